Source: an optimization exercise on an open RTL-to-GDS flow (aim: small area). Production flows keep margins and buffers that such runs may drop. RTL that was checked went through simulation tests only; none was proved equivalent to the original. Order is by start time. A run may have started before the one above it ended, and the first run may already hold edits. The series may have gaps, and a smaller design here may also do less where the tests do not look. No functional check of the RTL was part of runs 1, 5, 7, 8, 11, 14, 15 and 21.

## flow/run.sh

```bash
#!/bin/bash
# synth_recipe.tcl (not shown) runs the flow's synth.tcl, then flattens the netlist and writes it again
# the make line also repeats each setting of config.mk as NAME=value (left out here)
make -C /OpenROAD-flow-scripts/flow DESIGN_CONFIG=/design/flow/config.mk WORK_HOME=/design/flow/orfs CLKGATE_MAP_FILE= SYNTH_SCRIPT=/design/flow/synth_recipe.tcl finish
```

## flow/constraint.sdc

```tcl
create_clock -name core_clock -period 13.0 [get_ports {clk}]
set_input_delay 2.6000 -clock core_clock [delete_from_list [all_inputs] [get_ports {clk}]]
set_output_delay 2.6000 -clock core_clock [all_outputs]
set_load 0.01 [all_outputs]
```

## flow/design.v

```verilog
module dq #(  parameter width=8, parameter depth=2)  (clk, q, d);
  input  clk;
  input  [width-1:0] d;
  output [width-1:0] q;
  integer i;
  reg [width-1:0] delay_line [depth-1:0];
  always @(posedge clk) begin
    delay_line[0] <= {width{1'b1}} ^ d;
    for(i=1; i<depth; i=i+1) begin
      delay_line[i] <= delay_line[i-1];
    end
  end
  assign q = {width{1'b1}} ^ delay_line[depth-1];
endmodule
module dd #( parameter width = 8) (clk, d,q);
  input  clk;
  input  [width-1:0] d;
  output [width-1:0] q;
  reg [width-1:0] delay_line ;
  always @(posedge clk) begin
    delay_line <= {width{1'b1}} ^ d;
  end
  assign q = {width{1'b1}} ^ delay_line;
endmodule
module mul(clk, mul_a, mul_b, mul_z);
  input clk;
  input [31:0] mul_a;
  input [31:0] mul_b;
  output [31:0] mul_z;
  wire [31:0] s_0;
  wire [31:0] s_1;
  wire [31:0] s_2;
  wire [0:0] s_3;
  wire [0:0] s_4;
  wire [31:0] s_5;
  wire [0:0] s_6;
  wire [31:0] s_7;
  wire [30:0] s_8;
  wire [31:0] s_9;
  wire [31:0] s_10;
  wire [31:0] s_11;
  wire [30:0] s_12;
  wire [31:0] s_13;
  wire [31:0] s_14;
  wire [31:0] s_15;
  wire [30:0] s_16;
  wire [31:0] s_17;
  wire [31:0] s_18;
  wire [8:0] s_19;
  wire [8:0] s_20;
  wire [7:0] s_21;
  wire [22:0] s_22;
  wire [23:0] s_23;
  wire [23:0] s_24;
  wire [23:0] s_25;
  wire [24:0] s_26;
  wire [24:0] s_27;
  wire [24:0] s_28;
  wire [24:0] s_29;
  wire [23:0] s_30;
  wire [47:0] s_31;
  wire [47:0] s_32;
  wire [47:0] s_33;
  wire [47:0] s_34;
  wire [47:0] s_35;
  wire [95:0] s_36;
  wire [95:0] s_37;
  wire [47:0] s_38;
  wire [50:0] s_39;
  wire [16:0] s_40;
  wire [36:0] s_41;
  wire [36:0] s_42;
  wire [35:0] s_43;
  wire [33:0] s_44;
  wire [33:0] s_45;
  wire [33:0] s_46;
  wire [16:0] s_47;
  wire [33:0] s_48;
  wire [23:0] s_49;
  wire [0:0] s_50;
  wire [0:0] s_51;
  wire [0:0] s_52;
  wire [0:0] s_53;
  wire [7:0] s_54;
  wire [7:0] s_55;
  wire [6:0] s_56;
  wire [7:0] s_57;
  wire [22:0] s_58;
  wire [16:0] s_59;
  wire [33:0] s_60;
  wire [23:0] s_61;
  wire [0:0] s_62;
  wire [0:0] s_63;
  wire [0:0] s_64;
  wire [0:0] s_65;
  wire [7:0] s_66;
  wire [7:0] s_67;
  wire [6:0] s_68;
  wire [7:0] s_69;
  wire [22:0] s_70;
  wire [35:0] s_71;
  wire [35:0] s_72;
  wire [35:0] s_73;
  wire [34:0] s_74;
  wire [33:0] s_75;
  wire [33:0] s_76;
  wire [33:0] s_77;
  wire [16:0] s_78;
  wire [34:0] s_79;
  wire [34:0] s_80;
  wire [33:0] s_81;
  wire [33:0] s_82;
  wire [33:0] s_83;
  wire [16:0] s_84;
  wire [33:0] s_85;
  wire [33:0] s_86;
  wire [33:0] s_87;
  wire [4:0] s_88;
  wire [4:0] s_89;
  wire [33:0] s_90;
  wire [33:0] s_91;
  wire [16:0] s_92;
  wire [16:0] s_93;
  wire [16:0] s_94;
  wire [47:0] s_95;
  wire [9:0] s_96;
  wire [9:0] s_97;
  wire [0:0] s_98;
  wire [9:0] s_99;
  wire [9:0] s_100;
  wire [9:0] s_101;
  wire [9:0] s_102;
  wire [9:0] s_103;
  wire [7:0] s_104;
  wire [7:0] s_105;
  wire [9:0] s_106;
  wire [7:0] s_107;
  wire [7:0] s_108;
  wire [0:0] s_109;
  wire [0:0] s_110;
  wire [9:0] s_111;
  wire [9:0] s_112;
  wire [6:0] s_113;
  wire [6:0] s_114;
  wire [0:0] s_115;
  wire [0:0] s_116;
  wire [5:0] s_117;
  wire [0:0] s_118;
  wire [0:0] s_119;
  wire [4:0] s_120;
  wire [0:0] s_121;
  wire [0:0] s_122;
  wire [3:0] s_123;
  wire [0:0] s_124;
  wire [0:0] s_125;
  wire [2:0] s_126;
  wire [0:0] s_127;
  wire [0:0] s_128;
  wire [1:0] s_129;
  wire [0:0] s_130;
  wire [0:0] s_131;
  wire [0:0] s_132;
  wire [1:0] s_133;
  wire [3:0] s_134;
  wire [7:0] s_135;
  wire [15:0] s_136;
  wire [31:0] s_137;
  wire [63:0] s_138;
  wire [62:0] s_139;
  wire [61:0] s_140;
  wire [60:0] s_141;
  wire [59:0] s_142;
  wire [58:0] s_143;
  wire [57:0] s_144;
  wire [56:0] s_145;
  wire [55:0] s_146;
  wire [54:0] s_147;
  wire [53:0] s_148;
  wire [52:0] s_149;
  wire [51:0] s_150;
  wire [50:0] s_151;
  wire [49:0] s_152;
  wire [48:0] s_153;
  wire [0:0] s_154;
  wire [0:0] s_155;
  wire [0:0] s_156;
  wire [0:0] s_157;
  wire [0:0] s_158;
  wire [0:0] s_159;
  wire [0:0] s_160;
  wire [0:0] s_161;
  wire [0:0] s_162;
  wire [0:0] s_163;
  wire [0:0] s_164;
  wire [0:0] s_165;
  wire [0:0] s_166;
  wire [0:0] s_167;
  wire [0:0] s_168;
  wire [0:0] s_169;
  wire [0:0] s_170;
  wire [0:0] s_171;
  wire [0:0] s_172;
  wire [0:0] s_173;
  wire [0:0] s_174;
  wire [0:0] s_175;
  wire [0:0] s_176;
  wire [1:0] s_177;
  wire [0:0] s_178;
  wire [0:0] s_179;
  wire [0:0] s_180;
  wire [1:0] s_181;
  wire [0:0] s_182;
  wire [0:0] s_183;
  wire [0:0] s_184;
  wire [0:0] s_185;
  wire [0:0] s_186;
  wire [0:0] s_187;
  wire [1:0] s_188;
  wire [0:0] s_189;
  wire [0:0] s_190;
  wire [0:0] s_191;
  wire [0:0] s_192;
  wire [0:0] s_193;
  wire [0:0] s_194;
  wire [2:0] s_195;
  wire [0:0] s_196;
  wire [0:0] s_197;
  wire [1:0] s_198;
  wire [0:0] s_199;
  wire [0:0] s_200;
  wire [0:0] s_201;
  wire [1:0] s_202;
  wire [3:0] s_203;
  wire [0:0] s_204;
  wire [0:0] s_205;
  wire [0:0] s_206;
  wire [0:0] s_207;
  wire [0:0] s_208;
  wire [0:0] s_209;
  wire [0:0] s_210;
  wire [1:0] s_211;
  wire [0:0] s_212;
  wire [0:0] s_213;
  wire [0:0] s_214;
  wire [1:0] s_215;
  wire [0:0] s_216;
  wire [0:0] s_217;
  wire [0:0] s_218;
  wire [0:0] s_219;
  wire [0:0] s_220;
  wire [0:0] s_221;
  wire [1:0] s_222;
  wire [0:0] s_223;
  wire [0:0] s_224;
  wire [0:0] s_225;
  wire [0:0] s_226;
  wire [0:0] s_227;
  wire [2:0] s_228;
  wire [0:0] s_229;
  wire [0:0] s_230;
  wire [1:0] s_231;
  wire [1:0] s_232;
  wire [1:0] s_233;
  wire [0:0] s_234;
  wire [3:0] s_235;
  wire [0:0] s_236;
  wire [0:0] s_237;
  wire [2:0] s_238;
  wire [0:0] s_239;
  wire [0:0] s_240;
  wire [1:0] s_241;
  wire [0:0] s_242;
  wire [0:0] s_243;
  wire [0:0] s_244;
  wire [1:0] s_245;
  wire [3:0] s_246;
  wire [7:0] s_247;
  wire [0:0] s_248;
  wire [0:0] s_249;
  wire [0:0] s_250;
  wire [0:0] s_251;
  wire [0:0] s_252;
  wire [0:0] s_253;
  wire [0:0] s_254;
  wire [1:0] s_255;
  wire [0:0] s_256;
  wire [0:0] s_257;
  wire [0:0] s_258;
  wire [1:0] s_259;
  wire [0:0] s_260;
  wire [0:0] s_261;
  wire [0:0] s_262;
  wire [0:0] s_263;
  wire [0:0] s_264;
  wire [0:0] s_265;
  wire [1:0] s_266;
  wire [0:0] s_267;
  wire [0:0] s_268;
  wire [0:0] s_269;
  wire [0:0] s_270;
  wire [0:0] s_271;
  wire [0:0] s_272;
  wire [2:0] s_273;
  wire [0:0] s_274;
  wire [0:0] s_275;
  wire [1:0] s_276;
  wire [0:0] s_277;
  wire [0:0] s_278;
  wire [0:0] s_279;
  wire [1:0] s_280;
  wire [3:0] s_281;
  wire [0:0] s_282;
  wire [0:0] s_283;
  wire [0:0] s_284;
  wire [0:0] s_285;
  wire [0:0] s_286;
  wire [0:0] s_287;
  wire [0:0] s_288;
  wire [1:0] s_289;
  wire [0:0] s_290;
  wire [0:0] s_291;
  wire [0:0] s_292;
  wire [1:0] s_293;
  wire [0:0] s_294;
  wire [0:0] s_295;
  wire [0:0] s_296;
  wire [0:0] s_297;
  wire [0:0] s_298;
  wire [0:0] s_299;
  wire [1:0] s_300;
  wire [0:0] s_301;
  wire [0:0] s_302;
  wire [0:0] s_303;
  wire [0:0] s_304;
  wire [0:0] s_305;
  wire [2:0] s_306;
  wire [0:0] s_307;
  wire [0:0] s_308;
  wire [1:0] s_309;
  wire [1:0] s_310;
  wire [1:0] s_311;
  wire [3:0] s_312;
  wire [0:0] s_313;
  wire [0:0] s_314;
  wire [2:0] s_315;
  wire [2:0] s_316;
  wire [2:0] s_317;
  wire [0:0] s_318;
  wire [4:0] s_319;
  wire [0:0] s_320;
  wire [0:0] s_321;
  wire [3:0] s_322;
  wire [0:0] s_323;
  wire [0:0] s_324;
  wire [2:0] s_325;
  wire [0:0] s_326;
  wire [0:0] s_327;
  wire [1:0] s_328;
  wire [0:0] s_329;
  wire [0:0] s_330;
  wire [0:0] s_331;
  wire [1:0] s_332;
  wire [3:0] s_333;
  wire [7:0] s_334;
  wire [15:0] s_335;
  wire [0:0] s_336;
  wire [0:0] s_337;
  wire [0:0] s_338;
  wire [0:0] s_339;
  wire [0:0] s_340;
  wire [0:0] s_341;
  wire [0:0] s_342;
  wire [1:0] s_343;
  wire [0:0] s_344;
  wire [0:0] s_345;
  wire [0:0] s_346;
  wire [1:0] s_347;
  wire [0:0] s_348;
  wire [0:0] s_349;
  wire [0:0] s_350;
  wire [0:0] s_351;
  wire [0:0] s_352;
  wire [0:0] s_353;
  wire [1:0] s_354;
  wire [0:0] s_355;
  wire [0:0] s_356;
  wire [0:0] s_357;
  wire [0:0] s_358;
  wire [0:0] s_359;
  wire [0:0] s_360;
  wire [2:0] s_361;
  wire [0:0] s_362;
  wire [0:0] s_363;
  wire [1:0] s_364;
  wire [0:0] s_365;
  wire [0:0] s_366;
  wire [0:0] s_367;
  wire [1:0] s_368;
  wire [3:0] s_369;
  wire [0:0] s_370;
  wire [0:0] s_371;
  wire [0:0] s_372;
  wire [0:0] s_373;
  wire [0:0] s_374;
  wire [0:0] s_375;
  wire [0:0] s_376;
  wire [1:0] s_377;
  wire [0:0] s_378;
  wire [0:0] s_379;
  wire [0:0] s_380;
  wire [1:0] s_381;
  wire [0:0] s_382;
  wire [0:0] s_383;
  wire [0:0] s_384;
  wire [0:0] s_385;
  wire [0:0] s_386;
  wire [0:0] s_387;
  wire [1:0] s_388;
  wire [0:0] s_389;
  wire [0:0] s_390;
  wire [0:0] s_391;
  wire [0:0] s_392;
  wire [0:0] s_393;
  wire [2:0] s_394;
  wire [0:0] s_395;
  wire [0:0] s_396;
  wire [1:0] s_397;
  wire [1:0] s_398;
  wire [1:0] s_399;
  wire [0:0] s_400;
  wire [3:0] s_401;
  wire [0:0] s_402;
  wire [0:0] s_403;
  wire [2:0] s_404;
  wire [0:0] s_405;
  wire [0:0] s_406;
  wire [1:0] s_407;
  wire [0:0] s_408;
  wire [0:0] s_409;
  wire [0:0] s_410;
  wire [1:0] s_411;
  wire [3:0] s_412;
  wire [7:0] s_413;
  wire [0:0] s_414;
  wire [0:0] s_415;
  wire [0:0] s_416;
  wire [0:0] s_417;
  wire [0:0] s_418;
  wire [0:0] s_419;
  wire [0:0] s_420;
  wire [1:0] s_421;
  wire [0:0] s_422;
  wire [0:0] s_423;
  wire [0:0] s_424;
  wire [1:0] s_425;
  wire [0:0] s_426;
  wire [0:0] s_427;
  wire [0:0] s_428;
  wire [0:0] s_429;
  wire [0:0] s_430;
  wire [0:0] s_431;
  wire [1:0] s_432;
  wire [0:0] s_433;
  wire [0:0] s_434;
  wire [0:0] s_435;
  wire [0:0] s_436;
  wire [0:0] s_437;
  wire [0:0] s_438;
  wire [2:0] s_439;
  wire [0:0] s_440;
  wire [0:0] s_441;
  wire [1:0] s_442;
  wire [0:0] s_443;
  wire [0:0] s_444;
  wire [0:0] s_445;
  wire [1:0] s_446;
  wire [3:0] s_447;
  wire [0:0] s_448;
  wire [0:0] s_449;
  wire [0:0] s_450;
  wire [0:0] s_451;
  wire [0:0] s_452;
  wire [0:0] s_453;
  wire [0:0] s_454;
  wire [1:0] s_455;
  wire [0:0] s_456;
  wire [0:0] s_457;
  wire [0:0] s_458;
  wire [1:0] s_459;
  wire [0:0] s_460;
  wire [0:0] s_461;
  wire [0:0] s_462;
  wire [0:0] s_463;
  wire [0:0] s_464;
  wire [0:0] s_465;
  wire [1:0] s_466;
  wire [0:0] s_467;
  wire [0:0] s_468;
  wire [0:0] s_469;
  wire [0:0] s_470;
  wire [0:0] s_471;
  wire [2:0] s_472;
  wire [0:0] s_473;
  wire [0:0] s_474;
  wire [1:0] s_475;
  wire [1:0] s_476;
  wire [1:0] s_477;
  wire [3:0] s_478;
  wire [0:0] s_479;
  wire [0:0] s_480;
  wire [2:0] s_481;
  wire [2:0] s_482;
  wire [2:0] s_483;
  wire [4:0] s_484;
  wire [0:0] s_485;
  wire [0:0] s_486;
  wire [3:0] s_487;
  wire [3:0] s_488;
  wire [3:0] s_489;
  wire [0:0] s_490;
  wire [5:0] s_491;
  wire [0:0] s_492;
  wire [0:0] s_493;
  wire [4:0] s_494;
  wire [0:0] s_495;
  wire [0:0] s_496;
  wire [3:0] s_497;
  wire [0:0] s_498;
  wire [0:0] s_499;
  wire [2:0] s_500;
  wire [0:0] s_501;
  wire [0:0] s_502;
  wire [1:0] s_503;
  wire [0:0] s_504;
  wire [0:0] s_505;
  wire [0:0] s_506;
  wire [1:0] s_507;
  wire [3:0] s_508;
  wire [7:0] s_509;
  wire [15:0] s_510;
  wire [31:0] s_511;
  wire [0:0] s_512;
  wire [0:0] s_513;
  wire [0:0] s_514;
  wire [0:0] s_515;
  wire [0:0] s_516;
  wire [0:0] s_517;
  wire [0:0] s_518;
  wire [1:0] s_519;
  wire [0:0] s_520;
  wire [0:0] s_521;
  wire [0:0] s_522;
  wire [1:0] s_523;
  wire [0:0] s_524;
  wire [0:0] s_525;
  wire [0:0] s_526;
  wire [0:0] s_527;
  wire [0:0] s_528;
  wire [0:0] s_529;
  wire [1:0] s_530;
  wire [0:0] s_531;
  wire [0:0] s_532;
  wire [0:0] s_533;
  wire [0:0] s_534;
  wire [0:0] s_535;
  wire [0:0] s_536;
  wire [2:0] s_537;
  wire [0:0] s_538;
  wire [0:0] s_539;
  wire [1:0] s_540;
  wire [0:0] s_541;
  wire [0:0] s_542;
  wire [0:0] s_543;
  wire [1:0] s_544;
  wire [3:0] s_545;
  wire [0:0] s_546;
  wire [0:0] s_547;
  wire [0:0] s_548;
  wire [0:0] s_549;
  wire [0:0] s_550;
  wire [0:0] s_551;
  wire [0:0] s_552;
  wire [1:0] s_553;
  wire [0:0] s_554;
  wire [0:0] s_555;
  wire [0:0] s_556;
  wire [1:0] s_557;
  wire [0:0] s_558;
  wire [0:0] s_559;
  wire [0:0] s_560;
  wire [0:0] s_561;
  wire [0:0] s_562;
  wire [0:0] s_563;
  wire [1:0] s_564;
  wire [0:0] s_565;
  wire [0:0] s_566;
  wire [0:0] s_567;
  wire [0:0] s_568;
  wire [0:0] s_569;
  wire [2:0] s_570;
  wire [0:0] s_571;
  wire [0:0] s_572;
  wire [1:0] s_573;
  wire [1:0] s_574;
  wire [1:0] s_575;
  wire [0:0] s_576;
  wire [3:0] s_577;
  wire [0:0] s_578;
  wire [0:0] s_579;
  wire [2:0] s_580;
  wire [0:0] s_581;
  wire [0:0] s_582;
  wire [1:0] s_583;
  wire [0:0] s_584;
  wire [0:0] s_585;
  wire [0:0] s_586;
  wire [1:0] s_587;
  wire [3:0] s_588;
  wire [7:0] s_589;
  wire [0:0] s_590;
  wire [0:0] s_591;
  wire [0:0] s_592;
  wire [0:0] s_593;
  wire [0:0] s_594;
  wire [0:0] s_595;
  wire [0:0] s_596;
  wire [1:0] s_597;
  wire [0:0] s_598;
  wire [0:0] s_599;
  wire [0:0] s_600;
  wire [1:0] s_601;
  wire [0:0] s_602;
  wire [0:0] s_603;
  wire [0:0] s_604;
  wire [0:0] s_605;
  wire [0:0] s_606;
  wire [0:0] s_607;
  wire [1:0] s_608;
  wire [0:0] s_609;
  wire [0:0] s_610;
  wire [0:0] s_611;
  wire [0:0] s_612;
  wire [0:0] s_613;
  wire [0:0] s_614;
  wire [2:0] s_615;
  wire [0:0] s_616;
  wire [0:0] s_617;
  wire [1:0] s_618;
  wire [0:0] s_619;
  wire [0:0] s_620;
  wire [0:0] s_621;
  wire [1:0] s_622;
  wire [3:0] s_623;
  wire [0:0] s_624;
  wire [0:0] s_625;
  wire [0:0] s_626;
  wire [0:0] s_627;
  wire [0:0] s_628;
  wire [0:0] s_629;
  wire [0:0] s_630;
  wire [1:0] s_631;
  wire [0:0] s_632;
  wire [0:0] s_633;
  wire [0:0] s_634;
  wire [1:0] s_635;
  wire [0:0] s_636;
  wire [0:0] s_637;
  wire [0:0] s_638;
  wire [0:0] s_639;
  wire [0:0] s_640;
  wire [0:0] s_641;
  wire [1:0] s_642;
  wire [0:0] s_643;
  wire [0:0] s_644;
  wire [0:0] s_645;
  wire [0:0] s_646;
  wire [0:0] s_647;
  wire [2:0] s_648;
  wire [0:0] s_649;
  wire [0:0] s_650;
  wire [1:0] s_651;
  wire [1:0] s_652;
  wire [1:0] s_653;
  wire [3:0] s_654;
  wire [0:0] s_655;
  wire [0:0] s_656;
  wire [2:0] s_657;
  wire [2:0] s_658;
  wire [2:0] s_659;
  wire [0:0] s_660;
  wire [4:0] s_661;
  wire [0:0] s_662;
  wire [0:0] s_663;
  wire [3:0] s_664;
  wire [0:0] s_665;
  wire [0:0] s_666;
  wire [2:0] s_667;
  wire [0:0] s_668;
  wire [0:0] s_669;
  wire [1:0] s_670;
  wire [0:0] s_671;
  wire [0:0] s_672;
  wire [0:0] s_673;
  wire [1:0] s_674;
  wire [3:0] s_675;
  wire [7:0] s_676;
  wire [15:0] s_677;
  wire [0:0] s_678;
  wire [0:0] s_679;
  wire [0:0] s_680;
  wire [0:0] s_681;
  wire [0:0] s_682;
  wire [0:0] s_683;
  wire [0:0] s_684;
  wire [1:0] s_685;
  wire [0:0] s_686;
  wire [0:0] s_687;
  wire [0:0] s_688;
  wire [1:0] s_689;
  wire [0:0] s_690;
  wire [0:0] s_691;
  wire [0:0] s_692;
  wire [0:0] s_693;
  wire [0:0] s_694;
  wire [0:0] s_695;
  wire [1:0] s_696;
  wire [0:0] s_697;
  wire [0:0] s_698;
  wire [0:0] s_699;
  wire [0:0] s_700;
  wire [0:0] s_701;
  wire [0:0] s_702;
  wire [2:0] s_703;
  wire [0:0] s_704;
  wire [0:0] s_705;
  wire [1:0] s_706;
  wire [0:0] s_707;
  wire [0:0] s_708;
  wire [0:0] s_709;
  wire [1:0] s_710;
  wire [3:0] s_711;
  wire [0:0] s_712;
  wire [0:0] s_713;
  wire [0:0] s_714;
  wire [0:0] s_715;
  wire [0:0] s_716;
  wire [0:0] s_717;
  wire [0:0] s_718;
  wire [1:0] s_719;
  wire [0:0] s_720;
  wire [0:0] s_721;
  wire [0:0] s_722;
  wire [1:0] s_723;
  wire [0:0] s_724;
  wire [0:0] s_725;
  wire [0:0] s_726;
  wire [0:0] s_727;
  wire [0:0] s_728;
  wire [0:0] s_729;
  wire [1:0] s_730;
  wire [0:0] s_731;
  wire [0:0] s_732;
  wire [0:0] s_733;
  wire [0:0] s_734;
  wire [0:0] s_735;
  wire [2:0] s_736;
  wire [0:0] s_737;
  wire [0:0] s_738;
  wire [1:0] s_739;
  wire [1:0] s_740;
  wire [1:0] s_741;
  wire [0:0] s_742;
  wire [3:0] s_743;
  wire [0:0] s_744;
  wire [0:0] s_745;
  wire [2:0] s_746;
  wire [0:0] s_747;
  wire [0:0] s_748;
  wire [1:0] s_749;
  wire [0:0] s_750;
  wire [0:0] s_751;
  wire [0:0] s_752;
  wire [1:0] s_753;
  wire [3:0] s_754;
  wire [7:0] s_755;
  wire [0:0] s_756;
  wire [0:0] s_757;
  wire [0:0] s_758;
  wire [0:0] s_759;
  wire [0:0] s_760;
  wire [0:0] s_761;
  wire [0:0] s_762;
  wire [1:0] s_763;
  wire [0:0] s_764;
  wire [0:0] s_765;
  wire [0:0] s_766;
  wire [1:0] s_767;
  wire [0:0] s_768;
  wire [0:0] s_769;
  wire [0:0] s_770;
  wire [0:0] s_771;
  wire [0:0] s_772;
  wire [0:0] s_773;
  wire [1:0] s_774;
  wire [0:0] s_775;
  wire [0:0] s_776;
  wire [0:0] s_777;
  wire [0:0] s_778;
  wire [0:0] s_779;
  wire [0:0] s_780;
  wire [2:0] s_781;
  wire [0:0] s_782;
  wire [0:0] s_783;
  wire [1:0] s_784;
  wire [0:0] s_785;
  wire [0:0] s_786;
  wire [0:0] s_787;
  wire [1:0] s_788;
  wire [3:0] s_789;
  wire [0:0] s_790;
  wire [0:0] s_791;
  wire [0:0] s_792;
  wire [0:0] s_793;
  wire [0:0] s_794;
  wire [0:0] s_795;
  wire [0:0] s_796;
  wire [1:0] s_797;
  wire [0:0] s_798;
  wire [0:0] s_799;
  wire [0:0] s_800;
  wire [1:0] s_801;
  wire [0:0] s_802;
  wire [0:0] s_803;
  wire [0:0] s_804;
  wire [0:0] s_805;
  wire [0:0] s_806;
  wire [0:0] s_807;
  wire [1:0] s_808;
  wire [0:0] s_809;
  wire [0:0] s_810;
  wire [0:0] s_811;
  wire [0:0] s_812;
  wire [0:0] s_813;
  wire [2:0] s_814;
  wire [0:0] s_815;
  wire [0:0] s_816;
  wire [1:0] s_817;
  wire [1:0] s_818;
  wire [1:0] s_819;
  wire [3:0] s_820;
  wire [0:0] s_821;
  wire [0:0] s_822;
  wire [2:0] s_823;
  wire [2:0] s_824;
  wire [2:0] s_825;
  wire [4:0] s_826;
  wire [0:0] s_827;
  wire [0:0] s_828;
  wire [3:0] s_829;
  wire [3:0] s_830;
  wire [3:0] s_831;
  wire [5:0] s_832;
  wire [0:0] s_833;
  wire [0:0] s_834;
  wire [4:0] s_835;
  wire [4:0] s_836;
  wire [4:0] s_837;
  wire [9:0] s_838;
  wire [9:0] s_839;
  wire [9:0] s_840;
  wire [9:0] s_841;
  wire [9:0] s_842;
  wire [0:0] s_843;
  wire [9:0] s_844;
  wire [9:0] s_845;
  wire [0:0] s_846;
  wire [23:0] s_847;
  wire [0:0] s_848;
  wire [0:0] s_849;
  wire [0:0] s_850;
  wire [0:0] s_851;
  wire [0:0] s_852;
  wire [0:0] s_853;
  wire [0:0] s_854;
  wire [0:0] s_855;
  wire [0:0] s_856;
  wire [0:0] s_857;
  wire [21:0] s_858;
  wire [23:0] s_859;
  wire [0:0] s_860;
  wire [0:0] s_861;
  wire [47:0] s_862;
  wire [0:0] s_863;
  wire [0:0] s_864;
  wire [0:0] s_865;
  wire [23:0] s_866;
  wire [0:0] s_867;
  wire [31:0] s_868;
  wire [8:0] s_869;
  wire [0:0] s_870;
  wire [7:0] s_871;
  wire [7:0] s_872;
  wire [9:0] s_873;
  wire [9:0] s_874;
  wire [9:0] s_875;
  wire [9:0] s_876;
  wire [9:0] s_877;
  wire [9:0] s_878;
  wire [6:0] s_879;
  wire [22:0] s_880;
  wire [0:0] s_881;
  wire [0:0] s_882;
  wire [7:0] s_883;
  wire [0:0] s_884;
  wire [0:0] s_885;
  wire [0:0] s_886;
  wire [23:0] s_887;
  wire [0:0] s_888;
  wire [0:0] s_889;
  wire [0:0] s_890;
  wire [8:0] s_891;
  wire [0:0] s_892;
  wire [0:0] s_893;
  wire [0:0] s_894;
  wire [7:0] s_895;
  wire [0:0] s_896;
  wire [22:0] s_897;
  wire [0:0] s_898;
  wire [0:0] s_899;
  wire [0:0] s_900;
  wire [7:0] s_901;
  wire [0:0] s_902;
  wire [22:0] s_903;
  wire [0:0] s_904;
  wire [0:0] s_905;
  wire [0:0] s_906;
  wire [0:0] s_907;
  wire [0:0] s_908;
  wire [0:0] s_909;
  wire [7:0] s_910;
  wire [0:0] s_911;
  wire [22:0] s_912;
  wire [0:0] s_913;
  wire [0:0] s_914;
  wire [7:0] s_915;
  wire [0:0] s_916;
  wire [22:0] s_917;
  wire [0:0] s_918;
  wire [0:0] s_919;
  wire [0:0] s_920;
  wire [0:0] s_921;
  wire [0:0] s_922;
  wire [0:0] s_923;
  assign s_0 = s_904?s_1:s_9;
  dq #(32, 9) dq_s_1 (clk, s_1, s_2);
  assign s_2 = {s_3,s_8};
  assign s_3 = s_4 ^ s_6;
  assign s_4 = s_5[31];
  assign s_5 = mul_a;
  assign s_6 = s_7[31];
  assign s_7 = mul_b;
  assign s_8 = 31'd2143289344;
  assign s_9 = s_888?s_10:s_13;
  dq #(32, 9) dq_s_10 (clk, s_10, s_11);
  assign s_11 = {s_3,s_12};
  assign s_12 = 31'd2139095040;
  assign s_13 = s_886?s_14:s_17;
  dq #(32, 9) dq_s_14 (clk, s_14, s_15);
  assign s_15 = {s_3,s_16};
  assign s_16 = 31'd0;
  assign s_17 = s_881?s_18:s_868;
  assign s_18 = {s_19,s_22};
  dq #(9, 9) dq_s_19 (clk, s_19, s_20);
  assign s_20 = {s_3,s_21};
  assign s_21 = 8'd0;
  assign s_22 = s_23[22:0];
  dq #(24, 1) dq_s_23 (clk, s_23, s_24);
  assign s_24 = s_867?s_25:s_866;
  assign s_25 = s_26[24:1];
  assign s_26 = s_848?s_27:s_847;
  dq #(25, 1) dq_s_27 (clk, s_27, s_28);
  assign s_28 = s_29 + s_846;
  assign s_29 = s_30;
  assign s_30 = s_31[47:24];
  dq #(48, 1) dq_s_31 (clk, s_31, s_32);
  assign s_32 = s_33 << s_111;
  dq #(48, 2) dq_s_33 (clk, s_33, s_34);
  dq #(48, 1) dq_s_34 (clk, s_34, s_35);
  assign s_35 = s_36[95:48];
  assign s_36 = s_37 >> s_96;
  assign s_37 = {s_38,s_95};
  assign s_38 = s_39[47:0];
  assign s_39 = {s_40,s_90};
  assign s_40 = s_41[16:0];
  dq #(37, 1) dq_s_41 (clk, s_41, s_42);
  assign s_42 = s_43;
  assign s_43 = s_44 + s_71;
  dq #(34, 2) dq_s_44 (clk, s_44, s_45);
  assign s_45 = s_46 * s_59;
  assign s_46 = s_47;
  assign s_47 = s_48[33:17];
  assign s_48 = s_49;
  assign s_49 = {s_50,s_58};
  assign s_50 = s_53?s_51:s_52;
  assign s_51 = 1'd0;
  assign s_52 = 1'd1;
  assign s_53 = s_54 == s_57;
  assign s_54 = s_55 - s_56;
  assign s_55 = s_5[30:23];
  assign s_56 = 7'd127;
  assign s_57 = -8'd127;
  assign s_58 = s_5[22:0];
  assign s_59 = s_60[33:17];
  assign s_60 = s_61;
  assign s_61 = {s_62,s_70};
  assign s_62 = s_65?s_63:s_64;
  assign s_63 = 1'd0;
  assign s_64 = 1'd1;
  assign s_65 = s_66 == s_69;
  assign s_66 = s_67 - s_68;
  assign s_67 = s_7[30:23];
  assign s_68 = 7'd127;
  assign s_69 = -8'd127;
  assign s_70 = s_7[22:0];
  assign s_71 = s_72 >> s_89;
  dq #(36, 1) dq_s_72 (clk, s_72, s_73);
  assign s_73 = s_74;
  assign s_74 = s_75 + s_79;
  dq #(34, 1) dq_s_75 (clk, s_75, s_76);
  assign s_76 = s_77 * s_78;
  assign s_77 = s_47;
  assign s_78 = s_60[16:0];
  dq #(35, 1) dq_s_79 (clk, s_79, s_80);
  assign s_80 = s_81;
  assign s_81 = s_82 + s_85;
  assign s_82 = s_83 * s_59;
  assign s_83 = s_84;
  assign s_84 = s_48[16:0];
  assign s_85 = s_86 >> s_88;
  assign s_86 = s_87 * s_78;
  assign s_87 = s_84;
  assign s_88 = 5'd17;
  assign s_89 = 5'd17;
  dq #(34, 1) dq_s_90 (clk, s_90, s_91);
  assign s_91 = {s_92,s_93};
  assign s_92 = s_72[16:0];
  dq #(17, 2) dq_s_93 (clk, s_93, s_94);
  assign s_94 = s_86[16:0];
  assign s_95 = 48'd0;
  dq #(10, 3) dq_s_96 (clk, s_96, s_97);
  assign s_97 = s_110?s_98:s_99;
  assign s_98 = 1'd0;
  assign s_99 = s_100 - s_101;
  assign s_100 = -10'd126;
  assign s_101 = s_102 + s_109;
  assign s_102 = s_103 + s_106;
  assign s_103 = $signed(s_104);
  assign s_104 = s_53?s_105:s_54;
  assign s_105 = -8'd126;
  assign s_106 = $signed(s_107);
  assign s_107 = s_65?s_108:s_66;
  assign s_108 = -8'd126;
  assign s_109 = 1'd1;
  assign s_110 = s_99[9];
  dq #(10, 1) dq_s_111 (clk, s_111, s_112);
  assign s_112 = s_843?s_113:s_838;
  dq #(7, 1) dq_s_113 (clk, s_113, s_114);
  assign s_114 = {s_115,s_832};
  assign s_115 = s_116 & s_490;
  assign s_116 = s_117[5];
  assign s_117 = {s_118,s_484};
  assign s_118 = s_119 & s_318;
  assign s_119 = s_120[4];
  assign s_120 = {s_121,s_312};
  assign s_121 = s_122 & s_234;
  assign s_122 = s_123[3];
  assign s_123 = {s_124,s_228};
  assign s_124 = s_125 & s_194;
  assign s_125 = s_126[2];
  assign s_126 = {s_127,s_188};
  assign s_127 = s_128 & s_176;
  assign s_128 = s_129[1];
  assign s_129 = {s_130,s_172};
  assign s_130 = s_131 & s_170;
  assign s_131 = ~s_132;
  assign s_132 = s_133[1];
  assign s_133 = s_134[3:2];
  assign s_134 = s_135[7:4];
  assign s_135 = s_136[15:8];
  assign s_136 = s_137[31:16];
  assign s_137 = s_138[63:32];
  assign s_138 = {s_139,s_169};
  assign s_139 = {s_140,s_168};
  assign s_140 = {s_141,s_167};
  assign s_141 = {s_142,s_166};
  assign s_142 = {s_143,s_165};
  assign s_143 = {s_144,s_164};
  assign s_144 = {s_145,s_163};
  assign s_145 = {s_146,s_162};
  assign s_146 = {s_147,s_161};
  assign s_147 = {s_148,s_160};
  assign s_148 = {s_149,s_159};
  assign s_149 = {s_150,s_158};
  assign s_150 = {s_151,s_157};
  assign s_151 = {s_152,s_156};
  assign s_152 = {s_153,s_155};
  assign s_153 = {s_34,s_154};
  assign s_154 = 1'd1;
  assign s_155 = 1'd1;
  assign s_156 = 1'd1;
  assign s_157 = 1'd1;
  assign s_158 = 1'd1;
  assign s_159 = 1'd1;
  assign s_160 = 1'd1;
  assign s_161 = 1'd1;
  assign s_162 = 1'd1;
  assign s_163 = 1'd1;
  assign s_164 = 1'd1;
  assign s_165 = 1'd1;
  assign s_166 = 1'd1;
  assign s_167 = 1'd1;
  assign s_168 = 1'd1;
  assign s_169 = 1'd1;
  assign s_170 = ~s_171;
  assign s_171 = s_133[0];
  assign s_172 = s_173 & s_175;
  assign s_173 = ~s_174;
  assign s_174 = s_133[1];
  assign s_175 = s_133[0];
  assign s_176 = s_177[1];
  assign s_177 = {s_178,s_184};
  assign s_178 = s_179 & s_182;
  assign s_179 = ~s_180;
  assign s_180 = s_181[1];
  assign s_181 = s_134[1:0];
  assign s_182 = ~s_183;
  assign s_183 = s_181[0];
  assign s_184 = s_185 & s_187;
  assign s_185 = ~s_186;
  assign s_186 = s_181[1];
  assign s_187 = s_181[0];
  assign s_188 = {s_189,s_191};
  assign s_189 = s_128 & s_190;
  assign s_190 = ~s_176;
  assign s_191 = s_128?s_192:s_193;
  assign s_192 = s_177[0:0];
  assign s_193 = s_129[0:0];
  assign s_194 = s_195[2];
  assign s_195 = {s_196,s_222};
  assign s_196 = s_197 & s_210;
  assign s_197 = s_198[1];
  assign s_198 = {s_199,s_206};
  assign s_199 = s_200 & s_204;
  assign s_200 = ~s_201;
  assign s_201 = s_202[1];
  assign s_202 = s_203[3:2];
  assign s_203 = s_135[3:0];
  assign s_204 = ~s_205;
  assign s_205 = s_202[0];
  assign s_206 = s_207 & s_209;
  assign s_207 = ~s_208;
  assign s_208 = s_202[1];
  assign s_209 = s_202[0];
  assign s_210 = s_211[1];
  assign s_211 = {s_212,s_218};
  assign s_212 = s_213 & s_216;
  assign s_213 = ~s_214;
  assign s_214 = s_215[1];
  assign s_215 = s_203[1:0];
  assign s_216 = ~s_217;
  assign s_217 = s_215[0];
  assign s_218 = s_219 & s_221;
  assign s_219 = ~s_220;
  assign s_220 = s_215[1];
  assign s_221 = s_215[0];
  assign s_222 = {s_223,s_225};
  assign s_223 = s_197 & s_224;
  assign s_224 = ~s_210;
  assign s_225 = s_197?s_226:s_227;
  assign s_226 = s_211[0:0];
  assign s_227 = s_198[0:0];
  assign s_228 = {s_229,s_231};
  assign s_229 = s_125 & s_230;
  assign s_230 = ~s_194;
  assign s_231 = s_125?s_232:s_233;
  assign s_232 = s_195[1:0];
  assign s_233 = s_126[1:0];
  assign s_234 = s_235[3];
  assign s_235 = {s_236,s_306};
  assign s_236 = s_237 & s_272;
  assign s_237 = s_238[2];
  assign s_238 = {s_239,s_266};
  assign s_239 = s_240 & s_254;
  assign s_240 = s_241[1];
  assign s_241 = {s_242,s_250};
  assign s_242 = s_243 & s_248;
  assign s_243 = ~s_244;
  assign s_244 = s_245[1];
  assign s_245 = s_246[3:2];
  assign s_246 = s_247[7:4];
  assign s_247 = s_136[7:0];
  assign s_248 = ~s_249;
  assign s_249 = s_245[0];
  assign s_250 = s_251 & s_253;
  assign s_251 = ~s_252;
  assign s_252 = s_245[1];
  assign s_253 = s_245[0];
  assign s_254 = s_255[1];
  assign s_255 = {s_256,s_262};
  assign s_256 = s_257 & s_260;
  assign s_257 = ~s_258;
  assign s_258 = s_259[1];
  assign s_259 = s_246[1:0];
  assign s_260 = ~s_261;
  assign s_261 = s_259[0];
  assign s_262 = s_263 & s_265;
  assign s_263 = ~s_264;
  assign s_264 = s_259[1];
  assign s_265 = s_259[0];
  assign s_266 = {s_267,s_269};
  assign s_267 = s_240 & s_268;
  assign s_268 = ~s_254;
  assign s_269 = s_240?s_270:s_271;
  assign s_270 = s_255[0:0];
  assign s_271 = s_241[0:0];
  assign s_272 = s_273[2];
  assign s_273 = {s_274,s_300};
  assign s_274 = s_275 & s_288;
  assign s_275 = s_276[1];
  assign s_276 = {s_277,s_284};
  assign s_277 = s_278 & s_282;
  assign s_278 = ~s_279;
  assign s_279 = s_280[1];
  assign s_280 = s_281[3:2];
  assign s_281 = s_247[3:0];
  assign s_282 = ~s_283;
  assign s_283 = s_280[0];
  assign s_284 = s_285 & s_287;
  assign s_285 = ~s_286;
  assign s_286 = s_280[1];
  assign s_287 = s_280[0];
  assign s_288 = s_289[1];
  assign s_289 = {s_290,s_296};
  assign s_290 = s_291 & s_294;
  assign s_291 = ~s_292;
  assign s_292 = s_293[1];
  assign s_293 = s_281[1:0];
  assign s_294 = ~s_295;
  assign s_295 = s_293[0];
  assign s_296 = s_297 & s_299;
  assign s_297 = ~s_298;
  assign s_298 = s_293[1];
  assign s_299 = s_293[0];
  assign s_300 = {s_301,s_303};
  assign s_301 = s_275 & s_302;
  assign s_302 = ~s_288;
  assign s_303 = s_275?s_304:s_305;
  assign s_304 = s_289[0:0];
  assign s_305 = s_276[0:0];
  assign s_306 = {s_307,s_309};
  assign s_307 = s_237 & s_308;
  assign s_308 = ~s_272;
  assign s_309 = s_237?s_310:s_311;
  assign s_310 = s_273[1:0];
  assign s_311 = s_238[1:0];
  assign s_312 = {s_313,s_315};
  assign s_313 = s_122 & s_314;
  assign s_314 = ~s_234;
  assign s_315 = s_122?s_316:s_317;
  assign s_316 = s_235[2:0];
  assign s_317 = s_123[2:0];
  assign s_318 = s_319[4];
  assign s_319 = {s_320,s_478};
  assign s_320 = s_321 & s_400;
  assign s_321 = s_322[3];
  assign s_322 = {s_323,s_394};
  assign s_323 = s_324 & s_360;
  assign s_324 = s_325[2];
  assign s_325 = {s_326,s_354};
  assign s_326 = s_327 & s_342;
  assign s_327 = s_328[1];
  assign s_328 = {s_329,s_338};
  assign s_329 = s_330 & s_336;
  assign s_330 = ~s_331;
  assign s_331 = s_332[1];
  assign s_332 = s_333[3:2];
  assign s_333 = s_334[7:4];
  assign s_334 = s_335[15:8];
  assign s_335 = s_137[15:0];
  assign s_336 = ~s_337;
  assign s_337 = s_332[0];
  assign s_338 = s_339 & s_341;
  assign s_339 = ~s_340;
  assign s_340 = s_332[1];
  assign s_341 = s_332[0];
  assign s_342 = s_343[1];
  assign s_343 = {s_344,s_350};
  assign s_344 = s_345 & s_348;
  assign s_345 = ~s_346;
  assign s_346 = s_347[1];
  assign s_347 = s_333[1:0];
  assign s_348 = ~s_349;
  assign s_349 = s_347[0];
  assign s_350 = s_351 & s_353;
  assign s_351 = ~s_352;
  assign s_352 = s_347[1];
  assign s_353 = s_347[0];
  assign s_354 = {s_355,s_357};
  assign s_355 = s_327 & s_356;
  assign s_356 = ~s_342;
  assign s_357 = s_327?s_358:s_359;
  assign s_358 = s_343[0:0];
  assign s_359 = s_328[0:0];
  assign s_360 = s_361[2];
  assign s_361 = {s_362,s_388};
  assign s_362 = s_363 & s_376;
  assign s_363 = s_364[1];
  assign s_364 = {s_365,s_372};
  assign s_365 = s_366 & s_370;
  assign s_366 = ~s_367;
  assign s_367 = s_368[1];
  assign s_368 = s_369[3:2];
  assign s_369 = s_334[3:0];
  assign s_370 = ~s_371;
  assign s_371 = s_368[0];
  assign s_372 = s_373 & s_375;
  assign s_373 = ~s_374;
  assign s_374 = s_368[1];
  assign s_375 = s_368[0];
  assign s_376 = s_377[1];
  assign s_377 = {s_378,s_384};
  assign s_378 = s_379 & s_382;
  assign s_379 = ~s_380;
  assign s_380 = s_381[1];
  assign s_381 = s_369[1:0];
  assign s_382 = ~s_383;
  assign s_383 = s_381[0];
  assign s_384 = s_385 & s_387;
  assign s_385 = ~s_386;
  assign s_386 = s_381[1];
  assign s_387 = s_381[0];
  assign s_388 = {s_389,s_391};
  assign s_389 = s_363 & s_390;
  assign s_390 = ~s_376;
  assign s_391 = s_363?s_392:s_393;
  assign s_392 = s_377[0:0];
  assign s_393 = s_364[0:0];
  assign s_394 = {s_395,s_397};
  assign s_395 = s_324 & s_396;
  assign s_396 = ~s_360;
  assign s_397 = s_324?s_398:s_399;
  assign s_398 = s_361[1:0];
  assign s_399 = s_325[1:0];
  assign s_400 = s_401[3];
  assign s_401 = {s_402,s_472};
  assign s_402 = s_403 & s_438;
  assign s_403 = s_404[2];
  assign s_404 = {s_405,s_432};
  assign s_405 = s_406 & s_420;
  assign s_406 = s_407[1];
  assign s_407 = {s_408,s_416};
  assign s_408 = s_409 & s_414;
  assign s_409 = ~s_410;
  assign s_410 = s_411[1];
  assign s_411 = s_412[3:2];
  assign s_412 = s_413[7:4];
  assign s_413 = s_335[7:0];
  assign s_414 = ~s_415;
  assign s_415 = s_411[0];
  assign s_416 = s_417 & s_419;
  assign s_417 = ~s_418;
  assign s_418 = s_411[1];
  assign s_419 = s_411[0];
  assign s_420 = s_421[1];
  assign s_421 = {s_422,s_428};
  assign s_422 = s_423 & s_426;
  assign s_423 = ~s_424;
  assign s_424 = s_425[1];
  assign s_425 = s_412[1:0];
  assign s_426 = ~s_427;
  assign s_427 = s_425[0];
  assign s_428 = s_429 & s_431;
  assign s_429 = ~s_430;
  assign s_430 = s_425[1];
  assign s_431 = s_425[0];
  assign s_432 = {s_433,s_435};
  assign s_433 = s_406 & s_434;
  assign s_434 = ~s_420;
  assign s_435 = s_406?s_436:s_437;
  assign s_436 = s_421[0:0];
  assign s_437 = s_407[0:0];
  assign s_438 = s_439[2];
  assign s_439 = {s_440,s_466};
  assign s_440 = s_441 & s_454;
  assign s_441 = s_442[1];
  assign s_442 = {s_443,s_450};
  assign s_443 = s_444 & s_448;
  assign s_444 = ~s_445;
  assign s_445 = s_446[1];
  assign s_446 = s_447[3:2];
  assign s_447 = s_413[3:0];
  assign s_448 = ~s_449;
  assign s_449 = s_446[0];
  assign s_450 = s_451 & s_453;
  assign s_451 = ~s_452;
  assign s_452 = s_446[1];
  assign s_453 = s_446[0];
  assign s_454 = s_455[1];
  assign s_455 = {s_456,s_462};
  assign s_456 = s_457 & s_460;
  assign s_457 = ~s_458;
  assign s_458 = s_459[1];
  assign s_459 = s_447[1:0];
  assign s_460 = ~s_461;
  assign s_461 = s_459[0];
  assign s_462 = s_463 & s_465;
  assign s_463 = ~s_464;
  assign s_464 = s_459[1];
  assign s_465 = s_459[0];
  assign s_466 = {s_467,s_469};
  assign s_467 = s_441 & s_468;
  assign s_468 = ~s_454;
  assign s_469 = s_441?s_470:s_471;
  assign s_470 = s_455[0:0];
  assign s_471 = s_442[0:0];
  assign s_472 = {s_473,s_475};
  assign s_473 = s_403 & s_474;
  assign s_474 = ~s_438;
  assign s_475 = s_403?s_476:s_477;
  assign s_476 = s_439[1:0];
  assign s_477 = s_404[1:0];
  assign s_478 = {s_479,s_481};
  assign s_479 = s_321 & s_480;
  assign s_480 = ~s_400;
  assign s_481 = s_321?s_482:s_483;
  assign s_482 = s_401[2:0];
  assign s_483 = s_322[2:0];
  assign s_484 = {s_485,s_487};
  assign s_485 = s_119 & s_486;
  assign s_486 = ~s_318;
  assign s_487 = s_119?s_488:s_489;
  assign s_488 = s_319[3:0];
  assign s_489 = s_120[3:0];
  assign s_490 = s_491[5];
  assign s_491 = {s_492,s_826};
  assign s_492 = s_493 & s_660;
  assign s_493 = s_494[4];
  assign s_494 = {s_495,s_654};
  assign s_495 = s_496 & s_576;
  assign s_496 = s_497[3];
  assign s_497 = {s_498,s_570};
  assign s_498 = s_499 & s_536;
  assign s_499 = s_500[2];
  assign s_500 = {s_501,s_530};
  assign s_501 = s_502 & s_518;
  assign s_502 = s_503[1];
  assign s_503 = {s_504,s_514};
  assign s_504 = s_505 & s_512;
  assign s_505 = ~s_506;
  assign s_506 = s_507[1];
  assign s_507 = s_508[3:2];
  assign s_508 = s_509[7:4];
  assign s_509 = s_510[15:8];
  assign s_510 = s_511[31:16];
  assign s_511 = s_138[31:0];
  assign s_512 = ~s_513;
  assign s_513 = s_507[0];
  assign s_514 = s_515 & s_517;
  assign s_515 = ~s_516;
  assign s_516 = s_507[1];
  assign s_517 = s_507[0];
  assign s_518 = s_519[1];
  assign s_519 = {s_520,s_526};
  assign s_520 = s_521 & s_524;
  assign s_521 = ~s_522;
  assign s_522 = s_523[1];
  assign s_523 = s_508[1:0];
  assign s_524 = ~s_525;
  assign s_525 = s_523[0];
  assign s_526 = s_527 & s_529;
  assign s_527 = ~s_528;
  assign s_528 = s_523[1];
  assign s_529 = s_523[0];
  assign s_530 = {s_531,s_533};
  assign s_531 = s_502 & s_532;
  assign s_532 = ~s_518;
  assign s_533 = s_502?s_534:s_535;
  assign s_534 = s_519[0:0];
  assign s_535 = s_503[0:0];
  assign s_536 = s_537[2];
  assign s_537 = {s_538,s_564};
  assign s_538 = s_539 & s_552;
  assign s_539 = s_540[1];
  assign s_540 = {s_541,s_548};
  assign s_541 = s_542 & s_546;
  assign s_542 = ~s_543;
  assign s_543 = s_544[1];
  assign s_544 = s_545[3:2];
  assign s_545 = s_509[3:0];
  assign s_546 = ~s_547;
  assign s_547 = s_544[0];
  assign s_548 = s_549 & s_551;
  assign s_549 = ~s_550;
  assign s_550 = s_544[1];
  assign s_551 = s_544[0];
  assign s_552 = s_553[1];
  assign s_553 = {s_554,s_560};
  assign s_554 = s_555 & s_558;
  assign s_555 = ~s_556;
  assign s_556 = s_557[1];
  assign s_557 = s_545[1:0];
  assign s_558 = ~s_559;
  assign s_559 = s_557[0];
  assign s_560 = s_561 & s_563;
  assign s_561 = ~s_562;
  assign s_562 = s_557[1];
  assign s_563 = s_557[0];
  assign s_564 = {s_565,s_567};
  assign s_565 = s_539 & s_566;
  assign s_566 = ~s_552;
  assign s_567 = s_539?s_568:s_569;
  assign s_568 = s_553[0:0];
  assign s_569 = s_540[0:0];
  assign s_570 = {s_571,s_573};
  assign s_571 = s_499 & s_572;
  assign s_572 = ~s_536;
  assign s_573 = s_499?s_574:s_575;
  assign s_574 = s_537[1:0];
  assign s_575 = s_500[1:0];
  assign s_576 = s_577[3];
  assign s_577 = {s_578,s_648};
  assign s_578 = s_579 & s_614;
  assign s_579 = s_580[2];
  assign s_580 = {s_581,s_608};
  assign s_581 = s_582 & s_596;
  assign s_582 = s_583[1];
  assign s_583 = {s_584,s_592};
  assign s_584 = s_585 & s_590;
  assign s_585 = ~s_586;
  assign s_586 = s_587[1];
  assign s_587 = s_588[3:2];
  assign s_588 = s_589[7:4];
  assign s_589 = s_510[7:0];
  assign s_590 = ~s_591;
  assign s_591 = s_587[0];
  assign s_592 = s_593 & s_595;
  assign s_593 = ~s_594;
  assign s_594 = s_587[1];
  assign s_595 = s_587[0];
  assign s_596 = s_597[1];
  assign s_597 = {s_598,s_604};
  assign s_598 = s_599 & s_602;
  assign s_599 = ~s_600;
  assign s_600 = s_601[1];
  assign s_601 = s_588[1:0];
  assign s_602 = ~s_603;
  assign s_603 = s_601[0];
  assign s_604 = s_605 & s_607;
  assign s_605 = ~s_606;
  assign s_606 = s_601[1];
  assign s_607 = s_601[0];
  assign s_608 = {s_609,s_611};
  assign s_609 = s_582 & s_610;
  assign s_610 = ~s_596;
  assign s_611 = s_582?s_612:s_613;
  assign s_612 = s_597[0:0];
  assign s_613 = s_583[0:0];
  assign s_614 = s_615[2];
  assign s_615 = {s_616,s_642};
  assign s_616 = s_617 & s_630;
  assign s_617 = s_618[1];
  assign s_618 = {s_619,s_626};
  assign s_619 = s_620 & s_624;
  assign s_620 = ~s_621;
  assign s_621 = s_622[1];
  assign s_622 = s_623[3:2];
  assign s_623 = s_589[3:0];
  assign s_624 = ~s_625;
  assign s_625 = s_622[0];
  assign s_626 = s_627 & s_629;
  assign s_627 = ~s_628;
  assign s_628 = s_622[1];
  assign s_629 = s_622[0];
  assign s_630 = s_631[1];
  assign s_631 = {s_632,s_638};
  assign s_632 = s_633 & s_636;
  assign s_633 = ~s_634;
  assign s_634 = s_635[1];
  assign s_635 = s_623[1:0];
  assign s_636 = ~s_637;
  assign s_637 = s_635[0];
  assign s_638 = s_639 & s_641;
  assign s_639 = ~s_640;
  assign s_640 = s_635[1];
  assign s_641 = s_635[0];
  assign s_642 = {s_643,s_645};
  assign s_643 = s_617 & s_644;
  assign s_644 = ~s_630;
  assign s_645 = s_617?s_646:s_647;
  assign s_646 = s_631[0:0];
  assign s_647 = s_618[0:0];
  assign s_648 = {s_649,s_651};
  assign s_649 = s_579 & s_650;
  assign s_650 = ~s_614;
  assign s_651 = s_579?s_652:s_653;
  assign s_652 = s_615[1:0];
  assign s_653 = s_580[1:0];
  assign s_654 = {s_655,s_657};
  assign s_655 = s_496 & s_656;
  assign s_656 = ~s_576;
  assign s_657 = s_496?s_658:s_659;
  assign s_658 = s_577[2:0];
  assign s_659 = s_497[2:0];
  assign s_660 = s_661[4];
  assign s_661 = {s_662,s_820};
  assign s_662 = s_663 & s_742;
  assign s_663 = s_664[3];
  assign s_664 = {s_665,s_736};
  assign s_665 = s_666 & s_702;
  assign s_666 = s_667[2];
  assign s_667 = {s_668,s_696};
  assign s_668 = s_669 & s_684;
  assign s_669 = s_670[1];
  assign s_670 = {s_671,s_680};
  assign s_671 = s_672 & s_678;
  assign s_672 = ~s_673;
  assign s_673 = s_674[1];
  assign s_674 = s_675[3:2];
  assign s_675 = s_676[7:4];
  assign s_676 = s_677[15:8];
  assign s_677 = s_511[15:0];
  assign s_678 = ~s_679;
  assign s_679 = s_674[0];
  assign s_680 = s_681 & s_683;
  assign s_681 = ~s_682;
  assign s_682 = s_674[1];
  assign s_683 = s_674[0];
  assign s_684 = s_685[1];
  assign s_685 = {s_686,s_692};
  assign s_686 = s_687 & s_690;
  assign s_687 = ~s_688;
  assign s_688 = s_689[1];
  assign s_689 = s_675[1:0];
  assign s_690 = ~s_691;
  assign s_691 = s_689[0];
  assign s_692 = s_693 & s_695;
  assign s_693 = ~s_694;
  assign s_694 = s_689[1];
  assign s_695 = s_689[0];
  assign s_696 = {s_697,s_699};
  assign s_697 = s_669 & s_698;
  assign s_698 = ~s_684;
  assign s_699 = s_669?s_700:s_701;
  assign s_700 = s_685[0:0];
  assign s_701 = s_670[0:0];
  assign s_702 = s_703[2];
  assign s_703 = {s_704,s_730};
  assign s_704 = s_705 & s_718;
  assign s_705 = s_706[1];
  assign s_706 = {s_707,s_714};
  assign s_707 = s_708 & s_712;
  assign s_708 = ~s_709;
  assign s_709 = s_710[1];
  assign s_710 = s_711[3:2];
  assign s_711 = s_676[3:0];
  assign s_712 = ~s_713;
  assign s_713 = s_710[0];
  assign s_714 = s_715 & s_717;
  assign s_715 = ~s_716;
  assign s_716 = s_710[1];
  assign s_717 = s_710[0];
  assign s_718 = s_719[1];
  assign s_719 = {s_720,s_726};
  assign s_720 = s_721 & s_724;
  assign s_721 = ~s_722;
  assign s_722 = s_723[1];
  assign s_723 = s_711[1:0];
  assign s_724 = ~s_725;
  assign s_725 = s_723[0];
  assign s_726 = s_727 & s_729;
  assign s_727 = ~s_728;
  assign s_728 = s_723[1];
  assign s_729 = s_723[0];
  assign s_730 = {s_731,s_733};
  assign s_731 = s_705 & s_732;
  assign s_732 = ~s_718;
  assign s_733 = s_705?s_734:s_735;
  assign s_734 = s_719[0:0];
  assign s_735 = s_706[0:0];
  assign s_736 = {s_737,s_739};
  assign s_737 = s_666 & s_738;
  assign s_738 = ~s_702;
  assign s_739 = s_666?s_740:s_741;
  assign s_740 = s_703[1:0];
  assign s_741 = s_667[1:0];
  assign s_742 = s_743[3];
  assign s_743 = {s_744,s_814};
  assign s_744 = s_745 & s_780;
  assign s_745 = s_746[2];
  assign s_746 = {s_747,s_774};
  assign s_747 = s_748 & s_762;
  assign s_748 = s_749[1];
  assign s_749 = {s_750,s_758};
  assign s_750 = s_751 & s_756;
  assign s_751 = ~s_752;
  assign s_752 = s_753[1];
  assign s_753 = s_754[3:2];
  assign s_754 = s_755[7:4];
  assign s_755 = s_677[7:0];
  assign s_756 = ~s_757;
  assign s_757 = s_753[0];
  assign s_758 = s_759 & s_761;
  assign s_759 = ~s_760;
  assign s_760 = s_753[1];
  assign s_761 = s_753[0];
  assign s_762 = s_763[1];
  assign s_763 = {s_764,s_770};
  assign s_764 = s_765 & s_768;
  assign s_765 = ~s_766;
  assign s_766 = s_767[1];
  assign s_767 = s_754[1:0];
  assign s_768 = ~s_769;
  assign s_769 = s_767[0];
  assign s_770 = s_771 & s_773;
  assign s_771 = ~s_772;
  assign s_772 = s_767[1];
  assign s_773 = s_767[0];
  assign s_774 = {s_775,s_777};
  assign s_775 = s_748 & s_776;
  assign s_776 = ~s_762;
  assign s_777 = s_748?s_778:s_779;
  assign s_778 = s_763[0:0];
  assign s_779 = s_749[0:0];
  assign s_780 = s_781[2];
  assign s_781 = {s_782,s_808};
  assign s_782 = s_783 & s_796;
  assign s_783 = s_784[1];
  assign s_784 = {s_785,s_792};
  assign s_785 = s_786 & s_790;
  assign s_786 = ~s_787;
  assign s_787 = s_788[1];
  assign s_788 = s_789[3:2];
  assign s_789 = s_755[3:0];
  assign s_790 = ~s_791;
  assign s_791 = s_788[0];
  assign s_792 = s_793 & s_795;
  assign s_793 = ~s_794;
  assign s_794 = s_788[1];
  assign s_795 = s_788[0];
  assign s_796 = s_797[1];
  assign s_797 = {s_798,s_804};
  assign s_798 = s_799 & s_802;
  assign s_799 = ~s_800;
  assign s_800 = s_801[1];
  assign s_801 = s_789[1:0];
  assign s_802 = ~s_803;
  assign s_803 = s_801[0];
  assign s_804 = s_805 & s_807;
  assign s_805 = ~s_806;
  assign s_806 = s_801[1];
  assign s_807 = s_801[0];
  assign s_808 = {s_809,s_811};
  assign s_809 = s_783 & s_810;
  assign s_810 = ~s_796;
  assign s_811 = s_783?s_812:s_813;
  assign s_812 = s_797[0:0];
  assign s_813 = s_784[0:0];
  assign s_814 = {s_815,s_817};
  assign s_815 = s_745 & s_816;
  assign s_816 = ~s_780;
  assign s_817 = s_745?s_818:s_819;
  assign s_818 = s_781[1:0];
  assign s_819 = s_746[1:0];
  assign s_820 = {s_821,s_823};
  assign s_821 = s_663 & s_822;
  assign s_822 = ~s_742;
  assign s_823 = s_663?s_824:s_825;
  assign s_824 = s_743[2:0];
  assign s_825 = s_664[2:0];
  assign s_826 = {s_827,s_829};
  assign s_827 = s_493 & s_828;
  assign s_828 = ~s_660;
  assign s_829 = s_493?s_830:s_831;
  assign s_830 = s_661[3:0];
  assign s_831 = s_494[3:0];
  assign s_832 = {s_833,s_835};
  assign s_833 = s_116 & s_834;
  assign s_834 = ~s_490;
  assign s_835 = s_116?s_836:s_837;
  assign s_836 = s_491[4:0];
  assign s_837 = s_117[4:0];
  dq #(10, 4) dq_s_838 (clk, s_838, s_839);
  assign s_839 = s_840 - s_842;
  dq #(10, 1) dq_s_840 (clk, s_840, s_841);
  assign s_841 = s_101 + s_97;
  assign s_842 = -10'd126;
  assign s_843 = s_844 <= s_845;
  assign s_844 = s_113;
  dq #(10, 4) dq_s_845 (clk, s_845, s_839);
  assign s_846 = 1'd1;
  dq #(24, 1) dq_s_847 (clk, s_847, s_30);
  assign s_848 = s_849 & s_851;
  dq #(1, 1) dq_s_849 (clk, s_849, s_850);
  assign s_850 = s_31[23];
  assign s_851 = s_852 | s_864;
  assign s_852 = s_853 | s_855;
  dq #(1, 1) dq_s_853 (clk, s_853, s_854);
  assign s_854 = s_31[22];
  dq #(1, 1) dq_s_855 (clk, s_855, s_856);
  assign s_856 = s_857 | s_860;
  assign s_857 = s_858 != s_859;
  assign s_858 = s_31[21:0];
  assign s_859 = 24'd0;
  dq #(1, 4) dq_s_860 (clk, s_860, s_861);
  assign s_861 = s_862 != s_863;
  assign s_862 = s_36[47:0];
  assign s_863 = 1'd0;
  dq #(1, 1) dq_s_864 (clk, s_864, s_865);
  assign s_865 = s_30[0];
  assign s_866 = s_26[23:0];
  assign s_867 = s_26[24];
  assign s_868 = {s_869,s_880};
  assign s_869 = {s_870,s_871};
  dq #(1, 9) dq_s_870 (clk, s_870, s_3);
  assign s_871 = s_872 + s_879;
  assign s_872 = s_873[7:0];
  dq #(10, 1) dq_s_873 (clk, s_873, s_874);
  assign s_874 = s_875 + s_867;
  dq #(10, 1) dq_s_875 (clk, s_875, s_876);
  dq #(10, 1) dq_s_876 (clk, s_876, s_877);
  assign s_877 = s_878 - s_111;
  dq #(10, 5) dq_s_878 (clk, s_878, s_840);
  assign s_879 = 7'd127;
  assign s_880 = s_23[22:0];
  assign s_881 = s_882 & s_884;
  assign s_882 = s_872 == s_883;
  assign s_883 = -8'd126;
  assign s_884 = ~s_885;
  assign s_885 = s_23[23];
  assign s_886 = s_23 == s_887;
  assign s_887 = 24'd0;
  assign s_888 = s_889 | s_898;
  assign s_889 = s_890 | s_892;
  assign s_890 = $signed(s_873) > $signed(s_891);
  assign s_891 = 9'd127;
  dq #(1, 9) dq_s_892 (clk, s_892, s_893);
  assign s_893 = s_894 & s_896;
  assign s_894 = s_54 == s_895;
  assign s_895 = 8'd128;
  assign s_896 = s_58 == s_897;
  assign s_897 = 23'd0;
  dq #(1, 9) dq_s_898 (clk, s_898, s_899);
  assign s_899 = s_900 & s_902;
  assign s_900 = s_66 == s_901;
  assign s_901 = 8'd128;
  assign s_902 = s_70 == s_903;
  assign s_903 = 23'd0;
  dq #(1, 9) dq_s_904 (clk, s_904, s_905);
  assign s_905 = s_906 | s_921;
  assign s_906 = s_907 | s_918;
  assign s_907 = s_908 | s_913;
  assign s_908 = s_909 & s_911;
  assign s_909 = s_54 == s_910;
  assign s_910 = 8'd128;
  assign s_911 = s_58 != s_912;
  assign s_912 = 23'd0;
  assign s_913 = s_914 & s_916;
  assign s_914 = s_66 == s_915;
  assign s_915 = 8'd128;
  assign s_916 = s_70 != s_917;
  assign s_917 = 23'd0;
  assign s_918 = s_893 & s_919;
  assign s_919 = s_61 == s_920;
  assign s_920 = 1'd0;
  assign s_921 = s_899 & s_922;
  assign s_922 = s_49 == s_923;
  assign s_923 = 1'd0;
  assign mul_z = s_0;
endmodule
module add(clk, add_a, add_b, add_z);
  input clk;
  input [31:0] add_a;
  input [31:0] add_b;
  output [31:0] add_z;
  wire [31:0] s_0;
  wire [31:0] s_1;
  wire [0:0] s_2;
  wire [0:0] s_3;
  wire [0:0] s_4;
  wire [0:0] s_5;
  wire [0:0] s_6;
  wire [31:0] s_7;
  wire [0:0] s_8;
  wire [31:0] s_9;
  wire [0:0] s_10;
  wire [0:0] s_11;
  wire [0:0] s_12;
  wire [8:0] s_13;
  wire [7:0] s_14;
  wire [7:0] s_15;
  wire [7:0] s_16;
  wire [7:0] s_17;
  wire [6:0] s_18;
  wire [0:0] s_19;
  wire [7:0] s_20;
  wire [8:0] s_21;
  wire [7:0] s_22;
  wire [7:0] s_23;
  wire [7:0] s_24;
  wire [7:0] s_25;
  wire [6:0] s_26;
  wire [0:0] s_27;
  wire [7:0] s_28;
  wire [0:0] s_29;
  wire [0:0] s_30;
  wire [7:0] s_31;
  wire [0:0] s_32;
  wire [22:0] s_33;
  wire [22:0] s_34;
  wire [0:0] s_35;
  wire [0:0] s_36;
  wire [0:0] s_37;
  wire [7:0] s_38;
  wire [0:0] s_39;
  wire [22:0] s_40;
  wire [22:0] s_41;
  wire [0:0] s_42;
  wire [0:0] s_43;
  wire [27:0] s_44;
  wire [27:0] s_45;
  wire [23:0] s_46;
  wire [23:0] s_47;
  wire [0:0] s_48;
  wire [0:0] s_49;
  wire [0:0] s_50;
  wire [23:0] s_51;
  wire [0:0] s_52;
  wire [0:0] s_53;
  wire [0:0] s_54;
  wire [1:0] s_55;
  wire [27:0] s_56;
  wire [27:0] s_57;
  wire [27:0] s_58;
  wire [27:0] s_59;
  wire [23:0] s_60;
  wire [1:0] s_61;
  wire [8:0] s_62;
  wire [8:0] s_63;
  wire [8:0] s_64;
  wire [0:0] s_65;
  wire [27:0] s_66;
  wire [27:0] s_67;
  wire [27:0] s_68;
  wire [0:0] s_69;
  wire [0:0] s_70;
  wire [0:0] s_71;
  wire [0:0] s_72;
  wire [0:0] s_73;
  wire [0:0] s_74;
  wire [0:0] s_75;
  wire [27:0] s_76;
  wire [27:0] s_77;
  wire [27:0] s_78;
  wire [27:0] s_79;
  wire [27:0] s_80;
  wire [27:0] s_81;
  wire [27:0] s_82;
  wire [27:0] s_83;
  wire [27:0] s_84;
  wire [0:0] s_85;
  wire [0:0] s_86;
  wire [0:0] s_87;
  wire [0:0] s_88;
  wire [0:0] s_89;
  wire [8:0] s_90;
  wire [8:0] s_91;
  wire [8:0] s_92;
  wire [8:0] s_93;
  wire [8:0] s_94;
  wire [8:0] s_95;
  wire [8:0] s_96;
  wire [8:0] s_97;
  wire [8:0] s_98;
  wire [8:0] s_99;
  wire [0:0] s_100;
  wire [8:0] s_101;
  wire [8:0] s_102;
  wire [5:0] s_103;
  wire [5:0] s_104;
  wire [0:0] s_105;
  wire [0:0] s_106;
  wire [4:0] s_107;
  wire [0:0] s_108;
  wire [0:0] s_109;
  wire [3:0] s_110;
  wire [0:0] s_111;
  wire [0:0] s_112;
  wire [2:0] s_113;
  wire [0:0] s_114;
  wire [0:0] s_115;
  wire [1:0] s_116;
  wire [0:0] s_117;
  wire [0:0] s_118;
  wire [0:0] s_119;
  wire [1:0] s_120;
  wire [3:0] s_121;
  wire [7:0] s_122;
  wire [15:0] s_123;
  wire [31:0] s_124;
  wire [30:0] s_125;
  wire [29:0] s_126;
  wire [28:0] s_127;
  wire [27:0] s_128;
  wire [0:0] s_129;
  wire [0:0] s_130;
  wire [0:0] s_131;
  wire [0:0] s_132;
  wire [0:0] s_133;
  wire [0:0] s_134;
  wire [0:0] s_135;
  wire [0:0] s_136;
  wire [0:0] s_137;
  wire [0:0] s_138;
  wire [0:0] s_139;
  wire [1:0] s_140;
  wire [0:0] s_141;
  wire [0:0] s_142;
  wire [0:0] s_143;
  wire [1:0] s_144;
  wire [0:0] s_145;
  wire [0:0] s_146;
  wire [0:0] s_147;
  wire [0:0] s_148;
  wire [0:0] s_149;
  wire [0:0] s_150;
  wire [1:0] s_151;
  wire [0:0] s_152;
  wire [0:0] s_153;
  wire [0:0] s_154;
  wire [0:0] s_155;
  wire [0:0] s_156;
  wire [0:0] s_157;
  wire [2:0] s_158;
  wire [0:0] s_159;
  wire [0:0] s_160;
  wire [1:0] s_161;
  wire [0:0] s_162;
  wire [0:0] s_163;
  wire [0:0] s_164;
  wire [1:0] s_165;
  wire [3:0] s_166;
  wire [0:0] s_167;
  wire [0:0] s_168;
  wire [0:0] s_169;
  wire [0:0] s_170;
  wire [0:0] s_171;
  wire [0:0] s_172;
  wire [0:0] s_173;
  wire [1:0] s_174;
  wire [0:0] s_175;
  wire [0:0] s_176;
  wire [0:0] s_177;
  wire [1:0] s_178;
  wire [0:0] s_179;
  wire [0:0] s_180;
  wire [0:0] s_181;
  wire [0:0] s_182;
  wire [0:0] s_183;
  wire [0:0] s_184;
  wire [1:0] s_185;
  wire [0:0] s_186;
  wire [0:0] s_187;
  wire [0:0] s_188;
  wire [0:0] s_189;
  wire [0:0] s_190;
  wire [2:0] s_191;
  wire [0:0] s_192;
  wire [0:0] s_193;
  wire [1:0] s_194;
  wire [1:0] s_195;
  wire [1:0] s_196;
  wire [0:0] s_197;
  wire [3:0] s_198;
  wire [0:0] s_199;
  wire [0:0] s_200;
  wire [2:0] s_201;
  wire [0:0] s_202;
  wire [0:0] s_203;
  wire [1:0] s_204;
  wire [0:0] s_205;
  wire [0:0] s_206;
  wire [0:0] s_207;
  wire [1:0] s_208;
  wire [3:0] s_209;
  wire [7:0] s_210;
  wire [0:0] s_211;
  wire [0:0] s_212;
  wire [0:0] s_213;
  wire [0:0] s_214;
  wire [0:0] s_215;
  wire [0:0] s_216;
  wire [0:0] s_217;
  wire [1:0] s_218;
  wire [0:0] s_219;
  wire [0:0] s_220;
  wire [0:0] s_221;
  wire [1:0] s_222;
  wire [0:0] s_223;
  wire [0:0] s_224;
  wire [0:0] s_225;
  wire [0:0] s_226;
  wire [0:0] s_227;
  wire [0:0] s_228;
  wire [1:0] s_229;
  wire [0:0] s_230;
  wire [0:0] s_231;
  wire [0:0] s_232;
  wire [0:0] s_233;
  wire [0:0] s_234;
  wire [0:0] s_235;
  wire [2:0] s_236;
  wire [0:0] s_237;
  wire [0:0] s_238;
  wire [1:0] s_239;
  wire [0:0] s_240;
  wire [0:0] s_241;
  wire [0:0] s_242;
  wire [1:0] s_243;
  wire [3:0] s_244;
  wire [0:0] s_245;
  wire [0:0] s_246;
  wire [0:0] s_247;
  wire [0:0] s_248;
  wire [0:0] s_249;
  wire [0:0] s_250;
  wire [0:0] s_251;
  wire [1:0] s_252;
  wire [0:0] s_253;
  wire [0:0] s_254;
  wire [0:0] s_255;
  wire [1:0] s_256;
  wire [0:0] s_257;
  wire [0:0] s_258;
  wire [0:0] s_259;
  wire [0:0] s_260;
  wire [0:0] s_261;
  wire [0:0] s_262;
  wire [1:0] s_263;
  wire [0:0] s_264;
  wire [0:0] s_265;
  wire [0:0] s_266;
  wire [0:0] s_267;
  wire [0:0] s_268;
  wire [2:0] s_269;
  wire [0:0] s_270;
  wire [0:0] s_271;
  wire [1:0] s_272;
  wire [1:0] s_273;
  wire [1:0] s_274;
  wire [3:0] s_275;
  wire [0:0] s_276;
  wire [0:0] s_277;
  wire [2:0] s_278;
  wire [2:0] s_279;
  wire [2:0] s_280;
  wire [0:0] s_281;
  wire [4:0] s_282;
  wire [0:0] s_283;
  wire [0:0] s_284;
  wire [3:0] s_285;
  wire [0:0] s_286;
  wire [0:0] s_287;
  wire [2:0] s_288;
  wire [0:0] s_289;
  wire [0:0] s_290;
  wire [1:0] s_291;
  wire [0:0] s_292;
  wire [0:0] s_293;
  wire [0:0] s_294;
  wire [1:0] s_295;
  wire [3:0] s_296;
  wire [7:0] s_297;
  wire [15:0] s_298;
  wire [0:0] s_299;
  wire [0:0] s_300;
  wire [0:0] s_301;
  wire [0:0] s_302;
  wire [0:0] s_303;
  wire [0:0] s_304;
  wire [0:0] s_305;
  wire [1:0] s_306;
  wire [0:0] s_307;
  wire [0:0] s_308;
  wire [0:0] s_309;
  wire [1:0] s_310;
  wire [0:0] s_311;
  wire [0:0] s_312;
  wire [0:0] s_313;
  wire [0:0] s_314;
  wire [0:0] s_315;
  wire [0:0] s_316;
  wire [1:0] s_317;
  wire [0:0] s_318;
  wire [0:0] s_319;
  wire [0:0] s_320;
  wire [0:0] s_321;
  wire [0:0] s_322;
  wire [0:0] s_323;
  wire [2:0] s_324;
  wire [0:0] s_325;
  wire [0:0] s_326;
  wire [1:0] s_327;
  wire [0:0] s_328;
  wire [0:0] s_329;
  wire [0:0] s_330;
  wire [1:0] s_331;
  wire [3:0] s_332;
  wire [0:0] s_333;
  wire [0:0] s_334;
  wire [0:0] s_335;
  wire [0:0] s_336;
  wire [0:0] s_337;
  wire [0:0] s_338;
  wire [0:0] s_339;
  wire [1:0] s_340;
  wire [0:0] s_341;
  wire [0:0] s_342;
  wire [0:0] s_343;
  wire [1:0] s_344;
  wire [0:0] s_345;
  wire [0:0] s_346;
  wire [0:0] s_347;
  wire [0:0] s_348;
  wire [0:0] s_349;
  wire [0:0] s_350;
  wire [1:0] s_351;
  wire [0:0] s_352;
  wire [0:0] s_353;
  wire [0:0] s_354;
  wire [0:0] s_355;
  wire [0:0] s_356;
  wire [2:0] s_357;
  wire [0:0] s_358;
  wire [0:0] s_359;
  wire [1:0] s_360;
  wire [1:0] s_361;
  wire [1:0] s_362;
  wire [0:0] s_363;
  wire [3:0] s_364;
  wire [0:0] s_365;
  wire [0:0] s_366;
  wire [2:0] s_367;
  wire [0:0] s_368;
  wire [0:0] s_369;
  wire [1:0] s_370;
  wire [0:0] s_371;
  wire [0:0] s_372;
  wire [0:0] s_373;
  wire [1:0] s_374;
  wire [3:0] s_375;
  wire [7:0] s_376;
  wire [0:0] s_377;
  wire [0:0] s_378;
  wire [0:0] s_379;
  wire [0:0] s_380;
  wire [0:0] s_381;
  wire [0:0] s_382;
  wire [0:0] s_383;
  wire [1:0] s_384;
  wire [0:0] s_385;
  wire [0:0] s_386;
  wire [0:0] s_387;
  wire [1:0] s_388;
  wire [0:0] s_389;
  wire [0:0] s_390;
  wire [0:0] s_391;
  wire [0:0] s_392;
  wire [0:0] s_393;
  wire [0:0] s_394;
  wire [1:0] s_395;
  wire [0:0] s_396;
  wire [0:0] s_397;
  wire [0:0] s_398;
  wire [0:0] s_399;
  wire [0:0] s_400;
  wire [0:0] s_401;
  wire [2:0] s_402;
  wire [0:0] s_403;
  wire [0:0] s_404;
  wire [1:0] s_405;
  wire [0:0] s_406;
  wire [0:0] s_407;
  wire [0:0] s_408;
  wire [1:0] s_409;
  wire [3:0] s_410;
  wire [0:0] s_411;
  wire [0:0] s_412;
  wire [0:0] s_413;
  wire [0:0] s_414;
  wire [0:0] s_415;
  wire [0:0] s_416;
  wire [0:0] s_417;
  wire [1:0] s_418;
  wire [0:0] s_419;
  wire [0:0] s_420;
  wire [0:0] s_421;
  wire [1:0] s_422;
  wire [0:0] s_423;
  wire [0:0] s_424;
  wire [0:0] s_425;
  wire [0:0] s_426;
  wire [0:0] s_427;
  wire [0:0] s_428;
  wire [1:0] s_429;
  wire [0:0] s_430;
  wire [0:0] s_431;
  wire [0:0] s_432;
  wire [0:0] s_433;
  wire [0:0] s_434;
  wire [2:0] s_435;
  wire [0:0] s_436;
  wire [0:0] s_437;
  wire [1:0] s_438;
  wire [1:0] s_439;
  wire [1:0] s_440;
  wire [3:0] s_441;
  wire [0:0] s_442;
  wire [0:0] s_443;
  wire [2:0] s_444;
  wire [2:0] s_445;
  wire [2:0] s_446;
  wire [4:0] s_447;
  wire [0:0] s_448;
  wire [0:0] s_449;
  wire [3:0] s_450;
  wire [3:0] s_451;
  wire [3:0] s_452;
  wire [8:0] s_453;
  wire [8:0] s_454;
  wire [8:0] s_455;
  wire [0:0] s_456;
  wire [8:0] s_457;
  wire [8:0] s_458;
  wire [0:0] s_459;
  wire [24:0] s_460;
  wire [24:0] s_461;
  wire [24:0] s_462;
  wire [24:0] s_463;
  wire [23:0] s_464;
  wire [27:0] s_465;
  wire [27:0] s_466;
  wire [27:0] s_467;
  wire [0:0] s_468;
  wire [23:0] s_469;
  wire [0:0] s_470;
  wire [0:0] s_471;
  wire [0:0] s_472;
  wire [0:0] s_473;
  wire [0:0] s_474;
  wire [0:0] s_475;
  wire [0:0] s_476;
  wire [0:0] s_477;
  wire [0:0] s_478;
  wire [0:0] s_479;
  wire [0:0] s_480;
  wire [0:0] s_481;
  wire [0:0] s_482;
  wire [7:0] s_483;
  wire [0:0] s_484;
  wire [0:0] s_485;
  wire [30:0] s_486;
  wire [31:0] s_487;
  wire [31:0] s_488;
  wire [30:0] s_489;
  wire [31:0] s_490;
  wire [31:0] s_491;
  wire [30:0] s_492;
  wire [31:0] s_493;
  wire [31:0] s_494;
  wire [8:0] s_495;
  wire [7:0] s_496;
  wire [22:0] s_497;
  wire [23:0] s_498;
  wire [23:0] s_499;
  wire [23:0] s_500;
  wire [23:0] s_501;
  wire [31:0] s_502;
  wire [8:0] s_503;
  wire [7:0] s_504;
  wire [7:0] s_505;
  wire [6:0] s_506;
  wire [22:0] s_507;
  wire [0:0] s_508;
  wire [0:0] s_509;
  wire [7:0] s_510;
  wire [0:0] s_511;
  wire [0:0] s_512;
  wire [0:0] s_513;
  wire [23:0] s_514;
  wire [0:0] s_515;
  wire [0:0] s_516;
  wire [0:0] s_517;
  wire [0:0] s_518;
  wire [0:0] s_519;
  wire [7:0] s_520;
  wire [0:0] s_521;
  wire [22:0] s_522;
  wire [0:0] s_523;
  wire [0:0] s_524;
  wire [7:0] s_525;
  wire [0:0] s_526;
  wire [22:0] s_527;
  wire [0:0] s_528;
  wire [0:0] s_529;
  wire [0:0] s_530;
  assign s_0 = s_515?s_1:s_487;
  assign s_1 = {s_2,s_486};
  assign s_2 = s_87?s_3:s_70;
  dq #(1, 7) dq_s_3 (clk, s_3, s_4);
  assign s_4 = s_43?s_5:s_42;
  assign s_5 = s_10?s_6:s_8;
  assign s_6 = s_7[31];
  assign s_7 = add_a;
  assign s_8 = s_9[31];
  assign s_9 = add_b;
  assign s_10 = s_11 & s_35;
  assign s_11 = s_12 | s_29;
  assign s_12 = $signed(s_13) > $signed(s_21);
  assign s_13 = $signed(s_14);
  assign s_14 = s_19?s_15:s_16;
  assign s_15 = -8'd126;
  assign s_16 = s_17 - s_18;
  assign s_17 = s_7[30:23];
  assign s_18 = 7'd127;
  assign s_19 = s_16 == s_20;
  assign s_20 = -8'd127;
  assign s_21 = $signed(s_22);
  assign s_22 = s_27?s_23:s_24;
  assign s_23 = -8'd126;
  assign s_24 = s_25 - s_26;
  assign s_25 = s_9[30:23];
  assign s_26 = 7'd127;
  assign s_27 = s_24 == s_28;
  assign s_28 = -8'd127;
  assign s_29 = s_30 & s_32;
  assign s_30 = s_16 == s_31;
  assign s_31 = 8'd128;
  assign s_32 = s_33 == s_34;
  assign s_33 = s_7[22:0];
  assign s_34 = 23'd0;
  assign s_35 = ~s_36;
  assign s_36 = s_37 & s_39;
  assign s_37 = s_24 == s_38;
  assign s_38 = 8'd128;
  assign s_39 = s_40 == s_41;
  assign s_40 = s_9[22:0];
  assign s_41 = 23'd0;
  assign s_42 = s_10?s_8:s_6;
  assign s_43 = s_44 >= s_56;
  assign s_44 = s_45 << s_55;
  assign s_45 = s_46;
  assign s_46 = s_10?s_47:s_51;
  assign s_47 = {s_48,s_33};
  assign s_48 = s_19?s_49:s_50;
  assign s_49 = 1'd0;
  assign s_50 = 1'd1;
  assign s_51 = {s_52,s_40};
  assign s_52 = s_27?s_53:s_54;
  assign s_53 = 1'd0;
  assign s_54 = 1'd1;
  assign s_55 = 2'd3;
  assign s_56 = s_57 | s_65;
  assign s_57 = s_58 >> s_62;
  assign s_58 = s_59 << s_61;
  assign s_59 = s_60;
  assign s_60 = s_10?s_51:s_47;
  assign s_61 = 2'd3;
  assign s_62 = s_63 - s_64;
  assign s_63 = s_10?s_13:s_21;
  assign s_64 = s_10?s_21:s_13;
  assign s_65 = s_66 != s_69;
  assign s_66 = s_58 << s_67;
  assign s_67 = s_68 - s_62;
  assign s_68 = 28'd28;
  assign s_69 = 1'd0;
  dq #(1, 5) dq_s_70 (clk, s_70, s_71);
  assign s_71 = s_75?s_72:s_74;
  dq #(1, 2) dq_s_72 (clk, s_72, s_73);
  assign s_73 = s_6 & s_8;
  dq #(1, 2) dq_s_74 (clk, s_74, s_4);
  assign s_75 = s_76 == s_86;
  dq #(28, 1) dq_s_76 (clk, s_76, s_77);
  assign s_77 = s_78 + s_80;
  dq #(28, 1) dq_s_78 (clk, s_78, s_79);
  assign s_79 = s_43?s_44:s_56;
  dq #(28, 1) dq_s_80 (clk, s_80, s_81);
  assign s_81 = s_85?s_82:s_83;
  assign s_82 = s_43?s_56:s_44;
  assign s_83 = s_84 - s_82;
  assign s_84 = 28'd0;
  assign s_85 = s_6 == s_8;
  assign s_86 = 1'd0;
  assign s_87 = s_88 | s_485;
  assign s_88 = s_89 | s_484;
  assign s_89 = $signed(s_90) > $signed(s_483);
  dq #(9, 1) dq_s_90 (clk, s_90, s_91);
  assign s_91 = s_92 + s_459;
  dq #(9, 1) dq_s_92 (clk, s_92, s_93);
  dq #(9, 1) dq_s_93 (clk, s_93, s_94);
  assign s_94 = s_95 - s_101;
  dq #(9, 3) dq_s_95 (clk, s_95, s_96);
  dq #(9, 1) dq_s_96 (clk, s_96, s_97);
  assign s_97 = s_98 + s_100;
  assign s_98 = s_43?s_63:s_99;
  assign s_99 = s_64 + s_62;
  assign s_100 = 1'd1;
  dq #(9, 1) dq_s_101 (clk, s_101, s_102);
  assign s_102 = s_456?s_103:s_453;
  dq #(6, 1) dq_s_103 (clk, s_103, s_104);
  assign s_104 = {s_105,s_447};
  assign s_105 = s_106 & s_281;
  assign s_106 = s_107[4];
  assign s_107 = {s_108,s_275};
  assign s_108 = s_109 & s_197;
  assign s_109 = s_110[3];
  assign s_110 = {s_111,s_191};
  assign s_111 = s_112 & s_157;
  assign s_112 = s_113[2];
  assign s_113 = {s_114,s_151};
  assign s_114 = s_115 & s_139;
  assign s_115 = s_116[1];
  assign s_116 = {s_117,s_135};
  assign s_117 = s_118 & s_133;
  assign s_118 = ~s_119;
  assign s_119 = s_120[1];
  assign s_120 = s_121[3:2];
  assign s_121 = s_122[7:4];
  assign s_122 = s_123[15:8];
  assign s_123 = s_124[31:16];
  assign s_124 = {s_125,s_132};
  assign s_125 = {s_126,s_131};
  assign s_126 = {s_127,s_130};
  assign s_127 = {s_128,s_129};
  dq #(28, 1) dq_s_128 (clk, s_128, s_77);
  assign s_129 = 1'd1;
  assign s_130 = 1'd1;
  assign s_131 = 1'd1;
  assign s_132 = 1'd1;
  assign s_133 = ~s_134;
  assign s_134 = s_120[0];
  assign s_135 = s_136 & s_138;
  assign s_136 = ~s_137;
  assign s_137 = s_120[1];
  assign s_138 = s_120[0];
  assign s_139 = s_140[1];
  assign s_140 = {s_141,s_147};
  assign s_141 = s_142 & s_145;
  assign s_142 = ~s_143;
  assign s_143 = s_144[1];
  assign s_144 = s_121[1:0];
  assign s_145 = ~s_146;
  assign s_146 = s_144[0];
  assign s_147 = s_148 & s_150;
  assign s_148 = ~s_149;
  assign s_149 = s_144[1];
  assign s_150 = s_144[0];
  assign s_151 = {s_152,s_154};
  assign s_152 = s_115 & s_153;
  assign s_153 = ~s_139;
  assign s_154 = s_115?s_155:s_156;
  assign s_155 = s_140[0:0];
  assign s_156 = s_116[0:0];
  assign s_157 = s_158[2];
  assign s_158 = {s_159,s_185};
  assign s_159 = s_160 & s_173;
  assign s_160 = s_161[1];
  assign s_161 = {s_162,s_169};
  assign s_162 = s_163 & s_167;
  assign s_163 = ~s_164;
  assign s_164 = s_165[1];
  assign s_165 = s_166[3:2];
  assign s_166 = s_122[3:0];
  assign s_167 = ~s_168;
  assign s_168 = s_165[0];
  assign s_169 = s_170 & s_172;
  assign s_170 = ~s_171;
  assign s_171 = s_165[1];
  assign s_172 = s_165[0];
  assign s_173 = s_174[1];
  assign s_174 = {s_175,s_181};
  assign s_175 = s_176 & s_179;
  assign s_176 = ~s_177;
  assign s_177 = s_178[1];
  assign s_178 = s_166[1:0];
  assign s_179 = ~s_180;
  assign s_180 = s_178[0];
  assign s_181 = s_182 & s_184;
  assign s_182 = ~s_183;
  assign s_183 = s_178[1];
  assign s_184 = s_178[0];
  assign s_185 = {s_186,s_188};
  assign s_186 = s_160 & s_187;
  assign s_187 = ~s_173;
  assign s_188 = s_160?s_189:s_190;
  assign s_189 = s_174[0:0];
  assign s_190 = s_161[0:0];
  assign s_191 = {s_192,s_194};
  assign s_192 = s_112 & s_193;
  assign s_193 = ~s_157;
  assign s_194 = s_112?s_195:s_196;
  assign s_195 = s_158[1:0];
  assign s_196 = s_113[1:0];
  assign s_197 = s_198[3];
  assign s_198 = {s_199,s_269};
  assign s_199 = s_200 & s_235;
  assign s_200 = s_201[2];
  assign s_201 = {s_202,s_229};
  assign s_202 = s_203 & s_217;
  assign s_203 = s_204[1];
  assign s_204 = {s_205,s_213};
  assign s_205 = s_206 & s_211;
  assign s_206 = ~s_207;
  assign s_207 = s_208[1];
  assign s_208 = s_209[3:2];
  assign s_209 = s_210[7:4];
  assign s_210 = s_123[7:0];
  assign s_211 = ~s_212;
  assign s_212 = s_208[0];
  assign s_213 = s_214 & s_216;
  assign s_214 = ~s_215;
  assign s_215 = s_208[1];
  assign s_216 = s_208[0];
  assign s_217 = s_218[1];
  assign s_218 = {s_219,s_225};
  assign s_219 = s_220 & s_223;
  assign s_220 = ~s_221;
  assign s_221 = s_222[1];
  assign s_222 = s_209[1:0];
  assign s_223 = ~s_224;
  assign s_224 = s_222[0];
  assign s_225 = s_226 & s_228;
  assign s_226 = ~s_227;
  assign s_227 = s_222[1];
  assign s_228 = s_222[0];
  assign s_229 = {s_230,s_232};
  assign s_230 = s_203 & s_231;
  assign s_231 = ~s_217;
  assign s_232 = s_203?s_233:s_234;
  assign s_233 = s_218[0:0];
  assign s_234 = s_204[0:0];
  assign s_235 = s_236[2];
  assign s_236 = {s_237,s_263};
  assign s_237 = s_238 & s_251;
  assign s_238 = s_239[1];
  assign s_239 = {s_240,s_247};
  assign s_240 = s_241 & s_245;
  assign s_241 = ~s_242;
  assign s_242 = s_243[1];
  assign s_243 = s_244[3:2];
  assign s_244 = s_210[3:0];
  assign s_245 = ~s_246;
  assign s_246 = s_243[0];
  assign s_247 = s_248 & s_250;
  assign s_248 = ~s_249;
  assign s_249 = s_243[1];
  assign s_250 = s_243[0];
  assign s_251 = s_252[1];
  assign s_252 = {s_253,s_259};
  assign s_253 = s_254 & s_257;
  assign s_254 = ~s_255;
  assign s_255 = s_256[1];
  assign s_256 = s_244[1:0];
  assign s_257 = ~s_258;
  assign s_258 = s_256[0];
  assign s_259 = s_260 & s_262;
  assign s_260 = ~s_261;
  assign s_261 = s_256[1];
  assign s_262 = s_256[0];
  assign s_263 = {s_264,s_266};
  assign s_264 = s_238 & s_265;
  assign s_265 = ~s_251;
  assign s_266 = s_238?s_267:s_268;
  assign s_267 = s_252[0:0];
  assign s_268 = s_239[0:0];
  assign s_269 = {s_270,s_272};
  assign s_270 = s_200 & s_271;
  assign s_271 = ~s_235;
  assign s_272 = s_200?s_273:s_274;
  assign s_273 = s_236[1:0];
  assign s_274 = s_201[1:0];
  assign s_275 = {s_276,s_278};
  assign s_276 = s_109 & s_277;
  assign s_277 = ~s_197;
  assign s_278 = s_109?s_279:s_280;
  assign s_279 = s_198[2:0];
  assign s_280 = s_110[2:0];
  assign s_281 = s_282[4];
  assign s_282 = {s_283,s_441};
  assign s_283 = s_284 & s_363;
  assign s_284 = s_285[3];
  assign s_285 = {s_286,s_357};
  assign s_286 = s_287 & s_323;
  assign s_287 = s_288[2];
  assign s_288 = {s_289,s_317};
  assign s_289 = s_290 & s_305;
  assign s_290 = s_291[1];
  assign s_291 = {s_292,s_301};
  assign s_292 = s_293 & s_299;
  assign s_293 = ~s_294;
  assign s_294 = s_295[1];
  assign s_295 = s_296[3:2];
  assign s_296 = s_297[7:4];
  assign s_297 = s_298[15:8];
  assign s_298 = s_124[15:0];
  assign s_299 = ~s_300;
  assign s_300 = s_295[0];
  assign s_301 = s_302 & s_304;
  assign s_302 = ~s_303;
  assign s_303 = s_295[1];
  assign s_304 = s_295[0];
  assign s_305 = s_306[1];
  assign s_306 = {s_307,s_313};
  assign s_307 = s_308 & s_311;
  assign s_308 = ~s_309;
  assign s_309 = s_310[1];
  assign s_310 = s_296[1:0];
  assign s_311 = ~s_312;
  assign s_312 = s_310[0];
  assign s_313 = s_314 & s_316;
  assign s_314 = ~s_315;
  assign s_315 = s_310[1];
  assign s_316 = s_310[0];
  assign s_317 = {s_318,s_320};
  assign s_318 = s_290 & s_319;
  assign s_319 = ~s_305;
  assign s_320 = s_290?s_321:s_322;
  assign s_321 = s_306[0:0];
  assign s_322 = s_291[0:0];
  assign s_323 = s_324[2];
  assign s_324 = {s_325,s_351};
  assign s_325 = s_326 & s_339;
  assign s_326 = s_327[1];
  assign s_327 = {s_328,s_335};
  assign s_328 = s_329 & s_333;
  assign s_329 = ~s_330;
  assign s_330 = s_331[1];
  assign s_331 = s_332[3:2];
  assign s_332 = s_297[3:0];
  assign s_333 = ~s_334;
  assign s_334 = s_331[0];
  assign s_335 = s_336 & s_338;
  assign s_336 = ~s_337;
  assign s_337 = s_331[1];
  assign s_338 = s_331[0];
  assign s_339 = s_340[1];
  assign s_340 = {s_341,s_347};
  assign s_341 = s_342 & s_345;
  assign s_342 = ~s_343;
  assign s_343 = s_344[1];
  assign s_344 = s_332[1:0];
  assign s_345 = ~s_346;
  assign s_346 = s_344[0];
  assign s_347 = s_348 & s_350;
  assign s_348 = ~s_349;
  assign s_349 = s_344[1];
  assign s_350 = s_344[0];
  assign s_351 = {s_352,s_354};
  assign s_352 = s_326 & s_353;
  assign s_353 = ~s_339;
  assign s_354 = s_326?s_355:s_356;
  assign s_355 = s_340[0:0];
  assign s_356 = s_327[0:0];
  assign s_357 = {s_358,s_360};
  assign s_358 = s_287 & s_359;
  assign s_359 = ~s_323;
  assign s_360 = s_287?s_361:s_362;
  assign s_361 = s_324[1:0];
  assign s_362 = s_288[1:0];
  assign s_363 = s_364[3];
  assign s_364 = {s_365,s_435};
  assign s_365 = s_366 & s_401;
  assign s_366 = s_367[2];
  assign s_367 = {s_368,s_395};
  assign s_368 = s_369 & s_383;
  assign s_369 = s_370[1];
  assign s_370 = {s_371,s_379};
  assign s_371 = s_372 & s_377;
  assign s_372 = ~s_373;
  assign s_373 = s_374[1];
  assign s_374 = s_375[3:2];
  assign s_375 = s_376[7:4];
  assign s_376 = s_298[7:0];
  assign s_377 = ~s_378;
  assign s_378 = s_374[0];
  assign s_379 = s_380 & s_382;
  assign s_380 = ~s_381;
  assign s_381 = s_374[1];
  assign s_382 = s_374[0];
  assign s_383 = s_384[1];
  assign s_384 = {s_385,s_391};
  assign s_385 = s_386 & s_389;
  assign s_386 = ~s_387;
  assign s_387 = s_388[1];
  assign s_388 = s_375[1:0];
  assign s_389 = ~s_390;
  assign s_390 = s_388[0];
  assign s_391 = s_392 & s_394;
  assign s_392 = ~s_393;
  assign s_393 = s_388[1];
  assign s_394 = s_388[0];
  assign s_395 = {s_396,s_398};
  assign s_396 = s_369 & s_397;
  assign s_397 = ~s_383;
  assign s_398 = s_369?s_399:s_400;
  assign s_399 = s_384[0:0];
  assign s_400 = s_370[0:0];
  assign s_401 = s_402[2];
  assign s_402 = {s_403,s_429};
  assign s_403 = s_404 & s_417;
  assign s_404 = s_405[1];
  assign s_405 = {s_406,s_413};
  assign s_406 = s_407 & s_411;
  assign s_407 = ~s_408;
  assign s_408 = s_409[1];
  assign s_409 = s_410[3:2];
  assign s_410 = s_376[3:0];
  assign s_411 = ~s_412;
  assign s_412 = s_409[0];
  assign s_413 = s_414 & s_416;
  assign s_414 = ~s_415;
  assign s_415 = s_409[1];
  assign s_416 = s_409[0];
  assign s_417 = s_418[1];
  assign s_418 = {s_419,s_425};
  assign s_419 = s_420 & s_423;
  assign s_420 = ~s_421;
  assign s_421 = s_422[1];
  assign s_422 = s_410[1:0];
  assign s_423 = ~s_424;
  assign s_424 = s_422[0];
  assign s_425 = s_426 & s_428;
  assign s_426 = ~s_427;
  assign s_427 = s_422[1];
  assign s_428 = s_422[0];
  assign s_429 = {s_430,s_432};
  assign s_430 = s_404 & s_431;
  assign s_431 = ~s_417;
  assign s_432 = s_404?s_433:s_434;
  assign s_433 = s_418[0:0];
  assign s_434 = s_405[0:0];
  assign s_435 = {s_436,s_438};
  assign s_436 = s_366 & s_437;
  assign s_437 = ~s_401;
  assign s_438 = s_366?s_439:s_440;
  assign s_439 = s_402[1:0];
  assign s_440 = s_367[1:0];
  assign s_441 = {s_442,s_444};
  assign s_442 = s_284 & s_443;
  assign s_443 = ~s_363;
  assign s_444 = s_284?s_445:s_446;
  assign s_445 = s_364[2:0];
  assign s_446 = s_285[2:0];
  assign s_447 = {s_448,s_450};
  assign s_448 = s_106 & s_449;
  assign s_449 = ~s_281;
  assign s_450 = s_106?s_451:s_452;
  assign s_451 = s_282[3:0];
  assign s_452 = s_107[3:0];
  dq #(9, 2) dq_s_453 (clk, s_453, s_454);
  assign s_454 = s_96 - s_455;
  assign s_455 = -9'd126;
  assign s_456 = s_457 <= s_458;
  assign s_457 = s_103;
  dq #(9, 2) dq_s_458 (clk, s_458, s_454);
  assign s_459 = s_460[24];
  assign s_460 = s_470?s_461:s_469;
  dq #(25, 1) dq_s_461 (clk, s_461, s_462);
  assign s_462 = s_463 + s_468;
  assign s_463 = s_464;
  assign s_464 = s_465[27:4];
  dq #(28, 1) dq_s_465 (clk, s_465, s_466);
  assign s_466 = s_467 << s_101;
  dq #(28, 2) dq_s_467 (clk, s_467, s_128);
  assign s_468 = 1'd1;
  dq #(24, 1) dq_s_469 (clk, s_469, s_464);
  assign s_470 = s_471 & s_473;
  dq #(1, 1) dq_s_471 (clk, s_471, s_472);
  assign s_472 = s_465[3];
  assign s_473 = s_474 | s_481;
  assign s_474 = s_475 | s_477;
  dq #(1, 1) dq_s_475 (clk, s_475, s_476);
  assign s_476 = s_465[2];
  dq #(1, 1) dq_s_477 (clk, s_477, s_478);
  assign s_478 = s_479 | s_480;
  assign s_479 = s_465[1];
  assign s_480 = s_465[0];
  dq #(1, 1) dq_s_481 (clk, s_481, s_482);
  assign s_482 = s_464[0];
  assign s_483 = 8'd127;
  dq #(1, 7) dq_s_484 (clk, s_484, s_29);
  dq #(1, 7) dq_s_485 (clk, s_485, s_36);
  assign s_486 = 31'd2143289344;
  assign s_487 = s_87?s_488:s_490;
  assign s_488 = {s_2,s_489};
  assign s_489 = 31'd2139095040;
  assign s_490 = s_513?s_491:s_493;
  assign s_491 = {s_2,s_492};
  assign s_492 = 31'd0;
  assign s_493 = s_508?s_494:s_502;
  assign s_494 = {s_495,s_497};
  assign s_495 = {s_2,s_496};
  assign s_496 = 8'd0;
  assign s_497 = s_498[22:0];
  dq #(24, 1) dq_s_498 (clk, s_498, s_499);
  assign s_499 = s_459?s_500:s_501;
  assign s_500 = s_460[24:1];
  assign s_501 = s_460[23:0];
  assign s_502 = {s_503,s_507};
  assign s_503 = {s_2,s_504};
  assign s_504 = s_505 + s_506;
  assign s_505 = s_90[7:0];
  assign s_506 = 7'd127;
  assign s_507 = s_498[22:0];
  assign s_508 = s_509 & s_511;
  assign s_509 = s_505 == s_510;
  assign s_510 = -8'd126;
  assign s_511 = ~s_512;
  assign s_512 = s_498[23];
  assign s_513 = s_498 == s_514;
  assign s_514 = 24'd0;
  dq #(1, 7) dq_s_515 (clk, s_515, s_516);
  assign s_516 = s_517 | s_528;
  assign s_517 = s_518 | s_523;
  assign s_518 = s_519 & s_521;
  assign s_519 = s_16 == s_520;
  assign s_520 = 8'd128;
  assign s_521 = s_33 != s_522;
  assign s_522 = 23'd0;
  assign s_523 = s_524 & s_526;
  assign s_524 = s_24 == s_525;
  assign s_525 = 8'd128;
  assign s_526 = s_40 != s_527;
  assign s_527 = 23'd0;
  assign s_528 = s_529 & s_530;
  assign s_529 = s_29 & s_36;
  assign s_530 = s_6 ^ s_8;
  assign add_z = s_0;
endmodule
module mac(clk,a,b,c,op,z);
  input clk;
  input [31:0] a;
  input [31:0] b;
  input [31:0] c;
  input op;
  output [31:0] z;
  wire [31:0] ab;
  wire sign;
  wire [32:0] c0,c1,c2,c3,c4,c5,c6,c7,c8,c9;
  mul multiply (clk, a, b,ab);
  dd #(33) dd_s0 (clk, {op,c}, c0);
  dd #(33) dd_s1 (clk, c0, c1);
  dd #(33) dd_s2 (clk, c1, c2);
  dd #(33) dd_s3 (clk, c2, c3);
  dd #(33) dd_s4 (clk, c3, c4);
  dd #(33) dd_s5 (clk, c4, c5);
  dd #(33) dd_s6 (clk, c5, c6);
  dd #(33) dd_s7 (clk, c6, c7);
  dd #(33) dd_s8 (clk, c7, c8);
  dd #(33) dd_s9 (clk, c8, c9);
  assign sign =  ~c9[32] ^ c9[31];
  add add_sub (clk, ab, {sign,c9[30:0]},z);
endmodule
```

## flow/config.mk

```make
export PLATFORM = sky130hd
export DESIGN_NAME = mac
export DESIGN_NICKNAME = mac
export VERILOG_FILES = /design/flow/design.v
export SDC_FILE = /design/flow/constraint.sdc
export NUM_CORES = 4
export LEC_CHECK = 0
export CAP_MARGIN = 20
export CORE_MARGIN = 2
export CORE_UTILIZATION = 40
export SLEW_MARGIN = 20
```

==> out/qor.yml, run 1 <==
place.detailed.instances: 9685
boundaryPins: 130
outcome: "finished clean"
clockRootBuffer: "sky130_fd_sc_hd__clkbuf_16"
setup_repair_after_global_routing_missed_its_margin: "false"
yosys.cell_types.count: 100
count_of_maximum_capacitance_violations: 0
antenna_violation_net_count_after_detailed_routing: 0
cell_area_after_placement_sq_mm: 0.0739
wl_per_cell_um: 16.5
cells_after_synth: 7381
drtIter0Drc: 2765
initial_antenna_violation_count: 1
post_synthesis_share_of_cell_area_spent_on_and_or_nand_and_nor_gates_pct: 14.4
regToRegSetupSlack_ns: 0.94
finish.net_count: 8423
worst_hold_path_type: "reg2reg"
core_area_sq_mm: 0.173
first_global_vias: 50400
netlist.top_cell.by_area: "sky130_fd_sc_hd__dfxtp_1"
grt_max_degree: 87
final_cells: 9940
finalWirelength_um: 164000
worst_hold_path.num_cells: 0
worst_r2r_endpoint: "add_sub.dq_s_80.delay_line[0][24]$_DFF_P_"
detail_route.vias_per_cell: 5.00
min_to: "dd_s9.delay_line[22]$_DFF_P_"
final_setup_violations: 0
placement_rows: 153
synth.area.mux_share_pct: 6.13
cpPeakStageDelay_ns: 0.60
mappedNetlistArea_sq_mm: 0.0695
synth_top_area_share_pct: 39.2
hold_path.startpoint: "dd_s8.delay_line[22]$_DFF_P_"
drive_gt1_share_pct: 7.58
synth_adder_area_share_pct: 19.3
drt_pre_antenna_iters: 6
worst_slack_ns: 0.708
floorplan.initialDensity_pct: 40.1
tightestPinTransition_ns: 1.10
cts-buffers-inserted: 139
grt-ovfl-total: 0
synth_compound_area_share_pct: 10.1
critical_path_class: "in2reg"
syn2layout_area_growth_pct: 13.2
crit-reg2reg-launch: "multiply.dq_s_873.delay_line[0][1]$_DFF_P_"
clk_pin_slew_ns: 0.06
pre_cts_setup_slack_ns: -0.0981
critical_path.most_common_cell: "sky130_fd_sc_hd__fa_1"
io_buffer_count: 129
synth_sequential_area_ratio_pct: 39.2
timing.critical_path.fanout_max: 25
cp.arrival_ns: 13.01
global_route_wire_length_before_repair_um: 265000
die-height_um: 421
post_synth_main_area_contributors: "sky130_fd_sc_hd__dfxtp_1, sky130_fd_sc_hd__fa_1, sky130_fd_sc_hd__ha_1"
tritoncts: "yes"
slew_violations: 0
critical_path.slowest_cell: "sky130_fd_sc_hd__a2111oi_0"
gpl.final_weighted_congestion: 0.896
end_kind: "flip-flop"
layout_worst_path_cycle_share_pct: 94.6
synth-warning-count: 59
holdBufCountCts: 0
reg2regPathDepth: 53
maximum_clock_frequency_mhz: 81.4
clkSinkCount: 1363
dominant_combinational_cell_family_by_area_after_synthesis: "adder cells"
worst-path-buf-inv: 11
async_reset_ff_share_pct: 0
synth-seq-cells: 1363
cts_htree_levels: 4
route.vias.total: 49700
hold_violations: 0
detail_route.drc_violations: 0
clock_insertion_delay_worst_skew_ns: 0.78
post-route-min-period_ns: 12.29
tns_ns: 0
post-route-cell-area_sq_mm: 0.0787
skew_ns: 0.0330
fill_cells: 16500
die_area_sq_mm: 0.177
start_kind: "input port"
insertedDiodeCount: 0
avgSynthCellArea_sq_um: 9.42
critPathRequiredTime_ns: 13.71
overall_die_width_um: 421
worst_path_dominant_cell_family: "adder cells"
yosys.area_share.xor_xnor_pct: 4.09
global_routing_usage_summed_across_all_routing_layers_pct: 18.4
ys_dominant_reg_cell: "sky130_fd_sc_hd__dfxtp_1"
clock_path_buffers: 3
hpwl_um: 127000
synth_edf_count: 0
timing.max_slew.rel_slack_pct: 25.8
-- state kept, by name, indices dropped and copies added, names as in the netlist, 33 cells and up --
register	cells
add_sub.dq_s_467.delay_line	56
dd_s0.delay_line	33
dd_s1.delay_line	33
dd_s2.delay_line	33
dd_s3.delay_line	33
dd_s4.delay_line	33
dd_s5.delay_line	33
dd_s6.delay_line	33
dd_s7.delay_line	33
dd_s8.delay_line	33
dd_s9.delay_line	33
multiply.dq_s_31.delay_line	48
multiply.dq_s_33.delay_line	96
multiply.dq_s_34.delay_line	48
multiply.dq_s_845.delay_line	40
multiply.dq_s_878.delay_line	46
multiply.dq_s_90.delay_line	34
multiply.dq_s_93.delay_line	34
-- per-stage QoR --
step / hold slack (ns) / utilization [%]
2_1_floorplan: 0.310 / -
3_3_place_gp: 0.310 / 42.6
3_5_place_dp: 0.312 / 42.6
4_1_cts: 0.303 / 45.4
5_1_grt: 0.312 / 45.4
6_report: 0.310 / 45.4
-- kinds of logic (layout without fill, tap and decap cells) --
logic type / Yosys count / after routing
AND/OR/NAND/NOR: 2130 / 2130
flip-flops: 1363 / 1363
buffers and inverters: 1234 / 1461
AO/OA/AOI/OAI: 1109 / 1109
adder cells (fa/ha/maj): 822 / 822
multiplexers: 400 / 400
XOR/XNOR: 322 / 322
other: 1 / 8
-- synth_stat cells (all sizes together) (45+ instances only) --
master / count
o21bai: 63
a21oi: 364
nand2: 902
nand4: 74
mux2i: 304
and3: 45
mux2: 84
o211ai: 96
nor2: 346
fa: 419
xor2: 124
dfxtp: 1363
o21ai: 260
xnor2: 197
a31oi: 52
and2: 232
nor3: 138
clkbuf: 258
buf: 58
inv: 917
ha: 403
nand3: 139
-- final cells by class --
class	instances	area [sq um]	share of cell area, %
Inverter	918	3450	4.38
Timing Repair Buffer	290	2630	3.34
Clock inverter	66	866	1.10
Clock buffer	187	3910	4.96
Sequential cell	1363	27300	34.7
Multi-Input combinational cell	4791	37600	47.8
Tap cell	2325	2910	3.70
-- cell usage in the layout, fill, tap and decap left out, drive strengths merged, types with 63 or more instances in the layout --
cell type | Yosys | layout
nand4 | 74 | 74
inv | 917 | 932
fa | 419 | 419
buf | 58 | 161
clkbuf | 258 | 187
nor3 | 138 | 138
mux2 | 84 | 84
o21bai | 63 | 63
a21oi | 364 | 364
o21ai | 260 | 260
nand3 | 139 | 139
dfxtp | 1363 | 1363
ha | 403 | 403
xnor2 | 197 | 197
xor2 | 124 | 124
o211ai | 96 | 96
nor2 | 346 | 346
and2 | 232 | 232
mux2i | 304 | 304
clkdlybuf4s50 | 0 | 129
nand2 | 902 | 902
-- how the worst max path moves through the flow --
| stage | start | cells after the start | end | slack (ns) |
|---|---|---|---|---|
| global placement | b[2] | 43 | multiply.dq_s_79.delay_line[0][24]$_DFF_P_ | 0.11 |
| finish | b[2] | 45 | multiply.dq_s_79.delay_line[0][24]$_DFF_P_ | 0.71 |
| CTS | b[2] | 45 | multiply.dq_s_79.delay_line[0][24]$_DFF_P_ | 0.75 |
| floorplan | b[2] | 46 | multiply.dq_s_79.delay_line[0][24]$_DFF_P_ | 1.09 |
| global route | multiply.dq_s_873.delay_line[0][1]$_DFF_P_ | 52 | add_sub.dq_s_80.delay_line[0][24]$_DFF_P_ | 0.05 |
| detailed placement | b[2] | 45 | multiply.dq_s_79.delay_line[0][24]$_DFF_P_ | -0.1 |
-- routing by layer --
metal | vias to the layer above | global-route usage [%] | part of all wire (%)
li1 | 24500 | - | -
met1 | 23800 | 22.5 | 43
met2 | 1045 | 32.3 | 49
met3 | 320 | 2.52 | 3.9
met4 | 0 | 7.70 | 3.8
met5 | - | 0 | 0
-- repair_timing --
item,4_1_cts,5_1_grt
setup buffers,0,0
endpoints found under the setup margin,0,9
gates resized for setup,0,5
Power of run 1 is not shown: default switching activity piles up to over one toggle a cycle in this logic, so the estimate is an artifact.
==> run 2: changes to the inputs <==
==> flow/design.v (replaced) <==
module dline #(parameter W = 32, parameter N = 1) (clk, d, q);
  input          clk;
  input  [W-1:0] d;
  output [W-1:0] q;
  reg [W-1:0] r [0:N-1];
  integer i;
  always @(posedge clk) begin
    r[0] <= d;
    for (i = 1; i < N; i = i + 1)
      r[i] <= r[i-1];
  end
  assign q = r[N-1];
endmodule
module lzc24(x, n);
  input  [23:0] x;
  output reg [4:0] n;
  integer i;
  always @* begin
    n = 5'd24;
    for (i = 0; i < 24; i = i + 1)
      if (x[i]) n = 5'd23 - i[4:0];
  end
endmodule
module tzc24(x, n);
  input  [23:0] x;
  output reg [4:0] n;
  integer i;
  always @* begin
    n = 5'd24;
    for (i = 23; i >= 0; i = i - 1)
      if (x[i]) n = i[4:0];
  end
endmodule
module mul(a, b, z);
  input  [31:0] a, b;
  output [31:0] z;
  wire       s    = a[31] ^ b[31];
  wire [7:0] ea   = a[30:23];
  wire [7:0] eb   = b[30:23];
  wire       anz  = |ea;
  wire       bnz  = |eb;
  wire       amax = &ea;
  wire       bmax = &eb;
  wire       amz  = ~|a[22:0];
  wire       bmz  = ~|b[22:0];
  wire       nan  = (amax & ~amz) | (bmax & ~bmz) |
                    (amax & ~bnz & bmz) | (bmax & ~anz & amz);
  wire       inf  = amax | bmax;
  wire [23:0] ma = {anz, a[22:0]};
  wire [23:0] mb = {bnz, b[22:0]};
  wire [47:0] p  = ma * mb;
  wire [4:0] la, lb, ta, tb;
  lzc24 u_la(ma, la);
  lzc24 u_lb(mb, lb);
  tzc24 u_ta(ma, ta);
  tzc24 u_tb(mb, tb);
  wire [5:0] lza = la + lb;
  wire [5:0] tz  = ta + tb;
  wire signed [9:0] zb = $signed({2'b00, ea[7:1], ea[0] | ~anz}) +
                         $signed({2'b00, eb[7:1], eb[0] | ~bnz}) - 10'sd126;
  wire signed [9:0] zm1 = zb - 10'sd1;
  wire signed [9:0] lzs = $signed({4'b0000, lza});
  wire              lim = zm1 <= lzs;            
  wire signed [9:0] l0f = lim ? zm1 : lzs;       
  wire signed [6:0] l0  = (l0f < -10'sd31) ? -7'sd31 :
                          (l0f >  10'sd31) ?  7'sd31 : l0f[6:0];
  wire [5:0]        u   = 6'd31 - l0[5:0];       
  wire [109:0] w = {31'b0, p, 31'b0} >> u;
  wire [26:0]  q = w[47:21];
  wire extra = ~q[26] & ~lim;
  wire [23:0] m  = extra ? q[25:2] : q[26:3];
  wire        g  = extra ? q[1] : q[2];
  wire        r  = extra ? q[0] : q[1];
  wire signed [7:0] lowlim = 8'sd21 - {l0[6], l0};
  wire        st0 = ~lowlim[7] & ($signed({2'b00, tz}) < lowlim);
  wire        st = st0 | (~extra & q[0]);
  wire        up = g & (r | st | m[0]);
  wire [24:0] mr = {1'b0, m} + {24'b0, up};
  wire [23:0] mant = {mr[24] | mr[23], mr[22:0]};
  wire signed [9:0] e = zb - {{3{l0[6]}}, l0} - {9'b0, extra} + {9'b0, mr[24]};
  wire ovf = e > 10'sd254;
  assign z = nan         ? {s, 9'h1ff, 22'b0} :
             (inf | ovf) ? {s, 8'hff, 23'b0} :
                           {s, mant[23] ? e[7:0] : 8'h00, mant[22:0]};
endmodule
module add(x, y, z);
  input  [31:0] x, y;
  output [31:0] z;
  wire       sx   = x[31];
  wire       sy   = y[31];
  wire       xmax = &x[30:23];
  wire       ymax = &y[30:23];
  wire       xmz  = ~|x[22:0];
  wire       ymz  = ~|y[22:0];
  wire       xn   = xmax & ~xmz;
  wire       yn   = ymax & ~ymz;
  wire       xi   = xmax & xmz;
  wire       yi   = ymax & ymz;
  wire [32:0] kx = xmax ? {10'b0000000001, x[22:0]} : {x[30:0], 2'b00};
  wire [32:0] ky = ymax ? {10'b0000000001, y[22:0]} : {y[30:0], 2'b00};
  wire xgt = kx > ky;
  wire tie = kx == ky;
  wire sdp = tie ? (sx & sy) : (xgt ? sx : sy);
  wire sgn = (xi & yi)  ? sy :
             (xi & ~yn) ? sx :
             (yi & ~xn) ? sy : sdp;
  wire nan = xn | yn | (xi & yi & (sx ^ sy));
  wire inf = xi | yi;
  wire [30:0] bg = xgt ? x[30:0] : y[30:0];
  wire [30:0] sm = xgt ? y[30:0] : x[30:0];
  wire        bnz = |bg[30:23];
  wire        snz = |sm[30:23];
  wire [7:0]  eb  = {bg[30:24], bg[23] | ~bnz};
  wire [7:0]  es  = {sm[30:24], sm[23] | ~snz};
  wire [23:0] mb  = {bnz, bg[22:0]};
  wire [23:0] ms  = {snz, sm[22:0]};
  wire [7:0]  d   = eb - es;
  wire [4:0]  dd  = (d > 8'd31) ? 5'd31 : d[4:0];
  wire [26:0] sx3 = {ms, 3'b000};
  wire [26:0] sa  = sx3 >> dd;
  wire [26:0] lost = sx3 & ~({27{1'b1}} << dd);
  wire        stk = |lost;
  wire [27:0] bgx = {1'b0, mb, 3'b000};
  wire [27:0] smx = {1'b0, sa[26:1], sa[0] | stk};
  wire [27:0] sum = (sx ^ sy) ? bgx - smx : bgx + smx;
  reg [4:0] lz;
  integer i;
  always @* begin
    lz = 5'd28;
    for (i = 0; i < 28; i = i + 1)
      if (sum[i]) lz = 5'd27 - i[4:0];
  end
  wire [4:0]  sh  = ({3'b000, lz} <= eb) ? lz : eb[4:0];
  wire [27:0] sn  = sum << sh;
  wire [23:0] m   = sn[27:4];
  wire        g   = sn[3];
  wire        r   = sn[2];
  wire        st  = sn[1] | sn[0];
  wire        up  = g & (r | st | m[0]);
  wire [24:0] mr  = {1'b0, m} + {24'b0, up};
  wire [23:0] mant = {mr[24] | mr[23], mr[22:0]};
  wire [9:0]  e   = {2'b00, eb} + 10'd1 - {5'b0, sh} + {9'b0, mr[24]};
  wire        ovf = e > 10'd254;
  assign z = nan         ? {sgn, 9'h1ff, 22'b0} :
             (inf | ovf) ? {sgn, 8'hff, 23'b0} :
                           {sgn, mant[23] ? e[7:0] : 8'h00, mant[22:0]};
endmodule
module mac(clk, a, b, c, op, z);
  input         clk;
  input  [31:0] a;
  input  [31:0] b;
  input  [31:0] c;
  input         op;
  output [31:0] z;
  reg  [31:0] c1, c2, p2;
  wire [31:0] pm, s;
  mul u_mul(a, b, pm);
  always @(posedge clk) begin
    c1 <= {~op ^ c[31], c[30:0]};
    c2 <= c1;
    p2 <= pm;
  end
  add u_add(p2, c2, s);
  dline #(32, 15) u_dl(clk, s, z);
endmodule
==> run 2 against run 1 <==
Effect of this change: the layout now fails its checks (negative setup slack); clock skew about the same; utilization grew 10 points; area after synthesis fell by 28%; global-route usage grew 8.5 points; worst hold slack improved by 0.00078 ns; cell count down 9.3%; die area down 27%; sequential cell count decreased by 787; sequential share of layout area fell by 18 points.
==> out/qor.yml, run 2 <==
cells_after_synth: 5834
clockRootBuffer: "sky130_fd_sc_hd__clkbuf_16"
critical_path.most_common_cell: "sky130_fd_sc_hd__buf_4"
worst_r2r_endpoint: "u_dl.r[0][25]$_SDFF_PP1_"
count_of_maximum_capacitance_violations: 0
setup_repair_after_global_routing_missed_its_margin: "true"
grt_max_degree: 61
synth_most_common_cell: "sky130_fd_sc_hd__nand2_1"
worst_slack_ns: -3.47
io_buffer_count: 129
finish.net_count: 8256
final_cells: 9020
tightestPinTransition_ns: 1.19
synth_top_area_share_pct: 22.9
syn2layout_area_growth_pct: 38.7
layout.cells.most_common_list: "sky130_fd_sc_hd__buf_4, sky130_fd_sc_hd__nand2_1, sky130_fd_sc_hd__inv_1"
place.detailed.instances: 8785
cpPeakStageDelay_ns: 0.49
clkSinkCount: 576
final_setup_violations: 62
boundaryPins: 130
clock_insertion_delay_worst_skew_ns: 0.63
placement_rows: 130
worst_hold_path_type: "reg2reg"
largest_register_ffs: 480
holdBufCountCts: 0
hold_path.startpoint: "c1[30]$_DFF_P_"
mappedNetlistArea_sq_mm: 0.0504
clk_pin_slew_ns: 0.07
drive_gt1_share_pct: 30.0
netlist.top_cell.by_area: "sky130_fd_sc_hd__dfxtp_1"
regToRegSetupSlack_ns: -3.47
drtIter0Drc: 3565
maximum_clock_frequency_mhz: 60.7
yosys-top-cells-count: "sky130_fd_sc_hd__nand2_1, sky130_fd_sc_hd__inv_1, sky130_fd_sc_hd__dfxtp_1"
timing.max_slew.rel_slack_pct: 20.1
start_kind: "flip-flop"
clock_path_buffers: 3
final_common_cell: "sky130_fd_sc_hd__buf_4"
floorplan.initialDensity_pct: 40.2
end_kind: "flip-flop"
worst_hold_path.num_cells: 0
gpl.final_weighted_congestion: 0.953
min_to: "c2[30]$_DFF_P_"
synth-warning-count: 6
async_reset_ff_share_pct: 0
avgSynthCellArea_sq_um: 8.63
core_area_sq_mm: 0.125
antenna_violation_net_count_after_detailed_routing: 0
initial_antenna_violation_count: 3
worst-path-buf-inv: 20
wl_per_cell_um: 19.8
first_global_vias: 48000
cts-buffers-inserted: 50
die_area_sq_mm: 0.129
finalWirelength_um: 178000
synth-seq-cells: 576
timing.critical_path.from: "c2[23]$_DFF_P_"
grt-ovfl-total: 0
global_routing_usage_summed_across_all_routing_layers_pct: 26.9
critical_path_class: "reg2reg"
hpwl_um: 146000
post-route-min-period_ns: 16.47
slew_violations: 0
synth_edf_count: 0
critical_path.slowest_cell: "sky130_fd_sc_hd__or4b_4"
yosys.cell_types.count: 115
global_route_wire_length_before_repair_um: 274000
reg2regPathDepth: 94
detail_route.vias_per_cell: 5.33
outcome: "complete, but fails checks"
crit-reg2reg-launch: "c2[23]$_DFF_P_"
cts_htree_levels: 2
overall_die_width_um: 359
post_synth_main_area_contributors: "sky130_fd_sc_hd__dfxtp_1, sky130_fd_sc_hd__fa_1, sky130_fd_sc_hd__ha_1"
critPathRequiredTime_ns: 13.48
skew_ns: 0.0328
hold_violations: 0
synth_sequential_area_ratio_pct: 22.9
route.vias.total: 48100
failed_layout_checks: "negative setup slack"
drt_pre_antenna_iters: 7
worst_path_dominant_cell_family: "simple AND/OR/NAND/NOR gates"
layout_worst_path_cycle_share_pct: 127
cell_area_after_placement_sq_mm: 0.0650
detail_route.drc_violations: 0
cp.arrival_ns: 16.95
die-height_um: 359
tritoncts: "yes"
ys_dominant_reg_cell: "sky130_fd_sc_hd__dfxtp_1"
largest_register: "u_dl.r"
timing.critical_path.fanout_max: 10
post-route-cell-area_sq_mm: 0.0698
==> run 2: cell types whose count changed after synthesis, sizes merged, moves of 62 or more <==
cell	change
mux2i	-158
xnor2	-109
ha	-62
xor2	-85
nand2	-156
a211oi	+64
inv	-276
o21ai	-69
a21oi	-115
fa	+71
dfxtp	-787
==> run 2: through the flow <==
step                hold WS (ns)  util [%]  setup slack, ns  TNS (ns)
floorplan                  0.310         -            -3.42   -130.55
global placement           0.310      51.9            -3.60   -169.37
detailed placement         0.312      51.9            -4.00   -183.84
global route               0.323      55.8            -4.26   -177.23
finish                     0.311      55.8            -3.47   -138.94
CTS                        0.303      54.1            -3.32   -140.63
==> run 2: final cells by class <==
type	instances	area [sq um]
clock inverters	27	368
well taps	1650	2060
fillers	11300	55400
inverters	645	2430
clock buffers	66	1410
flip-flops and latches	576	11500
diodes	2	5.00
multi-input cells	4285	37000
repair buffers	1769	15000
==> run 2: worst max path at each step <==
stage / end / slack [ns] / cells past startpoint
final: u_dl.r[0][25]$_SDFF_PP1_ / -3.47 / 94
after global routing: u_dl.r[0][22]$_SDFF_PP1_ / -4.26 / 93
after CTS: u_dl.r[0][22]$_SDFF_PP1_ / -3.32 / 92
after detailed placement: u_dl.r[0][28]$_SDFF_PP1_ / -4.00 / 87
after global placement: u_dl.r[0][28]$_SDFF_PP1_ / -3.60 / 87
after floorplan: u_dl.r[0][23]$_SDFF_PP1_ / -3.42 / 100
==> run 2: what timing repair did <==
action	CTS	global route
gates cloned	5	9
gates resized for setup	115	303
endpoints found under the setup margin	62	62
setup buffers	44	87
pin swaps	57	144
==> run 2: cells by family after synthesis <==
| group | count (synthesis) | synth area share [%] |
|---|---|---|
| AO/OA/AOI/OAI | 1151 | 15.9 |
| XOR/XNOR | 129 | 2.30 |
| adder cells (fa/ha/maj) | 833 | 28.0 |
| buffers and inverters | 975 | 7.48 |
| flip-flops | 576 | 22.9 |
| multiplexers | 222 | 4.86 |
| AND/OR/NAND/NOR | 1948 | 18.5 |
==> run 2: metal layers <==
metal / share of wire [%] / track usage, % / vias to the layer above / wire [um]
li1: - / - / 22800 / -
met1: 45 / 37.4 / 23300 / 80000
met2: 46 / 43.9 / 1586 / 81200
met3: 6.3 / 3.23 / 297 / 11200
met4: 3.4 / 7.56 / 4 / 6030
met5: 0.015 / 0 / - / 27
Power of run 2 is left out for the same reason.
==> run 3: changes to the inputs <==
--- a/flow/design.v
+++ b/flow/design.v
@@ -33,5 +33,6 @@
 endmodule
-module mul(a, b, z);
+module mul(a, b, z, up);
   input  [31:0] a, b;
   output [31:0] z;
+  output        up;
   wire       s    = a[31] ^ b[31];
@@ -56,3 +57,3 @@
   tzc24 u_tb(mb, tb);
-  wire [5:0] lza = la + lb;
+  wire [5:0] lza = {1'b0, la | lb};
   wire [5:0] tz  = ta + tb;
@@ -76,14 +77,15 @@
   wire        st = st0 | (~extra & q[0]);
-  wire        up = g & (r | st | m[0]);
-  wire [24:0] mr = {1'b0, m} + {24'b0, up};
-  wire [23:0] mant = {mr[24] | mr[23], mr[22:0]};
-  wire signed [9:0] e = zb - {{3{l0[6]}}, l0} - {9'b0, extra} + {9'b0, mr[24]};
+  wire        rup = g & (r | st | m[0]);
+  wire signed [9:0] e = zb - {{3{l0[6]}}, l0} - {9'b0, extra};
   wire ovf = e > 10'sd254;
-  assign z = nan         ? {s, 9'h1ff, 22'b0} :
-             (inf | ovf) ? {s, 8'hff, 23'b0} :
-                           {s, mant[23] ? e[7:0] : 8'h00, mant[22:0]};
+  assign z  = nan         ? {s, 9'h1ff, 22'b0} :
+              (inf | ovf) ? {s, 8'hff, 23'b0} :
+                            {s, m[23] ? e[7:0] : 8'h00, m[22:0]};
+  assign up = rup & ~(nan | inf | ovf);
 endmodule
-module add(x, y, z);
+module add_align(x, y, sgn, nan, inf, eb, sum);
   input  [31:0] x, y;
-  output [31:0] z;
+  output        sgn, nan, inf;
+  output [7:0]  eb;
+  output [27:0] sum;
   wire       sx   = x[31];
@@ -103,7 +105,7 @@
   wire sdp = tie ? (sx & sy) : (xgt ? sx : sy);
-  wire sgn = (xi & yi)  ? sy :
-             (xi & ~yn) ? sx :
-             (yi & ~xn) ? sy : sdp;
-  wire nan = xn | yn | (xi & yi & (sx ^ sy));
-  wire inf = xi | yi;
+  assign sgn = (xi & yi)  ? sy :
+               (xi & ~yn) ? sx :
+               (yi & ~xn) ? sy : sdp;
+  assign nan = xn | yn | (xi & yi & (sx ^ sy));
+  assign inf = xi | yi;
   wire [30:0] bg = xgt ? x[30:0] : y[30:0];
@@ -112,3 +114,3 @@
   wire        snz = |sm[30:23];
-  wire [7:0]  eb  = {bg[30:24], bg[23] | ~bnz};
+  assign      eb  = {bg[30:24], bg[23] | ~bnz};
   wire [7:0]  es  = {sm[30:24], sm[23] | ~snz};
@@ -124,3 +126,9 @@
   wire [27:0] smx = {1'b0, sa[26:1], sa[0] | stk};
-  wire [27:0] sum = (sx ^ sy) ? bgx - smx : bgx + smx;
+  assign sum = (sx ^ sy) ? bgx - smx : bgx + smx;
+endmodule
+module add_round(sgn, nan, inf, eb, sum, z);
+  input         sgn, nan, inf;
+  input  [7:0]  eb;
+  input  [27:0] sum;
+  output [31:0] z;
   reg [4:0] lz;
@@ -139,9 +147,9 @@
   wire        up  = g & (r | st | m[0]);
-  wire [24:0] mr  = {1'b0, m} + {24'b0, up};
-  wire [23:0] mant = {mr[24] | mr[23], mr[22:0]};
-  wire [9:0]  e   = {2'b00, eb} + 10'd1 - {5'b0, sh} + {9'b0, mr[24]};
-  wire        ovf = e > 10'd254;
+  wire [8:0]  e   = {1'b0, eb} + 9'd1 - {4'b0, sh};
+  wire        ovf = e[8] | (&e[7:0]);             
+  wire [30:0] zu  = {m[23] ? e[7:0] : 8'h00, m[22:0]};
+  wire [30:0] zr  = zu + {30'b0, up};
   assign z = nan         ? {sgn, 9'h1ff, 22'b0} :
              (inf | ovf) ? {sgn, 8'hff, 23'b0} :
-                           {sgn, mant[23] ? e[7:0] : 8'h00, mant[22:0]};
+                           {sgn, zr};
 endmodule
@@ -154,12 +162,30 @@
   output [31:0] z;
-  reg  [31:0] c1, c2, p2;
-  wire [31:0] pm, s;
-  mul u_mul(a, b, pm);
+  reg  [31:0] c1, c2, p2, r4;
+  reg         u2;
+  reg         sg3, nan3, inf3;
+  reg  [7:0]  eb3;
+  reg  [27:0] sum3;
+  wire [31:0] pm;
+  wire        pu;
+  mul u_mul(a, b, pm, pu);
+  wire [31:0] x = {p2[31], p2[30:0] + {30'b0, u2}};
+  wire        sg, nan, inf;
+  wire [7:0]  eb;
+  wire [27:0] sum;
+  add_align u_al(x, c2, sg, nan, inf, eb, sum);
+  wire [31:0] s;
+  add_round u_rd(sg3, nan3, inf3, eb3, sum3, s);
   always @(posedge clk) begin
-    c1 <= {~op ^ c[31], c[30:0]};
-    c2 <= c1;
-    p2 <= pm;
+    c1   <= {~op ^ c[31], c[30:0]};
+    c2   <= c1;
+    p2   <= pm;
+    u2   <= pu;
+    sg3  <= sg;
+    nan3 <= nan;
+    inf3 <= inf;
+    eb3  <= eb;
+    sum3 <= sum;
+    r4   <= s;
   end
-  add u_add(p2, c2, s);
-  dline #(32, 15) u_dl(clk, s, z);
+  dline #(32, 13) u_dl(clk, r4, z);
 endmodule
==> run 3 against run 2 <==
Effect of this change: now clean on timing, DRC and antenna; first-iteration DRC count decreased by 13%; worst hold slack improved by 0.00098 ns; register-to-register slack improved by 4.1 ns; wire length decreased by 18%; non-clock buffer count decreased by 978; clock-buffer cell count unchanged; sequential share of layout area is 3.5 points higher; fmax rose by 31%.
==> out/qor.yml, run 3 <==
largest_register: "u_dl.r"
final_setup_violations: 0
timing.max_slew.rel_slack_pct: 23.7
tritoncts: "yes"
timing.critical_path.fanout_max: 13
netlist.top_cell.by_area: "sky130_fd_sc_hd__dfxtp_1"
grt-ovfl-total: 0
post-route-min-period_ns: 12.59
core_area_sq_mm: 0.119
first_global_vias: 40600
io_buffer_count: 129
ys_dominant_reg_cell: "sky130_fd_sc_hd__dfxtp_1"
globalRouteMet3Util_pct: 5.16
mappedNetlistArea_sq_mm: 0.0480
synth-warning-count: 6
start_kind: "input port"
yosys.cell_types.count: 110
placement_rows: 127
drive_gt1_share_pct: 16.9
critical_path.most_common_cell: "sky130_fd_sc_hd__fa_1"
grt.met1_usage_pct: 33.7
antenna_violation_net_count_after_detailed_routing: 0
gpl.final_weighted_congestion: 0.950
count_of_maximum_capacitance_violations: 0
finish.net_count: 6955
route.vias.total: 41100
global_route_wire_length_before_repair_um: 229000
initial_antenna_violation_count: 2
setup_repair_after_global_routing_missed_its_margin: "true"
finalWirelength_um: 146000
overall_die_width_um: 350
synth_most_common_cell: "sky130_fd_sc_hd__nand2_1"
clockRootBuffer: "sky130_fd_sc_hd__clkbuf_16"
yosys-top-cells-count: "sky130_fd_sc_hd__nand2_1, sky130_fd_sc_hd__inv_1, sky130_fd_sc_hd__dfxtp_1"
slew_violations: 0
holdBufCountCts: 0
synth_edf_count: 0
hpwl_um: 117000
grt_max_degree: 62
global_routing_usage_summed_across_all_routing_layers_pct: 23.5
boundaryPins: 130
clock_path_buffers: 3
die-height_um: 350
cts-buffers-inserted: 50
cpPeakStageDelay_ns: 0.59
clock_insertion_delay_worst_skew_ns: 0.62
clk_pin_slew_ns: 0.07
layout.cells.most_common_list: "sky130_fd_sc_hd__nand2_1, sky130_fd_sc_hd__inv_1, sky130_fd_sc_hd__dfxtp_1"
largest_register_ffs: 416
end_kind: "flip-flop"
drt_pre_antenna_iters: 8
avgSynthCellArea_sq_um: 8.72
cp.arrival_ns: 13.15
die_area_sq_mm: 0.123
hold_violations: 0
clkSinkCount: 584
maximum_clock_frequency_mhz: 79.4
worst_hold_path_type: "reg2reg"
drtIter0Drc: 3116
gr-max-usage-layer: "met2"
layout_worst_path_cycle_share_pct: 96.8
skew_ns: 0.0314
outcome: "finished clean"
detail_route.drc_violations: 0
cells_after_synth: 5507
syn2layout_area_growth_pct: 21.8
synth_sequential_area_ratio_pct: 24.4
tightestPinTransition_ns: 1.12
post_synth_main_area_contributors: "sky130_fd_sc_hd__dfxtp_1, sky130_fd_sc_hd__fa_1, sky130_fd_sc_hd__ha_1"
critPathRequiredTime_ns: 13.56
detail_route.vias_per_cell: 5.34
final_common_cell: "sky130_fd_sc_hd__nand2_1"
cts_htree_levels: 2
synth_top_area_share_pct: 24.4
critical_path_class: "in2reg"
synth-seq-cells: 584
wl_per_cell_um: 19.0
async_reset_ff_share_pct: 0
tns_ns: 0
global_route.usage.met2_pct: 36.3
critical_path.slowest_cell: "sky130_fd_sc_hd__fa_1"
floorplan.initialDensity_pct: 40.2
run 3: changes by cell type after synthesis, sizes merged, moves of 17 or more:
cell / previous run / this run
a211o: 30 / 11
a211oi: 89 / 106
a21oi: 249 / 293
and2: 224 / 185
buf: 86 / 65
ha: 341 / 321
mux2: 65 / 36
nand2: 746 / 718
nor2: 399 / 313
nor2b: 44 / 21
o211ai: 58 / 39
or3: 48 / 22
xor2: 39 / 61
run 3: cells by family (layout without fill, tap and decap cells):
family | after synthesis | count (layout) | share of synthesized area [%]
and+or+nand+nor | 1729 | 1729 | 17.0
AOI/OAI and AO/OA | 1077 | 1077 | 15.1
buffers and inverters | 962 | 1541 | 7.62
adders and majority gates | 811 | 811 | 28.8
DFF | 584 | 584 | 24.4
muxes | 178 | 178 | 4.07
xor gates and xnor gates | 166 | 166 | 3.12
other | 0 | 1 | 0
run 3: area by class of cell:
class / count / area (sq um)
fill: 11400 / 61000
multi-input combinational: 3961 / 33500
tap: 1612 / 2020
clock inverter: 24 / 310
clock buffer: 66 / 1380
inverter: 660 / 2480
sequential: 584 / 11700
antenna: 1 / 2.50
timing repair buffer: 791 / 7030
run 3: path summary, 6_finish.rpt:
kind / depth (start not counted) / to / from / slack [ns]
worst min-delay path: 0 / u_dl.r[0][0]$_DFF_P_ / r4[0]$_SDFF_PP0_ / 0.31
worst max register to register: 66 / sum3[24]$_DFF_P_ / p2[10]$_SDFF_PP0_ / 0.60
worst max-delay path: 50 / u2$_DFF_P_ / b[0] / 0.41
worst min register to register: 0 / u_dl.r[0][0]$_DFF_P_ / r4[0]$_SDFF_PP0_ / 0.31
run 3: routing by layer:
| layer | routed length (um) | share of wire, % |
|---|---|---|
| met5 | 64 | 0.044 |
| met4 | 3440 | 2.4 |
| met2 | 63500 | 43 |
| met3 | 11600 | 8.0 |
| met1 | 67400 | 46 |
run 3: per-stage QoR:
stage / instance area [sq um] / hold slack, ns / instances / utilization (%) / worst slack [ns]
floorplan: 48200 / 0.310 / 5507 / - / -0.0656
global placement: 55100 / 0.310 / 7553 / 46.1 / -0.830
detailed placement: 55100 / 0.312 / 7553 / 46.1 / -0.859
CTS: 56900 / 0.313 / 7643 / 47.6 / 0.00792
global route: 58500 / 0.312 / 7698 / 48.9 / -0.0557
finish: 58500 / 0.312 / 7699 / 48.9 / 0.411
run 3: worst max-delay path, delay by kind of cell:
family          cells  cell delay [ns]
compound gates     19             3.36
xor+xnor            3             0.47
fa+ha+maj          10             4.37
buf+inv            10             1.35
simple gates        8             0.96
run 3: what timing repair did:
item                       in CTS  in global routing
gates resized for setup        11                293
pin swaps                       2                159
setup endpoints to repair      32                 42
cloned                          0                  6
buffers inserted                0                 49
hold endpoints to repair        0                  0
Power of run 3 is left out for the same reason.
==> run 4: changes to the inputs <==
--- a/flow/config.mk
+++ b/flow/config.mk
@@ -7,5 +7,6 @@
 export LEC_CHECK = 0
-export CAP_MARGIN = 20
+export CAP_MARGIN = 0
 export CORE_MARGIN = 2
-export CORE_UTILIZATION = 40
-export SLEW_MARGIN = 20
+export CORE_UTILIZATION = 60
+export GPL_TIMING_DRIVEN = 0
+export SLEW_MARGIN = 0
==> run 4 against run 3 <==
Effect of this change: now fails the layout checks on max-capacitance violations, max-slew violations, negative setup slack; die area is 33% lower; area after synthesis unchanged; largest cell class unchanged; highest routed layer unchanged; critical path type unchanged; cell count decreased by 11%; worst setup slack got worse by 0.65 ns; register-to-register slack got worse by 0.10 ns; critical path depth is 2 lower.
==> out/qor.yml, run 4 <==
io_buffer_count: 108
layout.cells.most_common_list: "sky130_fd_sc_hd__nand2_1, sky130_fd_sc_hd__inv_1, sky130_fd_sc_hd__dfxtp_1"
detail_route.vias_per_cell: 6.44
failed_layout_checks: "max-capacitance violations, max-slew violations, negative setup slack"
synth_most_common_cell: "sky130_fd_sc_hd__nand2_1"
yosys.cell_types.count: 110
drive_gt1_share_pct: 12.2
worst_hold_path.num_cells: 0
maximum_clock_frequency_mhz: 75.5
hold_violations: 0
initial_antenna_violation_count: 12
antenna_violation_net_count_after_detailed_routing: 0
critPathRequiredTime_ns: 13.52
critical_path.most_common_cell: "sky130_fd_sc_hd__fa_1"
final_cells: 6890
cts-buffers-inserted: 47
reg2regPathDepth: 57
post_synthesis_share_of_cell_area_spent_on_and_or_nand_and_nor_gates_pct: 17.0
finalWirelength_um: 174000
worst_r2r_endpoint: "sum3[25]$_DFF_P_"
grt_max_degree: 20
slew_violations: 3
dominant_combinational_cell_family_by_area_after_synthesis: "adder cells"
core_area_sq_mm: 0.0791
syn2layout_area_growth_pct: 15.5
skew_ns: 0.0228
tritoncts: "yes"
layout_worst_path_cycle_share_pct: 102
critical_path_class: "in2reg"
tightestPinTransition_ns: 1.57
end_kind: "flip-flop"
finalHoldWorstSlack_ns: 0.313
detail_route.drc_violations: 0
hpwl_um: 126000
drtIter0Drc: 5944
clockRootBuffer: "sky130_fd_sc_hd__clkbuf_16"
overall_die_width_um: 287
timing.critical_path.fanout_max: 10
outcome: "complete, but fails checks"
timing.max_slew.rel_slack_pct: -7.19
grt-ovfl-total: 0
boundaryPins: 130
cells_after_synth: 5507
start_kind: "input port"
post_synth_main_area_contributors: "sky130_fd_sc_hd__dfxtp_1, sky130_fd_sc_hd__fa_1, sky130_fd_sc_hd__ha_1"
synth-seq-cells: 584
die_area_sq_mm: 0.0823
clkSinkCount: 584
min_to: "u_dl.r[10][3]$_DFF_P_"
hold_path.startpoint: "u_dl.r[9][3]$_DFF_P_"
final_common_cell: "sky130_fd_sc_hd__nand2_1"
setup_repair_after_global_routing_missed_its_margin: "true"
count_of_maximum_capacitance_violations: 1
pre_cts_setup_slack_ns: -3.51
final_setup_violations: 29
synth_adder_area_share_pct: 28.8
ys_dominant_reg_cell: "sky130_fd_sc_hd__dfxtp_1"
first_global_vias: 43800
floorplan.initialDensity_pct: 60.7
largest_register: "u_dl.r"
synth_top_area_share_pct: 24.4
clk_pin_slew_ns: 0.07
cp.arrival_ns: 13.75
largest_register_ffs: 416
regToRegSetupSlack_ns: 0.50
worst_slack_ns: -0.237
async_reset_ff_share_pct: 0
post-route-min-period_ns: 13.24
synth.area.mux_share_pct: 4.07
crit-reg2reg-launch: "p2[14]$_SDFF_PP0_"
mappedNetlistArea_sq_mm: 0.0480
finish.net_count: 6705
cts_htree_levels: 2
netlist.top_cell.by_area: "sky130_fd_sc_hd__dfxtp_1"
place.detailed.instances: 6665
cpPeakStageDelay_ns: 0.62
synth-warning-count: 6
drt_pre_antenna_iters: 9
worst_hold_path_type: "reg2reg"
route.vias.total: 44400
clock_path_buffers: 3
yosys-top-cells-count: "sky130_fd_sc_hd__nand2_1, sky130_fd_sc_hd__inv_1, sky130_fd_sc_hd__dfxtp_1"
global_routing_usage_summed_across_all_routing_layers_pct: 41.8
synth_sequential_area_ratio_pct: 24.4
synth_compound_area_share_pct: 15.1
die-height_um: 287
synth_edf_count: 0
avgSynthCellArea_sq_um: 8.72
critical_path.slowest_cell: "sky130_fd_sc_hd__fa_2"
wl_per_cell_um: 25.3
global_route_wire_length_before_repair_um: 262000
yosys.area_share.xor_xnor_pct: 3.12
clock_insertion_delay_worst_skew_ns: 0.60
gpl.final_weighted_congestion: 1.05
placement_rows: 103
==> run 4: cell count changes in the layout (fill, tap and decap cells not counted), sizes merged, moves of 4 or more <==
cell / before / now
diode: 1 / 5
dlymetal6s2s: 46 / 0
clkbuf: 74 / 289
buf: 658 / 238
clkdlybuf4s15: 0 / 9
dlygate4sd2: 0 / 6
clkdlybuf4s50: 79 / 67
==> run 4: stage by stage <==
step	cell area [sq um]	TNS, ns	utilization [%]
floorplan	48200	-0.789	-
global placement	50600	-156.03	63.9
detailed placement	50600	-155.98	63.9
CTS	54900	-0.0778	69.4
global route	55400	-12.57	70.1
finish	55500	-3.97	70.1
==> run 4: worst max-delay path: cells and delay by family <==
family          cells  cell delay, ns
buf+inv             8            1.30
simple gates        7            0.87
xor+xnor            2            0.31
fa+ha+maj          10            4.65
compound gates     21            4.01
==> run 4: layout make-up <==
cell class                      instances  area, sq um
Antenna cell                            5         12.5
Buffer                                287         2410
Clock buffer                           65         1340
Clock inverter                         21          238
Fill cell                            6120        23700
Inverter                              660         2490
Multi-Input combinational cell       3961        33700
Sequential cell                       584        11700
Tap cell                             1050         1310
Timing Repair Buffer                  257         2200
==> run 4: how the worst max path moves through the flow <==
stage | from | to | cells past startpoint
global route | a[1] | u2$_DFF_P_ | 48
floorplan | a[29] | u2$_DFF_P_ | 48
CTS | b[29] | u2$_DFF_P_ | 52
global placement | p2[14]$_SDFF_PP0_ | sum3[25]$_DFF_P_ | 63
finish | a[1] | u2$_DFF_P_ | 48
detailed placement | p2[14]$_SDFF_PP0_ | sum3[25]$_DFF_P_ | 63
==> run 4: kinds of logic (layout without fill, tap and decap cells) <==
kind of cell,Yosys count,in the layout
AO/OA/AOI/OAI,1077,1077
other,0,5
flip-flops,584,584
AND/OR/NAND/NOR,1729,1729
multiplexers,178,178
XOR/XNOR,166,166
buffers and inverters,962,1290
adder cells (fa/ha/maj),811,811
==> run 4: metal layers <==
metal  vias to the layer above  track usage (%)  routed length, um
met5                         -                0                 90
met4                         6             21.0              11600
met3                       916             14.0              23000
met2                      3303             63.6              74200
met1                     21100             53.2              65200
li1                      19100                -                  -
==> run 4: timing repair <==
item / 4_1_cts / 5_1_grt
pin swaps: 107 / 77
cloned: 1 / 1
hold buffers: 0 / 0
endpoints found under the setup margin: 59 / 44
setup buffers: 101 / 47
resized for setup: 661 / 87
Power of run 4 is left out for the same reason.
==> run 5: changes to the inputs <==
--- a/flow/design.v
+++ b/flow/design.v
@@ -51,3 +51,4 @@
   wire [23:0] mb = {bnz, b[22:0]};
-  wire [47:0] p  = ma * mb;
+  wire [47:0] p;
+  mult24 u_mult(ma, mb, p);
   wire [4:0] la, lb, ta, tb;
@@ -85,2 +86,1277 @@
 endmodule
+module mult24(x, y, p);
+  input  [23:0] x, y;
+  output [47:0] p;
+  wire one1 = y[0] ^ 1'b0;
+  wire two2 = (y[1] & ~y[0] & ~1'b0) | (~y[1] & y[0] & 1'b0);
+  wire neg3 = y[1] & ~(y[0] & 1'b0);
+  wire xn4 = x[0] ^ neg3;
+  wire xn5 = x[1] ^ neg3;
+  wire xn6 = x[2] ^ neg3;
+  wire xn7 = x[3] ^ neg3;
+  wire xn8 = x[4] ^ neg3;
+  wire xn9 = x[5] ^ neg3;
+  wire xn10 = x[6] ^ neg3;
+  wire xn11 = x[7] ^ neg3;
+  wire xn12 = x[8] ^ neg3;
+  wire xn13 = x[9] ^ neg3;
+  wire xn14 = x[10] ^ neg3;
+  wire xn15 = x[11] ^ neg3;
+  wire xn16 = x[12] ^ neg3;
+  wire xn17 = x[13] ^ neg3;
+  wire xn18 = x[14] ^ neg3;
+  wire xn19 = x[15] ^ neg3;
+  wire xn20 = x[16] ^ neg3;
+  wire xn21 = x[17] ^ neg3;
+  wire xn22 = x[18] ^ neg3;
+  wire xn23 = x[19] ^ neg3;
+  wire xn24 = x[20] ^ neg3;
+  wire xn25 = x[21] ^ neg3;
+  wire xn26 = x[22] ^ neg3;
+  wire xn27 = x[23] ^ neg3;
+  wire bp28 = (one1 & xn4) | (two2 & neg3);
+  wire bp29 = (one1 & xn5) | (two2 & xn4);
+  wire bp30 = (one1 & xn6) | (two2 & xn5);
+  wire bp31 = (one1 & xn7) | (two2 & xn6);
+  wire bp32 = (one1 & xn8) | (two2 & xn7);
+  wire bp33 = (one1 & xn9) | (two2 & xn8);
+  wire bp34 = (one1 & xn10) | (two2 & xn9);
+  wire bp35 = (one1 & xn11) | (two2 & xn10);
+  wire bp36 = (one1 & xn12) | (two2 & xn11);
+  wire bp37 = (one1 & xn13) | (two2 & xn12);
+  wire bp38 = (one1 & xn14) | (two2 & xn13);
+  wire bp39 = (one1 & xn15) | (two2 & xn14);
+  wire bp40 = (one1 & xn16) | (two2 & xn15);
+  wire bp41 = (one1 & xn17) | (two2 & xn16);
+  wire bp42 = (one1 & xn18) | (two2 & xn17);
+  wire bp43 = (one1 & xn19) | (two2 & xn18);
+  wire bp44 = (one1 & xn20) | (two2 & xn19);
+  wire bp45 = (one1 & xn21) | (two2 & xn20);
+  wire bp46 = (one1 & xn22) | (two2 & xn21);
+  wire bp47 = (one1 & xn23) | (two2 & xn22);
+  wire bp48 = (one1 & xn24) | (two2 & xn23);
+  wire bp49 = (one1 & xn25) | (two2 & xn24);
+  wire bp50 = (one1 & xn26) | (two2 & xn25);
+  wire bp51 = (one1 & xn27) | (two2 & xn26);
+  wire bp52 = (one1 & neg3) | (two2 & xn27);
+  wire ns53 = ~neg3;
+  wire ng54 = neg3;
+  wire one55 = y[2] ^ y[1];
+  wire two56 = (y[3] & ~y[2] & ~y[1]) | (~y[3] & y[2] & y[1]);
+  wire neg57 = y[3] & ~(y[2] & y[1]);
+  wire xn58 = x[0] ^ neg57;
+  wire xn59 = x[1] ^ neg57;
+  wire xn60 = x[2] ^ neg57;
+  wire xn61 = x[3] ^ neg57;
+  wire xn62 = x[4] ^ neg57;
+  wire xn63 = x[5] ^ neg57;
+  wire xn64 = x[6] ^ neg57;
+  wire xn65 = x[7] ^ neg57;
+  wire xn66 = x[8] ^ neg57;
+  wire xn67 = x[9] ^ neg57;
+  wire xn68 = x[10] ^ neg57;
+  wire xn69 = x[11] ^ neg57;
+  wire xn70 = x[12] ^ neg57;
+  wire xn71 = x[13] ^ neg57;
+  wire xn72 = x[14] ^ neg57;
+  wire xn73 = x[15] ^ neg57;
+  wire xn74 = x[16] ^ neg57;
+  wire xn75 = x[17] ^ neg57;
+  wire xn76 = x[18] ^ neg57;
+  wire xn77 = x[19] ^ neg57;
+  wire xn78 = x[20] ^ neg57;
+  wire xn79 = x[21] ^ neg57;
+  wire xn80 = x[22] ^ neg57;
+  wire xn81 = x[23] ^ neg57;
+  wire bp82 = (one55 & xn58) | (two56 & neg57);
+  wire bp83 = (one55 & xn59) | (two56 & xn58);
+  wire bp84 = (one55 & xn60) | (two56 & xn59);
+  wire bp85 = (one55 & xn61) | (two56 & xn60);
+  wire bp86 = (one55 & xn62) | (two56 & xn61);
+  wire bp87 = (one55 & xn63) | (two56 & xn62);
+  wire bp88 = (one55 & xn64) | (two56 & xn63);
+  wire bp89 = (one55 & xn65) | (two56 & xn64);
+  wire bp90 = (one55 & xn66) | (two56 & xn65);
+  wire bp91 = (one55 & xn67) | (two56 & xn66);
+  wire bp92 = (one55 & xn68) | (two56 & xn67);
+  wire bp93 = (one55 & xn69) | (two56 & xn68);
+  wire bp94 = (one55 & xn70) | (two56 & xn69);
+  wire bp95 = (one55 & xn71) | (two56 & xn70);
+  wire bp96 = (one55 & xn72) | (two56 & xn71);
+  wire bp97 = (one55 & xn73) | (two56 & xn72);
+  wire bp98 = (one55 & xn74) | (two56 & xn73);
+  wire bp99 = (one55 & xn75) | (two56 & xn74);
+  wire bp100 = (one55 & xn76) | (two56 & xn75);
+  wire bp101 = (one55 & xn77) | (two56 & xn76);
+  wire bp102 = (one55 & xn78) | (two56 & xn77);
+  wire bp103 = (one55 & xn79) | (two56 & xn78);
+  wire bp104 = (one55 & xn80) | (two56 & xn79);
+  wire bp105 = (one55 & xn81) | (two56 & xn80);
+  wire bp106 = (one55 & neg57) | (two56 & xn81);
+  wire ns107 = ~neg57;
+  wire ng108 = neg57;
+  wire one109 = y[4] ^ y[3];
+  wire two110 = (y[5] & ~y[4] & ~y[3]) | (~y[5] & y[4] & y[3]);
+  wire neg111 = y[5] & ~(y[4] & y[3]);
+  wire xn112 = x[0] ^ neg111;
+  wire xn113 = x[1] ^ neg111;
+  wire xn114 = x[2] ^ neg111;
+  wire xn115 = x[3] ^ neg111;
+  wire xn116 = x[4] ^ neg111;
+  wire xn117 = x[5] ^ neg111;
+  wire xn118 = x[6] ^ neg111;
+  wire xn119 = x[7] ^ neg111;
+  wire xn120 = x[8] ^ neg111;
+  wire xn121 = x[9] ^ neg111;
+  wire xn122 = x[10] ^ neg111;
+  wire xn123 = x[11] ^ neg111;
+  wire xn124 = x[12] ^ neg111;
+  wire xn125 = x[13] ^ neg111;
+  wire xn126 = x[14] ^ neg111;
+  wire xn127 = x[15] ^ neg111;
+  wire xn128 = x[16] ^ neg111;
+  wire xn129 = x[17] ^ neg111;
+  wire xn130 = x[18] ^ neg111;
+  wire xn131 = x[19] ^ neg111;
+  wire xn132 = x[20] ^ neg111;
+  wire xn133 = x[21] ^ neg111;
+  wire xn134 = x[22] ^ neg111;
+  wire xn135 = x[23] ^ neg111;
+  wire bp136 = (one109 & xn112) | (two110 & neg111);
+  wire bp137 = (one109 & xn113) | (two110 & xn112);
+  wire bp138 = (one109 & xn114) | (two110 & xn113);
+  wire bp139 = (one109 & xn115) | (two110 & xn114);
+  wire bp140 = (one109 & xn116) | (two110 & xn115);
+  wire bp141 = (one109 & xn117) | (two110 & xn116);
+  wire bp142 = (one109 & xn118) | (two110 & xn117);
+  wire bp143 = (one109 & xn119) | (two110 & xn118);
+  wire bp144 = (one109 & xn120) | (two110 & xn119);
+  wire bp145 = (one109 & xn121) | (two110 & xn120);
+  wire bp146 = (one109 & xn122) | (two110 & xn121);
+  wire bp147 = (one109 & xn123) | (two110 & xn122);
+  wire bp148 = (one109 & xn124) | (two110 & xn123);
+  wire bp149 = (one109 & xn125) | (two110 & xn124);
+  wire bp150 = (one109 & xn126) | (two110 & xn125);
+  wire bp151 = (one109 & xn127) | (two110 & xn126);
+  wire bp152 = (one109 & xn128) | (two110 & xn127);
+  wire bp153 = (one109 & xn129) | (two110 & xn128);
+  wire bp154 = (one109 & xn130) | (two110 & xn129);
+  wire bp155 = (one109 & xn131) | (two110 & xn130);
+  wire bp156 = (one109 & xn132) | (two110 & xn131);
+  wire bp157 = (one109 & xn133) | (two110 & xn132);
+  wire bp158 = (one109 & xn134) | (two110 & xn133);
+  wire bp159 = (one109 & xn135) | (two110 & xn134);
+  wire bp160 = (one109 & neg111) | (two110 & xn135);
+  wire ns161 = ~neg111;
+  wire ng162 = neg111;
+  wire one163 = y[6] ^ y[5];
+  wire two164 = (y[7] & ~y[6] & ~y[5]) | (~y[7] & y[6] & y[5]);
+  wire neg165 = y[7] & ~(y[6] & y[5]);
+  wire xn166 = x[0] ^ neg165;
+  wire xn167 = x[1] ^ neg165;
+  wire xn168 = x[2] ^ neg165;
+  wire xn169 = x[3] ^ neg165;
+  wire xn170 = x[4] ^ neg165;
+  wire xn171 = x[5] ^ neg165;
+  wire xn172 = x[6] ^ neg165;
+  wire xn173 = x[7] ^ neg165;
+  wire xn174 = x[8] ^ neg165;
+  wire xn175 = x[9] ^ neg165;
+  wire xn176 = x[10] ^ neg165;
+  wire xn177 = x[11] ^ neg165;
+  wire xn178 = x[12] ^ neg165;
+  wire xn179 = x[13] ^ neg165;
+  wire xn180 = x[14] ^ neg165;
+  wire xn181 = x[15] ^ neg165;
+  wire xn182 = x[16] ^ neg165;
+  wire xn183 = x[17] ^ neg165;
+  wire xn184 = x[18] ^ neg165;
+  wire xn185 = x[19] ^ neg165;
+  wire xn186 = x[20] ^ neg165;
+  wire xn187 = x[21] ^ neg165;
+  wire xn188 = x[22] ^ neg165;
+  wire xn189 = x[23] ^ neg165;
+  wire bp190 = (one163 & xn166) | (two164 & neg165);
+  wire bp191 = (one163 & xn167) | (two164 & xn166);
+  wire bp192 = (one163 & xn168) | (two164 & xn167);
+  wire bp193 = (one163 & xn169) | (two164 & xn168);
+  wire bp194 = (one163 & xn170) | (two164 & xn169);
+  wire bp195 = (one163 & xn171) | (two164 & xn170);
+  wire bp196 = (one163 & xn172) | (two164 & xn171);
+  wire bp197 = (one163 & xn173) | (two164 & xn172);
+  wire bp198 = (one163 & xn174) | (two164 & xn173);
+  wire bp199 = (one163 & xn175) | (two164 & xn174);
+  wire bp200 = (one163 & xn176) | (two164 & xn175);
+  wire bp201 = (one163 & xn177) | (two164 & xn176);
+  wire bp202 = (one163 & xn178) | (two164 & xn177);
+  wire bp203 = (one163 & xn179) | (two164 & xn178);
+  wire bp204 = (one163 & xn180) | (two164 & xn179);
+  wire bp205 = (one163 & xn181) | (two164 & xn180);
+  wire bp206 = (one163 & xn182) | (two164 & xn181);
+  wire bp207 = (one163 & xn183) | (two164 & xn182);
+  wire bp208 = (one163 & xn184) | (two164 & xn183);
+  wire bp209 = (one163 & xn185) | (two164 & xn184);
+  wire bp210 = (one163 & xn186) | (two164 & xn185);
+  wire bp211 = (one163 & xn187) | (two164 & xn186);
+  wire bp212 = (one163 & xn188) | (two164 & xn187);
+  wire bp213 = (one163 & xn189) | (two164 & xn188);
+  wire bp214 = (one163 & neg165) | (two164 & xn189);
+  wire ns215 = ~neg165;
+  wire ng216 = neg165;
+  wire one217 = y[8] ^ y[7];
+  wire two218 = (y[9] & ~y[8] & ~y[7]) | (~y[9] & y[8] & y[7]);
+  wire neg219 = y[9] & ~(y[8] & y[7]);
+  wire xn220 = x[0] ^ neg219;
+  wire xn221 = x[1] ^ neg219;
+  wire xn222 = x[2] ^ neg219;
+  wire xn223 = x[3] ^ neg219;
+  wire xn224 = x[4] ^ neg219;
+  wire xn225 = x[5] ^ neg219;
+  wire xn226 = x[6] ^ neg219;
+  wire xn227 = x[7] ^ neg219;
+  wire xn228 = x[8] ^ neg219;
+  wire xn229 = x[9] ^ neg219;
+  wire xn230 = x[10] ^ neg219;
+  wire xn231 = x[11] ^ neg219;
+  wire xn232 = x[12] ^ neg219;
+  wire xn233 = x[13] ^ neg219;
+  wire xn234 = x[14] ^ neg219;
+  wire xn235 = x[15] ^ neg219;
+  wire xn236 = x[16] ^ neg219;
+  wire xn237 = x[17] ^ neg219;
+  wire xn238 = x[18] ^ neg219;
+  wire xn239 = x[19] ^ neg219;
+  wire xn240 = x[20] ^ neg219;
+  wire xn241 = x[21] ^ neg219;
+  wire xn242 = x[22] ^ neg219;
+  wire xn243 = x[23] ^ neg219;
+  wire bp244 = (one217 & xn220) | (two218 & neg219);
+  wire bp245 = (one217 & xn221) | (two218 & xn220);
+  wire bp246 = (one217 & xn222) | (two218 & xn221);
+  wire bp247 = (one217 & xn223) | (two218 & xn222);
+  wire bp248 = (one217 & xn224) | (two218 & xn223);
+  wire bp249 = (one217 & xn225) | (two218 & xn224);
+  wire bp250 = (one217 & xn226) | (two218 & xn225);
+  wire bp251 = (one217 & xn227) | (two218 & xn226);
+  wire bp252 = (one217 & xn228) | (two218 & xn227);
+  wire bp253 = (one217 & xn229) | (two218 & xn228);
+  wire bp254 = (one217 & xn230) | (two218 & xn229);
+  wire bp255 = (one217 & xn231) | (two218 & xn230);
+  wire bp256 = (one217 & xn232) | (two218 & xn231);
+  wire bp257 = (one217 & xn233) | (two218 & xn232);
+  wire bp258 = (one217 & xn234) | (two218 & xn233);
+  wire bp259 = (one217 & xn235) | (two218 & xn234);
+  wire bp260 = (one217 & xn236) | (two218 & xn235);
+  wire bp261 = (one217 & xn237) | (two218 & xn236);
+  wire bp262 = (one217 & xn238) | (two218 & xn237);
+  wire bp263 = (one217 & xn239) | (two218 & xn238);
+  wire bp264 = (one217 & xn240) | (two218 & xn239);
+  wire bp265 = (one217 & xn241) | (two218 & xn240);
+  wire bp266 = (one217 & xn242) | (two218 & xn241);
+  wire bp267 = (one217 & xn243) | (two218 & xn242);
+  wire bp268 = (one217 & neg219) | (two218 & xn243);
+  wire ns269 = ~neg219;
+  wire ng270 = neg219;
+  wire one271 = y[10] ^ y[9];
+  wire two272 = (y[11] & ~y[10] & ~y[9]) | (~y[11] & y[10] & y[9]);
+  wire neg273 = y[11] & ~(y[10] & y[9]);
+  wire xn274 = x[0] ^ neg273;
+  wire xn275 = x[1] ^ neg273;
+  wire xn276 = x[2] ^ neg273;
+  wire xn277 = x[3] ^ neg273;
+  wire xn278 = x[4] ^ neg273;
+  wire xn279 = x[5] ^ neg273;
+  wire xn280 = x[6] ^ neg273;
+  wire xn281 = x[7] ^ neg273;
+  wire xn282 = x[8] ^ neg273;
+  wire xn283 = x[9] ^ neg273;
+  wire xn284 = x[10] ^ neg273;
+  wire xn285 = x[11] ^ neg273;
+  wire xn286 = x[12] ^ neg273;
+  wire xn287 = x[13] ^ neg273;
+  wire xn288 = x[14] ^ neg273;
+  wire xn289 = x[15] ^ neg273;
+  wire xn290 = x[16] ^ neg273;
+  wire xn291 = x[17] ^ neg273;
+  wire xn292 = x[18] ^ neg273;
+  wire xn293 = x[19] ^ neg273;
+  wire xn294 = x[20] ^ neg273;
+  wire xn295 = x[21] ^ neg273;
+  wire xn296 = x[22] ^ neg273;
+  wire xn297 = x[23] ^ neg273;
+  wire bp298 = (one271 & xn274) | (two272 & neg273);
+  wire bp299 = (one271 & xn275) | (two272 & xn274);
+  wire bp300 = (one271 & xn276) | (two272 & xn275);
+  wire bp301 = (one271 & xn277) | (two272 & xn276);
+  wire bp302 = (one271 & xn278) | (two272 & xn277);
+  wire bp303 = (one271 & xn279) | (two272 & xn278);
+  wire bp304 = (one271 & xn280) | (two272 & xn279);
+  wire bp305 = (one271 & xn281) | (two272 & xn280);
+  wire bp306 = (one271 & xn282) | (two272 & xn281);
+  wire bp307 = (one271 & xn283) | (two272 & xn282);
+  wire bp308 = (one271 & xn284) | (two272 & xn283);
+  wire bp309 = (one271 & xn285) | (two272 & xn284);
+  wire bp310 = (one271 & xn286) | (two272 & xn285);
+  wire bp311 = (one271 & xn287) | (two272 & xn286);
+  wire bp312 = (one271 & xn288) | (two272 & xn287);
+  wire bp313 = (one271 & xn289) | (two272 & xn288);
+  wire bp314 = (one271 & xn290) | (two272 & xn289);
+  wire bp315 = (one271 & xn291) | (two272 & xn290);
+  wire bp316 = (one271 & xn292) | (two272 & xn291);
+  wire bp317 = (one271 & xn293) | (two272 & xn292);
+  wire bp318 = (one271 & xn294) | (two272 & xn293);
+  wire bp319 = (one271 & xn295) | (two272 & xn294);
+  wire bp320 = (one271 & xn296) | (two272 & xn295);
+  wire bp321 = (one271 & xn297) | (two272 & xn296);
+  wire bp322 = (one271 & neg273) | (two272 & xn297);
+  wire ns323 = ~neg273;
+  wire ng324 = neg273;
+  wire one325 = y[12] ^ y[11];
+  wire two326 = (y[13] & ~y[12] & ~y[11]) | (~y[13] & y[12] & y[11]);
+  wire neg327 = y[13] & ~(y[12] & y[11]);
+  wire xn328 = x[0] ^ neg327;
+  wire xn329 = x[1] ^ neg327;
+  wire xn330 = x[2] ^ neg327;
+  wire xn331 = x[3] ^ neg327;
+  wire xn332 = x[4] ^ neg327;
+  wire xn333 = x[5] ^ neg327;
+  wire xn334 = x[6] ^ neg327;
+  wire xn335 = x[7] ^ neg327;
+  wire xn336 = x[8] ^ neg327;
+  wire xn337 = x[9] ^ neg327;
+  wire xn338 = x[10] ^ neg327;
+  wire xn339 = x[11] ^ neg327;
+  wire xn340 = x[12] ^ neg327;
+  wire xn341 = x[13] ^ neg327;
+  wire xn342 = x[14] ^ neg327;
+  wire xn343 = x[15] ^ neg327;
+  wire xn344 = x[16] ^ neg327;
+  wire xn345 = x[17] ^ neg327;
+  wire xn346 = x[18] ^ neg327;
+  wire xn347 = x[19] ^ neg327;
+  wire xn348 = x[20] ^ neg327;
+  wire xn349 = x[21] ^ neg327;
+  wire xn350 = x[22] ^ neg327;
+  wire xn351 = x[23] ^ neg327;
+  wire bp352 = (one325 & xn328) | (two326 & neg327);
+  wire bp353 = (one325 & xn329) | (two326 & xn328);
+  wire bp354 = (one325 & xn330) | (two326 & xn329);
+  wire bp355 = (one325 & xn331) | (two326 & xn330);
+  wire bp356 = (one325 & xn332) | (two326 & xn331);
+  wire bp357 = (one325 & xn333) | (two326 & xn332);
+  wire bp358 = (one325 & xn334) | (two326 & xn333);
+  wire bp359 = (one325 & xn335) | (two326 & xn334);
+  wire bp360 = (one325 & xn336) | (two326 & xn335);
+  wire bp361 = (one325 & xn337) | (two326 & xn336);
+  wire bp362 = (one325 & xn338) | (two326 & xn337);
+  wire bp363 = (one325 & xn339) | (two326 & xn338);
+  wire bp364 = (one325 & xn340) | (two326 & xn339);
+  wire bp365 = (one325 & xn341) | (two326 & xn340);
+  wire bp366 = (one325 & xn342) | (two326 & xn341);
+  wire bp367 = (one325 & xn343) | (two326 & xn342);
+  wire bp368 = (one325 & xn344) | (two326 & xn343);
+  wire bp369 = (one325 & xn345) | (two326 & xn344);
+  wire bp370 = (one325 & xn346) | (two326 & xn345);
+  wire bp371 = (one325 & xn347) | (two326 & xn346);
+  wire bp372 = (one325 & xn348) | (two326 & xn347);
+  wire bp373 = (one325 & xn349) | (two326 & xn348);
+  wire bp374 = (one325 & xn350) | (two326 & xn349);
+  wire bp375 = (one325 & xn351) | (two326 & xn350);
+  wire bp376 = (one325 & neg327) | (two326 & xn351);
+  wire ns377 = ~neg327;
+  wire ng378 = neg327;
+  wire one379 = y[14] ^ y[13];
+  wire two380 = (y[15] & ~y[14] & ~y[13]) | (~y[15] & y[14] & y[13]);
+  wire neg381 = y[15] & ~(y[14] & y[13]);
+  wire xn382 = x[0] ^ neg381;
+  wire xn383 = x[1] ^ neg381;
+  wire xn384 = x[2] ^ neg381;
+  wire xn385 = x[3] ^ neg381;
+  wire xn386 = x[4] ^ neg381;
+  wire xn387 = x[5] ^ neg381;
+  wire xn388 = x[6] ^ neg381;
+  wire xn389 = x[7] ^ neg381;
+  wire xn390 = x[8] ^ neg381;
+  wire xn391 = x[9] ^ neg381;
+  wire xn392 = x[10] ^ neg381;
+  wire xn393 = x[11] ^ neg381;
+  wire xn394 = x[12] ^ neg381;
+  wire xn395 = x[13] ^ neg381;
+  wire xn396 = x[14] ^ neg381;
+  wire xn397 = x[15] ^ neg381;
+  wire xn398 = x[16] ^ neg381;
+  wire xn399 = x[17] ^ neg381;
+  wire xn400 = x[18] ^ neg381;
+  wire xn401 = x[19] ^ neg381;
+  wire xn402 = x[20] ^ neg381;
+  wire xn403 = x[21] ^ neg381;
+  wire xn404 = x[22] ^ neg381;
+  wire xn405 = x[23] ^ neg381;
+  wire bp406 = (one379 & xn382) | (two380 & neg381);
+  wire bp407 = (one379 & xn383) | (two380 & xn382);
+  wire bp408 = (one379 & xn384) | (two380 & xn383);
+  wire bp409 = (one379 & xn385) | (two380 & xn384);
+  wire bp410 = (one379 & xn386) | (two380 & xn385);
+  wire bp411 = (one379 & xn387) | (two380 & xn386);
+  wire bp412 = (one379 & xn388) | (two380 & xn387);
+  wire bp413 = (one379 & xn389) | (two380 & xn388);
+  wire bp414 = (one379 & xn390) | (two380 & xn389);
+  wire bp415 = (one379 & xn391) | (two380 & xn390);
+  wire bp416 = (one379 & xn392) | (two380 & xn391);
+  wire bp417 = (one379 & xn393) | (two380 & xn392);
+  wire bp418 = (one379 & xn394) | (two380 & xn393);
+  wire bp419 = (one379 & xn395) | (two380 & xn394);
+  wire bp420 = (one379 & xn396) | (two380 & xn395);
+  wire bp421 = (one379 & xn397) | (two380 & xn396);
+  wire bp422 = (one379 & xn398) | (two380 & xn397);
+  wire bp423 = (one379 & xn399) | (two380 & xn398);
+  wire bp424 = (one379 & xn400) | (two380 & xn399);
+  wire bp425 = (one379 & xn401) | (two380 & xn400);
+  wire bp426 = (one379 & xn402) | (two380 & xn401);
+  wire bp427 = (one379 & xn403) | (two380 & xn402);
+  wire bp428 = (one379 & xn404) | (two380 & xn403);
+  wire bp429 = (one379 & xn405) | (two380 & xn404);
+  wire bp430 = (one379 & neg381) | (two380 & xn405);
+  wire ns431 = ~neg381;
+  wire ng432 = neg381;
+  wire one433 = y[16] ^ y[15];
+  wire two434 = (y[17] & ~y[16] & ~y[15]) | (~y[17] & y[16] & y[15]);
+  wire neg435 = y[17] & ~(y[16] & y[15]);
+  wire xn436 = x[0] ^ neg435;
+  wire xn437 = x[1] ^ neg435;
+  wire xn438 = x[2] ^ neg435;
+  wire xn439 = x[3] ^ neg435;
+  wire xn440 = x[4] ^ neg435;
+  wire xn441 = x[5] ^ neg435;
+  wire xn442 = x[6] ^ neg435;
+  wire xn443 = x[7] ^ neg435;
+  wire xn444 = x[8] ^ neg435;
+  wire xn445 = x[9] ^ neg435;
+  wire xn446 = x[10] ^ neg435;
+  wire xn447 = x[11] ^ neg435;
+  wire xn448 = x[12] ^ neg435;
+  wire xn449 = x[13] ^ neg435;
+  wire xn450 = x[14] ^ neg435;
+  wire xn451 = x[15] ^ neg435;
+  wire xn452 = x[16] ^ neg435;
+  wire xn453 = x[17] ^ neg435;
+  wire xn454 = x[18] ^ neg435;
+  wire xn455 = x[19] ^ neg435;
+  wire xn456 = x[20] ^ neg435;
+  wire xn457 = x[21] ^ neg435;
+  wire xn458 = x[22] ^ neg435;
+  wire xn459 = x[23] ^ neg435;
+  wire bp460 = (one433 & xn436) | (two434 & neg435);
+  wire bp461 = (one433 & xn437) | (two434 & xn436);
+  wire bp462 = (one433 & xn438) | (two434 & xn437);
+  wire bp463 = (one433 & xn439) | (two434 & xn438);
+  wire bp464 = (one433 & xn440) | (two434 & xn439);
+  wire bp465 = (one433 & xn441) | (two434 & xn440);
+  wire bp466 = (one433 & xn442) | (two434 & xn441);
+  wire bp467 = (one433 & xn443) | (two434 & xn442);
+  wire bp468 = (one433 & xn444) | (two434 & xn443);
+  wire bp469 = (one433 & xn445) | (two434 & xn444);
+  wire bp470 = (one433 & xn446) | (two434 & xn445);
+  wire bp471 = (one433 & xn447) | (two434 & xn446);
+  wire bp472 = (one433 & xn448) | (two434 & xn447);
+  wire bp473 = (one433 & xn449) | (two434 & xn448);
+  wire bp474 = (one433 & xn450) | (two434 & xn449);
+  wire bp475 = (one433 & xn451) | (two434 & xn450);
+  wire bp476 = (one433 & xn452) | (two434 & xn451);
+  wire bp477 = (one433 & xn453) | (two434 & xn452);
+  wire bp478 = (one433 & xn454) | (two434 & xn453);
+  wire bp479 = (one433 & xn455) | (two434 & xn454);
+  wire bp480 = (one433 & xn456) | (two434 & xn455);
+  wire bp481 = (one433 & xn457) | (two434 & xn456);
+  wire bp482 = (one433 & xn458) | (two434 & xn457);
+  wire bp483 = (one433 & xn459) | (two434 & xn458);
+  wire bp484 = (one433 & neg435) | (two434 & xn459);
+  wire ns485 = ~neg435;
+  wire ng486 = neg435;
+  wire one487 = y[18] ^ y[17];
+  wire two488 = (y[19] & ~y[18] & ~y[17]) | (~y[19] & y[18] & y[17]);
+  wire neg489 = y[19] & ~(y[18] & y[17]);
+  wire xn490 = x[0] ^ neg489;
+  wire xn491 = x[1] ^ neg489;
+  wire xn492 = x[2] ^ neg489;
+  wire xn493 = x[3] ^ neg489;
+  wire xn494 = x[4] ^ neg489;
+  wire xn495 = x[5] ^ neg489;
+  wire xn496 = x[6] ^ neg489;
+  wire xn497 = x[7] ^ neg489;
+  wire xn498 = x[8] ^ neg489;
+  wire xn499 = x[9] ^ neg489;
+  wire xn500 = x[10] ^ neg489;
+  wire xn501 = x[11] ^ neg489;
+  wire xn502 = x[12] ^ neg489;
+  wire xn503 = x[13] ^ neg489;
+  wire xn504 = x[14] ^ neg489;
+  wire xn505 = x[15] ^ neg489;
+  wire xn506 = x[16] ^ neg489;
+  wire xn507 = x[17] ^ neg489;
+  wire xn508 = x[18] ^ neg489;
+  wire xn509 = x[19] ^ neg489;
+  wire xn510 = x[20] ^ neg489;
+  wire xn511 = x[21] ^ neg489;
+  wire xn512 = x[22] ^ neg489;
+  wire xn513 = x[23] ^ neg489;
+  wire bp514 = (one487 & xn490) | (two488 & neg489);
+  wire bp515 = (one487 & xn491) | (two488 & xn490);
+  wire bp516 = (one487 & xn492) | (two488 & xn491);
+  wire bp517 = (one487 & xn493) | (two488 & xn492);
+  wire bp518 = (one487 & xn494) | (two488 & xn493);
+  wire bp519 = (one487 & xn495) | (two488 & xn494);
+  wire bp520 = (one487 & xn496) | (two488 & xn495);
+  wire bp521 = (one487 & xn497) | (two488 & xn496);
+  wire bp522 = (one487 & xn498) | (two488 & xn497);
+  wire bp523 = (one487 & xn499) | (two488 & xn498);
+  wire bp524 = (one487 & xn500) | (two488 & xn499);
+  wire bp525 = (one487 & xn501) | (two488 & xn500);
+  wire bp526 = (one487 & xn502) | (two488 & xn501);
+  wire bp527 = (one487 & xn503) | (two488 & xn502);
+  wire bp528 = (one487 & xn504) | (two488 & xn503);
+  wire bp529 = (one487 & xn505) | (two488 & xn504);
+  wire bp530 = (one487 & xn506) | (two488 & xn505);
+  wire bp531 = (one487 & xn507) | (two488 & xn506);
+  wire bp532 = (one487 & xn508) | (two488 & xn507);
+  wire bp533 = (one487 & xn509) | (two488 & xn508);
+  wire bp534 = (one487 & xn510) | (two488 & xn509);
+  wire bp535 = (one487 & xn511) | (two488 & xn510);
+  wire bp536 = (one487 & xn512) | (two488 & xn511);
+  wire bp537 = (one487 & xn513) | (two488 & xn512);
+  wire bp538 = (one487 & neg489) | (two488 & xn513);
+  wire ns539 = ~neg489;
+  wire ng540 = neg489;
+  wire one541 = y[20] ^ y[19];
+  wire two542 = (y[21] & ~y[20] & ~y[19]) | (~y[21] & y[20] & y[19]);
+  wire neg543 = y[21] & ~(y[20] & y[19]);
+  wire xn544 = x[0] ^ neg543;
+  wire xn545 = x[1] ^ neg543;
+  wire xn546 = x[2] ^ neg543;
+  wire xn547 = x[3] ^ neg543;
+  wire xn548 = x[4] ^ neg543;
+  wire xn549 = x[5] ^ neg543;
+  wire xn550 = x[6] ^ neg543;
+  wire xn551 = x[7] ^ neg543;
+  wire xn552 = x[8] ^ neg543;
+  wire xn553 = x[9] ^ neg543;
+  wire xn554 = x[10] ^ neg543;
+  wire xn555 = x[11] ^ neg543;
+  wire xn556 = x[12] ^ neg543;
+  wire xn557 = x[13] ^ neg543;
+  wire xn558 = x[14] ^ neg543;
+  wire xn559 = x[15] ^ neg543;
+  wire xn560 = x[16] ^ neg543;
+  wire xn561 = x[17] ^ neg543;
+  wire xn562 = x[18] ^ neg543;
+  wire xn563 = x[19] ^ neg543;
+  wire xn564 = x[20] ^ neg543;
+  wire xn565 = x[21] ^ neg543;
+  wire xn566 = x[22] ^ neg543;
+  wire xn567 = x[23] ^ neg543;
+  wire bp568 = (one541 & xn544) | (two542 & neg543);
+  wire bp569 = (one541 & xn545) | (two542 & xn544);
+  wire bp570 = (one541 & xn546) | (two542 & xn545);
+  wire bp571 = (one541 & xn547) | (two542 & xn546);
+  wire bp572 = (one541 & xn548) | (two542 & xn547);
+  wire bp573 = (one541 & xn549) | (two542 & xn548);
+  wire bp574 = (one541 & xn550) | (two542 & xn549);
+  wire bp575 = (one541 & xn551) | (two542 & xn550);
+  wire bp576 = (one541 & xn552) | (two542 & xn551);
+  wire bp577 = (one541 & xn553) | (two542 & xn552);
+  wire bp578 = (one541 & xn554) | (two542 & xn553);
+  wire bp579 = (one541 & xn555) | (two542 & xn554);
+  wire bp580 = (one541 & xn556) | (two542 & xn555);
+  wire bp581 = (one541 & xn557) | (two542 & xn556);
+  wire bp582 = (one541 & xn558) | (two542 & xn557);
+  wire bp583 = (one541 & xn559) | (two542 & xn558);
+  wire bp584 = (one541 & xn560) | (two542 & xn559);
+  wire bp585 = (one541 & xn561) | (two542 & xn560);
+  wire bp586 = (one541 & xn562) | (two542 & xn561);
+  wire bp587 = (one541 & xn563) | (two542 & xn562);
+  wire bp588 = (one541 & xn564) | (two542 & xn563);
+  wire bp589 = (one541 & xn565) | (two542 & xn564);
+  wire bp590 = (one541 & xn566) | (two542 & xn565);
+  wire bp591 = (one541 & xn567) | (two542 & xn566);
+  wire bp592 = (one541 & neg543) | (two542 & xn567);
+  wire ns593 = ~neg543;
+  wire ng594 = neg543;
+  wire one595 = y[22] ^ y[21];
+  wire two596 = (y[23] & ~y[22] & ~y[21]) | (~y[23] & y[22] & y[21]);
+  wire neg597 = y[23] & ~(y[22] & y[21]);
+  wire xn598 = x[0] ^ neg597;
+  wire xn599 = x[1] ^ neg597;
+  wire xn600 = x[2] ^ neg597;
+  wire xn601 = x[3] ^ neg597;
+  wire xn602 = x[4] ^ neg597;
+  wire xn603 = x[5] ^ neg597;
+  wire xn604 = x[6] ^ neg597;
+  wire xn605 = x[7] ^ neg597;
+  wire xn606 = x[8] ^ neg597;
+  wire xn607 = x[9] ^ neg597;
+  wire xn608 = x[10] ^ neg597;
+  wire xn609 = x[11] ^ neg597;
+  wire xn610 = x[12] ^ neg597;
+  wire xn611 = x[13] ^ neg597;
+  wire xn612 = x[14] ^ neg597;
+  wire xn613 = x[15] ^ neg597;
+  wire xn614 = x[16] ^ neg597;
+  wire xn615 = x[17] ^ neg597;
+  wire xn616 = x[18] ^ neg597;
+  wire xn617 = x[19] ^ neg597;
+  wire xn618 = x[20] ^ neg597;
+  wire xn619 = x[21] ^ neg597;
+  wire xn620 = x[22] ^ neg597;
+  wire xn621 = x[23] ^ neg597;
+  wire bp622 = (one595 & xn598) | (two596 & neg597);
+  wire bp623 = (one595 & xn599) | (two596 & xn598);
+  wire bp624 = (one595 & xn600) | (two596 & xn599);
+  wire bp625 = (one595 & xn601) | (two596 & xn600);
+  wire bp626 = (one595 & xn602) | (two596 & xn601);
+  wire bp627 = (one595 & xn603) | (two596 & xn602);
+  wire bp628 = (one595 & xn604) | (two596 & xn603);
+  wire bp629 = (one595 & xn605) | (two596 & xn604);
+  wire bp630 = (one595 & xn606) | (two596 & xn605);
+  wire bp631 = (one595 & xn607) | (two596 & xn606);
+  wire bp632 = (one595 & xn608) | (two596 & xn607);
+  wire bp633 = (one595 & xn609) | (two596 & xn608);
+  wire bp634 = (one595 & xn610) | (two596 & xn609);
+  wire bp635 = (one595 & xn611) | (two596 & xn610);
+  wire bp636 = (one595 & xn612) | (two596 & xn611);
+  wire bp637 = (one595 & xn613) | (two596 & xn612);
+  wire bp638 = (one595 & xn614) | (two596 & xn613);
+  wire bp639 = (one595 & xn615) | (two596 & xn614);
+  wire bp640 = (one595 & xn616) | (two596 & xn615);
+  wire bp641 = (one595 & xn617) | (two596 & xn616);
+  wire bp642 = (one595 & xn618) | (two596 & xn617);
+  wire bp643 = (one595 & xn619) | (two596 & xn618);
+  wire bp644 = (one595 & xn620) | (two596 & xn619);
+  wire bp645 = (one595 & xn621) | (two596 & xn620);
+  wire bp646 = (one595 & neg597) | (two596 & xn621);
+  wire ns647 = ~neg597;
+  wire ng648 = neg597;
+  wire pl649 = x[0] & y[23];
+  wire pl650 = x[1] & y[23];
+  wire pl651 = x[2] & y[23];
+  wire pl652 = x[3] & y[23];
+  wire pl653 = x[4] & y[23];
+  wire pl654 = x[5] & y[23];
+  wire pl655 = x[6] & y[23];
+  wire pl656 = x[7] & y[23];
+  wire pl657 = x[8] & y[23];
+  wire pl658 = x[9] & y[23];
+  wire pl659 = x[10] & y[23];
+  wire pl660 = x[11] & y[23];
+  wire pl661 = x[12] & y[23];
+  wire pl662 = x[13] & y[23];
+  wire pl663 = x[14] & y[23];
+  wire pl664 = x[15] & y[23];
+  wire pl665 = x[16] & y[23];
+  wire pl666 = x[17] & y[23];
+  wire pl667 = x[18] & y[23];
+  wire pl668 = x[19] & y[23];
+  wire pl669 = x[20] & y[23];
+  wire pl670 = x[21] & y[23];
+  wire pl671 = x[22] & y[23];
+  wire pl672 = x[23] & y[23];
+  wire s673 = ns53 ^ bp105;
+  wire c674 = ns53 & bp105;
+  wire s675 = bp106 ^ bp158;
+  wire c676 = bp106 & bp158;
+  wire s677 = bp44 ^ bp96;
+  wire c678 = bp44 & bp96;
+  wire s679 = bp45 ^ bp97;
+  wire c680 = bp45 & bp97;
+  wire s681 = bp46 ^ bp98 ^ bp150;
+  wire c682 = (bp46 & bp98) | (bp46 & bp150) | (bp98 & bp150);
+  wire s683 = bp202 ^ bp254;
+  wire c684 = bp202 & bp254;
+  wire s685 = bp47 ^ bp99 ^ bp151;
+  wire c686 = (bp47 & bp99) | (bp47 & bp151) | (bp99 & bp151);
+  wire s687 = bp203 ^ bp255;
+  wire c688 = bp203 & bp255;
+  wire s689 = bp48 ^ bp100 ^ bp152;
+  wire c690 = (bp48 & bp100) | (bp48 & bp152) | (bp100 & bp152);
+  wire s691 = bp204 ^ bp256 ^ bp308;
+  wire c692 = (bp204 & bp256) | (bp204 & bp308) | (bp256 & bp308);
+  wire s693 = bp360 ^ bp412;
+  wire c694 = bp360 & bp412;
+  wire s695 = bp49 ^ bp101 ^ bp153;
+  wire c696 = (bp49 & bp101) | (bp49 & bp153) | (bp101 & bp153);
+  wire s697 = bp205 ^ bp257 ^ bp309;
+  wire c698 = (bp205 & bp257) | (bp205 & bp309) | (bp257 & bp309);
+  wire s699 = bp361 ^ bp413;
+  wire c700 = bp361 & bp413;
+  wire s701 = bp50 ^ bp102 ^ bp154;
+  wire c702 = (bp50 & bp102) | (bp50 & bp154) | (bp102 & bp154);
+  wire s703 = bp206 ^ bp258 ^ bp310;
+  wire c704 = (bp206 & bp258) | (bp206 & bp310) | (bp258 & bp310);
+  wire s705 = bp362 ^ bp414 ^ bp466;
+  wire c706 = (bp362 & bp414) | (bp362 & bp466) | (bp414 & bp466);
+  wire s707 = bp518 ^ bp570;
+  wire c708 = bp518 & bp570;
+  wire s709 = bp51 ^ bp103 ^ bp155;
+  wire c710 = (bp51 & bp103) | (bp51 & bp155) | (bp103 & bp155);
+  wire s711 = bp207 ^ bp259 ^ bp311;
+  wire c712 = (bp207 & bp259) | (bp207 & bp311) | (bp259 & bp311);
+  wire s713 = bp363 ^ bp415 ^ bp467;
+  wire c714 = (bp363 & bp415) | (bp363 & bp467) | (bp415 & bp467);
+  wire s715 = bp519 ^ bp571;
+  wire c716 = bp519 & bp571;
+  wire s717 = bp52 ^ bp104 ^ bp156;
+  wire c718 = (bp52 & bp104) | (bp52 & bp156) | (bp104 & bp156);
+  wire s719 = bp208 ^ bp260 ^ bp312;
+  wire c720 = (bp208 & bp260) | (bp208 & bp312) | (bp260 & bp312);
+  wire s721 = bp364 ^ bp416 ^ bp468;
+  wire c722 = (bp364 & bp416) | (bp364 & bp468) | (bp416 & bp468);
+  wire s723 = bp520 ^ bp572 ^ bp624;
+  wire c724 = (bp520 & bp572) | (bp520 & bp624) | (bp572 & bp624);
+  wire s725 = bp157 ^ bp209 ^ bp261;
+  wire c726 = (bp157 & bp209) | (bp157 & bp261) | (bp209 & bp261);
+  wire s727 = bp313 ^ bp365 ^ bp417;
+  wire c728 = (bp313 & bp365) | (bp313 & bp417) | (bp365 & bp417);
+  wire s729 = bp469 ^ bp521 ^ bp573;
+  wire c730 = (bp469 & bp521) | (bp469 & bp573) | (bp521 & bp573);
+  wire s731 = bp625 ^ pl650 ^ 1'b1;
+  wire c732 = (bp625 & pl650) | (bp625 & 1'b1) | (pl650 & 1'b1);
+  wire s733 = bp210 ^ bp262 ^ bp314;
+  wire c734 = (bp210 & bp262) | (bp210 & bp314) | (bp262 & bp314);
+  wire s735 = bp366 ^ bp418 ^ bp470;
+  wire c736 = (bp366 & bp418) | (bp366 & bp470) | (bp418 & bp470);
+  wire s737 = bp522 ^ bp574 ^ bp626;
+  wire c738 = (bp522 & bp574) | (bp522 & bp626) | (bp574 & bp626);
+  wire s739 = pl651 ^ 1'b1 ^ c674;
+  wire c740 = (pl651 & 1'b1) | (pl651 & c674) | (1'b1 & c674);
+  wire s741 = ns107 ^ bp159 ^ bp211;
+  wire c742 = (ns107 & bp159) | (ns107 & bp211) | (bp159 & bp211);
+  wire s743 = bp263 ^ bp315 ^ bp367;
+  wire c744 = (bp263 & bp315) | (bp263 & bp367) | (bp315 & bp367);
+  wire s745 = bp419 ^ bp471 ^ bp523;
+  wire c746 = (bp419 & bp471) | (bp419 & bp523) | (bp471 & bp523);
+  wire s747 = bp575 ^ bp627 ^ pl652;
+  wire c748 = (bp575 & bp627) | (bp575 & pl652) | (bp627 & pl652);
+  wire s749 = bp160 ^ bp212 ^ bp264;
+  wire c750 = (bp160 & bp212) | (bp160 & bp264) | (bp212 & bp264);
+  wire s751 = bp316 ^ bp368 ^ bp420;
+  wire c752 = (bp316 & bp368) | (bp316 & bp420) | (bp368 & bp420);
+  wire s753 = bp472 ^ bp524 ^ bp576;
+  wire c754 = (bp472 & bp524) | (bp472 & bp576) | (bp524 & bp576);
+  wire s755 = bp628 ^ pl653;
+  wire c756 = bp628 & pl653;
+  wire s757 = ns161 ^ bp213 ^ bp265;
+  wire c758 = (ns161 & bp213) | (ns161 & bp265) | (bp213 & bp265);
+  wire s759 = bp317 ^ bp369 ^ bp421;
+  wire c760 = (bp317 & bp369) | (bp317 & bp421) | (bp369 & bp421);
+  wire s761 = bp473 ^ bp525 ^ bp577;
+  wire c762 = (bp473 & bp525) | (bp473 & bp577) | (bp525 & bp577);
+  wire s763 = bp214 ^ bp266 ^ bp318;
+  wire c764 = (bp214 & bp266) | (bp214 & bp318) | (bp266 & bp318);
+  wire s765 = bp370 ^ bp422 ^ bp474;
+  wire c766 = (bp370 & bp422) | (bp370 & bp474) | (bp422 & bp474);
+  wire s767 = bp526 ^ bp578;
+  wire c768 = bp526 & bp578;
+  wire s769 = ns215 ^ bp267 ^ bp319;
+  wire c770 = (ns215 & bp267) | (ns215 & bp319) | (bp267 & bp319);
+  wire s771 = bp371 ^ bp423 ^ bp475;
+  wire c772 = (bp371 & bp423) | (bp371 & bp475) | (bp423 & bp475);
+  wire s773 = bp268 ^ bp320 ^ bp372;
+  wire c774 = (bp268 & bp320) | (bp268 & bp372) | (bp320 & bp372);
+  wire s775 = bp424 ^ bp476;
+  wire c776 = bp424 & bp476;
+  wire s777 = ns269 ^ bp321 ^ bp373;
+  wire c778 = (ns269 & bp321) | (ns269 & bp373) | (bp321 & bp373);
+  wire s779 = bp322 ^ bp374;
+  wire c780 = bp322 & bp374;
+  wire s781 = bp38 ^ bp90;
+  wire c782 = bp38 & bp90;
+  wire s783 = bp39 ^ bp91;
+  wire c784 = bp39 & bp91;
+  wire s785 = bp40 ^ bp92 ^ bp144;
+  wire c786 = (bp40 & bp92) | (bp40 & bp144) | (bp92 & bp144);
+  wire s787 = bp196 ^ bp248;
+  wire c788 = bp196 & bp248;
+  wire s789 = bp41 ^ bp93 ^ bp145;
+  wire c790 = (bp41 & bp93) | (bp41 & bp145) | (bp93 & bp145);
+  wire s791 = bp197 ^ bp249;
+  wire c792 = bp197 & bp249;
+  wire s793 = bp42 ^ bp94 ^ bp146;
+  wire c794 = (bp42 & bp94) | (bp42 & bp146) | (bp94 & bp146);
+  wire s795 = bp198 ^ bp250 ^ bp302;
+  wire c796 = (bp198 & bp250) | (bp198 & bp302) | (bp250 & bp302);
+  wire s797 = bp354 ^ bp406;
+  wire c798 = bp354 & bp406;
+  wire s799 = bp43 ^ bp95 ^ bp147;
+  wire c800 = (bp43 & bp95) | (bp43 & bp147) | (bp95 & bp147);
+  wire s801 = bp199 ^ bp251 ^ bp303;
+  wire c802 = (bp199 & bp251) | (bp199 & bp303) | (bp251 & bp303);
+  wire s803 = bp355 ^ bp407;
+  wire c804 = bp355 & bp407;
+  wire s805 = bp148 ^ bp200 ^ bp252;
+  wire c806 = (bp148 & bp200) | (bp148 & bp252) | (bp200 & bp252);
+  wire s807 = bp304 ^ bp356 ^ bp408;
+  wire c808 = (bp304 & bp356) | (bp304 & bp408) | (bp356 & bp408);
+  wire s809 = bp460 ^ ng486 ^ s677;
+  wire c810 = (bp460 & ng486) | (bp460 & s677) | (ng486 & s677);
+  wire s811 = bp149 ^ bp201 ^ bp253;
+  wire c812 = (bp149 & bp201) | (bp149 & bp253) | (bp201 & bp253);
+  wire s813 = bp305 ^ bp357 ^ bp409;
+  wire c814 = (bp305 & bp357) | (bp305 & bp409) | (bp357 & bp409);
+  wire s815 = bp461 ^ c678 ^ s679;
+  wire c816 = (bp461 & c678) | (bp461 & s679) | (c678 & s679);
+  wire s817 = bp306 ^ bp358 ^ bp410;
+  wire c818 = (bp306 & bp358) | (bp306 & bp410) | (bp358 & bp410);
+  wire s819 = bp462 ^ bp514 ^ ng540;
+  wire c820 = (bp462 & bp514) | (bp462 & ng540) | (bp514 & ng540);
+  wire s821 = c680 ^ s681 ^ s683;
+  wire c822 = (c680 & s681) | (c680 & s683) | (s681 & s683);
+  wire s823 = bp307 ^ bp359 ^ bp411;
+  wire c824 = (bp307 & bp359) | (bp307 & bp411) | (bp359 & bp411);
+  wire s825 = bp463 ^ bp515 ^ c682;
+  wire c826 = (bp463 & bp515) | (bp463 & c682) | (bp515 & c682);
+  wire s827 = c684 ^ s685 ^ s687;
+  wire c828 = (c684 & s685) | (c684 & s687) | (s685 & s687);
+  wire s829 = bp464 ^ bp516 ^ bp568;
+  wire c830 = (bp464 & bp516) | (bp464 & bp568) | (bp516 & bp568);
+  wire s831 = ng594 ^ c686 ^ c688;
+  wire c832 = (ng594 & c686) | (ng594 & c688) | (c686 & c688);
+  wire s833 = s689 ^ s691 ^ s693;
+  wire c834 = (s689 & s691) | (s689 & s693) | (s691 & s693);
+  wire s835 = bp465 ^ bp517 ^ bp569;
+  wire c836 = (bp465 & bp517) | (bp465 & bp569) | (bp517 & bp569);
+  wire s837 = c690 ^ c692 ^ c694;
+  wire c838 = (c690 & c692) | (c690 & c694) | (c692 & c694);
+  wire s839 = s695 ^ s697 ^ s699;
+  wire c840 = (s695 & s697) | (s695 & s699) | (s697 & s699);
+  wire s841 = bp622 ^ ng648 ^ c696;
+  wire c842 = (bp622 & ng648) | (bp622 & c696) | (ng648 & c696);
+  wire s843 = c698 ^ c700 ^ s701;
+  wire c844 = (c698 & c700) | (c698 & s701) | (c700 & s701);
+  wire s845 = s703 ^ s705 ^ s707;
+  wire c846 = (s703 & s705) | (s703 & s707) | (s705 & s707);
+  wire s847 = bp623 ^ c702 ^ c704;
+  wire c848 = (bp623 & c702) | (bp623 & c704) | (c702 & c704);
+  wire s849 = c706 ^ c708 ^ s709;
+  wire c850 = (c706 & c708) | (c706 & s709) | (c708 & s709);
+  wire s851 = s711 ^ s713 ^ s715;
+  wire c852 = (s711 & s713) | (s711 & s715) | (s713 & s715);
+  wire s853 = pl649 ^ c710 ^ c712;
+  wire c854 = (pl649 & c710) | (pl649 & c712) | (c710 & c712);
+  wire s855 = c714 ^ c716 ^ s717;
+  wire c856 = (c714 & c716) | (c714 & s717) | (c716 & s717);
+  wire s857 = s719 ^ s721 ^ s723;
+  wire c858 = (s719 & s721) | (s719 & s723) | (s721 & s723);
+  wire s859 = s673 ^ c718 ^ c720;
+  wire c860 = (s673 & c718) | (s673 & c720) | (c718 & c720);
+  wire s861 = c722 ^ c724 ^ s725;
+  wire c862 = (c722 & c724) | (c722 & s725) | (c724 & s725);
+  wire s863 = s727 ^ s729 ^ s731;
+  wire c864 = (s727 & s729) | (s727 & s731) | (s729 & s731);
+  wire s865 = s675 ^ c726 ^ c728;
+  wire c866 = (s675 & c726) | (s675 & c728) | (c726 & c728);
+  wire s867 = c730 ^ c732 ^ s733;
+  wire c868 = (c730 & c732) | (c730 & s733) | (c732 & s733);
+  wire s869 = s735 ^ s737 ^ s739;
+  wire c870 = (s735 & s737) | (s735 & s739) | (s737 & s739);
+  wire s871 = c676 ^ c734 ^ c736;
+  wire c872 = (c676 & c734) | (c676 & c736) | (c734 & c736);
+  wire s873 = c738 ^ c740 ^ s741;
+  wire c874 = (c738 & c740) | (c738 & s741) | (c740 & s741);
+  wire s875 = s743 ^ s745 ^ s747;
+  wire c876 = (s743 & s745) | (s743 & s747) | (s745 & s747);
+  wire s877 = 1'b1 ^ c742 ^ c744;
+  wire c878 = (1'b1 & c742) | (1'b1 & c744) | (c742 & c744);
+  wire s879 = c746 ^ c748 ^ s749;
+  wire c880 = (c746 & c748) | (c746 & s749) | (c748 & s749);
+  wire s881 = s751 ^ s753 ^ s755;
+  wire c882 = (s751 & s753) | (s751 & s755) | (s753 & s755);
+  wire s883 = bp629 ^ pl654 ^ c750;
+  wire c884 = (bp629 & pl654) | (bp629 & c750) | (pl654 & c750);
+  wire s885 = c752 ^ c754 ^ c756;
+  wire c886 = (c752 & c754) | (c752 & c756) | (c754 & c756);
+  wire s887 = s757 ^ s759 ^ s761;
+  wire c888 = (s757 & s759) | (s757 & s761) | (s759 & s761);
+  wire s889 = bp630 ^ pl655 ^ 1'b1;
+  wire c890 = (bp630 & pl655) | (bp630 & 1'b1) | (pl655 & 1'b1);
+  wire s891 = c758 ^ c760 ^ c762;
+  wire c892 = (c758 & c760) | (c758 & c762) | (c760 & c762);
+  wire s893 = s763 ^ s765 ^ s767;
+  wire c894 = (s763 & s765) | (s763 & s767) | (s765 & s767);
+  wire s895 = bp527 ^ bp579 ^ bp631;
+  wire c896 = (bp527 & bp579) | (bp527 & bp631) | (bp579 & bp631);
+  wire s897 = pl656 ^ c764 ^ c766;
+  wire c898 = (pl656 & c764) | (pl656 & c766) | (c764 & c766);
+  wire s899 = c768 ^ s769 ^ s771;
+  wire c900 = (c768 & s769) | (c768 & s771) | (s769 & s771);
+  wire s901 = bp528 ^ bp580 ^ bp632;
+  wire c902 = (bp528 & bp580) | (bp528 & bp632) | (bp580 & bp632);
+  wire s903 = pl657 ^ 1'b1 ^ c770;
+  wire c904 = (pl657 & 1'b1) | (pl657 & c770) | (1'b1 & c770);
+  wire s905 = c772 ^ s773 ^ s775;
+  wire c906 = (c772 & s773) | (c772 & s775) | (s773 & s775);
+  wire s907 = bp425 ^ bp477 ^ bp529;
+  wire c908 = (bp425 & bp477) | (bp425 & bp529) | (bp477 & bp529);
+  wire s909 = bp581 ^ bp633 ^ pl658;
+  wire c910 = (bp581 & bp633) | (bp581 & pl658) | (bp633 & pl658);
+  wire s911 = c774 ^ c776 ^ s777;
+  wire c912 = (c774 & c776) | (c774 & s777) | (c776 & s777);
+  wire s913 = bp426 ^ bp478 ^ bp530;
+  wire c914 = (bp426 & bp478) | (bp426 & bp530) | (bp478 & bp530);
+  wire s915 = bp582 ^ bp634 ^ pl659;
+  wire c916 = (bp582 & bp634) | (bp582 & pl659) | (bp634 & pl659);
+  wire s917 = 1'b1 ^ c778 ^ s779;
+  wire c918 = (1'b1 & c778) | (1'b1 & s779) | (c778 & s779);
+  wire s919 = ns323 ^ bp375 ^ bp427;
+  wire c920 = (ns323 & bp375) | (ns323 & bp427) | (bp375 & bp427);
+  wire s921 = bp479 ^ bp531 ^ bp583;
+  wire c922 = (bp479 & bp531) | (bp479 & bp583) | (bp531 & bp583);
+  wire s923 = bp635 ^ pl660 ^ c780;
+  wire c924 = (bp635 & pl660) | (bp635 & c780) | (pl660 & c780);
+  wire s925 = bp376 ^ bp428 ^ bp480;
+  wire c926 = (bp376 & bp428) | (bp376 & bp480) | (bp428 & bp480);
+  wire s927 = bp532 ^ bp584 ^ bp636;
+  wire c928 = (bp532 & bp584) | (bp532 & bp636) | (bp584 & bp636);
+  wire s929 = pl661 ^ 1'b1;
+  wire c930 = pl661 & 1'b1;
+  wire s931 = ns377 ^ bp429 ^ bp481;
+  wire c932 = (ns377 & bp429) | (ns377 & bp481) | (bp429 & bp481);
+  wire s933 = bp533 ^ bp585 ^ bp637;
+  wire c934 = (bp533 & bp585) | (bp533 & bp637) | (bp585 & bp637);
+  wire s935 = bp430 ^ bp482 ^ bp534;
+  wire c936 = (bp430 & bp482) | (bp430 & bp534) | (bp482 & bp534);
+  wire s937 = bp586 ^ bp638;
+  wire c938 = bp586 & bp638;
+  wire s939 = ns431 ^ bp483 ^ bp535;
+  wire c940 = (ns431 & bp483) | (ns431 & bp535) | (bp483 & bp535);
+  wire s941 = bp484 ^ bp536;
+  wire c942 = bp484 & bp536;
+  wire s943 = bp34 ^ bp86;
+  wire c944 = bp34 & bp86;
+  wire s945 = bp35 ^ bp87;
+  wire c946 = bp35 & bp87;
+  wire s947 = bp36 ^ bp88 ^ bp140;
+  wire c948 = (bp36 & bp88) | (bp36 & bp140) | (bp88 & bp140);
+  wire s949 = bp192 ^ bp244;
+  wire c950 = bp192 & bp244;
+  wire s951 = bp37 ^ bp89 ^ bp141;
+  wire c952 = (bp37 & bp89) | (bp37 & bp141) | (bp89 & bp141);
+  wire s953 = bp193 ^ bp245;
+  wire c954 = bp193 & bp245;
+  wire s955 = bp142 ^ bp194 ^ bp246;
+  wire c956 = (bp142 & bp194) | (bp142 & bp246) | (bp194 & bp246);
+  wire s957 = bp298 ^ ng324 ^ s781;
+  wire c958 = (bp298 & ng324) | (bp298 & s781) | (ng324 & s781);
+  wire s959 = bp143 ^ bp195 ^ bp247;
+  wire c960 = (bp143 & bp195) | (bp143 & bp247) | (bp195 & bp247);
+  wire s961 = bp299 ^ c782 ^ s783;
+  wire c962 = (bp299 & c782) | (bp299 & s783) | (c782 & s783);
+  wire s963 = bp300 ^ bp352 ^ ng378;
+  wire c964 = (bp300 & bp352) | (bp300 & ng378) | (bp352 & ng378);
+  wire s965 = c784 ^ s785 ^ s787;
+  wire c966 = (c784 & s785) | (c784 & s787) | (s785 & s787);
+  wire s967 = bp301 ^ bp353 ^ c786;
+  wire c968 = (bp301 & bp353) | (bp301 & c786) | (bp353 & c786);
+  wire s969 = c788 ^ s789 ^ s791;
+  wire c970 = (c788 & s789) | (c788 & s791) | (s789 & s791);
+  wire s971 = ng432 ^ c790 ^ c792;
+  wire c972 = (ng432 & c790) | (ng432 & c792) | (c790 & c792);
+  wire s973 = s793 ^ s795 ^ s797;
+  wire c974 = (s793 & s795) | (s793 & s797) | (s795 & s797);
+  wire s975 = c794 ^ c796 ^ c798;
+  wire c976 = (c794 & c796) | (c794 & c798) | (c796 & c798);
+  wire s977 = s799 ^ s801 ^ s803;
+  wire c978 = (s799 & s801) | (s799 & s803) | (s801 & s803);
+  wire s979 = c800 ^ c802 ^ c804;
+  wire c980 = (c800 & c802) | (c800 & c804) | (c802 & c804);
+  wire s981 = s805 ^ s807 ^ s809;
+  wire c982 = (s805 & s807) | (s805 & s809) | (s807 & s809);
+  wire s983 = c806 ^ c808 ^ c810;
+  wire c984 = (c806 & c808) | (c806 & c810) | (c808 & c810);
+  wire s985 = s811 ^ s813 ^ s815;
+  wire c986 = (s811 & s813) | (s811 & s815) | (s813 & s815);
+  wire s987 = c812 ^ c814 ^ c816;
+  wire c988 = (c812 & c814) | (c812 & c816) | (c814 & c816);
+  wire s989 = s817 ^ s819 ^ s821;
+  wire c990 = (s817 & s819) | (s817 & s821) | (s819 & s821);
+  wire s991 = c818 ^ c820 ^ c822;
+  wire c992 = (c818 & c820) | (c818 & c822) | (c820 & c822);
+  wire s993 = s823 ^ s825 ^ s827;
+  wire c994 = (s823 & s825) | (s823 & s827) | (s825 & s827);
+  wire s995 = c824 ^ c826 ^ c828;
+  wire c996 = (c824 & c826) | (c824 & c828) | (c826 & c828);
+  wire s997 = s829 ^ s831 ^ s833;
+  wire c998 = (s829 & s831) | (s829 & s833) | (s831 & s833);
+  wire s999 = c830 ^ c832 ^ c834;
+  wire c1000 = (c830 & c832) | (c830 & c834) | (c832 & c834);
+  wire s1001 = s835 ^ s837 ^ s839;
+  wire c1002 = (s835 & s837) | (s835 & s839) | (s837 & s839);
+  wire s1003 = c836 ^ c838 ^ c840;
+  wire c1004 = (c836 & c838) | (c836 & c840) | (c838 & c840);
+  wire s1005 = s841 ^ s843 ^ s845;
+  wire c1006 = (s841 & s843) | (s841 & s845) | (s843 & s845);
+  wire s1007 = c842 ^ c844 ^ c846;
+  wire c1008 = (c842 & c844) | (c842 & c846) | (c844 & c846);
+  wire s1009 = s847 ^ s849 ^ s851;
+  wire c1010 = (s847 & s849) | (s847 & s851) | (s849 & s851);
+  wire s1011 = c848 ^ c850 ^ c852;
+  wire c1012 = (c848 & c850) | (c848 & c852) | (c850 & c852);
+  wire s1013 = s853 ^ s855 ^ s857;
+  wire c1014 = (s853 & s855) | (s853 & s857) | (s855 & s857);
+  wire s1015 = c854 ^ c856 ^ c858;
+  wire c1016 = (c854 & c856) | (c854 & c858) | (c856 & c858);
+  wire s1017 = s859 ^ s861 ^ s863;
+  wire c1018 = (s859 & s861) | (s859 & s863) | (s861 & s863);
+  wire s1019 = c860 ^ c862 ^ c864;
+  wire c1020 = (c860 & c862) | (c860 & c864) | (c862 & c864);
+  wire s1021 = s865 ^ s867 ^ s869;
+  wire c1022 = (s865 & s867) | (s865 & s869) | (s867 & s869);
+  wire s1023 = c866 ^ c868 ^ c870;
+  wire c1024 = (c866 & c868) | (c866 & c870) | (c868 & c870);
+  wire s1025 = s871 ^ s873 ^ s875;
+  wire c1026 = (s871 & s873) | (s871 & s875) | (s873 & s875);
+  wire s1027 = c872 ^ c874 ^ c876;
+  wire c1028 = (c872 & c874) | (c872 & c876) | (c874 & c876);
+  wire s1029 = s877 ^ s879 ^ s881;
+  wire c1030 = (s877 & s879) | (s877 & s881) | (s879 & s881);
+  wire s1031 = c878 ^ c880 ^ c882;
+  wire c1032 = (c878 & c880) | (c878 & c882) | (c880 & c882);
+  wire s1033 = s883 ^ s885 ^ s887;
+  wire c1034 = (s883 & s885) | (s883 & s887) | (s885 & s887);
+  wire s1035 = c884 ^ c886 ^ c888;
+  wire c1036 = (c884 & c886) | (c884 & c888) | (c886 & c888);
+  wire s1037 = s889 ^ s891 ^ s893;
+  wire c1038 = (s889 & s891) | (s889 & s893) | (s891 & s893);
+  wire s1039 = c890 ^ c892 ^ c894;
+  wire c1040 = (c890 & c892) | (c890 & c894) | (c892 & c894);
+  wire s1041 = s895 ^ s897 ^ s899;
+  wire c1042 = (s895 & s897) | (s895 & s899) | (s897 & s899);
+  wire s1043 = c896 ^ c898 ^ c900;
+  wire c1044 = (c896 & c898) | (c896 & c900) | (c898 & c900);
+  wire s1045 = s901 ^ s903 ^ s905;
+  wire c1046 = (s901 & s903) | (s901 & s905) | (s903 & s905);
+  wire s1047 = c902 ^ c904 ^ c906;
+  wire c1048 = (c902 & c904) | (c902 & c906) | (c904 & c906);
+  wire s1049 = s907 ^ s909 ^ s911;
+  wire c1050 = (s907 & s909) | (s907 & s911) | (s909 & s911);
+  wire s1051 = c908 ^ c910 ^ c912;
+  wire c1052 = (c908 & c910) | (c908 & c912) | (c910 & c912);
+  wire s1053 = s913 ^ s915 ^ s917;
+  wire c1054 = (s913 & s915) | (s913 & s917) | (s915 & s917);
+  wire s1055 = c914 ^ c916 ^ c918;
+  wire c1056 = (c914 & c916) | (c914 & c918) | (c916 & c918);
+  wire s1057 = s919 ^ s921 ^ s923;
+  wire c1058 = (s919 & s921) | (s919 & s923) | (s921 & s923);
+  wire s1059 = c920 ^ c922 ^ c924;
+  wire c1060 = (c920 & c922) | (c920 & c924) | (c922 & c924);
+  wire s1061 = s925 ^ s927 ^ s929;
+  wire c1062 = (s925 & s927) | (s925 & s929) | (s927 & s929);
+  wire s1063 = pl662 ^ c926 ^ c928;
+  wire c1064 = (pl662 & c926) | (pl662 & c928) | (c926 & c928);
+  wire s1065 = c930 ^ s931 ^ s933;
+  wire c1066 = (c930 & s931) | (c930 & s933) | (s931 & s933);
+  wire s1067 = pl663 ^ 1'b1 ^ c932;
+  wire c1068 = (pl663 & 1'b1) | (pl663 & c932) | (1'b1 & c932);
+  wire s1069 = c934 ^ s935 ^ s937;
+  wire c1070 = (c934 & s935) | (c934 & s937) | (s935 & s937);
+  wire s1071 = bp587 ^ bp639 ^ pl664;
+  wire c1072 = (bp587 & bp639) | (bp587 & pl664) | (bp639 & pl664);
+  wire s1073 = c936 ^ c938 ^ s939;
+  wire c1074 = (c936 & c938) | (c936 & s939) | (c938 & s939);
+  wire s1075 = bp588 ^ bp640 ^ pl665;
+  wire c1076 = (bp588 & bp640) | (bp588 & pl665) | (bp640 & pl665);
+  wire s1077 = 1'b1 ^ c940 ^ s941;
+  wire c1078 = (1'b1 & c940) | (1'b1 & s941) | (c940 & s941);
+  wire s1079 = ns485 ^ bp537 ^ bp589;
+  wire c1080 = (ns485 & bp537) | (ns485 & bp589) | (bp537 & bp589);
+  wire s1081 = bp641 ^ pl666 ^ c942;
+  wire c1082 = (bp641 & pl666) | (bp641 & c942) | (pl666 & c942);
+  wire s1083 = bp538 ^ bp590 ^ bp642;
+  wire c1084 = (bp538 & bp590) | (bp538 & bp642) | (bp590 & bp642);
+  wire s1085 = pl667 ^ 1'b1;
+  wire c1086 = pl667 & 1'b1;
+  wire s1087 = ns539 ^ bp591 ^ bp643;
+  wire c1088 = (ns539 & bp591) | (ns539 & bp643) | (bp591 & bp643);
+  wire s1089 = bp592 ^ bp644;
+  wire c1090 = bp592 & bp644;
+  wire s1091 = bp32 ^ bp84;
+  wire c1092 = bp32 & bp84;
+  wire s1093 = bp33 ^ bp85;
+  wire c1094 = bp33 & bp85;
+  wire s1095 = bp138 ^ bp190 ^ ng216;
+  wire c1096 = (bp138 & bp190) | (bp138 & ng216) | (bp190 & ng216);
+  wire s1097 = bp139 ^ bp191 ^ c944;
+  wire c1098 = (bp139 & bp191) | (bp139 & c944) | (bp191 & c944);
+  wire s1099 = ng270 ^ c946 ^ s947;
+  wire c1100 = (ng270 & c946) | (ng270 & s947) | (c946 & s947);
+  wire s1101 = c948 ^ c950 ^ s951;
+  wire c1102 = (c948 & c950) | (c948 & s951) | (c950 & s951);
+  wire s1103 = c952 ^ c954 ^ s955;
+  wire c1104 = (c952 & c954) | (c952 & s955) | (c954 & s955);
+  wire s1105 = c956 ^ c958 ^ s959;
+  wire c1106 = (c956 & c958) | (c956 & s959) | (c958 & s959);
+  wire s1107 = c960 ^ c962 ^ s963;
+  wire c1108 = (c960 & c962) | (c960 & s963) | (c962 & s963);
+  wire s1109 = c964 ^ c966 ^ s967;
+  wire c1110 = (c964 & c966) | (c964 & s967) | (c966 & s967);
+  wire s1111 = c968 ^ c970 ^ s971;
+  wire c1112 = (c968 & c970) | (c968 & s971) | (c970 & s971);
+  wire s1113 = c972 ^ c974 ^ s975;
+  wire c1114 = (c972 & c974) | (c972 & s975) | (c974 & s975);
+  wire s1115 = c976 ^ c978 ^ s979;
+  wire c1116 = (c976 & c978) | (c976 & s979) | (c978 & s979);
+  wire s1117 = c980 ^ c982 ^ s983;
+  wire c1118 = (c980 & c982) | (c980 & s983) | (c982 & s983);
+  wire s1119 = c984 ^ c986 ^ s987;
+  wire c1120 = (c984 & c986) | (c984 & s987) | (c986 & s987);
+  wire s1121 = c988 ^ c990 ^ s991;
+  wire c1122 = (c988 & c990) | (c988 & s991) | (c990 & s991);
+  wire s1123 = c992 ^ c994 ^ s995;
+  wire c1124 = (c992 & c994) | (c992 & s995) | (c994 & s995);
+  wire s1125 = c996 ^ c998 ^ s999;
+  wire c1126 = (c996 & c998) | (c996 & s999) | (c998 & s999);
+  wire s1127 = c1000 ^ c1002 ^ s1003;
+  wire c1128 = (c1000 & c1002) | (c1000 & s1003) | (c1002 & s1003);
+  wire s1129 = c1004 ^ c1006 ^ s1007;
+  wire c1130 = (c1004 & c1006) | (c1004 & s1007) | (c1006 & s1007);
+  wire s1131 = c1008 ^ c1010 ^ s1011;
+  wire c1132 = (c1008 & c1010) | (c1008 & s1011) | (c1010 & s1011);
+  wire s1133 = c1012 ^ c1014 ^ s1015;
+  wire c1134 = (c1012 & c1014) | (c1012 & s1015) | (c1014 & s1015);
+  wire s1135 = c1016 ^ c1018 ^ s1019;
+  wire c1136 = (c1016 & c1018) | (c1016 & s1019) | (c1018 & s1019);
+  wire s1137 = c1020 ^ c1022 ^ s1023;
+  wire c1138 = (c1020 & c1022) | (c1020 & s1023) | (c1022 & s1023);
+  wire s1139 = c1024 ^ c1026 ^ s1027;
+  wire c1140 = (c1024 & c1026) | (c1024 & s1027) | (c1026 & s1027);
+  wire s1141 = c1028 ^ c1030 ^ s1031;
+  wire c1142 = (c1028 & c1030) | (c1028 & s1031) | (c1030 & s1031);
+  wire s1143 = c1032 ^ c1034 ^ s1035;
+  wire c1144 = (c1032 & c1034) | (c1032 & s1035) | (c1034 & s1035);
+  wire s1145 = c1036 ^ c1038 ^ s1039;
+  wire c1146 = (c1036 & c1038) | (c1036 & s1039) | (c1038 & s1039);
+  wire s1147 = c1040 ^ c1042 ^ s1043;
+  wire c1148 = (c1040 & c1042) | (c1040 & s1043) | (c1042 & s1043);
+  wire s1149 = c1044 ^ c1046 ^ s1047;
+  wire c1150 = (c1044 & c1046) | (c1044 & s1047) | (c1046 & s1047);
+  wire s1151 = c1048 ^ c1050 ^ s1051;
+  wire c1152 = (c1048 & c1050) | (c1048 & s1051) | (c1050 & s1051);
+  wire s1153 = c1052 ^ c1054 ^ s1055;
+  wire c1154 = (c1052 & c1054) | (c1052 & s1055) | (c1054 & s1055);
+  wire s1155 = c1056 ^ c1058 ^ s1059;
+  wire c1156 = (c1056 & c1058) | (c1056 & s1059) | (c1058 & s1059);
+  wire s1157 = c1060 ^ c1062 ^ s1063;
+  wire c1158 = (c1060 & c1062) | (c1060 & s1063) | (c1062 & s1063);
+  wire s1159 = c1064 ^ c1066 ^ s1067;
+  wire c1160 = (c1064 & c1066) | (c1064 & s1067) | (c1066 & s1067);
+  wire s1161 = c1068 ^ c1070 ^ s1071;
+  wire c1162 = (c1068 & c1070) | (c1068 & s1071) | (c1070 & s1071);
+  wire s1163 = c1072 ^ c1074 ^ s1075;
+  wire c1164 = (c1072 & c1074) | (c1072 & s1075) | (c1074 & s1075);
+  wire s1165 = c1076 ^ c1078 ^ s1079;
+  wire c1166 = (c1076 & c1078) | (c1076 & s1079) | (c1078 & s1079);
+  wire s1167 = c1080 ^ c1082 ^ s1083;
+  wire c1168 = (c1080 & c1082) | (c1080 & s1083) | (c1082 & s1083);
+  wire s1169 = pl668 ^ c1084 ^ c1086;
+  wire c1170 = (pl668 & c1084) | (pl668 & c1086) | (c1084 & c1086);
+  wire s1171 = pl669 ^ 1'b1 ^ c1088;
+  wire c1172 = (pl669 & 1'b1) | (pl669 & c1088) | (1'b1 & c1088);
+  wire s1173 = ns593 ^ bp645 ^ pl670;
+  wire c1174 = (ns593 & bp645) | (ns593 & pl670) | (bp645 & pl670);
+  wire s1175 = bp646 ^ pl671;
+  wire c1176 = bp646 & pl671;
+  wire s1177 = bp30 ^ bp82;
+  wire c1178 = bp30 & bp82;
+  wire s1179 = bp31 ^ bp83;
+  wire c1180 = bp31 & bp83;
+  wire s1181 = bp136 ^ ng162 ^ s1091;
+  wire c1182 = (bp136 & ng162) | (bp136 & s1091) | (ng162 & s1091);
+  wire s1183 = bp137 ^ c1092 ^ s1093;
+  wire c1184 = (bp137 & c1092) | (bp137 & s1093) | (c1092 & s1093);
+  wire s1185 = s943 ^ c1094 ^ s1095;
+  wire c1186 = (s943 & c1094) | (s943 & s1095) | (c1094 & s1095);
+  wire s1187 = s945 ^ c1096 ^ s1097;
+  wire c1188 = (s945 & c1096) | (s945 & s1097) | (c1096 & s1097);
+  wire s1189 = s949 ^ c1098 ^ s1099;
+  wire c1190 = (s949 & c1098) | (s949 & s1099) | (c1098 & s1099);
+  wire s1191 = s953 ^ c1100 ^ s1101;
+  wire c1192 = (s953 & c1100) | (s953 & s1101) | (c1100 & s1101);
+  wire s1193 = s957 ^ c1102 ^ s1103;
+  wire c1194 = (s957 & c1102) | (s957 & s1103) | (c1102 & s1103);
+  wire s1195 = s961 ^ c1104 ^ s1105;
+  wire c1196 = (s961 & c1104) | (s961 & s1105) | (c1104 & s1105);
+  wire s1197 = s965 ^ c1106 ^ s1107;
+  wire c1198 = (s965 & c1106) | (s965 & s1107) | (c1106 & s1107);
+  wire s1199 = s969 ^ c1108 ^ s1109;
+  wire c1200 = (s969 & c1108) | (s969 & s1109) | (c1108 & s1109);
+  wire s1201 = s973 ^ c1110 ^ s1111;
+  wire c1202 = (s973 & c1110) | (s973 & s1111) | (c1110 & s1111);
+  wire s1203 = s977 ^ c1112 ^ s1113;
+  wire c1204 = (s977 & c1112) | (s977 & s1113) | (c1112 & s1113);
+  wire s1205 = s981 ^ c1114 ^ s1115;
+  wire c1206 = (s981 & c1114) | (s981 & s1115) | (c1114 & s1115);
+  wire s1207 = s985 ^ c1116 ^ s1117;
+  wire c1208 = (s985 & c1116) | (s985 & s1117) | (c1116 & s1117);
+  wire s1209 = s989 ^ c1118 ^ s1119;
+  wire c1210 = (s989 & c1118) | (s989 & s1119) | (c1118 & s1119);
+  wire s1211 = s993 ^ c1120 ^ s1121;
+  wire c1212 = (s993 & c1120) | (s993 & s1121) | (c1120 & s1121);
+  wire s1213 = s997 ^ c1122 ^ s1123;
+  wire c1214 = (s997 & c1122) | (s997 & s1123) | (c1122 & s1123);
+  wire s1215 = s1001 ^ c1124 ^ s1125;
+  wire c1216 = (s1001 & c1124) | (s1001 & s1125) | (c1124 & s1125);
+  wire s1217 = s1005 ^ c1126 ^ s1127;
+  wire c1218 = (s1005 & c1126) | (s1005 & s1127) | (c1126 & s1127);
+  wire s1219 = s1009 ^ c1128 ^ s1129;
+  wire c1220 = (s1009 & c1128) | (s1009 & s1129) | (c1128 & s1129);
+  wire s1221 = s1013 ^ c1130 ^ s1131;
+  wire c1222 = (s1013 & c1130) | (s1013 & s1131) | (c1130 & s1131);
+  wire s1223 = s1017 ^ c1132 ^ s1133;
+  wire c1224 = (s1017 & c1132) | (s1017 & s1133) | (c1132 & s1133);
+  wire s1225 = s1021 ^ c1134 ^ s1135;
+  wire c1226 = (s1021 & c1134) | (s1021 & s1135) | (c1134 & s1135);
+  wire s1227 = s1025 ^ c1136 ^ s1137;
+  wire c1228 = (s1025 & c1136) | (s1025 & s1137) | (c1136 & s1137);
+  wire s1229 = s1029 ^ c1138 ^ s1139;
+  wire c1230 = (s1029 & c1138) | (s1029 & s1139) | (c1138 & s1139);
+  wire s1231 = s1033 ^ c1140 ^ s1141;
+  wire c1232 = (s1033 & c1140) | (s1033 & s1141) | (c1140 & s1141);
+  wire s1233 = s1037 ^ c1142 ^ s1143;
+  wire c1234 = (s1037 & c1142) | (s1037 & s1143) | (c1142 & s1143);
+  wire s1235 = s1041 ^ c1144 ^ s1145;
+  wire c1236 = (s1041 & c1144) | (s1041 & s1145) | (c1144 & s1145);
+  wire s1237 = s1045 ^ c1146 ^ s1147;
+  wire c1238 = (s1045 & c1146) | (s1045 & s1147) | (c1146 & s1147);
+  wire s1239 = s1049 ^ c1148 ^ s1149;
+  wire c1240 = (s1049 & c1148) | (s1049 & s1149) | (c1148 & s1149);
+  wire s1241 = s1053 ^ c1150 ^ s1151;
+  wire c1242 = (s1053 & c1150) | (s1053 & s1151) | (c1150 & s1151);
+  wire s1243 = s1057 ^ c1152 ^ s1153;
+  wire c1244 = (s1057 & c1152) | (s1057 & s1153) | (c1152 & s1153);
+  wire s1245 = s1061 ^ c1154 ^ s1155;
+  wire c1246 = (s1061 & c1154) | (s1061 & s1155) | (c1154 & s1155);
+  wire s1247 = s1065 ^ c1156 ^ s1157;
+  wire c1248 = (s1065 & c1156) | (s1065 & s1157) | (c1156 & s1157);
+  wire s1249 = s1069 ^ c1158 ^ s1159;
+  wire c1250 = (s1069 & c1158) | (s1069 & s1159) | (c1158 & s1159);
+  wire s1251 = s1073 ^ c1160 ^ s1161;
+  wire c1252 = (s1073 & c1160) | (s1073 & s1161) | (c1160 & s1161);
+  wire s1253 = s1077 ^ c1162 ^ s1163;
+  wire c1254 = (s1077 & c1162) | (s1077 & s1163) | (c1162 & s1163);
+  wire s1255 = s1081 ^ c1164 ^ s1165;
+  wire c1256 = (s1081 & c1164) | (s1081 & s1165) | (c1164 & s1165);
+  wire s1257 = s1085 ^ c1166 ^ s1167;
+  wire c1258 = (s1085 & c1166) | (s1085 & s1167) | (c1166 & s1167);
+  wire s1259 = s1087 ^ c1168 ^ s1169;
+  wire c1260 = (s1087 & c1168) | (s1087 & s1169) | (c1168 & s1169);
+  wire s1261 = s1089 ^ c1170 ^ s1171;
+  wire c1262 = (s1089 & c1170) | (s1089 & s1171) | (c1170 & s1171);
+  wire s1263 = c1090 ^ c1172 ^ s1173;
+  wire c1264 = (c1090 & c1172) | (c1090 & s1173) | (c1172 & s1173);
+  wire s1265 = 1'b1 ^ c1174 ^ s1175;
+  wire c1266 = (1'b1 & c1174) | (1'b1 & s1175) | (c1174 & s1175);
+  wire s1267 = ns647 ^ pl672 ^ c1176;
+  wire c1268 = (ns647 & pl672) | (ns647 & c1176) | (pl672 & c1176);
+  wire [47:0] r0 = {c1266, c1264, c1262, c1260, c1258, c1256, c1254, c1252, c1250, c1248, c1246, c1244, c1242, c1240, c1238, c1236, c1234, c1232, c1230, c1228, c1226, c1224, c1222, c1220, c1218, c1216, c1214, c1212, c1210, c1208, c1206, c1204, c1202, c1200, c1198, c1196, c1194, c1192, c1190, c1188, c1186, c1184, c1182, c1180, c1178, ng108, bp29, bp28};
+  wire [47:0] r1 = {s1267, s1265, s1263, s1261, s1259, s1257, s1255, s1253, s1251, s1249, s1247, s1245, s1243, s1241, s1239, s1237, s1235, s1233, s1231, s1229, s1227, s1225, s1223, s1221, s1219, s1217, s1215, s1213, s1211, s1209, s1207, s1205, s1203, s1201, s1199, s1197, s1195, s1193, s1191, s1189, s1187, s1185, s1183, s1181, s1179, s1177, 1'b0, ng54};
+  assign p = r0 + r1;
+endmodule
 module add_align(x, y, sgn, nan, inf, eb, sum);
--- a/flow/config.mk
+++ b/flow/config.mk
@@ -7,6 +7,5 @@
 export LEC_CHECK = 0
-export CAP_MARGIN = 0
+export CAP_MARGIN = 20
 export CORE_MARGIN = 2
-export CORE_UTILIZATION = 60
-export GPL_TIMING_DRIVEN = 0
-export SLEW_MARGIN = 0
+export CORE_UTILIZATION = 40
+export SLEW_MARGIN = 20
==> run 5 against run 4 <==
Effect of this change: now clean on timing, DRC and antenna; synthesized cell count shrank 4.2%; register-to-register slack gained 0.30 ns; die area grew 40%; sequential share of layout area grew 1.4 points; cell count grew 2.6%; fmax grew 7.4%; via count shrank 9.6%; first-iteration DRC count shrank 42%; worst hold slack lost 0.021 ns; worst setup slack gained 0.91 ns; critical path type unchanged.
==> out/qor.yml, run 5 <==
finish.net_count: 6130
outcome: "finished clean"
antenna_violation_net_count_after_detailed_routing: 0
clockRootBuffer: "sky130_fd_sc_hd__clkbuf_16"
boundaryPins: 130
holdBufCountCts: 0
global_routing_usage_summed_across_all_routing_layers_pct: 25.1
initial_antenna_violation_count: 2
die_area_sq_mm: 0.115
clock_path_buffers: 3
synth-warning-count: 6
slew_violations: 0
worst_hold_path.num_cells: 0
synth_top_area_share_pct: 26.0
netlist.top_cell.by_area: "sky130_fd_sc_hd__dfxtp_1"
largest_register_ffs: 416
clkSinkCount: 584
syn2layout_area_growth_pct: 15.6
grt_max_degree: 77
tightestPinTransition_ns: 1.13
clock_insertion_delay_worst_skew_ns: 0.66
layout_worst_path_cycle_share_pct: 94.8
skew_ns: 0.0421
io_buffer_count: 129
floorplan.initialDensity_pct: 40.2
critPathRequiredTime_ns: 13.56
overall_die_width_um: 339
cts_htree_levels: 2
detail_route.drc_violations: 0
layout.cells.most_common_list: "sky130_fd_sc_hd__dfxtp_1, sky130_fd_sc_hd__inv_1, sky130_fd_sc_hd__nor2_1"
final_setup_violations: 0
cpPeakStageDelay_ns: 0.53
hold_violations: 0
global_route_wire_length_before_repair_um: 227000
drive_gt1_share_pct: 11.6
maximum_clock_frequency_mhz: 81.1
synth_edf_count: 0
pre_cts_setup_slack_ns: -0.161
post_synth_main_area_contributors: "sky130_fd_sc_hd__dfxtp_1, sky130_fd_sc_hd__fa_1, sky130_fd_sc_hd__xnor2_1"
synth_sequential_area_ratio_pct: 26.0
hpwl_um: 119000
clk_pin_slew_ns: 0.06
critical_path.slowest_cell: "sky130_fd_sc_hd__fa_1"
grt-ovfl-total: 0
setup_repair_after_global_routing_missed_its_margin: "false"
yosys.cell_types.count: 118
cts-buffers-inserted: 56
post-route-min-period_ns: 12.32
synth-seq-cells: 584
count_of_maximum_capacitance_violations: 0
die-height_um: 339
end_kind: "flip-flop"
core_area_sq_mm: 0.112
utilization_pct: 46.4
regToRegSetupSlack_ns: 0.80
wl_per_cell_um: 20.8
synth_most_common_cell: "sky130_fd_sc_hd__dfxtp_1"
drt_pre_antenna_iters: 6
critical_path_class: "in2reg"
avgSynthCellArea_sq_um: 8.53
start_kind: "input port"
finalWirelength_um: 147000
cells_after_synth: 5274
placement_rows: 123
gpl.final_weighted_congestion: 0.971
ys_dominant_reg_cell: "sky130_fd_sc_hd__dfxtp_1"
timing.critical_path.fanout_max: 18
timing.max_slew.rel_slack_pct: 24.2
mappedNetlistArea_sq_mm: 0.0450
final_common_cell: "sky130_fd_sc_hd__dfxtp_1"
critical_path.most_common_cell: "sky130_fd_sc_hd__fa_1"
worst_slack_ns: 0.677
tns_ns: 0
async_reset_ff_share_pct: 0
reg2regPathDepth: 55
yosys-top-cells-count: "sky130_fd_sc_hd__dfxtp_1, sky130_fd_sc_hd__inv_1, sky130_fd_sc_hd__nor2_1"
drtIter0Drc: 3474
first_global_vias: 38500
cp.arrival_ns: 12.88
largest_register: "u_dl.r"
route.vias.total: 40100
insertedDiodeCount: 0
detail_route.vias_per_cell: 5.67
tritoncts: "yes"
worst_hold_path_type: "reg2reg"
-- run 5: cell types whose count changed after synthesis, sizes merged, moves of 63 or more --
| cell | before | now |
|---|---|---|
| nand2 | 718 | 376 |
| o21ai | 194 | 257 |
| a21oi | 293 | 365 |
| inv | 657 | 452 |
| and2 | 185 | 27 |
| xnor2 | 103 | 359 |
| ha | 321 | 247 |
| fa | 488 | 259 |
| nor2 | 313 | 402 |
| o22ai | 18 | 171 |
-- run 5: worst max-delay path: cells and delay by family --
family,cells,cell delay [ns]
adder cells (fa/ha/maj),9,3.58
XOR/XNOR,3,0.39
buffers and inverters,8,1.26
AO/OA/AOI/OAI,17,3.69
multiplexers,1,0.28
AND/OR/NAND/NOR,8,1.07
-- run 5: path summary, 6_finish.rpt --
kind | from | end
hold reg to reg | u_dl.r[5][30]$_DFF_P_ | u_dl.r[6][30]$_DFF_P_
hold / removal | u_dl.r[5][30]$_DFF_P_ | u_dl.r[6][30]$_DFF_P_
setup / recovery | b[2] | p2[17]$_SDFF_PP0_
setup reg to reg | p2[24]$_SDFF_PP1_ | sum3[23]$_DFF_P_
-- run 5: routing by layer --
metal | up-vias | track usage (%) | wire length (um)
met5 | - | 0 | 10
met4 | 2 | 9.68 | 5910
met3 | 274 | 3.72 | 11000
met2 | 1598 | 39.9 | 65800
met1 | 19300 | 34.2 | 64600
li1 | 19000 | - | -
-- run 5: layout make-up --
class	instances	area (sq um)
clock inverter	32	400
sequential	584	11700
multi-input combinational	3921	30500
inverter	464	1750
fill	11100	60000
timing repair buffer	499	4200
clock buffer	72	1560
tap	1500	1880
-- run 5: metrics by stage --
stage,area (sq um),hold slack [ns],instances
after floorplan,45000,0.310,5274
after global placement,49900,0.310,6965
after detailed placement,49900,0.312,6965
after CTS,51900,0.288,7069
after global routing,52000,0.293,7072
final,52000,0.292,7072
-- run 5: logic make-up (layout without fill, tap and decap cells) --
group / count (synthesis) / after routing / synth area share [%]
compound gates: 1381 / 1382 / 20.1
xor+xnor: 440 / 440 / 8.80
fa+ha+maj: 508 / 508 / 18.4
buf+inv: 770 / 1067 / 6.62
flops: 584 / 584 / 26.0
mux: 227 / 227 / 5.49
simple gates: 1364 / 1364 / 14.6
-- run 5: what timing repair did --
action,CTS,global route
endpoints found under the setup margin,0,38
buffers inserted,0,2
resized for setup,0,16
Power of run 5 is left out for the same reason.
==> run 6: changes to the inputs <==
--- a/flow/design.v
+++ b/flow/design.v
@@ -62,8 +62,7 @@
                          $signed({2'b00, eb[7:1], eb[0] | ~bnz}) - 10'sd126;
+  wire signed [9:0] t   = zb - 10'sd1 - $signed({4'b0000, lza});
+  wire              lim = t[9] | (t == 10'sd0);   
   wire signed [9:0] zm1 = zb - 10'sd1;
-  wire signed [9:0] lzs = $signed({4'b0000, lza});
-  wire              lim = zm1 <= lzs;            
-  wire signed [9:0] l0f = lim ? zm1 : lzs;       
-  wire signed [6:0] l0  = (l0f < -10'sd31) ? -7'sd31 :
-                          (l0f >  10'sd31) ?  7'sd31 : l0f[6:0];
+  wire signed [6:0] l0  = lim ? ((zm1 < -10'sd31) ? -7'sd31 : zm1[6:0])
+                            : ((lza > 6'd31) ? 7'sd31 : {1'b0, lza});
   wire [5:0]        u   = 6'd31 - l0[5:0];       
@@ -79,4 +78,4 @@
   wire        rup = g & (r | st | m[0]);
-  wire signed [9:0] e = zb - {{3{l0[6]}}, l0} - {9'b0, extra};
-  wire ovf = e > 10'sd254;
+  wire signed [9:0] e = lim ? 10'sd1 : t + 10'sd1 - {9'b0, extra};
+  wire ovf = ~lim & (e > 10'sd254);
   assign z  = nan         ? {s, 9'h1ff, 22'b0} :
@@ -1402,3 +1401,4 @@
   wire [27:0] smx = {1'b0, sa[26:1], sa[0] | stk};
-  assign sum = (sx ^ sy) ? bgx - smx : bgx + smx;
+  wire        sub = sx ^ sy;
+  assign sum = bgx + (smx ^ {28{sub}}) + {27'b0, sub};
 endmodule
==> run 6 against run 5 <==
Effect of this change: via count is 5.2% lower; sequential cell count unchanged; register-to-register slack got worse by 0.08 ns; highest routed layer is now met4.
==> out/qor.yml, run 6 <==
outcome: "finished clean"
timing.critical_path.fanout_max: 10
yosys-top-cells-count: "sky130_fd_sc_hd__dfxtp_1, sky130_fd_sc_hd__nor2_1, sky130_fd_sc_hd__inv_1"
cpPeakStageDelay_ns: 0.58
drive_gt1_share_pct: 10.6
worst_hold_path_type: "reg2reg"
boundaryPins: 130
dominant_combinational_cell_family_by_area_after_synthesis: "compound AO/OA/AOI/OAI gates"
cp.arrival_ns: 12.79
placement_rows: 121
skew_ns: 0.0421
io_buffer_count: 129
clkSinkCount: 584
core_area_sq_mm: 0.109
slew_violations: 0
yosys.area_share.xor_xnor_pct: 9.07
synth_most_common_cell: "sky130_fd_sc_hd__dfxtp_1"
count_of_maximum_capacitance_violations: 0
crit-reg2reg-launch: "p2[0]$_SDFF_PP0_"
global_route_wire_length_before_repair_um: 214000
async_reset_ff_share_pct: 0
synth_top_area_share_pct: 26.8
final_common_cell: "sky130_fd_sc_hd__dfxtp_1"
insertedDiodeCount: 0
tns_ns: 0
clk_pin_slew_ns: 0.06
synth-warning-count: 6
maximum_clock_frequency_mhz: 81.5
route.vias.total: 38000
grt-ovfl-total: 0
holdBufCountCts: 0
wl_per_cell_um: 20.7
min_to: "u_dl.r[1][5]$_DFF_P_"
cells_after_synth: 5045
synth_adder_area_share_pct: 18.2
start_kind: "flip-flop"
regToRegSetupSlack_ns: 0.72
first_global_vias: 36500
finish.net_count: 5822
ys_dominant_reg_cell: "sky130_fd_sc_hd__dfxtp_1"
netlist.top_cell.by_area: "sky130_fd_sc_hd__dfxtp_1"
critical_path_class: "reg2reg"
layout_worst_path_cycle_share_pct: 94.4
detail_route.drc_violations: 0
drtIter0Drc: 3579
grt_max_degree: 81
tritoncts: "yes"
worst-path-buf-inv: 7
mappedNetlistArea_sq_mm: 0.0437
post_cts_buffers: 0
synth.area.mux_share_pct: 6.90
floorplan.initialDensity_pct: 40.2
synth_sequential_area_ratio_pct: 26.8
cts-resized-gates: 0
worst_hold_path.num_cells: 0
detail_route.vias_per_cell: 5.67
critPathRequiredTime_ns: 13.52
drt_pre_antenna_iters: 6
antenna_violation_net_count_after_detailed_routing: 0
reg2regPathDepth: 51
end_kind: "flip-flop"
clock_insertion_delay_worst_skew_ns: 0.64
post_synth_main_area_contributors: "sky130_fd_sc_hd__dfxtp_1, sky130_fd_sc_hd__fa_1, sky130_fd_sc_hd__xnor2_1"
yosys.cell_types.count: 98
finalWirelength_um: 139000
post_synthesis_share_of_cell_area_spent_on_and_or_nand_and_nor_gates_pct: 13.5
clock_path_buffers: 3
cts-buffers-inserted: 55
final_setup_violations: 0
avgSynthCellArea_sq_um: 8.65
global_routing_usage_summed_across_all_routing_layers_pct: 24.3
tightestPinTransition_ns: 0.991
clockRootBuffer: "sky130_fd_sc_hd__clkbuf_16"
gpl.final_weighted_congestion: 0.961
die-height_um: 334
largest_register: "u_dl.r"
initial_antenna_violation_count: 2
hold_path.startpoint: "u_dl.r[0][5]$_DFF_P_"
synth_compound_area_share_pct: 19.4
fill_cells: 10600
die_area_sq_mm: 0.112
worst_path_dominant_cell_family: "simple AND/OR/NAND/NOR gates"
hold_violations: 0
synth_edf_count: 0
critical_path.slowest_cell: "sky130_fd_sc_hd__a221oi_1"
critical_path.most_common_cell: "sky130_fd_sc_hd__ha_1"
largest_register_ffs: 416
synth-seq-cells: 584
cts_htree_levels: 2
hpwl_um: 111000
setup_repair_after_global_routing_missed_its_margin: "false"
syn2layout_area_growth_pct: 14.7
layout.cells.most_common_list: "sky130_fd_sc_hd__dfxtp_1, sky130_fd_sc_hd__nor2_1, sky130_fd_sc_hd__inv_1"
post-route-min-period_ns: 12.28
timing.max_slew.rel_slack_pct: 32.3
worst_r2r_endpoint: "sum3[20]$_DFF_P_"
overall_die_width_um: 334
## run 6: worst max path at each step
| stage | from | to | cells past startpoint |
|---|---|---|---|
| finish | p2[0]$_SDFF_PP0_ | sum3[20]$_DFF_P_ | 51 |
| global route | b[1] | p2[22]$_SDFF_PP1_ | 43 |
| CTS | b[1] | p2[14]$_SDFF_PP0_ | 42 |
| detailed placement | b[1] | u2$_DFF_P_ | 42 |
| global placement | b[1] | u2$_DFF_P_ | 46 |
| floorplan | b[7] | p2[12]$_SDFF_PP0_ | 42 |
## run 6: worst reg2reg max path, delay by kind of cell, from the launching register on
| family | cells | cell delay, ns |
|---|---|---|
| buf+inv | 7 | 1.41 |
| flops | 1 | 0.32 |
| xor+xnor | 1 | 0.13 |
| fa+ha+maj | 7 | 1.59 |
| simple gates | 19 | 5.29 |
| compound gates | 16 | 3.31 |
| mux | 1 | 0.12 |
## run 6: cell type report
cell class,count,area (sq um),share of cell area [%]
multi-input combinational,3747,29300,58.6
clock buffer,79,1570,3.13
timing repair buffer,459,3860,7.71
clock inverter,22,319,0.638
inverter,398,1500,3.00
tap,1414,1770,3.54
sequential,584,11700,23.4
## run 6: cells by family after synthesis
kind of cell    count (synthesis)
flops                         584
simple gates                 1258
fa+ha+maj                     479
compound gates               1296
mux                           267
buf+inv                       714
xor+xnor                      447
## run 6: stage by stage
stage	instances	cell area (sq um)	worst slack [ns]	utilization, %	hold WS, ns
finish	6703	50000	0.725	46.1	0.299
global route	6703	50000	0.00359	46.1	0.304
CTS	6703	50000	0.646	46.1	0.299
detailed placement	6602	48100	0.0318	44.3	0.312
global placement	6602	48100	0.252	44.3	0.310
floorplan	5045	43700	0.486	-	0.310
## run 6: routing by layer
layer | vias up | track usage, % | routed length, um
met5 | - | 0 | 0
met4 | 0 | 7.74 | 4380
met3 | 225 | 3.71 | 10100
met2 | 1418 | 38.0 | 61000
met1 | 18300 | 34.4 | 63300
li1 | 18100 | - | -
Power of run 6 is left out for the same reason.
==> run 7: changes to the inputs <==
--- a/flow/design.v
+++ b/flow/design.v
@@ -33,7 +33,10 @@
 endmodule
-module mul(a, b, z, up);
+module mul(a, b, s, nan, inf, lim, q, st0, e8, ovf0, ovf1);
   input  [31:0] a, b;
-  output [31:0] z;
-  output        up;
-  wire       s    = a[31] ^ b[31];
+  output        s, nan, inf, lim;
+  output [26:0] q;
+  output        st0;
+  output [7:0]  e8;
+  output        ovf0, ovf1;
+  assign     s    = a[31] ^ b[31];
   wire [7:0] ea   = a[30:23];
@@ -46,5 +49,5 @@
   wire       bmz  = ~|b[22:0];
-  wire       nan  = (amax & ~amz) | (bmax & ~bmz) |
+  assign     nan  = (amax & ~amz) | (bmax & ~bmz) |
                     (amax & ~bnz & bmz) | (bmax & ~anz & amz);
-  wire       inf  = amax | bmax;
+  assign     inf  = amax | bmax;
   wire [23:0] ma = {anz, a[22:0]};
@@ -63,3 +66,3 @@
   wire signed [9:0] t   = zb - 10'sd1 - $signed({4'b0000, lza});
-  wire              lim = t[9] | (t == 10'sd0);   
+  assign            lim = t[9] | (t == 10'sd0);   
   wire signed [9:0] zm1 = zb - 10'sd1;
@@ -69,3 +72,18 @@
   wire [109:0] w = {31'b0, p, 31'b0} >> u;
-  wire [26:0]  q = w[47:21];
+  assign       q = w[47:21];
+  wire signed [7:0] lowlim = 8'sd21 - {l0[6], l0};
+  assign st0 = ~lowlim[7] & ($signed({2'b00, tz}) < lowlim);
+  wire signed [9:0] et = t + 10'sd1;
+  assign e8   = lim ? 8'd1 : et[7:0];
+  assign ovf0 = ~lim & (et > 10'sd255);
+  assign ovf1 = ~lim & (et == 10'sd255);
+endmodule
+module mul_fin(s, nan, inf, lim, q, st0, e8, ovf0, ovf1, z, up);
+  input         s, nan, inf, lim;
+  input  [26:0] q;
+  input         st0;
+  input  [7:0]  e8;
+  input         ovf0, ovf1;
+  output [31:0] z;
+  output        up;
   wire extra = ~q[26] & ~lim;
@@ -74,11 +92,9 @@
   wire        r  = extra ? q[0] : q[1];
-  wire signed [7:0] lowlim = 8'sd21 - {l0[6], l0};
-  wire        st0 = ~lowlim[7] & ($signed({2'b00, tz}) < lowlim);
   wire        st = st0 | (~extra & q[0]);
   wire        rup = g & (r | st | m[0]);
-  wire signed [9:0] e = lim ? 10'sd1 : t + 10'sd1 - {9'b0, extra};
-  wire ovf = ~lim & (e > 10'sd254);
+  wire [7:0]  e  = e8 - {7'b0, extra};
+  wire        ovf = ovf0 | (ovf1 & ~extra);
   assign z  = nan         ? {s, 9'h1ff, 22'b0} :
               (inf | ovf) ? {s, 8'hff, 23'b0} :
-                            {s, m[23] ? e[7:0] : 8'h00, m[22:0]};
+                            {s, m[23] ? e : 8'h00, m[22:0]};
   assign up = rup & ~(nan | inf | ovf);
@@ -1438,4 +1454,6 @@
   output [31:0] z;
-  reg  [31:0] c1, c2, p2, r4;
-  reg         u2;
+  reg  [31:0] c1, c2, r4;
+  reg         ps2, pn2, pi2, pl2, pst2, po02, po12;
+  reg  [26:0] pq2;
+  reg  [7:0]  pe2;
   reg         sg3, nan3, inf3;
@@ -1443,6 +1461,10 @@
   reg  [27:0] sum3;
-  wire [31:0] pm;
+  wire        ps, pn, pi, pl, pst, po0, po1;
+  wire [26:0] pq;
+  wire [7:0]  pe;
+  mul u_mul(a, b, ps, pn, pi, pl, pq, pst, pe, po0, po1);
+  wire [31:0] pz;
   wire        pu;
-  mul u_mul(a, b, pm, pu);
-  wire [31:0] x = {p2[31], p2[30:0] + {30'b0, u2}};
+  mul_fin u_fin(ps2, pn2, pi2, pl2, pq2, pst2, pe2, po02, po12, pz, pu);
+  wire [31:0] x = {pz[31], pz[30:0] + {30'b0, pu}};
   wire        sg, nan, inf;
@@ -1456,4 +1478,11 @@
     c2   <= c1;
-    p2   <= pm;
-    u2   <= pu;
+    ps2  <= ps;
+    pn2  <= pn;
+    pi2  <= pi;
+    pl2  <= pl;
+    pq2  <= pq;
+    pst2 <= pst;
+    pe2  <= pe;
+    po02 <= po0;
+    po12 <= po1;
     sg3  <= sg;
==> run 7 against run 6 <==
Effect of this change: wire length decreased by 3.7%; utilization shrank 0.56 points; worst hold slack gained 0.0090 ns; synthesized cell count increased by 0.24%; fmax is 1.0% lower; cell count shrank 2.3%; highest routed layer unchanged; still clean.
==> out/qor.yml, run 7 <==
layout.cells.most_common_list: "sky130_fd_sc_hd__dfxtp_1, sky130_fd_sc_hd__nand2_1, sky130_fd_sc_hd__nor2_1"
core_area_sq_mm: 0.107
overall_die_width_um: 333
cp.arrival_ns: 12.88
regToRegSetupSlack_ns: 0.60
mappedNetlistArea_sq_mm: 0.0433
slew_violations: 0
wl_per_cell_um: 20.4
worst_hold_path_type: "reg2reg"
initial_antenna_violation_count: 2
start_kind: "flip-flop"
antenna_violation_net_count_after_detailed_routing: 0
min_to: "u_dl.r[1][16]$_DFF_P_"
route.vias.total: 37100
clock_path_buffers: 3
maximum_clock_frequency_mhz: 80.6
insertedDiodeCount: 0
worst_hold_path.num_cells: 0
synth-seq-cells: 593
cts_htree_levels: 2
drtIter0Drc: 3243
yosys.cell_types.count: 102
synth-warning-count: 6
timing.max_slew.rel_slack_pct: 25.0
synth_sequential_area_ratio_pct: 27.4
critPathRequiredTime_ns: 13.48
cells_after_synth: 5057
yosys-top-cells-count: "sky130_fd_sc_hd__dfxtp_1, sky130_fd_sc_hd__nand2_1, sky130_fd_sc_hd__nor2_1"
tightestPinTransition_ns: 1.12
placement_rows: 120
floorplan.initialDensity_pct: 40.4
synth_most_common_cell: "sky130_fd_sc_hd__dfxtp_1"
cts-buffers-inserted: 50
cell_area_after_placement_sq_mm: 0.0465
drt_pre_antenna_iters: 6
grt_max_degree: 76
avgSynthCellArea_sq_um: 8.57
detail_route.vias_per_cell: 5.67
tritoncts: "yes"
finalWirelength_um: 134000
clkSinkCount: 593
synth_edf_count: 0
critical_path.slowest_cell: "sky130_fd_sc_hd__or4_4"
post-route-min-period_ns: 12.40
largest_register_ffs: 416
reg2regPathDepth: 57
hold_violations: 0
end_kind: "flip-flop"
gpl.final_weighted_congestion: 0.968
detail_route.drc_violations: 0
io_buffer_count: 129
worst_slack_ns: 0.599
crit-reg2reg-launch: "po02$_DFF_P_"
largest_register: "u_dl.r"
layout_worst_path_cycle_share_pct: 95.4
outcome: "finished clean"
final_common_cell: "sky130_fd_sc_hd__dfxtp_1"
global_routing_usage_summed_across_all_routing_layers_pct: 23.5
grt-ovfl-total: 0
post-route-cell-area_sq_mm: 0.0488
critical_path_class: "reg2reg"
async_reset_ff_share_pct: 0
clockRootBuffer: "sky130_fd_sc_hd__clkbuf_16"
worst_r2r_endpoint: "sum3[25]$_DFF_P_"
die_area_sq_mm: 0.111
cpPeakStageDelay_ns: 0.59
netlist.top_cell.by_area: "sky130_fd_sc_hd__dfxtp_1"
count_of_maximum_capacitance_violations: 0
timing.critical_path.fanout_max: 10
skew_ns: 0.0340
die-height_um: 333
hold_path.startpoint: "u_dl.r[0][16]$_DFF_P_"
final_setup_violations: 0
first_global_vias: 35300
clock_insertion_delay_worst_skew_ns: 0.62
pre_cts_setup_slack_ns: 0.0649
drive_gt1_share_pct: 8.09
syn2layout_area_growth_pct: 12.7
ys_dominant_reg_cell: "sky130_fd_sc_hd__dfxtp_1"
utilization_pct: 45.5
post_synth_main_area_contributors: "sky130_fd_sc_hd__dfxtp_1, sky130_fd_sc_hd__fa_1, sky130_fd_sc_hd__xnor2_1"
finish.net_count: 5675
boundaryPins: 130
global_route_wire_length_before_repair_um: 207000
hpwl_um: 104000
clk_pin_slew_ns: 0.06
synth_top_area_share_pct: 27.4
fill_cells: 10600
## run 7: changes by cell type after synthesis, sizes merged, moves of 23 or more
cell / before / now
nand2: 323 / 417
o21ai: 201 / 274
a21oi: 354 / 303
nor2: 423 / 380
mux2i: 195 / 153
nand2b: 33 / 58
xor2: 111 / 134
## run 7: layout make-up
type	count	area (sq um)	share of cell area (%)
Clock inverter	26	510	1.05
Timing Repair Buffer	300	2650	5.44
Multi-Input combinational cell	3782	29300	59.9
Inverter	380	1430	2.92
Tap cell	1403	1760	3.60
Clock buffer	62	1350	2.76
Sequential cell	593	11900	24.3
## run 7: cell families (layout without fill, tap and decap cells)
| logic type | Yosys count | count (layout) | synth area share (%) |
|---|---|---|---|
| fa+ha+maj | 474 | 474 | 18.1 |
| mux | 203 | 203 | 5.09 |
| simple gates | 1340 | 1342 | 14.6 |
| flops | 593 | 593 | 27.4 |
| xor+xnor | 476 | 476 | 9.73 |
| buf+inv | 684 | 768 | 5.98 |
| compound gates | 1287 | 1287 | 19.1 |
## run 7: critical path, delay by kind of cell (launching register included)
kind                     cells  cell delay [ns]
buffers and inverters        7             0.97
AND/OR/NAND/NOR             25             6.31
flip-flops                   1             0.34
XOR/XNOR                     2             0.30
adder cells (fa/ha/maj)      5             1.13
multiplexers                 4             0.71
AO/OA/AOI/OAI               14             2.54
## run 7: through the flow
step | TNS [ns] | cells | hold WS (ns)
5_1_grt | -0.248 | 6546 | 0.314
2_1_floorplan | 0 | 5057 | 0.310
4_1_cts | 0 | 6515 | 0.313
3_3_place_gp | 0 | 6427 | 0.309
6_report | 0 | 6546 | 0.307
3_5_place_dp | 0 | 6427 | 0.312
## run 7: repair_timing
action | CTS | global route
gates resized for setup | 0 | 36
endpoints found under the setup margin | 0 | 21
setup buffers | 0 | 25
hold buffers | 0 | 0
## run 7: worst max path at each step
| stage | startpoint | endpoint | slack (ns) | cells past startpoint |
|---|---|---|---|---|
| 2_1_floorplan | po02$_DFF_P_ | sum3[25]$_DFF_P_ | 0.07 | 65 |
| 3_3_place_gp | po02$_DFF_P_ | sum3[25]$_DFF_P_ | 0.29 | 57 |
| 3_5_place_dp | po02$_DFF_P_ | sum3[25]$_DFF_P_ | 0.06 | 57 |
| 4_1_cts | pl2$_DFF_P_ | sum3[25]$_DFF_P_ | 0.008 | 57 |
| 5_1_grt | po02$_DFF_P_ | sum3[25]$_DFF_P_ | -0.14 | 58 |
| 6_report | po02$_DFF_P_ | sum3[25]$_DFF_P_ | 0.60 | 57 |
## run 7: routing by layer
metal	global-route usage (%)	wire, um
met2	36.1	57600
met5	0	0
met4	6.79	4140
met3	4.10	9900
met1	33.5	62000
Power of run 7 is left out for the same reason.
==> run 8: changes to the inputs <==
--- a/flow/design.v
+++ b/flow/design.v
@@ -33,2 +33,30 @@
 endmodule
+module inc_rip #(parameter W = 31) (a, ci, s);
+  input  [W-1:0] a;
+  input          ci;
+  output [W-1:0] s;
+  wire [W:0] c;
+  assign c[0] = ci;
+  genvar i;
+  generate
+    for (i = 0; i < W; i = i + 1) begin : g
+      assign s[i]   = a[i] ^ c[i];
+      assign c[i+1] = a[i] & c[i];
+    end
+  endgenerate
+endmodule
+module add_rip #(parameter W = 8) (a, b, ci, s);
+  input  [W-1:0] a, b;
+  input          ci;
+  output [W-1:0] s;
+  wire [W:0] c;
+  assign c[0] = ci;
+  genvar i;
+  generate
+    for (i = 0; i < W; i = i + 1) begin : g
+      assign s[i]   = a[i] ^ b[i] ^ c[i];
+      assign c[i+1] = (a[i] & b[i]) | (c[i] & (a[i] ^ b[i]));
+    end
+  endgenerate
+endmodule
 module mul(a, b, s, nan, inf, lim, q, st0, e8, ovf0, ovf1);
@@ -62,19 +90,21 @@
   wire [5:0] lza = {1'b0, la | lb};
-  wire [5:0] tz  = ta + tb;
-  wire signed [9:0] zb = $signed({2'b00, ea[7:1], ea[0] | ~anz}) +
-                         $signed({2'b00, eb[7:1], eb[0] | ~bnz}) - 10'sd126;
-  wire signed [9:0] t   = zb - 10'sd1 - $signed({4'b0000, lza});
-  assign            lim = t[9] | (t == 10'sd0);   
-  wire signed [9:0] zm1 = zb - 10'sd1;
-  wire signed [6:0] l0  = lim ? ((zm1 < -10'sd31) ? -7'sd31 : zm1[6:0])
-                            : ((lza > 6'd31) ? 7'sd31 : {1'b0, lza});
-  wire [5:0]        u   = 6'd31 - l0[5:0];       
+  wire [5:0] tz;
+  add_rip #(6) u_tz({1'b0, ta}, {1'b0, tb}, 1'b0, tz);
+  wire [9:0] es, zb, et, zm1;
+  add_rip #(10) u_es({2'b00, ea[7:1], ea[0] | ~anz}, {2'b00, eb[7:1], eb[0] | ~bnz}, 1'b0, es);
+  add_rip #(10) u_zb(es, -10'd126, 1'b0, zb);
+  add_rip #(10) u_zm(es, -10'd127, 1'b0, zm1);
+  add_rip #(10) u_et(zb, {4'b1111, ~lza}, 1'b1, et);
+  assign lim = et[9] | (et[8:1] == 8'd0);        
+  wire signed [6:0] l0  = lim ? ((zm1[9] & ~(&zm1[8:5] & |zm1[4:0])) ? -7'sd31 : zm1[6:0])
+                            : (lza[5] ? 7'sd31 : {1'b0, lza});
+  wire [5:0] u = {l0[5], ~l0[4:0]};              
   wire [109:0] w = {31'b0, p, 31'b0} >> u;
   assign       q = w[47:21];
-  wire signed [7:0] lowlim = 8'sd21 - {l0[6], l0};
-  assign st0 = ~lowlim[7] & ($signed({2'b00, tz}) < lowlim);
-  wire signed [9:0] et = t + 10'sd1;
+  wire [7:0] tl;
+  add_rip #(8) u_tl({2'b00, tz}, {l0[6], l0}, 1'b0, tl);
+  assign st0 = tl[7] | (tl < 8'd21);
   assign e8   = lim ? 8'd1 : et[7:0];
-  assign ovf0 = ~lim & (et > 10'sd255);
-  assign ovf1 = ~lim & (et == 10'sd255);
+  assign ovf0 = ~lim & ~et[9] & et[8];
+  assign ovf1 = ~lim & ~et[9] & ~et[8] & (&et[7:0]);
 endmodule
@@ -1442,3 +1472,4 @@
   wire [30:0] zu  = {m[23] ? e[7:0] : 8'h00, m[22:0]};
-  wire [30:0] zr  = zu + {30'b0, up};
+  wire [30:0] zr;
+  inc_rip #(31) u_inc(zu, up, zr);
   assign z = nan         ? {sgn, 9'h1ff, 22'b0} :
==> run 8 against run 7 <==
Effect of this change: global-route usage up 0.44 points; final area fell by 0.62%; synthesized cell count is 0.91% lower; area after synthesis is 0.10% higher; non-clock buffer count is 30 lower; first-iteration DRC count is 10% higher; sequential cell count is the same; utilization fell by 0.34 points; worst setup slack better by 0.29 ns; critical path type unchanged; critical endpoint is now sum3[26]$_DFF_P_; sequential share of layout area increased by 0.15 points.
==> out/qor.yml, run 8 <==
largest_register_ffs: 416
clkSinkCount: 593
synth_sequential_area_ratio_pct: 27.4
overall_die_width_um: 333
cp.arrival_ns: 12.63
drive_gt1_share_pct: 7.22
syn2layout_area_growth_pct: 11.9
drt_pre_antenna_iters: 9
synth-seq-cells: 593
final_cells: 6483
clk_pin_slew_ns: 0.07
global_route_wire_length_before_repair_um: 210000
yosys.cell_types.count: 107
synth_top_area_share_pct: 27.4
detail_route.drc_violations: 0
initial_antenna_violation_count: 2
mappedNetlistArea_sq_mm: 0.0434
worst_hold_path_type: "reg2reg"
insertedDiodeCount: 0
critical_path.slowest_cell: "sky130_fd_sc_hd__or4b_2"
finalWirelength_um: 136000
outcome: "finished clean"
avgSynthCellArea_sq_um: 8.66
cpPeakStageDelay_ns: 0.69
layout.cells.most_common_list: "sky130_fd_sc_hd__dfxtp_1, sky130_fd_sc_hd__nand2_1, sky130_fd_sc_hd__inv_1"
cells_after_synth: 5011
tns_ns: 0
cts-buffers-inserted: 55
critical_path.most_common_cell: "sky130_fd_sc_hd__ha_1"
clock_path_buffers: 3
setup_repair_after_global_routing_missed_its_margin: "false"
core_area_sq_mm: 0.107
start_kind: "flip-flop"
timing.critical_path.fanout_max: 21
yosys-top-cells-count: "sky130_fd_sc_hd__dfxtp_1, sky130_fd_sc_hd__nand2_1, sky130_fd_sc_hd__inv_1"
synth-warning-count: 6
hold_violations: 0
synth_most_common_cell: "sky130_fd_sc_hd__dfxtp_1"
netlist.top_cell.by_area: "sky130_fd_sc_hd__dfxtp_1"
final_common_cell: "sky130_fd_sc_hd__dfxtp_1"
hpwl_um: 106000
clockRootBuffer: "sky130_fd_sc_hd__clkbuf_16"
holdBufCountCts: 0
critical_path_class: "reg2reg"
post-route-min-period_ns: 12.11
ys_dominant_reg_cell: "sky130_fd_sc_hd__dfxtp_1"
post_synth_main_area_contributors: "sky130_fd_sc_hd__dfxtp_1, sky130_fd_sc_hd__fa_1, sky130_fd_sc_hd__ha_1"
antenna_violation_net_count_after_detailed_routing: 0
die-height_um: 333
boundaryPins: 130
grt-ovfl-total: 0
cts_htree_levels: 2
detail_route.vias_per_cell: 5.71
synth_edf_count: 0
count_of_maximum_capacitance_violations: 0
io_buffer_count: 129
async_reset_ff_share_pct: 0
gpl.final_weighted_congestion: 0.982
tightestPinTransition_ns: 1.20
clock_insertion_delay_worst_skew_ns: 0.63
floorplan.initialDensity_pct: 40.4
final_setup_violations: 0
finish.net_count: 5645
end_kind: "flip-flop"
first_global_vias: 35300
die_area_sq_mm: 0.111
critPathRequiredTime_ns: 13.51
route.vias.total: 37000
maximum_clock_frequency_mhz: 82.5
wl_per_cell_um: 20.9
slew_violations: 0
place.detailed.instances: 6384
largest_register: "u_dl.r"
skew_ns: 0.0440
grt_max_degree: 61
tritoncts: "yes"
timing.max_slew.rel_slack_pct: 17.7
layout_worst_path_cycle_share_pct: 93.2
placement_rows: 120
global_routing_usage_summed_across_all_routing_layers_pct: 23.9
finalHoldWorstSlack_ns: 0.292
drtIter0Drc: 3571
==> run 8: changes by cell type in the layout (fill, tap and decap cells not counted), sizes merged, moves of 32 or more <==
cell	change
nand3	-36
mux2i	+32
inv	+40
o21ai	-35
xor2	-32
and3	+35
==> run 8: cells by family after synthesis <==
| kind of cell | share of synthesized area, % |
|---|---|
| compound gates | 18.5 |
| xor+xnor | 8.52 |
| fa+ha+maj | 19.5 |
| buf+inv | 6.35 |
| flops | 27.4 |
| mux | 5.70 |
| simple gates | 14.0 |
==> run 8: per-layer routing <==
| metal | up-vias | global-route usage [%] | wire (um) | share of wire (%) |
|---|---|---|---|---|
| met5 | - | 0 | 13 | 0.0096 |
| met4 | 2 | 7.26 | 4180 | 3.1 |
| met3 | 242 | 3.51 | 10800 | 8.0 |
| met2 | 1483 | 37.1 | 59200 | 44 |
| met1 | 17900 | 34.2 | 61400 | 45 |
| li1 | 17400 | - | - | - |
==> run 8: final timing paths <==
check,startpoint,to,slack (ns),cells after the start
max,pl2$_DFF_P_,sum3[26]$_DFF_P_,0.89,53
min,u_dl.r[11][7]$_DFF_P_,u_dl.r[12][7]$_DFF_P_,0.29,0
max reg2reg,pl2$_DFF_P_,sum3[26]$_DFF_P_,0.89,53
min reg2reg,u_dl.r[11][7]$_DFF_P_,u_dl.r[12][7]$_DFF_P_,0.29,0
==> run 8: area by class of cell <==
| type | instances | area [sq um] |
|---|---|---|
| Fill cell | 10500 | 58800 |
| Multi-Input combinational cell | 3692 | 28900 |
| Sequential cell | 593 | 11900 |
| Timing Repair Buffer | 270 | 2360 |
| Tap cell | 1403 | 1760 |
| Inverter | 426 | 1600 |
| Clock buffer | 72 | 1530 |
| Clock inverter | 27 | 498 |
==> run 8: metrics by stage <==
| stage | util (%) | setup WS, ns | cell area [sq um] |
|---|---|---|---|
| 2_1_floorplan | - | 0.0604 | 43400 |
| 3_3_place_gp | 43.2 | 0.332 | 46400 |
| 3_5_place_dp | 43.2 | 0.0935 | 46400 |
| 4_1_cts | 45.1 | 0.0648 | 48400 |
| 5_1_grt | 45.2 | 0.0175 | 48500 |
| 6_report | 45.2 | 0.885 | 48500 |
==> run 8: worst max-delay path: cells and delay by family, from the launching register on <==
family | cells | cell delay, ns
AOI/OAI and AO/OA | 14 | 2.81
adders and majority gates | 6 | 1.57
buffers and inverters | 7 | 1.13
DFF | 1 | 0.39
muxes | 2 | 0.31
and+or+nand+nor | 24 | 5.80
==> run 8: timing repair <==
action                     in CTS  in global routing
gates resized for setup         0                 16
setup endpoints to repair       0                 24
buffers inserted                0                  0
Power of run 8 is left out for the same reason.
==> run 9: changes to the inputs <==
--- a/flow/design.v
+++ b/flow/design.v
@@ -1404,3 +1404,322 @@
   wire [47:0] r1 = {s1267, s1265, s1263, s1261, s1259, s1257, s1255, s1253, s1251, s1249, s1247, s1245, s1243, s1241, s1239, s1237, s1235, s1233, s1231, s1229, s1227, s1225, s1223, s1221, s1219, s1217, s1215, s1213, s1211, s1209, s1207, s1205, s1203, s1201, s1199, s1197, s1195, s1193, s1191, s1189, s1187, s1185, s1183, s1181, s1179, s1177, 1'b0, ng54};
-  assign p = r0 + r1;
+  wire g0_0 = r0[0] & r1[0];
+  wire p0_0 = r0[0] ^ r1[0];
+  wire g0_1 = r0[1] & r1[1];
+  wire p0_1 = r0[1] ^ r1[1];
+  wire g0_2 = r0[2] & r1[2];
+  wire p0_2 = r0[2] ^ r1[2];
+  wire g0_3 = r0[3] & r1[3];
+  wire p0_3 = r0[3] ^ r1[3];
+  wire g0_4 = r0[4] & r1[4];
+  wire p0_4 = r0[4] ^ r1[4];
+  wire g0_5 = r0[5] & r1[5];
+  wire p0_5 = r0[5] ^ r1[5];
+  wire g0_6 = r0[6] & r1[6];
+  wire p0_6 = r0[6] ^ r1[6];
+  wire g0_7 = r0[7] & r1[7];
+  wire p0_7 = r0[7] ^ r1[7];
+  wire g0_8 = r0[8] & r1[8];
+  wire p0_8 = r0[8] ^ r1[8];
+  wire g0_9 = r0[9] & r1[9];
+  wire p0_9 = r0[9] ^ r1[9];
+  wire g0_10 = r0[10] & r1[10];
+  wire p0_10 = r0[10] ^ r1[10];
+  wire g0_11 = r0[11] & r1[11];
+  wire p0_11 = r0[11] ^ r1[11];
+  wire g0_12 = r0[12] & r1[12];
+  wire p0_12 = r0[12] ^ r1[12];
+  wire g0_13 = r0[13] & r1[13];
+  wire p0_13 = r0[13] ^ r1[13];
+  wire g0_14 = r0[14] & r1[14];
+  wire p0_14 = r0[14] ^ r1[14];
+  wire g0_15 = r0[15] & r1[15];
+  wire p0_15 = r0[15] ^ r1[15];
+  wire g0_16 = r0[16] & r1[16];
+  wire p0_16 = r0[16] ^ r1[16];
+  wire g0_17 = r0[17] & r1[17];
+  wire p0_17 = r0[17] ^ r1[17];
+  wire g0_18 = r0[18] & r1[18];
+  wire p0_18 = r0[18] ^ r1[18];
+  wire g0_19 = r0[19] & r1[19];
+  wire p0_19 = r0[19] ^ r1[19];
+  wire g0_20 = r0[20] & r1[20];
+  wire p0_20 = r0[20] ^ r1[20];
+  wire g0_21 = r0[21] & r1[21];
+  wire p0_21 = r0[21] ^ r1[21];
+  wire g0_22 = r0[22] & r1[22];
+  wire p0_22 = r0[22] ^ r1[22];
+  wire g0_23 = r0[23] & r1[23];
+  wire p0_23 = r0[23] ^ r1[23];
+  wire g0_24 = r0[24] & r1[24];
+  wire p0_24 = r0[24] ^ r1[24];
+  wire g0_25 = r0[25] & r1[25];
+  wire p0_25 = r0[25] ^ r1[25];
+  wire g0_26 = r0[26] & r1[26];
+  wire p0_26 = r0[26] ^ r1[26];
+  wire g0_27 = r0[27] & r1[27];
+  wire p0_27 = r0[27] ^ r1[27];
+  wire g0_28 = r0[28] & r1[28];
+  wire p0_28 = r0[28] ^ r1[28];
+  wire g0_29 = r0[29] & r1[29];
+  wire p0_29 = r0[29] ^ r1[29];
+  wire g0_30 = r0[30] & r1[30];
+  wire p0_30 = r0[30] ^ r1[30];
+  wire g0_31 = r0[31] & r1[31];
+  wire p0_31 = r0[31] ^ r1[31];
+  wire g0_32 = r0[32] & r1[32];
+  wire p0_32 = r0[32] ^ r1[32];
+  wire g0_33 = r0[33] & r1[33];
+  wire p0_33 = r0[33] ^ r1[33];
+  wire g0_34 = r0[34] & r1[34];
+  wire p0_34 = r0[34] ^ r1[34];
+  wire g0_35 = r0[35] & r1[35];
+  wire p0_35 = r0[35] ^ r1[35];
+  wire g0_36 = r0[36] & r1[36];
+  wire p0_36 = r0[36] ^ r1[36];
+  wire g0_37 = r0[37] & r1[37];
+  wire p0_37 = r0[37] ^ r1[37];
+  wire g0_38 = r0[38] & r1[38];
+  wire p0_38 = r0[38] ^ r1[38];
+  wire g0_39 = r0[39] & r1[39];
+  wire p0_39 = r0[39] ^ r1[39];
+  wire g0_40 = r0[40] & r1[40];
+  wire p0_40 = r0[40] ^ r1[40];
+  wire g0_41 = r0[41] & r1[41];
+  wire p0_41 = r0[41] ^ r1[41];
+  wire g0_42 = r0[42] & r1[42];
+  wire p0_42 = r0[42] ^ r1[42];
+  wire g0_43 = r0[43] & r1[43];
+  wire p0_43 = r0[43] ^ r1[43];
+  wire g0_44 = r0[44] & r1[44];
+  wire p0_44 = r0[44] ^ r1[44];
+  wire g0_45 = r0[45] & r1[45];
+  wire p0_45 = r0[45] ^ r1[45];
+  wire g0_46 = r0[46] & r1[46];
+  wire p0_46 = r0[46] ^ r1[46];
+  wire g0_47 = r0[47] & r1[47];
+  wire p0_47 = r0[47] ^ r1[47];
+  wire gg1 = g0_1 | (p0_1 & g0_0);
+  wire pg1 = p0_1 & p0_0;
+  wire gg2 = g0_3 | (p0_3 & g0_2);
+  wire pg2 = p0_3 & p0_2;
+  wire gg3 = g0_5 | (p0_5 & g0_4);
+  wire pg3 = p0_5 & p0_4;
+  wire gg4 = g0_7 | (p0_7 & g0_6);
+  wire pg4 = p0_7 & p0_6;
+  wire gg5 = g0_9 | (p0_9 & g0_8);
+  wire pg5 = p0_9 & p0_8;
+  wire gg6 = g0_11 | (p0_11 & g0_10);
+  wire pg6 = p0_11 & p0_10;
+  wire gg7 = g0_13 | (p0_13 & g0_12);
+  wire pg7 = p0_13 & p0_12;
+  wire gg8 = g0_15 | (p0_15 & g0_14);
+  wire pg8 = p0_15 & p0_14;
+  wire gg9 = g0_17 | (p0_17 & g0_16);
+  wire pg9 = p0_17 & p0_16;
+  wire gg10 = g0_19 | (p0_19 & g0_18);
+  wire pg10 = p0_19 & p0_18;
+  wire gg11 = g0_21 | (p0_21 & g0_20);
+  wire pg11 = p0_21 & p0_20;
+  wire gg12 = g0_23 | (p0_23 & g0_22);
+  wire pg12 = p0_23 & p0_22;
+  wire gg13 = g0_25 | (p0_25 & g0_24);
+  wire pg13 = p0_25 & p0_24;
+  wire gg14 = g0_27 | (p0_27 & g0_26);
+  wire pg14 = p0_27 & p0_26;
+  wire gg15 = g0_29 | (p0_29 & g0_28);
+  wire pg15 = p0_29 & p0_28;
+  wire gg16 = g0_31 | (p0_31 & g0_30);
+  wire pg16 = p0_31 & p0_30;
+  wire gg17 = g0_33 | (p0_33 & g0_32);
+  wire pg17 = p0_33 & p0_32;
+  wire gg18 = g0_35 | (p0_35 & g0_34);
+  wire pg18 = p0_35 & p0_34;
+  wire gg19 = g0_37 | (p0_37 & g0_36);
+  wire pg19 = p0_37 & p0_36;
+  wire gg20 = g0_39 | (p0_39 & g0_38);
+  wire pg20 = p0_39 & p0_38;
+  wire gg21 = g0_41 | (p0_41 & g0_40);
+  wire pg21 = p0_41 & p0_40;
+  wire gg22 = g0_43 | (p0_43 & g0_42);
+  wire pg22 = p0_43 & p0_42;
+  wire gg23 = g0_45 | (p0_45 & g0_44);
+  wire pg23 = p0_45 & p0_44;
+  wire gg24 = g0_47 | (p0_47 & g0_46);
+  wire pg24 = p0_47 & p0_46;
+  wire gg25 = gg2 | (pg2 & gg1);
+  wire pg25 = pg2 & pg1;
+  wire gg26 = gg4 | (pg4 & gg3);
+  wire pg26 = pg4 & pg3;
+  wire gg27 = gg6 | (pg6 & gg5);
+  wire pg27 = pg6 & pg5;
+  wire gg28 = gg8 | (pg8 & gg7);
+  wire pg28 = pg8 & pg7;
+  wire gg29 = gg10 | (pg10 & gg9);
+  wire pg29 = pg10 & pg9;
+  wire gg30 = gg12 | (pg12 & gg11);
+  wire pg30 = pg12 & pg11;
+  wire gg31 = gg14 | (pg14 & gg13);
+  wire pg31 = pg14 & pg13;
+  wire gg32 = gg16 | (pg16 & gg15);
+  wire pg32 = pg16 & pg15;
+  wire gg33 = gg18 | (pg18 & gg17);
+  wire pg33 = pg18 & pg17;
+  wire gg34 = gg20 | (pg20 & gg19);
+  wire pg34 = pg20 & pg19;
+  wire gg35 = gg22 | (pg22 & gg21);
+  wire pg35 = pg22 & pg21;
+  wire gg36 = gg24 | (pg24 & gg23);
+  wire pg36 = pg24 & pg23;
+  wire gg37 = gg26 | (pg26 & gg25);
+  wire pg37 = pg26 & pg25;
+  wire gg38 = gg28 | (pg28 & gg27);
+  wire pg38 = pg28 & pg27;
+  wire gg39 = gg30 | (pg30 & gg29);
+  wire pg39 = pg30 & pg29;
+  wire gg40 = gg32 | (pg32 & gg31);
+  wire pg40 = pg32 & pg31;
+  wire gg41 = gg34 | (pg34 & gg33);
+  wire pg41 = pg34 & pg33;
+  wire gg42 = gg36 | (pg36 & gg35);
+  wire pg42 = pg36 & pg35;
+  wire gg43 = gg38 | (pg38 & gg37);
+  wire pg43 = pg38 & pg37;
+  wire gg44 = gg40 | (pg40 & gg39);
+  wire pg44 = pg40 & pg39;
+  wire gg45 = gg42 | (pg42 & gg41);
+  wire pg45 = pg42 & pg41;
+  wire gg46 = gg44 | (pg44 & gg43);
+  wire pg46 = pg44 & pg43;
+  wire gg47 = gg45 | (pg45 & gg46);
+  wire pg47 = pg45 & pg46;
+  wire gg48 = gg39 | (pg39 & gg43);
+  wire pg48 = pg39 & pg43;
+  wire gg49 = gg41 | (pg41 & gg46);
+  wire pg49 = pg41 & pg46;
+  wire gg50 = gg27 | (pg27 & gg37);
+  wire pg50 = pg27 & pg37;
+  wire gg51 = gg29 | (pg29 & gg43);
+  wire pg51 = pg29 & pg43;
+  wire gg52 = gg31 | (pg31 & gg48);
+  wire pg52 = pg31 & pg48;
+  wire gg53 = gg33 | (pg33 & gg46);
+  wire pg53 = pg33 & pg46;
+  wire gg54 = gg35 | (pg35 & gg49);
+  wire pg54 = pg35 & pg49;
+  wire gg55 = gg3 | (pg3 & gg25);
+  wire pg55 = pg3 & pg25;
+  wire gg56 = gg5 | (pg5 & gg37);
+  wire pg56 = pg5 & pg37;
+  wire gg57 = gg7 | (pg7 & gg50);
+  wire pg57 = pg7 & pg50;
+  wire gg58 = gg9 | (pg9 & gg43);
+  wire pg58 = pg9 & pg43;
+  wire gg59 = gg11 | (pg11 & gg51);
+  wire pg59 = pg11 & pg51;
+  wire gg60 = gg13 | (pg13 & gg48);
+  wire pg60 = pg13 & pg48;
+  wire gg61 = gg15 | (pg15 & gg52);
+  wire pg61 = pg15 & pg52;
+  wire gg62 = gg17 | (pg17 & gg46);
+  wire pg62 = pg17 & pg46;
+  wire gg63 = gg19 | (pg19 & gg53);
+  wire pg63 = pg19 & pg53;
+  wire gg64 = gg21 | (pg21 & gg49);
+  wire pg64 = pg21 & pg49;
+  wire gg65 = gg23 | (pg23 & gg54);
+  wire pg65 = pg23 & pg54;
+  wire gg66 = g0_2 | (p0_2 & gg1);
+  wire pg66 = p0_2 & pg1;
+  wire gg67 = g0_4 | (p0_4 & gg25);
+  wire pg67 = p0_4 & pg25;
+  wire gg68 = g0_6 | (p0_6 & gg55);
+  wire pg68 = p0_6 & pg55;
+  wire gg69 = g0_8 | (p0_8 & gg37);
+  wire pg69 = p0_8 & pg37;
+  wire gg70 = g0_10 | (p0_10 & gg56);
+  wire pg70 = p0_10 & pg56;
+  wire gg71 = g0_12 | (p0_12 & gg50);
+  wire pg71 = p0_12 & pg50;
+  wire gg72 = g0_14 | (p0_14 & gg57);
+  wire pg72 = p0_14 & pg57;
+  wire gg73 = g0_16 | (p0_16 & gg43);
+  wire pg73 = p0_16 & pg43;
+  wire gg74 = g0_18 | (p0_18 & gg58);
+  wire pg74 = p0_18 & pg58;
+  wire gg75 = g0_20 | (p0_20 & gg51);
+  wire pg75 = p0_20 & pg51;
+  wire gg76 = g0_22 | (p0_22 & gg59);
+  wire pg76 = p0_22 & pg59;
+  wire gg77 = g0_24 | (p0_24 & gg48);
+  wire pg77 = p0_24 & pg48;
+  wire gg78 = g0_26 | (p0_26 & gg60);
+  wire pg78 = p0_26 & pg60;
+  wire gg79 = g0_28 | (p0_28 & gg52);
+  wire pg79 = p0_28 & pg52;
+  wire gg80 = g0_30 | (p0_30 & gg61);
+  wire pg80 = p0_30 & pg61;
+  wire gg81 = g0_32 | (p0_32 & gg46);
+  wire pg81 = p0_32 & pg46;
+  wire gg82 = g0_34 | (p0_34 & gg62);
+  wire pg82 = p0_34 & pg62;
+  wire gg83 = g0_36 | (p0_36 & gg53);
+  wire pg83 = p0_36 & pg53;
+  wire gg84 = g0_38 | (p0_38 & gg63);
+  wire pg84 = p0_38 & pg63;
+  wire gg85 = g0_40 | (p0_40 & gg49);
+  wire pg85 = p0_40 & pg49;
+  wire gg86 = g0_42 | (p0_42 & gg64);
+  wire pg86 = p0_42 & pg64;
+  wire gg87 = g0_44 | (p0_44 & gg54);
+  wire pg87 = p0_44 & pg54;
+  wire gg88 = g0_46 | (p0_46 & gg65);
+  wire pg88 = p0_46 & pg65;
+  assign p[0] = p0_0;
+  assign p[1] = p0_1 ^ g0_0;
+  assign p[2] = p0_2 ^ gg1;
+  assign p[3] = p0_3 ^ gg66;
+  assign p[4] = p0_4 ^ gg25;
+  assign p[5] = p0_5 ^ gg67;
+  assign p[6] = p0_6 ^ gg55;
+  assign p[7] = p0_7 ^ gg68;
+  assign p[8] = p0_8 ^ gg37;
+  assign p[9] = p0_9 ^ gg69;
+  assign p[10] = p0_10 ^ gg56;
+  assign p[11] = p0_11 ^ gg70;
+  assign p[12] = p0_12 ^ gg50;
+  assign p[13] = p0_13 ^ gg71;
+  assign p[14] = p0_14 ^ gg57;
+  assign p[15] = p0_15 ^ gg72;
+  assign p[16] = p0_16 ^ gg43;
+  assign p[17] = p0_17 ^ gg73;
+  assign p[18] = p0_18 ^ gg58;
+  assign p[19] = p0_19 ^ gg74;
+  assign p[20] = p0_20 ^ gg51;
+  assign p[21] = p0_21 ^ gg75;
+  assign p[22] = p0_22 ^ gg59;
+  assign p[23] = p0_23 ^ gg76;
+  assign p[24] = p0_24 ^ gg48;
+  assign p[25] = p0_25 ^ gg77;
+  assign p[26] = p0_26 ^ gg60;
+  assign p[27] = p0_27 ^ gg78;
+  assign p[28] = p0_28 ^ gg52;
+  assign p[29] = p0_29 ^ gg79;
+  assign p[30] = p0_30 ^ gg61;
+  assign p[31] = p0_31 ^ gg80;
+  assign p[32] = p0_32 ^ gg46;
+  assign p[33] = p0_33 ^ gg81;
+  assign p[34] = p0_34 ^ gg62;
+  assign p[35] = p0_35 ^ gg82;
+  assign p[36] = p0_36 ^ gg53;
+  assign p[37] = p0_37 ^ gg83;
+  assign p[38] = p0_38 ^ gg63;
+  assign p[39] = p0_39 ^ gg84;
+  assign p[40] = p0_40 ^ gg49;
+  assign p[41] = p0_41 ^ gg85;
+  assign p[42] = p0_42 ^ gg64;
+  assign p[43] = p0_43 ^ gg86;
+  assign p[44] = p0_44 ^ gg54;
+  assign p[45] = p0_45 ^ gg87;
+  assign p[46] = p0_46 ^ gg65;
+  assign p[47] = p0_47 ^ gg88;
 endmodule
==> run 9 against run 8 <==
Effect of this change: still clean; register-to-register slack got worse by 0.22 ns; sequential share of layout area is 0.84 points higher; critical path depth decreased by 1; global-route usage is 0.75 points lower; non-clock buffer count grew 26; synthesized cell count fell by 7.7%; cell count down 5.5%; final area is 3.3% lower; sequential cell count stayed put; largest cell class unchanged.
==> out/qor.yml, run 9 <==
post-route-min-period_ns: 12.33
route.vias.total: 34000
maximum_clock_frequency_mhz: 81.1
dr_wl_met2_um: 55100
clock_path_buffers: 3
tritoncts: "yes"
fill_cells: 10100
die-height_um: 326
initial_antenna_violation_count: 3
gpl.final_weighted_congestion: 0.976
netlist.top_cell.by_area: "sky130_fd_sc_hd__dfxtp_1"
highest_metal_used: "met5"
routed-wl-met3_um: 9870
slew_violations: 0
wl_per_cell_um: 20.5
detail_route.vias_per_cell: 5.55
global_route_wire_length_before_repair_um: 194000
cts_htree_levels: 2
pre_cts_setup_slack_ns: 0.373
met1Wirelength_um: 56000
critPathRequiredTime_ns: 13.50
synth_edf_count: 0
synth_most_common_cell: "sky130_fd_sc_hd__dfxtp_1"
detail_route.drc_violations: 0
critical_path_class: "reg2reg"
layout.cells.most_common_list: "sky130_fd_sc_hd__dfxtp_1, sky130_fd_sc_hd__inv_1, sky130_fd_sc_hd__nand2_1"
layout_worst_path_cycle_share_pct: 94.9
async_reset_ff_share_pct: 0
hold_violations: 0
critical_path.most_common_cell: "sky130_fd_sc_hd__a21oi_1"
final_common_cell: "sky130_fd_sc_hd__dfxtp_1"
worst_slack_ns: 0.669
yosys-top-cells-count: "sky130_fd_sc_hd__dfxtp_1, sky130_fd_sc_hd__inv_1, sky130_fd_sc_hd__nand2_1"
finalWirelength_um: 125000
largest_register_ffs: 416
synth-seq-cells: 593
worst-path-buf-inv: 4
cp.arrival_ns: 12.83
boundaryPins: 130
core_area_sq_mm: 0.103
worst_hold_path_type: "reg2reg"
avgSynthCellArea_sq_um: 8.98
drt_pre_antenna_iters: 6
tightestPinTransition_ns: 1.06
regToRegSetupSlack_ns: 0.67
start_kind: "flip-flop"
skew_ns: 0.0922
clock_insertion_delay_worst_skew_ns: 0.65
first_global_vias: 33100
hpwl_um: 98900
critical_path.slowest_cell: "sky130_fd_sc_hd__or4_1"
placement_rows: 118
drive_gt1_share_pct: 7.90
synth_top_area_share_pct: 28.6
io_buffer_count: 129
antenna_violation_net_count_after_detailed_routing: 0
seqCellArea_sq_mm: 0.0119
ys_dominant_reg_cell: "sky130_fd_sc_hd__dfxtp_1"
finish.net_count: 5329
cts-buffers-inserted: 54
worst_path_dominant_cell_family: "compound AO/OA/AOI/OAI gates"
finalHoldWorstSlack_ns: 0.290
overall_die_width_um: 326
clockRootBuffer: "sky130_fd_sc_hd__clkbuf_16"
count_of_maximum_capacitance_violations: 0
yosys.cell_types.count: 115
final_setup_violations: 0
global_routing_usage_summed_across_all_routing_layers_pct: 23.2
floorplan.initialDensity_pct: 40.3
outcome: "finished clean"
largest_register: "u_dl.r"
end_kind: "flip-flop"
syn2layout_area_growth_pct: 12.9
synth-warning-count: 6
timing.max_slew.rel_slack_pct: 29.4
clkSinkCount: 593
post_synth_main_area_contributors: "sky130_fd_sc_hd__dfxtp_1, sky130_fd_sc_hd__fa_1, sky130_fd_sc_hd__ha_1"
cells_after_synth: 4627
cpPeakStageDelay_ns: 0.54
clk_pin_slew_ns: 0.06
grt_max_degree: 67
drtIter0Drc: 3212
synth_sequential_area_ratio_pct: 28.6
mappedNetlistArea_sq_mm: 0.0415
timing.critical_path.fanout_max: 17
die_area_sq_mm: 0.106
multi_input_comb_area_sq_mm: 0.0273
grt-ovfl-total: 0
run 9: repair_timing:
action | 4_1_cts | 5_1_grt
setup endpoints to repair | 0 | 18
resized for setup | 0 | 11
buffers inserted | 0 | 8
endpoints found under the hold margin | 0 | 0
hold buffers | 0 | 0
run 9: path summary, 6_finish.rpt:
check                           cells past startpoint                    end                   from
worst max-delay path                               52       sum3[22]$_DFF_P_           po02$_DFF_P_
worst min-delay path                                0  u_dl.r[5][21]$_DFF_P_  u_dl.r[4][21]$_DFF_P_
worst max register to register                     52       sum3[22]$_DFF_P_           po02$_DFF_P_
worst min register to register                      0  u_dl.r[5][21]$_DFF_P_  u_dl.r[4][21]$_DFF_P_
run 9: routing by layer:
| layer | GRT usage (%) | up-vias |
|---|---|---|
| met1 | 32.5 | 16300 |
| met2 | 36.3 | 1410 |
| met4 | 7.83 | 2 |
| li1 | - | 16000 |
| met3 | 3.63 | 238 |
| met5 | 0 | - |
run 9: kinds of logic after synthesis:
kind of cell | after synthesis | share of synthesized area [%]
AOI/OAI and AO/OA | 1058 | 16.4
buffers and inverters | 676 | 6.16
xor gates and xnor gates | 379 | 8.01
DFF | 593 | 28.6
muxes | 277 | 6.89
adders and majority gates | 532 | 21.4
and+or+nand+nor | 1112 | 12.6
run 9: worst reg2reg max path: cells and delay by family (launching register included):
family | cells | cell delay [ns]
buf+inv | 4 | 0.72
xor+xnor | 2 | 0.28
simple gates | 16 | 4.10
fa+ha+maj | 6 | 1.50
flops | 1 | 0.31
compound gates | 22 | 4.99
mux | 2 | 0.28
run 9: area by class of cell:
cell class              instances  area share (%)
diodes                          1         0.00534
repair buffers                296            5.58
clock buffers                  69            3.15
well taps                    1380            3.68
flip-flops and latches        593            25.3
inverters                     398            3.19
multi-input cells            3358            58.2
clock inverters                30           0.896
run 9: per-stage QoR:
stage	area [sq um]	util [%]	TNS (ns)	std cells
after CTS	46800	45.3	0	6116
after detailed placement	44900	43.5	0	6017
after global routing	46900	45.4	-0.224	6124
after global placement	44900	43.5	0	6017
final	46900	45.4	0	6125
after floorplan	41600	-	0	4627
Power of run 9 is left out for the same reason.
==> run 10: changes to the inputs <==
--- a/flow/design.v
+++ b/flow/design.v
@@ -13,120 +13,2 @@
 endmodule
-module lzc24(x, n);
-  input  [23:0] x;
-  output reg [4:0] n;
-  integer i;
-  always @* begin
-    n = 5'd24;
-    for (i = 0; i < 24; i = i + 1)
-      if (x[i]) n = 5'd23 - i[4:0];
-  end
-endmodule
-module tzc24(x, n);
-  input  [23:0] x;
-  output reg [4:0] n;
-  integer i;
-  always @* begin
-    n = 5'd24;
-    for (i = 23; i >= 0; i = i - 1)
-      if (x[i]) n = i[4:0];
-  end
-endmodule
-module inc_rip #(parameter W = 31) (a, ci, s);
-  input  [W-1:0] a;
-  input          ci;
-  output [W-1:0] s;
-  wire [W:0] c;
-  assign c[0] = ci;
-  genvar i;
-  generate
-    for (i = 0; i < W; i = i + 1) begin : g
-      assign s[i]   = a[i] ^ c[i];
-      assign c[i+1] = a[i] & c[i];
-    end
-  endgenerate
-endmodule
-module add_rip #(parameter W = 8) (a, b, ci, s);
-  input  [W-1:0] a, b;
-  input          ci;
-  output [W-1:0] s;
-  wire [W:0] c;
-  assign c[0] = ci;
-  genvar i;
-  generate
-    for (i = 0; i < W; i = i + 1) begin : g
-      assign s[i]   = a[i] ^ b[i] ^ c[i];
-      assign c[i+1] = (a[i] & b[i]) | (c[i] & (a[i] ^ b[i]));
-    end
-  endgenerate
-endmodule
-module mul(a, b, s, nan, inf, lim, q, st0, e8, ovf0, ovf1);
-  input  [31:0] a, b;
-  output        s, nan, inf, lim;
-  output [26:0] q;
-  output        st0;
-  output [7:0]  e8;
-  output        ovf0, ovf1;
-  assign     s    = a[31] ^ b[31];
-  wire [7:0] ea   = a[30:23];
-  wire [7:0] eb   = b[30:23];
-  wire       anz  = |ea;
-  wire       bnz  = |eb;
-  wire       amax = &ea;
-  wire       bmax = &eb;
-  wire       amz  = ~|a[22:0];
-  wire       bmz  = ~|b[22:0];
-  assign     nan  = (amax & ~amz) | (bmax & ~bmz) |
-                    (amax & ~bnz & bmz) | (bmax & ~anz & amz);
-  assign     inf  = amax | bmax;
-  wire [23:0] ma = {anz, a[22:0]};
-  wire [23:0] mb = {bnz, b[22:0]};
-  wire [47:0] p;
-  mult24 u_mult(ma, mb, p);
-  wire [4:0] la, lb, ta, tb;
-  lzc24 u_la(ma, la);
-  lzc24 u_lb(mb, lb);
-  tzc24 u_ta(ma, ta);
-  tzc24 u_tb(mb, tb);
-  wire [5:0] lza = {1'b0, la | lb};
-  wire [5:0] tz;
-  add_rip #(6) u_tz({1'b0, ta}, {1'b0, tb}, 1'b0, tz);
-  wire [9:0] es, zb, et, zm1;
-  add_rip #(10) u_es({2'b00, ea[7:1], ea[0] | ~anz}, {2'b00, eb[7:1], eb[0] | ~bnz}, 1'b0, es);
-  add_rip #(10) u_zb(es, -10'd126, 1'b0, zb);
-  add_rip #(10) u_zm(es, -10'd127, 1'b0, zm1);
-  add_rip #(10) u_et(zb, {4'b1111, ~lza}, 1'b1, et);
-  assign lim = et[9] | (et[8:1] == 8'd0);        
-  wire signed [6:0] l0  = lim ? ((zm1[9] & ~(&zm1[8:5] & |zm1[4:0])) ? -7'sd31 : zm1[6:0])
-                            : (lza[5] ? 7'sd31 : {1'b0, lza});
-  wire [5:0] u = {l0[5], ~l0[4:0]};              
-  wire [109:0] w = {31'b0, p, 31'b0} >> u;
-  assign       q = w[47:21];
-  wire [7:0] tl;
-  add_rip #(8) u_tl({2'b00, tz}, {l0[6], l0}, 1'b0, tl);
-  assign st0 = tl[7] | (tl < 8'd21);
-  assign e8   = lim ? 8'd1 : et[7:0];
-  assign ovf0 = ~lim & ~et[9] & et[8];
-  assign ovf1 = ~lim & ~et[9] & ~et[8] & (&et[7:0]);
-endmodule
-module mul_fin(s, nan, inf, lim, q, st0, e8, ovf0, ovf1, z, up);
-  input         s, nan, inf, lim;
-  input  [26:0] q;
-  input         st0;
-  input  [7:0]  e8;
-  input         ovf0, ovf1;
-  output [31:0] z;
-  output        up;
-  wire extra = ~q[26] & ~lim;
-  wire [23:0] m  = extra ? q[25:2] : q[26:3];
-  wire        g  = extra ? q[1] : q[2];
-  wire        r  = extra ? q[0] : q[1];
-  wire        st = st0 | (~extra & q[0]);
-  wire        rup = g & (r | st | m[0]);
-  wire [7:0]  e  = e8 - {7'b0, extra};
-  wire        ovf = ovf0 | (ovf1 & ~extra);
-  assign z  = nan         ? {s, 9'h1ff, 22'b0} :
-              (inf | ovf) ? {s, 8'hff, 23'b0} :
-                            {s, m[23] ? e : 8'h00, m[22:0]};
-  assign up = rup & ~(nan | inf | ovf);
-endmodule
 module mult24(x, y, p);
@@ -806,598 +688,598 @@
   wire pl672 = x[23] & y[23];
-  wire s673 = ns53 ^ bp105;
-  wire c674 = ns53 & bp105;
-  wire s675 = bp106 ^ bp158;
-  wire c676 = bp106 & bp158;
-  wire s677 = bp44 ^ bp96;
-  wire c678 = bp44 & bp96;
-  wire s679 = bp45 ^ bp97;
-  wire c680 = bp45 & bp97;
-  wire s681 = bp46 ^ bp98 ^ bp150;
-  wire c682 = (bp46 & bp98) | (bp46 & bp150) | (bp98 & bp150);
-  wire s683 = bp202 ^ bp254;
-  wire c684 = bp202 & bp254;
-  wire s685 = bp47 ^ bp99 ^ bp151;
-  wire c686 = (bp47 & bp99) | (bp47 & bp151) | (bp99 & bp151);
-  wire s687 = bp203 ^ bp255;
-  wire c688 = bp203 & bp255;
-  wire s689 = bp48 ^ bp100 ^ bp152;
-  wire c690 = (bp48 & bp100) | (bp48 & bp152) | (bp100 & bp152);
-  wire s691 = bp204 ^ bp256 ^ bp308;
-  wire c692 = (bp204 & bp256) | (bp204 & bp308) | (bp256 & bp308);
-  wire s693 = bp360 ^ bp412;
-  wire c694 = bp360 & bp412;
-  wire s695 = bp49 ^ bp101 ^ bp153;
-  wire c696 = (bp49 & bp101) | (bp49 & bp153) | (bp101 & bp153);
-  wire s697 = bp205 ^ bp257 ^ bp309;
-  wire c698 = (bp205 & bp257) | (bp205 & bp309) | (bp257 & bp309);
-  wire s699 = bp361 ^ bp413;
-  wire c700 = bp361 & bp413;
-  wire s701 = bp50 ^ bp102 ^ bp154;
-  wire c702 = (bp50 & bp102) | (bp50 & bp154) | (bp102 & bp154);
-  wire s703 = bp206 ^ bp258 ^ bp310;
-  wire c704 = (bp206 & bp258) | (bp206 & bp310) | (bp258 & bp310);
-  wire s705 = bp362 ^ bp414 ^ bp466;
-  wire c706 = (bp362 & bp414) | (bp362 & bp466) | (bp414 & bp466);
-  wire s707 = bp518 ^ bp570;
-  wire c708 = bp518 & bp570;
-  wire s709 = bp51 ^ bp103 ^ bp155;
-  wire c710 = (bp51 & bp103) | (bp51 & bp155) | (bp103 & bp155);
-  wire s711 = bp207 ^ bp259 ^ bp311;
-  wire c712 = (bp207 & bp259) | (bp207 & bp311) | (bp259 & bp311);
-  wire s713 = bp363 ^ bp415 ^ bp467;
-  wire c714 = (bp363 & bp415) | (bp363 & bp467) | (bp415 & bp467);
-  wire s715 = bp519 ^ bp571;
-  wire c716 = bp519 & bp571;
-  wire s717 = bp52 ^ bp104 ^ bp156;
-  wire c718 = (bp52 & bp104) | (bp52 & bp156) | (bp104 & bp156);
-  wire s719 = bp208 ^ bp260 ^ bp312;
-  wire c720 = (bp208 & bp260) | (bp208 & bp312) | (bp260 & bp312);
-  wire s721 = bp364 ^ bp416 ^ bp468;
-  wire c722 = (bp364 & bp416) | (bp364 & bp468) | (bp416 & bp468);
-  wire s723 = bp520 ^ bp572 ^ bp624;
-  wire c724 = (bp520 & bp572) | (bp520 & bp624) | (bp572 & bp624);
-  wire s725 = bp157 ^ bp209 ^ bp261;
-  wire c726 = (bp157 & bp209) | (bp157 & bp261) | (bp209 & bp261);
-  wire s727 = bp313 ^ bp365 ^ bp417;
-  wire c728 = (bp313 & bp365) | (bp313 & bp417) | (bp365 & bp417);
-  wire s729 = bp469 ^ bp521 ^ bp573;
-  wire c730 = (bp469 & bp521) | (bp469 & bp573) | (bp521 & bp573);
-  wire s731 = bp625 ^ pl650 ^ 1'b1;
-  wire c732 = (bp625 & pl650) | (bp625 & 1'b1) | (pl650 & 1'b1);
-  wire s733 = bp210 ^ bp262 ^ bp314;
-  wire c734 = (bp210 & bp262) | (bp210 & bp314) | (bp262 & bp314);
-  wire s735 = bp366 ^ bp418 ^ bp470;
-  wire c736 = (bp366 & bp418) | (bp366 & bp470) | (bp418 & bp470);
-  wire s737 = bp522 ^ bp574 ^ bp626;
-  wire c738 = (bp522 & bp574) | (bp522 & bp626) | (bp574 & bp626);
-  wire s739 = pl651 ^ 1'b1 ^ c674;
-  wire c740 = (pl651 & 1'b1) | (pl651 & c674) | (1'b1 & c674);
-  wire s741 = ns107 ^ bp159 ^ bp211;
-  wire c742 = (ns107 & bp159) | (ns107 & bp211) | (bp159 & bp211);
-  wire s743 = bp263 ^ bp315 ^ bp367;
-  wire c744 = (bp263 & bp315) | (bp263 & bp367) | (bp315 & bp367);
-  wire s745 = bp419 ^ bp471 ^ bp523;
-  wire c746 = (bp419 & bp471) | (bp419 & bp523) | (bp471 & bp523);
-  wire s747 = bp575 ^ bp627 ^ pl652;
-  wire c748 = (bp575 & bp627) | (bp575 & pl652) | (bp627 & pl652);
-  wire s749 = bp160 ^ bp212 ^ bp264;
-  wire c750 = (bp160 & bp212) | (bp160 & bp264) | (bp212 & bp264);
-  wire s751 = bp316 ^ bp368 ^ bp420;
-  wire c752 = (bp316 & bp368) | (bp316 & bp420) | (bp368 & bp420);
-  wire s753 = bp472 ^ bp524 ^ bp576;
-  wire c754 = (bp472 & bp524) | (bp472 & bp576) | (bp524 & bp576);
-  wire s755 = bp628 ^ pl653;
-  wire c756 = bp628 & pl653;
-  wire s757 = ns161 ^ bp213 ^ bp265;
-  wire c758 = (ns161 & bp213) | (ns161 & bp265) | (bp213 & bp265);
-  wire s759 = bp317 ^ bp369 ^ bp421;
-  wire c760 = (bp317 & bp369) | (bp317 & bp421) | (bp369 & bp421);
-  wire s761 = bp473 ^ bp525 ^ bp577;
-  wire c762 = (bp473 & bp525) | (bp473 & bp577) | (bp525 & bp577);
-  wire s763 = bp214 ^ bp266 ^ bp318;
-  wire c764 = (bp214 & bp266) | (bp214 & bp318) | (bp266 & bp318);
-  wire s765 = bp370 ^ bp422 ^ bp474;
-  wire c766 = (bp370 & bp422) | (bp370 & bp474) | (bp422 & bp474);
-  wire s767 = bp526 ^ bp578;
-  wire c768 = bp526 & bp578;
-  wire s769 = ns215 ^ bp267 ^ bp319;
-  wire c770 = (ns215 & bp267) | (ns215 & bp319) | (bp267 & bp319);
-  wire s771 = bp371 ^ bp423 ^ bp475;
-  wire c772 = (bp371 & bp423) | (bp371 & bp475) | (bp423 & bp475);
-  wire s773 = bp268 ^ bp320 ^ bp372;
-  wire c774 = (bp268 & bp320) | (bp268 & bp372) | (bp320 & bp372);
-  wire s775 = bp424 ^ bp476;
-  wire c776 = bp424 & bp476;
-  wire s777 = ns269 ^ bp321 ^ bp373;
-  wire c778 = (ns269 & bp321) | (ns269 & bp373) | (bp321 & bp373);
-  wire s779 = bp322 ^ bp374;
-  wire c780 = bp322 & bp374;
-  wire s781 = bp38 ^ bp90;
-  wire c782 = bp38 & bp90;
-  wire s783 = bp39 ^ bp91;
-  wire c784 = bp39 & bp91;
-  wire s785 = bp40 ^ bp92 ^ bp144;
-  wire c786 = (bp40 & bp92) | (bp40 & bp144) | (bp92 & bp144);
-  wire s787 = bp196 ^ bp248;
-  wire c788 = bp196 & bp248;
-  wire s789 = bp41 ^ bp93 ^ bp145;
-  wire c790 = (bp41 & bp93) | (bp41 & bp145) | (bp93 & bp145);
-  wire s791 = bp197 ^ bp249;
-  wire c792 = bp197 & bp249;
-  wire s793 = bp42 ^ bp94 ^ bp146;
-  wire c794 = (bp42 & bp94) | (bp42 & bp146) | (bp94 & bp146);
-  wire s795 = bp198 ^ bp250 ^ bp302;
-  wire c796 = (bp198 & bp250) | (bp198 & bp302) | (bp250 & bp302);
-  wire s797 = bp354 ^ bp406;
-  wire c798 = bp354 & bp406;
-  wire s799 = bp43 ^ bp95 ^ bp147;
-  wire c800 = (bp43 & bp95) | (bp43 & bp147) | (bp95 & bp147);
-  wire s801 = bp199 ^ bp251 ^ bp303;
-  wire c802 = (bp199 & bp251) | (bp199 & bp303) | (bp251 & bp303);
-  wire s803 = bp355 ^ bp407;
-  wire c804 = bp355 & bp407;
-  wire s805 = bp148 ^ bp200 ^ bp252;
-  wire c806 = (bp148 & bp200) | (bp148 & bp252) | (bp200 & bp252);
-  wire s807 = bp304 ^ bp356 ^ bp408;
-  wire c808 = (bp304 & bp356) | (bp304 & bp408) | (bp356 & bp408);
-  wire s809 = bp460 ^ ng486 ^ s677;
-  wire c810 = (bp460 & ng486) | (bp460 & s677) | (ng486 & s677);
-  wire s811 = bp149 ^ bp201 ^ bp253;
-  wire c812 = (bp149 & bp201) | (bp149 & bp253) | (bp201 & bp253);
-  wire s813 = bp305 ^ bp357 ^ bp409;
-  wire c814 = (bp305 & bp357) | (bp305 & bp409) | (bp357 & bp409);
-  wire s815 = bp461 ^ c678 ^ s679;
-  wire c816 = (bp461 & c678) | (bp461 & s679) | (c678 & s679);
-  wire s817 = bp306 ^ bp358 ^ bp410;
-  wire c818 = (bp306 & bp358) | (bp306 & bp410) | (bp358 & bp410);
-  wire s819 = bp462 ^ bp514 ^ ng540;
-  wire c820 = (bp462 & bp514) | (bp462 & ng540) | (bp514 & ng540);
-  wire s821 = c680 ^ s681 ^ s683;
-  wire c822 = (c680 & s681) | (c680 & s683) | (s681 & s683);
-  wire s823 = bp307 ^ bp359 ^ bp411;
-  wire c824 = (bp307 & bp359) | (bp307 & bp411) | (bp359 & bp411);
-  wire s825 = bp463 ^ bp515 ^ c682;
-  wire c826 = (bp463 & bp515) | (bp463 & c682) | (bp515 & c682);
-  wire s827 = c684 ^ s685 ^ s687;
-  wire c828 = (c684 & s685) | (c684 & s687) | (s685 & s687);
-  wire s829 = bp464 ^ bp516 ^ bp568;
-  wire c830 = (bp464 & bp516) | (bp464 & bp568) | (bp516 & bp568);
-  wire s831 = ng594 ^ c686 ^ c688;
-  wire c832 = (ng594 & c686) | (ng594 & c688) | (c686 & c688);
-  wire s833 = s689 ^ s691 ^ s693;
-  wire c834 = (s689 & s691) | (s689 & s693) | (s691 & s693);
-  wire s835 = bp465 ^ bp517 ^ bp569;
-  wire c836 = (bp465 & bp517) | (bp465 & bp569) | (bp517 & bp569);
-  wire s837 = c690 ^ c692 ^ c694;
-  wire c838 = (c690 & c692) | (c690 & c694) | (c692 & c694);
-  wire s839 = s695 ^ s697 ^ s699;
-  wire c840 = (s695 & s697) | (s695 & s699) | (s697 & s699);
-  wire s841 = bp622 ^ ng648 ^ c696;
-  wire c842 = (bp622 & ng648) | (bp622 & c696) | (ng648 & c696);
-  wire s843 = c698 ^ c700 ^ s701;
-  wire c844 = (c698 & c700) | (c698 & s701) | (c700 & s701);
-  wire s845 = s703 ^ s705 ^ s707;
-  wire c846 = (s703 & s705) | (s703 & s707) | (s705 & s707);
-  wire s847 = bp623 ^ c702 ^ c704;
-  wire c848 = (bp623 & c702) | (bp623 & c704) | (c702 & c704);
-  wire s849 = c706 ^ c708 ^ s709;
-  wire c850 = (c706 & c708) | (c706 & s709) | (c708 & s709);
-  wire s851 = s711 ^ s713 ^ s715;
-  wire c852 = (s711 & s713) | (s711 & s715) | (s713 & s715);
-  wire s853 = pl649 ^ c710 ^ c712;
-  wire c854 = (pl649 & c710) | (pl649 & c712) | (c710 & c712);
-  wire s855 = c714 ^ c716 ^ s717;
-  wire c856 = (c714 & c716) | (c714 & s717) | (c716 & s717);
-  wire s857 = s719 ^ s721 ^ s723;
-  wire c858 = (s719 & s721) | (s719 & s723) | (s721 & s723);
-  wire s859 = s673 ^ c718 ^ c720;
-  wire c860 = (s673 & c718) | (s673 & c720) | (c718 & c720);
-  wire s861 = c722 ^ c724 ^ s725;
-  wire c862 = (c722 & c724) | (c722 & s725) | (c724 & s725);
-  wire s863 = s727 ^ s729 ^ s731;
-  wire c864 = (s727 & s729) | (s727 & s731) | (s729 & s731);
-  wire s865 = s675 ^ c726 ^ c728;
-  wire c866 = (s675 & c726) | (s675 & c728) | (c726 & c728);
-  wire s867 = c730 ^ c732 ^ s733;
-  wire c868 = (c730 & c732) | (c730 & s733) | (c732 & s733);
-  wire s869 = s735 ^ s737 ^ s739;
-  wire c870 = (s735 & s737) | (s735 & s739) | (s737 & s739);
-  wire s871 = c676 ^ c734 ^ c736;
-  wire c872 = (c676 & c734) | (c676 & c736) | (c734 & c736);
-  wire s873 = c738 ^ c740 ^ s741;
-  wire c874 = (c738 & c740) | (c738 & s741) | (c740 & s741);
-  wire s875 = s743 ^ s745 ^ s747;
-  wire c876 = (s743 & s745) | (s743 & s747) | (s745 & s747);
-  wire s877 = 1'b1 ^ c742 ^ c744;
-  wire c878 = (1'b1 & c742) | (1'b1 & c744) | (c742 & c744);
-  wire s879 = c746 ^ c748 ^ s749;
-  wire c880 = (c746 & c748) | (c746 & s749) | (c748 & s749);
-  wire s881 = s751 ^ s753 ^ s755;
-  wire c882 = (s751 & s753) | (s751 & s755) | (s753 & s755);
-  wire s883 = bp629 ^ pl654 ^ c750;
-  wire c884 = (bp629 & pl654) | (bp629 & c750) | (pl654 & c750);
-  wire s885 = c752 ^ c754 ^ c756;
-  wire c886 = (c752 & c754) | (c752 & c756) | (c754 & c756);
-  wire s887 = s757 ^ s759 ^ s761;
-  wire c888 = (s757 & s759) | (s757 & s761) | (s759 & s761);
-  wire s889 = bp630 ^ pl655 ^ 1'b1;
-  wire c890 = (bp630 & pl655) | (bp630 & 1'b1) | (pl655 & 1'b1);
-  wire s891 = c758 ^ c760 ^ c762;
-  wire c892 = (c758 & c760) | (c758 & c762) | (c760 & c762);
-  wire s893 = s763 ^ s765 ^ s767;
-  wire c894 = (s763 & s765) | (s763 & s767) | (s765 & s767);
-  wire s895 = bp527 ^ bp579 ^ bp631;
-  wire c896 = (bp527 & bp579) | (bp527 & bp631) | (bp579 & bp631);
-  wire s897 = pl656 ^ c764 ^ c766;
-  wire c898 = (pl656 & c764) | (pl656 & c766) | (c764 & c766);
-  wire s899 = c768 ^ s769 ^ s771;
-  wire c900 = (c768 & s769) | (c768 & s771) | (s769 & s771);
-  wire s901 = bp528 ^ bp580 ^ bp632;
-  wire c902 = (bp528 & bp580) | (bp528 & bp632) | (bp580 & bp632);
-  wire s903 = pl657 ^ 1'b1 ^ c770;
-  wire c904 = (pl657 & 1'b1) | (pl657 & c770) | (1'b1 & c770);
-  wire s905 = c772 ^ s773 ^ s775;
-  wire c906 = (c772 & s773) | (c772 & s775) | (s773 & s775);
-  wire s907 = bp425 ^ bp477 ^ bp529;
-  wire c908 = (bp425 & bp477) | (bp425 & bp529) | (bp477 & bp529);
-  wire s909 = bp581 ^ bp633 ^ pl658;
-  wire c910 = (bp581 & bp633) | (bp581 & pl658) | (bp633 & pl658);
-  wire s911 = c774 ^ c776 ^ s777;
-  wire c912 = (c774 & c776) | (c774 & s777) | (c776 & s777);
-  wire s913 = bp426 ^ bp478 ^ bp530;
-  wire c914 = (bp426 & bp478) | (bp426 & bp530) | (bp478 & bp530);
-  wire s915 = bp582 ^ bp634 ^ pl659;
-  wire c916 = (bp582 & bp634) | (bp582 & pl659) | (bp634 & pl659);
-  wire s917 = 1'b1 ^ c778 ^ s779;
-  wire c918 = (1'b1 & c778) | (1'b1 & s779) | (c778 & s779);
-  wire s919 = ns323 ^ bp375 ^ bp427;
-  wire c920 = (ns323 & bp375) | (ns323 & bp427) | (bp375 & bp427);
-  wire s921 = bp479 ^ bp531 ^ bp583;
-  wire c922 = (bp479 & bp531) | (bp479 & bp583) | (bp531 & bp583);
-  wire s923 = bp635 ^ pl660 ^ c780;
-  wire c924 = (bp635 & pl660) | (bp635 & c780) | (pl660 & c780);
-  wire s925 = bp376 ^ bp428 ^ bp480;
-  wire c926 = (bp376 & bp428) | (bp376 & bp480) | (bp428 & bp480);
-  wire s927 = bp532 ^ bp584 ^ bp636;
-  wire c928 = (bp532 & bp584) | (bp532 & bp636) | (bp584 & bp636);
-  wire s929 = pl661 ^ 1'b1;
-  wire c930 = pl661 & 1'b1;
-  wire s931 = ns377 ^ bp429 ^ bp481;
-  wire c932 = (ns377 & bp429) | (ns377 & bp481) | (bp429 & bp481);
-  wire s933 = bp533 ^ bp585 ^ bp637;
-  wire c934 = (bp533 & bp585) | (bp533 & bp637) | (bp585 & bp637);
-  wire s935 = bp430 ^ bp482 ^ bp534;
-  wire c936 = (bp430 & bp482) | (bp430 & bp534) | (bp482 & bp534);
-  wire s937 = bp586 ^ bp638;
-  wire c938 = bp586 & bp638;
-  wire s939 = ns431 ^ bp483 ^ bp535;
-  wire c940 = (ns431 & bp483) | (ns431 & bp535) | (bp483 & bp535);
-  wire s941 = bp484 ^ bp536;
-  wire c942 = bp484 & bp536;
-  wire s943 = bp34 ^ bp86;
-  wire c944 = bp34 & bp86;
-  wire s945 = bp35 ^ bp87;
-  wire c946 = bp35 & bp87;
-  wire s947 = bp36 ^ bp88 ^ bp140;
-  wire c948 = (bp36 & bp88) | (bp36 & bp140) | (bp88 & bp140);
-  wire s949 = bp192 ^ bp244;
-  wire c950 = bp192 & bp244;
-  wire s951 = bp37 ^ bp89 ^ bp141;
-  wire c952 = (bp37 & bp89) | (bp37 & bp141) | (bp89 & bp141);
-  wire s953 = bp193 ^ bp245;
-  wire c954 = bp193 & bp245;
-  wire s955 = bp142 ^ bp194 ^ bp246;
-  wire c956 = (bp142 & bp194) | (bp142 & bp246) | (bp194 & bp246);
-  wire s957 = bp298 ^ ng324 ^ s781;
-  wire c958 = (bp298 & ng324) | (bp298 & s781) | (ng324 & s781);
-  wire s959 = bp143 ^ bp195 ^ bp247;
-  wire c960 = (bp143 & bp195) | (bp143 & bp247) | (bp195 & bp247);
-  wire s961 = bp299 ^ c782 ^ s783;
-  wire c962 = (bp299 & c782) | (bp299 & s783) | (c782 & s783);
-  wire s963 = bp300 ^ bp352 ^ ng378;
-  wire c964 = (bp300 & bp352) | (bp300 & ng378) | (bp352 & ng378);
-  wire s965 = c784 ^ s785 ^ s787;
-  wire c966 = (c784 & s785) | (c784 & s787) | (s785 & s787);
-  wire s967 = bp301 ^ bp353 ^ c786;
-  wire c968 = (bp301 & bp353) | (bp301 & c786) | (bp353 & c786);
-  wire s969 = c788 ^ s789 ^ s791;
-  wire c970 = (c788 & s789) | (c788 & s791) | (s789 & s791);
-  wire s971 = ng432 ^ c790 ^ c792;
-  wire c972 = (ng432 & c790) | (ng432 & c792) | (c790 & c792);
-  wire s973 = s793 ^ s795 ^ s797;
-  wire c974 = (s793 & s795) | (s793 & s797) | (s795 & s797);
-  wire s975 = c794 ^ c796 ^ c798;
-  wire c976 = (c794 & c796) | (c794 & c798) | (c796 & c798);
-  wire s977 = s799 ^ s801 ^ s803;
-  wire c978 = (s799 & s801) | (s799 & s803) | (s801 & s803);
-  wire s979 = c800 ^ c802 ^ c804;
-  wire c980 = (c800 & c802) | (c800 & c804) | (c802 & c804);
-  wire s981 = s805 ^ s807 ^ s809;
-  wire c982 = (s805 & s807) | (s805 & s809) | (s807 & s809);
-  wire s983 = c806 ^ c808 ^ c810;
-  wire c984 = (c806 & c808) | (c806 & c810) | (c808 & c810);
-  wire s985 = s811 ^ s813 ^ s815;
-  wire c986 = (s811 & s813) | (s811 & s815) | (s813 & s815);
-  wire s987 = c812 ^ c814 ^ c816;
-  wire c988 = (c812 & c814) | (c812 & c816) | (c814 & c816);
-  wire s989 = s817 ^ s819 ^ s821;
-  wire c990 = (s817 & s819) | (s817 & s821) | (s819 & s821);
-  wire s991 = c818 ^ c820 ^ c822;
-  wire c992 = (c818 & c820) | (c818 & c822) | (c820 & c822);
-  wire s993 = s823 ^ s825 ^ s827;
-  wire c994 = (s823 & s825) | (s823 & s827) | (s825 & s827);
-  wire s995 = c824 ^ c826 ^ c828;
-  wire c996 = (c824 & c826) | (c824 & c828) | (c826 & c828);
-  wire s997 = s829 ^ s831 ^ s833;
-  wire c998 = (s829 & s831) | (s829 & s833) | (s831 & s833);
-  wire s999 = c830 ^ c832 ^ c834;
-  wire c1000 = (c830 & c832) | (c830 & c834) | (c832 & c834);
-  wire s1001 = s835 ^ s837 ^ s839;
-  wire c1002 = (s835 & s837) | (s835 & s839) | (s837 & s839);
-  wire s1003 = c836 ^ c838 ^ c840;
-  wire c1004 = (c836 & c838) | (c836 & c840) | (c838 & c840);
-  wire s1005 = s841 ^ s843 ^ s845;
-  wire c1006 = (s841 & s843) | (s841 & s845) | (s843 & s845);
-  wire s1007 = c842 ^ c844 ^ c846;
-  wire c1008 = (c842 & c844) | (c842 & c846) | (c844 & c846);
-  wire s1009 = s847 ^ s849 ^ s851;
-  wire c1010 = (s847 & s849) | (s847 & s851) | (s849 & s851);
-  wire s1011 = c848 ^ c850 ^ c852;
-  wire c1012 = (c848 & c850) | (c848 & c852) | (c850 & c852);
-  wire s1013 = s853 ^ s855 ^ s857;
-  wire c1014 = (s853 & s855) | (s853 & s857) | (s855 & s857);
-  wire s1015 = c854 ^ c856 ^ c858;
-  wire c1016 = (c854 & c856) | (c854 & c858) | (c856 & c858);
-  wire s1017 = s859 ^ s861 ^ s863;
-  wire c1018 = (s859 & s861) | (s859 & s863) | (s861 & s863);
-  wire s1019 = c860 ^ c862 ^ c864;
-  wire c1020 = (c860 & c862) | (c860 & c864) | (c862 & c864);
-  wire s1021 = s865 ^ s867 ^ s869;
-  wire c1022 = (s865 & s867) | (s865 & s869) | (s867 & s869);
-  wire s1023 = c866 ^ c868 ^ c870;
-  wire c1024 = (c866 & c868) | (c866 & c870) | (c868 & c870);
-  wire s1025 = s871 ^ s873 ^ s875;
-  wire c1026 = (s871 & s873) | (s871 & s875) | (s873 & s875);
-  wire s1027 = c872 ^ c874 ^ c876;
-  wire c1028 = (c872 & c874) | (c872 & c876) | (c874 & c876);
-  wire s1029 = s877 ^ s879 ^ s881;
-  wire c1030 = (s877 & s879) | (s877 & s881) | (s879 & s881);
-  wire s1031 = c878 ^ c880 ^ c882;
-  wire c1032 = (c878 & c880) | (c878 & c882) | (c880 & c882);
-  wire s1033 = s883 ^ s885 ^ s887;
-  wire c1034 = (s883 & s885) | (s883 & s887) | (s885 & s887);
-  wire s1035 = c884 ^ c886 ^ c888;
-  wire c1036 = (c884 & c886) | (c884 & c888) | (c886 & c888);
-  wire s1037 = s889 ^ s891 ^ s893;
-  wire c1038 = (s889 & s891) | (s889 & s893) | (s891 & s893);
-  wire s1039 = c890 ^ c892 ^ c894;
-  wire c1040 = (c890 & c892) | (c890 & c894) | (c892 & c894);
-  wire s1041 = s895 ^ s897 ^ s899;
-  wire c1042 = (s895 & s897) | (s895 & s899) | (s897 & s899);
-  wire s1043 = c896 ^ c898 ^ c900;
-  wire c1044 = (c896 & c898) | (c896 & c900) | (c898 & c900);
-  wire s1045 = s901 ^ s903 ^ s905;
-  wire c1046 = (s901 & s903) | (s901 & s905) | (s903 & s905);
-  wire s1047 = c902 ^ c904 ^ c906;
-  wire c1048 = (c902 & c904) | (c902 & c906) | (c904 & c906);
-  wire s1049 = s907 ^ s909 ^ s911;
-  wire c1050 = (s907 & s909) | (s907 & s911) | (s909 & s911);
-  wire s1051 = c908 ^ c910 ^ c912;
-  wire c1052 = (c908 & c910) | (c908 & c912) | (c910 & c912);
-  wire s1053 = s913 ^ s915 ^ s917;
-  wire c1054 = (s913 & s915) | (s913 & s917) | (s915 & s917);
-  wire s1055 = c914 ^ c916 ^ c918;
-  wire c1056 = (c914 & c916) | (c914 & c918) | (c916 & c918);
-  wire s1057 = s919 ^ s921 ^ s923;
-  wire c1058 = (s919 & s921) | (s919 & s923) | (s921 & s923);
-  wire s1059 = c920 ^ c922 ^ c924;
-  wire c1060 = (c920 & c922) | (c920 & c924) | (c922 & c924);
-  wire s1061 = s925 ^ s927 ^ s929;
-  wire c1062 = (s925 & s927) | (s925 & s929) | (s927 & s929);
-  wire s1063 = pl662 ^ c926 ^ c928;
-  wire c1064 = (pl662 & c926) | (pl662 & c928) | (c926 & c928);
-  wire s1065 = c930 ^ s931 ^ s933;
-  wire c1066 = (c930 & s931) | (c930 & s933) | (s931 & s933);
-  wire s1067 = pl663 ^ 1'b1 ^ c932;
-  wire c1068 = (pl663 & 1'b1) | (pl663 & c932) | (1'b1 & c932);
-  wire s1069 = c934 ^ s935 ^ s937;
-  wire c1070 = (c934 & s935) | (c934 & s937) | (s935 & s937);
-  wire s1071 = bp587 ^ bp639 ^ pl664;
-  wire c1072 = (bp587 & bp639) | (bp587 & pl664) | (bp639 & pl664);
-  wire s1073 = c936 ^ c938 ^ s939;
-  wire c1074 = (c936 & c938) | (c936 & s939) | (c938 & s939);
-  wire s1075 = bp588 ^ bp640 ^ pl665;
-  wire c1076 = (bp588 & bp640) | (bp588 & pl665) | (bp640 & pl665);
-  wire s1077 = 1'b1 ^ c940 ^ s941;
-  wire c1078 = (1'b1 & c940) | (1'b1 & s941) | (c940 & s941);
-  wire s1079 = ns485 ^ bp537 ^ bp589;
-  wire c1080 = (ns485 & bp537) | (ns485 & bp589) | (bp537 & bp589);
-  wire s1081 = bp641 ^ pl666 ^ c942;
-  wire c1082 = (bp641 & pl666) | (bp641 & c942) | (pl666 & c942);
-  wire s1083 = bp538 ^ bp590 ^ bp642;
-  wire c1084 = (bp538 & bp590) | (bp538 & bp642) | (bp590 & bp642);
-  wire s1085 = pl667 ^ 1'b1;
-  wire c1086 = pl667 & 1'b1;
-  wire s1087 = ns539 ^ bp591 ^ bp643;
-  wire c1088 = (ns539 & bp591) | (ns539 & bp643) | (bp591 & bp643);
-  wire s1089 = bp592 ^ bp644;
-  wire c1090 = bp592 & bp644;
-  wire s1091 = bp32 ^ bp84;
-  wire c1092 = bp32 & bp84;
-  wire s1093 = bp33 ^ bp85;
-  wire c1094 = bp33 & bp85;
-  wire s1095 = bp138 ^ bp190 ^ ng216;
-  wire c1096 = (bp138 & bp190) | (bp138 & ng216) | (bp190 & ng216);
-  wire s1097 = bp139 ^ bp191 ^ c944;
-  wire c1098 = (bp139 & bp191) | (bp139 & c944) | (bp191 & c944);
-  wire s1099 = ng270 ^ c946 ^ s947;
-  wire c1100 = (ng270 & c946) | (ng270 & s947) | (c946 & s947);
-  wire s1101 = c948 ^ c950 ^ s951;
-  wire c1102 = (c948 & c950) | (c948 & s951) | (c950 & s951);
-  wire s1103 = c952 ^ c954 ^ s955;
-  wire c1104 = (c952 & c954) | (c952 & s955) | (c954 & s955);
-  wire s1105 = c956 ^ c958 ^ s959;
-  wire c1106 = (c956 & c958) | (c956 & s959) | (c958 & s959);
-  wire s1107 = c960 ^ c962 ^ s963;
-  wire c1108 = (c960 & c962) | (c960 & s963) | (c962 & s963);
-  wire s1109 = c964 ^ c966 ^ s967;
-  wire c1110 = (c964 & c966) | (c964 & s967) | (c966 & s967);
-  wire s1111 = c968 ^ c970 ^ s971;
-  wire c1112 = (c968 & c970) | (c968 & s971) | (c970 & s971);
-  wire s1113 = c972 ^ c974 ^ s975;
-  wire c1114 = (c972 & c974) | (c972 & s975) | (c974 & s975);
-  wire s1115 = c976 ^ c978 ^ s979;
-  wire c1116 = (c976 & c978) | (c976 & s979) | (c978 & s979);
-  wire s1117 = c980 ^ c982 ^ s983;
-  wire c1118 = (c980 & c982) | (c980 & s983) | (c982 & s983);
-  wire s1119 = c984 ^ c986 ^ s987;
-  wire c1120 = (c984 & c986) | (c984 & s987) | (c986 & s987);
-  wire s1121 = c988 ^ c990 ^ s991;
-  wire c1122 = (c988 & c990) | (c988 & s991) | (c990 & s991);
-  wire s1123 = c992 ^ c994 ^ s995;
-  wire c1124 = (c992 & c994) | (c992 & s995) | (c994 & s995);
-  wire s1125 = c996 ^ c998 ^ s999;
-  wire c1126 = (c996 & c998) | (c996 & s999) | (c998 & s999);
-  wire s1127 = c1000 ^ c1002 ^ s1003;
-  wire c1128 = (c1000 & c1002) | (c1000 & s1003) | (c1002 & s1003);
-  wire s1129 = c1004 ^ c1006 ^ s1007;
-  wire c1130 = (c1004 & c1006) | (c1004 & s1007) | (c1006 & s1007);
-  wire s1131 = c1008 ^ c1010 ^ s1011;
-  wire c1132 = (c1008 & c1010) | (c1008 & s1011) | (c1010 & s1011);
-  wire s1133 = c1012 ^ c1014 ^ s1015;
-  wire c1134 = (c1012 & c1014) | (c1012 & s1015) | (c1014 & s1015);
-  wire s1135 = c1016 ^ c1018 ^ s1019;
-  wire c1136 = (c1016 & c1018) | (c1016 & s1019) | (c1018 & s1019);
-  wire s1137 = c1020 ^ c1022 ^ s1023;
-  wire c1138 = (c1020 & c1022) | (c1020 & s1023) | (c1022 & s1023);
-  wire s1139 = c1024 ^ c1026 ^ s1027;
-  wire c1140 = (c1024 & c1026) | (c1024 & s1027) | (c1026 & s1027);
-  wire s1141 = c1028 ^ c1030 ^ s1031;
-  wire c1142 = (c1028 & c1030) | (c1028 & s1031) | (c1030 & s1031);
-  wire s1143 = c1032 ^ c1034 ^ s1035;
-  wire c1144 = (c1032 & c1034) | (c1032 & s1035) | (c1034 & s1035);
-  wire s1145 = c1036 ^ c1038 ^ s1039;
-  wire c1146 = (c1036 & c1038) | (c1036 & s1039) | (c1038 & s1039);
-  wire s1147 = c1040 ^ c1042 ^ s1043;
-  wire c1148 = (c1040 & c1042) | (c1040 & s1043) | (c1042 & s1043);
-  wire s1149 = c1044 ^ c1046 ^ s1047;
-  wire c1150 = (c1044 & c1046) | (c1044 & s1047) | (c1046 & s1047);
-  wire s1151 = c1048 ^ c1050 ^ s1051;
-  wire c1152 = (c1048 & c1050) | (c1048 & s1051) | (c1050 & s1051);
-  wire s1153 = c1052 ^ c1054 ^ s1055;
-  wire c1154 = (c1052 & c1054) | (c1052 & s1055) | (c1054 & s1055);
-  wire s1155 = c1056 ^ c1058 ^ s1059;
-  wire c1156 = (c1056 & c1058) | (c1056 & s1059) | (c1058 & s1059);
-  wire s1157 = c1060 ^ c1062 ^ s1063;
-  wire c1158 = (c1060 & c1062) | (c1060 & s1063) | (c1062 & s1063);
-  wire s1159 = c1064 ^ c1066 ^ s1067;
-  wire c1160 = (c1064 & c1066) | (c1064 & s1067) | (c1066 & s1067);
-  wire s1161 = c1068 ^ c1070 ^ s1071;
-  wire c1162 = (c1068 & c1070) | (c1068 & s1071) | (c1070 & s1071);
-  wire s1163 = c1072 ^ c1074 ^ s1075;
-  wire c1164 = (c1072 & c1074) | (c1072 & s1075) | (c1074 & s1075);
-  wire s1165 = c1076 ^ c1078 ^ s1079;
-  wire c1166 = (c1076 & c1078) | (c1076 & s1079) | (c1078 & s1079);
-  wire s1167 = c1080 ^ c1082 ^ s1083;
-  wire c1168 = (c1080 & c1082) | (c1080 & s1083) | (c1082 & s1083);
-  wire s1169 = pl668 ^ c1084 ^ c1086;
-  wire c1170 = (pl668 & c1084) | (pl668 & c1086) | (c1084 & c1086);
-  wire s1171 = pl669 ^ 1'b1 ^ c1088;
-  wire c1172 = (pl669 & 1'b1) | (pl669 & c1088) | (1'b1 & c1088);
-  wire s1173 = ns593 ^ bp645 ^ pl670;
-  wire c1174 = (ns593 & bp645) | (ns593 & pl670) | (bp645 & pl670);
-  wire s1175 = bp646 ^ pl671;
-  wire c1176 = bp646 & pl671;
-  wire s1177 = bp30 ^ bp82;
-  wire c1178 = bp30 & bp82;
-  wire s1179 = bp31 ^ bp83;
-  wire c1180 = bp31 & bp83;
-  wire s1181 = bp136 ^ ng162 ^ s1091;
-  wire c1182 = (bp136 & ng162) | (bp136 & s1091) | (ng162 & s1091);
-  wire s1183 = bp137 ^ c1092 ^ s1093;
-  wire c1184 = (bp137 & c1092) | (bp137 & s1093) | (c1092 & s1093);
-  wire s1185 = s943 ^ c1094 ^ s1095;
-  wire c1186 = (s943 & c1094) | (s943 & s1095) | (c1094 & s1095);
-  wire s1187 = s945 ^ c1096 ^ s1097;
-  wire c1188 = (s945 & c1096) | (s945 & s1097) | (c1096 & s1097);
-  wire s1189 = s949 ^ c1098 ^ s1099;
-  wire c1190 = (s949 & c1098) | (s949 & s1099) | (c1098 & s1099);
-  wire s1191 = s953 ^ c1100 ^ s1101;
-  wire c1192 = (s953 & c1100) | (s953 & s1101) | (c1100 & s1101);
-  wire s1193 = s957 ^ c1102 ^ s1103;
-  wire c1194 = (s957 & c1102) | (s957 & s1103) | (c1102 & s1103);
-  wire s1195 = s961 ^ c1104 ^ s1105;
-  wire c1196 = (s961 & c1104) | (s961 & s1105) | (c1104 & s1105);
-  wire s1197 = s965 ^ c1106 ^ s1107;
-  wire c1198 = (s965 & c1106) | (s965 & s1107) | (c1106 & s1107);
-  wire s1199 = s969 ^ c1108 ^ s1109;
-  wire c1200 = (s969 & c1108) | (s969 & s1109) | (c1108 & s1109);
-  wire s1201 = s973 ^ c1110 ^ s1111;
-  wire c1202 = (s973 & c1110) | (s973 & s1111) | (c1110 & s1111);
-  wire s1203 = s977 ^ c1112 ^ s1113;
-  wire c1204 = (s977 & c1112) | (s977 & s1113) | (c1112 & s1113);
-  wire s1205 = s981 ^ c1114 ^ s1115;
-  wire c1206 = (s981 & c1114) | (s981 & s1115) | (c1114 & s1115);
-  wire s1207 = s985 ^ c1116 ^ s1117;
-  wire c1208 = (s985 & c1116) | (s985 & s1117) | (c1116 & s1117);
-  wire s1209 = s989 ^ c1118 ^ s1119;
-  wire c1210 = (s989 & c1118) | (s989 & s1119) | (c1118 & s1119);
-  wire s1211 = s993 ^ c1120 ^ s1121;
-  wire c1212 = (s993 & c1120) | (s993 & s1121) | (c1120 & s1121);
-  wire s1213 = s997 ^ c1122 ^ s1123;
-  wire c1214 = (s997 & c1122) | (s997 & s1123) | (c1122 & s1123);
-  wire s1215 = s1001 ^ c1124 ^ s1125;
-  wire c1216 = (s1001 & c1124) | (s1001 & s1125) | (c1124 & s1125);
-  wire s1217 = s1005 ^ c1126 ^ s1127;
-  wire c1218 = (s1005 & c1126) | (s1005 & s1127) | (c1126 & s1127);
-  wire s1219 = s1009 ^ c1128 ^ s1129;
-  wire c1220 = (s1009 & c1128) | (s1009 & s1129) | (c1128 & s1129);
-  wire s1221 = s1013 ^ c1130 ^ s1131;
-  wire c1222 = (s1013 & c1130) | (s1013 & s1131) | (c1130 & s1131);
-  wire s1223 = s1017 ^ c1132 ^ s1133;
-  wire c1224 = (s1017 & c1132) | (s1017 & s1133) | (c1132 & s1133);
-  wire s1225 = s1021 ^ c1134 ^ s1135;
-  wire c1226 = (s1021 & c1134) | (s1021 & s1135) | (c1134 & s1135);
-  wire s1227 = s1025 ^ c1136 ^ s1137;
-  wire c1228 = (s1025 & c1136) | (s1025 & s1137) | (c1136 & s1137);
-  wire s1229 = s1029 ^ c1138 ^ s1139;
-  wire c1230 = (s1029 & c1138) | (s1029 & s1139) | (c1138 & s1139);
-  wire s1231 = s1033 ^ c1140 ^ s1141;
-  wire c1232 = (s1033 & c1140) | (s1033 & s1141) | (c1140 & s1141);
-  wire s1233 = s1037 ^ c1142 ^ s1143;
-  wire c1234 = (s1037 & c1142) | (s1037 & s1143) | (c1142 & s1143);
-  wire s1235 = s1041 ^ c1144 ^ s1145;
-  wire c1236 = (s1041 & c1144) | (s1041 & s1145) | (c1144 & s1145);
-  wire s1237 = s1045 ^ c1146 ^ s1147;
-  wire c1238 = (s1045 & c1146) | (s1045 & s1147) | (c1146 & s1147);
-  wire s1239 = s1049 ^ c1148 ^ s1149;
-  wire c1240 = (s1049 & c1148) | (s1049 & s1149) | (c1148 & s1149);
-  wire s1241 = s1053 ^ c1150 ^ s1151;
-  wire c1242 = (s1053 & c1150) | (s1053 & s1151) | (c1150 & s1151);
-  wire s1243 = s1057 ^ c1152 ^ s1153;
-  wire c1244 = (s1057 & c1152) | (s1057 & s1153) | (c1152 & s1153);
-  wire s1245 = s1061 ^ c1154 ^ s1155;
-  wire c1246 = (s1061 & c1154) | (s1061 & s1155) | (c1154 & s1155);
-  wire s1247 = s1065 ^ c1156 ^ s1157;
-  wire c1248 = (s1065 & c1156) | (s1065 & s1157) | (c1156 & s1157);
-  wire s1249 = s1069 ^ c1158 ^ s1159;
-  wire c1250 = (s1069 & c1158) | (s1069 & s1159) | (c1158 & s1159);
-  wire s1251 = s1073 ^ c1160 ^ s1161;
-  wire c1252 = (s1073 & c1160) | (s1073 & s1161) | (c1160 & s1161);
-  wire s1253 = s1077 ^ c1162 ^ s1163;
-  wire c1254 = (s1077 & c1162) | (s1077 & s1163) | (c1162 & s1163);
-  wire s1255 = s1081 ^ c1164 ^ s1165;
-  wire c1256 = (s1081 & c1164) | (s1081 & s1165) | (c1164 & s1165);
-  wire s1257 = s1085 ^ c1166 ^ s1167;
-  wire c1258 = (s1085 & c1166) | (s1085 & s1167) | (c1166 & s1167);
-  wire s1259 = s1087 ^ c1168 ^ s1169;
-  wire c1260 = (s1087 & c1168) | (s1087 & s1169) | (c1168 & s1169);
-  wire s1261 = s1089 ^ c1170 ^ s1171;
-  wire c1262 = (s1089 & c1170) | (s1089 & s1171) | (c1170 & s1171);
-  wire s1263 = c1090 ^ c1172 ^ s1173;
-  wire c1264 = (c1090 & c1172) | (c1090 & s1173) | (c1172 & s1173);
-  wire s1265 = 1'b1 ^ c1174 ^ s1175;
-  wire c1266 = (1'b1 & c1174) | (1'b1 & s1175) | (c1174 & s1175);
-  wire s1267 = ns647 ^ pl672 ^ c1176;
-  wire c1268 = (ns647 & pl672) | (ns647 & c1176) | (pl672 & c1176);
+  wire s673, c674;
+  ha2 u_s673(ns53, bp105, s673, c674);
+  wire s675, c676;
+  ha2 u_s675(bp106, bp158, s675, c676);
+  wire s677, c678;
+  ha2 u_s677(bp44, bp96, s677, c678);
+  wire s679, c680;
+  ha2 u_s679(bp45, bp97, s679, c680);
+  wire s681, c682;
+  fa3 u_s681(bp46, bp98, bp150, s681, c682);
+  wire s683, c684;
+  ha2 u_s683(bp202, bp254, s683, c684);
+  wire s685, c686;
+  fa3 u_s685(bp47, bp99, bp151, s685, c686);
+  wire s687, c688;
+  ha2 u_s687(bp203, bp255, s687, c688);
+  wire s689, c690;
+  fa3 u_s689(bp48, bp100, bp152, s689, c690);
+  wire s691, c692;
+  fa3 u_s691(bp204, bp256, bp308, s691, c692);
+  wire s693, c694;
+  ha2 u_s693(bp360, bp412, s693, c694);
+  wire s695, c696;
+  fa3 u_s695(bp49, bp101, bp153, s695, c696);
+  wire s697, c698;
+  fa3 u_s697(bp205, bp257, bp309, s697, c698);
+  wire s699, c700;
+  ha2 u_s699(bp361, bp413, s699, c700);
+  wire s701, c702;
+  fa3 u_s701(bp50, bp102, bp154, s701, c702);
+  wire s703, c704;
+  fa3 u_s703(bp206, bp258, bp310, s703, c704);
+  wire s705, c706;
+  fa3 u_s705(bp362, bp414, bp466, s705, c706);
+  wire s707, c708;
+  ha2 u_s707(bp518, bp570, s707, c708);
+  wire s709, c710;
+  fa3 u_s709(bp51, bp103, bp155, s709, c710);
+  wire s711, c712;
+  fa3 u_s711(bp207, bp259, bp311, s711, c712);
+  wire s713, c714;
+  fa3 u_s713(bp363, bp415, bp467, s713, c714);
+  wire s715, c716;
+  ha2 u_s715(bp519, bp571, s715, c716);
+  wire s717, c718;
+  fa3 u_s717(bp52, bp104, bp156, s717, c718);
+  wire s719, c720;
+  fa3 u_s719(bp208, bp260, bp312, s719, c720);
+  wire s721, c722;
+  fa3 u_s721(bp364, bp416, bp468, s721, c722);
+  wire s723, c724;
+  fa3 u_s723(bp520, bp572, bp624, s723, c724);
+  wire s725, c726;
+  fa3 u_s725(bp157, bp209, bp261, s725, c726);
+  wire s727, c728;
+  fa3 u_s727(bp313, bp365, bp417, s727, c728);
+  wire s729, c730;
+  fa3 u_s729(bp469, bp521, bp573, s729, c730);
+  wire s731, c732;
+  fa3 u_s731(bp625, pl650, 1'b1, s731, c732);
+  wire s733, c734;
+  fa3 u_s733(bp210, bp262, bp314, s733, c734);
+  wire s735, c736;
+  fa3 u_s735(bp366, bp418, bp470, s735, c736);
+  wire s737, c738;
+  fa3 u_s737(bp522, bp574, bp626, s737, c738);
+  wire s739, c740;
+  fa3 u_s739(pl651, 1'b1, c674, s739, c740);
+  wire s741, c742;
+  fa3 u_s741(ns107, bp159, bp211, s741, c742);
+  wire s743, c744;
+  fa3 u_s743(bp263, bp315, bp367, s743, c744);
+  wire s745, c746;
+  fa3 u_s745(bp419, bp471, bp523, s745, c746);
+  wire s747, c748;
+  fa3 u_s747(bp575, bp627, pl652, s747, c748);
+  wire s749, c750;
+  fa3 u_s749(bp160, bp212, bp264, s749, c750);
+  wire s751, c752;
+  fa3 u_s751(bp316, bp368, bp420, s751, c752);
+  wire s753, c754;
+  fa3 u_s753(bp472, bp524, bp576, s753, c754);
+  wire s755, c756;
+  ha2 u_s755(bp628, pl653, s755, c756);
+  wire s757, c758;
+  fa3 u_s757(ns161, bp213, bp265, s757, c758);
+  wire s759, c760;
+  fa3 u_s759(bp317, bp369, bp421, s759, c760);
+  wire s761, c762;
+  fa3 u_s761(bp473, bp525, bp577, s761, c762);
+  wire s763, c764;
+  fa3 u_s763(bp214, bp266, bp318, s763, c764);
+  wire s765, c766;
+  fa3 u_s765(bp370, bp422, bp474, s765, c766);
+  wire s767, c768;
+  ha2 u_s767(bp526, bp578, s767, c768);
+  wire s769, c770;
+  fa3 u_s769(ns215, bp267, bp319, s769, c770);
+  wire s771, c772;
+  fa3 u_s771(bp371, bp423, bp475, s771, c772);
+  wire s773, c774;
+  fa3 u_s773(bp268, bp320, bp372, s773, c774);
+  wire s775, c776;
+  ha2 u_s775(bp424, bp476, s775, c776);
+  wire s777, c778;
+  fa3 u_s777(ns269, bp321, bp373, s777, c778);
+  wire s779, c780;
+  ha2 u_s779(bp322, bp374, s779, c780);
+  wire s781, c782;
+  ha2 u_s781(bp38, bp90, s781, c782);
+  wire s783, c784;
+  ha2 u_s783(bp39, bp91, s783, c784);
+  wire s785, c786;
+  fa3 u_s785(bp40, bp92, bp144, s785, c786);
+  wire s787, c788;
+  ha2 u_s787(bp196, bp248, s787, c788);
+  wire s789, c790;
+  fa3 u_s789(bp41, bp93, bp145, s789, c790);
+  wire s791, c792;
+  ha2 u_s791(bp197, bp249, s791, c792);
+  wire s793, c794;
+  fa3 u_s793(bp42, bp94, bp146, s793, c794);
+  wire s795, c796;
+  fa3 u_s795(bp198, bp250, bp302, s795, c796);
+  wire s797, c798;
+  ha2 u_s797(bp354, bp406, s797, c798);
+  wire s799, c800;
+  fa3 u_s799(bp43, bp95, bp147, s799, c800);
+  wire s801, c802;
+  fa3 u_s801(bp199, bp251, bp303, s801, c802);
+  wire s803, c804;
+  ha2 u_s803(bp355, bp407, s803, c804);
+  wire s805, c806;
+  fa3 u_s805(bp148, bp200, bp252, s805, c806);
+  wire s807, c808;
+  fa3 u_s807(bp304, bp356, bp408, s807, c808);
+  wire s809, c810;
+  fa3 u_s809(bp460, ng486, s677, s809, c810);
+  wire s811, c812;
+  fa3 u_s811(bp149, bp201, bp253, s811, c812);
+  wire s813, c814;
+  fa3 u_s813(bp305, bp357, bp409, s813, c814);
+  wire s815, c816;
+  fa3 u_s815(bp461, c678, s679, s815, c816);
+  wire s817, c818;
+  fa3 u_s817(bp306, bp358, bp410, s817, c818);
+  wire s819, c820;
+  fa3 u_s819(bp462, bp514, ng540, s819, c820);
+  wire s821, c822;
+  fa3 u_s821(c680, s681, s683, s821, c822);
+  wire s823, c824;
+  fa3 u_s823(bp307, bp359, bp411, s823, c824);
+  wire s825, c826;
+  fa3 u_s825(bp463, bp515, c682, s825, c826);
+  wire s827, c828;
+  fa3 u_s827(c684, s685, s687, s827, c828);
+  wire s829, c830;
+  fa3 u_s829(bp464, bp516, bp568, s829, c830);
+  wire s831, c832;
+  fa3 u_s831(ng594, c686, c688, s831, c832);
+  wire s833, c834;
+  fa3 u_s833(s689, s691, s693, s833, c834);
+  wire s835, c836;
+  fa3 u_s835(bp465, bp517, bp569, s835, c836);
+  wire s837, c838;
+  fa3 u_s837(c690, c692, c694, s837, c838);
+  wire s839, c840;
+  fa3 u_s839(s695, s697, s699, s839, c840);
+  wire s841, c842;
+  fa3 u_s841(bp622, ng648, c696, s841, c842);
+  wire s843, c844;
+  fa3 u_s843(c698, c700, s701, s843, c844);
+  wire s845, c846;
+  fa3 u_s845(s703, s705, s707, s845, c846);
+  wire s847, c848;
+  fa3 u_s847(bp623, c702, c704, s847, c848);
+  wire s849, c850;
+  fa3 u_s849(c706, c708, s709, s849, c850);
+  wire s851, c852;
+  fa3 u_s851(s711, s713, s715, s851, c852);
+  wire s853, c854;
+  fa3 u_s853(pl649, c710, c712, s853, c854);
+  wire s855, c856;
+  fa3 u_s855(c714, c716, s717, s855, c856);
+  wire s857, c858;
+  fa3 u_s857(s719, s721, s723, s857, c858);
+  wire s859, c860;
+  fa3 u_s859(s673, c718, c720, s859, c860);
+  wire s861, c862;
+  fa3 u_s861(c722, c724, s725, s861, c862);
+  wire s863, c864;
+  fa3 u_s863(s727, s729, s731, s863, c864);
+  wire s865, c866;
+  fa3 u_s865(s675, c726, c728, s865, c866);
+  wire s867, c868;
+  fa3 u_s867(c730, c732, s733, s867, c868);
+  wire s869, c870;
+  fa3 u_s869(s735, s737, s739, s869, c870);
+  wire s871, c872;
+  fa3 u_s871(c676, c734, c736, s871, c872);
+  wire s873, c874;
+  fa3 u_s873(c738, c740, s741, s873, c874);
+  wire s875, c876;
+  fa3 u_s875(s743, s745, s747, s875, c876);
+  wire s877, c878;
+  fa3 u_s877(1'b1, c742, c744, s877, c878);
+  wire s879, c880;
+  fa3 u_s879(c746, c748, s749, s879, c880);
+  wire s881, c882;
+  fa3 u_s881(s751, s753, s755, s881, c882);
+  wire s883, c884;
+  fa3 u_s883(bp629, pl654, c750, s883, c884);
+  wire s885, c886;
+  fa3 u_s885(c752, c754, c756, s885, c886);
+  wire s887, c888;
+  fa3 u_s887(s757, s759, s761, s887, c888);
+  wire s889, c890;
+  fa3 u_s889(bp630, pl655, 1'b1, s889, c890);
+  wire s891, c892;
+  fa3 u_s891(c758, c760, c762, s891, c892);
+  wire s893, c894;
+  fa3 u_s893(s763, s765, s767, s893, c894);
+  wire s895, c896;
+  fa3 u_s895(bp527, bp579, bp631, s895, c896);
+  wire s897, c898;
+  fa3 u_s897(pl656, c764, c766, s897, c898);
+  wire s899, c900;
+  fa3 u_s899(c768, s769, s771, s899, c900);
+  wire s901, c902;
+  fa3 u_s901(bp528, bp580, bp632, s901, c902);
+  wire s903, c904;
+  fa3 u_s903(pl657, 1'b1, c770, s903, c904);
+  wire s905, c906;
+  fa3 u_s905(c772, s773, s775, s905, c906);
+  wire s907, c908;
+  fa3 u_s907(bp425, bp477, bp529, s907, c908);
+  wire s909, c910;
+  fa3 u_s909(bp581, bp633, pl658, s909, c910);
+  wire s911, c912;
+  fa3 u_s911(c774, c776, s777, s911, c912);
+  wire s913, c914;
+  fa3 u_s913(bp426, bp478, bp530, s913, c914);
+  wire s915, c916;
+  fa3 u_s915(bp582, bp634, pl659, s915, c916);
+  wire s917, c918;
+  fa3 u_s917(1'b1, c778, s779, s917, c918);
+  wire s919, c920;
+  fa3 u_s919(ns323, bp375, bp427, s919, c920);
+  wire s921, c922;
+  fa3 u_s921(bp479, bp531, bp583, s921, c922);
+  wire s923, c924;
+  fa3 u_s923(bp635, pl660, c780, s923, c924);
+  wire s925, c926;
+  fa3 u_s925(bp376, bp428, bp480, s925, c926);
+  wire s927, c928;
+  fa3 u_s927(bp532, bp584, bp636, s927, c928);
+  wire s929, c930;
+  ha2 u_s929(pl661, 1'b1, s929, c930);
+  wire s931, c932;
+  fa3 u_s931(ns377, bp429, bp481, s931, c932);
+  wire s933, c934;
+  fa3 u_s933(bp533, bp585, bp637, s933, c934);
+  wire s935, c936;
+  fa3 u_s935(bp430, bp482, bp534, s935, c936);
+  wire s937, c938;
+  ha2 u_s937(bp586, bp638, s937, c938);
+  wire s939, c940;
+  fa3 u_s939(ns431, bp483, bp535, s939, c940);
+  wire s941, c942;
+  ha2 u_s941(bp484, bp536, s941, c942);
+  wire s943, c944;
+  ha2 u_s943(bp34, bp86, s943, c944);
+  wire s945, c946;
+  ha2 u_s945(bp35, bp87, s945, c946);
+  wire s947, c948;
+  fa3 u_s947(bp36, bp88, bp140, s947, c948);
+  wire s949, c950;
+  ha2 u_s949(bp192, bp244, s949, c950);
+  wire s951, c952;
+  fa3 u_s951(bp37, bp89, bp141, s951, c952);
+  wire s953, c954;
+  ha2 u_s953(bp193, bp245, s953, c954);
+  wire s955, c956;
+  fa3 u_s955(bp142, bp194, bp246, s955, c956);
+  wire s957, c958;
+  fa3 u_s957(bp298, ng324, s781, s957, c958);
+  wire s959, c960;
+  fa3 u_s959(bp143, bp195, bp247, s959, c960);
+  wire s961, c962;
+  fa3 u_s961(bp299, c782, s783, s961, c962);
+  wire s963, c964;
+  fa3 u_s963(bp300, bp352, ng378, s963, c964);
+  wire s965, c966;
+  fa3 u_s965(c784, s785, s787, s965, c966);
+  wire s967, c968;
+  fa3 u_s967(bp301, bp353, c786, s967, c968);
+  wire s969, c970;
+  fa3 u_s969(c788, s789, s791, s969, c970);
+  wire s971, c972;
+  fa3 u_s971(ng432, c790, c792, s971, c972);
+  wire s973, c974;
+  fa3 u_s973(s793, s795, s797, s973, c974);
+  wire s975, c976;
+  fa3 u_s975(c794, c796, c798, s975, c976);
+  wire s977, c978;
+  fa3 u_s977(s799, s801, s803, s977, c978);
+  wire s979, c980;
+  fa3 u_s979(c800, c802, c804, s979, c980);
+  wire s981, c982;
+  fa3 u_s981(s805, s807, s809, s981, c982);
+  wire s983, c984;
+  fa3 u_s983(c806, c808, c810, s983, c984);
+  wire s985, c986;
+  fa3 u_s985(s811, s813, s815, s985, c986);
+  wire s987, c988;
+  fa3 u_s987(c812, c814, c816, s987, c988);
+  wire s989, c990;
+  fa3 u_s989(s817, s819, s821, s989, c990);
+  wire s991, c992;
+  fa3 u_s991(c818, c820, c822, s991, c992);
+  wire s993, c994;
+  fa3 u_s993(s823, s825, s827, s993, c994);
+  wire s995, c996;
+  fa3 u_s995(c824, c826, c828, s995, c996);
+  wire s997, c998;
+  fa3 u_s997(s829, s831, s833, s997, c998);
+  wire s999, c1000;
+  fa3 u_s999(c830, c832, c834, s999, c1000);
+  wire s1001, c1002;
+  fa3 u_s1001(s835, s837, s839, s1001, c1002);
+  wire s1003, c1004;
+  fa3 u_s1003(c836, c838, c840, s1003, c1004);
+  wire s1005, c1006;
+  fa3 u_s1005(s841, s843, s845, s1005, c1006);
+  wire s1007, c1008;
+  fa3 u_s1007(c842, c844, c846, s1007, c1008);
+  wire s1009, c1010;
+  fa3 u_s1009(s847, s849, s851, s1009, c1010);
+  wire s1011, c1012;
+  fa3 u_s1011(c848, c850, c852, s1011, c1012);
+  wire s1013, c1014;
+  fa3 u_s1013(s853, s855, s857, s1013, c1014);
+  wire s1015, c1016;
+  fa3 u_s1015(c854, c856, c858, s1015, c1016);
+  wire s1017, c1018;
+  fa3 u_s1017(s859, s861, s863, s1017, c1018);
+  wire s1019, c1020;
+  fa3 u_s1019(c860, c862, c864, s1019, c1020);
+  wire s1021, c1022;
+  fa3 u_s1021(s865, s867, s869, s1021, c1022);
+  wire s1023, c1024;
+  fa3 u_s1023(c866, c868, c870, s1023, c1024);
+  wire s1025, c1026;
+  fa3 u_s1025(s871, s873, s875, s1025, c1026);
+  wire s1027, c1028;
+  fa3 u_s1027(c872, c874, c876, s1027, c1028);
+  wire s1029, c1030;
+  fa3 u_s1029(s877, s879, s881, s1029, c1030);
+  wire s1031, c1032;
+  fa3 u_s1031(c878, c880, c882, s1031, c1032);
+  wire s1033, c1034;
+  fa3 u_s1033(s883, s885, s887, s1033, c1034);
+  wire s1035, c1036;
+  fa3 u_s1035(c884, c886, c888, s1035, c1036);
+  wire s1037, c1038;
+  fa3 u_s1037(s889, s891, s893, s1037, c1038);
+  wire s1039, c1040;
+  fa3 u_s1039(c890, c892, c894, s1039, c1040);
+  wire s1041, c1042;
+  fa3 u_s1041(s895, s897, s899, s1041, c1042);
+  wire s1043, c1044;
+  fa3 u_s1043(c896, c898, c900, s1043, c1044);
+  wire s1045, c1046;
+  fa3 u_s1045(s901, s903, s905, s1045, c1046);
+  wire s1047, c1048;
+  fa3 u_s1047(c902, c904, c906, s1047, c1048);
+  wire s1049, c1050;
+  fa3 u_s1049(s907, s909, s911, s1049, c1050);
+  wire s1051, c1052;
+  fa3 u_s1051(c908, c910, c912, s1051, c1052);
+  wire s1053, c1054;
+  fa3 u_s1053(s913, s915, s917, s1053, c1054);
+  wire s1055, c1056;
+  fa3 u_s1055(c914, c916, c918, s1055, c1056);
+  wire s1057, c1058;
+  fa3 u_s1057(s919, s921, s923, s1057, c1058);
+  wire s1059, c1060;
+  fa3 u_s1059(c920, c922, c924, s1059, c1060);
+  wire s1061, c1062;
+  fa3 u_s1061(s925, s927, s929, s1061, c1062);
+  wire s1063, c1064;
+  fa3 u_s1063(pl662, c926, c928, s1063, c1064);
+  wire s1065, c1066;
+  fa3 u_s1065(c930, s931, s933, s1065, c1066);
+  wire s1067, c1068;
+  fa3 u_s1067(pl663, 1'b1, c932, s1067, c1068);
+  wire s1069, c1070;
+  fa3 u_s1069(c934, s935, s937, s1069, c1070);
+  wire s1071, c1072;
+  fa3 u_s1071(bp587, bp639, pl664, s1071, c1072);
+  wire s1073, c1074;
+  fa3 u_s1073(c936, c938, s939, s1073, c1074);
+  wire s1075, c1076;
+  fa3 u_s1075(bp588, bp640, pl665, s1075, c1076);
+  wire s1077, c1078;
+  fa3 u_s1077(1'b1, c940, s941, s1077, c1078);
+  wire s1079, c1080;
+  fa3 u_s1079(ns485, bp537, bp589, s1079, c1080);
+  wire s1081, c1082;
+  fa3 u_s1081(bp641, pl666, c942, s1081, c1082);
+  wire s1083, c1084;
+  fa3 u_s1083(bp538, bp590, bp642, s1083, c1084);
+  wire s1085, c1086;
+  ha2 u_s1085(pl667, 1'b1, s1085, c1086);
+  wire s1087, c1088;
+  fa3 u_s1087(ns539, bp591, bp643, s1087, c1088);
+  wire s1089, c1090;
+  ha2 u_s1089(bp592, bp644, s1089, c1090);
+  wire s1091, c1092;
+  ha2 u_s1091(bp32, bp84, s1091, c1092);
+  wire s1093, c1094;
+  ha2 u_s1093(bp33, bp85, s1093, c1094);
+  wire s1095, c1096;
+  fa3 u_s1095(bp138, bp190, ng216, s1095, c1096);
+  wire s1097, c1098;
+  fa3 u_s1097(bp139, bp191, c944, s1097, c1098);
+  wire s1099, c1100;
+  fa3 u_s1099(ng270, c946, s947, s1099, c1100);
+  wire s1101, c1102;
+  fa3 u_s1101(c948, c950, s951, s1101, c1102);
+  wire s1103, c1104;
+  fa3 u_s1103(c952, c954, s955, s1103, c1104);
+  wire s1105, c1106;
+  fa3 u_s1105(c956, c958, s959, s1105, c1106);
+  wire s1107, c1108;
+  fa3 u_s1107(c960, c962, s963, s1107, c1108);
+  wire s1109, c1110;
+  fa3 u_s1109(c964, c966, s967, s1109, c1110);
+  wire s1111, c1112;
+  fa3 u_s1111(c968, c970, s971, s1111, c1112);
+  wire s1113, c1114;
+  fa3 u_s1113(c972, c974, s975, s1113, c1114);
+  wire s1115, c1116;
+  fa3 u_s1115(c976, c978, s979, s1115, c1116);
+  wire s1117, c1118;
+  fa3 u_s1117(c980, c982, s983, s1117, c1118);
+  wire s1119, c1120;
+  fa3 u_s1119(c984, c986, s987, s1119, c1120);
+  wire s1121, c1122;
+  fa3 u_s1121(c988, c990, s991, s1121, c1122);
+  wire s1123, c1124;
+  fa3 u_s1123(c992, c994, s995, s1123, c1124);
+  wire s1125, c1126;
+  fa3 u_s1125(c996, c998, s999, s1125, c1126);
+  wire s1127, c1128;
+  fa3 u_s1127(c1000, c1002, s1003, s1127, c1128);
+  wire s1129, c1130;
+  fa3 u_s1129(c1004, c1006, s1007, s1129, c1130);
+  wire s1131, c1132;
+  fa3 u_s1131(c1008, c1010, s1011, s1131, c1132);
+  wire s1133, c1134;
+  fa3 u_s1133(c1012, c1014, s1015, s1133, c1134);
+  wire s1135, c1136;
+  fa3 u_s1135(c1016, c1018, s1019, s1135, c1136);
+  wire s1137, c1138;
+  fa3 u_s1137(c1020, c1022, s1023, s1137, c1138);
+  wire s1139, c1140;
+  fa3 u_s1139(c1024, c1026, s1027, s1139, c1140);
+  wire s1141, c1142;
+  fa3 u_s1141(c1028, c1030, s1031, s1141, c1142);
+  wire s1143, c1144;
+  fa3 u_s1143(c1032, c1034, s1035, s1143, c1144);
+  wire s1145, c1146;
+  fa3 u_s1145(c1036, c1038, s1039, s1145, c1146);
+  wire s1147, c1148;
+  fa3 u_s1147(c1040, c1042, s1043, s1147, c1148);
+  wire s1149, c1150;
+  fa3 u_s1149(c1044, c1046, s1047, s1149, c1150);
+  wire s1151, c1152;
+  fa3 u_s1151(c1048, c1050, s1051, s1151, c1152);
+  wire s1153, c1154;
+  fa3 u_s1153(c1052, c1054, s1055, s1153, c1154);
+  wire s1155, c1156;
+  fa3 u_s1155(c1056, c1058, s1059, s1155, c1156);
+  wire s1157, c1158;
+  fa3 u_s1157(c1060, c1062, s1063, s1157, c1158);
+  wire s1159, c1160;
+  fa3 u_s1159(c1064, c1066, s1067, s1159, c1160);
+  wire s1161, c1162;
+  fa3 u_s1161(c1068, c1070, s1071, s1161, c1162);
+  wire s1163, c1164;
+  fa3 u_s1163(c1072, c1074, s1075, s1163, c1164);
+  wire s1165, c1166;
+  fa3 u_s1165(c1076, c1078, s1079, s1165, c1166);
+  wire s1167, c1168;
+  fa3 u_s1167(c1080, c1082, s1083, s1167, c1168);
+  wire s1169, c1170;
+  fa3 u_s1169(pl668, c1084, c1086, s1169, c1170);
+  wire s1171, c1172;
+  fa3 u_s1171(pl669, 1'b1, c1088, s1171, c1172);
+  wire s1173, c1174;
+  fa3 u_s1173(ns593, bp645, pl670, s1173, c1174);
+  wire s1175, c1176;
+  ha2 u_s1175(bp646, pl671, s1175, c1176);
+  wire s1177, c1178;
+  ha2 u_s1177(bp30, bp82, s1177, c1178);
+  wire s1179, c1180;
+  ha2 u_s1179(bp31, bp83, s1179, c1180);
+  wire s1181, c1182;
+  fa3 u_s1181(bp136, ng162, s1091, s1181, c1182);
+  wire s1183, c1184;
+  fa3 u_s1183(bp137, c1092, s1093, s1183, c1184);
+  wire s1185, c1186;
+  fa3 u_s1185(s943, c1094, s1095, s1185, c1186);
+  wire s1187, c1188;
+  fa3 u_s1187(s945, c1096, s1097, s1187, c1188);
+  wire s1189, c1190;
+  fa3 u_s1189(s949, c1098, s1099, s1189, c1190);
+  wire s1191, c1192;
+  fa3 u_s1191(s953, c1100, s1101, s1191, c1192);
+  wire s1193, c1194;
+  fa3 u_s1193(s957, c1102, s1103, s1193, c1194);
+  wire s1195, c1196;
+  fa3 u_s1195(s961, c1104, s1105, s1195, c1196);
+  wire s1197, c1198;
+  fa3 u_s1197(s965, c1106, s1107, s1197, c1198);
+  wire s1199, c1200;
+  fa3 u_s1199(s969, c1108, s1109, s1199, c1200);
+  wire s1201, c1202;
+  fa3 u_s1201(s973, c1110, s1111, s1201, c1202);
+  wire s1203, c1204;
+  fa3 u_s1203(s977, c1112, s1113, s1203, c1204);
+  wire s1205, c1206;
+  fa3 u_s1205(s981, c1114, s1115, s1205, c1206);
+  wire s1207, c1208;
+  fa3 u_s1207(s985, c1116, s1117, s1207, c1208);
+  wire s1209, c1210;
+  fa3 u_s1209(s989, c1118, s1119, s1209, c1210);
+  wire s1211, c1212;
+  fa3 u_s1211(s993, c1120, s1121, s1211, c1212);
+  wire s1213, c1214;
+  fa3 u_s1213(s997, c1122, s1123, s1213, c1214);
+  wire s1215, c1216;
+  fa3 u_s1215(s1001, c1124, s1125, s1215, c1216);
+  wire s1217, c1218;
+  fa3 u_s1217(s1005, c1126, s1127, s1217, c1218);
+  wire s1219, c1220;
+  fa3 u_s1219(s1009, c1128, s1129, s1219, c1220);
+  wire s1221, c1222;
+  fa3 u_s1221(s1013, c1130, s1131, s1221, c1222);
+  wire s1223, c1224;
+  fa3 u_s1223(s1017, c1132, s1133, s1223, c1224);
+  wire s1225, c1226;
+  fa3 u_s1225(s1021, c1134, s1135, s1225, c1226);
+  wire s1227, c1228;
+  fa3 u_s1227(s1025, c1136, s1137, s1227, c1228);
+  wire s1229, c1230;
+  fa3 u_s1229(s1029, c1138, s1139, s1229, c1230);
+  wire s1231, c1232;
+  fa3 u_s1231(s1033, c1140, s1141, s1231, c1232);
+  wire s1233, c1234;
+  fa3 u_s1233(s1037, c1142, s1143, s1233, c1234);
+  wire s1235, c1236;
+  fa3 u_s1235(s1041, c1144, s1145, s1235, c1236);
+  wire s1237, c1238;
+  fa3 u_s1237(s1045, c1146, s1147, s1237, c1238);
+  wire s1239, c1240;
+  fa3 u_s1239(s1049, c1148, s1149, s1239, c1240);
+  wire s1241, c1242;
+  fa3 u_s1241(s1053, c1150, s1151, s1241, c1242);
+  wire s1243, c1244;
+  fa3 u_s1243(s1057, c1152, s1153, s1243, c1244);
+  wire s1245, c1246;
+  fa3 u_s1245(s1061, c1154, s1155, s1245, c1246);
+  wire s1247, c1248;
+  fa3 u_s1247(s1065, c1156, s1157, s1247, c1248);
+  wire s1249, c1250;
+  fa3 u_s1249(s1069, c1158, s1159, s1249, c1250);
+  wire s1251, c1252;
+  fa3 u_s1251(s1073, c1160, s1161, s1251, c1252);
+  wire s1253, c1254;
+  fa3 u_s1253(s1077, c1162, s1163, s1253, c1254);
+  wire s1255, c1256;
+  fa3 u_s1255(s1081, c1164, s1165, s1255, c1256);
+  wire s1257, c1258;
+  fa3 u_s1257(s1085, c1166, s1167, s1257, c1258);
+  wire s1259, c1260;
+  fa3 u_s1259(s1087, c1168, s1169, s1259, c1260);
+  wire s1261, c1262;
+  fa3 u_s1261(s1089, c1170, s1171, s1261, c1262);
+  wire s1263, c1264;
+  fa3 u_s1263(c1090, c1172, s1173, s1263, c1264);
+  wire s1265, c1266;
+  fa3 u_s1265(1'b1, c1174, s1175, s1265, c1266);
+  wire s1267, c1268;
+  fa3 u_s1267(ns647, pl672, c1176, s1267, c1268);
   wire [47:0] r0 = {c1266, c1264, c1262, c1260, c1258, c1256, c1254, c1252, c1250, c1248, c1246, c1244, c1242, c1240, c1238, c1236, c1234, c1232, c1230, c1228, c1226, c1224, c1222, c1220, c1218, c1216, c1214, c1212, c1210, c1208, c1206, c1204, c1202, c1200, c1198, c1196, c1194, c1192, c1190, c1188, c1186, c1184, c1182, c1180, c1178, ng108, bp29, bp28};
@@ -1725,7 +1607,158 @@
 endmodule
-module add_align(x, y, sgn, nan, inf, eb, sum);
-  input  [31:0] x, y;
-  output        sgn, nan, inf;
-  output [7:0]  eb;
-  output [27:0] sum;
+module fa3(a, b, c, s, co);
+  input  a, b, c;
+  output s, co;
+  assign s  = a ^ b ^ c;
+  assign co = (a & b) | (a & c) | (b & c);
+endmodule
+module ha2(a, b, s, co);
+  input  a, b;
+  output s, co;
+  assign s  = a ^ b;
+  assign co = a & b;
+endmodule
+module mac(clk, a, b, c, op, z);
+  input         clk;
+  input  [31:0] a;
+  input  [31:0] b;
+  input  [31:0] c;
+  input         op;
+  output [31:0] z;
+  function [4:0] lzc24;
+    input [23:0] x;
+    integer i;
+    begin
+      lzc24 = 5'd24;
+      for (i = 0; i < 24; i = i + 1)
+        if (x[i]) lzc24 = 5'd23 - i[4:0];
+    end
+  endfunction
+  function [4:0] tzc24;
+    input [23:0] x;
+    integer i;
+    begin
+      tzc24 = 5'd24;
+      for (i = 23; i >= 0; i = i - 1)
+        if (x[i]) tzc24 = i[4:0];
+    end
+  endfunction
+  function [5:0] rip6;
+    input [5:0] x, y;
+    input ci;
+    integer i;
+    reg k;
+    begin
+      k = ci;
+      for (i = 0; i < 6; i = i + 1) begin
+        rip6[i] = x[i] ^ y[i] ^ k;
+        k = (x[i] & y[i]) | (k & (x[i] ^ y[i]));
+      end
+    end
+  endfunction
+  function [7:0] rip8;
+    input [7:0] x, y;
+    input ci;
+    integer i;
+    reg k;
+    begin
+      k = ci;
+      for (i = 0; i < 8; i = i + 1) begin
+        rip8[i] = x[i] ^ y[i] ^ k;
+        k = (x[i] & y[i]) | (k & (x[i] ^ y[i]));
+      end
+    end
+  endfunction
+  function [9:0] rip10;
+    input [9:0] x, y;
+    input ci;
+    integer i;
+    reg k;
+    begin
+      k = ci;
+      for (i = 0; i < 10; i = i + 1) begin
+        rip10[i] = x[i] ^ y[i] ^ k;
+        k = (x[i] & y[i]) | (k & (x[i] ^ y[i]));
+      end
+    end
+  endfunction
+  function [30:0] inc31;
+    input [30:0] x;
+    input ci;
+    integer i;
+    reg k;
+    begin
+      k = ci;
+      for (i = 0; i < 31; i = i + 1) begin
+        inc31[i] = x[i] ^ k;
+        k = x[i] & k;
+      end
+    end
+  endfunction
+  reg  [31:0] c1;
+  always @(posedge clk)
+    c1 <= {~op ^ c[31], c[30:0]};
+  wire       ms   = a[31] ^ b[31];
+  wire [7:0] ea   = a[30:23];
+  wire [7:0] eb   = b[30:23];
+  wire       anz  = |ea;
+  wire       bnz  = |eb;
+  wire       amax = &ea;
+  wire       bmax = &eb;
+  wire       amz  = ~|a[22:0];
+  wire       bmz  = ~|b[22:0];
+  wire       mnan = (amax & ~amz) | (bmax & ~bmz) |
+                    (amax & ~bnz & bmz) | (bmax & ~anz & amz);
+  wire       minf = amax | bmax;
+  wire [23:0] ma = {anz, a[22:0]};
+  wire [23:0] mb = {bnz, b[22:0]};
+  wire [47:0] p;
+  mult24 u_mult(ma, mb, p);
+  wire [5:0] lza = {1'b0, lzc24(ma) | lzc24(mb)};
+  wire [5:0] tz  = rip6({1'b0, tzc24(ma)}, {1'b0, tzc24(mb)}, 1'b0);
+  wire [9:0] es  = rip10({2'b00, ea[7:1], ea[0] | ~anz},
+                         {2'b00, eb[7:1], eb[0] | ~bnz}, 1'b0);
+  wire [9:0] zb  = rip10(es, -10'd126, 1'b0);
+  wire [9:0] zm1 = rip10(es, -10'd127, 1'b0);
+  wire [9:0] et  = rip10(zb, {4'b1111, ~lza}, 1'b1);
+  wire       lim = et[9] | (et[8:1] == 8'd0);    
+  wire signed [6:0] l0 = lim ? ((zm1[9] & ~(&zm1[8:5] & |zm1[4:0])) ? -7'sd31 : zm1[6:0])
+                             : (lza[5] ? 7'sd31 : {1'b0, lza});
+  wire [5:0] u = {l0[5], ~l0[4:0]};              
+  wire [109:0] w = {31'b0, p, 31'b0} >> u;
+  wire [26:0]  q = w[47:21];
+  wire [7:0] tl   = rip8({2'b00, tz}, {l0[6], l0}, 1'b0);
+  wire       st0  = tl[7] | (tl < 8'd21);
+  wire [7:0] e8   = lim ? 8'd1 : et[7:0];
+  wire       ovf0 = ~lim & ~et[9] & et[8];
+  wire       ovf1 = ~lim & ~et[9] & ~et[8] & (&et[7:0]);
+  reg         ps2, pn2, pi2, pl2, pst2, po02, po12;
+  reg  [26:0] pq2;
+  reg  [7:0]  pe2;
+  reg  [31:0] c2;
+  always @(posedge clk) begin
+    c2   <= c1;
+    ps2  <= ms;
+    pn2  <= mnan;
+    pi2  <= minf;
+    pl2  <= lim;
+    pq2  <= q;
+    pst2 <= st0;
+    pe2  <= e8;
+    po02 <= ovf0;
+    po12 <= ovf1;
+  end
+  wire        extra = ~pq2[26] & ~pl2;
+  wire [23:0] pm    = extra ? pq2[25:2] : pq2[26:3];
+  wire        pg    = extra ? pq2[1] : pq2[2];
+  wire        pr    = extra ? pq2[0] : pq2[1];
+  wire        pst   = pst2 | (~extra & pq2[0]);
+  wire        pup   = pg & (pr | pst | pm[0]);
+  wire [7:0]  pe    = pe2 - {7'b0, extra};
+  wire        povf  = po02 | (po12 & ~extra);
+  wire [30:0] pz    = pn2          ? {9'h1ff, 22'b0} :
+                      (pi2 | povf) ? {8'hff, 23'b0} :
+                                     {pm[23] ? pe : 8'h00, pm[22:0]};
+  wire        pu    = pup & ~(pn2 | pi2 | povf);
+  wire [31:0] x     = {ps2, pz + {30'b0, pu}};
+  wire [31:0] y     = c2;
   wire       sx   = x[31];
@@ -1745,18 +1778,18 @@
   wire sdp = tie ? (sx & sy) : (xgt ? sx : sy);
-  assign sgn = (xi & yi)  ? sy :
-               (xi & ~yn) ? sx :
-               (yi & ~xn) ? sy : sdp;
-  assign nan = xn | yn | (xi & yi & (sx ^ sy));
-  assign inf = xi | yi;
-  wire [30:0] bg = xgt ? x[30:0] : y[30:0];
-  wire [30:0] sm = xgt ? y[30:0] : x[30:0];
-  wire        bnz = |bg[30:23];
-  wire        snz = |sm[30:23];
-  assign      eb  = {bg[30:24], bg[23] | ~bnz};
-  wire [7:0]  es  = {sm[30:24], sm[23] | ~snz};
-  wire [23:0] mb  = {bnz, bg[22:0]};
-  wire [23:0] ms  = {snz, sm[22:0]};
-  wire [7:0]  d   = eb - es;
+  wire sgn = (xi & yi)  ? sy :
+             (xi & ~yn) ? sx :
+             (yi & ~xn) ? sy : sdp;
+  wire nan = xn | yn | (xi & yi & (sx ^ sy));
+  wire inf = xi | yi;
+  wire [30:0] bg  = xgt ? x[30:0] : y[30:0];
+  wire [30:0] sm  = xgt ? y[30:0] : x[30:0];
+  wire        bnz2 = |bg[30:23];
+  wire        snz2 = |sm[30:23];
+  wire [7:0]  ebg = {bg[30:24], bg[23] | ~bnz2};
+  wire [7:0]  esm = {sm[30:24], sm[23] | ~snz2};
+  wire [23:0] mbg = {bnz2, bg[22:0]};
+  wire [23:0] msm = {snz2, sm[22:0]};
+  wire [7:0]  d   = ebg - esm;
   wire [4:0]  dd  = (d > 8'd31) ? 5'd31 : d[4:0];
-  wire [26:0] sx3 = {ms, 3'b000};
+  wire [26:0] sx3 = {msm, 3'b000};
   wire [26:0] sa  = sx3 >> dd;
@@ -1764,12 +1797,16 @@
   wire        stk = |lost;
-  wire [27:0] bgx = {1'b0, mb, 3'b000};
+  wire [27:0] bgx = {1'b0, mbg, 3'b000};
   wire [27:0] smx = {1'b0, sa[26:1], sa[0] | stk};
   wire        sub = sx ^ sy;
-  assign sum = bgx + (smx ^ {28{sub}}) + {27'b0, sub};
-endmodule
-module add_round(sgn, nan, inf, eb, sum, z);
-  input         sgn, nan, inf;
-  input  [7:0]  eb;
-  input  [27:0] sum;
-  output [31:0] z;
+  wire [27:0] sum = bgx + (smx ^ {28{sub}}) + {27'b0, sub};
+  reg         sg3, nan3, inf3;
+  reg  [7:0]  eb3;
+  reg  [27:0] sum3;
+  always @(posedge clk) begin
+    sg3  <= sgn;
+    nan3 <= nan;
+    inf3 <= inf;
+    eb3  <= ebg;
+    sum3 <= sum;
+  end
   reg [4:0] lz;
@@ -1779,6 +1816,6 @@
     for (i = 0; i < 28; i = i + 1)
-      if (sum[i]) lz = 5'd27 - i[4:0];
+      if (sum3[i]) lz = 5'd27 - i[4:0];
   end
-  wire [4:0]  sh  = ({3'b000, lz} <= eb) ? lz : eb[4:0];
-  wire [27:0] sn  = sum << sh;
+  wire [4:0]  sh  = ({3'b000, lz} <= eb3) ? lz : eb3[4:0];
+  wire [27:0] sn  = sum3 << sh;
   wire [23:0] m   = sn[27:4];
@@ -1788,58 +1825,12 @@
   wire        up  = g & (r | st | m[0]);
-  wire [8:0]  e   = {1'b0, eb} + 9'd1 - {4'b0, sh};
-  wire        ovf = e[8] | (&e[7:0]);             
+  wire [8:0]  e   = {1'b0, eb3} + 9'd1 - {4'b0, sh};
+  wire        ovf = e[8] | (&e[7:0]);            
   wire [30:0] zu  = {m[23] ? e[7:0] : 8'h00, m[22:0]};
-  wire [30:0] zr;
-  inc_rip #(31) u_inc(zu, up, zr);
-  assign z = nan         ? {sgn, 9'h1ff, 22'b0} :
-             (inf | ovf) ? {sgn, 8'hff, 23'b0} :
-                           {sgn, zr};
-endmodule
-module mac(clk, a, b, c, op, z);
-  input         clk;
-  input  [31:0] a;
-  input  [31:0] b;
-  input  [31:0] c;
-  input         op;
-  output [31:0] z;
-  reg  [31:0] c1, c2, r4;
-  reg         ps2, pn2, pi2, pl2, pst2, po02, po12;
-  reg  [26:0] pq2;
-  reg  [7:0]  pe2;
-  reg         sg3, nan3, inf3;
-  reg  [7:0]  eb3;
-  reg  [27:0] sum3;
-  wire        ps, pn, pi, pl, pst, po0, po1;
-  wire [26:0] pq;
-  wire [7:0]  pe;
-  mul u_mul(a, b, ps, pn, pi, pl, pq, pst, pe, po0, po1);
-  wire [31:0] pz;
-  wire        pu;
-  mul_fin u_fin(ps2, pn2, pi2, pl2, pq2, pst2, pe2, po02, po12, pz, pu);
-  wire [31:0] x = {pz[31], pz[30:0] + {30'b0, pu}};
-  wire        sg, nan, inf;
-  wire [7:0]  eb;
-  wire [27:0] sum;
-  add_align u_al(x, c2, sg, nan, inf, eb, sum);
-  wire [31:0] s;
-  add_round u_rd(sg3, nan3, inf3, eb3, sum3, s);
-  always @(posedge clk) begin
-    c1   <= {~op ^ c[31], c[30:0]};
-    c2   <= c1;
-    ps2  <= ps;
-    pn2  <= pn;
-    pi2  <= pi;
-    pl2  <= pl;
-    pq2  <= pq;
-    pst2 <= pst;
-    pe2  <= pe;
-    po02 <= po0;
-    po12 <= po1;
-    sg3  <= sg;
-    nan3 <= nan;
-    inf3 <= inf;
-    eb3  <= eb;
-    sum3 <= sum;
-    r4   <= s;
-  end
+  wire [30:0] zr  = inc31(zu, up);
+  wire [31:0] s   = nan3         ? {sg3, 9'h1ff, 22'b0} :
+                    (inf3 | ovf) ? {sg3, 8'hff, 23'b0} :
+                                   {sg3, zr};
+  reg  [31:0] r4;
+  always @(posedge clk)
+    r4 <= s;
   dline #(32, 13) u_dl(clk, r4, z);
--- a/flow/config.mk
+++ b/flow/config.mk
@@ -11 +11,3 @@
 export SLEW_MARGIN = 20
+export SYNTH_HIERARCHICAL = 1
+export SYNTH_MINIMUM_KEEP_SIZE = 0
==> run 10 against run 9 <==
Effect of this change: largest cell class unchanged; cell count shrank 5.4%; critical path type unchanged; critical endpoint is now sum3[26]$_DFF_P_; first-iteration DRC count rose by 1.4%; clock skew down 0.055 ns.
==> out/qor.yml, run 10 <==
gr-max-usage-layer: "met2"
place.detailed.instances: 5695
insertedDiodeCount: 0
gpl.final_weighted_congestion: 0.959
critPathRequiredTime_ns: 13.53
clock_path_buffers: 3
final_cells: 5794
mappedNetlistArea_sq_mm: 0.0406
async_reset_ff_share_pct: 0
post_synth_main_area_contributors: "sky130_fd_sc_hd__dfxtp_1, sky130_fd_sc_hd__fa_1, sky130_fd_sc_hd__xnor2_1"
floorplan.initialDensity_pct: 40.4
post-route-min-period_ns: 12.32
cts-buffers-inserted: 51
finish.net_count: 5030
syn2layout_area_growth_pct: 13.0
layout_worst_path_cycle_share_pct: 94.8
detail_route.vias_per_cell: 5.69
core_area_sq_mm: 0.100
outcome: "finished clean"
antenna_violation_net_count_after_detailed_routing: 0
synth_sequential_area_ratio_pct: 29.2
count_of_maximum_capacitance_violations: 0
avgSynthCellArea_sq_um: 9.38
layout.cells.most_common_list: "sky130_fd_sc_hd__dfxtp_1, sky130_fd_sc_hd__nand2_1, sky130_fd_sc_hd__xnor2_1"
utilization_pct: 45.7
maximum_clock_frequency_mhz: 81.1
critical_path_class: "reg2reg"
clk_pin_slew_ns: 0.07
hold_violations: 0
route.vias.total: 32900
grt.met1_usage_pct: 33.1
synth-warning-count: 9
hpwl_um: 95500
cts_htree_levels: 2
cells_after_synth: 4330
timing.critical_path.fanout_max: 14
cp.arrival_ns: 12.85
finalWirelength_um: 123000
global_route.usage.met2_pct: 36.3
overall_die_width_um: 323
ys_dominant_reg_cell: "sky130_fd_sc_hd__dfxtp_1"
clockRootBuffer: "sky130_fd_sc_hd__clkbuf_16"
placement_rows: 116
synth_top_area_share_pct: 29.2
multi_input_comb_area_sq_mm: 0.0275
grt-ovfl-total: 0
worst_hold_path_type: "reg2reg"
timing.max_slew.rel_slack_pct: 19.9
first_global_vias: 31900
critical_path.slowest_cell: "sky130_fd_sc_hd__or4_4"
die-height_um: 323
die_area_sq_mm: 0.104
detail_route.drc_violations: 0
global_route_wire_length_before_repair_um: 190000
seqCellArea_sq_mm: 0.0119
drtIter0Drc: 3257
skew_ns: 0.0373
global_routing_usage_summed_across_all_routing_layers_pct: 23.4
synth_most_common_cell: "sky130_fd_sc_hd__dfxtp_1"
final_common_cell: "sky130_fd_sc_hd__dfxtp_1"
yosys-top-cells-count: "sky130_fd_sc_hd__dfxtp_1, sky130_fd_sc_hd__nand2_1, sky130_fd_sc_hd__xnor2_1"
slew_violations: 0
holdBufCountCts: 0
io_buffer_count: 129
clock_insertion_delay_worst_skew_ns: 0.62
largest_register: "u_dl.r"
initial_antenna_violation_count: 4
drt_pre_antenna_iters: 6
finalHoldWorstSlack_ns: 0.298
fill_cells: 9790
wl_per_cell_um: 21.3
start_kind: "flip-flop"
globalRouteMet3Util_pct: 4.56
largest_register_ffs: 416
clkSinkCount: 593
boundaryPins: 130
synth_edf_count: 0
cpPeakStageDelay_ns: 0.59
drive_gt1_share_pct: 7.82
end_kind: "flip-flop"
tritoncts: "yes"
yosys.cell_types.count: 93
synth-seq-cells: 593
netlist.top_cell.by_area: "sky130_fd_sc_hd__dfxtp_1"
final_setup_violations: 0
grt_max_degree: 63
tightestPinTransition_ns: 1.19
[run 10: final timing paths]
| path | slack [ns] | end | cells after the start | from |
|---|---|---|---|---|
| max reg2reg | 0.68 | sum3[26]$_DFF_P_ | 53 | pl2$_DFF_P_ |
| min reg2reg | 0.30 | u_dl.r[1][16]$_DFF_P_ | 0 | u_dl.r[0][16]$_DFF_P_ |
| min | 0.30 | u_dl.r[1][16]$_DFF_P_ | 0 | u_dl.r[0][16]$_DFF_P_ |
| max | 0.68 | sum3[26]$_DFF_P_ | 53 | pl2$_DFF_P_ |
[run 10: metrics by stage]
step                      worst slack, ns  cell area (sq um)  setup TNS [ns]
final                               0.677              45900               0
after global routing              -0.0546              45900         -0.0548
after CTS                          0.0561              45600               0
after detailed placement            0.164              43700               0
after global placement              0.308              43700               0
after floorplan                    0.0182              40700               0
[run 10: kinds of logic (layout without fill, tap and decap cells)]
family | Yosys count | count (layout) | share of synthesized area (%)
buffers and inverters | 418 | 514 | 4.01
xor gates and xnor gates | 384 | 384 | 8.38
AOI/OAI and AO/OA | 1042 | 1042 | 16.1
muxes | 299 | 299 | 7.62
DFF | 593 | 593 | 29.2
and+or+nand+nor | 1056 | 1056 | 12.5
adders and majority gates | 537 | 537 | 22.2
other | 1 | 12 | 0.00923
[run 10: critical path, delay by kind of cell (launching register included)]
family	cells	cell delay [ns]
flip-flops	1	0.34
XOR/XNOR	3	0.76
buffers and inverters	6	0.87
AND/OR/NAND/NOR	18	3.79
AO/OA/AOI/OAI	20	5.12
multiplexers	1	0.12
adder cells (fa/ha/maj)	5	1.22
[run 10: cell type report]
type,instances,share of cell area [%]
multi-input cells,3330,59.9
clock buffers,66,3.21
clock inverters,26,0.924
well taps,1357,3.70
repair buffers,260,5.12
flip-flops and latches,593,25.9
inverters,162,1.34
[run 10: per-module statistics from Yosys (local to each module, per instance), excerpt]
module,flip-flops and latches,times used,cells
fa3,0,264,1
ha2,0,34,1
mac,177,1,2542
mult24,0,1,1074
[run 10: repair_timing]
item / in CTS / in global routing
gates resized for setup: 0 / 41
endpoints found under the setup margin: 0 / 19
buffers inserted: 0 / 6
[run 10: per-layer routing]
| metal | share of wire (%) | wire, um |
|---|---|---|
| met3 | 8.4 | 10300 |
| met2 | 44 | 54000 |
| met4 | 2.6 | 3180 |
| met1 | 45 | 55900 |
| met5 | 0.011 | 13 |
Power of run 10 is left out for the same reason.
==> run 11: changes to the inputs <==
--- a/flow/design.v
+++ b/flow/design.v
@@ -1733,31 +1733,24 @@
   wire       ovf1 = ~lim & ~et[9] & ~et[8] & (&et[7:0]);
-  reg         ps2, pn2, pi2, pl2, pst2, po02, po12;
-  reg  [26:0] pq2;
-  reg  [7:0]  pe2;
+  wire        extra = ~q[26] & ~lim;
+  wire [23:0] pm    = extra ? q[25:2] : q[26:3];
+  wire        pg    = extra ? q[1] : q[2];
+  wire        pr    = extra ? q[0] : q[1];
+  wire        pst   = st0 | (~extra & q[0]);
+  wire        pup   = pg & (pr | pst | pm[0]);
+  wire [7:0]  pe    = e8 - {7'b0, extra};
+  wire        povf  = ovf0 | (ovf1 & ~extra);
+  wire [30:0] pz    = mnan          ? {9'h1ff, 22'b0} :
+                      (minf | povf) ? {8'hff, 23'b0} :
+                                      {pm[23] ? pe : 8'h00, pm[22:0]};
+  wire        pu    = pup & ~(mnan | minf | povf);
+  reg         ps2, pu2;
+  reg  [30:0] pz2;
   reg  [31:0] c2;
   always @(posedge clk) begin
-    c2   <= c1;
-    ps2  <= ms;
-    pn2  <= mnan;
-    pi2  <= minf;
-    pl2  <= lim;
-    pq2  <= q;
-    pst2 <= st0;
-    pe2  <= e8;
-    po02 <= ovf0;
-    po12 <= ovf1;
+    c2  <= c1;
+    ps2 <= ms;
+    pz2 <= pz;
+    pu2 <= pu;
   end
-  wire        extra = ~pq2[26] & ~pl2;
-  wire [23:0] pm    = extra ? pq2[25:2] : pq2[26:3];
-  wire        pg    = extra ? pq2[1] : pq2[2];
-  wire        pr    = extra ? pq2[0] : pq2[1];
-  wire        pst   = pst2 | (~extra & pq2[0]);
-  wire        pup   = pg & (pr | pst | pm[0]);
-  wire [7:0]  pe    = pe2 - {7'b0, extra};
-  wire        povf  = po02 | (po12 & ~extra);
-  wire [30:0] pz    = pn2          ? {9'h1ff, 22'b0} :
-                      (pi2 | povf) ? {8'hff, 23'b0} :
-                                     {pm[23] ? pe : 8'h00, pm[22:0]};
-  wire        pu    = pup & ~(pn2 | pi2 | povf);
-  wire [31:0] x     = {ps2, pz + {30'b0, pu}};
+  wire [31:0] x     = {ps2, pz2 + {30'b0, pu2}};
   wire [31:0] y     = c2;
==> run 11 against run 10 <==
Effect of this change: sequential cell count is 9 lower; area after synthesis rose by 0.82%; die area rose by 0.81%; clock skew rose by 0.019 ns; global-route usage down 0.29 points; highest routed layer is now met4; worst setup slack improved by 0.33 ns; cell count about the same; clock-buffer cell count did not move; worst hold slack got worse by 0.017 ns; fmax is 2.8% higher; largest cell class unchanged.
==> out/qor.yml, run 11 <==
wl_per_cell_um: 21.2
count_of_maximum_capacitance_violations: 0
slew_violations: 0
cells_after_synth: 4318
async_reset_ff_share_pct: 0
route.vias.total: 33300
synth_sequential_area_ratio_pct: 28.5
clock_path_buffers: 3
die_area_sq_mm: 0.105
finish.net_count: 5017
drtIter0Drc: 3111
critical_path_class: "reg2reg"
clkSinkCount: 584
drive_gt1_share_pct: 8.58
global_routing_usage_summed_across_all_routing_layers_pct: 23.1
die-height_um: 324
fill_cells: 9855
syn2layout_area_growth_pct: 12.4
yosys-top-cells-count: "sky130_fd_sc_hd__dfxtp_1, sky130_fd_sc_hd__xnor2_1, sky130_fd_sc_hd__nand2_1"
post_synthesis_share_of_cell_area_spent_on_and_or_nand_and_nor_gates_pct: 12.4
final_common_cell: "sky130_fd_sc_hd__dfxtp_1"
worst_hold_path_type: "reg2reg"
finalWirelength_um: 123000
critical_path.most_common_cell: "sky130_fd_sc_hd__ha_1"
tns_ns: 0
skew_ns: 0.0563
synth_compound_area_share_pct: 16.8
overall_die_width_um: 324
holdBufCountCts: 0
detail_route.vias_per_cell: 5.75
avgSynthCellArea_sq_um: 9.49
clockRootBuffer: "sky130_fd_sc_hd__clkbuf_16"
hpwl_um: 95700
synth_most_common_cell: "sky130_fd_sc_hd__dfxtp_1"
layout_worst_path_cycle_share_pct: 92.2
cpPeakStageDelay_ns: 0.59
boundaryPins: 130
finalHoldWorstSlack_ns: 0.281
drt_pre_antenna_iters: 6
ys_dominant_reg_cell: "sky130_fd_sc_hd__dfxtp_1"
largest_register_ffs: 416
global_route_wire_length_before_repair_um: 189000
multi_input_comb_area_sq_mm: 0.0277
cts-buffers-inserted: 53
routed-wl-met3_um: 9750
mappedNetlistArea_sq_mm: 0.0410
insertedDiodeCount: 0
post_cts_buffers: 0
netlist.top_cell.by_area: "sky130_fd_sc_hd__dfxtp_1"
gpl.final_weighted_congestion: 0.959
yosys.cell_types.count: 107
synth_edf_count: 0
met1Wirelength_um: 54400
synth_adder_area_share_pct: 22.0
detail_route.drc_violations: 0
synth-seq-cells: 584
critPathRequiredTime_ns: 13.51
grt_max_degree: 87
final_setup_violations: 0
first_global_vias: 32200
io_buffer_count: 129
post-route-min-period_ns: 11.99
yosys.area_share.xor_xnor_pct: 8.45
floorplan.initialDensity_pct: 40.3
tritoncts: "yes"
core_area_sq_mm: 0.102
dr_wl_met2_um: 54300
cp.arrival_ns: 12.50
tightestPinTransition_ns: 1.07
worst_path_dominant_cell_family: "simple AND/OR/NAND/NOR gates"
start_kind: "flip-flop"
synth_top_area_share_pct: 28.5
clk_pin_slew_ns: 0.07
synth-warning-count: 9
initial_antenna_violation_count: 1
clock_insertion_delay_worst_skew_ns: 0.63
hold_violations: 0
outcome: "finished clean"
critical_path.slowest_cell: "sky130_fd_sc_hd__or4_1"
largest_register: "u_dl.r"
post_synth_main_area_contributors: "sky130_fd_sc_hd__dfxtp_1, sky130_fd_sc_hd__fa_1, sky130_fd_sc_hd__xnor2_1"
setup_repair_after_global_routing_missed_its_margin: "false"
timing.max_slew.rel_slack_pct: 27.7
layout.cells.most_common_list: "sky130_fd_sc_hd__dfxtp_1, sky130_fd_sc_hd__xnor2_1, sky130_fd_sc_hd__nand2_1"
synth.area.mux_share_pct: 7.58
maximum_clock_frequency_mhz: 83.4
end_kind: "flip-flop"
worst-path-buf-inv: 2
seqCellArea_sq_mm: 0.0117
placement_rows: 117
antenna_violation_net_count_after_detailed_routing: 0
highest_metal_used: "met4"
cts_htree_levels: 2
cts-resized-gates: 0
timing.critical_path.fanout_max: 16
dominant_combinational_cell_family_by_area_after_synthesis: "adder cells"
grt-ovfl-total: 0
## run 11: kinds of logic after synthesis
group,after synthesis
compound gates,1056
xor+xnor,391
fa+ha+maj,537
buf+inv,432
flops,584
mux,287
other cells,1
simple gates,1030
## run 11: worst paths after layout
path                                            start                    end  slack [ns]  depth (start not counted)
worst min-delay path            u_dl.r[6][11]$_DFF_P_  u_dl.r[7][11]$_DFF_P_        0.28                          0
worst max-delay path                      pu2$_DFF_P_       sum3[21]$_DFF_P_        1.01                         45
worst max register to register            pu2$_DFF_P_       sum3[21]$_DFF_P_        1.01                         45
worst min register to register  u_dl.r[6][11]$_DFF_P_  u_dl.r[7][11]$_DFF_P_        0.28                          0
## run 11: modules after synthesis, one instance, submodules excluded, a selection
| module | flops+latches | cell area [sq um] | copies in the design | cells |
|---|---|---|---|---|
| ha2 | 0 | 12.5 | 34 | 1 |
| fa3 | 0 | 20.0 | 264 | 1 |
| mult24 | 0 | 7710 | 1 | 1075 |
| mac | 168 | 19200 | 1 | 2529 |
## run 11: routing by layer
metal  GRT usage [%]  vias up
met2            36.2     1433
met5               0        -
li1                -    15600
met1            32.0    16000
met3            3.64      275
met4            8.46        0
## run 11: area by class of cell
class	count	share of cell area, %
Timing Repair Buffer	270	5.13
Clock buffer	66	3.23
Sequential cell	584	25.4
Tap cell	1368	3.72
Inverter	163	1.33
Multi-Input combinational cell	3313	60.2
Clock inverter	32	1.01
## run 11: through the flow
step,util [%],setup WS [ns],area [sq um],instances
finish,45.3,1.01,46000,5796
global route,45.3,0.0906,46000,5796
CTS,45.3,0.876,46000,5796
detailed placement,43.4,0.617,44100,5698
global placement,43.4,0.738,44100,5698
floorplan,-,0.721,41000,4329
Power of run 11 is left out for the same reason.
==> run 12: changes to the inputs <==
--- a/flow/design.v
+++ b/flow/design.v
@@ -1733,24 +1733,31 @@
   wire       ovf1 = ~lim & ~et[9] & ~et[8] & (&et[7:0]);
-  wire        extra = ~q[26] & ~lim;
-  wire [23:0] pm    = extra ? q[25:2] : q[26:3];
-  wire        pg    = extra ? q[1] : q[2];
-  wire        pr    = extra ? q[0] : q[1];
-  wire        pst   = st0 | (~extra & q[0]);
-  wire        pup   = pg & (pr | pst | pm[0]);
-  wire [7:0]  pe    = e8 - {7'b0, extra};
-  wire        povf  = ovf0 | (ovf1 & ~extra);
-  wire [30:0] pz    = mnan          ? {9'h1ff, 22'b0} :
-                      (minf | povf) ? {8'hff, 23'b0} :
-                                      {pm[23] ? pe : 8'h00, pm[22:0]};
-  wire        pu    = pup & ~(mnan | minf | povf);
-  reg         ps2, pu2;
-  reg  [30:0] pz2;
+  reg         ps2, pn2, pi2, pl2, pst2, po02, po12;
+  reg  [26:0] pq2;
+  reg  [7:0]  pe2;
   reg  [31:0] c2;
   always @(posedge clk) begin
-    c2  <= c1;
-    ps2 <= ms;
-    pz2 <= pz;
-    pu2 <= pu;
+    c2   <= c1;
+    ps2  <= ms;
+    pn2  <= mnan;
+    pi2  <= minf;
+    pl2  <= lim;
+    pq2  <= q;
+    pst2 <= st0;
+    pe2  <= e8;
+    po02 <= ovf0;
+    po12 <= ovf1;
   end
-  wire [31:0] x     = {ps2, pz2 + {30'b0, pu2}};
+  wire        extra = ~pq2[26] & ~pl2;
+  wire [23:0] pm    = extra ? pq2[25:2] : pq2[26:3];
+  wire        pg    = extra ? pq2[1] : pq2[2];
+  wire        pr    = extra ? pq2[0] : pq2[1];
+  wire        pst   = pst2 | (~extra & pq2[0]);
+  wire        pup   = pg & (pr | pst | pm[0]);
+  wire [7:0]  pe    = pe2 - {7'b0, extra};
+  wire        povf  = po02 | (po12 & ~extra);
+  wire [30:0] pz    = pn2          ? {9'h1ff, 22'b0} :
+                      (pi2 | povf) ? {8'hff, 23'b0} :
+                                     {pm[23] ? pe : 8'h00, pm[22:0]};
+  wire        pu    = pup & ~(pn2 | pi2 | povf);
+  wire [31:0] x     = {ps2, pz + {30'b0, pu}};
   wire [31:0] y     = c2;
--- a/flow/config.mk
+++ b/flow/config.mk
@@ -9,3 +9,4 @@
 export CORE_MARGIN = 2
-export CORE_UTILIZATION = 40
+export CORE_UTILIZATION = 50
+export GPL_TIMING_DRIVEN = 0
 export SLEW_MARGIN = 20
==> run 12 against run 11 <==
Effect of this change: first-iteration DRC count grew 20%; register-to-register slack lost 0.68 ns; critical path type unchanged; clock skew grew 0.013 ns; worst setup slack lost 0.68 ns; global-route usage grew 9.4 points; cell count shrank 1.3%; utilization grew 13 points; largest cell class unchanged; sequential cell count grew 9; wire length grew 12%.
==> out/qor.yml, run 12 <==
outcome: "finished clean"
maximum_clock_frequency_mhz: 79.0
avgSynthCellArea_sq_um: 9.38
async_reset_ff_share_pct: 0
die_area_sq_mm: 0.0835
initial_antenna_violation_count: 1
cts_htree_levels: 2
yosys.cell_types.count: 93
synth_top_area_share_pct: 29.2
end_kind: "flip-flop"
hpwl_um: 112000
wl_per_cell_um: 24.2
synth_most_common_cell: "sky130_fd_sc_hd__dfxtp_1"
skew_ns: 0.0689
final_cells: 5721
clkSinkCount: 593
tritoncts: "yes"
fill_cells: 7237
grt_max_degree: 19
detail_route.vias_per_cell: 6.07
yosys-top-cells-count: "sky130_fd_sc_hd__dfxtp_1, sky130_fd_sc_hd__nand2_1, sky130_fd_sc_hd__xnor2_1"
drive_gt1_share_pct: 9.61
largest_register_ffs: 416
synth_edf_count: 0
overall_die_width_um: 289
hold_violations: 0
first_global_vias: 33300
worst_hold_path_type: "reg2reg"
layout.cells.most_common_list: "sky130_fd_sc_hd__dfxtp_1, sky130_fd_sc_hd__nand2_1, sky130_fd_sc_hd__xnor2_1"
drtIter0Drc: 3733
critical_path_class: "reg2reg"
synth.area.mux_share_pct: 7.62
netlist.top_cell.by_area: "sky130_fd_sc_hd__dfxtp_1"
final_setup_violations: 0
mappedNetlistArea_sq_mm: 0.0406
critPathRequiredTime_ns: 13.53
synth-seq-cells: 593
finish.net_count: 5248
antenna_violation_net_count_after_detailed_routing: 0
synth_compound_area_share_pct: 16.1
clock_path_buffers: 3
post_synth_main_area_contributors: "sky130_fd_sc_hd__dfxtp_1, sky130_fd_sc_hd__fa_1, sky130_fd_sc_hd__xnor2_1"
finalWirelength_um: 138000
die-height_um: 289
boundaryPins: 130
insertedDiodeCount: 0
cpPeakStageDelay_ns: 0.60
tightestPinTransition_ns: 1.37
clockRootBuffer: "sky130_fd_sc_hd__clkbuf_16"
grt-ovfl-total: 0
place.detailed.instances: 5530
route.vias.total: 34700
post_synthesis_share_of_cell_area_spent_on_and_or_nand_and_nor_gates_pct: 12.5
core_area_sq_mm: 0.0805
clk_pin_slew_ns: 0.06
floorplan.initialDensity_pct: 50.4
synth_sequential_area_ratio_pct: 29.2
gpl.final_weighted_congestion: 1.00
final_common_cell: "sky130_fd_sc_hd__dfxtp_1"
timing.max_slew.rel_slack_pct: 8.07
cts-buffers-inserted: 56
count_of_maximum_capacitance_violations: 0
largest_register: "u_dl.r"
dominant_combinational_cell_family_by_area_after_synthesis: "adder cells"
post-route-min-period_ns: 12.67
holdBufCountCts: 0
synth-warning-count: 9
cp.arrival_ns: 13.20
utilization_pct: 58.4
io_buffer_count: 129
detail_route.drc_violations: 0
drt_pre_antenna_iters: 7
clock_insertion_delay_worst_skew_ns: 0.65
finalHoldWorstSlack_ns: 0.263
yosys.area_share.xor_xnor_pct: 8.38
placement_rows: 104
layout_worst_path_cycle_share_pct: 97.4
cells_after_synth: 4330
timing.critical_path.fanout_max: 11
critical_path.slowest_cell: "sky130_fd_sc_hd__or4_4"
slew_violations: 0
syn2layout_area_growth_pct: 15.9
global_routing_usage_summed_across_all_routing_layers_pct: 32.5
ys_dominant_reg_cell: "sky130_fd_sc_hd__dfxtp_1"
global_route_wire_length_before_repair_um: 206000
start_kind: "flip-flop"
synth_adder_area_share_pct: 22.2
[run 12: repair_timing]
| item | CTS | global route |
|---|---|---|
| pin swaps | 45 | 65 |
| buffers inserted | 63 | 32 |
| endpoints found under the setup margin | 29 | 20 |
| gates resized for setup | 175 | 108 |
| gates cloned | 0 | 1 |
| endpoints found under the hold margin | 0 | 0 |
[run 12: cell type report]
cell class                 instances  area (sq um)  area share [%]
buffer                           249          1290            2.73
clock buffer                      77          1560            3.31
clock inverter                    26           399           0.848
inverter                         162           613            1.30
multi-input combinational       3330         28000            59.4
sequential                       593         11900            25.2
tap                             1060          1330            2.82
timing repair buffer             224          2050            4.36
[run 12: kinds of logic (layout without fill, tap and decap cells)]
family,Yosys count,in the layout
compound gates,1042,1042
xor+xnor,384,384
fa+ha+maj,537,537
buf+inv,418,738
flops,593,593
mux,299,299
other cells,1,12
simple gates,1056,1056
[run 12: per-layer routing]
metal / vias up / track usage [%] / part of all wire, %
met2: 1654 / 47.9 / 42
met4: 4 / 8.14 / 2.5
met5: - / 0 / 0.027
met1: 17000 / 47.3 / 45
li1: 15900 / - / -
met3: 233 / 8.36 / 10
[run 12: per-stage QoR]
step                TNS [ns]  area, sq um  worst slack, ns
global route          -0.128        47100          -0.0665
CTS                        0        46400           0.0141
finish                     0        47100            0.334
global placement      -87.66        43300            -4.34
floorplan                  0        40700           0.0182
detailed placement    -85.05        43300            -4.26
[run 12: per-module statistics from Yosys (local to each module, per instance), excerpt]
module	copies in the design	cell area [sq um]
mac	1	18900
mult24	1	7680
fa3	264	20.0
ha2	34	12.5
[run 12: worst paths after layout]
path / startpoint / end / slack (ns) / cells after the start
max: pl2$_DFF_P_ / sum3[26]$_DFF_P_ / 0.33 / 65
min: u_dl.r[10][0]$_DFF_P_ / u_dl.r[11][0]$_DFF_P_ / 0.26 / 0
max reg2reg: pl2$_DFF_P_ / sum3[26]$_DFF_P_ / 0.33 / 65
min reg2reg: u_dl.r[10][0]$_DFF_P_ / u_dl.r[11][0]$_DFF_P_ / 0.26 / 0
[run 12: critical path: cells and delay by family (launching register included)]
kind | cells | cell delay, ns
compound gates | 23 | 4.69
simple gates | 19 | 3.71
buf+inv | 12 | 1.71
fa+ha+maj | 6 | 1.34
xor+xnor | 3 | 0.47
flops | 1 | 0.36
mux | 2 | 0.31
Power of run 12 is left out for the same reason.
==> run 13: changes to the inputs <==
--- a/flow/config.mk
+++ b/flow/config.mk
@@ -9,4 +9,5 @@
 export CORE_MARGIN = 2
-export CORE_UTILIZATION = 50
-export GPL_TIMING_DRIVEN = 0
+export CORE_UTILIZATION = 40
+export CTS_BUF_LIST = sky130_fd_sc_hd__clkbuf_8
+export CTS_CLUSTER_SIZE = 30
 export SLEW_MARGIN = 20
==> run 13 against run 12 <==
Effect of this change: register-to-register slack gained 0.36 ns; clock-buffer cell count increased by 22; synthesized cell count did not move; first-iteration DRC count fell by 11%; final area decreased by 2.8%; utilization fell by 13 points; non-clock buffer count decreased by 213; via count fell by 4.1%; worst setup slack improved by 0.36 ns; clock skew is 0.011 ns lower; global-route usage decreased by 9.0 points; critical endpoint unchanged; highest routed layer unchanged.
==> out/qor.yml, run 13 <==
outcome: "finished clean"
globalRouteMet3Util_pct: 4.90
boundaryPins: 130
route.vias.total: 33300
utilization_pct: 45.6
synth_edf_count: 0
clockRootBuffer: "sky130_fd_sc_hd__clkbuf_8"
antenna_violation_net_count_after_detailed_routing: 0
cts-buffers-inserted: 83
clock_insertion_delay_worst_skew_ns: 0.70
global_routing_usage_summed_across_all_routing_layers_pct: 23.5
detail_route.vias_per_cell: 5.69
first_global_vias: 32200
synth_most_common_cell: "sky130_fd_sc_hd__dfxtp_1"
synth_sequential_area_ratio_pct: 29.2
gpl.final_weighted_congestion: 0.959
detail_route.drc_violations: 0
end_kind: "flip-flop"
tightestPinTransition_ns: 1.21
overall_die_width_um: 323
clkSinkCount: 593
drtIter0Drc: 3334
yosys-top-cells-count: "sky130_fd_sc_hd__dfxtp_1, sky130_fd_sc_hd__nand2_1, sky130_fd_sc_hd__xnor2_1"
critical_path_class: "reg2reg"
drt_pre_antenna_iters: 6
grt.met1_usage_pct: 33.0
synth-warning-count: 9
hold_violations: 0
syn2layout_area_growth_pct: 12.6
layout_worst_path_cycle_share_pct: 94.6
tritoncts: "yes"
start_kind: "flip-flop"
largest_register: "u_dl.r"
ys_dominant_reg_cell: "sky130_fd_sc_hd__dfxtp_1"
slew_violations: 0
netlist.top_cell.by_area: "sky130_fd_sc_hd__dfxtp_1"
hpwl_um: 95500
fill_cells: 9816
skew_ns: 0.0581
grt_max_degree: 63
timing.critical_path.fanout_max: 17
cpPeakStageDelay_ns: 0.60
reg2regPathDepth: 53
global_route_wire_length_before_repair_um: 190000
finish.net_count: 5062
count_of_maximum_capacitance_violations: 0
holdBufCountCts: 0
final_setup_violations: 0
floorplan.initialDensity_pct: 40.4
synth-seq-cells: 593
grt-ovfl-total: 0
yosys.cell_types.count: 93
crit-reg2reg-launch: "pq2[26]$_SDFF_PP0_"
mappedNetlistArea_sq_mm: 0.0406
die_area_sq_mm: 0.104
clock_path_buffers: 3
drive_gt1_share_pct: 8.44
largest_register_ffs: 416
placement_rows: 116
critical_path.most_common_cell: "sky130_fd_sc_hd__ha_1"
min_to: "u_dl.r[0][3]$_DFF_P_"
avgSynthCellArea_sq_um: 9.38
io_buffer_count: 129
hold_path.startpoint: "r4[3]$_SDFF_PP0_"
timing.max_slew.rel_slack_pct: 19.0
layout.cells.most_common_list: "sky130_fd_sc_hd__dfxtp_1, sky130_fd_sc_hd__nand2_1, sky130_fd_sc_hd__xnor2_1"
regToRegSetupSlack_ns: 0.70
core_area_sq_mm: 0.100
synth_top_area_share_pct: 29.2
async_reset_ff_share_pct: 0
worst_hold_path.num_cells: 0
cp.arrival_ns: 12.92
finalWirelength_um: 124000
worst_hold_path_type: "reg2reg"
final_common_cell: "sky130_fd_sc_hd__dfxtp_1"
global_route.usage.met2_pct: 36.4
initial_antenna_violation_count: 5
gr-max-usage-layer: "met2"
worst_r2r_endpoint: "sum3[26]$_DFF_P_"
wl_per_cell_um: 21.1
post-route-min-period_ns: 12.30
maximum_clock_frequency_mhz: 81.3
cells_after_synth: 4330
clk_pin_slew_ns: 0.07
cts_htree_levels: 3
die-height_um: 323
post_synth_main_area_contributors: "sky130_fd_sc_hd__dfxtp_1, sky130_fd_sc_hd__fa_1, sky130_fd_sc_hd__xnor2_1"
critPathRequiredTime_ns: 13.62
critical_path.slowest_cell: "sky130_fd_sc_hd__or4_4"
==> run 13: cell families (layout without fill, tap and decap cells) <==
group,Yosys count,after routing,share of synthesized area (%)
other,1,15,0.00923
XOR/XNOR,384,384,8.38
buffers and inverters,418,570,4.01
adder cells (fa/ha/maj),537,537,22.2
AND/OR/NAND/NOR,1056,1056,12.5
AO/OA/AOI/OAI,1042,1042,16.1
flip-flops,593,593,29.2
multiplexers,299,299,7.62
==> run 13: routing by layer <==
layer | vias up | share of wire (%)
li1 | 15500 | -
met1 | 16200 | 45
met2 | 1378 | 44
met3 | 201 | 8.6
met4 | 2 | 2.6
met5 | - | 0.011
==> run 13: timing repair <==
action | 4_1_cts | 5_1_grt
gates resized for setup | 0 | 43
setup buffers | 0 | 6
setup endpoints to repair | 0 | 19
==> run 13: worst max path at each step <==
stage	cells past startpoint	to	startpoint	slack (ns)
6_report	53	sum3[26]$_DFF_P_	pq2[26]$_SDFF_PP0_	0.70
5_1_grt	57	sum3[26]$_DFF_P_	pq2[26]$_SDFF_PP0_	-0.08
4_1_cts	52	sum3[24]$_DFF_P_	pq2[26]$_SDFF_PP0_	0.05
3_5_place_dp	52	sum3[24]$_DFF_P_	pq2[26]$_SDFF_PP0_	0.16
3_3_place_gp	51	sum3[26]$_DFF_P_	pq2[26]$_SDFF_PP0_	0.31
2_1_floorplan	66	sum3[26]$_DFF_P_	pl2$_DFF_P_	0.02
==> run 13: stage by stage <==
step / instances / hold WS [ns] / TNS (ns) / area [sq um] / setup WS [ns]
2_1_floorplan: 4341 / 0.310 / 0 / 40700 / 0.0182
3_3_place_gp: 5695 / 0.310 / 0 / 43700 / 0.308
3_5_place_dp: 5695 / 0.312 / 0 / 43700 / 0.164
4_1_cts: 5843 / 0.304 / 0 / 45500 / 0.0482
5_1_grt: 5851 / 0.313 / -0.117 / 45700 / -0.0767
6_report: 5853 / 0.310 / 0 / 45800 / 0.696
==> run 13: worst max-delay path, delay by kind of cell (launching register included) <==
family	cells	cell delay (ns)
AOI/OAI and AO/OA	21	5.44
DFF	1	0.37
muxes	1	0.20
adders and majority gates	5	1.14
xor gates and xnor gates	2	0.22
buffers and inverters	6	0.93
and+or+nand+nor	18	3.93
==> run 13: layout make-up <==
| type | instances | area, sq um | share of cell area (%) |
|---|---|---|---|
| repair buffers | 260 | 2350 | 5.13 |
| flip-flops and latches | 593 | 11900 | 26.0 |
| clock inverters | 49 | 367 | 0.801 |
| well taps | 1357 | 1700 | 3.71 |
| inverters | 162 | 613 | 1.34 |
| clock buffers | 99 | 1360 | 2.98 |
| multi-input cells | 3330 | 27500 | 60.1 |
| diodes | 3 | 7.51 | 0.0164 |
==> run 13: Yosys stat by module, one instance, submodules excluded, excerpt <==
module | times used | flops+latches
mult24 | 1 | 0
fa3 | 264 | 0
ha2 | 34 | 0
mac | 1 | 177
Power of run 13 is left out for the same reason.
==> run 14: changes to the inputs <==
--- a/flow/design.v
+++ b/flow/design.v
@@ -1733,31 +1733,24 @@
   wire       ovf1 = ~lim & ~et[9] & ~et[8] & (&et[7:0]);
-  reg         ps2, pn2, pi2, pl2, pst2, po02, po12;
-  reg  [26:0] pq2;
-  reg  [7:0]  pe2;
+  wire        extra = ~q[26] & ~lim;
+  wire [23:0] pm    = extra ? q[25:2] : q[26:3];
+  wire        pg    = extra ? q[1] : q[2];
+  wire        pr    = extra ? q[0] : q[1];
+  wire        pst   = st0 | (~extra & q[0]);
+  wire        pup   = pg & (pr | pst | pm[0]);
+  wire [7:0]  pe    = e8 - {7'b0, extra};
+  wire        povf  = ovf0 | (ovf1 & ~extra);
+  wire [30:0] pz    = mnan          ? {9'h1ff, 22'b0} :
+                      (minf | povf) ? {8'hff, 23'b0} :
+                                      {pm[23] ? pe : 8'h00, pm[22:0]};
+  wire        pu    = pup & ~(mnan | minf | povf);
+  reg         ps2, pu2;
+  reg  [30:0] pz2;
   reg  [31:0] c2;
   always @(posedge clk) begin
-    c2   <= c1;
-    ps2  <= ms;
-    pn2  <= mnan;
-    pi2  <= minf;
-    pl2  <= lim;
-    pq2  <= q;
-    pst2 <= st0;
-    pe2  <= e8;
-    po02 <= ovf0;
-    po12 <= ovf1;
+    c2  <= c1;
+    ps2 <= ms;
+    pz2 <= pz;
+    pu2 <= pu;
   end
-  wire        extra = ~pq2[26] & ~pl2;
-  wire [23:0] pm    = extra ? pq2[25:2] : pq2[26:3];
-  wire        pg    = extra ? pq2[1] : pq2[2];
-  wire        pr    = extra ? pq2[0] : pq2[1];
-  wire        pst   = pst2 | (~extra & pq2[0]);
-  wire        pup   = pg & (pr | pst | pm[0]);
-  wire [7:0]  pe    = pe2 - {7'b0, extra};
-  wire        povf  = po02 | (po12 & ~extra);
-  wire [30:0] pz    = pn2          ? {9'h1ff, 22'b0} :
-                      (pi2 | povf) ? {8'hff, 23'b0} :
-                                     {pm[23] ? pe : 8'h00, pm[22:0]};
-  wire        pu    = pup & ~(pn2 | pi2 | povf);
-  wire [31:0] x     = {ps2, pz + {30'b0, pu}};
+  wire [31:0] x     = {ps2, pz2 + {30'b0, pu2}};
   wire [31:0] y     = c2;
--- a/flow/config.mk
+++ b/flow/config.mk
@@ -9,3 +9,3 @@
 export CORE_MARGIN = 2
-export CORE_UTILIZATION = 40
+export CORE_UTILIZATION = 45
 export CTS_BUF_LIST = sky130_fd_sc_hd__clkbuf_8
==> run 14 against run 13 <==
Effect of this change: largest cell class unchanged; first-iteration DRC count shrank 4.1%; synthesized cell count is 0.28% lower; area after synthesis increased by 0.82%; final area rose by 0.96%; sequential cell count is 9 lower; highest routed layer is now met4; still clean; clock skew is 0.0091 ns higher; global-route usage rose by 2.5 points; sequential share of layout area is 0.64 points lower.
==> out/qor.yml, run 14 <==
outcome: "finished clean"
post-route-cell-area_sq_mm: 0.0462
count_of_maximum_capacitance_violations: 0
synth_edf_count: 0
finalWirelength_um: 122000
critical_path.most_common_cell: "sky130_fd_sc_hd__ha_1"
grt-ovfl-total: 0
hpwl_um: 95700
netlist.top_cell.by_area: "sky130_fd_sc_hd__dfxtp_1"
global_route_wire_length_before_repair_um: 191000
hold_violations: 0
timing.critical_path.fanout_max: 17
post_synth_main_area_contributors: "sky130_fd_sc_hd__dfxtp_1, sky130_fd_sc_hd__fa_1, sky130_fd_sc_hd__xnor2_1"
cts_htree_levels: 3
holdBufCountCts: 0
worst_slack_ns: 0.779
wl_per_cell_um: 21.3
synth-seq-cells: 584
floorplan.initialDensity_pct: 45.4
tritoncts: "yes"
pre_cts_setup_slack_ns: 0.607
synth-warning-count: 9
gpl.final_weighted_congestion: 0.967
drive_gt1_share_pct: 10.5
die_area_sq_mm: 0.0934
grt_max_degree: 85
slew_violations: 0
first_global_vias: 33300
timing.max_slew.rel_slack_pct: 27.2
ys_dominant_reg_cell: "sky130_fd_sc_hd__dfxtp_1"
core_area_sq_mm: 0.0901
end_kind: "flip-flop"
start_kind: "flip-flop"
syn2layout_area_growth_pct: 12.8
clock_path_buffers: 3
initial_antenna_violation_count: 2
utilization_pct: 51.2
detail_route.vias_per_cell: 5.89
async_reset_ff_share_pct: 0
yosys.cell_types.count: 107
post-route-min-period_ns: 12.22
antenna_violation_net_count_after_detailed_routing: 0
boundaryPins: 130
drt_pre_antenna_iters: 6
clock_insertion_delay_worst_skew_ns: 0.72
placement_rows: 110
critical_path.slowest_cell: "sky130_fd_sc_hd__or4_1"
avgSynthCellArea_sq_um: 9.49
global_routing_usage_summed_across_all_routing_layers_pct: 26.0
final_setup_violations: 0
largest_register_ffs: 416
worst_hold_path_type: "reg2reg"
clkSinkCount: 584
detail_route.drc_violations: 0
cp.arrival_ns: 12.82
clk_pin_slew_ns: 0.07
io_buffer_count: 129
maximum_clock_frequency_mhz: 81.8
tns_ns: 0
largest_register: "u_dl.r"
tightestPinTransition_ns: 1.09
cells_after_synth: 4318
synth_sequential_area_ratio_pct: 28.5
cell_area_after_placement_sq_mm: 0.0443
fill_cells: 8430
critPathRequiredTime_ns: 13.60
drtIter0Drc: 3197
layout.cells.most_common_list: "sky130_fd_sc_hd__dfxtp_1, sky130_fd_sc_hd__xnor2_1, sky130_fd_sc_hd__nand2_1"
post_cts_buffers: 0
die-height_um: 306
route.vias.total: 33700
finish.net_count: 5112
cts-resized-gates: 0
layout_worst_path_cycle_share_pct: 94.0
overall_die_width_um: 306
clockRootBuffer: "sky130_fd_sc_hd__clkbuf_8"
critical_path_class: "reg2reg"
synth_most_common_cell: "sky130_fd_sc_hd__dfxtp_1"
skew_ns: 0.0671
synth_top_area_share_pct: 28.5
setup_repair_after_global_routing_missed_its_margin: "false"
cts-buffers-inserted: 85
yosys-top-cells-count: "sky130_fd_sc_hd__dfxtp_1, sky130_fd_sc_hd__xnor2_1, sky130_fd_sc_hd__nand2_1"
final_common_cell: "sky130_fd_sc_hd__dfxtp_1"
cpPeakStageDelay_ns: 0.79
mappedNetlistArea_sq_mm: 0.0410
[run 14: cell count changes after synthesis, sizes merged, moves of 17 or more]
| cell | before | now |
|---|---|---|
| a22oi | 5 | 22 |
| o21ai | 199 | 176 |
| mux2i | 262 | 230 |
| nand4 | 36 | 53 |
| clkbuf | 165 | 185 |
| a21oi | 240 | 201 |
| nand2 | 383 | 313 |
[run 14: layout make-up]
cell class | count | area [sq um] | share of cell area [%]
multi-input cells | 3313 | 27700 | 60.0
flip-flops and latches | 584 | 11700 | 25.3
repair buffers | 333 | 2860 | 6.19
well taps | 1176 | 1470 | 3.19
clock buffers | 105 | 1450 | 3.13
inverters | 163 | 614 | 1.33
clock inverters | 48 | 394 | 0.853
diodes | 2 | 5.00 | 0.0108
[run 14: metal layers]
layer / part of all wire (%) / routed length (um) / GRT usage (%)
met5: 0 / 0 / 0
met3: 8.1 / 9900 / 4.97
met2: 43 / 53000 / 39.8
met4: 4.0 / 4890 / 10.0
met1: 44 / 54200 / 36.1
[run 14: cell families (layout without fill, tap and decap cells)]
kind of cell | after synthesis | in the layout | share of synthesized area (%)
fa+ha+maj | 537 | 537 | 22.0
flops | 584 | 584 | 28.5
other cells | 1 | 14 | 0.00916
compound gates | 1056 | 1056 | 16.8
mux | 287 | 287 | 7.58
simple gates | 1030 | 1030 | 12.4
xor+xnor | 391 | 391 | 8.45
buf+inv | 432 | 649 | 4.12
[run 14: per-module statistics from Yosys, one instance, submodules excluded, excerpt]
module | cells inside | area [sq um]
fa3 | 1 | 20.0
ha2 | 1 | 12.5
mac | 2529 | 19200
mult24 | 1075 | 7710
[run 14: path summary, 6_finish.rpt]
path | startpoint | end | slack (ns) | cells after the start
worst min register to register | r4[5]$_SDFF_PP0_ | u_dl.r[0][5]$_DFF_P_ | 0.27 | 0
worst max-delay path | pu2$_DFF_P_ | sum3[18]$_DFF_P_ | 0.78 | 48
worst max register to register | pu2$_DFF_P_ | sum3[18]$_DFF_P_ | 0.78 | 48
worst min-delay path | r4[5]$_SDFF_PP0_ | u_dl.r[0][5]$_DFF_P_ | 0.27 | 0
[run 14: worst max-delay path: cells and delay by family, from the launching register on]
| family | cells | cell delay (ns) |
|---|---|---|
| AO/OA/AOI/OAI | 13 | 3.29 |
| XOR/XNOR | 1 | 0.17 |
| adder cells (fa/ha/maj) | 7 | 1.57 |
| buffers and inverters | 5 | 0.91 |
| flip-flops | 1 | 0.33 |
| multiplexers | 2 | 0.52 |
| AND/OR/NAND/NOR | 20 | 5.33 |
[run 14: stage by stage]
step	hold WS [ns]	cells
5_1_grt	0.266	5723
3_3_place_gp	0.310	5569
2_1_floorplan	0.310	4329
3_5_place_dp	0.312	5569
4_1_cts	0.268	5722
6_report	0.270	5724
Power of run 14 is left out for the same reason.
==> run 15: changes to the inputs <==
--- a/flow/design.v
+++ b/flow/design.v
@@ -1696,2 +1696,20 @@
   endfunction
+  function [30:0] inc31b;
+    input [30:0] x;
+    input ci;
+    integer i;
+    reg k;
+    reg [3:0] cb;
+    begin
+      cb[0] = ci;
+      cb[1] = cb[0] & (&x[7:0]);
+      cb[2] = cb[1] & (&x[15:8]);
+      cb[3] = cb[2] & (&x[23:16]);
+      for (i = 0; i < 31; i = i + 1) begin
+        if (i % 8 == 0) k = cb[i / 8];
+        inc31b[i] = x[i] ^ k;
+        k = x[i] & k;
+      end
+    end
+  endfunction
   reg  [31:0] c1;
@@ -1754,3 +1772,3 @@
   end
-  wire [31:0] x     = {ps2, pz2 + {30'b0, pu2}};
+  wire [31:0] x     = {ps2, inc31b(pz2, pu2)};
   wire [31:0] y     = c2;
--- a/flow/config.mk
+++ b/flow/config.mk
@@ -9,5 +9,3 @@
 export CORE_MARGIN = 2
-export CORE_UTILIZATION = 45
-export CTS_BUF_LIST = sky130_fd_sc_hd__clkbuf_8
-export CTS_CLUSTER_SIZE = 30
+export CORE_UTILIZATION = 40
 export SLEW_MARGIN = 20
==> run 15 against run 14 <==
Effect of this change: non-clock buffer count rose by 28; cell count rose by 1.7%; critical path depth is 10 lower; sequential cell count stayed put; final area shrank 0.19%; clock-buffer cell count down 43; area after synthesis decreased by 1.1%; via count down 3.0%; synthesized cell count shrank 1.5%; first-iteration DRC count fell by 0.53%; worst hold slack improved by 0.044 ns; sequential share of layout area is essentially flat; critical path type is now in2reg.
==> out/qor.yml, run 15 <==
synth_compound_area_share_pct: 16.4
clock_insertion_delay_worst_skew_ns: 0.58
synth.area.mux_share_pct: 7.97
worst_path_dominant_cell_family: "adder cells"
final_setup_violations: 0
place.detailed.instances: 5731
drtIter0Drc: 3180
clockRootBuffer: "sky130_fd_sc_hd__clkbuf_16"
worst_r2r_endpoint: "sum3[26]$_DFF_P_"
grt_max_degree: 65
boundaryPins: 130
cts-buffers-inserted: 49
setup_repair_after_global_routing_missed_its_margin: "false"
post-route-min-period_ns: 12.25
placement_rows: 116
holdBufCountCts: 0
detail_route.vias_per_cell: 5.62
drive_gt1_share_pct: 10.4
finish.net_count: 5082
syn2layout_area_growth_pct: 13.8
cts_htree_levels: 2
clock_path_buffers: 3
synth_edf_count: 0
timing.critical_path.from: "b[12]"
cts-resized-gates: 0
post_cts_buffers: 0
tightestPinTransition_ns: 0.966
worst_hold_path_type: "reg2reg"
first_global_vias: 31800
grt-ovfl-total: 0
die-height_um: 322
yosys.area_share.xor_xnor_pct: 7.63
post_synthesis_share_of_cell_area_spent_on_and_or_nand_and_nor_gates_pct: 12.4
synth-seq-cells: 584
cell_area_after_placement_sq_mm: 0.0444
hold_violations: 0
seqCellArea_sq_mm: 0.0117
netlist.top_cell.by_area: "sky130_fd_sc_hd__dfxtp_1"
yosys-top-cells-count: "sky130_fd_sc_hd__dfxtp_1, sky130_fd_sc_hd__nand2_1, sky130_fd_sc_hd__xnor2_1"
tns_ns: 0
layout.cells.most_common_list: "sky130_fd_sc_hd__dfxtp_1, sky130_fd_sc_hd__nand2_1, sky130_fd_sc_hd__xnor2_1"
fill_cells: 9696
post_synth_main_area_contributors: "sky130_fd_sc_hd__dfxtp_1, sky130_fd_sc_hd__fa_1, sky130_fd_sc_hd__ha_1"
reg2regPathDepth: 55
final_cells: 5819
mappedNetlistArea_sq_mm: 0.0405
critPathRequiredTime_ns: 13.50
finalWirelength_um: 118000
slew_violations: 0
synth_sequential_area_ratio_pct: 28.9
crit-reg2reg-launch: "pz2[4]$_SDFF_PP0_"
critical_path_depth: 38
worst-path-buf-inv: 4
regToRegSetupSlack_ns: 1.03
post-route-cell-area_sq_mm: 0.0461
cpPeakStageDelay_ns: 0.65
overall_die_width_um: 322
largest_register_ffs: 416
final_common_cell: "sky130_fd_sc_hd__dfxtp_1"
critical_path_class: "in2reg"
clkSinkCount: 584
end_kind: "flip-flop"
maximum_clock_frequency_mhz: 81.6
cells_after_synth: 4253
synth_top_area_share_pct: 28.9
outcome: "finished clean"
skew_ns: 0.0197
ys_dominant_reg_cell: "sky130_fd_sc_hd__dfxtp_1"
timing.critical_path.fanout_max: 17
detail_route.drc_violations: 0
synth_adder_area_share_pct: 23.0
critPathCapture: "pz2[29]$_SDFF_PP1_"
multi_input_comb_area_sq_mm: 0.0274
synth_most_common_cell: "sky130_fd_sc_hd__dfxtp_1"
floorplan.initialDensity_pct: 40.4
async_reset_ff_share_pct: 0
cp.arrival_ns: 12.75
drt_pre_antenna_iters: 8
hpwl_um: 94100
global_route_wire_length_before_repair_um: 185000
finalHoldWorstSlack_ns: 0.314
count_of_maximum_capacitance_violations: 0
largest_register: "u_dl.r"
tritoncts: "yes"
critical_path.most_common_cell: "sky130_fd_sc_hd__fa_1"
critical_path.slowest_cell: "sky130_fd_sc_hd__fa_1"
core_area_sq_mm: 0.100
gpl.final_weighted_congestion: 0.968
wl_per_cell_um: 20.3
route.vias.total: 32700
clk_pin_slew_ns: 0.07
initial_antenna_violation_count: 3
layout_worst_path_cycle_share_pct: 94.2
die_area_sq_mm: 0.104
avgSynthCellArea_sq_um: 9.53
dominant_combinational_cell_family_by_area_after_synthesis: "adder cells"
global_routing_usage_summed_across_all_routing_layers_pct: 22.7
io_buffer_count: 129
timing.max_slew.rel_slack_pct: 35.4
antenna_violation_net_count_after_detailed_routing: 0
yosys.cell_types.count: 109
synth-warning-count: 9
start_kind: "input port"
==> run 15: changes by cell type in the layout (fill, tap and decap cells not counted), moves of 16 or more <==
cell                        delta
sky130_fd_sc_hd__a21o_1       -23
sky130_fd_sc_hd__a221oi_1     -16
sky130_fd_sc_hd__buf_4        +28
sky130_fd_sc_hd__clkbuf_16    +49
sky130_fd_sc_hd__clkbuf_8     -97
sky130_fd_sc_hd__ha_1         +25
sky130_fd_sc_hd__inv_1        -40
sky130_fd_sc_hd__nand2_1      +80
sky130_fd_sc_hd__nand4_1      -20
sky130_fd_sc_hd__xor2_1       -36
==> run 15: worst register-to-register path: cells and delay by family, from the launching register on <==
family,cells,cell delay (ns)
fa+ha+maj,9,1.90
simple gates,20,4.00
xor+xnor,1,0.15
mux,3,1.00
buf+inv,6,1.08
compound gates,16,3.39
flops,1,0.36
==> run 15: how the worst min path moves through the flow <==
stage / from / end / slack (ns) / cells after the start
final: u_dl.r[11][3]$_DFF_P_ / u_dl.r[12][3]$_DFF_P_ / 0.31 / 0
after global routing: u_dl.r[11][3]$_DFF_P_ / u_dl.r[12][3]$_DFF_P_ / 0.32 / 0
after CTS: u_dl.r[3][19]$_DFF_P_ / u_dl.r[4][19]$_DFF_P_ / 0.31 / 0
after detailed placement: c1[14]$_DFF_P_ / c2[14]$_DFF_P_ / 0.31 / 0
after global placement: u_dl.r[0][17]$_DFF_P_ / u_dl.r[1][17]$_DFF_P_ / 0.31 / 0
after floorplan: c1[0]$_DFF_P_ / c2[0]$_DFF_P_ / 0.31 / 0
==> run 15: modules after synthesis (local to each module, per instance), excerpt <==
module / flip-flops and latches / area, sq um
ha2: 0 / 12.5
fa3: 0 / 20.0
mult24: 0 / 7680
mac: 168 / 18800
==> run 15: final cells by class <==
| type | count | area share, % |
|---|---|---|
| diodes | 2 | 0.0109 |
| flip-flops and latches | 584 | 25.4 |
| repair buffers | 361 | 6.66 |
| well taps | 1357 | 3.68 |
| inverters | 141 | 1.15 |
| multi-input cells | 3288 | 59.4 |
| clock inverters | 24 | 0.752 |
| clock buffers | 62 | 2.94 |
==> run 15: layer usage <==
metal | track usage, % | vias up | routed length, um
met4 | 7.92 | 0 | 4570
met3 | 4.28 | 245 | 9050
met5 | 0 | - | 0
met2 | 35.0 | 1327 | 51200
met1 | 31.6 | 15600 | 53500
li1 | - | 15500 | -
==> run 15: cell families (layout without fill, tap and decap cells) <==
kind of cell / after synthesis / count (layout)
simple gates: 1058 / 1058
compound gates: 1010 / 1010
flops: 584 / 584
fa+ha+maj: 559 / 559
buf+inv: 392 / 588
xor+xnor: 353 / 353
mux: 296 / 296
other cells: 1 / 14
==> run 15: stage by stage <==
stage               setup slack (ns)  util [%]
finish                         0.750      46.0
global route                 0.00711      46.0
CTS                            0.768      46.0
detailed placement             0.186      44.3
global placement               0.303      44.3
floorplan                       1.35         -
Power of run 15 is left out for the same reason.
==> run 16: changes to the inputs <==
--- a/flow/design.v
+++ b/flow/design.v
@@ -1741,7 +1741,7 @@
   wire       lim = et[9] | (et[8:1] == 8'd0);    
-  wire signed [6:0] l0 = lim ? ((zm1[9] & ~(&zm1[8:5] & |zm1[4:0])) ? -7'sd31 : zm1[6:0])
-                             : (lza[5] ? 7'sd31 : {1'b0, lza});
-  wire [5:0] u = {l0[5], ~l0[4:0]};              
-  wire [109:0] w = {31'b0, p, 31'b0} >> u;
-  wire [26:0]  q = w[47:21];
+  wire signed [6:0] l0 = lim ? ((zm1[9] & ~(&zm1[8:5] & (zm1[4:0] > 5'd6))) ? -7'sd25 : zm1[6:0])
+                             : ((lza > 6'd24) ? 7'sd24 : {1'b0, lza});
+  wire [5:0] u = 6'd24 - l0[5:0];                
+  wire [96:0] w = {24'b0, p, 25'b0} >> u;
+  wire [26:0] q = w[48:22];
   wire [7:0] tl   = rip8({2'b00, tz}, {l0[6], l0}, 1'b0);
--- a/flow/config.mk
+++ b/flow/config.mk
@@ -10,2 +10,4 @@
 export CORE_UTILIZATION = 40
+export CTS_BUF_LIST = sky130_fd_sc_hd__clkbuf_8
+export CTS_CLUSTER_SIZE = 30
 export SLEW_MARGIN = 20
==> run 16 against run 15 <==
Effect of this change: first-iteration DRC count down 11%; global-route usage about the same; utilization about the same; via count fell by 0.28%; fmax up 0.87%; sequential cell count stayed put; clock skew is 0.022 ns higher; synthesized cell count fell by 0.85%; still clean on timing, DRC and antenna; cell count decreased by 0.67%.
==> out/qor.yml, run 16 <==
core_area_sq_mm: 0.100
placement_rows: 116
final_setup_violations: 0
yosys-top-cells-count: "sky130_fd_sc_hd__dfxtp_1, sky130_fd_sc_hd__nand2_1, sky130_fd_sc_hd__xnor2_1"
layout.cells.most_common_list: "sky130_fd_sc_hd__dfxtp_1, sky130_fd_sc_hd__nand2_1, sky130_fd_sc_hd__xnor2_1"
grt-ovfl-total: 0
avgSynthCellArea_sq_um: 9.60
timing.max_slew.rel_slack_pct: 23.7
hold_violations: 0
clockRootBuffer: "sky130_fd_sc_hd__clkbuf_8"
floorplan.initialDensity_pct: 40.4
setup_repair_after_global_routing_missed_its_margin: "false"
synth-seq-cells: 584
die_area_sq_mm: 0.104
largest_register: "u_dl.r"
post_synthesis_share_of_cell_area_spent_on_and_or_nand_and_nor_gates_pct: 12.0
overall_die_width_um: 322
async_reset_ff_share_pct: 0
fill_cells: 9679
finish.net_count: 5072
synth-warning-count: 9
tightestPinTransition_ns: 1.14
drt_pre_antenna_iters: 5
synth_edf_count: 0
ys_dominant_reg_cell: "sky130_fd_sc_hd__dfxtp_1"
end_kind: "flip-flop"
maximum_clock_frequency_mhz: 82.3
die-height_um: 322
finalHoldWorstSlack_ns: 0.304
tritoncts: "yes"
drive_gt1_share_pct: 10.8
clk_pin_slew_ns: 0.06
critical_path_class: "in2reg"
yosys.area_share.xor_xnor_pct: 7.98
cts-buffers-inserted: 82
final_common_cell: "sky130_fd_sc_hd__dfxtp_1"
worst_hold_path_type: "reg2reg"
tns_ns: 0
clkSinkCount: 584
synth_sequential_area_ratio_pct: 28.9
syn2layout_area_growth_pct: 13.8
global_routing_usage_summed_across_all_routing_layers_pct: 22.6
mappedNetlistArea_sq_mm: 0.0405
dominant_combinational_cell_family_by_area_after_synthesis: "adder cells"
critical_path.most_common_cell: "sky130_fd_sc_hd__fa_1"
outcome: "finished clean"
timing.critical_path.fanout_max: 12
finalWirelength_um: 119000
critical_path.slowest_cell: "sky130_fd_sc_hd__nor4_1"
layout_worst_path_cycle_share_pct: 93.4
synth_most_common_cell: "sky130_fd_sc_hd__dfxtp_1"
post_synth_main_area_contributors: "sky130_fd_sc_hd__dfxtp_1, sky130_fd_sc_hd__fa_1, sky130_fd_sc_hd__ha_1"
route.vias.total: 32600
first_global_vias: 31200
detail_route.drc_violations: 0
yosys.cell_types.count: 100
start_kind: "input port"
gpl.final_weighted_congestion: 0.979
synth_top_area_share_pct: 28.9
netlist.top_cell.by_area: "sky130_fd_sc_hd__dfxtp_1"
synth_adder_area_share_pct: 23.0
boundaryPins: 130
io_buffer_count: 129
antenna_violation_net_count_after_detailed_routing: 0
hpwl_um: 95300
wl_per_cell_um: 20.5
synth_compound_area_share_pct: 16.0
grt_max_degree: 52
cp.arrival_ns: 12.74
initial_antenna_violation_count: 5
post_cts_buffers: 0
cts_htree_levels: 3
largest_register_ffs: 416
drtIter0Drc: 2815
critPathRequiredTime_ns: 13.59
global_route_wire_length_before_repair_um: 183000
slew_violations: 0
count_of_maximum_capacitance_violations: 0
cpPeakStageDelay_ns: 0.84
synth.area.mux_share_pct: 8.40
cells_after_synth: 4217
detail_route.vias_per_cell: 5.64
clock_path_buffers: 3
post-route-min-period_ns: 12.14
clock_insertion_delay_worst_skew_ns: 0.69
skew_ns: 0.0418
==> run 16: area by class of cell <==
cell class / count / area [sq um] / share of cell area, %
clock buffer: 100 / 1380 / 2.99
inverter: 140 / 526 / 1.14
antenna: 3 / 7.51 / 0.0163
timing repair buffer: 352 / 3000 / 6.52
sequential: 584 / 11700 / 25.4
tap: 1298 / 1620 / 3.52
clock inverter: 49 / 394 / 0.855
multi-input combinational: 3254 / 27500 / 59.6
==> run 16: through the flow <==
stage	utilization [%]	cell area (sq um)	instances	worst slack, ns
after global routing	46.0	46100	5780	0.0121
after CTS	46.0	46100	5777	0.688
final	46.0	46100	5780	0.856
after detailed placement	44.2	44300	5628	0.214
after global placement	44.2	44300	5628	0.478
after floorplan	-	40500	4228	0.553
==> run 16: routing by layer <==
metal	global-route usage [%]	routed length, um	vias up
li1	-	-	15400
met1	31.2	53500	15700
met2	35.2	52000	1276
met3	3.68	7860	239
met4	9.20	5230	0
met5	0	0	-
==> run 16: critical path, delay by kind of cell <==
kind,cells,cell delay (ns)
adder cells (fa/ha/maj),10,4.05
AO/OA/AOI/OAI,10,1.78
AND/OR/NAND/NOR,6,1.77
buffers and inverters,4,1.45
multiplexers,2,0.88
XOR/XNOR,1,0.17
==> run 16: timing repair <==
| action | in CTS | in global routing |
|---|---|---|
| hold buffers | 0 | 0 |
| endpoints found under the setup margin | 0 | 14 |
| resized for setup | 0 | 1 |
==> run 16: cells by family after synthesis <==
| kind of cell | after synthesis |
|---|---|
| and+or+nand+nor | 1047 |
| AOI/OAI and AO/OA | 978 |
| xor gates and xnor gates | 368 |
| buffers and inverters | 390 |
| adders and majority gates | 560 |
| muxes | 289 |
| DFF | 584 |
| other | 1 |
==> run 16: worst paths after layout <==
path	startpoint	endpoint	slack (ns)	cells past startpoint
setup / recovery	b[13]	pz2[27]$_SDFF_PP1_	0.86	33
hold / removal	c1[30]$_DFF_P_	c2[30]$_DFF_P_	0.30	0
setup reg to reg	pu2$_DFF_P_	sum3[26]$_DFF_P_	0.88	56
hold reg to reg	c1[30]$_DFF_P_	c2[30]$_DFF_P_	0.30	0
==> run 16: Yosys stat by module (local to each module, per instance), a selection <==
module  area, sq um  copies in the design
mult24         7630                     1
mac           18800                     1
fa3            20.0                   264
ha2            12.5                    34
Power of run 16 is left out for the same reason.
==> run 17: changes to the inputs <==
--- a/flow/config.mk
+++ b/flow/config.mk
@@ -7,3 +7,3 @@
 export LEC_CHECK = 0
-export CAP_MARGIN = 20
+export CAP_MARGIN = 10
 export CORE_MARGIN = 2
@@ -12,3 +12,3 @@
 export CTS_CLUSTER_SIZE = 30
-export SLEW_MARGIN = 20
+export SLEW_MARGIN = 10
 export SYNTH_HIERARCHICAL = 1
==> run 17 against run 16 <==
Effect of this change: non-clock buffer count unchanged; largest cell class unchanged; via count about the same; first-iteration DRC count unchanged; sequential cell count stayed put; clock-buffer cell count did not move; wire length hardly changed; area after synthesis unchanged; clock skew hardly changed; worst hold slack is essentially flat; register-to-register slack is essentially flat.
==> out/qor.yml, run 17 <==
count_of_maximum_capacitance_violations: 0
cell_area_after_placement_sq_mm: 0.0443
worst_hold_path_type: "reg2reg"
skew_ns: 0.0418
yosys-top-cells-count: "sky130_fd_sc_hd__dfxtp_1, sky130_fd_sc_hd__nand2_1, sky130_fd_sc_hd__xnor2_1"
yosys.cell_types.count: 100
timing.max_slew.rel_slack_pct: 5.89
maximum_clock_frequency_mhz: 82.3
core_area_sq_mm: 0.100
synth_top_area_share_pct: 28.9
grt_max_degree: 52
global_route.usage.met2_pct: 35.2
largest_register: "u_dl.r"
holdBufCountCts: 0
drive_gt1_share_pct: 10.8
drtIter0Drc: 2815
hold_violations: 0
final_common_cell: "sky130_fd_sc_hd__dfxtp_1"
post_synth_main_area_contributors: "sky130_fd_sc_hd__dfxtp_1, sky130_fd_sc_hd__fa_1, sky130_fd_sc_hd__ha_1"
gr-max-usage-layer: "met2"
post-route-min-period_ns: 12.15
first_global_vias: 31200
clkSinkCount: 584
grt.met1_usage_pct: 31.2
clockRootBuffer: "sky130_fd_sc_hd__clkbuf_8"
hpwl_um: 95300
cells_after_synth: 4217
cts-resized-gates: 0
initial_antenna_violation_count: 5
tritoncts: "yes"
largest_register_ffs: 416
critPathRequiredTime_ns: 13.59
cts-buffers-inserted: 82
overall_die_width_um: 322
critical_path_class: "in2reg"
layout.cells.most_common_list: "sky130_fd_sc_hd__dfxtp_1, sky130_fd_sc_hd__nand2_1, sky130_fd_sc_hd__xnor2_1"
grt-ovfl-total: 0
post_cts_buffers: 0
synth-seq-cells: 584
avgSynthCellArea_sq_um: 9.60
synth_most_common_cell: "sky130_fd_sc_hd__dfxtp_1"
antenna_violation_net_count_after_detailed_routing: 0
cpPeakStageDelay_ns: 0.84
slew_violations: 0
synth-warning-count: 9
synth_sequential_area_ratio_pct: 28.9
layout_worst_path_cycle_share_pct: 93.4
globalRouteMet3Util_pct: 3.68
clock_insertion_delay_worst_skew_ns: 0.69
netlist.top_cell.by_area: "sky130_fd_sc_hd__dfxtp_1"
cp.arrival_ns: 12.74
wl_per_cell_um: 20.5
finish.net_count: 5072
detail_route.drc_violations: 0
gpl.final_weighted_congestion: 0.979
global_route_wire_length_before_repair_um: 183000
syn2layout_area_growth_pct: 13.8
critical_path.slowest_cell: "sky130_fd_sc_hd__nor4_1"
finalHoldWorstSlack_ns: 0.304
tns_ns: 0
end_kind: "flip-flop"
floorplan.initialDensity_pct: 40.4
drt_pre_antenna_iters: 5
boundaryPins: 130
clk_pin_slew_ns: 0.06
finalWirelength_um: 119000
global_routing_usage_summed_across_all_routing_layers_pct: 22.6
post-route-cell-area_sq_mm: 0.0461
start_kind: "input port"
setup_repair_after_global_routing_missed_its_margin: "false"
cts_htree_levels: 3
tightestPinTransition_ns: 1.39
timing.critical_path.fanout_max: 12
io_buffer_count: 129
outcome: "finished clean"
die_area_sq_mm: 0.104
detail_route.vias_per_cell: 5.64
route.vias.total: 32600
final_setup_violations: 0
mappedNetlistArea_sq_mm: 0.0405
ys_dominant_reg_cell: "sky130_fd_sc_hd__dfxtp_1"
clock_path_buffers: 3
async_reset_ff_share_pct: 0
die-height_um: 322
synth_edf_count: 0
critical_path.most_common_cell: "sky130_fd_sc_hd__fa_1"
placement_rows: 116
-- run 17: cell counts after synthesis --
No cell type changed its count.
-- run 17: cell families (layout without fill, tap and decap cells) --
group           count (synthesis)  count (layout)  synth area share [%]
other cells                     1              15               0.00927
simple gates                 1047            1047                  12.0
fa+ha+maj                     560             560                  23.0
xor+xnor                      368             368                  7.98
flops                         584             584                  28.9
buf+inv                       390             641                  3.70
compound gates                978             978                  16.0
mux                           289             289                  8.40
-- run 17: cell type report --
cell class                      count  area [sq um]
Fill cell                        9679         54100
Clock buffer                      100          1380
Clock inverter                     49           394
Inverter                          140           526
Antenna cell                        3          7.51
Timing Repair Buffer              352          3000
Multi-Input combinational cell   3254         27500
Sequential cell                   584         11700
Tap cell                         1298          1620
-- run 17: per-module statistics from Yosys (local to each module, per instance), a selection --
| module | cell area, sq um | times used | cells inside |
|---|---|---|---|
| mac | 18800 | 1 | 2437 |
| mult24 | 7630 | 1 | 1066 |
| fa3 | 20.0 | 264 | 1 |
| ha2 | 12.5 | 34 | 1 |
-- run 17: worst paths after layout --
| check | slack [ns] | cells after the start | start | end |
|---|---|---|---|---|
| worst max-delay path | 0.85 | 33 | b[13] | pz2[27]$_SDFF_PP1_ |
| worst min-delay path | 0.30 | 0 | c1[30]$_DFF_P_ | c2[30]$_DFF_P_ |
| worst max register to register | 0.88 | 56 | pu2$_DFF_P_ | sum3[26]$_DFF_P_ |
| worst min register to register | 0.30 | 0 | c1[30]$_DFF_P_ | c2[30]$_DFF_P_ |
-- run 17: routing by layer --
metal / routed length [um] / part of all wire [%] / vias to the layer above
met5: 0 / 0 / -
met4: 5220 / 4.4 / 0
met3: 7880 / 6.6 / 237
met2: 52100 / 44 / 1272
met1: 53500 / 45 / 15700
li1: - / - / 15400
-- run 17: critical path: cells and delay by family --
kind | cells | cell delay (ns)
buffers and inverters | 4 | 1.45
multiplexers | 2 | 0.88
XOR/XNOR | 1 | 0.17
adder cells (fa/ha/maj) | 10 | 4.05
AO/OA/AOI/OAI | 10 | 1.78
AND/OR/NAND/NOR | 6 | 1.77
-- run 17: metrics by stage --
stage	std cells	util (%)	setup WS [ns]
floorplan	4228	-	0.553
global placement	5628	44.2	0.478
detailed placement	5628	44.2	0.214
CTS	5777	46.0	0.688
global route	5780	46.0	0.0121
finish	5780	46.0	0.853
Power of run 17 is left out for the same reason.
==> run 18: changes to the inputs <==
--- a/flow/config.mk
+++ b/flow/config.mk
@@ -7,3 +7,3 @@
 export LEC_CHECK = 0
-export CAP_MARGIN = 10
+export CAP_MARGIN = 20
 export CORE_MARGIN = 2
@@ -12,3 +12,4 @@
 export CTS_CLUSTER_SIZE = 30
-export SLEW_MARGIN = 10
+export GPL_TIMING_DRIVEN = 0
+export SLEW_MARGIN = 20
 export SYNTH_HIERARCHICAL = 1
==> run 18 against run 17 <==
Effect of this change: global-route usage rose by 1.8 points; clock-buffer cell count fell by 1; synthesized cell count is the same; final area decreased by 0.78%; sequential share of layout area increased by 0.20 points; register-to-register slack got worse by 0.17 ns; critical path type unchanged.
==> out/qor.yml, run 18 <==
outcome: "finished clean"
hold_violations: 0
fill_cells: 9756
hpwl_um: 104000
drt_pre_antenna_iters: 6
cts_htree_levels: 3
die_area_sq_mm: 0.104
clockRootBuffer: "sky130_fd_sc_hd__clkbuf_8"
slew_violations: 0
start_kind: "input port"
timing.critical_path.from: "b[18]"
skew_ns: 0.0581
finish.net_count: 5106
final_setup_violations: 0
critical_path.slowest_cell: "sky130_fd_sc_hd__clkdlybuf4s50_1"
worst_hold_path_type: "reg2reg"
core_area_sq_mm: 0.100
global_routing_usage_summed_across_all_routing_layers_pct: 24.4
route.vias.total: 33300
cells_after_synth: 4217
finalWirelength_um: 128000
antenna_violation_net_count_after_detailed_routing: 0
detail_route.vias_per_cell: 5.73
grt_max_degree: 20
cts-buffers-inserted: 81
post_synth_main_area_contributors: "sky130_fd_sc_hd__dfxtp_1, sky130_fd_sc_hd__fa_1, sky130_fd_sc_hd__ha_1"
critical_path_class: "in2reg"
clock_path_buffers: 3
avgSynthCellArea_sq_um: 9.60
synth_top_area_share_pct: 28.9
layout_worst_path_cycle_share_pct: 96.4
drive_gt1_share_pct: 8.53
async_reset_ff_share_pct: 0
utilization_pct: 45.6
synth_most_common_cell: "sky130_fd_sc_hd__dfxtp_1"
critical_path.most_common_cell: "sky130_fd_sc_hd__fa_1"
timing.critical_path.fanout_max: 10
maximum_clock_frequency_mhz: 79.8
layout.cells.most_common_list: "sky130_fd_sc_hd__dfxtp_1, sky130_fd_sc_hd__nand2_1, sky130_fd_sc_hd__xnor2_1"
grt-ovfl-total: 0
clock_insertion_delay_worst_skew_ns: 0.68
cpPeakStageDelay_ns: 0.62
overall_die_width_um: 322
boundaryPins: 130
first_global_vias: 32600
tritoncts: "yes"
ys_dominant_reg_cell: "sky130_fd_sc_hd__dfxtp_1"
holdBufCountCts: 0
clk_pin_slew_ns: 0.07
count_of_maximum_capacitance_violations: 0
netlist.top_cell.by_area: "sky130_fd_sc_hd__dfxtp_1"
die-height_um: 322
drtIter0Drc: 2817
initial_antenna_violation_count: 4
critPathCapture: "pz2[27]$_SDFF_PP1_"
regToRegSetupSlack_ns: 0.71
synth-seq-cells: 584
reg2regPathDepth: 50
synth_sequential_area_ratio_pct: 28.9
syn2layout_area_growth_pct: 13.0
timing.max_slew.rel_slack_pct: 24.0
synth_edf_count: 0
end_kind: "flip-flop"
tightestPinTransition_ns: 1.13
global_route_wire_length_before_repair_um: 196000
crit-reg2reg-launch: "pz2[6]$_SDFF_PP0_"
cp.arrival_ns: 13.14
largest_register_ffs: 416
detail_route.drc_violations: 0
worst_r2r_endpoint: "sum3[26]$_DFF_P_"
yosys.cell_types.count: 100
post-route-min-period_ns: 12.53
wl_per_cell_um: 22.0
place.detailed.instances: 5657
placement_rows: 116
yosys-top-cells-count: "sky130_fd_sc_hd__dfxtp_1, sky130_fd_sc_hd__nand2_1, sky130_fd_sc_hd__xnor2_1"
gpl.final_weighted_congestion: 0.982
final_cells: 5814
mappedNetlistArea_sq_mm: 0.0405
largest_register: "u_dl.r"
final_common_cell: "sky130_fd_sc_hd__dfxtp_1"
floorplan.initialDensity_pct: 40.4
critPathRequiredTime_ns: 13.60
io_buffer_count: 129
synth-warning-count: 9
clkSinkCount: 584
run 18: cell types whose count changed in the layout (fill, tap and decap cells not counted), moves of 15 or more:
cell                       change
sky130_fd_sc_hd__buf_1        +28
sky130_fd_sc_hd__buf_2        +20
sky130_fd_sc_hd__buf_4       -209
sky130_fd_sc_hd__clkbuf_1    +137
sky130_fd_sc_hd__clkbuf_2     +42
sky130_fd_sc_hd__clkbuf_4     +15
run 18: area by class of cell:
class / count / area [sq um] / share of cell area (%)
repair buffers: 141 / 1400 / 3.07
multi-input cells: 3254 / 27700 / 60.5
clock buffers: 99 / 1360 / 2.98
well taps: 1298 / 1620 / 3.55
diodes: 3 / 7.51 / 0.0164
plain buffers: 246 / 1090 / 2.38
clock inverters: 49 / 342 / 0.747
flip-flops and latches: 584 / 11700 / 25.6
inverters: 140 / 538 / 1.18
run 18: logic make-up (layout without fill, tap and decap cells):
| group | count (synthesis) | in the layout | share of synthesized area [%] |
|---|---|---|---|
| fa+ha+maj | 560 | 560 | 23.0 |
| mux | 289 | 289 | 8.40 |
| simple gates | 1047 | 1047 | 12.0 |
| compound gates | 978 | 978 | 16.0 |
| other cells | 1 | 15 | 0.00927 |
| buf+inv | 390 | 675 | 3.70 |
| flops | 584 | 584 | 28.9 |
| xor+xnor | 368 | 368 | 7.98 |
run 18: per-layer routing:
| metal | wire, um | vias to the layer above | part of all wire (%) | track usage [%] |
|---|---|---|---|---|
| met5 | 13 | - | 0.010 | 0 |
| met2 | 55300 | 1352 | 43 | 37.6 |
| met4 | 5570 | 2 | 4.4 | 9.75 |
| met3 | 9610 | 287 | 7.5 | 4.42 |
| li1 | - | 15500 | - | - |
| met1 | 57300 | 16100 | 45 | 33.9 |
run 18: worst min-delay path by stage:
| stage | start | end | cells after the start |
|---|---|---|---|
| after detailed placement | c1[16]$_DFF_P_ | c2[16]$_DFF_P_ | 0 |
| after floorplan | c1[0]$_DFF_P_ | c2[0]$_DFF_P_ | 0 |
| after CTS | r4[9]$_SDFF_PP0_ | u_dl.r[0][9]$_DFF_P_ | 0 |
| after global routing | u_dl.r[2][2]$_DFF_P_ | u_dl.r[3][2]$_DFF_P_ | 0 |
| after global placement | u_dl.r[10][18]$_DFF_P_ | u_dl.r[11][18]$_DFF_P_ | 0 |
| final | u_dl.r[10][30]$_DFF_P_ | u_dl.r[11][30]$_DFF_P_ | 0 |
run 18: critical path: cells and delay by family:
family	cells	cell delay, ns
and+or+nand+nor	4	1.00
xor gates and xnor gates	1	0.21
buffers and inverters	5	1.67
muxes	2	0.89
AOI/OAI and AO/OA	13	2.63
adders and majority gates	10	4.12
run 18: per-module statistics from Yosys (local to each module, per instance), a selection:
module / cells inside / flops+latches / times used / cell area [sq um]
ha2: 1 / 0 / 34 / 12.5
mult24: 1066 / 0 / 1 / 7630
mac: 2437 / 168 / 1 / 18800
fa3: 1 / 0 / 264 / 20.0
run 18: stage by stage:
stage / instance area, sq um / setup TNS (ns) / hold slack, ns / setup slack (ns)
2_1_floorplan: 40500 / 0 / 0.310 / 0.553
3_3_place_gp: 43400 / -65.01 / 0.310 / -1.97
3_5_place_dp: 43400 / -66.03 / 0.312 / -2.16
4_1_cts: 45400 / 0 / 0.299 / 0.00252
5_1_grt: 45700 / -0.0190 / 0.295 / -0.0190
6_report: 45700 / 0 / 0.299 / 0.466
run 18: repair_timing:
| action | in CTS | in global routing |
|---|---|---|
| endpoints found under the setup margin | 53 | 51 |
| buffers inserted | 3 | 7 |
| resized for setup | 60 | 157 |
| pin swaps | 2 | 9 |
| cloned | 0 | 0 |
Power of run 18 is left out for the same reason.
==> run 19: changes to the inputs <==
--- a/flow/config.mk
+++ b/flow/config.mk
@@ -7,2 +7,3 @@
 export LEC_CHECK = 0
+export ABC_AREA = 1
 export CAP_MARGIN = 20
@@ -12,3 +13,2 @@
 export CTS_CLUSTER_SIZE = 30
-export GPL_TIMING_DRIVEN = 0
 export SLEW_MARGIN = 20
==> run 19 against run 18 <==
Effect of this change: still clean; clock skew is 0.00080 ns higher; worst setup slack better by 1.0 ns; register-to-register slack better by 1.5 ns; first-iteration DRC count is 12% higher; cell count is 12% higher; critical path type unchanged; critical endpoint is now pz2[29]$_SDFF_PP1_; highest routed layer unchanged.
==> out/qor.yml, run 19 <==
skew_ns: 0.0589
finalHoldWorstSlack_ns: 0.308
largest_register: "u_dl.r"
drtIter0Drc: 3145
core_area_sq_mm: 0.100
io_buffer_count: 129
largest_register_ffs: 416
final_common_cell: "sky130_fd_sc_hd__nand2_1"
layout_worst_path_cycle_share_pct: 88.8
finalWirelength_um: 115000
end_kind: "flip-flop"
wl_per_cell_um: 17.6
reg2regPathDepth: 58
placement_rows: 116
slew_violations: 0
synth_sequential_area_ratio_pct: 28.8
synth-seq-cells: 584
synth_edf_count: 0
critical_path_class: "in2reg"
hold_violations: 0
grt_max_degree: 94
timing.critical_path.from: "b[3]"
synth-warning-count: 9
drt_pre_antenna_iters: 6
critical_path.slowest_cell: "sky130_fd_sc_hd__clkdlybuf4s50_1"
cts-buffers-inserted: 79
critPathRequiredTime_ns: 13.50
cp.arrival_ns: 12.04
mappedNetlistArea_sq_mm: 0.0405
synth_top_area_share_pct: 28.8
first_global_vias: 33000
clock_path_buffers: 3
regToRegSetupSlack_ns: 2.17
cts-resized-gates: 0
maximum_clock_frequency_mhz: 86.7
clkSinkCount: 584
global_route_wire_length_before_repair_um: 182000
hpwl_um: 92000
ys_dominant_reg_cell: "sky130_fd_sc_hd__dfxtp_1"
gpl.final_weighted_congestion: 0.983
layout.cells.most_common_list: "sky130_fd_sc_hd__nand2_1, sky130_fd_sc_hd__dfxtp_1, sky130_fd_sc_hd__inv_1"
initial_antenna_violation_count: 3
cts_htree_levels: 3
die_area_sq_mm: 0.104
critPathCapture: "pz2[29]$_SDFF_PP1_"
async_reset_ff_share_pct: 0
worst_hold_path_type: "reg2reg"
syn2layout_area_growth_pct: 10.3
clockRootBuffer: "sky130_fd_sc_hd__clkbuf_8"
timing.max_slew.rel_slack_pct: 25.1
grt-ovfl-total: 0
outcome: "finished clean"
post_cts_buffers: 0
cpPeakStageDelay_ns: 0.64
crit-reg2reg-launch: "pz2[1]$_SDFF_PP0_"
tritoncts: "yes"
holdBufCountCts: 0
finish.net_count: 5748
synth_most_common_cell: "sky130_fd_sc_hd__nand2_1"
boundaryPins: 130
final_setup_violations: 0
setup_repair_after_global_routing_missed_its_margin: "false"
drive_gt1_share_pct: 6.04
tns_ns: 0
die-height_um: 322
start_kind: "input port"
timing.critical_path.fanout_max: 26
count_of_maximum_capacitance_violations: 0
detail_route.drc_violations: 0
yosys-top-cells-count: "sky130_fd_sc_hd__nand2_1, sky130_fd_sc_hd__dfxtp_1, sky130_fd_sc_hd__inv_1"
floorplan.initialDensity_pct: 40.4
post_synth_main_area_contributors: "sky130_fd_sc_hd__dfxtp_1, sky130_fd_sc_hd__fa_1, sky130_fd_sc_hd__nand2_1"
clock_insertion_delay_worst_skew_ns: 0.68
critical_path.most_common_cell: "sky130_fd_sc_hd__nand2_1"
worst_r2r_endpoint: "sum3[25]$_DFF_P_"
avgSynthCellArea_sq_um: 8.05
global_routing_usage_summed_across_all_routing_layers_pct: 22.0
post-route-min-period_ns: 11.54
antenna_violation_net_count_after_detailed_routing: 0
detail_route.vias_per_cell: 5.26
yosys.cell_types.count: 71
overall_die_width_um: 322
clk_pin_slew_ns: 0.06
tightestPinTransition_ns: 1.12
route.vias.total: 34200
netlist.top_cell.by_area: "sky130_fd_sc_hd__dfxtp_1"
cells_after_synth: 5036
[run 19: critical path: cells and delay by family]
family | cells | cell delay (ns)
simple gates | 32 | 3.85
fa+ha+maj | 12 | 3.06
buf+inv | 9 | 1.68
compound gates | 4 | 0.78
xor+xnor | 1 | 0.07
[run 19: worst min-delay path by stage]
stage                                start              endpoint  slack (ns)  cells after the start
final                     r4[1]$_SDFF_PP0_  u_dl.r[0][1]$_DFF_P_        0.31                      0
after detailed placement    c1[24]$_DFF_P_        c2[24]$_DFF_P_        0.31                      0
after floorplan              c1[0]$_DFF_P_         c2[0]$_DFF_P_        0.31                      0
after global routing      r4[1]$_SDFF_PP0_  u_dl.r[0][1]$_DFF_P_        0.30                      0
after CTS                 r4[1]$_SDFF_PP0_  u_dl.r[0][1]$_DFF_P_        0.30                      0
after global placement    r4[4]$_SDFF_PP0_  u_dl.r[0][4]$_DFF_P_        0.31                      0
[run 19: final cells by class]
class	instances	area (sq um)
diodes	6	15.0
clock inverters	37	287
repair buffers	199	1810
flip-flops and latches	584	11700
clock buffers	103	1420
fillers	10100	55600
well taps	1357	1700
inverters	504	1890
multi-input cells	3722	25900
[run 19: per-module statistics from Yosys (local to each module, per instance), excerpt]
module	area [sq um]	times used
mult24	7630	1
mac	18900	1
fa3	20.0	264
ha2	12.5	34
[run 19: metrics by stage]
| stage | setup slack, ns | instances | util [%] | cell area [sq um] |
|---|---|---|---|---|
| finish | 1.46 | 6512 | 44.6 | 44700 |
| global route | 0.515 | 6511 | 44.6 | 44700 |
| global placement | 1.12 | 6366 | 42.9 | 43000 |
| CTS | 1.61 | 6506 | 44.6 | 44700 |
| floorplan | 2.35 | 5047 | - | 40600 |
| detailed placement | 0.889 | 6366 | 42.9 | 43000 |
[run 19: routing by layer]
layer	GRT usage [%]	wire length, um	vias to the layer above
met2	34.8	50300	1276
met5	0	16	-
met3	3.90	8370	259
li1	-	-	16800
met4	8.25	4560	2
met1	30.0	51200	15900
[run 19: cell families (layout without fill, tap and decap cells)]
group	count (synthesis)	after routing	synth area share (%)
flip-flops	584	584	28.8
XOR/XNOR	363	363	7.84
adder cells (fa/ha/maj)	560	560	23.0
AND/OR/NAND/NOR	1941	1941	20.7
multiplexers	4	4	0.0988
AO/OA/AOI/OAI	842	842	12.2
other	1	18	0.00925
buffers and inverters	741	843	7.35
Power of run 19 is left out for the same reason.
==> run 20: changes to the inputs <==
--- a/flow/config.mk
+++ b/flow/config.mk
@@ -13,2 +13,3 @@
 export CTS_CLUSTER_SIZE = 30
+export GPL_TIMING_DRIVEN = 0
 export SLEW_MARGIN = 20
==> run 20 against run 19 <==
Effect of this change: first-iteration DRC count rose by 5.6%; area after synthesis did not move; critical endpoint unchanged; non-clock buffer count rose by 167.
==> out/qor.yml, run 20 <==
cells_after_synth: 5036
largest_register: "u_dl.r"
global_route_wire_length_before_repair_um: 201000
timing.max_slew.rel_slack_pct: 29.9
post-route-cell-area_sq_mm: 0.0452
clock_path_buffers: 3
worst_slack_ns: 0.810
io_buffer_count: 129
slew_violations: 0
largest_register_ffs: 416
die-height_um: 322
global_routing_usage_summed_across_all_routing_layers_pct: 25.1
floorplan.initialDensity_pct: 40.4
finish.net_count: 5914
final_common_cell: "sky130_fd_sc_hd__nand2_1"
critical_path.most_common_cell: "sky130_fd_sc_hd__ha_1"
first_global_vias: 34200
worst_hold_path_type: "reg2reg"
overall_die_width_um: 322
tritoncts: "yes"
synth-warning-count: 9
timing.critical_path.fanout_max: 10
drtIter0Drc: 3322
end_kind: "flip-flop"
maximum_clock_frequency_mhz: 82.0
grt_max_degree: 13
detail_route.vias_per_cell: 5.34
ys_dominant_reg_cell: "sky130_fd_sc_hd__dfxtp_1"
drt_pre_antenna_iters: 6
pre_cts_setup_slack_ns: -0.0291
critical_path_class: "in2reg"
route.vias.total: 35600
cts-buffers-inserted: 78
synth_sequential_area_ratio_pct: 28.8
boundaryPins: 130
critical_path.slowest_cell: "sky130_fd_sc_hd__fa_1"
layout.cells.most_common_list: "sky130_fd_sc_hd__nand2_1, sky130_fd_sc_hd__dfxtp_1, sky130_fd_sc_hd__inv_1"
setup_repair_after_global_routing_missed_its_margin: "false"
cpPeakStageDelay_ns: 0.49
finalWirelength_um: 131000
post_synth_main_area_contributors: "sky130_fd_sc_hd__dfxtp_1, sky130_fd_sc_hd__fa_1, sky130_fd_sc_hd__nand2_1"
detail_route.drc_violations: 0
mappedNetlistArea_sq_mm: 0.0405
synth_most_common_cell: "sky130_fd_sc_hd__nand2_1"
wl_per_cell_um: 19.6
yosys.cell_types.count: 71
count_of_maximum_capacitance_violations: 0
outcome: "finished clean"
insertedDiodeCount: 0
drive_gt1_share_pct: 5.89
avgSynthCellArea_sq_um: 8.05
gpl.final_weighted_congestion: 1.00
skew_ns: 0.0387
tightestPinTransition_ns: 1.04
post_cts_buffers: 0
placement_rows: 116
initial_antenna_violation_count: 0
antenna_violation_net_count_after_detailed_routing: 0
yosys-top-cells-count: "sky130_fd_sc_hd__nand2_1, sky130_fd_sc_hd__dfxtp_1, sky130_fd_sc_hd__inv_1"
core_area_sq_mm: 0.100
clock_insertion_delay_worst_skew_ns: 0.68
critPathRequiredTime_ns: 13.54
final_setup_violations: 0
cell_area_after_placement_sq_mm: 0.0436
grt-ovfl-total: 0
cp.arrival_ns: 12.73
cts_htree_levels: 3
post-route-min-period_ns: 12.19
clockRootBuffer: "sky130_fd_sc_hd__clkbuf_8"
hold_violations: 0
synth-seq-cells: 584
syn2layout_area_growth_pct: 11.5
synth_top_area_share_pct: 28.8
async_reset_ff_share_pct: 0
hpwl_um: 109000
synth_edf_count: 0
layout_worst_path_cycle_share_pct: 93.8
clkSinkCount: 584
netlist.top_cell.by_area: "sky130_fd_sc_hd__dfxtp_1"
die_area_sq_mm: 0.104
clk_pin_slew_ns: 0.08
start_kind: "input port"
[run 20: cell counts after synthesis]
No cell type changed its count.
[run 20: timing repair]
item | in CTS | in global routing
hold buffers | 0 | 0
resized for setup | 0 | 1
setup endpoints to repair | 0 | 3
[run 20: metrics by stage]
stage	instances	utilization, %	setup TNS, ns	hold WS, ns
3_5_place_dp	6533	43.4	-0.0291	0.312
3_3_place_gp	6533	43.4	0	0.310
4_1_cts	6669	45.0	0	0.295
6_report	6669	45.1	0	0.300
2_1_floorplan	5047	-	0	0.310
5_1_grt	6669	45.1	0	0.302
[run 20: cell families after synthesis]
group                      count (synthesis)  synth area share (%)
AOI/OAI and AO/OA                        842                  12.2
adders and majority gates                560                  23.0
xor gates and xnor gates                 363                  7.84
buffers and inverters                    741                  7.35
DFF                                      584                  28.8
other                                      1               0.00925
muxes                                      4                0.0988
and+or+nand+nor                         1941                  20.7
[run 20: per-layer routing]
| metal | vias to the layer above | routed length (um) | track usage (%) |
|---|---|---|---|
| li1 | 17100 | - | - |
| met1 | 16800 | 58700 | 34.9 |
| met2 | 1434 | 57800 | 39.7 |
| met3 | 235 | 10500 | 4.75 |
| met4 | 0 | 3520 | 6.65 |
| met5 | - | 0 | 0 |
[run 20: Yosys stat by module (local to each module, per instance), a selection]
| module | flip-flops and latches | cells inside |
|---|---|---|
| mult24 | 0 | 1105 |
| mac | 168 | 3217 |
| fa3 | 0 | 1 |
| ha2 | 0 | 1 |
[run 20: worst paths after layout]
path | startpoint | to | slack (ns) | depth (start not counted)
worst min-delay path | r4[25]$_SDFF_PP1_ | u_dl.r[0][25]$_DFF_P_ | 0.30 | 0
worst max register to register | pz2[6]$_SDFF_PP0_ | sum3[24]$_DFF_P_ | 1.22 | 64
worst max-delay path | a[28] | pz2[29]$_SDFF_PP1_ | 0.81 | 48
worst min register to register | r4[25]$_SDFF_PP1_ | u_dl.r[0][25]$_DFF_P_ | 0.30 | 0
[run 20: cell type report]
cell class	count	area, sq um
timing repair buffer	129	1290
clock inverter	43	339
buffer	237	1090
fill	10200	55100
sequential	584	11700
clock buffer	93	1280
multi-input combinational	3722	25900
inverter	504	1890
tap	1357	1700
[run 20: worst max-delay path: cells and delay by family]
family                   cells  cell delay (ns)
AO/OA/AOI/OAI                2             0.46
XOR/XNOR                     1             0.14
adder cells (fa/ha/maj)     14             4.14
buffers and inverters       14             2.52
AND/OR/NAND/NOR             17             2.85
Power of run 20 is left out for the same reason.
==> run 21: changes to the inputs <==
--- a/flow/design.v
+++ b/flow/design.v
@@ -1714,2 +1714,42 @@
   endfunction
+  function [27:0] bk28;
+    input [27:0] x, y;
+    input ci;
+    reg [27:0] gg, pp, hp;
+    integer k, dd;
+    begin
+      gg = x & y;
+      pp = x ^ y;
+      hp = pp;
+      gg[0] = gg[0] | (pp[0] & ci);
+      for (dd = 1; dd < 28; dd = dd * 2)
+        for (k = 2 * dd - 1; k < 28; k = k + 2 * dd) begin
+          gg[k] = gg[k] | (pp[k] & gg[k-dd]);
+          pp[k] = pp[k] & pp[k-dd];
+        end
+      for (dd = 8; dd >= 1; dd = dd / 2)
+        for (k = 3 * dd - 1; k < 28; k = k + 2 * dd) begin
+          gg[k] = gg[k] | (pp[k] & gg[k-dd]);
+          pp[k] = pp[k] & pp[k-dd];
+        end
+      bk28 = hp ^ {gg[26:0], ci};
+    end
+  endfunction
+  function gt33;
+    input [32:0] x, y;
+    reg [63:0] gg, pp;
+    integer k, w;
+    begin
+      gg = 64'd0;
+      pp = {64{1'b1}};
+      gg[32:0] = x & ~y;
+      pp[32:0] = x | ~y;
+      for (w = 32; w >= 1; w = w / 2)
+        for (k = 0; k < w; k = k + 1) begin
+          gg[k] = gg[2*k+1] | (pp[2*k+1] & gg[2*k]);
+          pp[k] = pp[2*k+1] & pp[2*k];
+        end
+      gt33 = gg[0];
+    end
+  endfunction
   reg  [31:0] c1;
@@ -1786,3 +1826,3 @@
   wire [32:0] ky = ymax ? {10'b0000000001, y[22:0]} : {y[30:0], 2'b00};
-  wire xgt = kx > ky;
+  wire xgt = gt33(kx, ky);
   wire tie = kx == ky;
@@ -1811,3 +1851,3 @@
   wire        sub = sx ^ sy;
-  wire [27:0] sum = bgx + (smx ^ {28{sub}}) + {27'b0, sub};
+  wire [27:0] sum = bk28(bgx, smx ^ {28{sub}}, sub);
   reg         sg3, nan3, inf3;
--- a/flow/config.mk
+++ b/flow/config.mk
@@ -13,3 +13,2 @@
 export CTS_CLUSTER_SIZE = 30
-export GPL_TIMING_DRIVEN = 0
 export SLEW_MARGIN = 20
==> run 21 against run 20 <==
Effect of this change: clock-buffer cell count increased by 7; wire length decreased by 12%; first-iteration DRC count decreased by 7.5%; register-to-register slack improved by 0.04 ns; highest routed layer unchanged; synthesized cell count decreased by 2.6%; global-route usage decreased by 2.9 points; largest cell class unchanged; sequential share of layout area increased by 0.31 points; fmax increased by 3.8%; die area decreased by 0.12%; clock skew increased by 0.036 ns; worst hold slack improved by 0.0043 ns.
==> out/qor.yml, run 21 <==
outcome: "finished clean"
cts_htree_levels: 3
timing.max_slew.rel_slack_pct: 23.3
finalHoldWorstSlack_ns: 0.305
cts-resized-gates: 0
detail_route.drc_violations: 0
critPathRequiredTime_ns: 13.53
clk_pin_slew_ns: 0.06
regToRegSetupSlack_ns: 1.26
critical_path_class: "reg2reg"
detail_route.vias_per_cell: 5.30
synth_top_area_share_pct: 28.9
grt-ovfl-total: 0
end_kind: "flip-flop"
cells_after_synth: 4903
global_route_wire_length_before_repair_um: 181000
io_buffer_count: 129
cp.arrival_ns: 12.27
tns_ns: 0
finish.net_count: 5671
layout.cells.most_common_list: "sky130_fd_sc_hd__nand2_1, sky130_fd_sc_hd__dfxtp_1, sky130_fd_sc_hd__inv_1"
post_cts_buffers: 0
clock_path_buffers: 3
clock_insertion_delay_worst_skew_ns: 0.69
worst_slack_ns: 1.26
utilization_pct: 44.6
ys_dominant_reg_cell: "sky130_fd_sc_hd__dfxtp_1"
clockRootBuffer: "sky130_fd_sc_hd__clkbuf_8"
boundaryPins: 130
avgSynthCellArea_sq_um: 8.26
netlist.top_cell.by_area: "sky130_fd_sc_hd__dfxtp_1"
timing.critical_path.from: "pu2$_DFF_P_"
worst_hold_path_type: "reg2reg"
routed-wl-met3_um: 8200
pre_cts_setup_slack_ns: 0.844
clkSinkCount: 584
tightestPinTransition_ns: 1.15
post-route-min-period_ns: 11.74
critPathCapture: "sum3[27]$_DFF_P_"
largest_register_ffs: 416
placement_rows: 116
yosys.cell_types.count: 63
synth_sequential_area_ratio_pct: 28.9
async_reset_ff_share_pct: 0
gpl.final_weighted_congestion: 0.989
final_setup_violations: 0
maximum_clock_frequency_mhz: 85.2
yosys-top-cells-count: "sky130_fd_sc_hd__nand2_1, sky130_fd_sc_hd__dfxtp_1, sky130_fd_sc_hd__inv_1"
synth_edf_count: 0
initial_antenna_violation_count: 1
final_common_cell: "sky130_fd_sc_hd__nand2_1"
drtIter0Drc: 3073
cpPeakStageDelay_ns: 0.63
crit-reg2reg-launch: "pu2$_DFF_P_"
finalWirelength_um: 115000
slew_violations: 0
hpwl_um: 91000
start_kind: "flip-flop"
core_area_sq_mm: 0.100
met1Wirelength_um: 51600
post_synth_main_area_contributors: "sky130_fd_sc_hd__dfxtp_1, sky130_fd_sc_hd__fa_1, sky130_fd_sc_hd__nand2_1"
largest_register: "u_dl.r"
wl_per_cell_um: 18.2
critical_path.slowest_cell: "sky130_fd_sc_hd__nand2_1"
grt_max_degree: 97
timing.critical_path.fanout_max: 28
highest_metal_used: "met4"
route.vias.total: 33600
syn2layout_area_growth_pct: 10.3
skew_ns: 0.0747
antenna_violation_net_count_after_detailed_routing: 0
reg2regPathDepth: 63
critical_path.most_common_cell: "sky130_fd_sc_hd__nand2_1"
layout_worst_path_cycle_share_pct: 90.3
count_of_maximum_capacitance_violations: 0
synth-seq-cells: 584
synth-warning-count: 9
dr_wl_met2_um: 50900
die_area_sq_mm: 0.104
mappedNetlistArea_sq_mm: 0.0405
drive_gt1_share_pct: 6.40
cts-buffers-inserted: 81
overall_die_width_um: 322
first_global_vias: 32600
floorplan.initialDensity_pct: 40.4
worst_r2r_endpoint: "sum3[27]$_DFF_P_"
global_routing_usage_summed_across_all_routing_layers_pct: 22.2
holdBufCountCts: 0
tritoncts: "yes"
drt_pre_antenna_iters: 7
synth_most_common_cell: "sky130_fd_sc_hd__nand2_1"
setup_repair_after_global_routing_missed_its_margin: "false"
hold_violations: 0
die-height_um: 322
run 21: cell families after synthesis:
kind of cell / count (synthesis) / share of synthesized area (%)
AND/OR/NAND/NOR: 1673 / 17.8
AO/OA/AOI/OAI: 878 / 12.7
adder cells (fa/ha/maj): 604 / 24.6
other: 1 / 0.00926
buffers and inverters: 786 / 7.84
XOR/XNOR: 360 / 7.79
flip-flops: 584 / 28.9
multiplexers: 17 / 0.420
run 21: cell type report:
type	count	area, sq um
timing repair buffer	210	1910
multi-input combinational	3544	25700
clock inverter	43	325
sequential	584	11700
inverter	548	2060
clock buffer	100	1380
tap	1298	1620
antenna	1	2.50
fill	10000	55500
run 21: worst max-delay path, delay by kind of cell (launching register included):
family                   cells  cell delay [ns]
AO/OA/AOI/OAI                8             1.97
AND/OR/NAND/NOR             32             5.33
adder cells (fa/ha/maj)     11             2.08
buffers and inverters        9             1.21
XOR/XNOR                     3             0.63
flip-flops                   1             0.35
run 21: worst min path at each step:
| stage | start | endpoint | cells past startpoint |
|---|---|---|---|
| finish | u_dl.r[0][16]$_DFF_P_ | u_dl.r[1][16]$_DFF_P_ | 0 |
| detailed placement | c1[15]$_DFF_P_ | c2[15]$_DFF_P_ | 0 |
| global placement | u_dl.r[6][9]$_DFF_P_ | u_dl.r[7][9]$_DFF_P_ | 0 |
| CTS | r4[19]$_SDFF_PP0_ | u_dl.r[0][19]$_DFF_P_ | 0 |
| global route | u_dl.r[7][12]$_DFF_P_ | u_dl.r[8][12]$_DFF_P_ | 0 |
| floorplan | c1[0]$_DFF_P_ | c2[0]$_DFF_P_ | 0 |
run 21: Yosys stat by module, one instance, submodules excluded, excerpt:
| module | cells inside | copies in the design | area [sq um] | flip-flops and latches |
|---|---|---|---|---|
| ha2 | 1 | 34 | 12.5 | 0 |
| mult24 | 1105 | 1 | 7630 | 0 |
| mac | 3084 | 1 | 18800 | 168 |
| fa3 | 1 | 264 | 20.0 | 0 |
run 21: per-stage QoR:
stage          std cells  instance area [sq um]
4_1_cts             6327                  44600
5_1_grt             6328                  44700
3_5_place_dp        6184                  42900
3_3_place_gp        6184                  42900
2_1_floorplan       4914                  40500
6_report            6328                  44700
run 21: layer usage:
metal	GRT usage [%]	up-vias
met5	0	-
met4	8.33	0
li1	-	16200
met2	34.9	1257
met1	30.3	15800
met3	3.87	245
Power of run 21 is left out for the same reason.
==> run 22: changes to the inputs <==
--- a/flow/design.v
+++ b/flow/design.v
@@ -1737,19 +1737,2 @@
   endfunction
-  function gt33;
-    input [32:0] x, y;
-    reg [63:0] gg, pp;
-    integer k, w;
-    begin
-      gg = 64'd0;
-      pp = {64{1'b1}};
-      gg[32:0] = x & ~y;
-      pp[32:0] = x | ~y;
-      for (w = 32; w >= 1; w = w / 2)
-        for (k = 0; k < w; k = k + 1) begin
-          gg[k] = gg[2*k+1] | (pp[2*k+1] & gg[2*k]);
-          pp[k] = pp[2*k+1] & pp[2*k];
-        end
-      gt33 = gg[0];
-    end
-  endfunction
   reg  [31:0] c1;
@@ -1826,3 +1809,3 @@
   wire [32:0] ky = ymax ? {10'b0000000001, y[22:0]} : {y[30:0], 2'b00};
-  wire xgt = gt33(kx, ky);
+  wire xgt = kx > ky;
   wire tie = kx == ky;
--- a/flow/config.mk
+++ b/flow/config.mk
@@ -12,3 +12,3 @@
 export CTS_BUF_LIST = sky130_fd_sc_hd__clkbuf_8
-export CTS_CLUSTER_SIZE = 30
+export CTS_CLUSTER_SIZE = 40
 export SLEW_MARGIN = 20
==> run 22 against run 21 <==
Effect of this change: still clean on timing, DRC and antenna; register-to-register slack improved by 0.54 ns; final area is 1.0% lower; first-iteration DRC count is 7.2% lower; synthesized cell count is 2.1% lower; utilization is 0.20 points higher; via count is 0.58% lower; area after synthesis fell by 1.2%; die area fell by 1.2%; sequential share of layout area increased by 0.27 points; largest cell class unchanged.
==> out/qor.yml, run 22 <==
ys_dominant_reg_cell: "sky130_fd_sc_hd__dfxtp_1"
critical_path_class: "in2reg"
wl_per_cell_um: 18.4
crit-reg2reg-launch: "pz2[2]$_SDFF_PP0_"
final_setup_violations: 0
overall_die_width_um: 320
critical_path.most_common_cell: "sky130_fd_sc_hd__ha_1"
fill_cells: 9881
hpwl_um: 90200
met1Wirelength_um: 50800
tritoncts: "yes"
placement_rows: 115
worst_hold_path_type: "reg2reg"
reg2regPathDepth: 67
synth_edf_count: 0
cp.arrival_ns: 12.35
detail_route.vias_per_cell: 5.35
finish.net_count: 5551
die_area_sq_mm: 0.102
min_to: "u_dl.r[3][0]$_DFF_P_"
post-route-min-period_ns: 11.69
routed-wl-met3_um: 8670
synth_most_common_cell: "sky130_fd_sc_hd__nand2_1"
slew_violations: 0
global_route_wire_length_before_repair_um: 181000
start_kind: "input port"
core_area_sq_mm: 0.0987
post_cts_buffers: 0
cts-resized-gates: 0
syn2layout_area_growth_pct: 10.6
mappedNetlistArea_sq_mm: 0.0400
skew_ns: 0.0861
largest_register: "u_dl.r"
boundaryPins: 130
cts-buffers-inserted: 82
drt_pre_antenna_iters: 6
yosys-top-cells-count: "sky130_fd_sc_hd__nand2_1, sky130_fd_sc_hd__dfxtp_1, sky130_fd_sc_hd__inv_1"
avgSynthCellArea_sq_um: 8.33
highest_metal_used: "met5"
synth-warning-count: 9
dr_wl_met2_um: 51000
clockRootBuffer: "sky130_fd_sc_hd__clkbuf_8"
cts_htree_levels: 3
hold_violations: 0
grt-ovfl-total: 0
antenna_violation_net_count_after_detailed_routing: 0
critPathRequiredTime_ns: 13.65
cpPeakStageDelay_ns: 0.53
post_synth_main_area_contributors: "sky130_fd_sc_hd__dfxtp_1, sky130_fd_sc_hd__fa_1, sky130_fd_sc_hd__nand2_1"
timing.critical_path.fanout_max: 27
clkSinkCount: 584
synth_top_area_share_pct: 29.2
global_routing_usage_summed_across_all_routing_layers_pct: 22.3
setup_repair_after_global_routing_missed_its_margin: "false"
critical_path.slowest_cell: "sky130_fd_sc_hd__inv_1"
first_global_vias: 32800
grt_max_degree: 78
synth-seq-cells: 584
route.vias.total: 33400
tns_ns: 0
drive_gt1_share_pct: 7.38
synth_sequential_area_ratio_pct: 29.2
yosys.cell_types.count: 71
clock_path_buffers: 3
largest_register_ffs: 416
floorplan.initialDensity_pct: 40.5
tightestPinTransition_ns: 1.18
outcome: "finished clean"
final_common_cell: "sky130_fd_sc_hd__nand2_1"
clk_pin_slew_ns: 0.07
maximum_clock_frequency_mhz: 85.5
holdBufCountCts: 0
layout.cells.most_common_list: "sky130_fd_sc_hd__nand2_1, sky130_fd_sc_hd__dfxtp_1, sky130_fd_sc_hd__inv_1"
clock_insertion_delay_worst_skew_ns: 0.72
io_buffer_count: 129
regToRegSetupSlack_ns: 1.80
worst_hold_path.num_cells: 0
netlist.top_cell.by_area: "sky130_fd_sc_hd__dfxtp_1"
drtIter0Drc: 2851
initial_antenna_violation_count: 4
detail_route.drc_violations: 0
finalWirelength_um: 115000
timing.max_slew.rel_slack_pct: 21.1
die-height_um: 320
gpl.final_weighted_congestion: 0.960
cells_after_synth: 4800
worst_r2r_endpoint: "sum3[27]$_DFF_P_"
end_kind: "flip-flop"
hold_path.startpoint: "u_dl.r[2][0]$_DFF_P_"
async_reset_ff_share_pct: 0
layout_worst_path_cycle_share_pct: 90.0
count_of_maximum_capacitance_violations: 0
==> run 22: layer usage <==
metal,GRT usage [%],vias to the layer above
met3,4.33,236
met4,8.12,4
met2,35.6,1249
met5,0,-
li1,-,16100
met1,30.0,15800
==> run 22: critical path, delay by kind of cell <==
family / cells / cell delay (ns)
compound gates: 2 / 0.24
xor+xnor: 1 / 0.14
fa+ha+maj: 14 / 4.38
buf+inv: 12 / 2.68
simple gates: 16 / 2.24
==> run 22: area by class of cell <==
cell class / instances / area [sq um] / share of cell area, %
antenna: 1 / 2.50 / 0.00566
clock buffer: 93 / 1280 / 2.90
clock inverter: 53 / 402 / 0.909
inverter: 476 / 1790 / 4.04
multi-input combinational: 3512 / 25400 / 57.5
sequential: 584 / 11700 / 26.4
tap: 1287 / 1610 / 3.64
timing repair buffer: 225 / 2010 / 4.54
==> run 22: through the flow <==
step / worst slack (ns) / std cells / hold WS, ns / util (%) / area (sq um)
final: 1.31 / 6231 / 0.284 / 44.8 / 44200
after global placement: 0.791 / 6084 / 0.309 / 43.1 / 42500
after detailed placement: 0.659 / 6084 / 0.312 / 43.1 / 42500
after floorplan: 1.89 / 4811 / 0.310 / - / 40000
after global routing: 0.446 / 6231 / 0.278 / 44.8 / 44200
after CTS: 1.39 / 6230 / 0.289 / 44.8 / 44200
==> run 22: cell families (layout without fill, tap and decap cells) <==
group                      after synthesis  in the layout  share of synthesized area [%]
AOI/OAI and AO/OA                      781            781                           11.5
DFF                                    584            584                           29.2
xor gates and xnor gates               358            358                           7.84
muxes                                    8              8                          0.200
and+or+nand+nor                       1781           1781                           20.0
other                                    1             13                        0.00938
adders and majority gates              572            572                           23.9
buffers and inverters                  715            847                           7.32
==> run 22: worst max-delay path by stage <==
stage | to | start | depth (start not counted)
finish | pz2[29]$_SDFF_PP1_ | a[28] | 45
global route | pz2[29]$_SDFF_PP1_ | a[28] | 45
CTS | pz2[29]$_SDFF_PP1_ | a[23] | 45
detailed placement | pz2[29]$_SDFF_PP1_ | a[23] | 45
global placement | pz2[29]$_SDFF_PP1_ | a[23] | 45
floorplan | pu2$_DFF_P_ | a[23] | 40
==> run 22: Yosys stat by module (local to each module, per instance), a selection <==
module | cell area, sq um | flops+latches
fa3 | 20.0 | 0
ha2 | 12.5 | 0
mac | 18300 | 168
mult24 | 7630 | 0
Power of run 22 is left out for the same reason.
==> run 23: changes to the inputs <==
--- a/flow/config.mk
+++ b/flow/config.mk
@@ -12,3 +12,3 @@
 export CTS_BUF_LIST = sky130_fd_sc_hd__clkbuf_8
-export CTS_CLUSTER_SIZE = 40
+export CTS_CLUSTER_SIZE = 30
 export SLEW_MARGIN = 20
==> run 23 against run 22 <==
Effect of this change: still clean on timing, DRC and antenna; fmax stayed put; sequential cell count stayed put; non-clock buffer count stayed put; first-iteration DRC count stayed put; die area stayed put; final area stayed put.
==> out/qor.yml, run 23 <==
timing.critical_path.from: "a[28]"
post_cts_buffers: 0
grt_max_degree: 78
yosys-top-cells-count: "sky130_fd_sc_hd__nand2_1, sky130_fd_sc_hd__dfxtp_1, sky130_fd_sc_hd__inv_1"
timing.critical_path.fanout_max: 27
fill_cells: 9881
first_global_vias: 32800
clk_pin_slew_ns: 0.07
gpl.final_weighted_congestion: 0.960
drtIter0Drc: 2851
synth_most_common_cell: "sky130_fd_sc_hd__nand2_1"
detail_route.drc_violations: 0
detail_route.vias_per_cell: 5.35
finalWirelength_um: 115000
reg2regPathDepth: 67
largest_register: "u_dl.r"
start_kind: "input port"
worst_hold_path_type: "reg2reg"
slew_violations: 0
skew_ns: 0.0861
cells_after_synth: 4800
tns_ns: 0
ys_dominant_reg_cell: "sky130_fd_sc_hd__dfxtp_1"
outcome: "finished clean"
critPathRequiredTime_ns: 13.65
clockRootBuffer: "sky130_fd_sc_hd__clkbuf_8"
critical_path_class: "in2reg"
holdBufCountCts: 0
post_synth_main_area_contributors: "sky130_fd_sc_hd__dfxtp_1, sky130_fd_sc_hd__fa_1, sky130_fd_sc_hd__nand2_1"
cts-buffers-inserted: 82
tritoncts: "yes"
synth-warning-count: 9
mappedNetlistArea_sq_mm: 0.0400
regToRegSetupSlack_ns: 1.80
post-route-min-period_ns: 11.69
final_setup_violations: 0
core_area_sq_mm: 0.0987
synth_edf_count: 0
initial_antenna_violation_count: 4
layout_worst_path_cycle_share_pct: 90.0
cts_htree_levels: 3
synth_sequential_area_ratio_pct: 29.2
layout.cells.most_common_list: "sky130_fd_sc_hd__nand2_1, sky130_fd_sc_hd__dfxtp_1, sky130_fd_sc_hd__inv_1"
drt_pre_antenna_iters: 6
overall_die_width_um: 320
antenna_violation_net_count_after_detailed_routing: 0
count_of_maximum_capacitance_violations: 0
die_area_sq_mm: 0.102
async_reset_ff_share_pct: 0
critical_path.most_common_cell: "sky130_fd_sc_hd__ha_1"
boundaryPins: 130
cp.arrival_ns: 12.35
cts-resized-gates: 0
hpwl_um: 90200
clock_path_buffers: 3
synth_top_area_share_pct: 29.2
grt-ovfl-total: 0
critical_path.slowest_cell: "sky130_fd_sc_hd__inv_1"
placement_rows: 115
timing.max_slew.rel_slack_pct: 21.1
global_routing_usage_summed_across_all_routing_layers_pct: 22.3
place.detailed.instances: 6084
netlist.top_cell.by_area: "sky130_fd_sc_hd__dfxtp_1"
critPathCapture: "pz2[29]$_SDFF_PP1_"
finish.net_count: 5551
worst_r2r_endpoint: "sum3[27]$_DFF_P_"
hold_violations: 0
clock_insertion_delay_worst_skew_ns: 0.72
io_buffer_count: 129
tightestPinTransition_ns: 1.18
cpPeakStageDelay_ns: 0.53
final_common_cell: "sky130_fd_sc_hd__nand2_1"
die-height_um: 320
syn2layout_area_growth_pct: 10.6
route.vias.total: 33400
maximum_clock_frequency_mhz: 85.5
floorplan.initialDensity_pct: 40.5
crit-reg2reg-launch: "pz2[2]$_SDFF_PP0_"
global_route_wire_length_before_repair_um: 181000
setup_repair_after_global_routing_missed_its_margin: "false"
final_cells: 6231
drive_gt1_share_pct: 7.38
synth-seq-cells: 584
yosys.cell_types.count: 71
clkSinkCount: 584
utilization_pct: 44.8
hold_path.startpoint: "u_dl.r[2][0]$_DFF_P_"
largest_register_ffs: 416
wl_per_cell_um: 18.4
end_kind: "flip-flop"
avgSynthCellArea_sq_um: 8.33
run 23: final cells by class:
| type | instances | area (sq um) | share of cell area (%) |
|---|---|---|---|
| Multi-Input combinational cell | 3512 | 25400 | 57.5 |
| Sequential cell | 584 | 11700 | 26.4 |
| Timing Repair Buffer | 225 | 2010 | 4.54 |
| Inverter | 476 | 1790 | 4.04 |
| Tap cell | 1287 | 1610 | 3.64 |
| Clock buffer | 93 | 1280 | 2.90 |
| Clock inverter | 53 | 402 | 0.909 |
| Antenna cell | 1 | 2.50 | 0.00566 |
run 23: stage by stage:
stage / hold slack [ns] / cell area (sq um) / setup slack [ns]
floorplan: 0.310 / 40000 / 1.89
global placement: 0.309 / 42500 / 0.791
detailed placement: 0.312 / 42500 / 0.659
CTS: 0.289 / 44200 / 1.39
global route: 0.278 / 44200 / 0.446
finish: 0.284 / 44200 / 1.31
run 23: metal layers:
| layer | GRT usage, % | share of wire, % | vias up |
|---|---|---|---|
| met4 | 8.12 | 3.6 | 4 |
| met3 | 4.33 | 7.6 | 236 |
| met1 | 30.0 | 44 | 15800 |
| met2 | 35.6 | 45 | 1249 |
| met5 | 0 | 0.021 | - |
| li1 | - | - | 16100 |
run 23: kinds of logic after synthesis:
group | after synthesis | synth area share [%]
AOI/OAI and AO/OA | 781 | 11.5
buffers and inverters | 715 | 7.32
other | 1 | 0.00938
xor gates and xnor gates | 358 | 7.84
muxes | 8 | 0.200
and+or+nand+nor | 1781 | 20.0
adders and majority gates | 572 | 23.9
DFF | 584 | 29.2
run 23: worst min path at each step:
stage	endpoint	slack (ns)	cells after the start
2_1_floorplan	c2[0]$_DFF_P_	0.31	0
3_3_place_gp	u_dl.r[7][31]$_DFF_P_	0.31	0
3_5_place_dp	c2[23]$_DFF_P_	0.31	0
4_1_cts	u_dl.r[1][4]$_DFF_P_	0.29	0
5_1_grt	u_dl.r[1][4]$_DFF_P_	0.28	0
6_report	u_dl.r[3][0]$_DFF_P_	0.28	0
run 23: worst max-delay path, delay by kind of cell:
kind | cells | cell delay, ns
AO/OA/AOI/OAI | 2 | 0.24
XOR/XNOR | 1 | 0.14
adder cells (fa/ha/maj) | 14 | 4.38
buffers and inverters | 12 | 2.68
AND/OR/NAND/NOR | 16 | 2.24
run 23: modules after synthesis, one instance, submodules excluded, excerpt:
module | cell area [sq um] | flip-flops and latches
ha2 | 12.5 | 0
fa3 | 20.0 | 0
mac | 18300 | 168
mult24 | 7630 | 0
Power of run 23 is left out for the same reason.
==> run 24: changes to the inputs <==
--- a/flow/config.mk
+++ b/flow/config.mk
@@ -11,3 +11,4 @@
 export CORE_UTILIZATION = 40
-export CTS_BUF_LIST = sky130_fd_sc_hd__clkbuf_8
+export CTS_BUF_LIST = sky130_fd_sc_hd__clkbuf_16
+export CTS_CLUSTER_DIAMETER = 80
 export CTS_CLUSTER_SIZE = 30
==> run 24 against run 23 <==
Effect of this change: clock skew shrank 0.029 ns; worst setup slack lost 0.12 ns; critical path depth is the same; via count is 1.2% lower; largest cell class unchanged; critical endpoint unchanged.
==> out/qor.yml, run 24 <==
seqCellArea_sq_mm: 0.0117
async_reset_ff_share_pct: 0
detail_route.drc_violations: 0
synth-warning-count: 9
start_kind: "input port"
post_cts_buffers: 0
tritoncts: "yes"
cts-resized-gates: 0
gpl.final_weighted_congestion: 0.960
holdBufCountCts: 0
post-route-min-period_ns: 11.82
hpwl_um: 90200
drtIter0Drc: 2991
yosys.cell_types.count: 71
core_area_sq_mm: 0.0987
ys_dominant_reg_cell: "sky130_fd_sc_hd__dfxtp_1"
overall_die_width_um: 320
hold_violations: 0
worst_hold_path_type: "reg2reg"
synth_edf_count: 0
layout_worst_path_cycle_share_pct: 90.9
netlist.top_cell.by_area: "sky130_fd_sc_hd__dfxtp_1"
fill_cells: 9931
skew_ns: 0.0570
first_global_vias: 32200
reg2regPathDepth: 64
clockRootBuffer: "sky130_fd_sc_hd__clkbuf_16"
final_setup_violations: 0
synth_most_common_cell: "sky130_fd_sc_hd__nand2_1"
worst_r2r_endpoint: "sum3[27]$_DFF_P_"
timing.critical_path.fanout_max: 27
io_buffer_count: 129
regToRegSetupSlack_ns: 1.72
end_kind: "flip-flop"
final_common_cell: "sky130_fd_sc_hd__nand2_1"
mappedNetlistArea_sq_mm: 0.0400
floorplan.initialDensity_pct: 40.5
worst_hold_path.num_cells: 0
cpPeakStageDelay_ns: 0.56
placement_rows: 115
synth_top_area_share_pct: 29.2
utilization_pct: 44.0
layout.cells.most_common_list: "sky130_fd_sc_hd__nand2_1, sky130_fd_sc_hd__dfxtp_1, sky130_fd_sc_hd__inv_1"
largest_register_ffs: 416
timing.max_slew.rel_slack_pct: 22.4
finalWirelength_um: 113000
critPathRequiredTime_ns: 13.57
clk_pin_slew_ns: 0.10
slew_violations: 0
critical_path_class: "in2reg"
die-height_um: 320
tightestPinTransition_ns: 1.16
maximum_clock_frequency_mhz: 84.6
outcome: "finished clean"
hold_path.startpoint: "u_dl.r[0][7]$_DFF_P_"
clock_insertion_delay_worst_skew_ns: 0.63
syn2layout_area_growth_pct: 8.51
cts_htree_levels: 1
grt_max_degree: 78
synth_sequential_area_ratio_pct: 29.2
finish.net_count: 5496
clock_path_buffers: 3
worst_path_dominant_cell_family: "adder cells"
die_area_sq_mm: 0.102
avgSynthCellArea_sq_um: 8.33
worst-path-buf-inv: 12
critical_path.most_common_cell: "sky130_fd_sc_hd__ha_1"
cells_after_synth: 4800
global_route_wire_length_before_repair_um: 179000
clkSinkCount: 584
yosys-top-cells-count: "sky130_fd_sc_hd__nand2_1, sky130_fd_sc_hd__dfxtp_1, sky130_fd_sc_hd__inv_1"
initial_antenna_violation_count: 2
route.vias.total: 33000
synth-seq-cells: 584
cp.arrival_ns: 12.39
global_routing_usage_summed_across_all_routing_layers_pct: 21.9
critical_path.slowest_cell: "sky130_fd_sc_hd__inv_1"
largest_register: "u_dl.r"
drive_gt1_share_pct: 5.92
cts-buffers-inserted: 27
pre_cts_setup_slack_ns: 0.659
count_of_maximum_capacitance_violations: 0
wl_per_cell_um: 18.5
grt-ovfl-total: 0
multi_input_comb_area_sq_mm: 0.0254
detail_route.vias_per_cell: 5.38
tns_ns: 0
setup_repair_after_global_routing_missed_its_margin: "false"
drt_pre_antenna_iters: 8
crit-reg2reg-launch: "pu2$_DFF_P_"
boundaryPins: 130
post_synth_main_area_contributors: "sky130_fd_sc_hd__dfxtp_1, sky130_fd_sc_hd__fa_1, sky130_fd_sc_hd__nand2_1"
worst_slack_ns: 1.18
antenna_violation_net_count_after_detailed_routing: 0
min_to: "u_dl.r[1][7]$_DFF_P_"
-- run 24: cell families (layout without fill, tap and decap cells) --
kind of cell / after synthesis / in the layout / share of synthesized area [%]
compound gates: 781 / 781 / 11.5
xor+xnor: 358 / 358 / 7.84
fa+ha+maj: 572 / 572 / 23.9
buf+inv: 715 / 739 / 7.32
flops: 584 / 584 / 29.2
mux: 8 / 8 / 0.200
other cells: 1 / 13 / 0.00938
simple gates: 1781 / 1781 / 20.0
-- run 24: worst reg2reg max path, delay by kind of cell, from the launching register on --
kind	cells	cell delay, ns
AO/OA/AOI/OAI	7	1.95
XOR/XNOR	3	0.62
adder cells (fa/ha/maj)	11	2.29
buffers and inverters	6	0.93
flip-flops	1	0.36
AND/OR/NAND/NOR	37	4.98
-- run 24: layout make-up --
type / count / area share [%]
Clock buffer: 27 / 1.56
Antenna cell: 1 / 0.00577
Sequential cell: 584 / 26.9
Timing Repair Buffer: 225 / 4.63
Inverter: 476 / 4.12
Tap cell: 1287 / 3.71
Clock inverter: 11 / 0.424
Multi-Input combinational cell: 3512 / 58.6
-- run 24: per-stage QoR --
step,std cells,hold slack [ns],instance area (sq um)
floorplan,4811,0.310,40000
global placement,6084,0.309,42500
detailed placement,6084,0.312,42500
CTS,6122,0.293,43400
global route,6122,0.293,43400
finish,6123,0.296,43400
-- run 24: Yosys stat by module (local to each module, per instance), a selection --
module  cells  area [sq um]  flops+latches
ha2         1          12.5              0
mult24   1105          7630              0
fa3         1          20.0              0
mac      2981         18300            168
-- run 24: layer usage --
layer / GRT usage [%] / up-vias / wire length [um]
li1: - / 15900 / -
met2: 35.4 / 1198 / 50500
met4: 7.15 / 0 / 4070
met5: 0 / - / 0
met1: 30.0 / 15600 / 50600
met3: 3.37 / 216 / 7960
-- run 24: worst max-delay path by stage --
stage                      from                  to  slack (ns)  cells after the start
after floorplan           a[23]         pu2$_DFF_P_        1.89                     40
final                     a[28]  pz2[29]$_SDFF_PP1_        1.18                     45
after CTS                 a[23]  pz2[29]$_SDFF_PP1_        1.29                     45
after global placement    a[23]  pz2[29]$_SDFF_PP1_        0.79                     45
after global routing      a[28]  pz2[29]$_SDFF_PP1_        0.35                     45
after detailed placement  a[23]  pz2[29]$_SDFF_PP1_        0.66                     45
Power of run 24 is left out for the same reason.

-- afterwards: timing with drivers on the ports --
The results above use ideal ports. As a check the final layouts listed here were re-extracted and re-timed, cells and wires unchanged.
Step 1 sets driving cells, clkbuf_16 on the clock port and buf_2 on the other inputs (assumed; they add their load-dependent delay and slew).
Step 2 moves the port delays by t, midway between the first and last clock arrival at a register: inputs arrive t later, outputs are due t later. That takes back most of the time a late clock gives input paths.
a / b / c = no drivers / after step 1 / after step 2; a / b = the first two.
run	t, ns	setup slack, ns	slew at the worst register clock pin (ns)
run 1	0.842	0.708 / 0.764 / -0.078	0.07 / 0.07
run 2	0.683	-3.469 / -3.469 / -3.469	0.09 / 0.09
run 3	0.661	0.411 / 0.422 / -0.239	0.07 / 0.07
run 4	0.655	-0.237 / -0.211 / -0.867	0.08 / 0.08
run 5	0.712	0.677 / 0.713 / 0.002	0.07 / 0.07
run 6	0.688	0.725 / 0.725 / 0.163	0.07 / 0.07
run 7	0.666	0.599 / 0.599 / 0.599	0.07 / 0.07
run 8	0.669	0.885 / 0.885 / 0.885	0.07 / 0.07
run 9	0.672	0.669 / 0.669 / 0.282	0.08 / 0.08
run 10	0.667	0.676 / 0.677 / 0.677	0.07 / 0.07
run 11	0.665	1.010 / 1.010 / 0.470	0.07 / 0.07
run 12	0.683	0.334 / 0.334 / -0.106	0.08 / 0.08
run 13	0.728	0.696 / 0.696 / 0.696	0.09 / 0.09
run 14	0.752	0.779 / 0.779 / 0.416	0.07 / 0.07
run 15	0.632	0.750 / 0.782 / 0.150	0.07 / 0.07
run 16	0.728	0.856 / 0.885 / 0.164	0.07 / 0.07
run 17	0.729	0.853 / 0.885 / 0.161	0.07 / 0.07
run 18	0.716	0.466 / 0.503 / -0.212	0.07 / 0.07
run 19	0.708	1.462 / 1.472 / 0.765	0.07 / 0.07
run 20	0.709	0.810 / 0.839 / 0.130	0.08 / 0.08
run 21	0.715	1.257 / 1.257 / 0.802	0.07 / 0.07
run 22	0.733	1.305 / 1.344 / 0.611	0.07 / 0.07
run 23	0.733	1.305 / 1.344 / 0.611	0.07 / 0.07
run 24	0.661	1.184 / 1.223 / 0.562	0.11 / 0.11
Met with ideal ports but missed after step 2: setup timing in run 1, run 3, run 12 and run 18. The setup slack of run 1, which loses most, moves by +0.056 ns with the drivers and by -0.786 ns with both steps.
